This design comes from an exercise in tuning for small area and a short achievable clock period on the open sky130 flow, not from production work.
Where RTL was checked, it was by simulation tests only, not by an equivalence proof against the original.
Order is by start time. A run may have started before the one above it ended, and the first run may already hold edits.
Not every run is shown, and edits may drop behaviour that the tests do not exercise.
For runs 2 to 5, 9 to 16, 19, 22 to 26, 29 to 35, 38, 42 and 44, only the layout was checked, not whether the RTL still works.
No driver is modelled on the clock port, so clock power and skew are understated where the tree is cut down; a real chip needs a root buffer or a tree.
Power figures rest on the tool's default switching activity, not on a simulated workload.

## flow/design.v

```verilog
module partial_full_adder (
    input  wire in_a,
    input  wire in_b,
    input  wire carry_in,
    output wire sum_out,
    output wire propagate,
    output wire generate_out
);
    assign sum_out = in_a ^ in_b ^ carry_in;
    assign propagate = in_a ^ in_b;
    assign generate_out = in_a & in_b;
endmodule
module carry_look_ahead_4bit (
    input  wire [3:0] operand_a,
    input  wire [3:0] operand_b,
    input  wire       carry_in,
    output wire [3:0] sum_out,
    output wire       carry_out,
    output wire       prop_group,
    output wire       gen_group
);
    wire [3:0] prop, gen;
    wire carry1, carry2, carry3;
    partial_full_adder PFA1 (.in_a(operand_a[0]), .in_b(operand_b[0]), .carry_in(carry_in), .sum_out(sum_out[0]), .propagate(prop[0]), .generate_out(gen[0]));
    partial_full_adder PFA2 (.in_a(operand_a[1]), .in_b(operand_b[1]), .carry_in(carry1),  .sum_out(sum_out[1]), .propagate(prop[1]), .generate_out(gen[1]));
    partial_full_adder PFA3 (.in_a(operand_a[2]), .in_b(operand_b[2]), .carry_in(carry2),  .sum_out(sum_out[2]), .propagate(prop[2]), .generate_out(gen[2]));
    partial_full_adder PFA4 (.in_a(operand_a[3]), .in_b(operand_b[3]), .carry_in(carry3),  .sum_out(sum_out[3]), .propagate(prop[3]), .generate_out(gen[3]));
    assign carry1   = gen[0] | (prop[0] & carry_in);
    assign carry2   = gen[1] | (prop[1] & gen[0]) | (prop[1] & prop[0] & carry_in);
    assign carry3   = gen[2] | (prop[2] & gen[1]) | (prop[2] & prop[1] & gen[0]) | (prop[2] & prop[1] & prop[0] & carry_in);
    assign carry_out = gen[3] | (prop[3] & gen[2]) | (prop[3] & prop[2] & gen[1]) |
                  (prop[3] & prop[2] & prop[1] & gen[0]) |
                  (prop[3] & prop[2] & prop[1] & prop[0] & carry_in);
    assign prop_group = &prop;
    assign gen_group = gen[3] | (prop[3] & gen[2]) | (prop[3] & prop[2] & gen[1]) |
                     (prop[3] & prop[2] & prop[1] & gen[0]);
endmodule
module carry_look_ahead_32bit (
    input  wire [31:0] input_a,
    input  wire [31:0] input_b,
    input  wire        carry_in,
    output wire [31:0] sum_out,
    output wire        carry_out
);
    wire [7:0] prop_group, gen_group;
    wire [8:0] carry_block;
    assign carry_block[0] = carry_in;
    genvar idx;
    generate
        for (idx = 0; idx < 8; idx = idx + 1) begin : CLA_4BIT_GEN
            carry_look_ahead_4bit CLA4 (
                .operand_a(input_a[(idx*4)+3 : (idx*4)]),
                .operand_b(input_b[(idx*4)+3 : (idx*4)]),
                .carry_in(carry_block[idx]),
                .sum_out(sum_out[(idx*4)+3 : (idx*4)]),
                .carry_out(),
                .prop_group(prop_group[idx]),
                .gen_group(gen_group[idx])
            );
            assign carry_block[idx+1] = gen_group[idx] | (prop_group[idx] & carry_block[idx]);
        end
    endgenerate
    assign carry_out = carry_block[8];
endmodule
module compressor_4to2(
    input  wire [31:0] in1,
    input  wire [31:0] in2,
    input  wire [31:0] in3,
    input  wire [31:0] in4,
    output wire [31:0] sum_out,
    output wire [31:0] carry_out
);
    wire [31:0] xor_12;
    wire [31:0] and_12, and_13, and_23;
    wire [31:0] temp_sum1, temp_carry1;
    wire [31:0] shifted_carry1;
    wire [31:0] temp_sum2, temp_carry2;
    assign xor_12 = in1 ^ in2;
    assign and_12 = in1 & in2;
    assign and_13 = in1 & in3;
    assign and_23 = in2 & in3;
    assign temp_sum1 = xor_12 ^ in3;
    assign temp_carry1 = and_12 | and_13 | and_23;
    assign shifted_carry1 = temp_carry1 << 1;
    assign temp_sum2 = temp_sum1 ^ in4 ^ shifted_carry1;
    assign temp_carry2 = (temp_sum1 & in4) | (temp_sum1 & shifted_carry1) | (in4 & shifted_carry1);
    assign sum_out = temp_sum2;
    assign carry_out = temp_carry2 << 1;
endmodule
module wallace_multiplier_16bit(
    input  wire        clk,
    input  wire        rst,
    input  wire [15:0] multiplicand,
    input  wire [15:0] multiplier,
    output reg  [31:0] result
);
    wire bit_products [15:0][15:0];
    wire [31:0] partial_prod [15:0];
    genvar row_idx, col_idx;
    generate
        for (row_idx = 0; row_idx < 16; row_idx = row_idx + 1) begin : BIT_PRODUCT_GEN
            for (col_idx = 0; col_idx < 16; col_idx = col_idx + 1) begin : BIT_AND
                assign bit_products[row_idx][col_idx] = multiplicand[col_idx] & multiplier[row_idx];
            end
        end
        for (row_idx = 0; row_idx < 16; row_idx = row_idx + 1) begin : PARTIAL_PROD_GEN
            wire [31:0] extended_row;
            wire [15:0] row_bits;
            genvar bit_idx;
            for (bit_idx = 0; bit_idx < 16; bit_idx = bit_idx + 1) begin : ROW_BITS
                assign row_bits[bit_idx] = bit_products[row_idx][bit_idx];
            end
            assign extended_row = {16'b0, row_bits};
            assign partial_prod[row_idx] = extended_row << row_idx;
        end
    endgenerate
    reg [31:0] partial_prod_reg [15:0];
    integer reg_idx;
    always @(posedge clk or posedge rst) begin
        if (rst) begin
            for (reg_idx = 0; reg_idx < 16; reg_idx = reg_idx + 1)
                partial_prod_reg[reg_idx] <= 32'd0;
        end else begin
            for (reg_idx = 0; reg_idx < 16; reg_idx = reg_idx + 1)
                partial_prod_reg[reg_idx] <= partial_prod[reg_idx];
        end
    end
    wire [31:0] stage1_sum [3:0];
    wire [31:0] stage1_carry [3:0];
    genvar comp_idx;
    generate
        for (comp_idx = 0; comp_idx < 4; comp_idx = comp_idx + 1) begin : LEVEL1_COMPRESS
            compressor_4to2 comp_l1 (
                .in1(partial_prod_reg[comp_idx*4]),
                .in2(partial_prod_reg[comp_idx*4+1]),
                .in3(partial_prod_reg[comp_idx*4+2]),
                .in4(partial_prod_reg[comp_idx*4+3]),
                .sum_out(stage1_sum[comp_idx]),
                .carry_out(stage1_carry[comp_idx])
            );
        end
    endgenerate
    reg [31:0] stage1_sum_reg [3:0];
    reg [31:0] stage1_carry_reg [3:0];
    always @(posedge clk or posedge rst) begin
        if (rst) begin
            for (reg_idx = 0; reg_idx < 4; reg_idx = reg_idx + 1) begin
                stage1_sum_reg[reg_idx] <= 32'd0;
                stage1_carry_reg[reg_idx] <= 32'd0;
            end
        end else begin
            for (reg_idx = 0; reg_idx < 4; reg_idx = reg_idx + 1) begin
                stage1_sum_reg[reg_idx] <= stage1_sum[reg_idx];
                stage1_carry_reg[reg_idx] <= stage1_carry[reg_idx];
            end
        end
    end
    wire [31:0] stage2_sum [1:0];
    wire [31:0] stage2_carry [1:0];
    compressor_4to2 comp_l2_0 (
        .in1(stage1_sum_reg[0]),
        .in2(stage1_carry_reg[0]),
        .in3(stage1_sum_reg[1]),
        .in4(stage1_carry_reg[1]),
        .sum_out(stage2_sum[0]),
        .carry_out(stage2_carry[0])
    );
    compressor_4to2 comp_l2_1 (
        .in1(stage1_sum_reg[2]),
        .in2(stage1_carry_reg[2]),
        .in3(stage1_sum_reg[3]),
        .in4(stage1_carry_reg[3]),
        .sum_out(stage2_sum[1]),
        .carry_out(stage2_carry[1])
    );
    reg [31:0] stage2_sum_reg [1:0];
    reg [31:0] stage2_carry_reg [1:0];
    always @(posedge clk or posedge rst) begin
        if (rst) begin
            stage2_sum_reg[0] <= 32'd0;
            stage2_sum_reg[1] <= 32'd0;
            stage2_carry_reg[0] <= 32'd0;
            stage2_carry_reg[1] <= 32'd0;
        end else begin
            stage2_sum_reg[0] <= stage2_sum[0];
            stage2_sum_reg[1] <= stage2_sum[1];
            stage2_carry_reg[0] <= stage2_carry[0];
            stage2_carry_reg[1] <= stage2_carry[1];
        end
    end
    wire [31:0] stage3_sum;
    wire [31:0] stage3_carry;
    compressor_4to2 comp_l3 (
        .in1(stage2_sum_reg[0]),
        .in2(stage2_carry_reg[0]),
        .in3(stage2_sum_reg[1]),
        .in4(stage2_carry_reg[1]),
        .sum_out(stage3_sum),
        .carry_out(stage3_carry)
    );
    reg [31:0] stage3_sum_reg;
    reg [31:0] stage3_carry_reg;
    always @(posedge clk or posedge rst) begin
        if (rst) begin
            stage3_sum_reg <= 32'd0;
            stage3_carry_reg <= 32'd0;
        end else begin
            stage3_sum_reg <= stage3_sum;
            stage3_carry_reg <= stage3_carry;
        end
    end
    wire [31:0] final_output;
    carry_look_ahead_32bit cla_final (
        .input_a(stage3_sum_reg),
        .input_b(stage3_carry_reg),
        .carry_in(1'b0),
        .sum_out(final_output),
        .carry_out()
    );
    always @(posedge clk or posedge rst) begin
        if (rst)
            result <= 32'd0;
        else
            result <= final_output;
    end
endmodule
```

## flow/constraint.sdc

```tcl
create_clock -name core_clock -period 3.0 [get_ports {clk}]
set_input_delay 0.6000 -clock core_clock [delete_from_list [all_inputs] [get_ports {clk}]]
set_output_delay 0.6000 -clock core_clock [all_outputs]
set_load 0.01 [all_outputs]
```

## flow/config.mk

```make
export PLATFORM = sky130hd
export DESIGN_NAME = wallace_multiplier_16bit
export DESIGN_NICKNAME = wallace_multiplier_16bit
export VERILOG_FILES = /design/flow/design.v
export SDC_FILE = /design/flow/constraint.sdc
export NUM_CORES = 4
export LEC_CHECK = 0
export CAP_MARGIN = 20
export CORE_MARGIN = 2
export CORE_UTILIZATION = 40
export SLEW_MARGIN = 20
```

## flow/run.sh

```bash
#!/bin/bash
# synth_recipe.tcl (not shown) runs the flow's synth.tcl, then flattens the netlist and writes it again
# the make line also repeats each setting of config.mk as NAME=value (left out here)
make -C /OpenROAD-flow-scripts/flow DESIGN_CONFIG=/design/flow/config.mk WORK_HOME=/design/flow/orfs CLKGATE_MAP_FILE= SYNTH_SCRIPT=/design/flow/synth_recipe.tcl finish
```

==> flow_summary_export.csv, run 1 <==
group,metric,value,unit
placement,place_area,23300,sq um
sta,min_period,2830,ps
pwr,p_leak,12.0,nW
yosys,syn_area_per_cell,17.0,sq um
grt,grt_pass1_wl,62.2,mm
drt,wire_per_inst,17.8,um
floorplan,initial_utilization,40.4,%
sta,fmax,353,MHz
placement,dp_cells,2021,
drt,drc,0,
yosys,syn_inst,1278,
critical_path,critPathTopFamily,"compound AO/OA/AOI/OAI gates",
cells_and_area,fin_cells,2119,
sta,tns,0,ps
yosys,yosys_warnings,11,
cells_and_area,final_layout_size_suffix_gt1_share,7.59,%
yosys,yosysSeqAreaShare,65.6,%
floorplan,core_area,53700,sq um
pwr,finalPower,21.1,mW
run,cap_violations,0,
yosys,async_flop_share,100,%
critical_path,crit_buf_inv,1,
sta,hold_violations,0,
worst_hold_path,hold_path_class,"input port to async pin",
critical_path,rrSetupSlack,170,ps
sta,worst_pin_slew,899,ps
sta,skew,17.9,ps
placement,port_buffers,65,
sta,slew_headroom,39.9,%
cells_and_area,fin_nets,1688,
drt,viasPerCell,4.50,
clocking,clock-sinks,569,
yosys,synthDistinctLibCells,34,
placement,dp_hpwl,26.2,mm
floorplan,die_area,56100,sq um
critical_path,crit_path_end_kind,"register",
grt,antenna_found_initial,4,
grt,met2_usage,21.1,%
floorplan,dieWidth,237,um
clocking,cts-root-buf,"clkbuf_16",
sta,fin_crit_sh,94.4,%
critical_path,path_class,"register to register",
clocking,cts_buffer_depth,3,
pwr,peakVddDrop,391,uV
yosys,synth_area_leaders,"dfrtp_1 (66%), fa_1 (19%), and2_1 (7.4%), ha_1 (3.9%), inv_1 (1.2%)",
grt,grt_pass1_vias,10900,
yosys,synth_top_area_cell,"dfrtp_1",
drt,drtPass1Iterations,5,
critical_path,crit_path_cell_trace,"ha_1 -> nand4_1 -> nor3_2 -> o311ai_1 -> buf_4 -> a21boi_4 -> a31oi_4 -> o21ai_1 -> a21oi_1 -> fa_1 -> xnor2_1",
cells_and_area,fin_area,25200,sq um
clocking,cts_tree,"done",
pwr,power_density,840,nW/um^2
critical_path,critPathMaxStageDelay,450,ps
critical_path,cp_slowest_cell,"fa_1",
yosys,synth.cell_area,21700,sq um
sta,finalSetupViolations,0,
yosys,ys_ff_latch,569,
yosys,synth_top_flop_cell,"dfrtp_1",
yosys,synth_edf_count,0,
critical_path,rr_endpoint,"result[29]$_DFF_PP0_",
critical_path,critPathArrivalTime,3300,ps
outcome,status,"no timing/DRC/antenna violations",
floorplan,die_h,237,um
clocking,cts-hold-fix-buffers,0,
critical_path,r2r-start,"stage3_carry_reg[17]$_DFF_PP0_",
yosys,netlist.area_leader.share,65.6,%
placement,place_congestion,0.747,
grt,grt_use_met1,22.4,%
cells_and_area,largest_reg_flops,76,
grt,grt-ovfl-total,0,
drt,initialDrtViolationCount,556,
drt,antenna_left,0,
grt,track_usage,14.5,%
drt,vias,9527,
grt,top_usage_layer,"met1",
clocking,path_clk_slew,60,ps
grt,use_met3,2.88,%
critical_path,start_kind,"register",
drt,postRouteWirelength,37.8,mm
cells_and_area,areaGrowthSynthToFinish,15.9,%
clocking,clk_latency,590,ps
critical_path,rr_worst_depth,11,
grt,grt_max_degree,100,
critical_path,cp_max_fo,4,
sta,slew_viol_final,0,
floorplan,num_io_pins,66,
critical_path,required,3470,ps
clocking,numCtsBuffers,55,
sta,rsz0062_at_grt,"false",
floorplan,rows,85,
clocking,htreeDepth,2,
[per-layer routing]
| metal | up-vias | share of wire (%) |
|---|---|---|
| li1 | 4141 | - |
| met3 | 55 | 4.8 |
| met2 | 149 | 44 |
| met1 | 5182 | 49 |
| met5 | - | 0 |
| met4 | 0 | 2.0 |
[kinds of logic after synthesis]
logic type | count (synthesis) | synth area share (%)
flops | 569 | 65.6
xor+xnor | 16 | 0.646
simple gates | 281 | 7.96
compound gates | 38 | 1.26
fa+ha+maj | 272 | 22.8
buf+inv | 102 | 1.76
[metrics by stage]
stage	util, %	setup slack (ps)	hold slack, ps
after floorplan	-	-5350	331
after global placement	43.4	59.0	332
after detailed placement	43.4	41.7	335
after CTS	46.8	78.2	256
after global routing	46.8	13.9	273
final	46.8	167	288
[worst reg2reg max path, delay by kind of cell (launching register included)]
kind,cells,cell delay [ps]
and+or+nand+nor,2,390
adders and majority gates,2,820
DFF,1,370
buffers and inverters,1,170
AOI/OAI and AO/OA,5,840
xor gates and xnor gates,1,130
[power by group]
| group | internal (mW) | switching, mW | total [mW] |
|---|---|---|---|
| Combinational | 2.15 | 2.43 | 4.57 |
| Sequential | 9.14 | 0.614 | 9.75 |
| Clock | 4.04 | 2.77 | 6.80 |
[final cells by class]
cell class / instances / area (sq um)
diodes: 1 / 2.50
clock buffers: 82 / 1650
clock inverters: 15 / 160
fillers: 4510 / 28600
inverters: 70 / 267
multi-input cells: 607 / 7100
flip-flops and latches: 569 / 14200
well taps: 696 / 871
repair buffers: 79 / 868
[synthesized netlist by cell type (all sizes together) (3+ instances only)]
master,instances
a211oi,3
a21oi,11
and2,256
clkbuf,32
dfrtp,569
fa,205
ha,67
inv,70
nand2,4
nor2,9
nor3,4
o21ai,8
o311ai,3
xnor2,12
xor2,4
[what timing repair did]
item | in CTS | in global routing
setup endpoints to repair | 1 | 3
gates resized for setup | 1 | 2
gates cloned | 0 | 0
setup buffers | 0 | 0
endpoints found under the hold margin | 0 | 0
[layout by cell type (no fill, tap or decap), drive strengths merged, types with 3 or more instances in the layout]
cell,synthesis,routed
bufinv,0,3
nand2,4,4
a21oi,11,11
fa,205,205
ha,67,67
o21ai,8,8
nor2,9,9
o311ai,3,3
xnor2,12,12
clkdlybuf4s50,0,65
clkinv,0,8
xor2,4,4
inv,70,69
a211oi,3,3
and2,256,256
clkinvlp,0,5
buf,0,14
clkbuf,32,82
nor3,4,4
dfrtp,569,569
[how the worst max path moves through the flow]
stage	endpoint	from	slack (ps)	depth (start not counted)
after detailed placement	result[29]$_DFF_PP0_	stage3_carry_reg[19]$_DFF_PP0_	40	11
after global placement	result[28]$_DFF_PP0_	stage3_carry_reg[19]$_DFF_PP0_	60	11
after global routing	result[28]$_DFF_PP0_	stage3_carry_reg[8]$_DFF_PP0_	10	11
final	result[29]$_DFF_PP0_	stage3_carry_reg[17]$_DFF_PP0_	170	11
after CTS	result[29]$_DFF_PP0_	stage3_carry_reg[19]$_DFF_PP0_	80	11
after floorplan	LEVEL1_COMPRESS[0].comp_l1.in2[10]$_DFF_PP0_	rst	-5350	1
==> run 2: changes to the inputs <==
==> flow/design.v (replaced) <==
module wallace_multiplier_16bit(
    input  wire        clk,
    input  wire        rst,
    input  wire [15:0] multiplicand,
    input  wire [15:0] multiplier,
    output reg  [31:0] result
);
    reg [15:0] a_r, b_r;
    reg [31:0] p2, p3, p4;
    reg [3:0] v;
    always @(posedge clk) begin
        a_r <= multiplicand;
        b_r <= multiplier;
        p2 <= a_r * b_r;
        p3 <= p2;
        p4 <= p3;
    end
    always @(posedge clk or posedge rst) begin
        if (rst) begin
            v <= 4'd0;
            result <= 32'd0;
        end else begin
            v <= {v[2:0], 1'b1};
            result <= v[3] ? p4 : 32'd0;
        end
    end
endmodule
==> flow_summary_export.csv, run 2 <==
group,metric,value,unit
drt,vias,8566,
grt,grt-ovfl-total,0,
floorplan,rows,64,
critical_path,critPathTopFamily,"adder cells",
clocking,numCtsBuffers,17,
cells_and_area,fin_nets,1787,
sta,fmax,188,MHz
sta,fin_crit_sh,177,%
clocking,clock-sinks,164,
sta,rsz0062_at_grt,"true",
yosys,synth_top_flop_cell,"dfxtp_1",
sta,min_period,5320,ps
yosys,syn_area_per_cell,10.3,sq um
clocking,path_clk_slew,80,ps
critical_path,critPathMaxStageDelay,550,ps
sta,skew,17.2,ps
placement,dp_hpwl,22.1,mm
run,cap_violations,0,
critical_path,crit_top_cell,"fa_1",
critical_path,cp_slowest_cell,"fa_1",
critical_path,crit_path_cell_trace,"buf_6 -> and2_4 -> fa_1 -> inv_2 -> fa_2 -> fa_1 -> fa_1 -> inv_1 -> fa_1 -> inv_2 -> fa_1 -> inv_2 -> ha_4 -> o21a_1 -> nor2_4 -> nor4_4 -> a21oi_2 -> a41oi_2 -> mux2i_1 -> a221oi_1",
placement,place_congestion,0.861,
sta,finalSetupViolations,28,
drt,wire_per_inst,14.9,um
drt,drc,0,
yosys,synthDistinctLibCells,52,
yosys,synth_edf_count,0,
outcome,status,"finished with violations",
cells_and_area,fin_cells,1864,
floorplan,die_h,180,um
sta,slew_headroom,47.2,%
cells_and_area,mostFrequentLayoutCells,"inv_1 (204), fa_1 (173), buf_4 (172)",
yosys,syn_inst,1204,
yosys,synthTopCellsByCount,"inv_1 (231), fa_1 (194), and2_1 (157)",
critical_path,crit_buf_inv,5,
clocking,cts_tree,"done",
clocking,clk_latency,440,ps
yosys,ys_ff_latch,164,
outcome,failed_checks,"setup timing",
clocking,cts_buffer_depth,2,
critical_path,crit_path_end_kind,"register",
placement,dp_cells,1775,
critical_path,rrSetupSlack,-2320,ps
clocking,cts-root-buf,"clkbuf_16",
grt,grt_pass1_vias,9280,
floorplan,dieWidth,180,um
drt,postRouteWirelength,27.8,mm
critical_path,path_class,"register to register",
grt,grt_pass1_wl,45.6,mm
floorplan,core_area,30500,sq um
placement,post-place-ws,-2600,ps
floorplan,num_io_pins,66,
critical_path,rr_worst_depth,20,
drt,viasPerCell,4.60,
yosys,yosysSeqAreaShare,28.0,%
sta,worst_pin_slew,791,ps
worst_hold_path,hold_path_class,"register to register",
cells_and_area,final_layout_size_suffix_gt1_share,29.0,%
worst_hold_path,hold_path_depth,0,
critical_path,critPathArrivalTime,5660,ps
grt,track_usage,17.7,%
yosys,async_flop_share,22.0,%
drt,drtPass1Iterations,5,
sta,fin_hold_ws,324,ps
cells_and_area,diodes,0,
yosys,yosys_warnings,1,
drt,antenna_left,0,
sta,timing.final.ws_setup,-2320,ps
floorplan,die_area,32300,sq um
yosys,netlist.area_leader.share,31.4,%
critical_path,cp_max_fo,7,
critical_path,required,3340,ps
cells_and_area,post-route-util,54.3,%
yosys,synth.cell_area,12300,sq um
drt,initialDrtViolationCount,434,
grt,antenna_found_initial,0,
sta,hold_violations,0,
floorplan,initial_utilization,40.5,%
yosys,synth_area_leaders,"fa_1 (31%), dfxtp_1 (21%), ha_1 (11%), and2_1 (8.0%), dfrtp_1 (7.3%)",
sta,slew_viol_final,0,
clocking,cts-hold-fix-buffers,0,
critical_path,start_kind,"register",
cells_and_area,areaGrowthSynthToFinish,34.2,%
critical_path,crit_cells,20,
grt,grt_max_degree,37,
cells_and_area,final_common_cell,"inv_1",
clocking,htreeDepth,4,
placement,port_buffers,65,
yosys,synth_top_area_cell,"fa_1",
cells_and_area,fill_cells,2661,
yosys,synth_most_common_cell,"inv_1",
==> run 2: cell families (layout without fill, tap and decap cells) <==
kind of cell	count (synthesis)	in the layout	share of synthesized area, %
muxes	1	1	0.0811
xor gates and xnor gates	26	26	1.84
and+or+nand+nor	350	350	14.5
other	1	1	0.0304
AOI/OAI and AO/OA	92	92	5.23
adders and majority gates	298	298	42.0
DFF	164	164	28.0
buffers and inverters	272	536	8.31
==> run 2: path summary, 6_finish.rpt <==
| path | start | endpoint |
|---|---|---|
| max reg2reg | a_r[5]$_DFF_P_ | p2[31]$_DFF_P_ |
| min in group asynchronous | rst | v[1]$_DFF_PP0_ |
| max | a_r[5]$_DFF_P_ | p2[31]$_DFF_P_ |
| min reg2reg | p3[30]$_DFF_P_ | p4[30]$_DFF_P_ |
| min | p3[30]$_DFF_P_ | p4[30]$_DFF_P_ |
| max in group asynchronous | rst | result[14]$_DFF_PP0_ |
==> run 2: what timing repair did <==
action / 4_1_cts / 5_1_grt
setup buffers: 45 / 16
pin swaps: 49 / 64
setup endpoints to repair: 28 / 28
gates resized for setup: 129 / 72
==> run 2: per-stage QoR <==
stage          TNS (ps)  area (sq um)
5_1_grt          -56960         16600
2_1_floorplan    -44610         12900
3_3_place_gp     -54610         14800
4_1_cts          -51830         16200
6_report         -52170         16600
3_5_place_dp     -55720         14800
==> run 2: routing by layer <==
metal  GRT usage [%]  routed length, um
met1            22.4              12200
met2            31.3              14300
met3            2.33                705
met4            5.98                559
met5               0                  0
==> run 2: area by class of cell <==
cell class / count / area [sq um] / share of cell area (%)
Sequential cell: 164 / 3550 / 21.4
Clock inverter: 14 / 168 / 1.01
Clock buffer: 18 / 429 / 2.59
Timing Repair Buffer: 273 / 2420 / 14.6
Inverter: 231 / 867 / 5.23
Multi-Input combinational cell: 768 / 8640 / 52.1
Tap cell: 396 / 495 / 2.99
Power of run 2 is left out: the tool's default activity adds up to more than one toggle a clock period on the data nets, which glitch-free logic cannot reach.
==> run 3: too many edits to list; what changed since run 2 <==
flow/design.v: 27 -> 1340 lines; modules unchanged: 0
  wallace_multiplier_16bit: edited, 27 -> 1340 lines, shown in part
==> module wallace_multiplier_16bit, changes in run 3, first 88 of 1355 lines <==
@@ -5,23 +5,1336 @@
     input  wire [15:0] multiplier,
     output reg  [31:0] result
 );
-    reg [15:0] a_r, b_r;
-    reg [31:0] p2, p3, p4;
-    reg [3:0] v;
-    always @(posedge clk) begin
-        a_r <= multiplicand;
-        b_r <= multiplier;
-        p2 <= a_r * b_r;
-        p3 <= p2;
-        p4 <= p3;
-    end
-    always @(posedge clk or posedge rst) begin
-        if (rst) begin
-            v <= 4'd0;
-            result <= 32'd0;
-        end else begin
-            v <= {v[2:0], 1'b1};
-            result <= v[3] ? p4 : 32'd0;
-        end
+reg q1_multiplicand_0;
+reg q1_multiplicand_1;
+reg q1_multiplicand_2;
+reg q1_multiplicand_3;
+reg q1_multiplicand_4;
+reg q1_multiplicand_5;
+reg q1_multiplicand_6;
+reg q1_multiplicand_7;
+reg q1_multiplicand_8;
+reg q1_multiplicand_9;
+reg q1_multiplicand_10;
+reg q1_multiplicand_11;
+reg q1_multiplicand_12;
+reg q1_multiplicand_13;
+reg q1_multiplicand_14;
+reg q1_multiplicand_15;
+reg q1_multiplier_0;
+reg q1_multiplier_1;
+reg q1_multiplier_2;
+reg q1_multiplier_3;
+reg q1_multiplier_4;
+reg q1_multiplier_5;
+reg q1_multiplier_6;
+reg q1_multiplier_7;
+reg q1_multiplier_8;
+reg q1_multiplier_9;
+reg q1_multiplier_10;
+reg q1_multiplier_11;
+reg q1_multiplier_12;
+reg q1_multiplier_13;
+reg q1_multiplier_14;
+reg q1_multiplier_15;
+reg q2_p33;
+reg q2_s397;
+reg q2_s399;
+reg q2_s413;
+reg q2_s401;
+reg q2_s421;
+reg q2_c402;
+reg q2_s403;
+reg q2_c422;
+reg q2_s335;
+reg q2_c386;
+reg q2_s387;
+reg q2_c404;
+reg q2_s339;
+reg q2_c388;
+reg q2_s389;
+reg q2_c338;
+reg q2_c340;
+reg q2_s341;
+reg q2_s343;
+reg q2_c390;
+reg q2_c342;
+reg q2_c344;
+reg q2_s345;
+reg q2_s347;
+reg q2_s265;
+reg q2_s267;
+reg q2_s269;
+reg q2_c346;
+reg q2_c348;
+reg q2_s349;
+reg q2_c270;
+reg q2_s273;
+reg q2_s275;
==> flow_summary_export.csv, run 3 <==
group,metric,value,unit
pwr,p_comb_share,30.5,%
yosys,yosysSeqAreaShare,45.1,%
run,cap_violations,0,
critical_path,path_class,"register to register",
sta,rsz0062_at_grt,"false",
yosys,synth.cell_area,15100,sq um
critical_path,required,3450,ps
yosys,ys_ff_latch,331,
cells_and_area,largest_reg_flops,32,
yosys,synth_top_area_cell,"dfxtp_1",
critical_path,critPathMaxStageDelay,460,ps
critical_path,critPathTopFamily,"compound AO/OA/AOI/OAI gates",
pwr,p_int,10.6,mW
critical_path,cp_max_fo,4,
clocking,cts-root-buf,"clkbuf_16",
pwr,pwr-share-clk,29.8,%
sta,fmax,402,MHz
critical_path,critPathArrivalTime,2930,ps
placement,place_congestion,0.786,
sta,slew_headroom,41.4,%
placement,port_buffers,65,
floorplan,dieWidth,198,um
drt,drtPass1Iterations,5,
pwr,peakVddDrop,401,uV
yosys,synth_area_leaders,"dfxtp_1 (39%), fa_1 (27%), inv_1 (7.8%), dfrtp_1 (6.0%), and2_1 (5.5%)",
floorplan,initial_utilization,40.4,%
yosys,syn_inst,1354,
yosys,synth_edf_count,0,
cells_and_area,fill_cells,3417,
cells_and_area,fin_area,17600,sq um
sta,worst_pin_slew,877,ps
yosys,synth_top_flop_cell,"dfxtp_1",
yosys,netlist.area_leader.share,39.1,%
placement,place_area,16300,sq um
clocking,cts_resized,0,
clocking,post_cts_buffers,0,
sta,timing.final.ws_setup,514,ps
grt,grt_max_degree,37,
cells_and_area,final_common_cell,"inv_1",
critical_path,cp_slowest_cell,"fa_1",
cells_and_area,final_layout_size_suffix_gt1_share,5.29,%
worst_hold_path,hold_path_class,"register to register",
critical_path,crit_path_cell_trace,"inv_1 -> fa_1 -> inv_1 -> fa_1 -> nand2b_1 -> a21oi_1 -> o2111ai_1 -> nand2_1 -> a211oi_1 -> mux2i_1",
sta,fin_hold_ws,323,ps
clocking,cts_buffer_depth,3,
placement,dp_hpwl,20.1,mm
sta,slew_viol_final,0,
drt,postRouteWirelength,28.4,mm
floorplan,die_area,39300,sq um
sta,min_period,2490,ps
sta,skew,13.2,ps
critical_path,start_kind,"register",
floorplan,rows,71,
yosys,synth_most_common_cell,"inv_1",
clocking,cts_tree,"done",
drt,wire_per_inst,14.4,um
grt,grt-ovfl-total,0,
critical_path,crit_path_end_kind,"register",
grt,grt_pass1_vias,8979,
cells_and_area,fin_cells,1966,
clocking,numCtsBuffers,36,
drt,initialDrtViolationCount,330,
floorplan,die_h,198,um
yosys,async_flop_share,10.9,%
drt,viasPerCell,4.33,
drt,drc,0,
clocking,cts-hold-fix-buffers,0,
outcome,status,"no timing/DRC/antenna violations",
drt,antenna_left,0,
yosys,synthTopCellsByCount,"inv_1 (315), dfxtp_1 (295), fa_1 (200)",
sta,tns,0,ps
clocking,clock-sinks,331,
clocking,path_clk_slew,60,ps
grt,track_usage,15.3,%
sta,hold_violations,0,
cells_and_area,diodes,0,
cells_and_area,seqCellArea,6810,sq um
cells_and_area,fin_nets,1721,
placement,dp_cells,1901,
pwr,swShare,31.3,%
sta,fin_crit_sh,82.9,%
drt,vias,8515,
clocking,clk_latency,530,ps
grt,antenna_found_initial,0,
cells_and_area,mostFrequentLayoutCells,"inv_1 (315), dfxtp_1 (295), fa_1 (200)",
yosys,syn_area_per_cell,11.2,sq um
yosys,synthDistinctLibCells,37,
cells_and_area,multiInputGateArea,6970,sq um
cells_and_area,reg.largest.list,"result: 32 flops, vld: 4 flops",
clocking,htreeDepth,2,
pwr,p_leak,8.31,nW
grt,grt_pass1_wl,46.7,mm
floorplan,num_io_pins,66,
critical_path,crit_buf_inv,2,
cells_and_area,areaGrowthSynthToFinish,16.4,%
floorplan,core_area,37400,sq um
pwr,seq_power_share,39.7,%
yosys,yosys_warnings,1,
sta,finalSetupViolations,0,
pwr,power_density,879,nW/um^2
placement,post-place-ws,503,ps
pwr,power.switching,4.84,mW
## run 3: cell count changes after synthesis, sizes merged, moves of 7 or more
cell / previous run / this run
a21o: 17 / 5
ha: 104 / 59
o21a: 8 / 1
dfxtp: 128 / 295
and2: 157 / 133
inv: 231 / 315
nand2: 146 / 167
xnor2: 17 / 10
## run 3: worst paths after layout
kind	slack [ps]	cells after the start	endpoint	start
max	510	10	result[27]$_DFF_PP0_	q4_q3_c638$_DFF_P_
min in group asynchronous	480	3	result[2]$_DFF_PP0_	rst
min	320	0	q4_q3_r471_0$_DFF_P_	q3_r471_0$_DFF_P_
max in group asynchronous	2190	3	result[25]$_DFF_PP0_	rst
min reg2reg	320	0	q4_q3_r471_0$_DFF_P_	q3_r471_0$_DFF_P_
max reg2reg	510	10	result[27]$_DFF_PP0_	q4_q3_c638$_DFF_P_
## run 3: kinds of logic (layout without fill, tap and decap cells)
group	count (synthesis)	after routing	synth area share (%)
buffers and inverters	351	452	8.73
multiplexers	2	2	0.133
adder cells (fa/ha/maj)	259	259	31.4
AO/OA/AOI/OAI	59	59	2.69
XOR/XNOR	19	19	1.10
AND/OR/NAND/NOR	332	332	10.8
flip-flops	331	331	45.1
other	1	1	0.0248
## run 3: area by class of cell
type                       count  share of cell area (%)
multi-input combinational    672                    39.7
inverter                     315                    6.73
clock buffer                  49                    6.22
sequential                   331                    38.7
tap                          511                    3.64
timing repair buffer          72                    4.00
clock inverter                16                    1.01
## run 3: through the flow
step / power, mW / util (%)
5_1_grt: 16.7 / 47.0
2_1_floorplan: 9.43 / -
4_1_cts: 15.7 / 47.0
6_report: 15.4 / 47.0
3_5_place_dp: 11.0 / 43.6
3_3_place_gp: 10.9 / 43.6
## run 3: power groups by stage
stage               Sequential, mW  Combinational, mW  Clock (mW)
floorplan                     6.10               3.33           0
global placement              6.22               4.66           0
detailed placement            6.24               4.77           0
CTS                           6.15               4.80        4.74
global route                  6.26               5.55        4.93
finish                        6.13               4.72        4.60
## run 3: metal layers
layer	part of all wire [%]	global-route usage, %	wire length (um)	vias up
met1	47	21.1	13400	4190
li1	-	-	-	4064
met3	5.8	3.29	1630	54
met2	45	24.2	12700	207
met4	2.3	4.87	655	0
met5	0	0	0	-
==> run 4: changes to the inputs <==
--- a/flow/config.mk
+++ b/flow/config.mk
@@ -8,4 +8,5 @@
 export CAP_MARGIN = 20
 export CORE_MARGIN = 2
 export CORE_UTILIZATION = 40
+export SETUP_SLACK_MARGIN = 1.0
 export SLEW_MARGIN = 20
==> flow_summary_export.csv, run 4 <==
group,metric,value,unit
cells_and_area,mostFrequentLayoutCells,"inv_1 (311), dfxtp_1 (263), fa_1 (196)",
yosys,syn_inst,1354,
cells_and_area,diodes,0,
run,cap_violations,0,
floorplan,dieWidth,198,um
pwr,peakVddDrop,387,uV
yosys,synthDistinctLibCells,37,
critical_path,start_kind,"register",
critical_path,cp_max_fo,5,
clocking,cts_buffer_depth,3,
yosys,netlist.area_leader.share,39.1,%
yosys,synthTopCellsByCount,"inv_1 (315), dfxtp_1 (295), fa_1 (200)",
yosys,synth_compound_area_share,2.69,%
cells_and_area,reg.largest.list,"result: 32 flops, vld: 4 flops",
grt,use_met3,3.41,%
sta,rsz0062_at_grt,"true",
placement,place_congestion,0.796,
yosys,syn_area_per_cell,11.2,sq um
grt,grt_max_degree,37,
yosys,yosys_warnings,1,
pwr,power_density,874,nW/um^2
yosys,synth.cell_area,15100,sq um
yosys,synth_most_common_cell,"inv_1",
cells_and_area,fill_cells,3399,
grt,grt_pass1_vias,9186,
yosys,synth_top_area_cell,"dfxtp_1",
drt,drtPass1Iterations,5,
clocking,clock-sinks,331,
critical_path,path_class,"register to register",
drt,wire_per_inst,14.4,um
sta,slew_viol_final,0,
cells_and_area,largest_reg_flops,32,
placement,dp_hpwl,20.2,mm
sta,fin_hold_ws,324,ps
cells_and_area,fin_area,17700,sq um
yosys,ys_ff_latch,331,
floorplan,num_io_pins,66,
yosys,synthSimpleGateAreaFrac,10.8,%
critical_path,critPathArrivalTime,2550,ps
sta,skew,22.4,ps
drt,vias,8466,
cells_and_area,areaGrowthSynthToFinish,17.4,%
floorplan,initial_utilization,40.4,%
sta,worst_pin_slew,857,ps
clocking,htreeDepth,2,
yosys,synth.area.mux_share,0.133,%
grt,antenna_found_initial,0,
sta,timing.final.ws_setup,842,ps
cells_and_area,post-route-util,47.4,%
pwr,finalPower,15.5,mW
yosys,synth_top_family_by_area,"adder cells",
drt,viasPerCell,4.30,
sta,tns,0,ps
drt,antenna_left,0,
yosys,async_flop_share,10.9,%
placement,port_buffers,65,
grt,met2_usage,24.3,%
outcome,status,"no timing/DRC/antenna violations",
yosys,synth_xor_area_share,1.10,%
cells_and_area,final_layout_size_suffix_gt1_share,9.12,%
sta,finalSetupViolations,0,
yosys,synth_top_flop_cell,"dfxtp_1",
placement,dp_cells,1901,
floorplan,die_area,39300,sq um
grt,grt-ovfl-total,0,
placement,post-place-ws,769,ps
yosys,synthAdderAreaFrac,31.4,%
yosys,synth_area_leaders,"dfxtp_1 (39%), fa_1 (27%), inv_1 (7.8%), dfrtp_1 (6.0%), and2_1 (5.5%)",
critical_path,crit_path_end_kind,"register",
cells_and_area,fin_nets,1728,
clocking,cts_tree,"done",
placement,place_area,16300,sq um
yosys,yosysSeqAreaShare,45.1,%
sta,min_period,2160,ps
floorplan,core_area,37400,sq um
sta,fmax,463,MHz
cells_and_area,fin_cells,1970,
clocking,numCtsBuffers,37,
grt,grt_pass1_wl,47.1,mm
sta,slew_headroom,42.9,%
clocking,path_clk_slew,60,ps
critical_path,required,3390,ps
worst_hold_path,hold_path_class,"register to register",
yosys,synth_edf_count,0,
clocking,cts-hold-fix-buffers,0,
sta,hold_violations,0,
drt,initialDrtViolationCount,339,
floorplan,die_h,198,um
clocking,cts-root-buf,"clkbuf_16",
grt,track_usage,15.4,%
sta,fin_crit_sh,71.9,%
pwr,p_leak,8.58,nW
grt,top_usage_layer,"met2",
drt,drc,0,
grt,grt_use_met1,21.3,%
drt,postRouteWirelength,28.5,mm
floorplan,rows,71,
cells_and_area,final_common_cell,"inv_1",
clocking,clk_latency,520,ps
run 4: cell count changes in the layout (fill, tap and decap cells not counted), sizes merged:
cell           delta
inv               -2
clkdlybuf4s50    -29
clkbuf            +3
bufinv            -1
dlygate4sd2      +14
buf               +6
dlymetal6s2s     +15
clkinv            -1
clkinvlp          -1
run 4: layout make-up:
class	count	area, sq um	share of cell area [%]
clock buffers	52	1090	6.16
clock inverters	11	115	0.649
inverters	315	1180	6.67
multi-input cells	672	7080	39.9
flip-flops and latches	331	6850	38.6
well taps	511	639	3.61
repair buffers	78	776	4.38
run 4: worst paths after layout:
| kind | start | to | slack (ps) | cells past startpoint |
|---|---|---|---|---|
| max | q4_k640$_DFF_P_ | result[28]$_DFF_PP0_ | 840 | 8 |
| min | q1_multiplier_13$_DFF_P_ | q2_q1_multiplier_13$_DFF_P_ | 320 | 0 |
| max reg2reg | q4_k640$_DFF_P_ | result[28]$_DFF_PP0_ | 840 | 8 |
| min reg2reg | q1_multiplier_13$_DFF_P_ | q2_q1_multiplier_13$_DFF_P_ | 320 | 0 |
| max in group asynchronous | rst | result[30]$_DFF_PP0_ | 2170 | 3 |
| min in group asynchronous | rst | result[4]$_DFF_PP0_ | 500 | 3 |
run 4: worst max-delay path: stages (launching register included):
cell      delay (ps)
dfxtp_2          330
fa_2             390
buf_4            150
a211oi_4         240
o211ai_2         150
a41oi_4          360
o31ai_2          120
xnor2_1          140
and2_1           160
run 4: metal layers:
metal / vias to the layer above / wire, um
li1: 4080 / -
met1: 4145 / 13600
met2: 187 / 12500
met3: 54 / 1630
met4: 0 / 721
met5: - / 0
run 4: cell families after synthesis:
kind of cell	Yosys count
simple gates	332
buf+inv	351
fa+ha+maj	259
flops	331
other cells	1
compound gates	59
xor+xnor	19
mux	2
run 4: what timing repair did:
item	CTS	global route
gates resized for setup	55	29
buffers inserted	5	1
pin swaps	14	10
endpoints found under the setup margin	81	33
run 4: report_power, final:
part	internal [mW]	total [mW]	switching [mW]
Clock	2.70	4.41	1.71
Combinational	2.25	4.96	2.72
Sequential	5.63	6.13	0.498
Total	10.6	15.5	4.93
==> run 5: too many edits to list; what changed since run 4 <==
flow/design.v: 1340 -> 1256 lines; modules unchanged: 0
  wallace_multiplier_16bit: edited, 1340 -> 1242 lines, not shown
  mul_fa: new, 4 lines
  mul_han: new, 4 lines
  mul_xnor: new, 3 lines
  mul_or: new, 3 lines
==> module mul_fa as of run 5 <==
module mul_fa(input wire a, input wire b, input wire c, output wire s, output wire co);
    assign s = a ^ b ^ c;
    assign co = (a & b) | (a & c) | (b & c);
endmodule
==> module mul_han as of run 5 <==
module mul_han(input wire a, input wire b, output wire s, output wire co);
    mul_xnor u_s (.a(a), .b(b), .y(s));
    mul_or u_c (.a(a), .b(b), .y(co));
endmodule
==> module mul_xnor as of run 5 <==
module mul_xnor(input wire a, input wire b, output wire y);
    assign y = ~(a ^ b);
endmodule
==> module mul_or as of run 5 <==
module mul_or(input wire a, input wire b, output wire y);
    assign y = a | b;
endmodule
--- a/flow/config.mk
+++ b/flow/config.mk
@@ -8,5 +8,7 @@
 export CAP_MARGIN = 20
 export CORE_MARGIN = 2
 export CORE_UTILIZATION = 40
-export SETUP_SLACK_MARGIN = 1.0
+export SETUP_SLACK_MARGIN = 0.6
 export SLEW_MARGIN = 20
+export SYNTH_HIERARCHICAL = 1
+export SYNTH_MINIMUM_KEEP_SIZE = 0
==> flow_summary_export.csv, run 5 <==
group,metric,value,unit
pwr,swShare,32.1,%
critical_path,start_kind,"register",
cells_and_area,fin_nets,1394,
drt,vias,7234,
drt,antenna_left,0,
floorplan,rows,65,
floorplan,core_area,31600,sq um
pwr,peakVddDrop,522,uV
clocking,htreeDepth,1,
pwr,power_density,948,nW/um^2
critical_path,rrSetupSlack,670,ps
sta,tns,0,ps
drt,wire_per_inst,14.8,um
critical_path,crit_cells,9,
clocking,cts_tree,"done",
yosys,syn_inst,1071,
clocking,clk_latency,550,ps
grt,grt_max_degree,37,
sta,slew_headroom,52.0,%
cells_and_area,areaGrowthSynthToFinish,17.1,%
placement,port_buffers,65,
critical_path,cp_max_fo,5,
critical_path,critPathArrivalTime,2780,ps
critical_path,critPathMaxStageDelay,380,ps
clocking,cts_buffer_depth,3,
placement,place_congestion,0.837,
cells_and_area,largest_reg_flops,32,
pwr,p_int,9.65,mW
cells_and_area,mostFrequentLayoutCells,"nand2_1 (274), dfxtp_1 (214), fa_1 (200)",
sta,fin_crit_sh,77.7,%
grt,track_usage,14.4,%
clocking,path_clk_slew,60,ps
critical_path,crit_path_end_kind,"register",
floorplan,die_h,183,um
critical_path,crit_start,"q4_s645$_DFF_P_",
cells_and_area,final_layout_size_suffix_gt1_share,8.72,%
sta,worst_pin_slew,720,ps
grt,grt_pass1_vias,7849,
sta,hold_violations,0,
drt,drc,0,
pwr,p_leak,5.82,nW
critical_path,critPathTopFamily,"compound AO/OA/AOI/OAI gates",
clocking,numCtsBuffers,30,
pwr,seq_power_share,37.0,%
cells_and_area,fill_cells,2866,
grt,antenna_found_initial,0,
yosys,yosys_warnings,7,
pwr,power.switching,4.56,mW
worst_hold_path,hold_path_class,"register to register",
sta,timing.final.ws_setup,668,ps
sta,fmax,429,MHz
yosys,synth.cell_area,12800,sq um
drt,drtPass1Iterations,5,
placement,post-place-ws,491,ps
sta,finalSetupViolations,0,
cells_and_area,final_common_cell,"nand2_1",
floorplan,die_area,33400,sq um
clocking,clock-sinks,275,
placement,dp_hpwl,17.7,mm
pwr,p_comb_share,36.0,%
critical_path,rr_endpoint,"result[29]$_DFF_PP0_",
outcome,status,"no timing/DRC/antenna violations",
critical_path,cp-endpoint,"result[29]$_DFF_PP0_",
critical_path,r2r-start,"q4_s645$_DFF_P_",
critical_path,cp_slowest_cell,"fa_1",
floorplan,num_io_pins,66,
clocking,cts-root-buf,"clkbuf_16",
yosys,syn_area_per_cell,11.9,sq um
pwr,pwr-share-clk,27.0,%
sta,skew,8.08,ps
run,cap_violations,0,
sta,min_period,2330,ps
critical_path,rr_worst_depth,9,
floorplan,dieWidth,183,um
grt,grt_pass1_wl,39.1,mm
cells_and_area,reg.largest.list,"result: 32 flops, vld: 4 flops",
critical_path,path_class,"register to register",
drt,initialDrtViolationCount,332,
sta,rsz0062_at_grt,"true",
critical_path,crit_buf_inv,1,
drt,viasPerCell,4.64,
cells_and_area,diodes,0,
critical_path,crit_path_cell_trace,"fa_2 -> inv_1 -> fa_1 -> nand2b_4 -> a21oi_4 -> o2111ai_1 -> o211ai_1 -> mux2_1 -> o311ai_1",
sta,slew_viol_final,0,
critical_path,required,3450,ps
floorplan,initial_utilization,40.5,%
grt,grt-ovfl-total,0,
drt,postRouteWirelength,23.1,mm
[run 5: routing by layer]
layer  track usage (%)  vias up  wire [um]
met5                 0        -          0
met4              4.51        0        585
met3              2.44       45       1280
met2              23.8      213      10400
met1              19.6     3551      10800
li1                  -     3425          -
[run 5: how the worst min path moves through the flow]
stage / from / endpoint / cells after the start
6_report: q3_r355_1$_DFF_P_ / q4_q3_r355_1$_DFF_P_ / 0
3_3_place_gp: q1_multiplier_15$_DFF_P_ / q2_q1_multiplier_15$_DFF_P_ / 0
3_5_place_dp: q1_multiplier_8$_DFF_P_ / q2_q1_multiplier_8$_DFF_P_ / 0
2_1_floorplan: q1_multiplier_10$_DFF_P_ / q2_q1_multiplier_10$_DFF_P_ / 0
5_1_grt: q3_q2_r81_0$_DFF_P_ / q4_q3_q2_r81_0$_DFF_P_ / 0
4_1_cts: q3_r355_1$_DFF_P_ / q4_q3_r355_1$_DFF_P_ / 0
[run 5: power groups by stage]
stage	combinational (mW)	clock, mW	sequential, mW
2_1_floorplan	3.67	0	5.25
3_3_place_gp	4.96	0	5.33
3_5_place_dp	5.08	0	5.35
4_1_cts	5.12	3.93	5.28
5_1_grt	5.84	4.06	5.37
6_report	5.11	3.83	5.26
[run 5: layout make-up]
class / count / area (sq um) / area share (%)
Tap cell: 402 / 503 / 3.36
Inverter: 34 / 128 / 0.852
Clock buffer: 37 / 828 / 5.53
Sequential cell: 275 / 5720 / 38.2
Timing Repair Buffer: 82 / 778 / 5.20
Clock inverter: 17 / 223 / 1.49
Multi-Input combinational cell: 713 / 6800 / 45.4
[run 5: through the flow]
stage,instance area [sq um],instances,power [mW],utilization (%),hold WS [ps]
6_report,15000,1560,14.2,47.5,321
3_3_place_gp,13900,1505,10.3,44.0,311
2_1_floorplan,12800,1071,8.92,-,310
4_1_cts,14900,1559,14.3,47.4,323
5_1_grt,15000,1560,15.3,47.5,330
3_5_place_dp,13900,1505,10.4,44.0,312
[run 5: repair_timing]
action,4_1_cts,5_1_grt
pin swaps,1,1
setup endpoints to repair,41,47
hold buffers,0,0
gates resized for setup,13,17
setup buffers,0,1
--- run 6: outline of the changes from run 5 ---
flow/design.v: 1256 -> 1354 lines; modules unchanged: 4
  wallace_multiplier_16bit: edited, 1242 -> 1340 lines, not shown
--- a/flow/config.mk
+++ b/flow/config.mk
@@ -8,7 +8,7 @@
 export CAP_MARGIN = 20
 export CORE_MARGIN = 2
 export CORE_UTILIZATION = 40
-export SETUP_SLACK_MARGIN = 0.6
+export SETUP_SLACK_MARGIN = 1.0
 export SLEW_MARGIN = 20
 export SYNTH_HIERARCHICAL = 1
 export SYNTH_MINIMUM_KEEP_SIZE = 0
==> flow_summary_export.csv, run 6 <==
group,metric,value,unit
outcome,status,"no timing/DRC/antenna violations",
sta,slew_headroom,60.1,%
yosys,synthTopCellsByCount,"dfxtp_1 (295), nand2_1 (279), fa_1 (200)",
grt,antenna_found_initial,0,
placement,dp_hpwl,18.9,mm
placement,port_buffers,65,
sta,min_period,2050,ps
clocking,clock-sinks,331,
yosys,syn_inst,1120,
cells_and_area,reg.largest.list,"result: 32 flops, vld: 4 flops",
cells_and_area,mostFrequentLayoutCells,"nand2_1 (279), dfxtp_1 (264), fa_1 (198)",
cells_and_area,areaGrowthSynthToFinish,18.6,%
grt,grt-ovfl-total,0,
pwr,power_density,966,nW/um^2
drt,viasPerCell,4.58,
cells_and_area,fin_nets,1443,
yosys,synth_area_leaders,"dfxtp_1 (43%), fa_1 (29%), nand2_1 (7.6%), dfrtp_1 (6.5%), ha_1 (2.3%)",
grt,grt_pass1_vias,8393,
clocking,cts-root-buf,"clkbuf_16",
clocking,cts_tree,"done",
yosys,yosysSeqAreaShare,49.1,%
drt,antenna_left,0,
sta,hold_violations,0,
critical_path,path_class,"register to register",
yosys,synth.cell_area,13900,sq um
critical_path,crit_path_end_kind,"register",
floorplan,die_area,36200,sq um
clocking,cts-hold-fix-buffers,0,
run,cap_violations,0,
floorplan,num_io_pins,66,
clocking,clk_latency,510,ps
drt,drc,0,
critical_path,rrSetupSlack,950,ps
critical_path,start_kind,"register",
sta,timing.final.ws_setup,953,ps
drt,initialDrtViolationCount,372,
drt,postRouteWirelength,26.9,mm
sta,fin_crit_sh,68.2,%
yosys,synthDistinctLibCells,42,
floorplan,rows,68,
yosys,synth_edf_count,0,
cells_and_area,diodes,0,
pwr,peakVddDrop,384,uV
yosys,ys_ff_latch,331,
worst_hold_path,min-delay-start,"q2_r209_0$_DFF_P_",
worst_hold_path,hold_path_class,"register to register",
clocking,htreeDepth,2,
placement,post-place-ws,746,ps
clocking,post_cts_buffers,0,
sta,finalSetupViolations,0,
sta,worst_pin_slew,597,ps
clocking,numCtsBuffers,35,
worst_hold_path,hold_end,"q3_q2_r209_0$_DFF_P_",
critical_path,rr_worst_depth,9,
yosys,async_flop_share,10.9,%
pwr,p_leak,6.73,nW
drt,wire_per_inst,16.1,um
critical_path,cp_max_fo,4,
cells_and_area,final_common_cell,"nand2_1",
yosys,netlist.area_leader.share,42.6,%
sta,slew_viol_final,0,
yosys,yosys_warnings,7,
critical_path,critPathArrivalTime,2430,ps
placement,place_congestion,0.836,
sta,rsz0062_at_grt,"true",
clocking,path_clk_slew,60,ps
critical_path,critPathMaxStageDelay,400,ps
cells_and_area,fill_cells,3080,
critical_path,cp_slowest_cell,"fa_2",
yosys,synth_most_common_cell,"dfxtp_1",
critical_path,rr_endpoint,"result[31]$_DFF_PP0_",
floorplan,initial_utilization,40.3,%
critical_path,crit_top_cell,"fa_2",
sta,skew,8.37,ps
cells_and_area,final_layout_size_suffix_gt1_share,10.2,%
critical_path,required,3390,ps
worst_hold_path,hold_path_depth,0,
drt,drtPass1Iterations,5,
floorplan,dieWidth,190,um
yosys,synth_top_area_cell,"dfxtp_1",
critical_path,crit_path_cell_trace,"fa_2 -> inv_2 -> fa_2 -> nand2b_4 -> a21oi_4 -> o211ai_2 -> nand4_1 -> a41o_1 -> mux2i_1",
sta,tns,0,ps
yosys,synth_top_flop_cell,"dfxtp_1",
critical_path,r2r-start,"q4_q3_c638$_DFF_P_",
cells_and_area,largest_reg_flops,32,
grt,grt_max_degree,37,
yosys,syn_area_per_cell,12.4,sq um
grt,grt_pass1_wl,44.8,mm
floorplan,core_area,34400,sq um
floorplan,die_h,190,um
sta,fmax,489,MHz
grt,track_usage,15.7,%
drt,vias,7632,
clocking,cts_buffer_depth,3,
[run 6: logic make-up after synthesis]
logic type / after synthesis / synth area share [%]
other: 1 / 0.0270
AND/OR/NAND/NOR: 368 / 11.1
multiplexers: 8 / 0.578
flip-flops: 331 / 49.1
adder cells (fa/ha/maj): 226 / 31.2
AO/OA/AOI/OAI: 66 / 3.18
buffers and inverters: 77 / 2.14
XOR/XNOR: 43 / 2.72
[run 6: worst max path at each step]
stage,from,to,slack (ps),depth (start not counted)
after floorplan,q1_multiplier_3$_DFF_P_,q2_s281$_DFF_P_,1020,5
after global placement,q1_multiplier_8$_DFF_P_,q2_c406$_DFF_P_,810,4
after detailed placement,q1_multiplier_8$_DFF_P_,q2_c406$_DFF_P_,750,4
after CTS,q4_q3_c638$_DFF_P_,result[29]$_DFF_PP0_,1000,9
after global routing,q4_q3_c638$_DFF_P_,result[31]$_DFF_PP0_,830,9
final,q4_q3_c638$_DFF_P_,result[31]$_DFF_PP0_,950,9
[run 6: timing repair]
action | in CTS | in global routing
resized for setup | 40 | 37
setup endpoints to repair | 80 | 41
pin swaps | 7 | 2
[run 6: report_power, final]
| part | switching (mW) | leakage (nW) | internal [mW] |
|---|---|---|---|
| clock | 1.73 | 0.642 | 3.04 |
| combinational | 2.54 | 3.15 | 2.34 |
| sequential | 0.602 | 2.94 | 5.64 |
| total | 4.88 | 6.73 | 11.0 |
[run 6: layout make-up]
class	count	area [sq um]	area share [%]
Inverter	26	97.6	0.593
Clock inverter	11	228	1.38
Sequential cell	331	6860	41.7
Tap cell	455	569	3.46
Multi-Input combinational cell	712	6820	41.5
Clock buffer	53	1090	6.61
Timing Repair Buffer	77	793	4.82
[run 6: through the flow]
stage          util [%]  std cells  total power, mW  hold slack, ps  cell area, sq um
2_1_floorplan         -       1120             9.64             310             13900
3_3_place_gp       43.6       1601             11.1             312             15000
3_5_place_dp       43.6       1601             11.2             312             15000
4_1_cts            47.6       1665             16.0             326             16400
5_1_grt            47.9       1665             17.1             328             16400
6_report           47.9       1665             15.9             326             16400
[run 6: critical path: cells and delay by family (launching register included)]
kind | cells | cell delay, ps
compound gates | 3 | 500
fa+ha+maj | 2 | 600
buf+inv | 1 | 70
flops | 1 | 320
mux | 1 | 120
simple gates | 2 | 320
[run 6: modules after synthesis (local to each module, per instance), a selection]
module                    copies in the design  cell area, sq um
mul_fa                                     193              20.0
mul_xnor                                    33              8.76
mul_or                                      33              6.26
wallace_multiplier_16bit                     1              9510
[run 6: layer usage]
metal  track usage, %  part of all wire [%]  vias to the layer above  wire [um]
li1                 -                     -                     3583          -
met1             22.1                    48                     3804      12800
met2             24.7                    44                      208      11800
met3             3.38                   6.5                       37       1760
met4             4.38                   1.9                        0        506
met5                0                     0                        -          0
==> run 7: changes to the inputs <==
--- a/flow/config.mk
+++ b/flow/config.mk
@@ -7,7 +7,7 @@
 export LEC_CHECK = 0
 export CAP_MARGIN = 20
 export CORE_MARGIN = 2
-export CORE_UTILIZATION = 40
+export CORE_UTILIZATION = 60
 export SETUP_SLACK_MARGIN = 1.0
 export SLEW_MARGIN = 20
 export SYNTH_HIERARCHICAL = 1
==> flow_summary_export.csv, run 7 <==
group,metric,value,unit
floorplan,die_h,156,um
sta,fin_crit_sh,66.5,%
cells_and_area,mostFrequentLayoutCells,"nand2_1 (279), dfxtp_1 (265), fa_1 (198)",
clocking,clk_latency,510,ps
grt,grt_pass1_wl,41.5,mm
sta,fmax,501,MHz
cells_and_area,fin_nets,1441,
grt,grt_max_degree,37,
yosys,synth.cell_area,13900,sq um
yosys,async_flop_share,10.9,%
grt,track_usage,22.2,%
yosys,syn_area_per_cell,12.4,sq um
yosys,synthDistinctLibCells,42,
sta,rsz0062_at_grt,"true",
cells_and_area,diodes,0,
yosys,syn_inst,1120,
pwr,finalPower,15.6,mW
critical_path,start_kind,"register",
grt,antenna_found_initial,0,
pwr,power_density,969,nW/um^2
drt,initialDrtViolationCount,374,
sta,worst_pin_slew,665,ps
critical_path,critPathArrivalTime,2390,ps
cells_and_area,fin_cells,1492,
clocking,cts_buffer_depth,3,
grt,grt-ovfl-total,0,
cells_and_area,reg.largest.list,"result: 32 flops, vld: 4 flops",
floorplan,dieWidth,156,um
outcome,status,"no timing/DRC/antenna violations",
pwr,p_leak,6.46,nW
drt,drc,0,
cells_and_area,final_common_cell,"nand2_1",
placement,place_congestion,0.850,
yosys,synth_top_area_cell,"dfxtp_1",
pwr,peakVddDrop,637,uV
drt,vias,7703,
floorplan,initial_utilization,61.2,%
floorplan,rows,55,
sta,slew_headroom,55.6,%
grt,grt_pass1_vias,8020,
sta,finalSetupViolations,0,
critical_path,rrSetupSlack,1000,ps
clocking,clock-sinks,331,
placement,place_area,14700,sq um
clocking,cts-hold-fix-buffers,0,
clocking,htreeDepth,2,
clocking,numCtsBuffers,35,
yosys,synth_most_common_cell,"dfxtp_1",
yosys,synth_top_flop_cell,"dfxtp_1",
sta,min_period,2000,ps
sta,slew_viol_final,0,
run,cap_violations,0,
clocking,cts-root-buf,"clkbuf_16",
cells_and_area,areaGrowthSynthToFinish,15.9,%
drt,viasPerCell,5.16,
yosys,netlist.area_leader.share,42.6,%
cells_and_area,fin_area,16100,sq um
drt,postRouteWirelength,25.1,mm
critical_path,cp_max_fo,4,
yosys,synthTopCellsByCount,"dfxtp_1 (295), nand2_1 (279), fa_1 (200)",
cells_and_area,fill_cells,1556,
floorplan,num_io_pins,66,
yosys,synth_edf_count,0,
yosys,synth_area_leaders,"dfxtp_1 (43%), fa_1 (29%), nand2_1 (7.6%), dfrtp_1 (6.5%), ha_1 (2.3%)",
drt,wire_per_inst,16.8,um
placement,post-place-ws,820,ps
sta,timing.final.ws_setup,1000,ps
sta,skew,12.1,ps
floorplan,core_area,22600,sq um
placement,dp_hpwl,18.1,mm
clocking,path_clk_slew,60,ps
placement,port_buffers,65,
placement,dp_cells,1427,
critical_path,path_class,"register to register",
clocking,cts_tree,"done",
drt,antenna_left,0,
critical_path,crit_path_end_kind,"register",
worst_hold_path,hold_path_class,"register to register",
cells_and_area,largest_reg_flops,32,
yosys,yosysSeqAreaShare,49.1,%
critical_path,required,3390,ps
sta,hold_violations,0,
floorplan,die_area,24300,sq um
cells_and_area,final_layout_size_suffix_gt1_share,9.53,%
yosys,ys_ff_latch,331,
yosys,yosys_warnings,7,
drt,drtPass1Iterations,8,
sta,tns,0,ps
[run 7: area by class of cell]
type	instances	area, sq um	area share, %
Clock buffer	50	1020	6.38
Inverter	26	97.6	0.607
Tap cell	285	357	2.22
Sequential cell	331	6850	42.6
Multi-Input combinational cell	712	6810	42.4
Timing Repair Buffer	75	748	4.66
Clock inverter	13	184	1.14
[run 7: timing repair]
action | CTS | global route
pin swaps | 6 | 3
gates resized for setup | 34 | 17
setup buffers | 2 | 0
setup endpoints to repair | 65 | 37
[run 7: critical path: stages (launching register included)]
cell      delay (ps)
dfxtp_2          320
fa_2             390
inv_2             60
fa_2             180
nand2b_4         130
a21oi_4           60
o211ai_2         190
nand4_1          170
a41o_1           260
mux2i_1          110
[run 7: logic make-up after synthesis]
family                   count (synthesis)  synth area share, %
other                                    1               0.0270
flip-flops                             331                 49.1
AND/OR/NAND/NOR                        368                 11.1
adder cells (fa/ha/maj)                226                 31.2
XOR/XNOR                                43                 2.72
multiplexers                             8                0.578
buffers and inverters                   77                 2.14
AO/OA/AOI/OAI                           66                 3.18
[run 7: per-layer routing]
metal | vias to the layer above | wire, um | GRT usage, %
li1 | 3586 | - | -
met1 | 3789 | 12400 | 34.0
met2 | 277 | 10600 | 32.0
met3 | 51 | 1660 | 4.39
met4 | 0 | 525 | 7.43
met5 | - | 0 | 0
[run 7: power breakdown]
group          switching, mW  internal, mW
registers              0.601          5.64
clock network           1.68          2.74
logic                   2.51          2.40
[run 7: path summary, 6_finish.rpt]
check | start | end | cells after the start
hold reg to reg | q3_r471_1$_DFF_P_ | q4_q3_r471_1$_DFF_P_ | 0
min in group asynchronous | rst | result[10]$_DFF_PP0_ | 3
setup / recovery | q4_k640$_DFF_P_ | result[31]$_DFF_PP0_ | 9
setup reg to reg | q4_k640$_DFF_P_ | result[31]$_DFF_PP0_ | 9
max in group asynchronous | rst | result[25]$_DFF_PP0_ | 3
hold / removal | q3_r471_1$_DFF_P_ | q4_q3_r471_1$_DFF_P_ | 0
[run 7: stage by stage]
step / utilization (%) / hold slack, ps
2_1_floorplan: - / 310
3_3_place_gp: 65.1 / 312
3_5_place_dp: 65.1 / 312
4_1_cts: 70.8 / 326
5_1_grt: 71.0 / 332
6_report: 71.0 / 325
[run 7: modules after synthesis, one instance, submodules excluded, excerpt]
module,flops+latches,cells,copies in the design,area (sq um)
mul_fa,0,1,193,20.0
mul_or,0,1,33,6.26
mul_xnor,0,1,33,8.76
wallace_multiplier_16bit,331,861,1,9510
==> run 8: changes to the inputs <==
--- a/flow/config.mk
+++ b/flow/config.mk
@@ -8,6 +8,8 @@
 export CAP_MARGIN = 20
 export CORE_MARGIN = 2
 export CORE_UTILIZATION = 60
+export CTS_BUF_LIST = sky130_fd_sc_hd__clkbuf_8
+export CTS_CLUSTER_SIZE = 20
 export SETUP_SLACK_MARGIN = 1.0
 export SLEW_MARGIN = 20
 export SYNTH_HIERARCHICAL = 1
==> flow_summary_export.csv, run 8 <==
group,metric,value,unit
floorplan,die_h,156,um
clocking,cts_tree,"done",
cells_and_area,diodes,0,
grt,antenna_found_initial,0,
critical_path,crit_path_end_kind,"register",
grt,grt-ovfl-total,0,
cells_and_area,largest_reg_flops,32,
sta,finalSetupViolations,0,
run,cap_violations,0,
pwr,power_density,927,nW/um^2
grt,grt_pass1_wl,41.3,mm
pwr,pwr-share-clk,24.9,%
cells_and_area,final_common_cell,"nand2_1",
yosys,synth_top_flop_cell,"dfxtp_1",
cells_and_area,final_layout_size_suffix_gt1_share,11.0,%
placement,port_buffers,65,
critical_path,rr_worst_depth,9,
sta,fin_crit_sh,66.9,%
pwr,swShare,32.2,%
sta,tns,0,ps
yosys,ys_ff_latch,331,
drt,wire_per_inst,16.3,um
pwr,power.switching,4.73,mW
yosys,synth_most_common_cell,"dfxtp_1",
critical_path,critPathArrivalTime,2460,ps
cells_and_area,fin_cells,1524,
yosys,netlist.area_leader.share,42.6,%
yosys,synth_area_leaders,"dfxtp_1 (43%), fa_1 (29%), nand2_1 (7.6%), dfrtp_1 (6.5%), ha_1 (2.3%)",
pwr,p_int,9.94,mW
grt,grt_max_degree,37,
yosys,yosys_warnings,7,
sta,skew,17.0,ps
clocking,path_clk_slew,60,ps
cells_and_area,fin_nets,1458,
clocking,numCtsBuffers,52,
yosys,synth_edf_count,0,
floorplan,rows,55,
floorplan,core_area,22600,sq um
floorplan,num_io_pins,66,
yosys,synth.cell_area,13900,sq um
critical_path,rrSetupSlack,990,ps
drt,initialDrtViolationCount,350,
critical_path,path_class,"register to register",
placement,dp_cells,1427,
yosys,async_flop_share,10.9,%
yosys,syn_inst,1120,
sta,slew_viol_final,0,
worst_hold_path,hold_path_depth,0,
grt,grt_pass1_vias,8087,
pwr,peakVddDrop,431,uV
clocking,clock-sinks,331,
drt,vias,7661,
cells_and_area,mostFrequentLayoutCells,"nand2_1 (279), dfxtp_1 (265), fa_1 (198)",
cells_and_area,areaGrowthSynthToFinish,14.2,%
yosys,yosysSeqAreaShare,49.1,%
pwr,p_leak,6.45,nW
sta,slew_headroom,55.9,%
critical_path,start_kind,"register",
placement,place_congestion,0.850,
floorplan,initial_utilization,61.2,%
clocking,cts_buffer_depth,3,
placement,dp_hpwl,18.1,mm
sta,rsz0062_at_grt,"true",
floorplan,die_area,24300,sq um
sta,worst_pin_slew,661,ps
clocking,cts-root-buf,"clkbuf_8",
drt,postRouteWirelength,24.9,mm
drt,antenna_left,0,
drt,drc,0,
outcome,status,"no timing/DRC/antenna violations",
worst_hold_path,hold_path_class,"register to register",
floorplan,dieWidth,156,um
yosys,synthDistinctLibCells,42,
pwr,p_comb_share,32.7,%
critical_path,cp_max_fo,4,
clocking,cts-hold-fix-buffers,0,
drt,drtPass1Iterations,5,
grt,track_usage,22.1,%
drt,viasPerCell,5.03,
sta,min_period,2010,ps
yosys,synthTopCellsByCount,"dfxtp_1 (295), nand2_1 (279), fa_1 (200)",
clocking,htreeDepth,2,
pwr,seq_power_share,42.5,%
clocking,clk_latency,580,ps
sta,fmax,498,MHz
sta,hold_violations,0,
critical_path,required,3450,ps
yosys,synth_top_area_cell,"dfxtp_1",
cells_and_area,reg.largest.list,"result: 32 flops, vld: 4 flops",
yosys,syn_area_per_cell,12.4,sq um
==> run 8: cell families (layout without fill, tap and decap cells) <==
logic type	count (synthesis)	after routing	share of synthesized area (%)
muxes	8	8	0.578
AOI/OAI and AO/OA	66	66	3.18
DFF	331	331	49.1
other	1	1	0.0270
xor gates and xnor gates	43	43	2.72
buffers and inverters	77	196	2.14
and+or+nand+nor	368	368	11.1
adders and majority gates	226	226	31.2
==> run 8: what timing repair did <==
action / 4_1_cts / 5_1_grt
resized for setup: 66 / 8
buffers inserted: 2 / 0
gates cloned: 0 / 0
setup endpoints to repair: 95 / 23
pin swaps: 6 / 3
==> run 8: worst max-delay path: stages, from the launching register on <==
cell      delay [ps]
dfxtp_2          320
fa_2             390
inv_2             60
fa_2             180
nand2b_4         130
a21oi_4           60
o211ai_2         200
nand4_1          170
a41o_1           260
mux2i_1          110
==> run 8: per-module statistics from Yosys (local to each module, per instance), excerpt <==
module                    cells inside  copies in the design  flip-flops and latches  area [sq um]
mul_or                               1                    33                       0          6.26
wallace_multiplier_16bit           861                     1                     331          9510
mul_fa                               1                   193                       0          20.0
mul_xnor                             1                    33                       0          8.76
==> run 8: power groups by stage <==
stage / combinational [mW] / sequential, mW / clock, mW
finish: 4.79 / 6.23 / 3.65
global placement: 4.70 / 6.31 / 0
global route: 5.50 / 6.36 / 3.97
floorplan: 3.43 / 6.20 / 0
detailed placement: 4.80 / 6.34 / 0
CTS: 4.83 / 6.25 / 3.76
==> run 8: routing by layer <==
| metal | vias to the layer above | wire length, um | global-route usage, % |
|---|---|---|---|
| li1 | 3628 | - | - |
| met1 | 3728 | 12300 | 33.8 |
| met2 | 259 | 10400 | 31.7 |
| met3 | 46 | 1620 | 4.83 |
| met4 | 0 | 459 | 6.99 |
| met5 | - | 0 | 0 |
==> run 8: layout make-up <==
class                           count  area, sq um
Clock inverter                     32          174
Fill cell                        1663         6810
Timing Repair Buffer               75          686
Tap cell                          285          357
Inverter                           26         97.6
Multi-Input combinational cell    712         6800
Clock buffer                       63          867
Sequential cell                   331         6850
==> run 8: worst paths after layout <==
kind	from	to
setup / recovery	q4_k640$_DFF_P_	result[31]$_DFF_PP0_
hold reg to reg	q2_r209_0$_DFF_P_	q3_q2_r209_0$_DFF_P_
max in group asynchronous	rst	result[21]$_DFF_PP0_
hold / removal	q2_r209_0$_DFF_P_	q3_q2_r209_0$_DFF_P_
min in group asynchronous	rst	result[10]$_DFF_PP0_
setup reg to reg	q4_k640$_DFF_P_	result[31]$_DFF_PP0_
==> run 8: stage by stage <==
stage	utilization [%]	power [mW]	hold slack [ps]	cell area (sq um)	setup slack, ps
finish	69.9	14.7	324	15800	992
global placement	65.1	11.0	312	14700	852
CTS	69.9	14.8	325	15800	991
floorplan	-	9.64	310	13900	1020
global route	69.9	15.8	327	15800	854
detailed placement	65.1	11.1	312	14700	820
--- run 9: outline of the changes from run 8 ---
flow/design.v: 1354 -> 1439 lines; modules unchanged: 4
  wallace_multiplier_16bit: edited, 1340 -> 1418 lines, not shown
  mul_ha: new, 4 lines
  mul_bpp: new, 3 lines
==> module mul_ha as of run 9 <==
module mul_ha(input wire a, input wire b, output wire s, output wire co);
    assign s = a ^ b;
    assign co = a & b;
endmodule
==> module mul_bpp as of run 9 <==
module mul_bpp(input wire ah, input wire al, input wire one, input wire two, input wire neg, output wire y);
    assign y = ~(((one & ah) | (two & al)) ^ neg);
endmodule
--- a/flow/config.mk
+++ b/flow/config.mk
@@ -8,9 +8,10 @@
 export CAP_MARGIN = 20
 export CORE_MARGIN = 2
 export CORE_UTILIZATION = 60
-export CTS_BUF_LIST = sky130_fd_sc_hd__clkbuf_8
-export CTS_CLUSTER_SIZE = 20
-export SETUP_SLACK_MARGIN = 1.0
+export CTS_BUF_LIST = sky130_fd_sc_hd__clkbuf_4 sky130_fd_sc_hd__clkbuf_8
+export CTS_CLUSTER_DIAMETER = 50
+export CTS_CLUSTER_SIZE = 12
+export SETUP_SLACK_MARGIN = 1.25
 export SLEW_MARGIN = 20
 export SYNTH_HIERARCHICAL = 1
 export SYNTH_MINIMUM_KEEP_SIZE = 0
==> flow_summary_export.csv, run 9 <==
group,metric,value,unit
cells_and_area,diodes,0,
floorplan,dieWidth,157,um
placement,port_buffers,65,
drt,drtPass1Iterations,4,
grt,grt_max_degree,37,
sta,finalSetupViolations,0,
cells_and_area,final_common_cell,"dfxtp_1",
yosys,syn_area_per_cell,13.3,sq um
placement,post-place-ws,116,ps
drt,viasPerCell,5.33,
cells_and_area,reg.largest.list,"result: 32 flops, vld: 4 flops",
drt,drc,0,
clocking,cts_buffer_depth,3,
clocking,cts_tree,"done",
grt,grt_pass1_wl,46.8,mm
clocking,clk_latency,540,ps
cells_and_area,fin_nets,1459,
grt,track_usage,24.9,%
sta,tns,0,ps
drt,antenna_left,0,
critical_path,cp_max_fo,2,
floorplan,initial_utilization,60.4,%
cells_and_area,largest_reg_flops,32,
drt,postRouteWirelength,30.7,mm
drt,dr.max_layer_used,"met4",
drt,wire_per_inst,19.0,um
outcome,status,"no timing/DRC/antenna violations",
drt,vias,8631,
sta,skew,13.9,ps
cells_and_area,fin_area,18000,sq um
floorplan,num_io_pins,66,
grt,grt_pass1_vias,8670,
placement,place_area,16200,sq um
clocking,clock-sinks,325,
drt,wl_met3,2.38,mm
sta,slew_viol_final,0,
floorplan,rows,56,
yosys,yosys_warnings,7,
critical_path,crit_path_cell_trace,"fa_2 -> a211oi_4 -> buf_4 -> nor3_4 -> or3_4 -> a221o_1 -> xor2_1",
cells_and_area,final_layout_size_suffix_gt1_share,38.7,%
cells_and_area,areaGrowthSynthToFinish,28.1,%
sta,hold_violations,0,
sta,min_period,2150,ps
pwr,peakVddDrop,661,uV
pwr,power_density,952,nW/um^2
drt,initialDrtViolationCount,435,
clocking,htreeDepth,2,
sta,fmax,465,MHz
critical_path,path_class,"register to register",
clocking,cts-root-buf,"clkbuf_8",
floorplan,die_h,157,um
clocking,numCtsBuffers,36,
yosys,syn_inst,1054,
sta,rsz0062_at_grt,"true",
critical_path,critPathTopFamily,"compound AO/OA/AOI/OAI gates",
sta,timing.final.ws_setup,848,ps
yosys,synth.cell_area,14100,sq um
placement,dp_hpwl,20.0,mm
critical_path,start_kind,"register",
pwr,finalPower,17.1,mW
floorplan,die_area,24700,sq um
grt,grt-ovfl-total,0,
placement,place_congestion,0.868,
critical_path,required,3420,ps
critical_path,crit_buf_inv,1,
floorplan,core_area,23300,sq um
worst_hold_path,hold_path_class,"register to register",
critical_path,critPathArrivalTime,2580,ps
pwr,p_leak,7.21,nW
drt,wl_met2,13.8,mm
sta,fin_crit_sh,71.7,%
clocking,cts-hold-fix-buffers,0,
sta,slew_headroom,42.0,%
grt,antenna_found_initial,0,
run,cap_violations,0,
cells_and_area,mostFrequentLayoutCells,"dfxtp_1 (278), a22oi_2 (121), xor2_1 (100)",
clocking,path_clk_slew,70,ps
critical_path,cp_slowest_cell,"fa_2",
sta,worst_pin_slew,869,ps
drt,m1WireLength,14.1,mm
critical_path,crit_path_end_kind,"register",
critical_path,critPathMaxStageDelay,420,ps
## run 9: metrics by stage
stage          hold slack (ps)  util [%]  instances
2_1_floorplan              310         -       1054
3_3_place_gp               310      69.5       1497
3_5_place_dp               312      69.5       1497
4_1_cts                    330      75.5       1593
5_1_grt                    338      77.5       1618
6_report                   329      77.5       1618
## run 9: repair_timing
item,in CTS,in global routing
pin swaps,36,47
buffers inserted,34,21
resized for setup,221,100
cloned,4,4
setup endpoints to repair,150,82
## run 9: layer usage
layer | track usage [%] | up-vias
met5 | 0 | -
met1 | 37.1 | 4304
met2 | 38.3 | 328
met3 | 4.43 | 44
met4 | 5.45 | 0
li1 | - | 3955
## run 9: power by group
| group | total (mW) | switching (mW) | internal [mW] |
|---|---|---|---|
| registers | 6.83 | 0.774 | 6.05 |
| clock network | 3.24 | 1.49 | 1.74 |
| logic | 7.08 | 3.32 | 3.76 |
## run 9: path summary, 6_finish.rpt
| path | startpoint | end | slack, ps | cells after the start |
|---|---|---|---|---|
| setup reg to reg | q3_k413$_DFF_P_ | q4_r491_10$_DFF_P_ | 850 | 7 |
| hold / removal | q1_s259$_DFF_P_ | q2_q1_s259$_DFF_P_ | 330 | 0 |
| max in group asynchronous | rst | result[29]$_DFF_PP0_ | 2190 | 3 |
| hold reg to reg | q1_s259$_DFF_P_ | q2_q1_s259$_DFF_P_ | 330 | 0 |
| setup / recovery | q3_k413$_DFF_P_ | q4_r491_10$_DFF_P_ | 850 | 7 |
| min in group asynchronous | rst | result[7]$_DFF_PP0_ | 480 | 3 |
## run 9: cell type report
class                   instances  area (sq um)
multi-input cells             680          8020
flip-flops and latches        325          6700
fillers                      1519          5250
repair buffers                194          1950
clock buffers                  48           598
well taps                     319           399
clock inverters                10           190
inverters                      42           160
## Run 10: large edit since run 9, in outline
flow/design.v: 1439 -> 1529 lines; modules unchanged: 5
  wallace_multiplier_16bit: edited, 1418 -> 1511 lines, shown in part
  removed: mul_bpp
==> module wallace_multiplier_16bit as of run 10, first 83 of 1511 lines <==
module wallace_multiplier_16bit(
    input  wire        clk,
    input  wire        rst,
    input  wire [15:0] multiplicand,
    input  wire [15:0] multiplier,
    output reg  [31:0] result
);
reg q1_multiplicand_0;
reg q1_multiplicand_1;
reg q1_multiplicand_2;
reg q1_multiplicand_3;
reg q1_multiplicand_4;
reg q1_multiplicand_5;
reg q1_multiplicand_6;
reg q1_multiplicand_7;
reg q1_multiplicand_8;
reg q1_multiplicand_9;
reg q1_multiplicand_10;
reg q1_multiplicand_11;
reg q1_multiplicand_12;
reg q1_multiplicand_13;
reg q1_multiplicand_14;
reg q1_multiplicand_15;
reg q1_multiplier_0;
reg q1_multiplier_1;
reg q1_multiplier_2;
reg q1_multiplier_3;
reg q1_multiplier_4;
reg q1_multiplier_5;
reg q1_multiplier_6;
reg q1_multiplier_7;
reg q1_multiplier_8;
reg q1_multiplier_9;
reg q1_multiplier_10;
reg q1_multiplier_11;
reg q1_multiplier_12;
reg q1_multiplier_13;
reg q1_multiplier_14;
reg q1_multiplier_15;
reg q2_p33;
reg q2_s398;
reg q2_s400;
reg q2_s416;
reg q2_c417;
reg q2_s418;
reg q2_c419;
reg q2_s420;
reg q2_s336;
reg q2_c387;
reg q2_s388;
reg q2_c405;
reg q2_c421;
reg q2_s390;
reg q2_s406;
reg q2_c339;
reg q2_c341;
reg q2_s342;
reg q2_s344;
reg q2_c391;
reg q2_c407;
reg q2_c343;
reg q2_c345;
reg q2_s346;
reg q2_s348;
reg q2_s266;
reg q2_s268;
reg q2_s270;
reg q2_c347;
reg q2_c349;
reg q2_s350;
reg q2_c271;
reg q2_s274;
reg q2_s276;
reg q2_c351;
reg q2_s352;
reg q2_c277;
reg q2_s280;
reg q2_s282;
reg q2_c353;
reg q2_s354;
reg q2_c281;
reg q2_c283;
reg q2_s286;
--- a/flow/config.mk
+++ b/flow/config.mk
@@ -11,7 +11,7 @@
 export CTS_BUF_LIST = sky130_fd_sc_hd__clkbuf_4 sky130_fd_sc_hd__clkbuf_8
 export CTS_CLUSTER_DIAMETER = 50
 export CTS_CLUSTER_SIZE = 12
-export SETUP_SLACK_MARGIN = 1.25
+export SETUP_SLACK_MARGIN = 1.05
 export SLEW_MARGIN = 20
 export SYNTH_HIERARCHICAL = 1
 export SYNTH_MINIMUM_KEEP_SIZE = 0
==> flow_summary_export.csv, run 10 <==
group,metric,value,unit
clocking,cts-hold-fix-buffers,0,
sta,finalSetupViolations,0,
yosys,synth_compound_area_share,2.00,%
clocking,clock-sinks,327,
clocking,htreeDepth,2,
drt,wire_per_inst,17.2,um
critical_path,start_kind,"register",
drt,drtPass1Iterations,4,
cells_and_area,reg.largest.list,"result: 32 flops, vld: 4 flops",
critical_path,rr_worst_depth,8,
pwr,p_leak,6.28,nW
sta,skew,24.8,ps
pwr,peakVddDrop,355,uV
cells_and_area,seqCellArea,6830,sq um
yosys,ys_ff_latch,327,
outcome,status,"no timing/DRC/antenna violations",
placement,dp_hpwl,18.4,mm
sta,rsz0062_at_grt,"true",
sta,worst_pin_slew,566,ps
critical_path,crit_path_end_kind,"register",
yosys,synth.area.mux_share,0.156,%
yosys,synth.cell_area,13600,sq um
yosys,synth_edf_count,0,
grt,grt_max_degree,37,
sta,fmax,446,MHz
grt,grt-ovfl-total,0,
floorplan,num_io_pins,66,
cells_and_area,final_common_cell,"nand2_1",
critical_path,required,3460,ps
floorplan,initial_utilization,60.6,%
drt,viasPerCell,5.10,
cells_and_area,areaGrowthSynthToFinish,16.3,%
critical_path,rrSetupSlack,760,ps
sta,min_period,2240,ps
critical_path,r2r-start,"q4_s702$_DFF_P_",
yosys,syn_inst,1076,
yosys,synth_top_area_cell,"dfxtp_1",
sta,slew_headroom,62.2,%
yosys,synth_area_leaders,"dfxtp_1 (43%), fa_1 (30%), nand2_1 (7.2%), dfrtp_1 (6.6%), xnor2_1 (2.2%)",
drt,vias,7565,
cells_and_area,post-route-util,70.5,%
sta,hold_violations,0,
yosys,synth_xor_area_share,2.71,%
yosys,synth_top_family_by_area,"adder cells",
critical_path,cp-endpoint,"result[27]$_DFF_PP0_",
cells_and_area,largest_reg_flops,32,
yosys,async_flop_share,11.0,%
sta,slew_viol_final,0,
yosys,synthDistinctLibCells,43,
critical_path,critPathArrivalTime,2710,ps
sta,tns,0,ps
drt,drc,0,
critical_path,crit_start,"q4_s702$_DFF_P_",
clocking,path_clk_slew,80,ps
grt,track_usage,22.5,%
drt,postRouteWirelength,25.5,mm
floorplan,dieWidth,155,um
clocking,cts-root-buf,"clkbuf_8",
cells_and_area,multiInputGateArea,6840,sq um
worst_hold_path,hold_path_class,"register to register",
yosys,synthAdderAreaFrac,32.4,%
pwr,power_density,893,nW/um^2
sta,fin_crit_sh,74.8,%
critical_path,cp_max_fo,5,
drt,initialDrtViolationCount,350,
cells_and_area,mostFrequentLayoutCells,"nand2_1 (259), dfxtp_1 (244), fa_1 (196)",
critical_path,path_class,"register to register",
yosys,synthTopCellsByCount,"dfxtp_1 (291), nand2_1 (260), fa_1 (206)",
drt,antenna_left,0,
run,cap_violations,0,
cells_and_area,fin_nets,1445,
floorplan,core_area,22400,sq um
grt,grt_pass1_vias,8196,
floorplan,rows,55,
grt,grt_pass1_wl,41.5,mm
clocking,clk_latency,540,ps
cells_and_area,final_layout_size_suffix_gt1_share,17.5,%
yosys,synthSimpleGateAreaFrac,11.0,%
cells_and_area,fill_cells,1606,
cells_and_area,diodes,0,
floorplan,die_h,155,um
floorplan,die_area,23900,sq um
clocking,cts_buffer_depth,3,
placement,place_congestion,0.813,
grt,antenna_found_initial,0,
clocking,numCtsBuffers,35,
yosys,yosys_warnings,7,
placement,port_buffers,65,
critical_path,rr_endpoint,"result[27]$_DFF_PP0_",
yosys,synth_most_common_cell,"dfxtp_1",
clocking,cts_tree,"done",
yosys,syn_area_per_cell,12.6,sq um
yosys,netlist.area_leader.share,42.8,%
yosys,yosysSeqAreaShare,49.5,%
yosys,synth_top_flop_cell,"dfxtp_1",
## run 10: Yosys stat by module, one instance, submodules excluded, excerpt
| module | flops+latches | times used | area [sq um] |
|---|---|---|---|
| mul_or | 0 | 33 | 6.26 |
| mul_fa | 0 | 193 | 20.0 |
| wallace_multiplier_16bit | 327 | 1 | 9240 |
| mul_xnor | 0 | 33 | 8.76 |
## run 10: layout make-up
type,count,share of cell area [%]
multi-input cells,670,43.3
inverters,30,0.712
clock buffers,45,3.68
flip-flops and latches,327,43.2
well taps,285,2.25
repair buffers,118,6.60
clock inverters,7,0.340
## run 10: per-layer routing
metal / routed length (um) / up-vias / share of wire, % / global-route usage [%]
met5: 0 / - / 0 / 0
met4: 682 / 0 / 2.7 / 8.11
met2: 11200 / 246 / 44 / 34.3
met3: 1480 / 59 / 5.8 / 5.13
met1: 12100 / 3776 / 48 / 32.2
li1: - / 3484 / - / -
## run 10: per-stage QoR
step                      hold WS (ps)  setup slack [ps]  area (sq um)  cells  power [mW]
final                              329               756         15800   1482        14.1
after global routing               331               663         15800   1482        15.2
after CTS                          330               858         15600   1468        13.9
after detailed placement           313               698         14600   1398        10.7
after global placement             312               751         14600   1398        10.6
after floorplan                    310               896         13700   1076        9.18
## run 10: cells by family (layout without fill, tap and decap cells)
logic type | count (synthesis) | in the layout
compound gates | 40 | 40
flops | 327 | 327
buf+inv | 79 | 200
other cells | 1 | 1
simple gates | 356 | 356
mux | 2 | 2
fa+ha+maj | 229 | 229
xor+xnor | 42 | 42
## run 10: worst min path at each step
stage                                   from                     endpoint  cells past startpoint
global route        q1_multiplier_14$_DFF_P_  q2_q1_multiplier_14$_DFF_P_                      0
floorplan           q1_multiplier_13$_DFF_P_  q2_q1_multiplier_13$_DFF_P_                      0
finish              q1_multiplier_14$_DFF_P_  q2_q1_multiplier_14$_DFF_P_                      0
CTS                 q1_multiplier_14$_DFF_P_  q2_q1_multiplier_14$_DFF_P_                      0
detailed placement         q3_r637_0$_DFF_P_         q4_q3_r637_0$_DFF_P_                      0
global placement    q1_multiplier_15$_DFF_P_  q2_q1_multiplier_15$_DFF_P_                      0
## run 10: repair_timing
action                                  4_1_cts  5_1_grt
endpoints found under the setup margin      129       36
pin swaps                                    26       20
buffers inserted                             18       14
resized for setup                           110       41
## run 10: critical path: stages, from the launching register on
cell and delay (ps):
dfxtp_2 340, ha_4 300, nand4_1 230, a211oi_4 330
o21ai_2 150, a21boi_2 180, or2_4 130, fa_2 420
nor2_1 90
## run 10: where the power goes
part / internal, mW / total [mW] / switching [mW]
Sequential: 5.58 / 6.23 / 0.650
Clock: 1.27 / 2.71 / 1.44
Combinational: 2.66 / 5.18 / 2.52
--- run 11: outline of the changes from run 10 ---
flow/design.v: 1529 -> 1386 lines; modules unchanged: 5
  wallace_multiplier_16bit: edited, 1511 -> 1365 lines, not shown
  mul_bpp: new, 3 lines
==> module mul_bpp as of run 11 <==
module mul_bpp(input wire ah, input wire al, input wire one, input wire two, input wire neg, output wire y);
    assign y = ~(((one & ah) | (two & al)) ^ neg);
endmodule
==> flow_summary_export.csv, run 11 <==
group,metric,value,unit
outcome,status,"no timing/DRC/antenna violations",
critical_path,r2r-start,"q4_c452$_DFF_P_",
cells_and_area,fin_nets,1420,
drt,vias,8346,
cells_and_area,largest_reg_flops,32,
grt,grt_pass1_vias,8628,
sta,fin_crit_sh,73.0,%
yosys,yosys_warnings,7,
floorplan,rows,54,
drt,drtPass1Iterations,5,
cells_and_area,post-route-util,78.2,%
cells_and_area,fin_cells,1539,
clocking,cts_tree,"done",
grt,grt_use_met1,37.2,%
sta,slew_viol_final,0,
clocking,htreeDepth,2,
clocking,clock-sinks,304,
grt,top_usage_layer,"met2",
run,cap_violations,0,
critical_path,required,3410,ps
drt,drc,0,
sta,slew_headroom,58.1,%
cells_and_area,reg.largest.list,"result: 32 flops, vld: 4 flops",
critical_path,crit_path_cell_trace,"ha_4 -> nor2b_4 -> o311a_4 -> o211a_1 -> o21ai_1 -> nand2b_1 -> fa_2 -> nor2_1",
worst_hold_path,hold_path_class,"register to register",
sta,tns,0,ps
clocking,clk_latency,540,ps
pwr,p_leak,6.95,nW
floorplan,initial_utilization,61.5,%
grt,grt_pass1_wl,46.9,mm
floorplan,num_io_pins,66,
clocking,cts_buffer_depth,3,
sta,hold_violations,0,
cells_and_area,fin_area,17200,sq um
grt,use_met3,5.78,%
grt,grt-ovfl-total,0,
grt,grt_max_degree,37,
clocking,numCtsBuffers,34,
cells_and_area,final_common_cell,"dfxtp_1",
sta,finalSetupViolations,0,
critical_path,cp_slowest_cell,"fa_2",
cells_and_area,final_layout_size_suffix_gt1_share,33.5,%
drt,viasPerCell,5.42,
yosys,syn_inst,1024,
critical_path,crit_buf_inv,0,
yosys,syn_area_per_cell,13.2,sq um
critical_path,path_class,"register to register",
placement,dp_hpwl,20.0,mm
sta,fmax,456,MHz
critical_path,critPathMaxStageDelay,530,ps
drt,initialDrtViolationCount,564,
pwr,power_density,893,nW/um^2
sta,skew,25.1,ps
sta,min_period,2190,ps
cells_and_area,mostFrequentLayoutCells,"dfxtp_1 (237), a22oi_2 (120), xor2_1 (104)",
critical_path,rr_worst_depth,8,
placement,place_area,15000,sq um
sta,worst_pin_slew,612,ps
sta,timing.final.ws_setup,809,ps
grt,track_usage,25.6,%
critical_path,cp_max_fo,2,
floorplan,core_area,22000,sq um
floorplan,dieWidth,154,um
clocking,path_clk_slew,80,ps
drt,wire_per_inst,19.5,um
cells_and_area,areaGrowthSynthToFinish,27.2,%
grt,met2_usage,39.1,%
placement,post-place-ws,623,ps
clocking,cts-root-buf,"clkbuf_8",
sta,rsz0062_at_grt,"true",
worst_hold_path,hold_path_depth,0,
critical_path,start_kind,"register",
worst_hold_path,min-delay-start,"q3_r296_1$_DFF_P_",
critical_path,crit_cells,8,
drt,antenna_left,0,
critical_path,critPathTopFamily,"adder cells",
pwr,finalPower,15.3,mW
drt,postRouteWirelength,29.9,mm
sta,fin_hold_ws,321,ps
placement,port_buffers,65,
grt,antenna_found_initial,0,
critical_path,critPathArrivalTime,2600,ps
yosys,synth.cell_area,13500,sq um
floorplan,die_h,154,um
cells_and_area,diodes,0,
critical_path,crit_path_end_kind,"register",
critical_path,crit_start,"q4_c452$_DFF_P_",
placement,dp_cells,1392,
pwr,peakVddDrop,588,uV
floorplan,die_area,23700,sq um
placement,place_congestion,0.901,
[run 11: timing repair]
action | in CTS | in global routing
setup buffers | 70 | 18
cloned | 1 | 3
setup endpoints to repair | 135 | 84
pin swaps | 27 | 85
resized for setup | 77 | 81
hold buffers | 0 | 0
[run 11: path summary, 6_finish.rpt]
path	end	slack (ps)
worst max-delay path	result[29]$_DFF_PP0_	810
worst min-delay path	q4_q3_r296_1$_DFF_P_	320
worst max register to register	result[29]$_DFF_PP0_	810
worst min register to register	q4_q3_r296_1$_DFF_P_	320
max in group asynchronous	result[22]$_DFF_PP0_	2200
min in group asynchronous	result[6]$_DFF_PP0_	480
[run 11: layer usage]
layer | wire length, um | vias up
met2 | 13300 | 282
met4 | 599 | 0
li1 | - | 3861
met5 | 0 | -
met1 | 14000 | 4160
met3 | 1940 | 43
[run 11: power by group]
part	switching, mW	leakage (nW)	internal [mW]
combinational	3.00	3.86	3.07
clock	1.41	0.375	1.60
sequential	0.737	2.72	5.53
total	5.14	6.95	10.2
[run 11: area by class of cell]
cell class | instances | area (sq um)
clock buffers | 45 | 569
clock inverters | 10 | 171
flip-flops and latches | 304 | 6330
repair buffers | 187 | 1900
multi-input cells | 673 | 7700
well taps | 280 | 350
inverters | 40 | 156
fillers | 1390 | 4780
--- run 12: outline of the changes from run 11 ---
flow/design.v: 1386 -> 1574 lines; modules unchanged: 5
  wallace_multiplier_16bit: edited, 1365 -> 1556 lines, shown in part
  removed: mul_bpp
==> module wallace_multiplier_16bit as of run 12, first 83 of 1556 lines <==
module wallace_multiplier_16bit(
    input  wire        clk,
    input  wire        rst,
    input  wire [15:0] multiplicand,
    input  wire [15:0] multiplier,
    output reg  [31:0] result
);
reg q1_multiplicand_0;
reg q1_multiplicand_1;
reg q1_multiplicand_2;
reg q1_multiplicand_3;
reg q1_multiplicand_4;
reg q1_multiplicand_5;
reg q1_multiplicand_6;
reg q1_multiplicand_7;
reg q1_multiplicand_8;
reg q1_multiplicand_9;
reg q1_multiplicand_10;
reg q1_multiplicand_11;
reg q1_multiplicand_12;
reg q1_multiplicand_13;
reg q1_multiplicand_14;
reg q1_multiplicand_15;
reg q1_multiplier_0;
reg q1_multiplier_1;
reg q1_multiplier_2;
reg q1_multiplier_3;
reg q1_multiplier_4;
reg q1_multiplier_5;
reg q1_multiplier_6;
reg q1_multiplier_7;
reg q1_multiplier_8;
reg q1_multiplier_9;
reg q1_multiplier_10;
reg q1_multiplier_11;
reg q1_multiplier_12;
reg q1_multiplier_13;
reg q1_multiplier_14;
reg q1_multiplier_15;
reg q2_p33;
reg q2_s494;
reg q2_s496;
reg q2_s510;
reg q2_s498;
reg q2_s518;
reg q2_c499;
reg q2_s500;
reg q2_c519;
reg q2_s438;
reg q2_c483;
reg q2_s484;
reg q2_c501;
reg q2_s442;
reg q2_c485;
reg q2_s486;
reg q2_c441;
reg q2_c443;
reg q2_s444;
reg q2_s446;
reg q2_c487;
reg q2_c445;
reg q2_c447;
reg q2_s448;
reg q2_s450;
reg q2_s356;
reg q2_s358;
reg q2_s360;
reg q2_c449;
reg q2_c451;
reg q2_s452;
reg q2_c361;
reg q2_s364;
reg q2_s366;
reg q2_c453;
reg q2_s454;
reg q2_c367;
reg q2_s370;
reg q2_s372;
reg q2_c455;
reg q2_s456;
reg q2_c369;
reg q2_c371;
reg q2_c373;
--- a/flow/config.mk
+++ b/flow/config.mk
@@ -11,7 +11,7 @@
 export CTS_BUF_LIST = sky130_fd_sc_hd__clkbuf_4 sky130_fd_sc_hd__clkbuf_8
 export CTS_CLUSTER_DIAMETER = 50
 export CTS_CLUSTER_SIZE = 12
-export SETUP_SLACK_MARGIN = 1.05
+export SETUP_SLACK_MARGIN = 1.15
 export SLEW_MARGIN = 20
 export SYNTH_HIERARCHICAL = 1
 export SYNTH_MINIMUM_KEEP_SIZE = 0
==> flow_summary_export.csv, run 12 <==
group,metric,value,unit
outcome,status,"no timing/DRC/antenna violations",
grt,antenna_found_initial,0,
placement,dp_hpwl,18.9,mm
cells_and_area,areaGrowthSynthToFinish,17.9,%
floorplan,die_h,157,um
cells_and_area,fin_cells,1561,
grt,grt-ovfl-total,0,
clocking,numCtsBuffers,38,
sta,finalSetupViolations,0,
sta,worst_pin_slew,724,ps
clocking,cts_tree,"done",
sta,slew_viol_final,0,
grt,track_usage,23.0,%
cells_and_area,final_common_cell,"dfxtp_1",
pwr,p_comb_share,35.0,%
floorplan,rows,55,
pwr,p_leak,6.59,nW
critical_path,rr_worst_depth,10,
floorplan,num_io_pins,66,
drt,vias,7879,
cells_and_area,multiInputGateArea,7070,sq um
sta,min_period,2220,ps
grt,grt_pass1_wl,43.0,mm
drt,drtPass1Iterations,6,
drt,postRouteWirelength,26.9,mm
pwr,power_density,894,nW/um^2
yosys,yosys_warnings,7,
sta,tns,0,ps
sta,fmax,451,MHz
drt,initialDrtViolationCount,488,
floorplan,core_area,22800,sq um
sta,hold_violations,0,
cells_and_area,diodes,0,
pwr,power.switching,4.65,mW
grt,grt_pass1_vias,8222,
critical_path,path_class,"register to register",
cells_and_area,fill_cells,1571,
placement,port_buffers,65,
cells_and_area,fin_nets,1490,
drt,drc,0,
sta,fin_crit_sh,73.8,%
clocking,cts_buffer_depth,3,
cells_and_area,largest_reg_flops,32,
drt,wire_per_inst,17.2,um
critical_path,crit_path_end_kind,"register",
critical_path,cp_max_fo,2,
cells_and_area,post-route-util,72.7,%
sta,skew,26.1,ps
worst_hold_path,hold_path_depth,0,
clocking,htreeDepth,2,
critical_path,critPathArrivalTime,2640,ps
drt,antenna_left,0,
yosys,syn_area_per_cell,12.5,sq um
critical_path,required,3420,ps
sta,rsz0062_at_grt,"true",
critical_path,start_kind,"register",
clocking,path_clk_slew,80,ps
pwr,peakVddDrop,401,uV
pwr,p_int,10.2,mW
placement,dp_cells,1458,
floorplan,initial_utilization,61.6,%
yosys,syn_inst,1122,
yosys,synth.cell_area,14000,sq um
cells_and_area,final_layout_size_suffix_gt1_share,16.0,%
cells_and_area,seqCellArea,6980,sq um
pwr,pwr-share-clk,21.7,%
placement,place_congestion,0.861,
sta,slew_headroom,51.8,%
drt,viasPerCell,5.05,
pwr,seq_power_share,43.2,%
worst_hold_path,hold_path_class,"register to register",
clocking,cts-root-buf,"clkbuf_8",
floorplan,die_area,24600,sq um
grt,grt_max_degree,37,
cells_and_area,reg.largest.list,"result: 32 flops, vld: 4 flops",
clocking,clock-sinks,334,
clocking,cts-hold-fix-buffers,0,
clocking,clk_latency,550,ps
cells_and_area,mostFrequentLayoutCells,"dfxtp_1 (261), nand2_1 (259), fa_1 (196)",
floorplan,dieWidth,157,um
pwr,swShare,31.4,%
run,cap_violations,0,
run 12: cell type report:
class | instances | share of cell area, %
multi-input combinational | 699 | 42.7
sequential | 334 | 42.2
tap | 313 | 2.37
timing repair buffer | 129 | 7.36
inverter | 26 | 0.590
clock inverter | 10 | 0.907
clock buffer | 50 | 3.89
run 12: worst max-delay path, cell delays in order (launching register included):
cell      delay [ps]
dfxtp_2          330
inv_2             40
fa_2             380
nand2b_4         160
a211oi_4         250
o21ai_2          130
a21oi_2          170
nor2_2            50
fa_2             330
xor2_1           140
and2_1           130
run 12: final timing paths:
path | start | slack (ps) | endpoint
setup / recovery | q4_s661$_DFF_P_ | 780 | result[27]$_DFF_PP0_
hold / removal | q2_c517$_DFF_P_ | 330 | q3_q2_c517$_DFF_P_
setup reg to reg | q4_s661$_DFF_P_ | 780 | result[27]$_DFF_PP0_
hold reg to reg | q2_c517$_DFF_P_ | 330 | q3_q2_c517$_DFF_P_
max in group asynchronous | rst | 2230 | result[30]$_DFF_PP0_
min in group asynchronous | rst | 460 | result[15]$_DFF_PP0_
run 12: per-layer routing:
metal	vias up	wire, um	global-route usage (%)
met1	3844	12300	33.5
met4	0	767	7.47
met2	329	11300	33.3
li1	3633	-	-
met5	-	0	0
met3	73	2630	7.10
run 12: per-stage QoR:
step / cell area [sq um] / power (mW) / hold WS [ps] / worst slack, ps
final: 16600 / 14.8 / 329 / 785
after global routing: 16600 / 16.0 / 332 / 663
after CTS: 16000 / 14.5 / 329 / 774
after global placement: 15000 / 11.0 / 309 / 690
after detailed placement: 15000 / 11.2 / 312 / 658
after floorplan: 14200 / 9.76 / 310 / 806
run 12: power by group through the flow:
stage | clock [mW] | sequential (mW) | combinational (mW)
after detailed placement | 0 | 6.50 | 4.70
after global routing | 3.51 | 6.54 | 5.91
after floorplan | 0 | 6.35 | 3.41
after CTS | 3.32 | 6.40 | 4.78
final | 3.22 | 6.40 | 5.19
after global placement | 0 | 6.45 | 4.59
run 12: repair_timing:
| action | 4_1_cts | 5_1_grt |
|---|---|---|
| pin swaps | 12 | 27 |
| gates cloned | 0 | 0 |
| setup buffers | 10 | 33 |
| gates resized for setup | 102 | 39 |
| setup endpoints to repair | 143 | 36 |
==> run 13: too many edits to list; what changed since run 12 <==
flow/design.v: 1574 -> 1389 lines; modules unchanged: 5
  wallace_multiplier_16bit: edited, 1556 -> 1365 lines, shown in part
  mul_xor: new, 3 lines
  mul_bpp: new, 3 lines
==> module wallace_multiplier_16bit as of run 13, first 60 of 1365 lines <==
module wallace_multiplier_16bit(
    input  wire        clk,
    input  wire        rst,
    input  wire [15:0] multiplicand,
    input  wire [15:0] multiplier,
    output reg  [31:0] result
);
reg q1_multiplicand_0;
reg q1_multiplicand_1;
reg q1_multiplicand_2;
reg q1_multiplicand_3;
reg q1_multiplicand_4;
reg q1_multiplicand_5;
reg q1_multiplicand_6;
reg q1_multiplicand_7;
reg q1_multiplicand_8;
reg q1_multiplicand_9;
reg q1_multiplicand_10;
reg q1_multiplicand_11;
reg q1_multiplicand_12;
reg q1_multiplicand_13;
reg q1_multiplicand_14;
reg q1_multiplicand_15;
reg q1_multiplier_0;
reg q1_multiplier_1;
reg q1_multiplier_2;
reg q1_multiplier_3;
reg q1_multiplier_4;
reg q1_multiplier_5;
reg q1_multiplier_6;
reg q1_multiplier_7;
reg q1_multiplier_8;
reg q1_multiplier_9;
reg q1_multiplier_10;
reg q1_multiplier_11;
reg q1_multiplier_12;
reg q1_multiplier_13;
reg q1_multiplier_14;
reg q1_multiplier_15;
reg q2_p21;
reg q2_s266;
reg q2_c267;
reg q2_s268;
reg q2_s270;
reg q2_s286;
reg q2_c287;
reg q2_s288;
reg q2_p42;
reg q2_p59;
reg q2_s252;
reg q2_c273;
reg q2_c289;
reg q2_s254;
reg q2_s274;
reg q2_s212;
reg q2_c255;
reg q2_s256;
reg q2_c275;
reg q2_p62;
reg q2_p79;
==> module mul_xor as of run 13 <==
module mul_xor(input wire a, input wire b, output wire y);
    assign y = a ^ b;
endmodule
==> module mul_bpp as of run 13 <==
module mul_bpp(input wire ah, input wire al, input wire one, input wire two, input wire neg, output wire y);
    assign y = ~(((one & ah) | (two & al)) ^ neg);
endmodule
--- a/flow/config.mk
+++ b/flow/config.mk
@@ -11,7 +11,7 @@
 export CTS_BUF_LIST = sky130_fd_sc_hd__clkbuf_4 sky130_fd_sc_hd__clkbuf_8
 export CTS_CLUSTER_DIAMETER = 50
 export CTS_CLUSTER_SIZE = 12
-export SETUP_SLACK_MARGIN = 1.15
+export SETUP_SLACK_MARGIN = 1.0
 export SLEW_MARGIN = 20
 export SYNTH_HIERARCHICAL = 1
 export SYNTH_MINIMUM_KEEP_SIZE = 0
==> flow_summary_export.csv, run 13 <==
group,metric,value,unit
cells_and_area,areaGrowthSynthToFinish,25.9,%
sta,min_period,2220,ps
critical_path,start_kind,"register",
grt,grt-ovfl-total,0,
critical_path,rr_worst_depth,9,
clocking,clock-sinks,304,
cells_and_area,largest_reg_flops,32,
yosys,synth.cell_area,13400,sq um
critical_path,r2r-start,"q4_s451$_DFF_P_",
critical_path,crit_start,"q4_s451$_DFF_P_",
clocking,cts-hold-fix-buffers,0,
sta,rsz0062_at_grt,"true",
drt,viasPerCell,5.41,
placement,place_congestion,0.844,
floorplan,num_io_pins,66,
grt,grt_max_degree,37,
clocking,clk_latency,550,ps
critical_path,required,3460,ps
worst_hold_path,hold_path_class,"register to register",
placement,dp_hpwl,19.6,mm
yosys,yosys_warnings,7,
sta,slew_viol_final,0,
critical_path,rr_endpoint,"result[27]$_DFF_PP0_",
clocking,numCtsBuffers,36,
drt,initialDrtViolationCount,611,
sta,finalSetupViolations,0,
floorplan,rows,54,
run,cap_violations,0,
pwr,power_density,927,nW/um^2
sta,fin_crit_sh,74.0,%
cells_and_area,mostFrequentLayoutCells,"dfxtp_1 (244), xor2_1 (134), a22oi_2 (120)",
clocking,path_clk_slew,80,ps
clocking,cts_buffer_depth,3,
grt,grt_pass1_vias,8584,
cells_and_area,diodes,0,
critical_path,cp_max_fo,3,
yosys,syn_inst,990,
critical_path,rrSetupSlack,780,ps
floorplan,dieWidth,153,um
grt,antenna_found_initial,0,
grt,grt_pass1_wl,46.8,mm
cells_and_area,fin_area,16800,sq um
floorplan,die_h,153,um
sta,skew,22.4,ps
clocking,cts-root-buf,"clkbuf_8",
sta,slew_headroom,34.1,%
cells_and_area,reg.largest.list,"result: 32 flops, vld: 4 flops",
cells_and_area,fin_nets,1386,
drt,drtPass1Iterations,5,
drt,antenna_left,0,
cells_and_area,final_common_cell,"dfxtp_1",
critical_path,crit_path_end_kind,"register",
sta,fmax,451,MHz
pwr,p_leak,6.84,nW
floorplan,die_area,23500,sq um
cells_and_area,final_layout_size_suffix_gt1_share,31.8,%
placement,place_area,14800,sq um
drt,wire_per_inst,19.5,um
sta,worst_pin_slew,989,ps
drt,postRouteWirelength,29.7,mm
drt,vias,8236,
critical_path,critPathArrivalTime,2680,ps
yosys,syn_area_per_cell,13.5,sq um
cells_and_area,fill_cells,1414,
floorplan,initial_utilization,61.2,%
drt,drc,0,
clocking,cts_tree,"done",
sta,hold_violations,0,
clocking,htreeDepth,2,
floorplan,core_area,21800,sq um
sta,fin_hold_ws,329,ps
grt,track_usage,25.6,%
sta,tns,0,ps
critical_path,cp-endpoint,"result[27]$_DFF_PP0_",
pwr,peakVddDrop,649,uV
critical_path,path_class,"register to register",
placement,port_buffers,65,
outcome,status,"no timing/DRC/antenna violations",
## run 13: how the worst min path moves through the flow
| stage | from | end | slack, ps | cells after the start |
|---|---|---|---|---|
| final | q2_r169_1$_DFF_P_ | q3_q2_r169_1$_DFF_P_ | 330 | 0 |
| after CTS | q2_r169_1$_DFF_P_ | q3_q2_r169_1$_DFF_P_ | 330 | 0 |
| after floorplan | q2_r169_0$_DFF_P_ | q3_q2_r169_0$_DFF_P_ | 310 | 0 |
| after detailed placement | q2_r169_1$_DFF_P_ | q3_q2_r169_1$_DFF_P_ | 310 | 0 |
| after global placement | q3_q2_r169_1$_DFF_P_ | q4_q3_q2_r169_1$_DFF_P_ | 310 | 0 |
| after global routing | q3_r296_1$_DFF_P_ | q4_q3_r296_1$_DFF_P_ | 340 | 0 |
## run 13: through the flow
step	setup slack, ps	power (mW)	utilization, %	instances
global route	708	16.8	77.0	1521
CTS	728	15.4	74.8	1493
floorplan	763	10.2	-	991
global placement	646	11.7	67.8	1353
finish	781	15.6	77.0	1521
detailed placement	595	11.9	67.8	1353
## run 13: power by group
group	internal [mW]	switching, mW
logic	3.30	2.99
clock network	1.56	1.48
registers	5.54	0.713
## run 13: worst max-delay path, stage by stage (launching register included)
cell,delay [ps]
dfxtp_2,340
ha_4,230
a21o_1,180
a31o_4,250
a31o_4,260
a31o_4,270
a21o_1,190
a21o_1,160
xor2_1,150
nor2b_1,110
## run 13: layer usage
layer,part of all wire (%),vias to the layer above,track usage (%)
met5,0,-,0
met3,5.8,65,4.00
met2,46,296,40.3
met1,46,4086,37.0
li1,-,3789,-
met4,2.5,0,7.50
## run 13: timing repair
| action | CTS | global route |
|---|---|---|
| pin swaps | 33 | 57 |
| endpoints found under the setup margin | 133 | 58 |
| gates cloned | 1 | 1 |
| resized for setup | 51 | 48 |
| setup buffers | 74 | 27 |
## run 13: layout make-up
cell class              count  area [sq um]  share of cell area, %
inverters                  13          58.8                  0.350
clock buffers              52           628                   3.74
clock inverters            13           146                  0.871
repair buffers            192          1800                   10.7
well taps                 280           350                   2.08
multi-input cells         667          7500                   44.7
flip-flops and latches    304          6320                   37.6
--- run 14: outline of the changes from run 13 ---
flow/design.v: 1389 -> 1532 lines; modules unchanged: 6
  wallace_multiplier_16bit: edited, 1365 -> 1511 lines, not shown
  removed: mul_bpp
--- a/flow/config.mk
+++ b/flow/config.mk
@@ -11,7 +11,7 @@
 export CTS_BUF_LIST = sky130_fd_sc_hd__clkbuf_4 sky130_fd_sc_hd__clkbuf_8
 export CTS_CLUSTER_DIAMETER = 50
 export CTS_CLUSTER_SIZE = 12
-export SETUP_SLACK_MARGIN = 1.0
+export SETUP_SLACK_MARGIN = 1.05
 export SLEW_MARGIN = 20
 export SYNTH_HIERARCHICAL = 1
 export SYNTH_MINIMUM_KEEP_SIZE = 0
==> flow_summary_export.csv, run 14 <==
group,metric,value,unit
cells_and_area,largest_reg_flops,32,
cells_and_area,seqCellArea,6830,sq um
sta,worst_pin_slew,714,ps
critical_path,critPathArrivalTime,2490,ps
floorplan,initial_utilization,61.5,%
sta,slew_headroom,52.4,%
clocking,clock-sinks,327,
critical_path,rr_worst_depth,9,
yosys,synth_top_area_cell,"dfxtp_1",
critical_path,r2r-start,"q4_c703$_DFF_P_",
drt,drtPass1Iterations,5,
grt,grt-ovfl-total,0,
drt,wire_per_inst,17.2,um
sta,tns,0,ps
critical_path,cp_slowest_cell,"or3_4",
clocking,htreeDepth,2,
floorplan,die_area,23700,sq um
cells_and_area,mostFrequentLayoutCells,"nand2_1 (258), dfxtp_1 (245), fa_1 (193)",
sta,rsz0062_at_grt,"true",
yosys,synth_top_flop_cell,"dfxtp_1",
worst_hold_path,min-delay-start,"q3_q2_r209_0$_DFF_P_",
sta,fin_hold_ws,328,ps
worst_hold_path,hold_path_class,"register to register",
cells_and_area,final_common_cell,"nand2_1",
sta,min_period,2090,ps
drt,postRouteWirelength,24.9,mm
floorplan,dieWidth,154,um
sta,skew,28.5,ps
clocking,cts-hold-fix-buffers,0,
drt,viasPerCell,5.06,
critical_path,cp_max_fo,5,
cells_and_area,diodes,0,
clocking,clk_latency,540,ps
critical_path,critPathMaxStageDelay,380,ps
sta,fmax,479,MHz
yosys,yosys_warnings,7,
drt,antenna_left,0,
sta,slew_viol_final,0,
worst_hold_path,hold_path_depth,0,
floorplan,core_area,22000,sq um
critical_path,crit_path_end_kind,"register",
cells_and_area,fin_nets,1406,
yosys,synth.cell_area,13500,sq um
yosys,netlist.area_leader.share,43.1,%
critical_path,rr_endpoint,"result[29]$_DFF_PP0_",
pwr,power_density,893,nW/um^2
yosys,synthDistinctLibCells,32,
critical_path,crit_path_cell_trace,"ha_4 -> and4_4 -> nand2_4 -> or3_4 -> a41o_4 -> buf_4 -> nand2b_4 -> xor2_1 -> nor2b_1",
placement,dp_hpwl,17.8,mm
clocking,numCtsBuffers,35,
floorplan,die_h,154,um
placement,port_buffers,65,
yosys,syn_area_per_cell,12.8,sq um
grt,track_usage,22.2,%
cells_and_area,multiInputGateArea,6830,sq um
outcome,status,"no timing/DRC/antenna violations",
drt,drc,0,
critical_path,crit_buf_inv,1,
sta,finalSetupViolations,0,
critical_path,start_kind,"register",
worst_hold_path,hold_end,"q4_q3_q2_r209_0$_DFF_P_",
floorplan,rows,54,
cells_and_area,reg.largest.list,"result: 32 flops, vld: 4 flops",
drt,initialDrtViolationCount,350,
cells_and_area,final_layout_size_suffix_gt1_share,14.6,%
grt,grt_max_degree,37,
yosys,synth_area_leaders,"dfxtp_1 (43%), fa_1 (29%), nand2_1 (7.2%), dfrtp_1 (6.7%), ha_1 (2.8%)",
grt,grt_pass1_vias,7720,
clocking,cts_buffer_depth,3,
yosys,syn_inst,1052,
yosys,synth_most_common_cell,"dfxtp_1",
critical_path,path_class,"register to register",
critical_path,critPathTopFamily,"simple AND/OR/NAND/NOR gates",
placement,place_congestion,0.831,
clocking,cts_tree,"done",
cells_and_area,fill_cells,1567,
sta,fin_crit_sh,69.5,%
drt,vias,7321,
yosys,synth_edf_count,0,
yosys,yosysSeqAreaShare,49.8,%
floorplan,num_io_pins,66,
pwr,p_leak,6.24,nW
clocking,cts-root-buf,"clkbuf_8",
cells_and_area,areaGrowthSynthToFinish,15.7,%
run,cap_violations,0,
yosys,ys_ff_latch,327,
pwr,peakVddDrop,403,uV
critical_path,required,3400,ps
sta,hold_violations,0,
yosys,synthTopCellsByCount,"dfxtp_1 (291), nand2_1 (259), fa_1 (193)",
clocking,path_clk_slew,70,ps
grt,antenna_found_initial,0,
grt,grt_pass1_wl,41.0,mm
critical_path,rrSetupSlack,910,ps
yosys,async_flop_share,11.0,%
==> run 14: power by group <==
group | internal [mW] | switching, mW | total (mW)
registers | 5.61 | 0.671 | 6.28
logic | 2.57 | 2.36 | 4.93
clock network | 1.30 | 1.45 | 2.75
total | 9.48 | 4.49 | 14.0
==> run 14: layout make-up <==
class,count,share of cell area [%]
inverters,4,0.0960
flip-flops and latches,327,43.6
clock inverters,9,0.352
multi-input cells,674,43.6
repair buffers,107,6.21
well taps,280,2.24
clock buffers,46,3.81
==> run 14: kinds of logic (layout without fill, tap and decap cells) <==
logic type / Yosys count / count (layout) / synth area share, %
other: 1 / 3 / 0.0277
adder cells (fa/ha/maj): 223 / 223 / 31.4
AO/OA/AOI/OAI: 42 / 42 / 2.15
AND/OR/NAND/NOR: 340 / 340 / 10.9
XOR/XNOR: 66 / 66 / 4.28
buffers and inverters: 53 / 166 / 1.47
flip-flops: 327 / 327 / 49.8
==> run 14: modules after synthesis, one instance, submodules excluded, a selection <==
module,flops+latches,times used,cells inside,area [sq um]
wallace_multiplier_16bit,327,1,761,8870
mul_xnor,0,33,1,8.76
mul_fa,0,193,1,20.0
mul_xor,0,32,1,8.76
mul_or,0,33,1,6.26
==> run 14: how the worst max path moves through the flow <==
stage / slack, ps / cells after the start / end / from
after floorplan: 970 / 6 / q2_c421$_DFF_P_ / q1_multiplier_5$_DFF_P_
after global placement: 790 / 4 / q2_c421$_DFF_P_ / q1_multiplier_0$_DFF_P_
after detailed placement: 760 / 4 / q2_c421$_DFF_P_ / q1_multiplier_0$_DFF_P_
after CTS: 980 / 8 / result[31]$_DFF_PP0_ / q4_c713$_DFF_P_
after global routing: 830 / 9 / result[29]$_DFF_PP0_ / q4_c703$_DFF_P_
final: 910 / 9 / result[29]$_DFF_PP0_ / q4_c703$_DFF_P_
==> run 14: repair_timing <==
item                                    4_1_cts  5_1_grt
endpoints found under the setup margin      122       17
resized for setup                            95       28
endpoints found under the hold margin         0        0
pin swaps                                    14       12
setup buffers                                 7       22
==> run 14: routing by layer <==
| layer | share of wire, % | routed length (um) | global-route usage, % | vias to the layer above |
|---|---|---|---|---|
| met1 | 50 | 12400 | 35.2 | 3587 |
| met4 | 1.7 | 421 | 5.83 | 0 |
| li1 | - | - | - | 3421 |
| met3 | 6.5 | 1620 | 3.86 | 37 |
| met5 | 0 | 0 | 0 | - |
| met2 | 42 | 10500 | 31.9 | 276 |
==> run 14: stage by stage <==
| stage | power, mW | setup slack [ps] | std cells | instance area (sq um) | utilization (%) |
|---|---|---|---|---|---|
| 5_1_grt | 15.0 | 831 | 1447 | 15600 | 71.2 |
| 3_5_place_dp | 10.7 | 757 | 1363 | 14400 | 65.8 |
| 3_3_place_gp | 10.6 | 786 | 1363 | 14400 | 65.8 |
| 6_report | 14.0 | 914 | 1447 | 15600 | 71.2 |
| 2_1_floorplan | 9.28 | 966 | 1054 | 13600 | - |
| 4_1_cts | 13.8 | 982 | 1425 | 15400 | 69.9 |
## Run 15: large edit since run 14, in outline
flow/design.v: 1532 -> 1411 lines; modules unchanged: 6
  wallace_multiplier_16bit: edited, 1511 -> 1387 lines, not shown
  mul_bpp: new, 3 lines
==> module mul_bpp as of run 15 <==
module mul_bpp(input wire ah, input wire al, input wire one, input wire two, input wire neg, output wire y);
    assign y = ~(((one & ah) | (two & al)) ^ neg);
endmodule
--- a/flow/config.mk
+++ b/flow/config.mk
@@ -11,7 +11,7 @@
 export CTS_BUF_LIST = sky130_fd_sc_hd__clkbuf_4 sky130_fd_sc_hd__clkbuf_8
 export CTS_CLUSTER_DIAMETER = 50
 export CTS_CLUSTER_SIZE = 12
-export SETUP_SLACK_MARGIN = 1.05
+export SETUP_SLACK_MARGIN = 1.1
 export SLEW_MARGIN = 20
 export SYNTH_HIERARCHICAL = 1
 export SYNTH_MINIMUM_KEEP_SIZE = 0
==> flow_summary_export.csv, run 15 <==
group,metric,value,unit
sta,hold_violations,0,
placement,place_congestion,0.802,
critical_path,rrSetupSlack,960,ps
clocking,cts_buffer_depth,3,
critical_path,path_class,"register to register",
grt,antenna_found_initial,1,
sta,tns,0,ps
drt,wire_per_inst,18.6,um
yosys,yosys_warnings,7,
outcome,status,"no timing/DRC/antenna violations",
clocking,numCtsBuffers,34,
sta,finalSetupViolations,0,
floorplan,rows,54,
clocking,clk_latency,540,ps
sta,min_period,2040,ps
sta,fin_crit_sh,67.9,%
floorplan,die_h,154,um
worst_hold_path,hold_path_class,"register to register",
grt,grt_pass1_vias,8185,
run,cap_violations,0,
floorplan,core_area,22000,sq um
cells_and_area,fill_cells,1426,
drt,initialDrtViolationCount,353,
sta,worst_pin_slew,802,ps
grt,grt_use_met1,35.5,%
clocking,cts-root-buf,"clkbuf_8",
critical_path,required,3400,ps
cells_and_area,final_layout_size_suffix_gt1_share,30.2,%
clocking,htreeDepth,2,
critical_path,start_kind,"register",
pwr,peakVddDrop,532,uV
grt,met2_usage,35.5,%
critical_path,critPathArrivalTime,2430,ps
cells_and_area,final_common_cell,"dfxtp_1",
cells_and_area,mostFrequentLayoutCells,"dfxtp_1 (265), xor2_1 (138), a22oi_2 (120)",
grt,track_usage,23.8,%
clocking,path_clk_slew,80,ps
sta,slew_viol_final,0,
placement,port_buffers,65,
sta,slew_headroom,46.5,%
drt,drtPass1Iterations,4,
drt,viasPerCell,5.29,
floorplan,die_area,23800,sq um
floorplan,num_io_pins,66,
critical_path,crit_path_end_kind,"register",
grt,grt_pass1_wl,44.3,mm
placement,dp_hpwl,18.5,mm
floorplan,dieWidth,154,um
drt,antenna_left,0,
cells_and_area,fin_nets,1333,
floorplan,initial_utilization,61.6,%
drt,postRouteWirelength,27.1,mm
clocking,clock-sinks,318,
sta,fin_hold_ws,328,ps
sta,rsz0062_at_grt,"true",
pwr,power_density,928,nW/um^2
cells_and_area,reg.largest.list,"result: 32 flops, vld: 4 flops",
pwr,p_leak,6.71,nW
grt,grt-ovfl-total,0,
clocking,cts_tree,"done",
cells_and_area,diodes,0,
sta,fmax,491,MHz
grt,top_usage_layer,"met1",
cells_and_area,areaGrowthSynthToFinish,22.1,%
grt,use_met3,4.54,%
yosys,syn_area_per_cell,13.6,sq um
clocking,cts-hold-fix-buffers,0,
drt,vias,7717,
cells_and_area,largest_reg_flops,32,
sta,skew,21.4,ps
critical_path,cp_max_fo,6,
yosys,syn_inst,995,
drt,drc,0,
grt,grt_max_degree,37,
yosys,synth.cell_area,13500,sq um
==> run 15: what timing repair did <==
item / CTS / global route
setup endpoints to repair: 153 / 68
cloned: 2 / 1
pin swaps: 37 / 25
setup buffers: 36 / 3
gates resized for setup: 66 / 58
hold endpoints to repair: 0 / 0
==> run 15: final cells by class <==
class / count / area, sq um / area share [%]
Clock buffer: 49 / 599 / 3.63
Clock inverter: 8 / 55.1 / 0.333
Inverter: 18 / 81.3 / 0.492
Multi-Input combinational cell: 655 / 7440 / 45.1
Sequential cell: 318 / 6580 / 39.8
Tap cell: 280 / 350 / 2.12
Timing Repair Buffer: 132 / 1410 / 8.51
==> run 15: worst paths after layout <==
| path | cells after the start | start | to |
|---|---|---|---|
| setup reg to reg | 7 | q1_multiplier_9$_DFF_P_ | q2_s264$_DFF_P_ |
| max in group asynchronous | 3 | rst | result[27]$_DFF_PP0_ |
| hold reg to reg | 0 | q3_q2_r215_0$_DFF_P_ | q4_q3_q2_r215_0$_DFF_P_ |
| hold / removal | 0 | q3_q2_r215_0$_DFF_P_ | q4_q3_q2_r215_0$_DFF_P_ |
| setup / recovery | 7 | q1_multiplier_9$_DFF_P_ | q2_s264$_DFF_P_ |
| min in group asynchronous | 3 | rst | vld[1]$_DFF_PP0_ |
==> run 15: stage by stage <==
step / instance area [sq um] / total power [mW] / utilization [%] / instances / worst slack [ps]
floorplan: 13900 / 10.5 / - / 997 / 852
global route: 16500 / 16.5 / 75.2 / 1460 / 926
finish: 16500 / 15.3 / 75.2 / 1460 / 964
CTS: 16300 / 15.2 / 74.0 / 1456 / 981
detailed placement: 15100 / 12.3 / 68.8 / 1361 / 205
global placement: 15100 / 12.1 / 68.8 / 1361 / 237
==> run 15: critical path: stages (launching register included) <==
cell and delay [ps]:
dfxtp_4 380, buf_6 130, buf_6 120, xor2_4 210
buf_16 180, a22oi_2 180, xor2_1 210, fa_2 490
==> run 15: routing by layer <==
metal  share of wire [%]  wire length, um  up-vias
met5                   0                0        -
met2                  44            12000      216
met3                 5.3             1450       45
met1                  48            13000     3785
met4                 2.4              642        0
li1                    -                -     3671
==> run 15: power by group <==
part | switching [mW] | internal (mW)
clock | 1.41 | 1.30
combinational | 2.99 | 3.12
sequential | 0.674 | 5.84
## Run 16: large edit since run 15, in outline
flow/design.v: 1411 -> 1551 lines; modules unchanged: 6
  wallace_multiplier_16bit: edited, 1387 -> 1530 lines, not shown
  removed: mul_bpp
==> flow_summary_export.csv, run 16 <==
group,metric,value,unit
outcome,status,"no timing/DRC/antenna violations",
drt,wire_per_inst,18.3,um
critical_path,required,3410,ps
cells_and_area,final_common_cell,"dfxtp_1",
cells_and_area,areaGrowthSynthToFinish,19.7,%
clocking,clock-sinks,340,
sta,rsz0062_at_grt,"true",
yosys,synth.cell_area,13700,sq um
critical_path,crit_top_cell,"fa_1",
sta,fin_crit_sh,64.7,%
cells_and_area,largest_reg_flops,32,
grt,grt_pass1_wl,43.5,mm
placement,place_congestion,0.821,
floorplan,initial_utilization,60.8,%
clocking,cts_buffer_depth,3,
yosys,syn_inst,1058,
sta,slew_viol_final,0,
floorplan,rows,55,
critical_path,critPathArrivalTime,2350,ps
pwr,pwr-share-clk,21.7,%
pwr,power_density,867,nW/um^2
yosys,synth_top_area_cell,"dfxtp_1",
pwr,p_int,9.88,mW
clocking,path_clk_slew,70,ps
pwr,seq_power_share,45.8,%
critical_path,critPathMaxStageDelay,630,ps
yosys,ys_ff_latch,340,
drt,vias,7637,
sta,fmax,515,MHz
floorplan,die_area,24100,sq um
critical_path,crit_path_end_kind,"register",
worst_hold_path,hold_path_class,"register to register",
floorplan,core_area,22600,sq um
yosys,async_flop_share,10.6,%
sta,min_period,1940,ps
yosys,synthTopCellsByCount,"dfxtp_1 (304), nand2_1 (259), fa_1 (193)",
floorplan,num_io_pins,66,
clocking,cts_tree,"done",
clocking,numCtsBuffers,37,
drt,postRouteWirelength,27.5,mm
grt,grt-ovfl-total,0,
sta,finalSetupViolations,0,
yosys,synth_edf_count,0,
cells_and_area,mostFrequentLayoutCells,"dfxtp_1 (301), nand2_1 (238), fa_1 (185)",
critical_path,start_kind,"input port",
sta,hold_violations,0,
sta,worst_pin_slew,664,ps
yosys,syn_area_per_cell,13.0,sq um
grt,antenna_found_initial,0,
clocking,cts-root-buf,"clkbuf_8",
cells_and_area,post-route-util,72.8,%
cells_and_area,seqCellArea,6990,sq um
critical_path,path_class,"input port to register",
yosys,synthDistinctLibCells,31,
cells_and_area,fill_cells,1594,
pwr,p_comb_share,32.5,%
yosys,synth_area_leaders,"dfxtp_1 (44%), fa_1 (28%), nand2_1 (7.1%), dfrtp_1 (6.6%), ha_1 (2.7%)",
drt,drtPass1Iterations,5,
pwr,peakVddDrop,395,uV
cells_and_area,multiInputGateArea,6690,sq um
clocking,cts-hold-fix-buffers,0,
yosys,synth_most_common_cell,"dfxtp_1",
cells_and_area,reg.largest.list,"result: 32 flops, vld: 4 flops",
sta,tns,0,ps
yosys,yosys_warnings,7,
sta,slew_headroom,55.7,%
placement,port_buffers,65,
drt,viasPerCell,5.08,
yosys,netlist.area_leader.share,44.3,%
drt,antenna_left,0,
floorplan,dieWidth,155,um
pwr,power.switching,4.37,mW
cells_and_area,diodes,0,
critical_path,crit_path_cell_trace,"clkdlybuf4s50_1 -> nand2_2 -> fa_1 -> fa_1",
grt,track_usage,23.8,%
critical_path,cp_slowest_cell,"clkdlybuf4s50_1",
floorplan,die_h,155,um
clocking,htreeDepth,2,
grt,grt_pass1_vias,7993,
grt,grt_max_degree,37,
yosys,yosysSeqAreaShare,50.9,%
drt,initialDrtViolationCount,392,
pwr,p_leak,6.81,nW
critical_path,cp_max_fo,4,
placement,dp_hpwl,17.7,mm
run,cap_violations,0,
pwr,swShare,30.7,%
drt,drc,0,
clocking,clk_latency,540,ps
cells_and_area,fin_nets,1461,
yosys,synth_top_flop_cell,"dfxtp_1",
cells_and_area,final_layout_size_suffix_gt1_share,15.3,%
sta,skew,33.6,ps
run 16: power by group through the flow:
| stage | Combinational (mW) | Clock, mW | Sequential, mW |
|---|---|---|---|
| 2_1_floorplan | 3.02 | 0 | 6.54 |
| 3_3_place_gp | 4.23 | 0 | 6.59 |
| 3_5_place_dp | 4.34 | 0 | 6.63 |
| 4_1_cts | 4.51 | 3.18 | 6.54 |
| 5_1_grt | 5.28 | 3.36 | 6.65 |
| 6_report | 4.63 | 3.09 | 6.52 |
run 16: path summary, 6_finish.rpt:
| path | to | from | slack [ps] | cells past startpoint |
|---|---|---|---|---|
| min in group asynchronous | result[30]$_DFF_PP0_ | rst | 460 | 3 |
| setup / recovery | q1_s368$_DFF_P_ | multiplier[12] | 1060 | 4 |
| setup reg to reg | q4_r714_12$_DFF_P_ | q3_q2_c634$_DFF_P_ | 1070 | 8 |
| hold / removal | q3_q2_q1_r209_1$_DFF_P_ | q2_q1_r209_1$_DFF_P_ | 320 | 0 |
| max in group asynchronous | result[17]$_DFF_PP0_ | rst | 2230 | 3 |
| hold reg to reg | q3_q2_q1_r209_1$_DFF_P_ | q2_q1_r209_1$_DFF_P_ | 320 | 0 |
run 16: timing repair:
action | 4_1_cts | 5_1_grt
cloned | 16 | 2
endpoints found under the hold margin | 0 | 0
gates resized for setup | 99 | 28
setup endpoints to repair | 136 | 43
buffers inserted | 33 | 3
pin swaps | 12 | 13
run 16: cell families after synthesis:
family	Yosys count	share of synthesized area, %
DFF	340	50.9
and+or+nand+nor	339	10.6
adders and majority gates	223	30.9
xor gates and xnor gates	64	4.08
buffers and inverters	54	1.48
AOI/OAI and AO/OA	37	2.02
other	1	0.0273
run 16: per-module statistics from Yosys, one instance, submodules excluded, excerpt:
module	times used	area, sq um	cells inside
mul_xnor	31	8.76	1
mul_xor	32	8.76	1
wallace_multiplier_16bit	1	9120	771
mul_or	31	6.26	1
mul_fa	193	20.0	1
run 16: metrics by stage:
stage | hold WS, ps | worst slack (ps) | instance area [sq um] | power (mW) | cells
6_report | 322 | 1060 | 16400 | 14.2 | 1504
5_1_grt | 334 | 1010 | 16400 | 15.3 | 1504
4_1_cts | 325 | 1070 | 16300 | 14.2 | 1499
3_5_place_dp | 312 | 165 | 14900 | 11.0 | 1396
3_3_place_gp | 310 | 205 | 14900 | 10.8 | 1396
2_1_floorplan | 310 | 1010 | 14100 | 9.56 | 1060
run 16: area by class of cell:
| cell class | count | share of cell area [%] |
|---|---|---|
| Timing Repair Buffer | 154 | 10.0 |
| Multi-Input combinational cell | 666 | 40.7 |
| Clock inverter | 11 | 1.04 |
| Inverter | 5 | 0.114 |
| Tap cell | 285 | 2.17 |
| Sequential cell | 340 | 42.6 |
| Clock buffer | 43 | 3.37 |
run 16: per-layer routing:
layer	track usage [%]	routed length [um]	part of all wire, %
met1	34.6	12600	46
met3	5.77	2000	7.3
met4	8.87	956	3.5
met5	0	0	0
met2	35.3	11900	43
run 16: critical path: cells and delay by family:
| family | cells | cell delay, ps |
|---|---|---|
| adder cells (fa/ha/maj) | 2 | 1010 |
| buffers and inverters | 1 | 630 |
| AND/OR/NAND/NOR | 1 | 110 |
==> run 17: changes to the inputs <==
==> flow/design.v: back to that of run 6 <==
--- a/flow/config.mk
+++ b/flow/config.mk
@@ -11,7 +11,7 @@
 export CTS_BUF_LIST = sky130_fd_sc_hd__clkbuf_4 sky130_fd_sc_hd__clkbuf_8
 export CTS_CLUSTER_DIAMETER = 50
 export CTS_CLUSTER_SIZE = 12
-export SETUP_SLACK_MARGIN = 1.1
+export SETUP_SLACK_MARGIN = 1.0
 export SLEW_MARGIN = 20
 export SYNTH_HIERARCHICAL = 1
 export SYNTH_MINIMUM_KEEP_SIZE = 0
==> flow_summary_export.csv, run 17 <==
group,metric,value,unit
floorplan,initial_utilization,61.2,%
sta,slew_headroom,55.6,%
sta,min_period,2000,ps
clocking,htreeDepth,2,
drt,postRouteWirelength,24.6,mm
critical_path,rrSetupSlack,1000,ps
critical_path,critPathArrivalTime,2430,ps
pwr,peakVddDrop,419,uV
sta,skew,17.1,ps
pwr,pwr-share-clk,21.9,%
cells_and_area,reg.largest.list,"result: 32 flops, vld: 4 flops",
placement,place_congestion,0.850,
cells_and_area,fin_cells,1484,
sta,slew_viol_final,0,
critical_path,crit_path_end_kind,"register",
grt,grt-ovfl-total,0,
clocking,numCtsBuffers,36,
grt,grt_pass1_wl,40.8,mm
pwr,p_leak,6.23,nW
grt,grt_pass1_vias,7897,
sta,tns,0,ps
yosys,netlist.area_leader.share,42.6,%
floorplan,die_h,156,um
drt,vias,7567,
clocking,path_clk_slew,80,ps
pwr,p_int,9.58,mW
clocking,cts_tree,"done",
worst_hold_path,min-delay-start,"q1_multiplier_13$_DFF_P_",
drt,initialDrtViolationCount,360,
yosys,yosysSeqAreaShare,49.1,%
floorplan,core_area,22600,sq um
yosys,yosys_warnings,7,
outcome,status,"no timing/DRC/antenna violations",
cells_and_area,fill_cells,1668,
cells_and_area,largest_reg_flops,32,
critical_path,start_kind,"register",
yosys,ys_ff_latch,331,
sta,rsz0062_at_grt,"true",
cells_and_area,fin_nets,1442,
yosys,synthTopCellsByCount,"dfxtp_1 (295), nand2_1 (279), fa_1 (200)",
grt,grt_max_degree,37,
run,cap_violations,0,
cells_and_area,final_common_cell,"nand2_1",
critical_path,path_class,"register to register",
sta,hold_violations,0,
cells_and_area,diodes,0,
drt,wire_per_inst,16.6,um
yosys,synth_top_area_cell,"dfxtp_1",
pwr,power_density,909,nW/um^2
yosys,synth_top_flop_cell,"dfxtp_1",
clocking,clk_latency,550,ps
placement,dp_cells,1427,
yosys,synth_edf_count,0,
sta,finalSetupViolations,0,
pwr,power.switching,4.55,mW
sta,fmax,499,MHz
sta,fin_crit_sh,66.8,%
pwr,swShare,32.2,%
yosys,synth_area_leaders,"dfxtp_1 (43%), fa_1 (29%), nand2_1 (7.6%), dfrtp_1 (6.5%), ha_1 (2.3%)",
drt,viasPerCell,5.10,
pwr,seq_power_share,44.0,%
worst_hold_path,hold_end,"q2_q1_multiplier_13$_DFF_P_",
floorplan,num_io_pins,66,
placement,dp_hpwl,18.1,mm
pwr,finalPower,14.1,mW
cells_and_area,areaGrowthSynthToFinish,12.2,%
critical_path,rr_endpoint,"result[31]$_DFF_PP0_",
critical_path,cp_max_fo,4,
pwr,p_comb_share,34.0,%
floorplan,die_area,24300,sq um
drt,antenna_left,0,
cells_and_area,final_layout_size_suffix_gt1_share,9.67,%
critical_path,rr_worst_depth,9,
floorplan,rows,55,
placement,post-place-ws,820,ps
sta,worst_pin_slew,666,ps
grt,track_usage,21.9,%
worst_hold_path,hold_path_class,"register to register",
drt,drtPass1Iterations,4,
yosys,synth.cell_area,13900,sq um
yosys,syn_area_per_cell,12.4,sq um
critical_path,r2r-start,"q4_k640$_DFF_P_",
placement,port_buffers,65,
yosys,async_flop_share,10.9,%
worst_hold_path,hold_path_depth,0,
clocking,cts_buffer_depth,3,
yosys,synthDistinctLibCells,42,
clocking,cts-root-buf,"clkbuf_8",
critical_path,required,3430,ps
floorplan,dieWidth,156,um
drt,drc,0,
sta,timing.final.ws_setup,997,ps
grt,antenna_found_initial,0,
yosys,synth_most_common_cell,"dfxtp_1",
yosys,syn_inst,1120,
clocking,clock-sinks,331,
cells_and_area,mostFrequentLayoutCells,"nand2_1 (279), dfxtp_1 (264), fa_1 (198)",
run 17: changes by cell type after synthesis, sizes merged, moves of 6 or more:
cell	change
nor2b	-33
xor2	-26
nor2	+24
inv	+21
nand2	+20
a21oi	+17
a21o	-12
dfxtp	-9
nand2b	+9
mux2i	+8
o21ai	+8
fa	+7
o21a	+6
run 17: per-module statistics from Yosys (local to each module, per instance), a selection:
| module | cells inside | area (sq um) |
|---|---|---|
| mul_xnor | 1 | 8.76 |
| mul_or | 1 | 6.26 |
| wallace_multiplier_16bit | 861 | 9510 |
| mul_fa | 1 | 20.0 |
run 17: cells by family (layout without fill, tap and decap cells):
group	count (synthesis)	in the layout	synth area share [%]
AND/OR/NAND/NOR	368	368	11.1
flip-flops	331	331	49.1
adder cells (fa/ha/maj)	226	226	31.2
buffers and inverters	77	156	2.14
AO/OA/AOI/OAI	66	66	3.18
XOR/XNOR	43	43	2.72
multiplexers	8	8	0.578
other	1	1	0.0270
run 17: power by group through the flow:
stage / Sequential [mW] / Combinational, mW / Clock (mW)
after global routing: 6.35 / 5.51 / 3.39
final: 6.22 / 4.81 / 3.10
after floorplan: 6.20 / 3.43 / 0
after CTS: 6.24 / 4.82 / 3.21
after detailed placement: 6.34 / 4.80 / 0
after global placement: 6.31 / 4.70 / 0
run 17: worst max path at each step:
stage                          startpoint                   end  cells after the start
6_report                  q4_k640$_DFF_P_  result[31]$_DFF_PP0_                      9
5_1_grt                   q4_k640$_DFF_P_  result[29]$_DFF_PP0_                      9
4_1_cts                   q4_k640$_DFF_P_  result[30]$_DFF_PP0_                      7
3_5_place_dp           q4_q3_c638$_DFF_P_  result[29]$_DFF_PP0_                      9
3_3_place_gp   q1_multiplicand_15$_DFF_P_       q2_c406$_DFF_P_                      4
2_1_floorplan     q1_multiplier_3$_DFF_P_       q2_s281$_DFF_P_                      5
run 17: final cells by class:
class                      count  area [sq um]  area share, %
inverter                      26          97.6          0.627
tap                          285           357           2.29
clock inverter                 7           121          0.780
timing repair buffer          75           686           4.41
sequential                   331          6850           44.0
clock buffer                  48           636           4.09
multi-input combinational    712          6810           43.8
run 17: through the flow:
stage	instance area (sq um)	util, %	hold slack [ps]
finish	15600	68.7	326
global placement	14700	65.1	312
global route	15600	68.7	337
floorplan	13900	-	310
detailed placement	14700	65.1	312
CTS	15500	68.6	330
run 17: timing repair:
action,in CTS,in global routing
endpoints found under the setup margin,95,25
setup buffers,2,0
pin swaps,6,3
hold endpoints to repair,0,0
gates resized for setup,66,10
hold buffers,0,0
run 17: worst max-delay path, cell delays in order (launching register included):
cell	delay [ps]
dfxtp_2	330
fa_2	390
inv_2	60
fa_2	180
nand2b_4	130
a21oi_4	60
o211ai_2	200
nand4_1	170
a41o_1	260
mux2i_1	110
run 17: metal layers:
metal / global-route usage, % / wire length (um) / up-vias
met5: 0 / 0 / -
met4: 6.25 / 514 / 0
met3: 5.75 / 1690 / 51
met2: 31.1 / 10200 / 242
met1: 33.5 / 12300 / 3702
li1: - / - / 3572
==> run 18: changes to the inputs <==
==> flow/flow/run.sh (new file) <==
#!/bin/bash
# Standard ORFS layout (standard.sh) with plain buf_1 cells as the
# port buffers instead of the delay cells buffer_ports picks by default.
set -euo pipefail
export BUFFER_PORTS_ARGS="-buffer_cell sky130_fd_sc_hd__buf_1"
bash standard.sh > standard_flow.log 2>&1
==> flow/standard.sh (new file) <==
#!/bin/bash
# synth_recipe.tcl (not shown) runs the flow's synth.tcl, then flattens the netlist and writes it again
# the make line also repeats each setting of config.mk as NAME=value (left out here)
make -C /OpenROAD-flow-scripts/flow DESIGN_CONFIG=/design/flow/config.mk WORK_HOME=/design/flow/orfs CLKGATE_MAP_FILE= SYNTH_SCRIPT=/design/flow/synth_recipe.tcl "${@:-finish}"
removed: flow/run.sh
==> flow_summary_export.csv, run 18 <==
group,metric,value,unit
placement,port_buffers,65,
cells_and_area,fin_nets,1440,
floorplan,die_h,156,um
grt,antenna_found_initial,0,
floorplan,num_io_pins,66,
grt,track_usage,22.4,%
clocking,cts_buffer_depth,3,
placement,place_congestion,0.832,
cells_and_area,post-route-util,66.8,%
yosys,yosys_warnings,7,
cells_and_area,largest_reg_flops,32,
yosys,synthDistinctLibCells,42,
clocking,cts-root-buf,"clkbuf_8",
critical_path,cp-endpoint,"result[31]$_DFF_PP0_",
cells_and_area,reg.largest.list,"result: 32 flops, vld: 4 flops",
critical_path,crit_path_end_kind,"register",
critical_path,critPathArrivalTime,2480,ps
critical_path,critPathMaxStageDelay,390,ps
pwr,finalPower,13.9,mW
yosys,netlist.area_leader.share,42.6,%
yosys,synth_edf_count,0,
floorplan,rows,55,
sta,slew_viol_final,0,
critical_path,r2r-start,"q4_k640$_DFF_P_",
outcome,status,"no timing/DRC/antenna violations",
pwr,peakVddDrop,397,uV
grt,grt_pass1_vias,8077,
floorplan,initial_utilization,61.2,%
grt,grt-ovfl-total,0,
clocking,clk_latency,540,ps
cells_and_area,diodes,0,
drt,postRouteWirelength,25.3,mm
drt,drtPass1Iterations,5,
floorplan,die_area,24300,sq um
drt,vias,7559,
cells_and_area,fin_cells,1483,
clocking,numCtsBuffers,36,
floorplan,core_area,22600,sq um
critical_path,cp_slowest_cell,"fa_2",
placement,place_area,14300,sq um
sta,min_period,2060,ps
placement,dp_hpwl,18.3,mm
critical_path,crit_top_cell,"fa_2",
cells_and_area,final_common_cell,"nand2_1",
run,cap_violations,0,
placement,post-place-ws,733,ps
drt,wire_per_inst,17.0,um
placement,dp_cells,1426,
sta,finalSetupViolations,0,
yosys,async_flop_share,10.9,%
yosys,yosysSeqAreaShare,49.1,%
sta,worst_pin_slew,659,ps
sta,tns,0,ps
critical_path,rr_worst_depth,9,
drt,viasPerCell,5.10,
sta,rsz0062_at_grt,"true",
yosys,synth.cell_area,13900,sq um
clocking,path_clk_slew,80,ps
critical_path,cp_max_fo,4,
sta,fmax,486,MHz
clocking,cts-hold-fix-buffers,0,
sta,slew_headroom,56.1,%
drt,initialDrtViolationCount,363,
critical_path,crit_path_cell_trace,"fa_2 -> inv_2 -> fa_2 -> nand2b_4 -> a21oi_4 -> o211ai_2 -> nand4_1 -> a41o_1 -> mux2i_1",
drt,antenna_left,0,
pwr,p_leak,5.92,nW
worst_hold_path,hold_path_class,"input port to async pin",
yosys,synthTopCellsByCount,"dfxtp_1 (295), nand2_1 (279), fa_1 (200)",
critical_path,crit_start,"q4_k640$_DFF_P_",
cells_and_area,fin_area,15100,sq um
grt,grt_pass1_wl,42.0,mm
critical_path,rrSetupSlack,940,ps
critical_path,start_kind,"register",
sta,fin_crit_sh,68.6,%
yosys,syn_inst,1120,
cells_and_area,areaGrowthSynthToFinish,9.11,%
yosys,synth_most_common_cell,"dfxtp_1",
floorplan,dieWidth,156,um
cells_and_area,mostFrequentLayoutCells,"nand2_1 (279), dfxtp_1 (265), fa_1 (198)",
yosys,synth_area_leaders,"dfxtp_1 (43%), fa_1 (29%), nand2_1 (7.6%), dfrtp_1 (6.5%), ha_1 (2.3%)",
yosys,synth_top_flop_cell,"dfxtp_1",
sta,fin_hold_ws,121,ps
yosys,synth_top_area_cell,"dfxtp_1",
sta,timing.final.ws_setup,943,ps
pwr,power_density,917,nW/um^2
yosys,syn_area_per_cell,12.4,sq um
critical_path,path_class,"register to register",
cells_and_area,final_layout_size_suffix_gt1_share,9.60,%
grt,grt_max_degree,37,
critical_path,required,3430,ps
yosys,ys_ff_latch,331,
drt,drc,0,
sta,hold_violations,0,
clocking,cts_tree,"done",
critical_path,rr_endpoint,"result[31]$_DFF_PP0_",
clocking,htreeDepth,2,
clocking,clock-sinks,331,
sta,skew,19.5,ps
[run 18: cell counts after synthesis]
No cell type changed its count.
[run 18: critical path: cells and delay by family (launching register included)]
kind	cells	cell delay (ps)
AND/OR/NAND/NOR	2	340
flip-flops	1	330
AO/OA/AOI/OAI	3	540
buffers and inverters	1	60
multiplexers	1	120
adder cells (fa/ha/maj)	2	580
[run 18: worst min path at each step]
stage | end | cells after the start | slack, ps | from
finish | result[6]$_DFF_PP0_ | 3 | 120 | rst
global route | q1_multiplicand_9$_DFF_P_ | 1 | 130 | multiplicand[9]
CTS | result[6]$_DFF_PP0_ | 3 | 100 | rst
detailed placement | q2_q1_multiplier_15$_DFF_P_ | 0 | 310 | q1_multiplier_15$_DFF_P_
global placement | q2_q1_multiplier_14$_DFF_P_ | 0 | 310 | q1_multiplier_14$_DFF_P_
floorplan | q2_q1_multiplier_13$_DFF_P_ | 0 | 310 | q1_multiplier_13$_DFF_P_
[run 18: routing by layer]
layer / global-route usage [%] / wire, um
met5: 0 / 0
met2: 32.4 / 10700
met1: 33.8 / 12300
met3: 4.61 / 1650
met4: 8.13 / 621
[run 18: repair_timing]
| action | CTS | global route |
|---|---|---|
| resized for setup | 35 | 8 |
| endpoints found under the setup margin | 72 | 24 |
| buffers inserted | 1 | 0 |
| pin swaps | 6 | 4 |
[run 18: cell type report]
cell class	count	area, sq um
inverters	26	97.6
fillers	1719	7510
repair buffers	73	304
well taps	285	357
flip-flops and latches	331	6850
clock buffers	49	637
clock inverters	7	76.3
multi-input cells	712	6810
[run 18: where the power goes]
part           leakage [nW]  switching (mW)  internal, mW  total, mW
combinational          2.62            2.49          2.20       4.70
clock                 0.364            1.47          1.47       2.94
sequential             2.94           0.600          5.63       6.23
[run 18: modules after synthesis (local to each module, per instance), a selection]
module,copies in the design,flip-flops and latches
wallace_multiplier_16bit,1,331
mul_or,33,0
mul_fa,193,0
mul_xnor,33,0
[run 18: logic make-up after synthesis]
logic type      after synthesis  synth area share (%)
simple gates                368                  11.1
flops                       331                  49.1
fa+ha+maj                   226                  31.2
buf+inv                      77                  2.14
compound gates               66                  3.18
xor+xnor                     43                  2.72
mux                           8                 0.578
other cells                   1                0.0270
==> run 19: too many edits to list; what changed since run 18 <==
flow/design.v: 1354 -> 1597 lines; modules unchanged: 4
  wallace_multiplier_16bit: edited, 1340 -> 1576 lines, not shown
  mul_xor: new, 3 lines
  mul_ha: new, 4 lines
==> module mul_xor as of run 19 <==
module mul_xor(input wire a, input wire b, output wire y);
    assign y = a ^ b;
endmodule
==> module mul_ha as of run 19 <==
module mul_ha(input wire a, input wire b, output wire s, output wire co);
    assign s = a ^ b;
    assign co = a & b;
endmodule
removed: flow/flow/run.sh
removed: flow/standard.sh
==> flow/run.sh (new file) <==
#!/bin/bash
# synth_recipe.tcl (not shown) runs the flow's synth.tcl, then flattens the netlist and writes it again
# the make line also repeats each setting of config.mk as NAME=value (left out here)
make -C /OpenROAD-flow-scripts/flow DESIGN_CONFIG=/design/flow/config.mk WORK_HOME=/design/flow/orfs CLKGATE_MAP_FILE= SYNTH_SCRIPT=/design/flow/synth_recipe.tcl finish
--- a/flow/config.mk
+++ b/flow/config.mk
@@ -11,7 +11,7 @@
 export CTS_BUF_LIST = sky130_fd_sc_hd__clkbuf_4 sky130_fd_sc_hd__clkbuf_8
 export CTS_CLUSTER_DIAMETER = 50
 export CTS_CLUSTER_SIZE = 12
-export SETUP_SLACK_MARGIN = 1.0
+export SETUP_SLACK_MARGIN = 1.2
 export SLEW_MARGIN = 20
 export SYNTH_HIERARCHICAL = 1
 export SYNTH_MINIMUM_KEEP_SIZE = 0
==> flow_summary_export.csv, run 19 <==
group,metric,value,unit
sta,skew,29.5,ps
cells_and_area,largest_reg_flops,32,
grt,top_usage_layer,"met2",
grt,grt_pass1_wl,49.5,mm
drt,wire_per_inst,20.2,um
grt,antenna_found_initial,0,
critical_path,cp_slowest_cell,"dfxtp_2",
sta,finalSetupViolations,0,
floorplan,die_h,157,um
grt,use_met3,7.90,%
clocking,cts-root-buf,"clkbuf_8",
floorplan,dieWidth,157,um
critical_path,crit_path_end_kind,"register",
critical_path,crit_buf_inv,0,
cells_and_area,final_common_cell,"dfxtp_1",
drt,viasPerCell,5.24,
cells_and_area,fin_cells,1611,
cells_and_area,areaGrowthSynthToFinish,26.1,%
floorplan,rows,56,
critical_path,path_class,"register to register",
placement,dp_cells,1483,
floorplan,num_io_pins,66,
clocking,clock-sinks,342,
drt,initialDrtViolationCount,607,
clocking,htreeDepth,2,
sta,fin_hold_ws,321,ps
drt,drc,0,
placement,port_buffers,65,
sta,hold_violations,0,
clocking,clk_latency,550,ps
run,cap_violations,0,
cells_and_area,final_layout_size_suffix_gt1_share,23.8,%
floorplan,die_area,24800,sq um
yosys,synth.cell_area,14100,sq um
worst_hold_path,hold_path_class,"register to register",
sta,rsz0062_at_grt,"true",
grt,grt_max_degree,37,
yosys,syn_inst,1121,
critical_path,required,3410,ps
grt,grt-ovfl-total,0,
grt,track_usage,27.4,%
outcome,status,"no timing/DRC/antenna violations",
cells_and_area,reg.largest.list,"result: 32 flops, vld: 4 flops",
sta,fmax,543,MHz
critical_path,critPathTopFamily,"compound AO/OA/AOI/OAI gates",
cells_and_area,diodes,0,
clocking,path_clk_slew,80,ps
critical_path,cp_max_fo,4,
cells_and_area,post-route-util,76.5,%
cells_and_area,fill_cells,1519,
grt,grt_pass1_vias,8770,
pwr,p_leak,7.22,nW
critical_path,critPathMaxStageDelay,340,ps
critical_path,crit_path_cell_trace,"ha_4 -> and3_4 -> a22o_4 -> a41o_4 -> a31oi_4 -> o21bai_1 -> xor2_1",
clocking,cts-hold-fix-buffers,0,
cells_and_area,mostFrequentLayoutCells,"dfxtp_1 (300), nand2_1 (199), fa_1 (146)",
pwr,peakVddDrop,494,uV
placement,dp_hpwl,18.3,mm
placement,place_congestion,0.846,
drt,postRouteWirelength,32.5,mm
grt,met2_usage,41.4,%
cells_and_area,multiInputGateArea,7270,sq um
sta,worst_pin_slew,674,ps
drt,antenna_left,0,
critical_path,start_kind,"register",
sta,min_period,1840,ps
critical_path,critPathArrivalTime,2250,ps
sta,fin_crit_sh,61.3,%
sta,slew_headroom,55.1,%
clocking,numCtsBuffers,37,
floorplan,core_area,23300,sq um
drt,vias,8441,
sta,tns,0,ps
yosys,yosys_warnings,7,
grt,grt_use_met1,36.9,%
yosys,syn_area_per_cell,12.6,sq um
clocking,cts_buffer_depth,3,
sta,slew_viol_final,0,
cells_and_area,seqCellArea,7030,sq um
floorplan,initial_utilization,60.7,%
pwr,power_density,844,nW/um^2
clocking,cts_tree,"done",
cells_and_area,fin_nets,1525,
drt,drtPass1Iterations,5,
run 19: worst paths after layout:
kind / startpoint / to / slack, ps / cells past startpoint
min reg2reg: q1_r257_0$_DFF_P_ / q2_q1_r257_0$_DFF_P_ / 320 / 0
max in group asynchronous: rst / vld[0]$_DFF_PP0_ / 2240 / 3
min in group asynchronous: rst / result[17]$_DFF_PP0_ / 470 / 3
max: q3_c719$_DFF_P_ / q4_r756_12$_DFF_P_ / 1160 / 7
max reg2reg: q3_c719$_DFF_P_ / q4_r756_12$_DFF_P_ / 1160 / 7
min: q1_r257_0$_DFF_P_ / q2_q1_r257_0$_DFF_P_ / 320 / 0
run 19: power breakdown:
group	switching, mW	internal (mW)
clock	1.55	1.57
sequential	0.598	6.05
combinational	2.50	2.75
total	4.65	10.4
run 19: stage by stage:
step	area, sq um	total power [mW]	worst slack, ps
floorplan	15300	10.1	993
global placement	15600	11.3	399
detailed placement	15600	11.5	379
CTS	17800	14.9	1150
global route	17800	16.1	1080
finish	17800	15.0	1160
run 19: final cells by class:
type	count	share of cell area, %
Multi-Input combinational cell	712	40.8
Clock inverter	8	0.591
Clock buffer	52	3.63
Inverter	6	0.127
Sequential cell	342	39.5
Tap cell	319	2.24
Timing Repair Buffer	172	13.1
run 19: timing repair:
| item | 4_1_cts | 5_1_grt |
|---|---|---|
| pin swaps | 12 | 10 |
| resized for setup | 160 | 60 |
| setup endpoints to repair | 130 | 66 |
| gates cloned | 28 | 0 |
| buffers inserted | 37 | 3 |
run 19: routing by layer:
metal / vias to the layer above / share of wire (%)
met2: 498 / 44
met4: 0 / 4.9
met3: 119 / 10
met1: 4094 / 41
li1: 3730 / -
met5: - / 0
==> run 20: changes to the inputs <==
==> flow/design.v: back to that of run 6 <==
--- a/flow/config.mk
+++ b/flow/config.mk
@@ -11,7 +11,7 @@
 export CTS_BUF_LIST = sky130_fd_sc_hd__clkbuf_4 sky130_fd_sc_hd__clkbuf_8
 export CTS_CLUSTER_DIAMETER = 50
 export CTS_CLUSTER_SIZE = 12
-export SETUP_SLACK_MARGIN = 1.2
+export SETUP_SLACK_MARGIN = 0.5
 export SLEW_MARGIN = 20
 export SYNTH_HIERARCHICAL = 1
 export SYNTH_MINIMUM_KEEP_SIZE = 0
==> flow_summary_export.csv, run 20 <==
group,metric,value,unit
outcome,status,"no timing/DRC/antenna violations",
yosys,synth.area.mux_share,0.578,%
yosys,async_flop_share,10.9,%
drt,viasPerCell,5.11,
sta,finalSetupViolations,0,
cells_and_area,areaGrowthSynthToFinish,11.7,%
yosys,synthSimpleGateAreaFrac,11.1,%
clocking,cts-hold-fix-buffers,0,
yosys,yosys_warnings,7,
pwr,p_comb_share,33.9,%
drt,drtPass1Iterations,5,
yosys,synth_top_family_by_area,"adder cells",
drt,initialDrtViolationCount,403,
critical_path,start_kind,"register",
critical_path,critPathMaxStageDelay,430,ps
yosys,synth.cell_area,13900,sq um
cells_and_area,reg.largest.list,"result: 32 flops, vld: 4 flops",
critical_path,crit_path_end_kind,"register",
pwr,swShare,31.9,%
grt,top_usage_layer,"met1",
grt,use_met3,5.64,%
clocking,cts-root-buf,"clkbuf_8",
cells_and_area,fin_nets,1440,
critical_path,rr_worst_depth,9,
cells_and_area,final_layout_size_suffix_gt1_share,6.27,%
grt,grt_pass1_vias,7879,
sta,fin_crit_sh,73.5,%
sta,skew,18.1,ps
clocking,clock-sinks,331,
cells_and_area,multiInputGateArea,6760,sq um
pwr,power.switching,4.50,mW
clocking,cts_buffer_depth,3,
placement,dp_hpwl,18.1,mm
placement,post-place-ws,820,ps
yosys,synth_top_area_cell,"dfxtp_1",
critical_path,critPathArrivalTime,2660,ps
critical_path,crit_top_cell,"fa_1",
grt,track_usage,21.9,%
yosys,netlist.area_leader.share,42.6,%
sta,slew_viol_final,0,
pwr,pwr-share-clk,22.0,%
cells_and_area,mostFrequentLayoutCells,"dfxtp_1 (295), nand2_1 (279), fa_1 (200)",
sta,rsz0062_at_grt,"false",
cells_and_area,seqCellArea,6810,sq um
critical_path,rrSetupSlack,800,ps
pwr,p_leak,6.11,nW
grt,grt_pass1_wl,40.8,mm
sta,fmax,454,MHz
critical_path,r2r-start,"q4_q3_c638$_DFF_P_",
sta,worst_pin_slew,788,ps
drt,vias,7578,
drt,drc,0,
sta,tns,0,ps
run,cap_violations,0,
yosys,synthDistinctLibCells,42,
critical_path,cp_max_fo,4,
placement,port_buffers,65,
drt,antenna_left,0,
critical_path,crit_start,"q4_q3_c638$_DFF_P_",
drt,wire_per_inst,16.6,um
cells_and_area,largest_reg_flops,32,
sta,hold_violations,0,
grt,antenna_found_initial,0,
pwr,peakVddDrop,418,uV
yosys,synth_xor_area_share,2.72,%
pwr,p_int,9.61,mW
floorplan,die_h,156,um
sta,min_period,2200,ps
placement,place_congestion,0.850,
critical_path,cp_slowest_cell,"fa_1",
grt,grt_use_met1,33.6,%
clocking,clk_latency,550,ps
critical_path,rr_endpoint,"result[29]$_DFF_PP0_",
yosys,synthTopCellsByCount,"dfxtp_1 (295), nand2_1 (279), fa_1 (200)",
yosys,synth_area_leaders,"dfxtp_1 (43%), fa_1 (29%), nand2_1 (7.6%), dfrtp_1 (6.5%), ha_1 (2.3%)",
clocking,post_cts_buffers,0,
floorplan,core_area,22600,sq um
critical_path,cp-endpoint,"result[29]$_DFF_PP0_",
clocking,path_clk_slew,70,ps
clocking,cts_resized,0,
floorplan,dieWidth,156,um
drt,postRouteWirelength,24.6,mm
worst_hold_path,hold_path_class,"register to register",
critical_path,required,3460,ps
cells_and_area,fill_cells,1667,
cells_and_area,diodes,0,
yosys,synth_top_flop_cell,"dfxtp_1",
sta,fin_hold_ws,329,ps
floorplan,initial_utilization,61.2,%
sta,slew_headroom,47.4,%
yosys,yosysSeqAreaShare,49.1,%
floorplan,rows,55,
cells_and_area,final_common_cell,"dfxtp_1",
clocking,htreeDepth,2,
yosys,synth_compound_area_share,3.18,%
grt,grt_max_degree,37,
critical_path,path_class,"register to register",
yosys,syn_area_per_cell,12.4,sq um
pwr,seq_power_share,44.1,%
sta,timing.final.ws_setup,796,ps
pwr,power_density,911,nW/um^2
floorplan,die_area,24300,sq um
cells_and_area,post-route-util,68.4,%
yosys,synth_edf_count,0,
yosys,syn_inst,1120,
grt,met2_usage,31.0,%
grt,grt-ovfl-total,0,
critical_path,crit_path_cell_trace,"fa_1 -> inv_1 -> fa_1 -> nand2b_1 -> a21oi_2 -> o211ai_2 -> nand4_1 -> a21boi_0 -> mux2i_1",
clocking,numCtsBuffers,36,
clocking,cts_tree,"done",
yosys,synth_most_common_cell,"dfxtp_1",
yosys,ys_ff_latch,331,
floorplan,num_io_pins,66,
yosys,synthAdderAreaFrac,31.2,%
run 20: worst min path at each step:
stage / start / to / cells after the start
finish: q3_r471_1$_DFF_P_ / q4_q3_r471_1$_DFF_P_ / 0
global route: q3_q2_r209_0$_DFF_P_ / q4_q3_q2_r209_0$_DFF_P_ / 0
CTS: q3_r471_1$_DFF_P_ / q4_q3_r471_1$_DFF_P_ / 0
detailed placement: q3_r471_1$_DFF_P_ / q4_q3_r471_1$_DFF_P_ / 0
global placement: q1_multiplier_14$_DFF_P_ / q2_q1_multiplier_14$_DFF_P_ / 0
floorplan: q1_multiplier_13$_DFF_P_ / q2_q1_multiplier_13$_DFF_P_ / 0
run 20: per-module statistics from Yosys (local to each module, per instance), excerpt:
module                    cell area (sq um)  flip-flops and latches  cells inside  times used
wallace_multiplier_16bit               9510                     331           861           1
mul_fa                                 20.0                       0             1         193
mul_xnor                               8.76                       0             1          33
mul_or                                 6.26                       0             1          33
run 20: cells by family (layout without fill, tap and decap cells):
logic type | after synthesis | in the layout
buf+inv | 77 | 154
mux | 8 | 8
simple gates | 368 | 368
fa+ha+maj | 226 | 226
flops | 331 | 331
xor+xnor | 43 | 43
other cells | 1 | 1
compound gates | 66 | 66
run 20: worst max-delay path, delay by kind of cell (launching register included):
family | cells | cell delay, ps
AO/OA/AOI/OAI | 3 | 580
adder cells (fa/ha/maj) | 2 | 600
buffers and inverters | 1 | 80
flip-flops | 1 | 320
multiplexers | 1 | 220
AND/OR/NAND/NOR | 2 | 320
run 20: power by group through the flow:
stage	sequential (mW)	clock [mW]	combinational, mW
floorplan	6.20	0	3.43
global route	6.35	3.39	5.47
global placement	6.31	0	4.70
detailed placement	6.34	0	4.80
CTS	6.24	3.21	4.81
finish	6.22	3.10	4.78
run 20: area by class of cell:
class                      instances  share of cell area, %
clock buffer                      48                   4.10
sequential                       331                   43.9
inverter                          26                  0.630
timing repair buffer              73                   4.59
multi-input combinational        712                   43.7
clock inverter                     7                  0.783
tap                              285                   2.30
run 20: layer usage:
metal  wire length (um)  share of wire (%)
met1              12100                 49
met2              10100                 41
met3               1860                7.6
met4                484                2.0
met5                  0                  0
run 20: metrics by stage:
step                instance area [sq um]  instances  power [mW]
floorplan                           13900       1120        9.64
global placement                    14700       1427        11.0
detailed placement                  14700       1427        11.1
CTS                                 15500       1482        14.3
global route                        15500       1482        15.2
finish                              15500       1482        14.1
==> run 21: changes to the inputs <==
--- a/flow/config.mk
+++ b/flow/config.mk
@@ -11,7 +11,7 @@
 export CTS_BUF_LIST = sky130_fd_sc_hd__clkbuf_4 sky130_fd_sc_hd__clkbuf_8
 export CTS_CLUSTER_DIAMETER = 50
 export CTS_CLUSTER_SIZE = 12
-export SETUP_SLACK_MARGIN = 0.5
+export SETUP_SLACK_MARGIN = 1.3
 export SLEW_MARGIN = 20
 export SYNTH_HIERARCHICAL = 1
 export SYNTH_MINIMUM_KEEP_SIZE = 0
==> flow_summary_export.csv, run 21 <==
group,metric,value,unit
yosys,synth_top_flop_cell,"dfxtp_1",
yosys,ys_ff_latch,331,
critical_path,cp_max_fo,3,
sta,timing.final.ws_setup,964,ps
sta,min_period,2040,ps
cells_and_area,post-route-util,75.9,%
yosys,synth_top_area_cell,"dfxtp_1",
yosys,async_flop_share,10.9,%
drt,wire_per_inst,18.5,um
clocking,cts_tree,"done",
yosys,synthTopCellsByCount,"dfxtp_1 (295), nand2_1 (279), fa_1 (200)",
grt,grt-ovfl-total,0,
pwr,peakVddDrop,463,uV
run,cap_violations,0,
floorplan,initial_utilization,61.2,%
floorplan,rows,55,
critical_path,crit_path_cell_trace,"fa_2 -> inv_2 -> fa_2 -> nand2b_4 -> a21oi_4 -> o211ai_2 -> nand4_1 -> a21boi_1 -> mux2i_1",
placement,dp_hpwl,17.9,mm
drt,vias,8216,
cells_and_area,areaGrowthSynthToFinish,24.0,%
pwr,p_leak,6.98,nW
sta,skew,29.5,ps
yosys,yosys_warnings,7,
critical_path,critPathMaxStageDelay,410,ps
worst_hold_path,hold_path_class,"register to register",
grt,antenna_found_initial,0,
placement,post-place-ws,822,ps
sta,finalSetupViolations,0,
sta,hold_violations,0,
yosys,synth_edf_count,0,
floorplan,num_io_pins,66,
floorplan,dieWidth,156,um
cells_and_area,diodes,0,
yosys,netlist.area_leader.share,42.6,%
critical_path,crit_path_end_kind,"register",
clocking,cts_buffer_depth,3,
critical_path,crit_buf_inv,1,
cells_and_area,reg.largest.list,"result: 32 flops, vld: 4 flops",
yosys,syn_inst,1120,
drt,antenna_left,0,
sta,fin_crit_sh,67.9,%
sta,fmax,491,MHz
cells_and_area,fin_cells,1594,
sta,worst_pin_slew,709,ps
sta,slew_headroom,52.7,%
placement,dp_cells,1430,
clocking,clk_latency,550,ps
grt,grt_max_degree,37,
sta,slew_viol_final,0,
pwr,power_density,848,nW/um^2
cells_and_area,mostFrequentLayoutCells,"dfxtp_1 (249), nand2_1 (236), fa_1 (155)",
cells_and_area,largest_reg_flops,32,
floorplan,core_area,22600,sq um
yosys,yosysSeqAreaShare,49.1,%
drt,initialDrtViolationCount,540,
yosys,syn_area_per_cell,12.4,sq um
yosys,synthDistinctLibCells,42,
grt,grt_pass1_vias,8418,
grt,track_usage,23.5,%
clocking,numCtsBuffers,36,
clocking,htreeDepth,2,
yosys,synth.cell_area,13900,sq um
sta,rsz0062_at_grt,"true",
sta,tns,0,ps
cells_and_area,final_common_cell,"dfxtp_1",
drt,drtPass1Iterations,4,
critical_path,start_kind,"register",
floorplan,die_area,24300,sq um
critical_path,crit_top_cell,"fa_2",
drt,drc,0,
floorplan,die_h,156,um
drt,postRouteWirelength,29.4,mm
clocking,path_clk_slew,80,ps
grt,grt_pass1_wl,43.8,mm
placement,port_buffers,65,
drt,viasPerCell,5.15,
outcome,status,"no timing/DRC/antenna violations",
yosys,synth_area_leaders,"dfxtp_1 (43%), fa_1 (29%), nand2_1 (7.6%), dfrtp_1 (6.5%), ha_1 (2.3%)",
critical_path,critPathTopFamily,"adder cells",
critical_path,critPathArrivalTime,2490,ps
cells_and_area,fin_nets,1551,
critical_path,cp_slowest_cell,"fa_2",
cells_and_area,final_layout_size_suffix_gt1_share,28.6,%
critical_path,required,3460,ps
placement,place_congestion,0.828,
critical_path,path_class,"register to register",
yosys,synth_most_common_cell,"dfxtp_1",
clocking,cts-root-buf,"clkbuf_8",
clocking,clock-sinks,331,
## run 21: worst paths after layout
check	cells past startpoint	slack [ps]	startpoint	to
max	9	960	q4_q3_c638$_DFF_P_	result[29]$_DFF_PP0_
min	0	330	q3_r471_2$_DFF_P_	q4_q3_r471_2$_DFF_P_
max reg2reg	9	960	q4_q3_c638$_DFF_P_	result[29]$_DFF_PP0_
min reg2reg	0	330	q3_r471_2$_DFF_P_	q4_q3_r471_2$_DFF_P_
max in group asynchronous	3	2230	rst	result[31]$_DFF_PP0_
min in group asynchronous	3	460	rst	result[4]$_DFF_PP0_
## run 21: per-module statistics from Yosys (local to each module, per instance), excerpt
module,flops+latches,cell area [sq um],times used,cells
mul_xnor,0,8.76,33,1
wallace_multiplier_16bit,331,9510,1,861
mul_or,0,6.26,33,1
mul_fa,0,20.0,193,1
## run 21: layer usage
layer  global-route usage [%]  vias to the layer above  wire [um]
met1                     33.9                     3961      12900
met4                     8.08                        0       1160
met2                     35.2                      360      13000
li1                         -                     3800          -
met3                     6.03                       95       2370
met5                        0                        -          0
## run 21: where the power goes
| group | total [mW] | leakage (nW) | internal, mW | switching, mW |
|---|---|---|---|---|
| clock | 2.96 | 0.368 | 1.47 | 1.49 |
| sequential | 6.20 | 2.94 | 5.63 | 0.571 |
| combinational | 5.41 | 3.67 | 2.64 | 2.78 |
## run 21: cell families (layout without fill, tap and decap cells)
kind of cell | Yosys count | after routing | share of synthesized area (%)
and+or+nand+nor | 368 | 368 | 11.1
other | 1 | 1 | 0.0270
xor gates and xnor gates | 43 | 43 | 2.72
muxes | 8 | 8 | 0.578
adders and majority gates | 226 | 226 | 31.2
buffers and inverters | 77 | 266 | 2.14
AOI/OAI and AO/OA | 66 | 66 | 3.18
DFF | 331 | 331 | 49.1
## run 21: worst reg2reg max path, delay by kind of cell (launching register included)
kind / cells / cell delay (ps)
AOI/OAI and AO/OA: 3 / 470
adders and majority gates: 2 / 600
buffers and inverters: 1 / 70
DFF: 1 / 330
muxes: 1 / 190
and+or+nand+nor: 2 / 300
## run 21: timing repair
item | CTS | global route
pin swaps | 36 | 52
setup endpoints to repair | 173 | 82
buffers inserted | 51 | 54
gates cloned | 2 | 1
gates resized for setup | 250 | 103
hold buffers | 0 | 0
## run 21: area by class of cell
type,instances,area (sq um)
clock inverters,10,113
repair buffers,184,1860
flip-flops and latches,331,6940
well taps,285,357
clock buffers,46,596
multi-input cells,712,7230
inverters,26,97.6
fillers,1398,5450
## run 21: metrics by stage
step           hold slack, ps  cell area (sq um)  power [mW]
3_5_place_dp              312              14900        11.2
4_1_cts                   327              16300        14.3
3_3_place_gp              311              14900        11.1
5_1_grt                   331              17200        15.7
2_1_floorplan             310              14400        9.80
6_report                  326              17200        14.6
==> run 22: too many edits to list; what changed since run 21 <==
flow/design.v: 1354 -> 1545 lines; modules unchanged: 4
  wallace_multiplier_16bit: edited, 1340 -> 1524 lines, not shown
  mul_xor: new, 3 lines
  mul_ha: new, 4 lines
==> module mul_xor as of run 22 <==
module mul_xor(input wire a, input wire b, output wire y);
    assign y = a ^ b;
endmodule
==> module mul_ha as of run 22 <==
module mul_ha(input wire a, input wire b, output wire s, output wire co);
    assign s = a ^ b;
    assign co = a & b;
endmodule
--- a/flow/config.mk
+++ b/flow/config.mk
@@ -11,7 +11,7 @@
 export CTS_BUF_LIST = sky130_fd_sc_hd__clkbuf_4 sky130_fd_sc_hd__clkbuf_8
 export CTS_CLUSTER_DIAMETER = 50
 export CTS_CLUSTER_SIZE = 12
-export SETUP_SLACK_MARGIN = 1.3
+export SETUP_SLACK_MARGIN = 1.1
 export SLEW_MARGIN = 20
 export SYNTH_HIERARCHICAL = 1
 export SYNTH_MINIMUM_KEEP_SIZE = 0
==> flow_summary_export.csv, run 22 <==
group,metric,value,unit
outcome,status,"no timing/DRC/antenna violations",
critical_path,crit_path_cell_trace,"fa_1 -> fa_1 -> fa_1",
yosys,synth.cell_area,13600,sq um
drt,wire_per_inst,17.1,um
grt,grt_pass1_wl,40.8,mm
floorplan,die_h,155,um
yosys,netlist.area_leader.share,43.2,%
cells_and_area,seqCellArea,6870,sq um
critical_path,required,3400,ps
floorplan,die_area,23900,sq um
pwr,finalPower,13.7,mW
worst_hold_path,hold_path_class,"register to register",
critical_path,cp_max_fo,1,
drt,initialDrtViolationCount,402,
critical_path,crit_path_end_kind,"register",
yosys,syn_inst,1060,
sta,slew_headroom,50.2,%
pwr,swShare,31.5,%
yosys,synth_top_flop_cell,"dfxtp_1",
clocking,numCtsBuffers,37,
critical_path,start_kind,"register",
drt,vias,7304,
cells_and_area,multiInputGateArea,6680,sq um
clocking,clock-sinks,330,
drt,drtPass1Iterations,5,
floorplan,num_io_pins,66,
critical_path,path_class,"register to register",
yosys,yosysSeqAreaShare,49.8,%
yosys,synth_area_leaders,"dfxtp_1 (43%), fa_1 (28%), nand2_1 (7.2%), dfrtp_1 (6.6%), ha_1 (2.8%)",
yosys,syn_area_per_cell,12.8,sq um
cells_and_area,areaGrowthSynthToFinish,12.7,%
cells_and_area,mostFrequentLayoutCells,"nand2_1 (260), dfxtp_1 (260), fa_1 (190)",
run,cap_violations,0,
sta,hold_violations,0,
floorplan,rows,55,
placement,place_congestion,0.860,
cells_and_area,fill_cells,1700,
cells_and_area,reg.largest.list,"result: 32 flops, vld: 4 flops",
clocking,path_clk_slew,70,ps
sta,worst_pin_slew,748,ps
critical_path,crit_top_cell,"fa_1",
sta,min_period,1880,ps
clocking,cts-root-buf,"clkbuf_8",
grt,antenna_found_initial,0,
pwr,p_leak,6.11,nW
grt,grt_pass1_vias,7708,
cells_and_area,fin_area,15400,sq um
sta,skew,18.1,ps
pwr,peakVddDrop,457,uV
critical_path,critPathMaxStageDelay,520,ps
sta,fin_crit_sh,62.8,%
floorplan,core_area,22400,sq um
sta,slew_viol_final,0,
sta,fmax,531,MHz
pwr,p_int,9.38,mW
cells_and_area,diodes,0,
worst_hold_path,hold_path_depth,0,
sta,fin_hold_ws,326,ps
pwr,seq_power_share,47.2,%
drt,viasPerCell,5.10,
cells_and_area,final_layout_size_suffix_gt1_share,9.95,%
floorplan,initial_utilization,60.7,%
placement,port_buffers,65,
yosys,synth_edf_count,0,
clocking,cts_buffer_depth,3,
grt,grt-ovfl-total,0,
yosys,ys_ff_latch,330,
clocking,clk_latency,540,ps
pwr,p_comb_share,30.5,%
grt,grt_max_degree,37,
yosys,yosys_warnings,7,
cells_and_area,largest_reg_flops,32,
drt,antenna_left,0,
yosys,synth_most_common_cell,"dfxtp_1",
sta,rsz0062_at_grt,"true",
clocking,cts_tree,"done",
yosys,synth_top_area_cell,"dfxtp_1",
yosys,async_flop_share,10.9,%
sta,finalSetupViolations,0,
grt,track_usage,22.1,%
drt,drc,0,
yosys,synthDistinctLibCells,34,
placement,dp_hpwl,17.4,mm
critical_path,critPathArrivalTime,2280,ps
pwr,power_density,891,nW/um^2
cells_and_area,post-route-util,68.4,%
pwr,power.switching,4.30,mW
pwr,pwr-share-clk,22.4,%
drt,postRouteWirelength,24.4,mm
critical_path,cp_slowest_cell,"fa_1",
cells_and_area,fin_nets,1383,
yosys,synthTopCellsByCount,"dfxtp_1 (294), nand2_1 (260), fa_1 (193)",
sta,tns,0,ps
floorplan,dieWidth,155,um
clocking,htreeDepth,2,
placement,place_area,14500,sq um
critical_path,rr_worst_depth,3,
-- run 22: critical path: cells and delay by family, from the launching register on --
family | cells | cell delay, ps
adder cells (fa/ha/maj) | 3 | 1420
flip-flops | 1 | 320
-- run 22: layout make-up --
class,instances,share of cell area (%)
clock inverter,10,0.733
inverter,8,0.196
multi-input combinational,675,43.5
timing repair buffer,73,4.37
clock buffer,50,4.12
sequential,330,44.7
tap,285,2.32
-- run 22: logic make-up after synthesis --
kind of cell               share of synthesized area (%)
and+or+nand+nor                                     10.8
DFF                                                 49.8
adders and majority gates                           31.2
xor gates and xnor gates                            4.24
buffers and inverters                               1.57
AOI/OAI and AO/OA                                   2.26
other                                             0.0275
-- run 22: final timing paths --
| check | to | slack, ps | start |
|---|---|---|---|
| worst max-delay path | q3_s579$_DFF_P_ | 1120 | q2_s300$_DFF_P_ |
| worst min-delay path | q2_q1_multiplier_13$_DFF_P_ | 330 | q1_multiplier_13$_DFF_P_ |
| worst max register to register | q3_s579$_DFF_P_ | 1120 | q2_s300$_DFF_P_ |
| worst min register to register | q2_q1_multiplier_13$_DFF_P_ | 330 | q1_multiplier_13$_DFF_P_ |
| max in group asynchronous | result[31]$_DFF_PP0_ | 2230 | rst |
| min in group asynchronous | result[7]$_DFF_PP0_ | 460 | rst |
-- run 22: stage by stage --
stage,std cells,worst slack (ps)
after floorplan,1062,1060
after global placement,1369,758
after detailed placement,1369,741
after CTS,1430,1040
after global routing,1431,1080
final,1431,1120
-- run 22: per-module statistics from Yosys, one instance, submodules excluded, excerpt --
module / flops+latches / cells / cell area [sq um] / copies in the design
wallace_multiplier_16bit: 330 / 746 / 8700 / 1
mul_fa: 0 / 1 / 20.0 / 193
mul_ha: 0 / 1 / 12.5 / 21
mul_xnor: 0 / 1 / 8.76 / 34
mul_xor: 0 / 1 / 8.76 / 32
mul_or: 0 / 1 / 6.26 / 34
-- run 22: routing by layer --
layer | vias up | part of all wire (%) | track usage, %
met2 | 294 | 41 | 31.5
li1 | 3374 | - | -
met1 | 3576 | 49 | 34.6
met4 | 0 | 2.4 | 7.10
met3 | 60 | 7.2 | 4.23
met5 | - | 0 | 0
-- run 22: power by group through the flow --
stage	Sequential [mW]	Combinational [mW]	Clock (mW)
after detailed placement	6.56	4.21	0
after floorplan	6.38	2.88	0
after global routing	6.59	4.93	3.33
after CTS	6.46	4.17	3.15
final	6.45	4.17	3.06
after global placement	6.52	4.13	0
-- run 22: timing repair --
| action | 4_1_cts | 5_1_grt |
|---|---|---|
| gates cloned | 0 | 0 |
| resized for setup | 66 | 27 |
| pin swaps | 1 | 7 |
| endpoints found under the setup margin | 132 | 25 |
| hold buffers | 0 | 0 |
| setup buffers | 1 | 1 |
==> run 23: changes to the inputs <==
==> flow/flow/run.sh (new file) <==
#!/bin/bash
# Standard ORFS layout (standard.sh) with two changes:
#  - plain buf_1 cells as the port buffers (buffer_ports picks delay cells by default);
#  - clock tree synthesis without dummy load cells.
set -euo pipefail
export BUFFER_PORTS_ARGS="-buffer_cell sky130_fd_sc_hd__buf_1"
export CTS_ARGS="-sink_clustering_enable -repair_clock_nets -dont_use_dummy_load -sink_clustering_size 12 -sink_clustering_max_diameter 50 -buf_list {sky130_fd_sc_hd__clkbuf_4 sky130_fd_sc_hd__clkbuf_8}"
bash standard.sh > standard_flow.log 2>&1
==> flow/standard.sh (new file) <==
#!/bin/bash
# synth_recipe.tcl (not shown) runs the flow's synth.tcl, then flattens the netlist and writes it again
# the make line also repeats each setting of config.mk as NAME=value (left out here)
make -C /OpenROAD-flow-scripts/flow DESIGN_CONFIG=/design/flow/config.mk WORK_HOME=/design/flow/orfs CLKGATE_MAP_FILE= SYNTH_SCRIPT=/design/flow/synth_recipe.tcl "${@:-finish}"
removed: flow/run.sh
==> flow_summary_export.csv, run 23 <==
group,metric,value,unit
placement,place_congestion,0.870,
pwr,p_leak,5.71,nW
drt,drtPass1Iterations,4,
critical_path,critPathArrivalTime,2290,ps
drt,initialDrtViolationCount,343,
floorplan,dieWidth,155,um
critical_path,crit_path_end_kind,"register",
worst_hold_path,hold_path_class,"input port to async pin",
yosys,ys_ff_latch,330,
cells_and_area,fin_nets,1384,
placement,port_buffers,65,
yosys,synthDistinctLibCells,34,
yosys,synthTopCellsByCount,"dfxtp_1 (294), nand2_1 (260), fa_1 (193)",
cells_and_area,diodes,0,
floorplan,die_h,155,um
clocking,htreeDepth,2,
floorplan,num_io_pins,66,
yosys,synth_edf_count,0,
drt,viasPerCell,5.05,
critical_path,required,3440,ps
floorplan,rows,55,
yosys,synth_top_flop_cell,"dfxtp_1",
clocking,cts-root-buf,"clkbuf_8",
yosys,synth.cell_area,13600,sq um
drt,drc,0,
yosys,synth_area_leaders,"dfxtp_1 (43%), fa_1 (28%), nand2_1 (7.2%), dfrtp_1 (6.6%), ha_1 (2.8%)",
sta,tns,0,ps
sta,hold_violations,0,
drt,antenna_left,0,
yosys,yosysSeqAreaShare,49.8,%
clocking,cts_tree,"done",
critical_path,path_class,"register to register",
cells_and_area,post-route-util,65.6,%
critical_path,start_kind,"register",
yosys,synth_top_area_cell,"dfxtp_1",
grt,antenna_found_initial,0,
grt,track_usage,21.7,%
grt,grt_max_degree,37,
floorplan,die_area,23900,sq um
clocking,cts_buffer_depth,3,
placement,dp_hpwl,17.4,mm
cells_and_area,reg.largest.list,"result: 32 flops, vld: 4 flops",
cells_and_area,fill_cells,1722,
clocking,clock-sinks,330,
sta,rsz0062_at_grt,"true",
sta,worst_pin_slew,699,ps
clocking,path_clk_slew,80,ps
pwr,peakVddDrop,423,uV
cells_and_area,final_common_cell,"dfxtp_1",
pwr,power_density,876,nW/um^2
yosys,syn_inst,1060,
cells_and_area,areaGrowthSynthToFinish,8.11,%
sta,slew_viol_final,0,
floorplan,core_area,22400,sq um
clocking,cts-hold-fix-buffers,0,
yosys,yosys_warnings,7,
grt,grt-ovfl-total,0,
grt,grt_pass1_vias,7543,
sta,slew_headroom,53.4,%
cells_and_area,final_layout_size_suffix_gt1_share,7.47,%
grt,grt_pass1_wl,40.1,mm
drt,vias,7117,
drt,postRouteWirelength,24.0,mm
sta,min_period,1860,ps
critical_path,cp_max_fo,3,
yosys,async_flop_share,10.9,%
sta,finalSetupViolations,0,
yosys,synth_most_common_cell,"dfxtp_1",
sta,fin_crit_sh,61.9,%
yosys,netlist.area_leader.share,43.2,%
floorplan,initial_utilization,60.7,%
cells_and_area,mostFrequentLayoutCells,"dfxtp_1 (263), nand2_1 (260), fa_1 (191)",
sta,skew,31.2,ps
yosys,syn_area_per_cell,12.8,sq um
run,cap_violations,0,
drt,wire_per_inst,17.0,um
cells_and_area,largest_reg_flops,32,
sta,fmax,539,MHz
outcome,status,"no timing/DRC/antenna violations",
clocking,numCtsBuffers,36,
clocking,clk_latency,520,ps
==> run 23: layout make-up <==
class / count / area, sq um / share of cell area, %
Sequential cell: 330 / 6870 / 46.7
Clock buffer: 36 / 495 / 3.37
Multi-Input combinational cell: 675 / 6650 / 45.1
Tap cell: 285 / 357 / 2.42
Timing Repair Buffer: 75 / 323 / 2.19
Inverter: 8 / 30.0 / 0.204
==> run 23: cell families after synthesis <==
logic type,Yosys count,synth area share [%]
simple gates,340,10.8
flops,330,49.8
fa+ha+maj,224,31.2
xor+xnor,66,4.24
buf+inv,57,1.57
compound gates,42,2.26
other cells,1,0.0275
==> run 23: layer usage <==
| layer | share of wire, % | track usage [%] | vias up |
|---|---|---|---|
| met4 | 1.8 | 6.97 | 0 |
| met3 | 7.5 | 4.48 | 37 |
| met1 | 50 | 33.8 | 3488 |
| met5 | 0 | 0 | - |
| li1 | - | - | 3364 |
| met2 | 41 | 30.8 | 228 |
==> run 23: final timing paths <==
path	start	end	slack [ps]	cells past startpoint
worst min register to register	q3_q2_r209_1$_DFF_P_	q4_q3_q2_r209_1$_DFF_P_	330	0
min in group core_clock	multiplier[3]	q1_multiplier_3$_DFF_P_	160	1
max in group asynchronous	rst	result[24]$_DFF_PP0_	2550	3
worst max-delay path	q4_pp729$_DFF_P_	result[28]$_DFF_PP0_	1140	7
worst min-delay path	rst	result[6]$_DFF_PP0_	130	3
worst max register to register	q4_pp729$_DFF_P_	result[28]$_DFF_PP0_	1140	7
==> run 23: worst max-delay path, cell delays in order (launching register included) <==
cell,delay [ps]
dfxtp_1,340
and3_1,200
a22o_4,280
a22o_1,220
or2_4,250
a31o_1,230
xor2_1,160
nor2b_1,100
==> run 23: per-module statistics from Yosys, one instance, submodules excluded, excerpt <==
module                    cells inside  cell area (sq um)
wallace_multiplier_16bit           746               8700
mul_fa                               1               20.0
mul_ha                               1               12.5
mul_xnor                             1               8.76
mul_xor                              1               8.76
mul_or                               1               6.26
==> run 23: through the flow <==
step                area (sq um)  total power, mW  setup WS, ps  std cells  hold slack [ps]
floorplan                  13600             9.26          1060       1062              310
global placement           14100             10.5           801       1372              310
detailed placement         14100             10.6           783       1372              313
CTS                        14700             13.1          1050       1408              122
global route               14700             14.1          1050       1409              132
finish                     14700             12.9          1140       1409              134
==> run 23: timing repair <==
| action | 4_1_cts | 5_1_grt |
|---|---|---|
| pin swaps | 0 | 2 |
| setup buffers | 0 | 1 |
| gates cloned | 0 | 0 |
| resized for setup | 32 | 24 |
| setup endpoints to repair | 101 | 35 |
| hold endpoints to repair | 0 | 0 |
==> run 23: power by group <==
part | switching (mW) | internal (mW) | total, mW
clock network | 1.34 | 1.07 | 2.41
registers | 0.738 | 5.70 | 6.44
logic | 2.03 | 2.02 | 4.05
total | 4.11 | 8.79 | 12.9
--- run 24: outline of the changes from run 23 ---
flow/design.v: 1545 -> 1543 lines; modules unchanged: 6
  wallace_multiplier_16bit: edited, 1524 -> 1522 lines, not shown
removed: flow/flow/run.sh
removed: flow/standard.sh
==> flow/run.sh (new file) <==
#!/bin/bash
# synth_recipe.tcl (not shown) runs the flow's synth.tcl, then flattens the netlist and writes it again
# the make line also repeats each setting of config.mk as NAME=value (left out here)
make -C /OpenROAD-flow-scripts/flow DESIGN_CONFIG=/design/flow/config.mk WORK_HOME=/design/flow/orfs CLKGATE_MAP_FILE= SYNTH_SCRIPT=/design/flow/synth_recipe.tcl finish
--- a/flow/config.mk
+++ b/flow/config.mk
@@ -11,7 +11,7 @@
 export CTS_BUF_LIST = sky130_fd_sc_hd__clkbuf_4 sky130_fd_sc_hd__clkbuf_8
 export CTS_CLUSTER_DIAMETER = 50
 export CTS_CLUSTER_SIZE = 12
-export SETUP_SLACK_MARGIN = 1.1
+export SETUP_SLACK_MARGIN = 1.15
 export SLEW_MARGIN = 20
 export SYNTH_HIERARCHICAL = 1
 export SYNTH_MINIMUM_KEEP_SIZE = 0
==> flow_summary_export.csv, run 24 <==
group,metric,value,unit
outcome,status,"no timing/DRC/antenna violations",
sta,fmax,541,MHz
placement,dp_cells,1368,
floorplan,die_area,23900,sq um
yosys,synthDistinctLibCells,34,
yosys,yosysSeqAreaShare,49.9,%
clocking,clock-sinks,330,
critical_path,critPathTopFamily,"adder cells",
clocking,cts_buffer_depth,3,
cells_and_area,multiInputGateArea,6710,sq um
yosys,synth_most_common_cell,"dfxtp_1",
drt,wire_per_inst,16.7,um
clocking,clk_latency,540,ps
pwr,seq_power_share,47.5,%
sta,timing.final.ws_setup,1150,ps
sta,skew,21.2,ps
sta,rsz0062_at_grt,"true",
sta,slew_headroom,51.9,%
drt,initialDrtViolationCount,350,
critical_path,cp_slowest_cell,"fa_1",
grt,antenna_found_initial,0,
critical_path,critPathMaxStageDelay,540,ps
critical_path,crit_path_cell_trace,"fa_2 -> fa_1 -> fa_1",
critical_path,crit_path_end_kind,"register",
cells_and_area,diodes,0,
worst_hold_path,hold_path_class,"register to register",
clocking,htreeDepth,2,
critical_path,path_class,"register to register",
cells_and_area,mostFrequentLayoutCells,"nand2_1 (260), dfxtp_1 (254), fa_1 (183)",
pwr,swShare,31.4,%
yosys,ys_ff_latch,330,
drt,postRouteWirelength,24.0,mm
pwr,p_leak,6.13,nW
drt,viasPerCell,5.02,
critical_path,rrSetupSlack,1150,ps
floorplan,num_io_pins,66,
yosys,synth_top_area_cell,"dfxtp_1",
cells_and_area,fin_nets,1388,
worst_hold_path,min-delay-start,"q1_multiplier_13$_DFF_P_",
placement,place_congestion,0.839,
critical_path,crit_top_cell,"fa_1",
yosys,async_flop_share,10.9,%
grt,grt_pass1_vias,7499,
pwr,pwr-share-clk,20.9,%
critical_path,required,3390,ps
floorplan,initial_utilization,60.6,%
placement,port_buffers,65,
clocking,cts-root-buf,"clkbuf_8",
yosys,synth_area_leaders,"dfxtp_1 (43%), fa_1 (28%), nand2_1 (7.2%), dfrtp_1 (6.6%), ha_1 (2.9%)",
pwr,finalPower,13.6,mW
critical_path,r2r-start,"q2_s266$_DFF_P_",
cells_and_area,final_layout_size_suffix_gt1_share,11.8,%
clocking,cts_tree,"done",
clocking,numCtsBuffers,36,
grt,grt_max_degree,37,
cells_and_area,fin_cells,1433,
sta,finalSetupViolations,0,
sta,tns,0,ps
critical_path,cp_max_fo,1,
clocking,path_clk_slew,70,ps
critical_path,rr_endpoint,"q3_s617$_DFF_P_",
placement,dp_hpwl,17.4,mm
critical_path,crit_start,"q2_s266$_DFF_P_",
yosys,synth_edf_count,0,
yosys,syn_inst,1058,
floorplan,rows,55,
grt,grt_pass1_wl,39.8,mm
sta,slew_viol_final,0,
sta,worst_pin_slew,722,ps
cells_and_area,areaGrowthSynthToFinish,13.6,%
yosys,synthTopCellsByCount,"dfxtp_1 (294), nand2_1 (260), fa_1 (193)",
worst_hold_path,hold_end,"q2_q1_multiplier_13$_DFF_P_",
grt,track_usage,21.7,%
worst_hold_path,hold_path_depth,0,
pwr,peakVddDrop,399,uV
grt,grt-ovfl-total,0,
floorplan,core_area,22400,sq um
pwr,p_int,9.31,mW
yosys,syn_area_per_cell,12.9,sq um
pwr,power.switching,4.25,mW
critical_path,crit_buf_inv,0,
pwr,p_comb_share,31.6,%
yosys,synth_top_flop_cell,"dfxtp_1",
yosys,synth.cell_area,13600,sq um
pwr,power_density,878,nW/um^2
drt,antenna_left,0,
critical_path,critPathArrivalTime,2240,ps
drt,vias,7198,
floorplan,die_h,155,um
drt,drc,0,
cells_and_area,seqCellArea,6900,sq um
drt,drtPass1Iterations,5,
yosys,yosys_warnings,7,
run,cap_violations,0,
sta,hold_violations,0,
cells_and_area,reg.largest.list,"result: 32 flops, vld: 4 flops",
sta,fin_hold_ws,327,ps
yosys,netlist.area_leader.share,43.3,%
placement,post-place-ws,799,ps
cells_and_area,largest_reg_flops,32,
floorplan,dieWidth,155,um
cells_and_area,final_common_cell,"nand2_1",
critical_path,start_kind,"register",
sta,fin_crit_sh,61.6,%
cells_and_area,fill_cells,1679,
sta,min_period,1850,ps
critical_path,rr_worst_depth,3,
[run 24: cell count changes in the layout (fill, tap and decap cells not counted), moves of 3 or more]
cell and delta:
buf_1 -65, buf_12 +3, clkbuf_4 +12, clkdlybuf4s50_1 +33, dfxtp_1 -9, dfxtp_4 +7, dlygate4sd2_1 +32, fa_1 -8
fa_2 +8, o31ai_1 -3, o31ai_2 +3
[run 24: worst reg2reg max path: stages (launching register included)]
cell	delay, ps
dfxtp_2	330
fa_2	390
fa_1	540
fa_1	460
[run 24: per-stage QoR]
stage                     instance area [sq um]  util (%)
after floorplan                           13700         -
after global placement                    14500      64.6
after detailed placement                  14500      64.6
after CTS                                 15200      67.8
after global routing                      15500      68.9
final                                     15500      68.9
[run 24: worst max-delay path by stage]
stage                      endpoint  slack [ps]  depth (start not counted)
2_1_floorplan       q3_s579$_DFF_P_        1160                          5
6_report            q3_s617$_DFF_P_        1150                          3
5_1_grt        result[28]$_DFF_PP0_        1100                          7
3_3_place_gp        q2_c407$_DFF_P_         820                          4
3_5_place_dp        q2_c407$_DFF_P_         800                          4
4_1_cts             q2_c407$_DFF_P_        1050                          4
[run 24: cells by family after synthesis]
logic type | share of synthesized area, %
buffers and inverters | 1.57
xor gates and xnor gates | 4.19
DFF | 49.9
adders and majority gates | 31.3
other | 0.0276
AOI/OAI and AO/OA | 2.26
and+or+nand+nor | 10.8
[run 24: area by class of cell]
cell class / count / area share (%)
Timing Repair Buffer: 81 / 5.02
Clock inverter: 6 / 0.437
Multi-Input combinational cell: 673 / 43.4
Inverter: 8 / 0.194
Clock buffer: 50 / 3.97
Sequential cell: 330 / 44.7
Tap cell: 285 / 2.31
[run 24: repair_timing]
action                     CTS  global route
pin swaps                    7            14
buffers inserted             2             7
gates resized for setup     73            53
setup endpoints to repair  142            53
hold buffers                 0             0
[run 24: power groups by stage]
stage          clock [mW]  sequential (mW)  combinational [mW]
2_1_floorplan           0             6.38                2.88
3_3_place_gp            0             6.52                4.13
3_5_place_dp            0             6.55                4.24
4_1_cts              2.95             6.44                4.20
5_1_grt              3.14             6.58                4.99
6_report             2.83             6.45                4.29
[run 24: per-module statistics from Yosys (local to each module, per instance), excerpt]
module                    cell area [sq um]  flip-flops and latches  copies in the design
wallace_multiplier_16bit               8700                     330                     1
mul_fa                                 20.0                       0                   193
mul_ha                                 12.5                       0                    21
mul_xor                                8.76                       0                    32
mul_xnor                               8.76                       0                    33
mul_or                                 6.26                       0                    33
[run 24: per-layer routing]
| layer | global-route usage, % | up-vias | part of all wire, % |
|---|---|---|---|
| li1 | - | 3379 | - |
| met1 | 33.2 | 3523 | 48 |
| met2 | 31.1 | 263 | 42 |
| met3 | 5.21 | 33 | 8.1 |
| met4 | 6.35 | 0 | 1.6 |
| met5 | 0 | - | 0 |
==> run 25: changes to the inputs <==
==> flow/design.v: back to that of run 22 <==
==> flow/flow/run.sh (new file) <==
#!/bin/bash
# Standard ORFS layout (standard.sh) with two changes:
#  - plain buf_1 cells as the port buffers (buffer_ports picks delay cells by default);
#  - clock tree synthesis without dummy load cells.
set -euo pipefail
export BUFFER_PORTS_ARGS="-buffer_cell sky130_fd_sc_hd__buf_1"
export CTS_ARGS="-sink_clustering_enable -repair_clock_nets -dont_use_dummy_load -sink_clustering_size 16 -sink_clustering_max_diameter 60 -buf_list {sky130_fd_sc_hd__clkbuf_4 sky130_fd_sc_hd__clkbuf_8}"
bash standard.sh > standard_flow.log 2>&1
==> flow/standard.sh (new file) <==
#!/bin/bash
# synth_recipe.tcl (not shown) runs the flow's synth.tcl, then flattens the netlist and writes it again
# the make line also repeats each setting of config.mk as NAME=value (left out here)
make -C /OpenROAD-flow-scripts/flow DESIGN_CONFIG=/design/flow/config.mk WORK_HOME=/design/flow/orfs CLKGATE_MAP_FILE= SYNTH_SCRIPT=/design/flow/synth_recipe.tcl "${@:-finish}"
--- a/flow/config.mk
+++ b/flow/config.mk
@@ -11,7 +11,7 @@
 export CTS_BUF_LIST = sky130_fd_sc_hd__clkbuf_4 sky130_fd_sc_hd__clkbuf_8
 export CTS_CLUSTER_DIAMETER = 50
 export CTS_CLUSTER_SIZE = 12
-export SETUP_SLACK_MARGIN = 1.15
+export SETUP_SLACK_MARGIN = 1.1
 export SLEW_MARGIN = 20
 export SYNTH_HIERARCHICAL = 1
 export SYNTH_MINIMUM_KEEP_SIZE = 0
removed: flow/run.sh
==> flow_summary_export.csv, run 25 <==
group,metric,value,unit
outcome,status,"no timing/DRC/antenna violations",
drt,viasPerCell,5.08,
clocking,clk_latency,570,ps
clocking,numCtsBuffers,27,
grt,track_usage,21.3,%
placement,place_congestion,0.870,
critical_path,crit_path_end_kind,"register",
drt,drc,0,
drt,antenna_left,0,
grt,antenna_found_initial,0,
floorplan,rows,55,
cells_and_area,multiInputGateArea,6690,sq um
yosys,synth_area_leaders,"dfxtp_1 (43%), fa_1 (28%), nand2_1 (7.2%), dfrtp_1 (6.6%), ha_1 (2.8%)",
yosys,ys_ff_latch,330,
grt,grt_max_degree,37,
pwr,power.switching,4.09,mW
grt,grt-ovfl-total,0,
floorplan,core_area,22400,sq um
sta,fin_crit_sh,62.5,%
drt,wl_met2,9.56,mm
pwr,swShare,32.4,%
critical_path,critPathArrivalTime,2270,ps
yosys,synth.cell_area,13600,sq um
cells_and_area,diodes,0,
cells_and_area,fill_cells,1720,
sta,rsz0062_at_grt,"false",
pwr,p_comb_share,32.6,%
placement,dp_hpwl,17.4,mm
sta,min_period,1870,ps
cells_and_area,seqCellArea,6890,sq um
floorplan,dieWidth,155,um
grt,grt_pass1_vias,7484,
cells_and_area,fin_nets,1380,
drt,postRouteWirelength,23.8,mm
drt,wire_per_inst,17.0,um
worst_hold_path,hold_path_class,"input port to async pin",
pwr,finalPower,12.6,mW
sta,fmax,534,MHz
critical_path,path_class,"register to register",
placement,port_buffers,65,
pwr,power_density,859,nW/um^2
drt,vias,7143,
yosys,synth_top_area_cell,"dfxtp_1",
grt,grt_pass1_wl,39.6,mm
drt,dr.max_layer_used,"met4",
floorplan,die_area,23900,sq um
clocking,htreeDepth,1,
yosys,synth_most_common_cell,"dfxtp_1",
yosys,yosysSeqAreaShare,49.8,%
yosys,synth_top_flop_cell,"dfxtp_1",
critical_path,cp_max_fo,1,
floorplan,die_h,155,um
sta,worst_pin_slew,694,ps
drt,wl_met3,1.70,mm
pwr,p_leak,5.69,nW
sta,finalSetupViolations,0,
yosys,yosys_warnings,7,
critical_path,required,3400,ps
sta,hold_violations,0,
cells_and_area,largest_reg_flops,32,
pwr,peakVddDrop,395,uV
clocking,path_clk_slew,100,ps
cells_and_area,areaGrowthSynthToFinish,8.00,%
drt,m1WireLength,12.1,mm
yosys,synthTopCellsByCount,"dfxtp_1 (294), nand2_1 (260), fa_1 (193)",
cells_and_area,final_layout_size_suffix_gt1_share,7.95,%
yosys,syn_area_per_cell,12.8,sq um
drt,initialDrtViolationCount,371,
floorplan,num_io_pins,66,
clocking,cts_buffer_depth,3,
clocking,cts_tree,"done",
yosys,netlist.area_leader.share,43.2,%
floorplan,initial_utilization,60.7,%
sta,tns,0,ps
yosys,async_flop_share,10.9,%
clocking,cts-root-buf,"clkbuf_8",
yosys,syn_inst,1060,
run,cap_violations,0,
sta,fin_hold_ws,87.1,ps
yosys,synth_edf_count,0,
cells_and_area,mostFrequentLayoutCells,"nand2_1 (260), dfxtp_1 (260), fa_1 (191)",
sta,slew_viol_final,0,
pwr,p_int,8.55,mW
cells_and_area,reg.largest.list,"result: 32 flops, vld: 4 flops",
clocking,clock-sinks,330,
drt,drtPass1Iterations,5,
yosys,synthDistinctLibCells,34,
pwr,seq_power_share,51.0,%
sta,skew,49.3,ps
clocking,cts-hold-fix-buffers,0,
critical_path,start_kind,"register",
sta,slew_headroom,53.7,%
pwr,pwr-share-clk,16.4,%
[run 25: cell types whose count changed in the layout (fill, tap and decap cells not counted), moves of 8 or more]
cell             delta
clkbuf_8           -11
fa_2                -8
clkbuf_4           -12
clkdlybuf4s50_1    -33
dlygate4sd2_1      -32
fa_1                +8
buf_1              +65
[run 25: worst max-delay path: stages (launching register included)]
cell     delay (ps)
dfxtp_1         330
fa_1            430
fa_1            510
fa_1            450
[run 25: final cells by class]
class / count / share of cell area (%)
clock buffer: 27 / 2.53
inverter: 8 / 0.204
multi-input combinational: 675 / 45.5
sequential: 330 / 46.8
tap: 285 / 2.42
timing repair buffer: 80 / 2.51
[run 25: per-stage QoR]
step / instance area, sq um / util, % / setup slack [ps] / instances
3_3_place_gp: 14100 / 62.9 / 801 / 1372
5_1_grt: 14700 / 65.6 / 1100 / 1405
4_1_cts: 14500 / 64.8 / 1060 / 1399
3_5_place_dp: 14100 / 62.9 / 783 / 1372
2_1_floorplan: 13600 / - / 1060 / 1062
6_report: 14700 / 65.6 / 1130 / 1405
[run 25: kinds of logic after synthesis]
| group | count (synthesis) | synth area share, % |
|---|---|---|
| buffers and inverters | 57 | 1.57 |
| adder cells (fa/ha/maj) | 224 | 31.2 |
| other | 1 | 0.0275 |
| XOR/XNOR | 66 | 4.24 |
| AND/OR/NAND/NOR | 340 | 10.8 |
| AO/OA/AOI/OAI | 42 | 2.26 |
| flip-flops | 330 | 49.8 |
[run 25: path summary, 6_finish.rpt]
check                                            to  slack, ps         startpoint  cells after the start
min                            result[17]$_DFF_PP0_         90                rst                      3
max reg2reg                         q3_s617$_DFF_P_       1130    q2_s266$_DFF_P_                      3
min reg2reg                    q4_q3_r472_1$_DFF_P_        320  q3_r472_1$_DFF_P_                      0
max in group asynchronous      result[15]$_DFF_PP0_       2600                rst                      3
max                                 q3_s617$_DFF_P_       1130    q2_s266$_DFF_P_                      3
min in group core_clock    q1_multiplier_13$_DFF_P_        110     multiplier[13]                      1
[run 25: per-layer routing]
metal	vias to the layer above	track usage, %
met2	247	30.3
met4	0	5.47
met1	3499	33.8
li1	3349	-
met5	-	0
met3	48	4.09
[run 25: per-module statistics from Yosys (local to each module, per instance), excerpt]
module                    flops+latches  area (sq um)  times used
mul_fa                                0          20.0         193
mul_ha                                0          12.5          21
mul_xor                               0          8.76          32
wallace_multiplier_16bit            330          8700           1
mul_xnor                              0          8.76          34
mul_or                                0          6.26          34
[run 25: repair_timing]
action | CTS | global route
endpoints found under the setup margin | 99 | 35
pin swaps | 0 | 5
buffers inserted | 0 | 6
gates resized for setup | 34 | 37
[run 25: power by group through the flow]
stage	logic (mW)	registers [mW]	clock network, mW
6_report	4.12	6.44	2.07
5_1_grt	4.83	6.59	2.33
4_1_cts	4.06	6.45	2.17
3_5_place_dp	4.04	6.55	0
3_3_place_gp	3.96	6.52	0
2_1_floorplan	2.88	6.38	0
==> run 26: changes to the inputs <==
==> flow/flow/run.sh (replaced) <==
#!/bin/bash
# Standard ORFS layout (standard.sh) with two changes:
#  - plain buf_1 cells as the port buffers (buffer_ports picks delay cells by default);
#  - clock tree synthesis without dummy load cells.
set -euo pipefail
export BUFFER_PORTS_ARGS="-buffer_cell sky130_fd_sc_hd__buf_1"
export CTS_ARGS="-sink_clustering_enable -repair_clock_nets -dont_use_dummy_load -sink_clustering_size 10 -sink_clustering_max_diameter 40 -buf_list {sky130_fd_sc_hd__clkbuf_4}"
bash standard.sh > standard_flow.log 2>&1
==> flow_summary_export.csv, run 26 <==
group,metric,value,unit
grt,track_usage,21.6,%
outcome,status,"no timing/DRC/antenna violations",
placement,dp_hpwl,17.4,mm
sta,hold_violations,0,
sta,rsz0062_at_grt,"true",
yosys,synth.cell_area,13600,sq um
clocking,clk_latency,640,ps
grt,grt_max_degree,37,
sta,tns,0,ps
clocking,cts-root-buf,"clkbuf_4",
critical_path,critPathArrivalTime,2360,ps
sta,slew_headroom,53.6,%
critical_path,crit_path_end_kind,"register",
placement,post-place-ws,783,ps
cells_and_area,fin_nets,1397,
cells_and_area,fin_area,14600,sq um
yosys,synth_top_area_cell,"dfxtp_1",
clocking,numCtsBuffers,44,
sta,worst_pin_slew,696,ps
clocking,path_clk_slew,100,ps
yosys,ys_ff_latch,330,
drt,postRouteWirelength,24.0,mm
drt,antenna_left,0,
drt,initialDrtViolationCount,335,
yosys,synth_edf_count,0,
placement,place_area,14100,sq um
critical_path,path_class,"register to register",
pwr,finalPower,12.5,mW
floorplan,initial_utilization,60.7,%
sta,slew_viol_final,0,
clocking,htreeDepth,2,
drt,wire_per_inst,16.8,um
cells_and_area,post-route-util,65.3,%
clocking,cts_buffer_depth,3,
drt,drc,0,
sta,min_period,1890,ps
floorplan,die_h,155,um
yosys,async_flop_share,10.9,%
drt,vias,7227,
yosys,synth_top_flop_cell,"dfxtp_1",
yosys,netlist.area_leader.share,43.2,%
cells_and_area,largest_reg_flops,32,
cells_and_area,mostFrequentLayoutCells,"nand2_1 (260), dfxtp_1 (260), fa_1 (190)",
placement,port_buffers,65,
floorplan,die_area,23900,sq um
pwr,power_density,854,nW/um^2
critical_path,start_kind,"register",
grt,grt_pass1_vias,7635,
pwr,peakVddDrop,388,uV
cells_and_area,reg.largest.list,"result: 32 flops, vld: 4 flops",
drt,viasPerCell,5.08,
critical_path,cp_max_fo,16,
yosys,syn_area_per_cell,12.8,sq um
placement,place_congestion,0.870,
yosys,syn_inst,1060,
cells_and_area,areaGrowthSynthToFinish,7.55,%
critical_path,required,3480,ps
yosys,yosys_warnings,7,
grt,antenna_found_initial,1,
yosys,synthDistinctLibCells,34,
worst_hold_path,hold_path_class,"input port to register",
pwr,p_leak,5.68,nW
sta,fmax,530,MHz
floorplan,num_io_pins,66,
clocking,clock-sinks,330,
sta,timing.final.ws_setup,1110,ps
sta,skew,45.5,ps
sta,finalSetupViolations,0,
cells_and_area,final_layout_size_suffix_gt1_share,9.15,%
yosys,synthTopCellsByCount,"dfxtp_1 (294), nand2_1 (260), fa_1 (193)",
sta,fin_crit_sh,62.9,%
clocking,cts_tree,"done",
yosys,synth_most_common_cell,"dfxtp_1",
floorplan,core_area,22400,sq um
drt,drtPass1Iterations,4,
grt,grt-ovfl-total,0,
yosys,yosysSeqAreaShare,49.8,%
floorplan,rows,55,
floorplan,dieWidth,155,um
yosys,synth_area_leaders,"dfxtp_1 (43%), fa_1 (28%), nand2_1 (7.2%), dfrtp_1 (6.6%), ha_1 (2.8%)",
grt,grt_pass1_wl,40.0,mm
run,cap_violations,0,
==> run 26: cell families after synthesis <==
| kind of cell | Yosys count | synth area share (%) |
|---|---|---|
| compound gates | 42 | 2.26 |
| simple gates | 340 | 10.8 |
| xor+xnor | 66 | 4.24 |
| other cells | 1 | 0.0275 |
| flops | 330 | 49.8 |
| fa+ha+maj | 224 | 31.2 |
| buf+inv | 57 | 1.57 |
==> run 26: worst max-delay path, cell delays in order, from the launching register on <==
cell and delay (ps):
dfxtp_2 600, nand2_1 140, fa_1 530, fa_1 470
==> run 26: cell type report <==
type,instances,area (sq um)
clock buffer,44,330
tap,285,357
antenna,1,2.50
sequential,330,6870
multi-input combinational,675,6690
inverter,8,30.0
fill,1736,7790
timing repair buffer,80,364
==> run 26: worst paths after layout <==
kind	startpoint	to	slack, ps	cells after the start
max in group asynchronous	rst	result[21]$_DFF_PP0_	2110	4
min reg2reg	q3_r472_2$_DFF_P_	q4_q3_r472_2$_DFF_P_	310	0
min	multiplicand[5]	q1_multiplicand_5$_DFF_P_	40	1
max reg2reg	q1_multiplier_4$_DFF_P_	q2_s368$_DFF_P_	1110	3
max	q1_multiplier_4$_DFF_P_	q2_s368$_DFF_P_	1110	3
min in group asynchronous	rst	result[9]$_DFF_PP0_	570	4
==> run 26: metrics by stage <==
| stage | std cells | hold slack [ps] |
|---|---|---|
| 3_5_place_dp | 1372 | 313 |
| 5_1_grt | 1423 | 1.22 |
| 2_1_floorplan | 1062 | 310 |
| 6_report | 1423 | 42.6 |
| 3_3_place_gp | 1372 | 310 |
| 4_1_cts | 1419 | 7.69 |
==> run 26: per-layer routing <==
| layer | vias to the layer above | track usage [%] | wire length [um] | share of wire, % |
|---|---|---|---|---|
| li1 | 3407 | - | - | - |
| met1 | 3528 | 33.2 | 11900 | 50 |
| met2 | 245 | 31.0 | 9760 | 41 |
| met3 | 47 | 4.90 | 1770 | 7.4 |
| met4 | 0 | 6.88 | 523 | 2.2 |
| met5 | - | 0 | 0 | 0 |
==> run 26: power breakdown <==
part	total (mW)	switching [mW]	internal, mW
Sequential	6.45	0.748	5.70
Combinational	4.10	2.05	2.05
Clock	1.95	1.28	0.676
Total	12.5	4.08	8.43
==> run 26: modules after synthesis (local to each module, per instance), excerpt <==
module                    flops+latches  copies in the design  area [sq um]
mul_fa                                0                   193          20.0
mul_ha                                0                    21          12.5
mul_or                                0                    34          6.26
mul_xnor                              0                    34          8.76
mul_xor                               0                    32          8.76
wallace_multiplier_16bit            330                     1          8700
==> run 26: timing repair <==
action | in CTS | in global routing
setup buffers | 0 | 3
endpoints found under the hold margin | 38 | 0
setup endpoints to repair | 95 | 33
gates resized for setup | 33 | 31
hold buffers | 3 | 0
pin swaps | 2 | 6
--- run 27: outline of the changes from run 26 ---
flow/design.v: 1545 -> 1543 lines; modules unchanged: 6
  wallace_multiplier_16bit: edited, 1524 -> 1522 lines, not shown
==> flow/flow/run.sh (replaced) <==
#!/bin/bash
# Standard ORFS layout (standard.sh) with two changes:
#  - plain buf_1 cells as the port buffers (buffer_ports picks delay cells by default);
#  - clock tree synthesis without dummy load cells.
set -euo pipefail
export BUFFER_PORTS_ARGS="-buffer_cell sky130_fd_sc_hd__buf_1"
export CTS_ARGS="-sink_clustering_enable -repair_clock_nets -dont_use_dummy_load -sink_clustering_size 12 -sink_clustering_max_diameter 50 -buf_list {sky130_fd_sc_hd__clkbuf_4 sky130_fd_sc_hd__clkbuf_8}"
bash standard.sh > standard_flow.log 2>&1
--- a/flow/config.mk
+++ b/flow/config.mk
@@ -7,11 +7,11 @@
 export LEC_CHECK = 0
 export CAP_MARGIN = 20
 export CORE_MARGIN = 2
-export CORE_UTILIZATION = 60
+export CORE_UTILIZATION = 75
 export CTS_BUF_LIST = sky130_fd_sc_hd__clkbuf_4 sky130_fd_sc_hd__clkbuf_8
 export CTS_CLUSTER_DIAMETER = 50
 export CTS_CLUSTER_SIZE = 12
-export SETUP_SLACK_MARGIN = 1.1
+export SETUP_SLACK_MARGIN = 1.15
 export SLEW_MARGIN = 20
 export SYNTH_HIERARCHICAL = 1
 export SYNTH_MINIMUM_KEEP_SIZE = 0
==> flow_summary_export.csv, run 27 <==
group,metric,value,unit
yosys,synthTopCellsByCount,"dfxtp_1 (294), nand2_1 (261), fa_1 (193)",
cells_and_area,post-route-util,81.9,%
yosys,netlist.area_leader.share,43.5,%
cells_and_area,areaGrowthSynthToFinish,8.12,%
clocking,path_clk_slew,70,ps
floorplan,initial_utilization,75.8,%
clocking,cts-root-buf,"clkbuf_8",
clocking,numCtsBuffers,34,
drt,vias,7323,
yosys,yosysSeqAreaShare,50.2,%
sta,finalSetupViolations,0,
critical_path,crit_path_end_kind,"register",
critical_path,crit_path_cell_trace,"a21o_1 -> a22o_1 -> a22o_1 -> nor3_2 -> o31ai_2 -> xor2_1 -> nor2_1",
critical_path,required,3370,ps
placement,place_congestion,0.873,
run,cap_violations,0,
critical_path,rrSetupSlack,1160,ps
pwr,peakVddDrop,579,uV
clocking,clk_latency,520,ps
critical_path,critPathArrivalTime,2210,ps
floorplan,core_area,17800,sq um
yosys,async_flop_share,10.9,%
yosys,synth.cell_area,13500,sq um
clocking,htreeDepth,2,
cells_and_area,reg.largest.list,"result: 32 flops, vld_n: 4 flops",
grt,grt_pass1_vias,7848,
yosys,synth_top_flop_cell,"dfxtp_1",
floorplan,dieWidth,138,um
yosys,synthDistinctLibCells,34,
drt,drtPass1Iterations,5,
sta,min_period,1840,ps
placement,port_buffers,65,
yosys,syn_area_per_cell,12.8,sq um
grt,antenna_found_initial,0,
drt,wire_per_inst,17.9,um
critical_path,crit_buf_inv,0,
sta,slew_viol_final,0,
critical_path,path_class,"register to register",
floorplan,die_area,19100,sq um
cells_and_area,fin_nets,1383,
grt,grt_max_degree,33,
sta,hold_violations,0,
placement,dp_hpwl,17.3,mm
critical_path,crit_top_cell,"a22o_1",
sta,skew,56.7,ps
drt,viasPerCell,5.42,
drt,antenna_left,0,
floorplan,die_h,138,um
critical_path,critPathMaxStageDelay,320,ps
critical_path,start_kind,"register",
cells_and_area,fin_area,14600,sq um
drt,drc,0,
cells_and_area,diodes,0,
worst_hold_path,hold_path_class,"input port to async pin",
outcome,status,"no timing/DRC/antenna violations",
sta,fin_crit_sh,61.2,%
cells_and_area,final_common_cell,"nand2_1",
cells_and_area,mostFrequentLayoutCells,"nand2_1 (261), dfxtp_1 (255), fa_1 (185)",
pwr,power_density,885,nW/um^2
drt,postRouteWirelength,24.2,mm
clocking,cts_tree,"done",
clocking,cts_buffer_depth,3,
floorplan,num_io_pins,66,
critical_path,critPathTopFamily,"compound AO/OA/AOI/OAI gates",
sta,worst_pin_slew,717,ps
grt,track_usage,26.2,%
yosys,synth_most_common_cell,"dfxtp_1",
grt,grt_pass1_wl,38.8,mm
yosys,synth_top_area_cell,"dfxtp_1",
sta,fin_hold_ws,164,ps
cells_and_area,largest_reg_flops,32,
clocking,clock-sinks,330,
critical_path,cp_max_fo,3,
drt,initialDrtViolationCount,461,
sta,slew_headroom,52.2,%
yosys,yosys_warnings,7,
pwr,p_leak,5.70,nW
yosys,ys_ff_latch,330,
sta,fmax,545,MHz
clocking,cts-hold-fix-buffers,0,
cells_and_area,final_layout_size_suffix_gt1_share,9.71,%
pwr,finalPower,12.9,mW
yosys,synth_area_leaders,"dfxtp_1 (44%), fa_1 (29%), nand2_1 (7.2%), dfrtp_1 (5.9%), ha_1 (2.9%)",
placement,place_area,13900,sq um
yosys,synth_edf_count,0,
floorplan,rows,49,
yosys,syn_inst,1058,
sta,tns,0,ps
grt,grt-ovfl-total,0,
sta,rsz0062_at_grt,"true",
critical_path,cp_slowest_cell,"dfxtp_2",
-- run 27: path summary, 6_finish.rpt --
path | from | endpoint | cells past startpoint
worst min register to register | q1_multiplier_14$_DFF_P_ | q2_q1_multiplier_14$_DFF_P_ | 0
worst min-delay path | rst | result[14]$_DFF_PP0_ | 2
worst max-delay path | q4_pp721$_DFF_P_ | result[30]$_DFF_PP0_ | 7
min in group core_clock | multiplier[9] | q1_multiplier_9$_DFF_P_ | 1
max in group asynchronous | rst | result[21]$_DFF_PP0_ | 3
worst max register to register | q4_pp721$_DFF_P_ | result[30]$_DFF_PP0_ | 7
-- run 27: cells by family (layout without fill, tap and decap cells) --
group / Yosys count / count (layout) / synth area share [%]
and+or+nand+nor: 339 / 339 / 10.3
xor gates and xnor gates: 64 / 64 / 4.15
DFF: 330 / 330 / 50.2
AOI/OAI and AO/OA: 42 / 42 / 2.28
other: 2 / 2 / 0.0555
buffers and inverters: 57 / 122 / 1.58
adders and majority gates: 224 / 224 / 31.4
-- run 27: final cells by class --
class / count / area, sq um
repair buffers: 80 / 369
clock buffers: 34 / 468
fillers: 1014 / 3220
well taps: 229 / 287
multi-input cells: 671 / 6570
inverters: 8 / 30.0
flip-flops and latches: 330 / 6900
-- run 27: where the power goes --
part / leakage (nW) / total [mW] / internal, mW / switching, mW
clock: 0.244 / 2.32 / 1.01 / 1.31
combinational: 2.53 / 4.15 / 2.07 / 2.08
sequential: 2.93 / 6.46 / 5.71 / 0.753
-- run 27: repair_timing --
item / in CTS / in global routing
endpoints found under the setup margin: 110 / 42
buffers inserted: 3 / 8
pin swaps: 6 / 10
endpoints found under the hold margin: 0 / 0
resized for setup: 44 / 36
-- run 27: worst reg2reg max path, stage by stage (launching register included) --
cell and delay (ps):
dfxtp_2 320, a21o_1 210, a22o_1 260, a22o_1 260, nor3_2 320, o31ai_2 110, xor2_1 170, nor2_1 50
-- run 27: layer usage --
metal / global-route usage, % / part of all wire, % / up-vias
met5: 1.75 / 0.19 / -
met4: 10.0 / 2.6 / 2
met3: 6.27 / 7.9 / 59
met2: 40.8 / 45 / 331
met1: 36.6 / 44 / 3578
li1: - / - / 3353
-- run 27: modules after synthesis, one instance, submodules excluded, a selection --
module,cells,times used,cell area (sq um)
mul_xor,1,31,8.76
mul_fa,1,193,20.0
mul_or,1,33,6.26
mul_ha,1,21,12.5
wallace_multiplier_16bit,747,1,8630
mul_xnor,1,33,8.76
-- run 27: through the flow --
stage | worst slack, ps | std cells
3_5_place_dp | 807 | 1307
3_3_place_gp | 824 | 1307
6_report | 1160 | 1352
5_1_grt | 1090 | 1352
4_1_cts | 1060 | 1344
2_1_floorplan | 1160 | 1058
==> run 28: changes to the inputs <==
--- a/flow/config.mk
+++ b/flow/config.mk
@@ -7,7 +7,7 @@
 export LEC_CHECK = 0
 export CAP_MARGIN = 20
 export CORE_MARGIN = 2
-export CORE_UTILIZATION = 75
+export CORE_UTILIZATION = 60
 export CTS_BUF_LIST = sky130_fd_sc_hd__clkbuf_4 sky130_fd_sc_hd__clkbuf_8
 export CTS_CLUSTER_DIAMETER = 50
 export CTS_CLUSTER_SIZE = 12
==> flow_summary_export.csv, run 28 <==
group,metric,value,unit
sta,fin_crit_sh,61.6,%
clocking,clock-sinks,330,
drt,initialDrtViolationCount,451,
yosys,synth_area_leaders,"dfxtp_1 (44%), fa_1 (29%), nand2_1 (7.2%), dfrtp_1 (5.9%), ha_1 (2.9%)",
pwr,p_leak,5.71,nW
clocking,cts-root-buf,"clkbuf_8",
clocking,clk_latency,520,ps
cells_and_area,fill_cells,1663,
critical_path,required,3390,ps
floorplan,core_area,22000,sq um
drt,antenna_left,0,
cells_and_area,multiInputGateArea,6580,sq um
yosys,synth_most_common_cell,"dfxtp_1",
critical_path,cp_max_fo,1,
drt,viasPerCell,5.12,
yosys,synth.cell_area,13500,sq um
cells_and_area,final_layout_size_suffix_gt1_share,9.55,%
floorplan,num_io_pins,66,
yosys,syn_area_per_cell,12.8,sq um
floorplan,die_h,154,um
sta,fin_hold_ws,132,ps
clocking,htreeDepth,2,
cells_and_area,mostFrequentLayoutCells,"nand2_1 (261), dfxtp_1 (255), fa_1 (185)",
worst_hold_path,hold_path_class,"input port to async pin",
yosys,ys_ff_latch,330,
yosys,yosys_warnings,7,
critical_path,critPathArrivalTime,2240,ps
floorplan,rows,54,
cells_and_area,diodes,0,
placement,place_congestion,0.857,
sta,worst_pin_slew,538,ps
pwr,power_density,880,nW/um^2
yosys,netlist.area_leader.share,43.5,%
floorplan,dieWidth,154,um
drt,wire_per_inst,17.2,um
drt,m1WireLength,12.3,mm
grt,grt_pass1_wl,40.2,mm
critical_path,path_class,"register to register",
grt,antenna_found_initial,0,
grt,track_usage,21.8,%
yosys,synthTopCellsByCount,"dfxtp_1 (294), nand2_1 (261), fa_1 (193)",
run,cap_violations,0,
clocking,cts-hold-fix-buffers,0,
grt,grt_pass1_vias,7592,
clocking,cts_tree,"done",
drt,vias,7170,
placement,dp_hpwl,17.5,mm
yosys,synth_edf_count,0,
critical_path,crit_path_end_kind,"register",
cells_and_area,reg.largest.list,"result: 32 flops, vld_n: 4 flops",
floorplan,initial_utilization,61.6,%
clocking,numCtsBuffers,35,
sta,hold_violations,0,
sta,finalSetupViolations,0,
yosys,syn_inst,1058,
yosys,yosysSeqAreaShare,50.2,%
drt,wl_met2,9.81,mm
grt,grt_max_degree,37,
yosys,synth_top_flop_cell,"dfxtp_1",
sta,slew_headroom,64.1,%
outcome,status,"no timing/DRC/antenna violations",
sta,fmax,541,MHz
drt,postRouteWirelength,24.1,mm
critical_path,start_kind,"register",
cells_and_area,largest_reg_flops,32,
cells_and_area,fin_nets,1381,
cells_and_area,areaGrowthSynthToFinish,8.62,%
grt,grt-ovfl-total,0,
clocking,path_clk_slew,80,ps
sta,min_period,1850,ps
drt,drc,0,
yosys,async_flop_share,10.9,%
sta,slew_viol_final,0,
clocking,cts_buffer_depth,3,
sta,tns,0,ps
yosys,synth_top_area_cell,"dfxtp_1",
pwr,peakVddDrop,463,uV
placement,port_buffers,65,
cells_and_area,final_common_cell,"nand2_1",
drt,dr.max_layer_used,"met4",
drt,wl_met3,1.35,mm
cells_and_area,seqCellArea,6900,sq um
floorplan,die_area,23800,sq um
sta,skew,20.5,ps
drt,drtPass1Iterations,5,
sta,rsz0062_at_grt,"true",
yosys,synthDistinctLibCells,34,
## run 28: cell types whose count changed in the layout (fill, tap and decap cells not counted)
cell	previous run	this run
buf_4	14	10
a22o_1	2	0
a22o_4	0	2
a21oi_1	6	7
a21oi_2	1	0
buf_6	0	1
clkbuf_8	34	35
o31ai_1	0	1
o31ai_2	3	2
## run 28: cells by family (layout without fill, tap and decap cells)
family	count (synthesis)	count (layout)	share of synthesized area, %
AOI/OAI and AO/OA	42	42	2.28
xor gates and xnor gates	64	64	4.15
adders and majority gates	224	224	31.4
buffers and inverters	57	120	1.58
DFF	330	330	50.2
other	2	2	0.0555
and+or+nand+nor	339	339	10.3
## run 28: per-module statistics from Yosys, one instance, submodules excluded, a selection
| module | cells | cell area, sq um | copies in the design |
|---|---|---|---|
| mul_fa | 1 | 20.0 | 193 |
| mul_ha | 1 | 12.5 | 21 |
| mul_or | 1 | 6.26 | 33 |
| mul_xnor | 1 | 8.76 | 33 |
| mul_xor | 1 | 8.76 | 31 |
| wallace_multiplier_16bit | 747 | 8630 | 1 |
## run 28: repair_timing
action | CTS | global route
gates cloned | 0 | 0
pin swaps | 7 | 10
buffers inserted | 2 | 3
setup endpoints to repair | 108 | 49
resized for setup | 42 | 39
## run 28: power breakdown
part           internal (mW)  switching, mW  leakage (nW)  total [mW]
sequential              5.71          0.747          2.93        6.46
clock                   1.04           1.33         0.252        2.38
combinational           2.04           2.06          2.52        4.09
## run 28: per-stage QoR
stage	total power [mW]	setup slack [ps]	area (sq um)	instances	utilization, %
after floorplan	9.24	1160	13600	1058	-
after global placement	10.4	835	14000	1361	63.7
after detailed placement	10.6	782	14000	1361	63.7
after CTS	13.0	1100	14600	1398	66.3
after global routing	14.1	1090	14700	1401	66.9
final	12.9	1150	14700	1401	66.9
## run 28: worst max-delay path: stages, from the launching register on
cell	delay, ps
dfxtp_1	330
fa_2	430
fa_1	540
fa_1	410
## run 28: cell type report
cell class | instances | area share, %
Clock buffer | 35 | 3.28
Multi-Input combinational cell | 671 | 44.8
Tap cell | 280 | 2.39
Timing Repair Buffer | 77 | 2.39
Sequential cell | 330 | 47.0
Inverter | 8 | 0.204
## run 28: metal layers
layer	track usage (%)	vias to the layer above
li1	-	3352
met1	34.9	3536
met2	30.8	225
met3	3.38	57
met4	6.63	0
met5	0	-
## run 28: final timing paths
kind                                   start                 endpoint  slack (ps)  cells after the start
max reg2reg                  q2_c293$_DFF_P_          q3_s579$_DFF_P_        1150                      3
max                          q2_c293$_DFF_P_          q3_s579$_DFF_P_        1150                      3
min in group core_clock        multiplier[7]  q1_multiplier_7$_DFF_P_         170                      1
max in group asynchronous                rst       vld_n[3]$_DFF_PP1_        2540                      3
min                                      rst      result[8]$_DFF_PP0_         130                      3
min reg2reg                q2_r209_0$_DFF_P_     q3_q2_r209_0$_DFF_P_         330                      0
--- run 29: outline of the changes from run 28 ---
flow/design.v: 1543 -> 1458 lines; modules unchanged: 6
  wallace_multiplier_16bit: edited, 1522 -> 1437 lines, not shown
new, not shown: flow/flow/skew.tcl
==> flow/flow/run.sh (replaced) <==
#!/bin/bash
set -euo pipefail
export BUFFER_PORTS_ARGS="-buffer_cell sky130_fd_sc_hd__buf_1"
export CTS_ARGS="-sink_clustering_enable -repair_clock_nets -dont_use_dummy_load -sink_clustering_size 12 -sink_clustering_max_diameter 50 -buf_list {sky130_fd_sc_hd__clkbuf_4 sky130_fd_sc_hd__clkbuf_8}"
bash standard.sh cts > standard_to_cts.log 2>&1
RES=orfs/results/${FLOW_PLATFORM:-sky130hd}/wallace_multiplier_16bit/base R5_MODE=none \
  openroad -no_init -exit flow/skew.tcl > skew.log 2>&1
bash standard.sh > standard_finish.log 2>&1
==> flow_summary_export.csv, run 29 <==
group,metric,value,unit
outcome,status,"no timing/DRC/antenna violations",
sta,min_period,1950,ps
critical_path,start_kind,"register",
placement,dp_hpwl,17.5,mm
clocking,path_clk_slew,110,ps
sta,worst_pin_slew,583,ps
grt,track_usage,25.2,%
floorplan,die_h,149,um
pwr,p_comb_share,37.0,%
cells_and_area,post-route-util,75.8,%
grt,grt_pass1_wl,42.2,mm
pwr,p_int,8.38,mW
critical_path,required,3380,ps
pwr,seq_power_share,45.5,%
sta,slew_viol_final,0,
pwr,p_leak,6.28,nW
grt,grt_pass1_vias,8080,
cells_and_area,fin_nets,1490,
cells_and_area,mostFrequentLayoutCells,"dfxtp_1 (210), nand2_1 (209), fa_1 (99)",
cells_and_area,diodes,0,
sta,skew,355,ps
drt,drc,0,
cells_and_area,reg.largest.list,"result: 32 flops, vld_n: 4 flops",
critical_path,critPathArrivalTime,2330,ps
critical_path,cp_max_fo,13,
critical_path,cp_slowest_cell,"fa_1",
grt,use_met3,6.88,%
floorplan,core_area,20900,sq um
run,cap_violations,0,
sta,fin_crit_sh,65.0,%
grt,met2_usage,37.3,%
floorplan,initial_utilization,60.7,%
critical_path,path_class,"register to register",
pwr,power.switching,4.04,mW
critical_path,critPathTopFamily,"adder cells",
floorplan,rows,53,
grt,grt_max_degree,33,
sta,finalSetupViolations,0,
grt,top_usage_layer,"met2",
floorplan,die_area,22300,sq um
critical_path,crit_top_cell,"fa_1",
worst_hold_path,hold_path_class,"input port to async pin",
clocking,clk_latency,520,ps
drt,initialDrtViolationCount,539,
grt,grt_use_met1,35.8,%
critical_path,crit_buf_inv,0,
cells_and_area,final_common_cell,"dfxtp_1",
yosys,syn_area_per_cell,12.1,sq um
pwr,peakVddDrop,683,uV
cells_and_area,largest_reg_flops,32,
floorplan,num_io_pins,66,
floorplan,dieWidth,149,um
sta,slew_headroom,61.1,%
yosys,yosys_warnings,7,
yosys,synth.cell_area,12700,sq um
drt,vias,7836,
critical_path,critPathMaxStageDelay,590,ps
sta,rsz0062_at_grt,"true",
drt,wire_per_inst,18.0,um
grt,antenna_found_initial,1,
drt,drtPass1Iterations,5,
sta,hold_violations,0,
critical_path,crit_path_end_kind,"register",
grt,grt-ovfl-total,0,
pwr,swShare,32.6,%
drt,postRouteWirelength,27.1,mm
critical_path,crit_path_cell_trace,"nand2_1 -> fa_1 -> fa_1 -> fa_2",
sta,tns,0,ps
cells_and_area,final_layout_size_suffix_gt1_share,30.2,%
drt,antenna_left,0,
clocking,clock-sinks,277,
cells_and_area,areaGrowthSynthToFinish,24.9,%
sta,fmax,513,MHz
cells_and_area,fill_cells,1342,
yosys,syn_inst,1046,
pwr,pwr-share-clk,17.4,%
drt,viasPerCell,5.20,
pwr,power_density,784,nW/um^2
placement,port_buffers,65,
placement,place_congestion,0.884,
-- run 29: final cells by class --
class	count	area (sq um)	share of cell area, %
sequential	277	5820	36.7
timing repair buffer	216	1990	12.6
inverter	7	26.3	0.166
tap	275	344	2.17
multi-input combinational	699	7190	45.4
buffer	1	25.0	0.158
clock buffer	32	440	2.78
-- run 29: per-stage QoR --
stage | area (sq um) | power (mW) | hold slack, ps | instances | worst slack (ps)
3_5_place_dp | 13600 | 9.94 | 312 | 1359 | 497
3_3_place_gp | 13600 | 9.80 | 310 | 1359 | 509
2_1_floorplan | 13700 | 8.85 | 310 | 1046 | 788
4_1_cts | 15400 | 12.4 | 91.1 | 1473 | 767
5_1_grt | 15800 | 13.5 | 120 | 1507 | 1020
6_report | 15800 | 12.4 | 104 | 1507 | 1050
-- run 29: repair_timing --
action / 4_1_cts / 5_1_grt
hold buffers: 0 / 0
resized for setup: 128 / 43
pin swaps: 26 / 35
cloned: 4 / 2
endpoints found under the setup margin: 89 / 36
buffers inserted: 76 / 33
-- run 29: routing by layer --
metal  vias up  wire length [um]  part of all wire [%]
met5         -                 0                     0
met4         0               962                   3.6
met3        80              2270                   8.4
met2       352             11800                    44
met1      3861             12000                    44
li1       3543                 -                     -
-- run 29: power groups by stage --
stage                     Combinational, mW  Sequential, mW  Clock [mW]
final                                  4.60            5.66        2.16
after global routing                   5.27            5.79        2.41
after CTS                              4.46            5.65        2.26
after detailed placement               4.20            5.74           0
after global placement                 4.09            5.71           0
after floorplan                        3.23            5.62           0
-- run 29: final timing paths --
kind                                              start                   end  slack, ps  cells after the start
max in group asynchronous                           rst   result[5]$_DFF_PP0_       2220                      3
worst min register to register        q3_r585_2$_DFF_P_  q4_q3_r585_2$_DFF_P_        330                      0
worst min-delay path                                rst  result[21]$_DFF_PP0_        100                      2
worst max-delay path            q1_multiplier_1$_DFF_P_       q2_s468$_DFF_P_       1050                      4
worst max register to register  q1_multiplier_1$_DFF_P_       q2_s468$_DFF_P_       1050                      4
min in group core_clock               q3_r585_2$_DFF_P_  q4_q3_r585_2$_DFF_P_        330                      0
--- run 30: outline of the changes from run 29 ---
flow/design.v: 1458 -> 1476 lines; modules unchanged: 6
  wallace_multiplier_16bit: edited, 1437 -> 1455 lines, not shown
==> flow/flow/run.sh (replaced) <==
#!/bin/bash
set -euo pipefail
export BUFFER_PORTS_ARGS="-buffer_cell sky130_fd_sc_hd__buf_1"
export CTS_ARGS="-sink_clustering_enable -repair_clock_nets -dont_use_dummy_load -sink_clustering_size 12 -sink_clustering_max_diameter 50 -buf_list {sky130_fd_sc_hd__clkbuf_4 sky130_fd_sc_hd__clkbuf_8}"
bash standard.sh cts > standard_to_cts.log 2>&1
RES=orfs/results/${FLOW_PLATFORM:-sky130hd}/wallace_multiplier_16bit/base R5_MODE=leaf \
  openroad -no_init -exit flow/skew.tcl > skew.log 2>&1
bash standard.sh > standard_finish.log 2>&1
--- a/flow/config.mk
+++ b/flow/config.mk
@@ -11,7 +11,7 @@
 export CTS_BUF_LIST = sky130_fd_sc_hd__clkbuf_4 sky130_fd_sc_hd__clkbuf_8
 export CTS_CLUSTER_DIAMETER = 50
 export CTS_CLUSTER_SIZE = 12
-export SETUP_SLACK_MARGIN = 1.15
+export SETUP_SLACK_MARGIN = 1.2
 export SLEW_MARGIN = 20
 export SYNTH_HIERARCHICAL = 1
 export SYNTH_MINIMUM_KEEP_SIZE = 0
==> flow_summary_export.csv, run 30 <==
group,metric,value,unit
outcome,status,"no timing/DRC/antenna violations",
floorplan,num_io_pins,66,
cells_and_area,fin_nets,1427,
yosys,yosys_warnings,7,
pwr,peakVddDrop,528,uV
cells_and_area,final_layout_size_suffix_gt1_share,24.4,%
grt,antenna_found_initial,0,
sta,rsz0062_at_grt,"true",
critical_path,required,3390,ps
drt,initialDrtViolationCount,362,
drt,wire_per_inst,17.1,um
worst_hold_path,hold_end,"q2_q1_multiplier_12$_DFF_P_",
worst_hold_path,hold_path_class,"register to register",
sta,fin_crit_sh,64.5,%
clocking,cts_tree,"done",
sta,tns,0,ps
sta,skew,349,ps
worst_hold_path,min-delay-start,"q1_multiplier_12$_DFF_P_",
critical_path,crit_start,"q1_multiplier_2$_DFF_P_",
yosys,netlist.area_leader.share,40.8,%
placement,place_area,13600,sq um
floorplan,initial_utilization,61.2,%
drt,drc,0,
sta,min_period,1930,ps
critical_path,start_kind,"register",
sta,finalSetupViolations,0,
critical_path,critPathArrivalTime,2320,ps
yosys,synthTopCellsByCount,"dfxtp_1 (262), nand2_1 (262), fa_1 (193)",
sta,slew_headroom,64.4,%
drt,postRouteWirelength,24.6,mm
placement,port_buffers,65,
floorplan,die_area,22600,sq um
pwr,power_density,835,nW/um^2
critical_path,rr_worst_depth,5,
floorplan,rows,53,
cells_and_area,mostFrequentLayoutCells,"nand2_1 (230), dfxtp_1 (230), fa_1 (130)",
sta,fin_hold_ws,7.91,ps
critical_path,path_class,"register to register",
yosys,syn_inst,1030,
grt,grt_max_degree,37,
sta,slew_viol_final,0,
floorplan,dieWidth,150,um
yosys,syn_area_per_cell,12.5,sq um
yosys,synth_top_area_cell,"dfxtp_1",
yosys,async_flop_share,12.1,%
cells_and_area,reg.largest.list,"result: 32 flops, vld_n: 4 flops",
grt,track_usage,23.3,%
grt,grt_pass1_wl,39.7,mm
clocking,htreeDepth,2,
drt,antenna_left,0,
critical_path,cp_max_fo,9,
clocking,path_clk_slew,120,ps
clocking,numCtsBuffers,34,
yosys,synth_edf_count,0,
cells_and_area,post-route-util,72.3,%
yosys,yosysSeqAreaShare,47.8,%
clocking,cts-root-buf,"clkbuf_8",
placement,dp_hpwl,16.9,mm
sta,fmax,517,MHz
floorplan,core_area,21000,sq um
drt,drtPass1Iterations,5,
cells_and_area,fin_area,15200,sq um
yosys,ys_ff_latch,298,
pwr,finalPower,12.7,mW
drt,vias,7340,
sta,worst_pin_slew,533,ps
floorplan,die_h,150,um
yosys,synth_area_leaders,"dfxtp_1 (41%), fa_1 (30%), nand2_1 (7.6%), dfrtp_1 (6.2%), ha_1 (3.0%)",
yosys,synthDistinctLibCells,33,
clocking,cts_buffer_depth,3,
cells_and_area,largest_reg_flops,32,
pwr,p_leak,6.05,nW
grt,grt_pass1_vias,7508,
critical_path,rrSetupSlack,1070,ps
critical_path,r2r-start,"q1_multiplier_2$_DFF_P_",
run,cap_violations,0,
yosys,synth.cell_area,12900,sq um
placement,place_congestion,0.865,
sta,hold_violations,0,
drt,viasPerCell,5.09,
clocking,clock-sinks,298,
clocking,clk_latency,520,ps
yosys,synth_top_flop_cell,"dfxtp_1",
cells_and_area,diodes,0,
cells_and_area,areaGrowthSynthToFinish,18.1,%
worst_hold_path,hold_path_depth,0,
critical_path,crit_path_end_kind,"register",
critical_path,rr_endpoint,"q2_s320$_DFF_P_",
grt,grt-ovfl-total,0,
run 30: cell count changes in the layout (fill, tap and decap cells not counted), moves of 10 or more:
cell      before  now
nand2_1      209  230
clkbuf_2       0   27
fa_1          99  130
buf_4         92   49
buf_1         65   35
buf_12        30   14
dfxtp_4       19   29
dfxtp_1      210  230
xnor2_1       46   32
or2_1         46   33
nand2_2       31   19
fa_2          92   63
run 30: logic make-up after synthesis:
family	count (synthesis)	share of synthesized area, %
AO/OA/AOI/OAI	42	2.24
XOR/XNOR	63	4.29
adder cells (fa/ha/maj)	224	33.0
buffers and inverters	55	1.60
flip-flops	298	47.8
other	2	0.0584
AND/OR/NAND/NOR	346	11.0
run 30: power by group:
group	switching, mW	internal (mW)	leakage, nW	total, mW
Clock	1.26	1.13	0.269	2.39
Sequential	0.705	5.27	2.67	5.97
Combinational	2.14	2.18	3.12	4.32
Total	4.11	8.57	6.05	12.7
run 30: worst max path at each step:
stage	endpoint
detailed placement	q2_s384$_DFF_P_
CTS	q2_s380$_DFF_P_
global placement	q2_s384$_DFF_P_
floorplan	q2_s320$_DFF_P_
finish	q2_s320$_DFF_P_
global route	q2_s386$_DFF_P_
run 30: modules after synthesis, one instance, submodules excluded, excerpt:
module                    cells inside  cell area (sq um)  copies in the design  flops+latches
mul_or                               1               6.26                    32              0
mul_fa                               1               20.0                   193              0
mul_xnor                             1               8.76                    32              0
mul_xor                              1               8.76                    31              0
wallace_multiplier_16bit           723               8010                     1            298
mul_ha                               1               12.5                    19              0
run 30: critical path: stages (launching register included):
cell	delay, ps
dfxtp_4	440
buf_4	130
nand2_1	60
fa_1	500
fa_2	580
fa_2	430
run 30: per-layer routing:
layer / routed length, um / global-route usage, %
met5: 0 / 0
met4: 736 / 7.69
met3: 1660 / 4.94
met2: 10700 / 34.5
met1: 11500 / 34.6
run 30: timing repair:
| action | in CTS | in global routing |
|---|---|---|
| setup endpoints to repair | 99 | 68 |
| pin swaps | 31 | 20 |
| cloned | 1 | 1 |
| hold buffers | 0 | 2 |
| hold endpoints to repair | 0 | 33 |
| buffers inserted | 44 | 17 |
| resized for setup | 99 | 70 |
run 30: stage by stage:
step                      setup slack, ps  std cells
after detailed placement              428       1341
final                                1070       1442
after global routing                 1040       1442
after floorplan                       843       1030
after global placement                538       1341
after CTS                             826       1420
run 30: cell type report:
| class | count | area, sq um |
|---|---|---|
| sequential | 298 | 6260 |
| inverter | 6 | 22.5 |
| tap | 275 | 344 |
| clock buffer | 34 | 468 |
| timing repair buffer | 150 | 1230 |
| multi-input combinational | 677 | 6810 |
| buffer | 2 | 50.0 |
| fill | 1465 | 5830 |
==> run 31: changes to the inputs <==
==> flow/design.v: back to that of run 29 <==
==> flow/flow/run.sh (replaced) <==
#!/bin/bash
# Standard ORFS layout (standard.sh) with these changes:
#  - plain buf_1 cells as the port buffers (buffer_ports picks delay cells by default);
#  - clock tree synthesis without dummy load cells;
set -euo pipefail
export BUFFER_PORTS_ARGS="-buffer_cell sky130_fd_sc_hd__buf_1"
export CTS_ARGS="-sink_clustering_enable -repair_clock_nets -dont_use_dummy_load -sink_clustering_size 12 -sink_clustering_max_diameter 50 -buf_list {sky130_fd_sc_hd__clkbuf_4 sky130_fd_sc_hd__clkbuf_8}"
SKIP_CTS_REPAIR_TIMING=1 SETUP_SLACK_MARGIN=0 bash standard.sh cts > standard_to_cts.log 2>&1
RES=orfs/results/${FLOW_PLATFORM:-sky130hd}/wallace_multiplier_16bit/base R5_MODE=none \
  openroad -no_init -exit flow/skew.tcl > skew.log 2>&1
SETUP_SLACK_MARGIN=1.15 bash standard.sh > standard_finish.log 2>&1
--- a/flow/config.mk
+++ b/flow/config.mk
@@ -11,7 +11,6 @@
 export CTS_BUF_LIST = sky130_fd_sc_hd__clkbuf_4 sky130_fd_sc_hd__clkbuf_8
 export CTS_CLUSTER_DIAMETER = 50
 export CTS_CLUSTER_SIZE = 12
-export SETUP_SLACK_MARGIN = 1.2
 export SLEW_MARGIN = 20
 export SYNTH_HIERARCHICAL = 1
 export SYNTH_MINIMUM_KEEP_SIZE = 0
==> flow_summary_export.csv, run 31 <==
group,metric,value,unit
clocking,clk_latency,560,ps
floorplan,initial_utilization,60.7,%
critical_path,start_kind,"register",
cells_and_area,largest_reg_flops,32,
sta,hold_violations,0,
sta,fmax,523,MHz
sta,skew,394,ps
floorplan,die_h,149,um
drt,drc,0,
cells_and_area,fin_nets,1449,
floorplan,die_area,22300,sq um
sta,slew_headroom,54.1,%
critical_path,crit_path_end_kind,"register",
cells_and_area,final_common_cell,"nand2_1",
placement,dp_hpwl,17.9,mm
pwr,power_density,809,nW/um^2
cells_and_area,fill_cells,1485,
critical_path,r2r-start,"q1_multiplier_10$_DFF_P_",
cells_and_area,reg.largest.list,"result: 32 flops, vld_n: 4 flops",
floorplan,rows,53,
drt,viasPerCell,5.18,
clocking,path_clk_slew,120,ps
cells_and_area,diodes,0,
pwr,pwr-share-clk,16.4,%
placement,port_buffers,65,
drt,drtPass1Iterations,5,
pwr,p_int,8.11,mW
grt,antenna_found_initial,0,
critical_path,rrSetupSlack,1090,ps
sta,rsz0062_at_grt,"true",
sta,fin_crit_sh,63.7,%
pwr,p_leak,5.88,nW
floorplan,core_area,20900,sq um
placement,place_congestion,0.889,
sta,timing.final.ws_setup,1090,ps
yosys,syn_area_per_cell,12.1,sq um
pwr,seq_power_share,47.0,%
sta,worst_pin_slew,687,ps
sta,tns,0,ps
grt,grt_max_degree,33,
cells_and_area,areaGrowthSynthToFinish,17.5,%
cells_and_area,final_layout_size_suffix_gt1_share,18.6,%
drt,vias,7589,
critical_path,rr_worst_depth,5,
critical_path,cp_max_fo,12,
drt,initialDrtViolationCount,602,
grt,grt_pass1_wl,38.4,mm
grt,grt-ovfl-total,0,
yosys,synth.cell_area,12700,sq um
sta,slew_viol_final,0,
critical_path,required,3380,ps
pwr,swShare,32.7,%
clocking,clock-sinks,277,
drt,antenna_left,0,
floorplan,dieWidth,149,um
grt,track_usage,22.3,%
placement,post-place-ws,407,ps
drt,postRouteWirelength,25.9,mm
placement,place_area,13300,sq um
pwr,power.switching,3.95,mW
worst_hold_path,hold_path_class,"input port to async pin",
sta,min_period,1910,ps
yosys,syn_inst,1046,
cells_and_area,fin_area,14900,sq um
critical_path,rr_endpoint,"q2_s476$_DFF_P_",
critical_path,path_class,"register to register",
grt,grt_pass1_vias,7573,
sta,finalSetupViolations,0,
critical_path,critPathArrivalTime,2300,ps
yosys,yosys_warnings,7,
pwr,p_comb_share,36.5,%
cells_and_area,mostFrequentLayoutCells,"nand2_1 (253), dfxtp_1 (207), fa_1 (165)",
run,cap_violations,0,
outcome,status,"no timing/DRC/antenna violations",
floorplan,num_io_pins,66,
drt,wire_per_inst,17.7,um
pwr,peakVddDrop,650,uV
[run 31: how the worst max path moves through the flow]
stage / slack, ps / end / cells after the start / startpoint
5_1_grt: 1080 / q2_s476$_DFF_P_ / 5 / q1_multiplier_10$_DFF_P_
4_1_cts: 410 / q2_s486$_DFF_P_ / 4 / q1_multiplier_2$_DFF_P_
3_5_place_dp: 410 / q2_s486$_DFF_P_ / 4 / q1_multiplier_2$_DFF_P_
3_3_place_gp: 450 / q2_s486$_DFF_P_ / 4 / q1_multiplier_2$_DFF_P_
6_report: 1090 / q2_s476$_DFF_P_ / 5 / q1_multiplier_10$_DFF_P_
2_1_floorplan: 530 / q2_s476$_DFF_P_ / 6 / q1_multiplier_6$_DFF_P_
[run 31: cell type report]
cell class / instances / area [sq um] / area share [%]
flip-flops and latches: 277 / 5840 / 39.2
inverters: 7 / 26.3 / 0.176
clock buffers: 28 / 385 / 2.59
well taps: 275 / 344 / 2.31
multi-input cells: 699 / 6820 / 45.8
plain buffers: 1 / 25.0 / 0.168
repair buffers: 179 / 1460 / 9.77
[run 31: through the flow]
| stage | instances | power [mW] | utilization [%] | hold slack (ps) |
|---|---|---|---|---|
| after global routing | 1466 | 13.1 | 71.3 | 144 |
| after CTS | 1393 | 11.9 | 65.8 | 85.8 |
| after detailed placement | 1363 | 9.90 | 63.8 | 312 |
| final | 1466 | 12.1 | 71.3 | 112 |
| after floorplan | 1046 | 8.69 | - | 310 |
| after global placement | 1363 | 9.75 | 63.8 | 311 |
[run 31: power groups by stage]
stage	sequential [mW]	clock, mW	combinational [mW]
3_5_place_dp	5.78	0	4.12
2_1_floorplan	5.62	0	3.07
5_1_grt	5.81	2.21	5.08
3_3_place_gp	5.74	0	4.01
6_report	5.67	1.98	4.41
4_1_cts	5.69	2.07	4.14
[run 31: layer usage]
| layer | track usage (%) | part of all wire, % | up-vias |
|---|---|---|---|
| met3 | 5.05 | 9.2 | 65 |
| met2 | 32.5 | 43 | 365 |
| met5 | 0 | 0 | - |
| met4 | 5.86 | 3.0 | 0 |
| li1 | - | - | 3466 |
| met1 | 34.2 | 45 | 3693 |
[run 31: critical path, stage by stage (launching register included)]
cell     delay [ps]
dfxtp_2         350
buf_8           150
nand2_1         110
fa_1            490
fa_1            580
fa_1            430
## Run 32: large edit since run 31, in outline
flow/design.v: 1458 -> 1550 lines; modules unchanged: 6
  wallace_multiplier_16bit: edited, 1437 -> 1529 lines, not shown
==> flow_summary_export.csv, run 32 <==
group,metric,value,unit
floorplan,die_area,23800,sq um
clocking,clk_latency,530,ps
cells_and_area,fin_nets,1420,
cells_and_area,post-route-util,67.7,%
sta,finalSetupViolations,0,
sta,worst_pin_slew,560,ps
critical_path,cp_slowest_cell,"or3b_4",
placement,place_area,14100,sq um
drt,drtPass1Iterations,5,
critical_path,crit_path_cell_trace,"and4_4 -> and2_4 -> or3b_4 -> a31o_4 -> a21boi_2 -> xor2_1 -> nor2_1",
cells_and_area,fin_area,14900,sq um
cells_and_area,diodes,0,
grt,track_usage,23.1,%
grt,grt-ovfl-total,0,
placement,port_buffers,65,
critical_path,critPathArrivalTime,2230,ps
sta,slew_headroom,62.7,%
drt,drc,0,
clocking,clock-sinks,321,
sta,min_period,1860,ps
cells_and_area,multiInputGateArea,6730,sq um
cells_and_area,final_common_cell,"nand2_1",
cells_and_area,areaGrowthSynthToFinish,9.77,%
outcome,status,"no timing/DRC/antenna violations",
drt,antenna_left,0,
pwr,p_leak,5.83,nW
floorplan,dieWidth,154,um
grt,grt_pass1_wl,41.4,mm
yosys,yosys_warnings,7,
critical_path,critPathMaxStageDelay,380,ps
drt,viasPerCell,5.14,
grt,antenna_found_initial,0,
cells_and_area,largest_reg_flops,32,
drt,vias,7409,
sta,tns,0,ps
critical_path,required,3370,ps
critical_path,rr_worst_depth,7,
cells_and_area,final_layout_size_suffix_gt1_share,12.0,%
floorplan,num_io_pins,66,
grt,grt_pass1_vias,7726,
sta,slew_viol_final,0,
floorplan,core_area,22000,sq um
sta,fmax,538,MHz
sta,fin_crit_sh,62.0,%
sta,skew,366,ps
clocking,path_clk_slew,70,ps
yosys,synth.cell_area,13500,sq um
pwr,power_density,877,nW/um^2
cells_and_area,reg.largest.list,"result: 32 flops, vld_n: 4 flops",
critical_path,path_class,"register to register",
pwr,finalPower,13.0,mW
placement,place_congestion,0.909,
sta,fin_hold_ws,125,ps
critical_path,cp_max_fo,3,
floorplan,initial_utilization,61.6,%
run,cap_violations,0,
floorplan,die_h,154,um
drt,initialDrtViolationCount,510,
sta,hold_violations,0,
placement,dp_hpwl,19.5,mm
grt,grt_max_degree,37,
pwr,peakVddDrop,573,uV
worst_hold_path,hold_path_class,"input port to async pin",
critical_path,start_kind,"register",
critical_path,crit_buf_inv,0,
drt,wire_per_inst,17.8,um
critical_path,rr_endpoint,"result[30]$_DFF_PP0_",
drt,postRouteWirelength,25.7,mm
critical_path,rrSetupSlack,1140,ps
yosys,syn_inst,1080,
sta,rsz0062_at_grt,"true",
floorplan,rows,54,
cells_and_area,fill_cells,1658,
cells_and_area,seqCellArea,6700,sq um
critical_path,r2r-start,"q4_pp778$_DFF_P_",
cells_and_area,mostFrequentLayoutCells,"nand2_1 (258), dfxtp_1 (245), fa_1 (191)",
critical_path,crit_path_end_kind,"register",
critical_path,critPathTopFamily,"simple AND/OR/NAND/NOR gates",
yosys,syn_area_per_cell,12.5,sq um
## run 32: worst max path at each step
stage                           endpoint  cells past startpoint                 startpoint  slack [ps]
floorplan                q2_s460$_DFF_P_                      6    q1_multiplier_6$_DFF_P_         680
CTS                      q2_s460$_DFF_P_                      4  q1_multiplicand_3$_DFF_P_         560
global placement         q2_s460$_DFF_P_                      4  q1_multiplicand_3$_DFF_P_         680
global route        result[28]$_DFF_PP0_                      8           q4_pp778$_DFF_P_        1060
finish              result[30]$_DFF_PP0_                      7           q4_pp778$_DFF_P_        1140
detailed placement       q2_s460$_DFF_P_                      4  q1_multiplicand_3$_DFF_P_         590
## run 32: final cells by class
type,instances,area share [%]
plain buffers,1,0.168
clock buffers,32,2.96
inverters,2,0.0505
multi-input cells,694,45.3
flip-flops and latches,321,45.1
well taps,280,2.36
repair buffers,112,4.02
## run 32: layer usage
metal	global-route usage (%)	part of all wire [%]	vias to the layer above	wire, um
li1	-	-	3446	-
met1	35.5	49	3657	12600
met2	33.1	41	259	10600
met3	5.63	7.8	47	2010
met4	6.23	2.2	0	561
met5	0	0	-	0
## run 32: per-stage QoR
| step | worst slack (ps) | instances |
|---|---|---|
| after floorplan | 682 | 1080 |
| after global placement | 677 | 1391 |
| after detailed placement | 594 | 1391 |
| after CTS | 560 | 1425 |
| after global routing | 1060 | 1442 |
| final | 1140 | 1442 |
## run 32: power breakdown
group	total (mW)	switching [mW]	internal (mW)
clock	2.28	1.27	1.01
sequential	6.41	0.727	5.68
combinational	4.34	2.15	2.19
total	13.0	4.14	8.89
## run 32: worst reg2reg max path: stages (launching register included)
cell      delay, ps
dfxtp_4         350
and4_4          230
and2_4          140
or3b_4          380
a31o_4          260
a21boi_2        150
xor2_1          150
nor2_1           50
==> run 33: changes to the inputs <==
==> flow/design.v: back to that of run 29 <==
--- a/flow/flow/run.sh
+++ b/flow/flow/run.sh
@@ -8,4 +8,4 @@
 SKIP_CTS_REPAIR_TIMING=1 SETUP_SLACK_MARGIN=0 bash standard.sh cts > standard_to_cts.log 2>&1
 RES=orfs/results/${FLOW_PLATFORM:-sky130hd}/wallace_multiplier_16bit/base R5_MODE=none \
   openroad -no_init -exit flow/skew.tcl > skew.log 2>&1
-SETUP_SLACK_MARGIN=1.15 bash standard.sh > standard_finish.log 2>&1
+SETUP_SLACK_MARGIN=1.05 bash standard.sh > standard_finish.log 2>&1
==> flow_summary_export.csv, run 33 <==
group,metric,value,unit
outcome,status,"no timing/DRC/antenna violations",
grt,grt_pass1_wl,38.4,mm
drt,initialDrtViolationCount,471,
floorplan,rows,53,
critical_path,crit_buf_inv,1,
drt,antenna_left,0,
cells_and_area,multiInputGateArea,6710,sq um
pwr,peakVddDrop,678,uV
placement,dp_hpwl,17.9,mm
yosys,syn_inst,1046,
grt,antenna_found_initial,0,
critical_path,cp_slowest_cell,"fa_1",
grt,grt_pass1_vias,7573,
sta,slew_headroom,54.1,%
drt,wire_per_inst,16.8,um
critical_path,path_class,"register to register",
sta,rsz0062_at_grt,"true",
placement,port_buffers,65,
critical_path,crit_path_end_kind,"register",
critical_path,required,3380,ps
floorplan,die_area,22300,sq um
critical_path,critPathMaxStageDelay,590,ps
yosys,synth.cell_area,12700,sq um
sta,worst_pin_slew,687,ps
cells_and_area,fin_nets,1383,
sta,finalSetupViolations,0,
placement,place_congestion,0.889,
grt,grt_max_degree,33,
critical_path,start_kind,"register",
floorplan,num_io_pins,66,
cells_and_area,fin_cells,1400,
sta,fmax,508,MHz
sta,slew_viol_final,0,
cells_and_area,fill_cells,1623,
sta,fin_crit_sh,65.6,%
grt,grt-ovfl-total,0,
sta,min_period,1970,ps
cells_and_area,areaGrowthSynthToFinish,10.4,%
floorplan,die_h,149,um
worst_hold_path,hold_path_class,"input port to async pin",
cells_and_area,reg.largest.list,"result: 32 flops, vld_n: 4 flops",
cells_and_area,diodes,0,
sta,tns,0,ps
floorplan,dieWidth,149,um
pwr,power_density,843,nW/um^2
sta,skew,395,ps
critical_path,cp_max_fo,11,
critical_path,critPathTopFamily,"adder cells",
critical_path,critPathArrivalTime,2350,ps
cells_and_area,final_layout_size_suffix_gt1_share,10.3,%
yosys,syn_area_per_cell,12.1,sq um
critical_path,crit_top_cell,"fa_1",
clocking,path_clk_slew,120,ps
drt,postRouteWirelength,23.5,mm
pwr,p_leak,5.44,nW
cells_and_area,final_common_cell,"nand2_1",
sta,hold_violations,0,
floorplan,core_area,20900,sq um
critical_path,crit_path_cell_trace,"buf_6 -> nand2_1 -> fa_1 -> fa_1 -> fa_1",
yosys,yosys_warnings,7,
cells_and_area,largest_reg_flops,32,
clocking,clk_latency,560,ps
placement,dp_cells,1363,
drt,drtPass1Iterations,5,
clocking,clock-sinks,277,
cells_and_area,seqCellArea,5810,sq um
drt,viasPerCell,5.11,
floorplan,initial_utilization,60.7,%
drt,vias,7160,
cells_and_area,mostFrequentLayoutCells,"nand2_1 (261), dfxtp_1 (216), fa_1 (186)",
grt,track_usage,22.3,%
run,cap_violations,0,
drt,drc,0,
## run 33: area by class of cell
| type | instances | area share, % |
|---|---|---|
| clock buffers | 28 | 2.75 |
| plain buffers | 1 | 0.179 |
| repair buffers | 113 | 4.97 |
| well taps | 275 | 2.46 |
| flip-flops and latches | 277 | 41.5 |
| multi-input cells | 699 | 47.9 |
| inverters | 7 | 0.188 |
## run 33: per-layer routing
layer / track usage (%) / wire length (um)
met1: 34.2 / 11300
met5: 0 / 0
met2: 32.5 / 9940
met4: 5.86 / 374
met3: 5.05 / 1900
## run 33: worst paths after layout
path,startpoint,endpoint,slack (ps),cells past startpoint
min in group core_clock,q1_multiplier_0$_DFF_P_,q2_r257_0$_DFF_P_,250,2
min reg2reg,q1_multiplier_0$_DFF_P_,q2_r257_0$_DFF_P_,250,2
max in group asynchronous,rst,result[16]$_DFF_PP0_,2210,3
max,q1_multiplier_8$_DFF_P_,q2_s476$_DFF_P_,1030,5
min,rst,result[23]$_DFF_PP0_,110,2
max reg2reg,q1_multiplier_8$_DFF_P_,q2_s476$_DFF_P_,1030,5
## run 33: where the power goes
group / switching (mW) / internal [mW] / total, mW
sequential: 0.681 / 4.99 / 5.67
combinational: 2.08 / 2.07 / 4.15
clock: 1.09 / 0.885 / 1.98
total: 3.85 / 7.95 / 11.8
## run 33: stage by stage
stage / total power, mW / hold WS [ps] / instance area [sq um] / setup WS [ps] / util, %
global placement: 9.75 / 311 / 13300 / 449 / 63.8
detailed placement: 9.90 / 312 / 13300 / 407 / 63.8
CTS: 11.9 / 85.8 / 13700 / 415 / 65.8
global route: 12.9 / 144 / 14000 / 1010 / 67.0
floorplan: 8.69 / 310 / 12700 / 529 / -
finish: 11.8 / 111 / 14000 / 1030 / 67.0
==> run 34: changes to the inputs <==
==> flow/design.v: back to that of run 32 <==
==> flow/flow/run.sh (replaced) <==
#!/bin/bash
# Standard ORFS layout (standard.sh) with these changes:
#  - plain buf_1 cells as the port buffers (buffer_ports picks delay cells by default);
#  - clock tree synthesis without dummy load cells;
set -euo pipefail
export BUFFER_PORTS_ARGS="-buffer_cell sky130_fd_sc_hd__buf_1"
export CTS_ARGS="-sink_clustering_enable -repair_clock_nets -dont_use_dummy_load -sink_clustering_size 12 -sink_clustering_max_diameter 50 -buf_list {sky130_fd_sc_hd__clkbuf_4 sky130_fd_sc_hd__clkbuf_8}"
SKIP_CTS_REPAIR_TIMING=1 SETUP_SLACK_MARGIN=0 bash standard.sh cts > standard_to_cts.log 2>&1
RES=orfs/results/${FLOW_PLATFORM:-sky130hd}/wallace_multiplier_16bit/base R5_MODE=leaf \
  openroad -no_init -exit flow/skew.tcl > skew.log 2>&1
SETUP_SLACK_MARGIN=1.2 bash standard.sh > standard_finish.log 2>&1
==> flow_summary_export.csv, run 34 <==
group,metric,value,unit
cells_and_area,fill_cells,1679,
pwr,p_int,8.78,mW
floorplan,rows,54,
sta,fin_crit_sh,61.6,%
critical_path,critPathArrivalTime,1250,ps
cells_and_area,fin_nets,1411,
sta,slew_headroom,62.5,%
sta,hold_violations,0,
critical_path,crit_path_cell_trace,"clkbuf_2",
pwr,swShare,31.7,%
pwr,p_leak,5.87,nW
run,cap_violations,0,
clocking,clock-sinks,321,
grt,track_usage,23.2,%
yosys,yosys_warnings,7,
floorplan,num_io_pins,66,
drt,postRouteWirelength,25.5,mm
sta,slew_viol_final,0,
drt,drc,0,
grt,grt-ovfl-total,0,
drt,antenna_left,0,
placement,port_buffers,65,
cells_and_area,largest_reg_flops,32,
worst_hold_path,hold_path_class,"register to register",
sta,rsz0062_at_grt,"true",
critical_path,start_kind,"register",
yosys,synth.cell_area,13500,sq um
sta,finalSetupViolations,0,
critical_path,path_class,"register to output pin",
grt,antenna_found_initial,0,
drt,drtPass1Iterations,5,
cells_and_area,areaGrowthSynthToFinish,9.39,%
pwr,seq_power_share,49.8,%
floorplan,initial_utilization,61.6,%
floorplan,dieWidth,154,um
sta,fmax,541,MHz
critical_path,cp_max_fo,1,
floorplan,core_area,22000,sq um
drt,vias,7344,
critical_path,critPathMaxStageDelay,390,ps
critical_path,crit_path_end_kind,"output pin",
pwr,peakVddDrop,569,uV
grt,grt_max_degree,37,
outcome,status,"no timing/DRC/antenna violations",
placement,dp_hpwl,19.5,mm
pwr,pwr-share-clk,18.3,%
floorplan,die_h,154,um
floorplan,die_area,23800,sq um
critical_path,critPathTopFamily,"flip-flops",
drt,viasPerCell,5.12,
cells_and_area,final_common_cell,"nand2_1",
yosys,syn_area_per_cell,12.5,sq um
critical_path,cp_slowest_cell,"dfrtp_1",
yosys,syn_inst,1080,
critical_path,crit_buf_inv,1,
drt,initialDrtViolationCount,497,
cells_and_area,diodes,0,
clocking,path_clk_slew,120,ps
clocking,clk_latency,530,ps
pwr,p_comb_share,31.9,%
cells_and_area,final_layout_size_suffix_gt1_share,13.2,%
sta,worst_pin_slew,563,ps
grt,grt_pass1_wl,41.6,mm
critical_path,required,2400,ps
pwr,power_density,868,nW/um^2
placement,place_congestion,0.909,
sta,skew,369,ps
grt,grt_pass1_vias,7767,
pwr,finalPower,12.9,mW
pwr,power.switching,4.07,mW
sta,tns,0,ps
cells_and_area,mostFrequentLayoutCells,"nand2_1 (258), dfxtp_1 (246), fa_1 (191)",
sta,min_period,1850,ps
drt,wire_per_inst,17.8,um
cells_and_area,reg.largest.list,"result: 32 flops, vld_n: 4 flops",
==> run 34: cell types whose count changed in the layout (fill, tap and decap cells not counted), sizes merged, moves of 3 or more <==
cell and delta:
dfxtp +44, buf -41, clkbuf +34, a21o +7, nor2 -6, inv -5
a31o +3, nand2 -3
==> run 34: path summary, 6_finish.rpt <==
kind / slack (ps) / depth (start not counted) / to / start
worst max-delay path: 1150 / 1 / result[5] / result[5]$_DFF_PP0_
worst min-delay path: 140 / 1 / result[0]$_DFF_PP0_ / q4_q3_q2_r257_0$_DFF_P_
worst max register to register: 1180 / 4 / q2_s460$_DFF_P_ / q1_multiplier_11$_DFF_P_
worst min register to register: 140 / 1 / result[0]$_DFF_PP0_ / q4_q3_q2_r257_0$_DFF_P_
max in group asynchronous: 2170 / 4 / vld_n[0]$_DFF_PP1_ / rst
min in group asynchronous: 500 / 4 / result[4]$_DFF_PP0_ / rst
==> run 34: cell type report <==
class                      count  area (sq um)  area share, %
sequential                   321          6700           45.2
timing repair buffer         102           564           3.81
tap                          280           350           2.37
buffer                         2          50.0          0.338
multi-input combinational    694          6700           45.2
clock buffer                  32           440           2.97
inverter                       2          7.51         0.0507
==> run 34: power groups by stage <==
stage | logic (mW) | clock network [mW] | registers, mW
floorplan | 2.91 | 0 | 6.32
global placement | 3.91 | 0 | 6.45
detailed placement | 4.06 | 0 | 6.49
CTS | 4.08 | 2.40 | 6.39
global route | 4.84 | 2.61 | 6.55
finish | 4.10 | 2.36 | 6.40
==> run 34: routing by layer <==
metal	vias up	part of all wire, %	global-route usage (%)	routed length, um
li1	3429	-	-	-
met1	3634	49	35.4	12400
met2	242	41	33.6	10500
met4	0	1.8	6.23	463
met3	39	8.1	5.63	2070
met5	-	0	0	0
==> run 34: metrics by stage <==
| step | utilization (%) | worst slack [ps] | area (sq um) | hold WS, ps | std cells |
|---|---|---|---|---|---|
| floorplan | - | 682 | 13500 | 310 | 1080 |
| global placement | 64.3 | 677 | 14100 | 311 | 1391 |
| detailed placement | 64.3 | 594 | 14100 | 313 | 1391 |
| CTS | 66.4 | 560 | 14600 | 108 | 1425 |
| global route | 67.4 | 1090 | 14800 | 150 | 1433 |
| finish | 67.4 | 1150 | 14800 | 141 | 1433 |
## Run 35: large edit since run 34, in outline
flow/design.v: 1550 -> 1361 lines; modules unchanged: 6
  wallace_multiplier_16bit: edited, 1529 -> 1337 lines, not shown
  mul_bpp: new, 3 lines
==> module mul_bpp as of run 35 <==
module mul_bpp(input wire ah, input wire al, input wire one, input wire two, input wire neg, output wire y);
    assign y = ~(((one & ah) | (two & al)) ^ neg);
endmodule
changed, not shown: flow/flow/skew.tcl
--- a/flow/flow/run.sh
+++ b/flow/flow/run.sh
@@ -6,6 +6,6 @@
 export BUFFER_PORTS_ARGS="-buffer_cell sky130_fd_sc_hd__buf_1"
 export CTS_ARGS="-sink_clustering_enable -repair_clock_nets -dont_use_dummy_load -sink_clustering_size 12 -sink_clustering_max_diameter 50 -buf_list {sky130_fd_sc_hd__clkbuf_4 sky130_fd_sc_hd__clkbuf_8}"
 SKIP_CTS_REPAIR_TIMING=1 SETUP_SLACK_MARGIN=0 bash standard.sh cts > standard_to_cts.log 2>&1
-RES=orfs/results/${FLOW_PLATFORM:-sky130hd}/wallace_multiplier_16bit/base R5_MODE=leaf \
+RES=orfs/results/${FLOW_PLATFORM:-sky130hd}/wallace_multiplier_16bit/base R5_MODE=none \
   openroad -no_init -exit flow/skew.tcl > skew.log 2>&1
-SETUP_SLACK_MARGIN=1.2 bash standard.sh > standard_finish.log 2>&1
+SETUP_SLACK_MARGIN=1.15 bash standard.sh > standard_finish.log 2>&1
==> flow_summary_export.csv, run 35 <==
group,metric,value,unit
outcome,status,"no timing/DRC/antenna violations",
sta,rsz0062_at_grt,"true",
cells_and_area,largest_reg_flops,32,
pwr,peakVddDrop,565,uV
cells_and_area,mostFrequentLayoutCells,"dfxtp_1 (222), xor2_1 (141), a22oi_2 (120)",
cells_and_area,fin_cells,1477,
floorplan,die_area,22800,sq um
grt,grt_max_degree,37,
critical_path,required,3370,ps
cells_and_area,diodes,0,
yosys,syn_inst,998,
floorplan,num_io_pins,66,
floorplan,initial_utilization,61.4,%
placement,place_area,14100,sq um
placement,dp_hpwl,19.2,mm
clocking,clk_latency,550,ps
drt,initialDrtViolationCount,456,
yosys,syn_area_per_cell,13.0,sq um
drt,drtPass1Iterations,5,
sta,skew,421,ps
drt,viasPerCell,5.40,
yosys,yosys_warnings,7,
critical_path,cp_max_fo,6,
sta,finalSetupViolations,0,
clocking,clock-sinks,277,
floorplan,rows,53,
floorplan,core_area,21100,sq um
run,cap_violations,0,
sta,min_period,2090,ps
sta,fmax,478,MHz
cells_and_area,final_layout_size_suffix_gt1_share,28.2,%
placement,port_buffers,65,
critical_path,path_class,"register to register",
sta,tns,0,ps
sta,slew_viol_final,0,
cells_and_area,fin_nets,1376,
grt,grt_pass1_wl,42.2,mm
sta,hold_violations,0,
sta,worst_pin_slew,637,ps
drt,postRouteWirelength,26.9,mm
yosys,synth.cell_area,12900,sq um
grt,track_usage,24.3,%
cells_and_area,areaGrowthSynthToFinish,19.4,%
placement,dp_cells,1386,
sta,slew_headroom,57.5,%
cells_and_area,fin_area,15400,sq um
cells_and_area,final_common_cell,"dfxtp_1",
grt,antenna_found_initial,0,
grt,grt-ovfl-total,0,
placement,place_congestion,0.850,
drt,drc,0,
grt,grt_pass1_vias,7841,
sta,fin_crit_sh,69.8,%
drt,wire_per_inst,18.2,um
drt,antenna_left,0,
drt,vias,7969,
worst_hold_path,hold_path_class,"input port to async pin",
pwr,p_leak,6.10,nW
critical_path,start_kind,"register",
pwr,finalPower,13.6,mW
floorplan,dieWidth,151,um
pwr,power_density,882,nW/um^2
cells_and_area,reg.largest.list,"result: 32 flops, vld_n: 4 flops",
critical_path,crit_path_end_kind,"register",
floorplan,die_h,151,um
clocking,path_clk_slew,80,ps
critical_path,critPathArrivalTime,2470,ps
==> run 35: where the power goes <==
group | internal, mW | switching [mW] | leakage, nW
clock | 0.942 | 1.11 | 0.226
sequential | 5.25 | 0.836 | 2.49
combinational | 2.83 | 2.64 | 3.38
==> run 35: metal layers <==
metal | global-route usage (%) | up-vias | wire length, um
met5 | 0 | - | 0
met4 | 7.38 | 0 | 591
met3 | 5.48 | 47 | 1840
met2 | 36.3 | 291 | 11900
met1 | 35.4 | 3879 | 12500
li1 | - | 3752 | -
==> run 35: worst paths after layout <==
path	start	to	slack, ps	depth (start not counted)
min reg2reg	q3_r342_3$_DFF_P_	q4_q3_r342_3$_DFF_P_	330	0
min in group core_clock	q3_r342_3$_DFF_P_	q4_q3_r342_3$_DFF_P_	330	0
max	q1_multiplier_7$_DFF_P_	q2_s238$_DFF_P_	910	9
min	rst	result[28]$_DFF_PP0_	110	3
max in group asynchronous	rst	vld_n[3]$_DFF_PP1_	2550	3
max reg2reg	q1_multiplier_7$_DFF_P_	q2_s238$_DFF_P_	910	9
==> run 35: critical path: stages (launching register included) <==
cell and delay, ps:
dfxtp_4 410, buf_4 140, nand2b_4 50, o21ai_4 180, buf_6 150, buf_6 140
a22oi_2 60, xor2_1 190, fa_1 580, fa_1 440
==> run 35: stage by stage <==
step | utilization (%) | worst slack [ps] | hold slack [ps]
3_5_place_dp | 66.8 | 287 | 312
5_1_grt | 73.2 | 884 | 121
6_report | 73.2 | 907 | 112
2_1_floorplan | - | 104 | 310
4_1_cts | 68.7 | 311 | 68.6
3_3_place_gp | 66.8 | 362 | 313
==> run 35: layout make-up <==
cell class	count	area (sq um)
sequential	277	5770
inverter	14	63.8
tap	275	344
multi-input combinational	699	7470
clock buffer	28	385
buffer	2	50.0
timing repair buffer	182	1360
fill	1541	5640
## Run 36: large edit since run 35, in outline
flow/design.v: 1361 -> 1534 lines; modules unchanged: 6
  wallace_multiplier_16bit: edited, 1337 -> 1513 lines, not shown
  removed: mul_bpp
==> flow_summary_export.csv, run 36 <==
group,metric,value,unit
outcome,status,"no timing/DRC/antenna violations",
sta,fin_hold_ws,143,ps
drt,drtPass1Iterations,5,
floorplan,core_area,21900,sq um
cells_and_area,final_common_cell,"dfxtp_1",
placement,place_congestion,0.864,
floorplan,num_io_pins,66,
critical_path,rrSetupSlack,1200,ps
critical_path,cp_max_fo,12,
drt,viasPerCell,5.04,
cells_and_area,largest_reg_flops,32,
cells_and_area,post-route-util,66.1,%
floorplan,dieWidth,153,um
placement,dp_hpwl,19.7,mm
pwr,p_leak,5.66,nW
clocking,cts_tree,"done",
floorplan,die_h,153,um
yosys,syn_area_per_cell,12.6,sq um
pwr,pwr-share-clk,18.3,%
critical_path,path_class,"register to register",
grt,track_usage,22.8,%
sta,slew_headroom,46.4,%
sta,timing.final.ws_setup,1200,ps
worst_hold_path,hold_path_class,"input port to async pin",
sta,skew,448,ps
sta,worst_pin_slew,804,ps
sta,tns,0,ps
critical_path,crit_path_cell_trace,"buf_4 -> nand2_1 -> fa_1 -> fa_1 -> fa_1",
yosys,syn_inst,1063,
critical_path,required,3420,ps
cells_and_area,fin_nets,1386,
clocking,cts_buffer_depth,3,
run,cap_violations,0,
critical_path,cp_slowest_cell,"dfxtp_1",
critical_path,start_kind,"register",
drt,antenna_left,0,
pwr,power.switching,4.05,mW
drt,drc,0,
pwr,peakVddDrop,719,uV
pwr,seq_power_share,50.6,%
critical_path,crit_path_end_kind,"register",
cells_and_area,final_layout_size_suffix_gt1_share,8.34,%
pwr,p_comb_share,31.1,%
grt,grt_pass1_vias,7587,
grt,antenna_found_initial,0,
cells_and_area,diodes,0,
sta,min_period,1800,ps
floorplan,initial_utilization,61.2,%
floorplan,rows,54,
drt,initialDrtViolationCount,442,
cells_and_area,fill_cells,1678,
clocking,clk_latency,580,ps
clocking,htreeDepth,1,
sta,fin_crit_sh,60.1,%
grt,grt-ovfl-total,0,
placement,post-place-ws,601,ps
critical_path,crit_top_cell,"fa_1",
sta,hold_violations,0,
placement,port_buffers,65,
clocking,cts-root-buf,"clkbuf_8",
sta,rsz0062_at_grt,"true",
clocking,path_clk_slew,90,ps
pwr,swShare,31.9,%
sta,finalSetupViolations,0,
grt,grt_max_degree,33,
drt,wire_per_inst,18.0,um
clocking,numCtsBuffers,31,
clocking,clock-sinks,320,
drt,vias,7094,
critical_path,crit_buf_inv,1,
cells_and_area,areaGrowthSynthToFinish,8.10,%
critical_path,critPathMaxStageDelay,480,ps
critical_path,critPathArrivalTime,2220,ps
critical_path,critPathTopFamily,"adder cells",
yosys,synth.cell_area,13400,sq um
yosys,yosys_warnings,7,
cells_and_area,mostFrequentLayoutCells,"dfxtp_1 (265), nand2_1 (260), fa_1 (197)",
pwr,power_density,875,nW/um^2
grt,grt_pass1_wl,41.6,mm
sta,slew_viol_final,0,
floorplan,die_area,23500,sq um
pwr,p_int,8.62,mW
cells_and_area,reg.largest.list,"result: 32 flops, vld_n: 4 flops",
drt,postRouteWirelength,25.3,mm
sta,fmax,554,MHz
run 36: cell count changes in the layout (fill, tap and decap cells not counted), sizes merged, moves of 16 or more:
| cell | before | now |
|---|---|---|
| nand2 | 33 | 260 |
| xor2 | 159 | 31 |
| o21ai | 21 | 5 |
| xnor2 | 66 | 32 |
| buf | 180 | 94 |
| a22oi | 120 | 0 |
| or2 | 54 | 35 |
| fa | 99 | 197 |
| dfxtp | 241 | 284 |
run 36: final timing paths:
check | start | to | cells after the start
setup / recovery | q1_multiplicand_13$_DFF_P_ | q2_s496$_DFF_P_ | 5
hold / removal | rst | result[17]$_DFF_PP0_ | 2
setup reg to reg | q1_multiplicand_13$_DFF_P_ | q2_s496$_DFF_P_ | 5
hold reg to reg | q1_multiplier_0$_DFF_P_ | q2_r257_0$_DFF_P_ | 1
max in group asynchronous | rst | result[25]$_DFF_PP0_ | 3
min in group core_clock | q1_multiplier_0$_DFF_P_ | q2_r257_0$_DFF_P_ | 1
run 36: final cells by class:
type	instances	area [sq um]	share of cell area [%]
inverter	8	30.0	0.207
tap	280	350	2.42
timing repair buffer	94	462	3.19
buffer	2	50.0	0.346
clock buffer	31	427	2.95
sequential	320	6620	45.7
multi-input combinational	672	6540	45.2
run 36: worst register-to-register path, delay by kind of cell (launching register included):
family,cells,cell delay (ps)
adders and majority gates,3,1220
DFF,1,480
buffers and inverters,1,270
and+or+nand+nor,1,100
run 36: power groups by stage:
stage,logic [mW],registers (mW),clock network (mW)
after floorplan,2.82,6.35,0
after global placement,3.90,6.47,0
after detailed placement,4.00,6.51,0
after CTS,4.02,6.41,2.26
after global routing,4.66,6.56,2.56
final,3.94,6.41,2.32
run 36: metrics by stage:
step | std cells | power, mW | area [sq um]
detailed placement | 1374 | 10.5 | 14000
global placement | 1374 | 10.4 | 14000
floorplan | 1063 | 9.17 | 13400
finish | 1407 | 12.7 | 14500
global route | 1407 | 13.8 | 14500
CTS | 1405 | 12.7 | 14400
run 36: layer usage:
layer	vias to the layer above	wire length, um	global-route usage [%]
met5	-	0	0
met4	0	355	4.98
met3	34	1550	4.00
met2	225	10600	33.3
met1	3500	12800	36.3
li1	3335	-	-
==> run 37: changes to the inputs <==
--- a/flow/flow/run.sh
+++ b/flow/flow/run.sh
@@ -8,4 +8,4 @@
 SKIP_CTS_REPAIR_TIMING=1 SETUP_SLACK_MARGIN=0 bash standard.sh cts > standard_to_cts.log 2>&1
 RES=orfs/results/${FLOW_PLATFORM:-sky130hd}/wallace_multiplier_16bit/base R5_MODE=none \
   openroad -no_init -exit flow/skew.tcl > skew.log 2>&1
-SETUP_SLACK_MARGIN=1.15 bash standard.sh > standard_finish.log 2>&1
+SETUP_SLACK_MARGIN=1.22 bash standard.sh > standard_finish.log 2>&1
==> flow_summary_export.csv, run 37 <==
group,metric,value,unit
grt,grt_max_degree,33,
sta,worst_pin_slew,804,ps
placement,dp_hpwl,19.7,mm
yosys,yosys_warnings,7,
floorplan,core_area,21900,sq um
drt,postRouteWirelength,25.3,mm
sta,fin_hold_ws,140,ps
cells_and_area,final_common_cell,"nand2_1",
drt,dr.max_layer_used,"met4",
placement,place_congestion,0.864,
critical_path,required,3390,ps
drt,wl_met2,10.6,mm
cells_and_area,largest_reg_flops,32,
pwr,peakVddDrop,721,uV
yosys,synth.cell_area,13400,sq um
placement,dp_cells,1374,
critical_path,critPathArrivalTime,2170,ps
clocking,path_clk_slew,90,ps
grt,antenna_found_initial,0,
worst_hold_path,hold_path_class,"input port to async pin",
cells_and_area,post-route-util,66.3,%
floorplan,rows,54,
clocking,cts_tree,"done",
outcome,status,"no timing/DRC/antenna violations",
cells_and_area,fin_nets,1386,
cells_and_area,fin_cells,1407,
pwr,p_leak,5.66,nW
floorplan,dieWidth,153,um
sta,skew,450,ps
cells_and_area,mostFrequentLayoutCells,"nand2_1 (260), dfxtp_1 (259), fa_1 (196)",
critical_path,path_class,"register to register",
drt,vias,7154,
sta,tns,0,ps
grt,grt-ovfl-total,0,
drt,antenna_left,0,
grt,grt_pass1_vias,7587,
clocking,clock-sinks,320,
placement,port_buffers,65,
cells_and_area,reg.largest.list,"result: 32 flops, vld_n: 4 flops",
drt,wire_per_inst,18.0,um
grt,track_usage,22.8,%
clocking,cts_buffer_depth,3,
floorplan,die_h,153,um
floorplan,initial_utilization,61.2,%
clocking,htreeDepth,1,
sta,finalSetupViolations,0,
critical_path,rr_worst_depth,5,
pwr,power_density,876,nW/um^2
clocking,clk_latency,580,ps
clocking,cts-root-buf,"clkbuf_8",
grt,grt_pass1_wl,41.6,mm
sta,slew_headroom,46.3,%
cells_and_area,diodes,0,
cells_and_area,areaGrowthSynthToFinish,8.32,%
drt,initialDrtViolationCount,454,
floorplan,die_area,23500,sq um
sta,fin_crit_sh,59.4,%
drt,m1WireLength,12.7,mm
yosys,syn_area_per_cell,12.6,sq um
clocking,numCtsBuffers,31,
drt,drc,0,
sta,hold_violations,0,
sta,min_period,1780,ps
drt,wl_met3,1.57,mm
run,cap_violations,0,
sta,rsz0062_at_grt,"true",
critical_path,crit_path_end_kind,"register",
critical_path,cp_max_fo,9,
sta,slew_viol_final,0,
yosys,syn_inst,1063,
cells_and_area,final_layout_size_suffix_gt1_share,9.14,%
drt,viasPerCell,5.08,
sta,fmax,561,MHz
floorplan,num_io_pins,66,
drt,drtPass1Iterations,5,
critical_path,start_kind,"register",
-- run 37: power breakdown --
part	internal [mW]	switching, mW	total [mW]	leakage (nW)
sequential	5.64	0.770	6.41	2.84
combinational	1.98	2.00	3.98	2.57
clock	1.03	1.29	2.32	0.248
total	8.65	4.07	12.7	5.66
-- run 37: critical path, cell delays in order, from the launching register on --
cell and delay [ps]:
dfxtp_2 440, buf_4 200, nand2_1 90, fa_1 450
fa_1 390, fa_1 440
-- run 37: path summary, 6_finish.rpt --
| path | end | start | slack, ps |
|---|---|---|---|
| hold / removal | result[17]$_DFF_PP0_ | rst | 140 |
| setup / recovery | q2_s458$_DFF_P_ | q1_multiplier_6$_DFF_P_ | 1220 |
| max in group asynchronous | result[25]$_DFF_PP0_ | rst | 2190 |
| min in group core_clock | q2_r257_0$_DFF_P_ | q1_multiplier_0$_DFF_P_ | 200 |
| hold reg to reg | q2_r257_0$_DFF_P_ | q1_multiplier_0$_DFF_P_ | 200 |
| setup reg to reg | q2_s458$_DFF_P_ | q1_multiplier_6$_DFF_P_ | 1220 |
-- run 37: area by class of cell --
cell class / instances / area [sq um]
fillers: 1679 / 7390
flip-flops and latches: 320 / 6630
multi-input cells: 672 / 6550
repair buffers: 94 / 465
clock buffers: 31 / 427
well taps: 280 / 350
plain buffers: 2 / 50.0
inverters: 8 / 30.0
-- run 37: stage by stage --
| stage | setup WS, ps | area, sq um | power, mW |
|---|---|---|---|
| after global placement | 693 | 14000 | 10.4 |
| after CTS | 593 | 14400 | 12.7 |
| final | 1220 | 14500 | 12.7 |
| after floorplan | 682 | 13400 | 9.17 |
| after detailed placement | 601 | 14000 | 10.5 |
| after global routing | 1130 | 14500 | 13.8 |
-- run 37: per-layer routing --
layer	global-route usage, %	vias to the layer above
met4	4.98	0
met5	0	-
met2	33.3	251
met1	36.3	3537
met3	4.00	33
li1	-	3333
--- run 38: outline of the changes from run 37 ---
flow/design.v: 1534 -> 1545 lines; modules unchanged: 6
  wallace_multiplier_16bit: edited, 1513 -> 1524 lines, not shown
==> flow_summary_export.csv, run 38 <==
group,metric,value,unit
outcome,status,"no timing/DRC/antenna violations",
critical_path,path_class,"register to register",
clocking,cts_tree,"done",
grt,track_usage,23.1,%
floorplan,num_io_pins,66,
sta,timing.final.ws_setup,1190,ps
sta,rsz0062_at_grt,"true",
clocking,cts-root-buf,"clkbuf_8",
floorplan,die_h,154,um
floorplan,core_area,22000,sq um
cells_and_area,areaGrowthSynthToFinish,9.31,%
critical_path,critPathMaxStageDelay,380,ps
sta,worst_pin_slew,648,ps
critical_path,rrSetupSlack,1190,ps
floorplan,die_area,23700,sq um
cells_and_area,largest_reg_flops,32,
floorplan,rows,54,
drt,viasPerCell,5.13,
placement,dp_hpwl,19.7,mm
clocking,path_clk_slew,70,ps
critical_path,cp_slowest_cell,"a211o_1",
clocking,numCtsBuffers,34,
placement,post-place-ws,661,ps
grt,grt_max_degree,33,
yosys,syn_inst,1079,
sta,min_period,1810,ps
drt,drc,0,
cells_and_area,mostFrequentLayoutCells,"nand2_1 (264), dfxtp_1 (255), fa_1 (197)",
placement,place_congestion,0.886,
sta,hold_violations,0,
drt,drtPass1Iterations,5,
drt,antenna_left,0,
cells_and_area,diodes,0,
pwr,finalPower,13.1,mW
pwr,power_density,888,nW/um^2
critical_path,critPathTopFamily,"compound AO/OA/AOI/OAI gates",
cells_and_area,final_layout_size_suffix_gt1_share,10.7,%
critical_path,crit_path_end_kind,"register",
cells_and_area,fin_nets,1409,
critical_path,cp_max_fo,4,
drt,wire_per_inst,18.2,um
cells_and_area,reg.largest.list,"result: 32 flops, vld_n: 4 flops",
sta,finalSetupViolations,0,
sta,fin_crit_sh,60.4,%
grt,grt-ovfl-total,0,
drt,initialDrtViolationCount,372,
critical_path,start_kind,"register",
drt,vias,7336,
critical_path,critPathArrivalTime,2200,ps
yosys,yosys_warnings,7,
yosys,synth.cell_area,13500,sq um
clocking,cts_buffer_depth,3,
clocking,clk_latency,520,ps
cells_and_area,final_common_cell,"nand2_1",
critical_path,required,3380,ps
drt,postRouteWirelength,26.0,mm
sta,slew_headroom,56.7,%
worst_hold_path,hold_path_class,"input port to async pin",
floorplan,initial_utilization,61.5,%
grt,grt_pass1_vias,7619,
floorplan,dieWidth,154,um
sta,fmax,552,MHz
pwr,p_leak,5.77,nW
pwr,peakVddDrop,501,uV
yosys,syn_area_per_cell,12.5,sq um
placement,port_buffers,65,
clocking,htreeDepth,2,
cells_and_area,fin_cells,1430,
grt,antenna_found_initial,2,
grt,grt_pass1_wl,41.5,mm
sta,tns,0,ps
run,cap_violations,0,
critical_path,crit_buf_inv,0,
sta,skew,389,ps
critical_path,crit_path_cell_trace,"o211ai_1 -> a211o_1 -> o21ai_4 -> a41oi_2 -> o21ai_1 -> xor2_1 -> nor2_1",
placement,dp_cells,1391,
sta,slew_viol_final,0,
sta,fin_hold_ws,104,ps
clocking,clock-sinks,323,
-- run 38: layout make-up --
type | count | area (sq um)
buffer | 2 | 50.0
clock buffer | 34 | 468
fill | 1637 | 7190
inverter | 10 | 37.5
multi-input combinational | 683 | 6650
sequential | 323 | 6710
tap | 280 | 350
timing repair buffer | 98 | 495
-- run 38: layer usage --
metal	up-vias	GRT usage, %	wire length [um]
met5	-	0	13
li1	3410	-	-
met1	3602	35.5	12600
met3	51	4.74	1910
met4	2	7.61	601
met2	271	33.0	10900
-- run 38: power breakdown --
group	switching [mW]	internal, mW	leakage (nW)
registers	0.822	5.70	2.87
clock network	1.33	1.13	0.269
logic	2.08	2.04	2.63
total	4.24	8.87	5.77
-- run 38: through the flow --
stage	utilization (%)	cell area (sq um)
3_5_place_dp	64.2	14100
6_report	67.3	14800
3_3_place_gp	64.2	14100
2_1_floorplan	-	13500
5_1_grt	67.3	14800
4_1_cts	66.3	14600
-- run 38: final timing paths --
check / from / endpoint / depth (start not counted)
min in group core_clock: q1_multiplier_0$_DFF_P_ / q2_r257_0$_DFF_P_ / 1
hold / removal: rst / result[20]$_DFF_PP0_ / 2
setup / recovery: q4_pp741$_DFF_P_ / result[27]$_DFF_PP0_ / 7
max in group asynchronous: rst / result[17]$_DFF_PP0_ / 3
setup reg to reg: q4_pp741$_DFF_P_ / result[27]$_DFF_PP0_ / 7
hold reg to reg: q1_multiplier_0$_DFF_P_ / q2_r257_0$_DFF_P_ / 1
==> run 39: changes to the inputs <==
==> flow/design.v: back to that of run 36 <==
--- a/flow/flow/run.sh
+++ b/flow/flow/run.sh
@@ -8,4 +8,4 @@
 SKIP_CTS_REPAIR_TIMING=1 SETUP_SLACK_MARGIN=0 bash standard.sh cts > standard_to_cts.log 2>&1
 RES=orfs/results/${FLOW_PLATFORM:-sky130hd}/wallace_multiplier_16bit/base R5_MODE=none \
   openroad -no_init -exit flow/skew.tcl > skew.log 2>&1
-SETUP_SLACK_MARGIN=1.22 bash standard.sh > standard_finish.log 2>&1
+SETUP_SLACK_MARGIN=1.4 bash standard.sh > standard_finish.log 2>&1
==> flow_summary_export.csv, run 39 <==
group,metric,value,unit
grt,grt_pass1_wl,41.6,mm
outcome,status,"no timing/DRC/antenna violations",
pwr,peakVddDrop,743,uV
cells_and_area,final_common_cell,"nand2_1",
clocking,clock-sinks,320,
floorplan,num_io_pins,66,
floorplan,rows,54,
critical_path,rrSetupSlack,1260,ps
floorplan,die_area,23500,sq um
drt,antenna_left,0,
critical_path,cp_slowest_cell,"dfxtp_2",
sta,slew_viol_final,0,
critical_path,crit_path_end_kind,"register",
sta,min_period,1740,ps
yosys,yosys_warnings,7,
run,cap_violations,0,
critical_path,path_class,"register to register",
critical_path,cp_max_fo,3,
clocking,cts_tree,"done",
floorplan,dieWidth,153,um
sta,fin_crit_sh,58.1,%
drt,dr.max_layer_used,"met4",
drt,drc,0,
drt,initialDrtViolationCount,528,
sta,fin_hold_ws,140,ps
cells_and_area,final_layout_size_suffix_gt1_share,17.2,%
drt,wire_per_inst,17.9,um
sta,skew,446,ps
pwr,p_leak,5.97,nW
grt,antenna_found_initial,0,
grt,grt_max_degree,33,
clocking,cts-root-buf,"clkbuf_8",
sta,timing.final.ws_setup,1260,ps
cells_and_area,largest_reg_flops,32,
clocking,numCtsBuffers,31,
drt,drtPass1Iterations,5,
critical_path,start_kind,"register",
pwr,power_density,870,nW/um^2
yosys,syn_area_per_cell,12.6,sq um
grt,grt-ovfl-total,0,
sta,fmax,573,MHz
clocking,htreeDepth,1,
critical_path,crit_path_cell_trace,"a21o_1 -> a31oi_4 -> o21ai_4 -> a21o_1 -> buf_4 -> a21o_1 -> xor2_1 -> nor2_1",
floorplan,die_h,153,um
clocking,clk_latency,580,ps
yosys,synth.cell_area,13400,sq um
cells_and_area,reg.largest.list,"result: 32 flops, vld_n: 4 flops",
critical_path,required,3440,ps
sta,worst_pin_slew,799,ps
drt,m1WireLength,12.7,mm
drt,viasPerCell,5.07,
worst_hold_path,hold_path_class,"input port to async pin",
placement,place_congestion,0.864,
floorplan,initial_utilization,61.2,%
drt,postRouteWirelength,26.0,mm
cells_and_area,mostFrequentLayoutCells,"nand2_1 (260), dfxtp_1 (246), fa_1 (185)",
drt,wl_met2,11.0,mm
drt,wl_met3,1.81,mm
drt,vias,7364,
placement,dp_hpwl,19.7,mm
clocking,path_clk_slew,70,ps
sta,tns,0,ps
sta,finalSetupViolations,0,
placement,port_buffers,65,
sta,slew_headroom,46.7,%
critical_path,critPathMaxStageDelay,320,ps
cells_and_area,areaGrowthSynthToFinish,12.7,%
critical_path,crit_start,"q4_k688$_DFF_P_",
grt,track_usage,22.8,%
yosys,syn_inst,1063,
critical_path,crit_top_cell,"a21o_1",
floorplan,core_area,21900,sq um
cells_and_area,fin_nets,1430,
clocking,cts_buffer_depth,3,
sta,hold_violations,0,
critical_path,rr_endpoint,"result[22]$_DFF_PP0_",
critical_path,r2r-start,"q4_k688$_DFF_P_",
sta,rsz0062_at_grt,"true",
placement,post-place-ws,601,ps
critical_path,rr_worst_depth,8,
critical_path,critPathArrivalTime,2180,ps
grt,grt_pass1_vias,7587,
run 39: cell types whose count changed in the layout (fill, tap and decap cells not counted), moves of 4 or more:
cell and delta:
dfxtp_2 -11, dfxtp_1 -9, dfxtp_4 +17, clkbuf_2 +21
fa_1 -12, buf_6 +5, buf_4 +30, fa_2 +12
nand2_1 -4, ha_1 -4, a21o_1 +5, buf_1 -21
run 39: worst max-delay path by stage:
stage,end,slack [ps]
2_1_floorplan,q2_s460$_DFF_P_,680
3_3_place_gp,q2_s458$_DFF_P_,690
3_5_place_dp,q2_s458$_DFF_P_,600
4_1_cts,q2_s458$_DFF_P_,590
5_1_grt,result[22]$_DFF_PP0_,1170
6_report,result[22]$_DFF_PP0_,1260
run 39: cell type report:
type / instances / area [sq um]
antenna: 1 / 2.50
buffer: 2 / 50.0
clock buffer: 31 / 427
fill: 1613 / 6800
inverter: 8 / 30.0
multi-input combinational: 672 / 6650
sequential: 320 / 6700
tap: 280 / 350
timing repair buffer: 138 / 878
run 39: layer usage:
metal	vias up	global-route usage, %
li1	3426	-
met1	3623	36.3
met2	276	33.3
met3	39	4.00
met4	0	4.98
met5	-	0
run 39: power breakdown:
part	internal, mW	switching, mW
Clock	1.03	1.29
Combinational	2.26	2.14
Sequential	5.64	0.773
Total	8.92	4.21
run 39: worst max-delay path: cells and delay by family (launching register included):
kind / cells / cell delay, ps
compound gates: 5 / 950
xor+xnor: 1 / 170
buf+inv: 1 / 140
flops: 1 / 320
simple gates: 1 / 50
run 39: per-stage QoR:
| stage | cell area [sq um] | utilization (%) | power [mW] | instances |
|---|---|---|---|---|
| 6_report | 15100 | 68.9 | 13.1 | 1452 |
| 5_1_grt | 15100 | 68.9 | 14.2 | 1451 |
| 4_1_cts | 14400 | 65.7 | 12.7 | 1405 |
| 3_5_place_dp | 14000 | 63.8 | 10.5 | 1374 |
| 3_3_place_gp | 14000 | 63.8 | 10.4 | 1374 |
| 2_1_floorplan | 13400 | - | 9.17 | 1063 |
==> run 40: changes to the inputs <==
--- a/flow/flow/run.sh
+++ b/flow/flow/run.sh
@@ -8,4 +8,4 @@
 SKIP_CTS_REPAIR_TIMING=1 SETUP_SLACK_MARGIN=0 bash standard.sh cts > standard_to_cts.log 2>&1
 RES=orfs/results/${FLOW_PLATFORM:-sky130hd}/wallace_multiplier_16bit/base R5_MODE=none \
   openroad -no_init -exit flow/skew.tcl > skew.log 2>&1
-SETUP_SLACK_MARGIN=1.4 bash standard.sh > standard_finish.log 2>&1
+SETUP_SLACK_MARGIN=1.3 bash standard.sh > standard_finish.log 2>&1
==> flow_summary_export.csv, run 40 <==
group,metric,value,unit
critical_path,crit_path_end_kind,"register",
drt,postRouteWirelength,25.6,mm
sta,finalSetupViolations,0,
clocking,cts-root-buf,"clkbuf_8",
clocking,clock-sinks,320,
critical_path,cp_max_fo,3,
drt,drtPass1Iterations,5,
floorplan,initial_utilization,61.2,%
floorplan,core_area,21900,sq um
grt,track_usage,22.8,%
drt,antenna_left,0,
critical_path,r2r-start,"q4_k688$_DFF_P_",
drt,drc,0,
sta,rsz0062_at_grt,"true",
yosys,synth.cell_area,13400,sq um
sta,skew,450,ps
cells_and_area,seqCellArea,6660,sq um
critical_path,cp_slowest_cell,"dfxtp_2",
cells_and_area,fin_nets,1396,
sta,hold_violations,0,
cells_and_area,largest_reg_flops,32,
sta,slew_viol_final,0,
cells_and_area,diodes,0,
run,cap_violations,0,
pwr,p_leak,5.76,nW
grt,grt_pass1_wl,41.6,mm
sta,slew_headroom,46.6,%
grt,grt_pass1_vias,7587,
cells_and_area,multiInputGateArea,6590,sq um
floorplan,dieWidth,153,um
critical_path,required,3440,ps
sta,worst_pin_slew,801,ps
clocking,htreeDepth,1,
cells_and_area,areaGrowthSynthToFinish,9.59,%
placement,dp_hpwl,19.7,mm
clocking,numCtsBuffers,31,
drt,wire_per_inst,18.0,um
critical_path,start_kind,"register",
clocking,cts_buffer_depth,3,
sta,min_period,1740,ps
worst_hold_path,hold_path_class,"input port to async pin",
outcome,status,"no timing/DRC/antenna violations",
floorplan,rows,54,
critical_path,critPathMaxStageDelay,320,ps
pwr,peakVddDrop,717,uV
yosys,syn_inst,1063,
sta,fmax,574,MHz
critical_path,crit_buf_inv,1,
critical_path,crit_top_cell,"a21o_1",
placement,post-place-ws,601,ps
floorplan,die_area,23500,sq um
cells_and_area,final_common_cell,"nand2_1",
placement,port_buffers,65,
critical_path,crit_path_cell_trace,"a21o_1 -> a31oi_4 -> o21ai_4 -> a21o_1 -> buf_4 -> a21o_1 -> xor2_1 -> nor2_1",
critical_path,critPathTopFamily,"compound AO/OA/AOI/OAI gates",
sta,tns,0,ps
yosys,yosys_warnings,7,
cells_and_area,final_layout_size_suffix_gt1_share,12.2,%
drt,vias,7202,
yosys,syn_area_per_cell,12.6,sq um
placement,place_congestion,0.864,
sta,timing.final.ws_setup,1260,ps
critical_path,path_class,"register to register",
drt,initialDrtViolationCount,486,
sta,fin_crit_sh,58.0,%
floorplan,num_io_pins,66,
grt,antenna_found_initial,0,
clocking,path_clk_slew,70,ps
cells_and_area,mostFrequentLayoutCells,"nand2_1 (260), dfxtp_1 (253), fa_1 (192)",
critical_path,crit_start,"q4_k688$_DFF_P_",
pwr,power_density,880,nW/um^2
grt,grt-ovfl-total,0,
critical_path,critPathArrivalTime,2180,ps
grt,grt_max_degree,33,
cells_and_area,reg.largest.list,"result: 32 flops, vld_n: 4 flops",
clocking,cts_tree,"done",
cells_and_area,fill_cells,1656,
floorplan,die_h,153,um
clocking,clk_latency,580,ps
drt,viasPerCell,5.08,
-- run 40: area by class of cell --
type                       instances  area share (%)
inverter                           8           0.205
sequential                       320            45.4
multi-input combinational        672            44.9
timing repair buffer             104            3.86
buffer                             2           0.341
tap                              280            2.39
clock buffer                      31            2.91
-- run 40: final timing paths --
kind,to,cells past startpoint,slack [ps]
hold reg to reg,q2_r257_0$_DFF_P_,2,260
max in group asynchronous,result[25]$_DFF_PP0_,3,2200
setup reg to reg,result[22]$_DFF_PP0_,8,1260
min in group core_clock,q2_r257_0$_DFF_P_,2,260
setup / recovery,result[22]$_DFF_PP0_,8,1260
hold / removal,result[17]$_DFF_PP0_,2,140
-- run 40: power breakdown --
group	internal, mW	switching [mW]
Clock	1.03	1.29
Sequential	5.64	0.780
Combinational	2.11	2.06
-- run 40: worst register-to-register path: stages (launching register included) --
cell     delay (ps)
dfxtp_2         320
a21o_1          230
a31oi_4         240
o21ai_4          90
a21o_1          210
buf_4           140
a21o_1          180
xor2_1          170
nor2_1           50
-- run 40: per-layer routing --
layer,GRT usage (%),vias up,wire [um]
li1,-,3356,-
met1,36.3,3545,12700
met2,33.3,267,10800
met3,4.00,34,1720
met4,4.98,0,356
met5,0,-,0
-- run 40: metrics by stage --
stage	area [sq um]	util (%)	total power, mW	hold slack, ps	std cells
after floorplan	13400	-	9.17	310	1063
after global routing	14700	67.0	14.0	212	1417
after CTS	14400	65.7	12.7	66.7	1405
after detailed placement	14000	63.8	10.5	314	1374
after global placement	14000	63.8	10.4	312	1374
final	14700	67.0	12.9	138	1417
==> run 41: changes to the inputs <==
--- a/flow/config.mk
+++ b/flow/config.mk
@@ -7,7 +7,7 @@
 export LEC_CHECK = 0
 export CAP_MARGIN = 20
 export CORE_MARGIN = 2
-export CORE_UTILIZATION = 60
+export CORE_UTILIZATION = 70
 export CTS_BUF_LIST = sky130_fd_sc_hd__clkbuf_4 sky130_fd_sc_hd__clkbuf_8
 export CTS_CLUSTER_DIAMETER = 50
 export CTS_CLUSTER_SIZE = 12
==> flow_summary_export.csv, run 41 <==
group,metric,value,unit
placement,port_buffers,65,
sta,rsz0062_at_grt,"true",
sta,fmax,580,MHz
drt,drtPass1Iterations,5,
pwr,pwr-share-clk,18.8,%
outcome,status,"no timing/DRC/antenna violations",
clocking,numCtsBuffers,34,
sta,finalSetupViolations,0,
cells_and_area,final_common_cell,"nand2_1",
sta,worst_pin_slew,696,ps
grt,grt_pass1_wl,41.1,mm
sta,hold_violations,0,
placement,place_congestion,0.891,
sta,skew,390,ps
clocking,cts_tree,"done",
drt,viasPerCell,5.37,
pwr,p_leak,5.75,nW
yosys,yosys_warnings,7,
grt,grt-ovfl-total,0,
floorplan,rows,50,
critical_path,path_class,"register to register",
pwr,p_comb_share,31.8,%
sta,slew_headroom,53.6,%
drt,drc,0,
grt,track_usage,27.2,%
pwr,power.switching,4.15,mW
floorplan,initial_utilization,71.3,%
pwr,seq_power_share,49.3,%
pwr,p_int,8.86,mW
critical_path,required,3370,ps
floorplan,die_h,142,um
yosys,syn_area_per_cell,12.6,sq um
critical_path,crit_path_end_kind,"register",
cells_and_area,final_layout_size_suffix_gt1_share,11.4,%
clocking,path_clk_slew,90,ps
drt,postRouteWirelength,25.6,mm
sta,min_period,1720,ps
clocking,htreeDepth,2,
run,cap_violations,0,
floorplan,num_io_pins,66,
critical_path,rrSetupSlack,1280,ps
yosys,syn_inst,1063,
sta,tns,0,ps
cells_and_area,mostFrequentLayoutCells,"nand2_1 (260), dfxtp_1 (254), fa_1 (189)",
cells_and_area,areaGrowthSynthToFinish,9.59,%
cells_and_area,fin_nets,1399,
clocking,clock-sinks,320,
grt,grt_pass1_vias,7943,
critical_path,cp_max_fo,16,
placement,dp_hpwl,19.0,mm
critical_path,critPathArrivalTime,2090,ps
clocking,cts-root-buf,"clkbuf_8",
drt,initialDrtViolationCount,564,
sta,slew_viol_final,0,
drt,antenna_left,0,
floorplan,die_area,20300,sq um
grt,grt_max_degree,37,
pwr,swShare,31.9,%
cells_and_area,post-route-util,78.2,%
cells_and_area,fin_cells,1375,
floorplan,core_area,18800,sq um
pwr,power_density,887,nW/um^2
clocking,cts_buffer_depth,3,
sta,fin_crit_sh,57.4,%
worst_hold_path,hold_path_class,"input port to async pin",
drt,vias,7382,
clocking,clk_latency,520,ps
yosys,synth.cell_area,13400,sq um
cells_and_area,largest_reg_flops,32,
placement,dp_cells,1321,
floorplan,dieWidth,142,um
cells_and_area,reg.largest.list,"result: 32 flops, vld_n: 4 flops",
critical_path,start_kind,"register",
grt,antenna_found_initial,1,
drt,wire_per_inst,18.6,um
pwr,peakVddDrop,553,uV
==> run 41: power groups by stage <==
stage / Combinational, mW / Clock, mW / Sequential [mW]
after global routing: 4.81 / 2.68 / 6.57
after floorplan: 2.82 / 0 / 6.35
after CTS: 4.03 / 2.38 / 6.42
after global placement: 3.81 / 0 / 6.47
final: 4.14 / 2.45 / 6.42
after detailed placement: 3.98 / 0 / 6.51
==> run 41: per-layer routing <==
metal | wire length, um | share of wire (%) | global-route usage (%)
met4 | 595 | 2.3 | 9.12
met1 | 11200 | 44 | 38.3
met2 | 11300 | 44 | 40.7
met5 | 51 | 0.20 | 2.01
met3 | 2490 | 9.7 | 8.61
==> run 41: through the flow <==
stage	setup WS [ps]	instance area, sq um	power (mW)	hold WS [ps]
2_1_floorplan	682	13400	9.17	310
3_3_place_gp	676	13900	10.3	311
3_5_place_dp	540	13900	10.5	312
4_1_cts	530	14300	12.8	128
5_1_grt	1180	14700	14.1	193
6_report	1280	14700	13.0	137
==> run 41: critical path, stage by stage (launching register included) <==
cell	delay (ps)
dfxtp_4	460
nand2_1	110
fa_1	460
fa_1	440
fa_1	460
==> run 41: path summary, 6_finish.rpt <==
kind,cells after the start,end,startpoint
worst max-delay path,4,q2_s458$_DFF_P_,q1_multiplicand_13$_DFF_P_
worst min-delay path,3,result[31]$_DFF_PP0_,rst
worst max register to register,4,q2_s458$_DFF_P_,q1_multiplicand_13$_DFF_P_
worst min register to register,1,q2_p256$_DFF_P_,q1_multiplicand_15$_DFF_P_
max in group asynchronous,3,vld_n[0]$_DFF_PP1_,rst
min in group core_clock,1,q2_p256$_DFF_P_,q1_multiplicand_15$_DFF_P_
==> run 41: final cells by class <==
cell class,count,area [sq um]
Sequential cell,320,6680
Fill cell,1165,4090
Buffer,2,50.0
Timing Repair Buffer,104,576
Multi-Input combinational cell,672,6580
Antenna cell,1,2.50
Tap cell,234,293
Clock buffer,34,468
Inverter,8,30.0
==> run 42: changes to the inputs <==
--- a/flow/design.v
+++ b/flow/design.v
@@ -1110,79 +1110,151 @@
 wire a774_g2 = q4_s690 & 1'b1;
 wire a774_p2 = q4_s690 ^ 1'b1;
 wire a774_G0_1 = q4_gg731 | (q4_pp730 & q4_k688);
+wire a774_G0_2 = q4_gg733 | (q4_pp732 & q4_gg731);
+wire a774_P0_2 = q4_pp732 & q4_pp730;
 wire a774_G0_3 = a774_g2 | (a774_p2 & q4_gg733);
 wire a774_P0_3 = a774_p2 & q4_pp732;
+wire a774_G0_4 = q4_gg735 | (q4_pp734 & a774_g2);
+wire a774_P0_4 = q4_pp734 & a774_p2;
 wire a774_G0_5 = q4_gg737 | (q4_pp736 & q4_gg735);
 wire a774_P0_5 = q4_pp736 & q4_pp734;
+wire a774_G0_6 = q4_gg739 | (q4_pp738 & q4_gg737);
+wire a774_P0_6 = q4_pp738 & q4_pp736;
 wire a774_G0_7 = q4_gg741 | (q4_pp740 & q4_gg739);
 wire a774_P0_7 = q4_pp740 & q4_pp738;
+wire a774_G0_8 = q4_gg743 | (q4_pp742 & q4_gg741);
+wire a774_P0_8 = q4_pp742 & q4_pp740;
 wire a774_G0_9 = q4_gg745 | (q4_pp744 & q4_gg743);
 wire a774_P0_9 = q4_pp744 & q4_pp742;
+wire a774_G0_10 = q4_gg747 | (q4_pp746 & q4_gg745);
+wire a774_P0_10 = q4_pp746 & q4_pp744;
 wire a774_G0_11 = q4_gg749 | (q4_pp748 & q4_gg747);
 wire a774_P0_11 = q4_pp748 & q4_pp746;
+wire a774_G0_12 = q4_gg751 | (q4_pp750 & q4_gg749);
+wire a774_P0_12 = q4_pp750 & q4_pp748;
 wire a774_G0_13 = q4_gg753 | (q4_pp752 & q4_gg751);
 wire a774_P0_13 = q4_pp752 & q4_pp750;
+wire a774_G0_14 = q4_gg755 | (q4_pp754 & q4_gg753);
+wire a774_P0_14 = q4_pp754 & q4_pp752;
 wire a774_G0_15 = q4_gg757 | (q4_pp756 & q4_gg755);
 wire a774_P0_15 = q4_pp756 & q4_pp754;
+wire a774_G0_16 = q4_gg759 | (q4_pp758 & q4_gg757);
+wire a774_P0_16 = q4_pp758 & q4_pp756;
 wire a774_G0_17 = q4_gg761 | (q4_pp760 & q4_gg759);
 wire a774_P0_17 = q4_pp760 & q4_pp758;
+wire a774_G0_18 = q4_gg763 | (q4_pp762 & q4_gg761);
+wire a774_P0_18 = q4_pp762 & q4_pp760;
 wire a774_G0_19 = q4_gg765 | (q4_pp764 & q4_gg763);
 wire a774_P0_19 = q4_pp764 & q4_pp762;
+wire a774_G0_20 = q4_gg767 | (q4_pp766 & q4_gg765);
+wire a774_P0_20 = q4_pp766 & q4_pp764;
 wire a774_G0_21 = q4_gg769 | (q4_pp768 & q4_gg767);
 wire a774_P0_21 = q4_pp768 & q4_pp766;
-wire a774_G1_2 = q4_gg733 | (q4_pp732 & a774_G0_1);
+wire a774_G0_22 = q4_gg771 | (q4_pp770 & q4_gg769);
+wire a774_P0_22 = q4_pp770 & q4_pp768;
+wire a774_G1_2 = a774_G0_2 | (a774_P0_2 & q4_k688);
 wire a774_G1_3 = a774_G0_3 | (a774_P0_3 & a774_G0_1);
-wire a774_G1_6 = q4_gg739 | (q4_pp738 & a774_G0_5);
-wire a774_P1_6 = q4_pp738 & a774_P0_5;
+wire a774_G1_4 = a774_G0_4 | (a774_P0_4 & a774_G0_2);
+wire a774_P1_4 = a774_P0_4 & a774_P0_2;
+wire a774_G1_5 = a774_G0_5 | (a774_P0_5 & a774_G0_3);
+wire a774_P1_5 = a774_P0_5 & a774_P0_3;
+wire a774_G1_6 = a774_G0_6 | (a774_P0_6 & a774_G0_4);
+wire a774_P1_6 = a774_P0_6 & a774_P0_4;
 wire a774_G1_7 = a774_G0_7 | (a774_P0_7 & a774_G0_5);
 wire a774_P1_7 = a774_P0_7 & a774_P0_5;
-wire a774_G1_10 = q4_gg747 | (q4_pp746 & a774_G0_9);
-wire a774_P1_10 = q4_pp746 & a774_P0_9;
+wire a774_G1_8 = a774_G0_8 | (a774_P0_8 & a774_G0_6);
+wire a774_P1_8 = a774_P0_8 & a774_P0_6;
+wire a774_G1_9 = a774_G0_9 | (a774_P0_9 & a774_G0_7);
+wire a774_P1_9 = a774_P0_9 & a774_P0_7;
+wire a774_G1_10 = a774_G0_10 | (a774_P0_10 & a774_G0_8);
+wire a774_P1_10 = a774_P0_10 & a774_P0_8;
 wire a774_G1_11 = a774_G0_11 | (a774_P0_11 & a774_G0_9);
 wire a774_P1_11 = a774_P0_11 & a774_P0_9;
-wire a774_G1_14 = q4_gg755 | (q4_pp754 & a774_G0_13);
-wire a774_P1_14 = q4_pp754 & a774_P0_13;
+wire a774_G1_12 = a774_G0_12 | (a774_P0_12 & a774_G0_10);
+wire a774_P1_12 = a774_P0_12 & a774_P0_10;
+wire a774_G1_13 = a774_G0_13 | (a774_P0_13 & a774_G0_11);
+wire a774_P1_13 = a774_P0_13 & a774_P0_11;
+wire a774_G1_14 = a774_G0_14 | (a774_P0_14 & a774_G0_12);
+wire a774_P1_14 = a774_P0_14 & a774_P0_12;
 wire a774_G1_15 = a774_G0_15 | (a774_P0_15 & a774_G0_13);
 wire a774_P1_15 = a774_P0_15 & a774_P0_13;
-wire a774_G1_18 = q4_gg763 | (q4_pp762 & a774_G0_17);
-wire a774_P1_18 = q4_pp762 & a774_P0_17;
+wire a774_G1_16 = a774_G0_16 | (a774_P0_16 & a774_G0_14);
+wire a774_P1_16 = a774_P0_16 & a774_P0_14;
+wire a774_G1_17 = a774_G0_17 | (a774_P0_17 & a774_G0_15);
+wire a774_P1_17 = a774_P0_17 & a774_P0_15;
+wire a774_G1_18 = a774_G0_18 | (a774_P0_18 & a774_G0_16);
+wire a774_P1_18 = a774_P0_18 & a774_P0_16;
 wire a774_G1_19 = a774_G0_19 | (a774_P0_19 & a774_G0_17);
 wire a774_P1_19 = a774_P0_19 & a774_P0_17;
-wire a774_G1_22 = q4_gg771 | (q4_pp770 & a774_G0_21);
-wire a774_P1_22 = q4_pp770 & a774_P0_21;
-wire a774_G2_4 = q4_gg735 | (q4_pp734 & a774_G1_3);
-wire a774_G2_5 = a774_G0_5 | (a774_P0_5 & a774_G1_3);
-wire a774_G2_6 = a774_G1_6 | (a774_P1_6 & a774_G1_3);
+wire a774_G1_20 = a774_G0_20 | (a774_P0_20 & a774_G0_18);
+wire a774_P1_20 = a774_P0_20 & a774_P0_18;
+wire a774_G1_21 = a774_G0_21 | (a774_P0_21 & a774_G0_19);
+wire a774_P1_21 = a774_P0_21 & a774_P0_19;
+wire a774_G1_22 = a774_G0_22 | (a774_P0_22 & a774_G0_20);
+wire a774_P1_22 = a774_P0_22 & a774_P0_20;
+wire a774_G2_4 = a774_G1_4 | (a774_P1_4 & q4_k688);
+wire a774_G2_5 = a774_G1_5 | (a774_P1_5 & a774_G0_1);
+wire a774_G2_6 = a774_G1_6 | (a774_P1_6 & a774_G1_2);
 wire a774_G2_7 = a774_G1_7 | (a774_P1_7 & a774_G1_3);
-wire a774_G2_12 = q4_gg751 | (q4_pp750 & a774_G1_11);
-wire a774_P2_12 = q4_pp750 & a774_P1_11;
-wire a774_G2_13 = a774_G0_13 | (a774_P0_13 & a774_G1_11);
-wire a774_P2_13 = a774_P0_13 & a774_P1_11;
-wire a774_G2_14 = a774_G1_14 | (a774_P1_14 & a774_G1_11);
-wire a774_P2_14 = a774_P1_14 & a774_P1_11;
+wire a774_G2_8 = a774_G1_8 | (a774_P1_8 & a774_G1_4);
+wire a774_P2_8 = a774_P1_8 & a774_P1_4;
+wire a774_G2_9 = a774_G1_9 | (a774_P1_9 & a774_G1_5);
+wire a774_P2_9 = a774_P1_9 & a774_P1_5;
+wire a774_G2_10 = a774_G1_10 | (a774_P1_10 & a774_G1_6);
+wire a774_P2_10 = a774_P1_10 & a774_P1_6;
+wire a774_G2_11 = a774_G1_11 | (a774_P1_11 & a774_G1_7);
+wire a774_P2_11 = a774_P1_11 & a774_P1_7;
+wire a774_G2_12 = a774_G1_12 | (a774_P1_12 & a774_G1_8);
+wire a774_P2_12 = a774_P1_12 & a774_P1_8;
+wire a774_G2_13 = a774_G1_13 | (a774_P1_13 & a774_G1_9);
+wire a774_P2_13 = a774_P1_13 & a774_P1_9;
+wire a774_G2_14 = a774_G1_14 | (a774_P1_14 & a774_G1_10);
+wire a774_P2_14 = a774_P1_14 & a774_P1_10;
 wire a774_G2_15 = a774_G1_15 | (a774_P1_15 & a774_G1_11);
 wire a774_P2_15 = a774_P1_15 & a774_P1_11;
-wire a774_G2_20 = q4_gg767 | (q4_pp766 & a774_G1_19);
-wire a774_P2_20 = q4_pp766 & a774_P1_19;
-wire a774_G2_21 = a774_G0_21 | (a774_P0_21 & a774_G1_19);
-wire a774_P2_21 = a774_P0_21 & a774_P1_19;
-wire a774_G2_22 = a774_G1_22 | (a774_P1_22 & a774_G1_19);
-wire a774_P2_22 = a774_P1_22 & a774_P1_19;
-wire a774_G3_8 = q4_gg743 | (q4_pp742 & a774_G2_7);
-wire a774_G3_9 = a774_G0_9 | (a774_P0_9 & a774_G2_7);
-wire a774_G3_10 = a774_G1_10 | (a774_P1_10 & a774_G2_7);
-wire a774_G3_11 = a774_G1_11 | (a774_P1_11 & a774_G2_7);
-wire a774_G3_12 = a774_G2_12 | (a774_P2_12 & a774_G2_7);
-wire a774_G3_13 = a774_G2_13 | (a774_P2_13 & a774_G2_7);
-wire a774_G3_14 = a774_G2_14 | (a774_P2_14 & a774_G2_7);
+wire a774_G2_16 = a774_G1_16 | (a774_P1_16 & a774_G1_12);
+wire a774_P2_16 = a774_P1_16 & a774_P1_12;
+wire a774_G2_17 = a774_G1_17 | (a774_P1_17 & a774_G1_13);
+wire a774_P2_17 = a774_P1_17 & a774_P1_13;
+wire a774_G2_18 = a774_G1_18 | (a774_P1_18 & a774_G1_14);
+wire a774_P2_18 = a774_P1_18 & a774_P1_14;
+wire a774_G2_19 = a774_G1_19 | (a774_P1_19 & a774_G1_15);
+wire a774_P2_19 = a774_P1_19 & a774_P1_15;
+wire a774_G2_20 = a774_G1_20 | (a774_P1_20 & a774_G1_16);
+wire a774_P2_20 = a774_P1_20 & a774_P1_16;
+wire a774_G2_21 = a774_G1_21 | (a774_P1_21 & a774_G1_17);
+wire a774_P2_21 = a774_P1_21 & a774_P1_17;
+wire a774_G2_22 = a774_G1_22 | (a774_P1_22 & a774_G1_18);
+wire a774_P2_22 = a774_P1_22 & a774_P1_18;
+wire a774_G3_8 = a774_G2_8 | (a774_P2_8 & q4_k688);
+wire a774_G3_9 = a774_G2_9 | (a774_P2_9 & a774_G0_1);
+wire a774_G3_10 = a774_G2_10 | (a774_P2_10 & a774_G1_2);
+wire a774_G3_11 = a774_G2_11 | (a774_P2_11 & a774_G1_3);
+wire a774_G3_12 = a774_G2_12 | (a774_P2_12 & a774_G2_4);
+wire a774_G3_13 = a774_G2_13 | (a774_P2_13 & a774_G2_5);
+wire a774_G3_14 = a774_G2_14 | (a774_P2_14 & a774_G2_6);
 wire a774_G3_15 = a774_G2_15 | (a774_P2_15 & a774_G2_7);
-wire a774_G4_16 = q4_gg759 | (q4_pp758 & a774_G3_15);
-wire a774_G4_17 = a774_G0_17 | (a774_P0_17 & a774_G3_15);
-wire a774_G4_18 = a774_G1_18 | (a774_P1_18 & a774_G3_15);
-wire a774_G4_19 = a774_G1_19 | (a774_P1_19 & a774_G3_15);
-wire a774_G4_20 = a774_G2_20 | (a774_P2_20 & a774_G3_15);
-wire a774_G4_21 = a774_G2_21 | (a774_P2_21 & a774_G3_15);
-wire a774_G4_22 = a774_G2_22 | (a774_P2_22 & a774_G3_15);
+wire a774_G3_16 = a774_G2_16 | (a774_P2_16 & a774_G2_8);
+wire a774_P3_16 = a774_P2_16 & a774_P2_8;
+wire a774_G3_17 = a774_G2_17 | (a774_P2_17 & a774_G2_9);
+wire a774_P3_17 = a774_P2_17 & a774_P2_9;
+wire a774_G3_18 = a774_G2_18 | (a774_P2_18 & a774_G2_10);
+wire a774_P3_18 = a774_P2_18 & a774_P2_10;
+wire a774_G3_19 = a774_G2_19 | (a774_P2_19 & a774_G2_11);
+wire a774_P3_19 = a774_P2_19 & a774_P2_11;
+wire a774_G3_20 = a774_G2_20 | (a774_P2_20 & a774_G2_12);
+wire a774_P3_20 = a774_P2_20 & a774_P2_12;
+wire a774_G3_21 = a774_G2_21 | (a774_P2_21 & a774_G2_13);
+wire a774_P3_21 = a774_P2_21 & a774_P2_13;
+wire a774_G3_22 = a774_G2_22 | (a774_P2_22 & a774_G2_14);
+wire a774_P3_22 = a774_P2_22 & a774_P2_14;
+wire a774_G4_16 = a774_G3_16 | (a774_P3_16 & q4_k688);
+wire a774_G4_17 = a774_G3_17 | (a774_P3_17 & a774_G0_1);
+wire a774_G4_18 = a774_G3_18 | (a774_P3_18 & a774_G1_2);
+wire a774_G4_19 = a774_G3_19 | (a774_P3_19 & a774_G1_3);
+wire a774_G4_20 = a774_G3_20 | (a774_P3_20 & a774_G2_4);
+wire a774_G4_21 = a774_G3_21 | (a774_P3_21 & a774_G2_5);
+wire a774_G4_22 = a774_G3_22 | (a774_P3_22 & a774_G2_6);
 mul_xor u_a774_x0 (.a(q4_pp730), .b(q4_k688), .y(r772[0]));
 mul_xor u_a774_x1 (.a(q4_pp732), .b(a774_G0_1), .y(r772[1]));
 mul_xor u_a774_x2 (.a(a774_p2), .b(a774_G1_2), .y(r772[2]));
--- a/flow/config.mk
+++ b/flow/config.mk
@@ -7,7 +7,7 @@
 export LEC_CHECK = 0
 export CAP_MARGIN = 20
 export CORE_MARGIN = 2
-export CORE_UTILIZATION = 70
+export CORE_UTILIZATION = 60
 export CTS_BUF_LIST = sky130_fd_sc_hd__clkbuf_4 sky130_fd_sc_hd__clkbuf_8
 export CTS_CLUSTER_DIAMETER = 50
 export CTS_CLUSTER_SIZE = 12
==> flow_summary_export.csv, run 42 <==
group,metric,value,unit
outcome,status,"no timing/DRC/antenna violations",
cells_and_area,areaGrowthSynthToFinish,11.0,%
critical_path,crit_path_end_kind,"register",
cells_and_area,fin_area,15100,sq um
pwr,finalPower,13.5,mW
pwr,pwr-share-clk,18.3,%
grt,met2_usage,33.1,%
cells_and_area,reg.largest.list,"result: 32 flops, vld_n: 4 flops",
floorplan,core_area,22400,sq um
yosys,synth.cell_area,13600,sq um
pwr,seq_power_share,48.2,%
sta,fin_crit_sh,68.9,%
drt,wire_per_inst,17.8,um
placement,post-place-ws,649,ps
sta,slew_headroom,64.7,%
yosys,yosys_warnings,7,
drt,initialDrtViolationCount,530,
sta,fmax,483,MHz
placement,port_buffers,65,
drt,vias,7601,
grt,track_usage,23.1,%
clocking,clk_latency,560,ps
grt,antenna_found_initial,2,
critical_path,critPathArrivalTime,2450,ps
placement,dp_hpwl,19.9,mm
pwr,p_comb_share,33.5,%
grt,grt_pass1_wl,42.0,mm
cells_and_area,final_common_cell,"nand2_1",
critical_path,cp_slowest_cell,"or4_1",
sta,tns,0,ps
grt,grt_pass1_vias,7771,
cells_and_area,fin_cells,1475,
placement,place_congestion,0.904,
yosys,syn_area_per_cell,12.3,sq um
drt,drc,0,
cells_and_area,largest_reg_flops,32,
critical_path,rr_worst_depth,7,
floorplan,num_io_pins,66,
run,cap_violations,0,
pwr,power_density,893,nW/um^2
cells_and_area,fill_cells,1697,
critical_path,crit_path_cell_trace,"a21o_1 -> a311oi_4 -> o21ai_2 -> nor4b_4 -> or4_1 -> xor2_1 -> nor2_1",
cells_and_area,mostFrequentLayoutCells,"nand2_1 (267), dfxtp_1 (247), fa_1 (187)",
floorplan,initial_utilization,60.6,%
drt,drtPass1Iterations,6,
drt,postRouteWirelength,26.2,mm
sta,hold_violations,0,
floorplan,die_area,23900,sq um
floorplan,rows,55,
sta,timing.final.ws_setup,932,ps
clocking,clock-sinks,320,
pwr,peakVddDrop,729,uV
placement,dp_cells,1417,
pwr,power.switching,4.45,mW
sta,min_period,2070,ps
critical_path,required,3380,ps
grt,grt-ovfl-total,0,
worst_hold_path,hold_path_class,"input port to async pin",
grt,use_met3,5.91,%
cells_and_area,final_layout_size_suffix_gt1_share,13.4,%
sta,worst_pin_slew,529,ps
pwr,swShare,33.0,%
sta,fin_hold_ws,91.5,ps
cells_and_area,fin_nets,1448,
floorplan,dieWidth,154,um
floorplan,die_h,154,um
pwr,p_leak,5.87,nW
clocking,path_clk_slew,70,ps
sta,rsz0062_at_grt,"true",
critical_path,path_class,"register to register",
yosys,syn_inst,1100,
critical_path,start_kind,"register",
sta,slew_viol_final,0,
drt,antenna_left,0,
grt,top_usage_layer,"met1",
cells_and_area,post-route-util,67.2,%
drt,viasPerCell,5.15,
grt,grt_max_degree,37,
critical_path,cp_max_fo,4,
placement,place_area,14200,sq um
pwr,p_int,9.02,mW
sta,skew,424,ps
sta,finalSetupViolations,0,
grt,grt_use_met1,35.4,%
critical_path,critPathMaxStageDelay,480,ps
[run 42: cell types whose count changed in the layout (fill, tap and decap cells not counted), moves of 3 or more]
cell	change
inv_1	+6
a21o_1	-5
a21oi_1	+12
buf_4	+12
nand2_1	+7
dfxtp_2	+9
o21ai_0	+4
dfxtp_1	-7
nand3_1	+3
nand4_1	+4
[run 42: path summary, 6_finish.rpt]
kind,end,slack [ps],startpoint
setup / recovery,result[26]$_DFF_PP0_,930,q4_k688$_DFF_P_
hold / removal,result[9]$_DFF_PP0_,90,rst
setup reg to reg,result[26]$_DFF_PP0_,930,q4_k688$_DFF_P_
hold reg to reg,q2_s516$_DFF_P_,230,q1_multiplier_14$_DFF_P_
max in group asynchronous,result[31]$_DFF_PP0_,2570,rst
min in group core_clock,q2_s516$_DFF_P_,230,q1_multiplier_14$_DFF_P_
[run 42: metal layers]
layer  vias up  part of all wire [%]
li1       3529                     -
met1      3742                    48
met2       282                    42
met3        46                   7.8
met4         2                   2.0
met5         -                 0.050
[run 42: final cells by class]
type / instances / area, sq um / share of cell area [%]
multi-input combinational: 701 / 6790 / 45.0
sequential: 320 / 6680 / 44.3
timing repair buffer: 117 / 678 / 4.50
clock buffer: 34 / 468 / 3.10
tap: 285 / 357 / 2.36
inverter: 15 / 56.3 / 0.373
buffer: 2 / 50.0 / 0.332
antenna: 1 / 2.50 / 0.0166
[run 42: critical path, delay by kind of cell (launching register included)]
kind,cells,cell delay (ps)
XOR/XNOR,1,160
AND/OR/NAND/NOR,3,690
AO/OA/AOI/OAI,3,720
flip-flops,1,320
[run 42: power groups by stage]
stage	Clock, mW	Combinational (mW)	Sequential (mW)
finish	2.46	4.51	6.50
global route	2.71	5.21	6.66
CTS	2.45	4.25	6.48
detailed placement	0	4.23	6.58
global placement	0	4.10	6.55
floorplan	0	3.00	6.40
==> run 43: changes to the inputs <==
==> flow/design.v: back to that of run 27 <==
==> flow/flow/run.sh (replaced) <==
#!/bin/bash
# Standard ORFS layout (standard.sh) with these changes:
#  - plain buf_1 cells as the port buffers (buffer_ports picks delay cells by default);
#  - clock tree synthesis without dummy load cells;
#  - timing repair only after global routing, with a setup margin.
set -euo pipefail
export BUFFER_PORTS_ARGS="-buffer_cell sky130_fd_sc_hd__buf_1"
export CTS_ARGS="-sink_clustering_enable -repair_clock_nets -dont_use_dummy_load -sink_clustering_size 12 -sink_clustering_max_diameter 50 -buf_list {sky130_fd_sc_hd__clkbuf_4 sky130_fd_sc_hd__clkbuf_8}"
SKIP_CTS_REPAIR_TIMING=1 SETUP_SLACK_MARGIN=0 bash standard.sh cts > standard_to_cts.log 2>&1
SETUP_SLACK_MARGIN=1.3 bash standard.sh > standard_finish.log 2>&1
removed: flow/flow/skew.tcl
==> flow_summary_export.csv, run 43 <==
group,metric,value,unit
yosys,synth_edf_count,0,
pwr,peakVddDrop,470,uV
run,cap_violations,0,
clocking,cts_tree,"done",
critical_path,critPathArrivalTime,2280,ps
cells_and_area,fill_cells,1400,
drt,vias,8046,
sta,rsz0062_at_grt,"true",
clocking,clk_latency,530,ps
yosys,syn_inst,1058,
cells_and_area,diodes,0,
pwr,power_density,822,nW/um^2
grt,antenna_found_initial,0,
drt,postRouteWirelength,30.0,mm
cells_and_area,final_common_cell,"dfxtp_1",
drt,wire_per_inst,19.9,um
yosys,synth_most_common_cell,"dfxtp_1",
cells_and_area,final_layout_size_suffix_gt1_share,24.9,%
sta,tns,0,ps
pwr,p_int,9.06,mW
floorplan,die_area,23800,sq um
pwr,finalPower,13.5,mW
yosys,async_flop_share,10.9,%
clocking,numCtsBuffers,36,
clocking,path_clk_slew,70,ps
clocking,htreeDepth,2,
pwr,pwr-share-clk,18.2,%
sta,hold_violations,0,
clocking,cts_buffer_depth,3,
floorplan,dieWidth,154,um
sta,worst_pin_slew,530,ps
critical_path,cp_max_fo,1,
pwr,swShare,32.7,%
pwr,power.switching,4.39,mW
yosys,ys_ff_latch,330,
floorplan,core_area,22000,sq um
outcome,status,"no timing/DRC/antenna violations",
floorplan,rows,54,
cells_and_area,fin_area,16400,sq um
sta,fin_crit_sh,63.3,%
yosys,synthTopCellsByCount,"dfxtp_1 (294), nand2_1 (261), fa_1 (193)",
cells_and_area,seqCellArea,6930,sq um
drt,antenna_left,0,
yosys,yosysSeqAreaShare,50.2,%
grt,grt-ovfl-total,0,
cells_and_area,reg.largest.list,"result: 32 flops, vld_n: 4 flops",
cells_and_area,largest_reg_flops,32,
pwr,p_leak,6.52,nW
yosys,yosys_warnings,7,
yosys,synth.cell_area,13500,sq um
yosys,netlist.area_leader.share,43.5,%
yosys,synth_area_leaders,"dfxtp_1 (44%), fa_1 (29%), nand2_1 (7.2%), dfrtp_1 (5.9%), ha_1 (2.9%)",
yosys,syn_area_per_cell,12.8,sq um
pwr,seq_power_share,47.7,%
sta,fin_hold_ws,136,ps
sta,fmax,526,MHz
critical_path,path_class,"register to register",
drt,drc,0,
floorplan,initial_utilization,61.6,%
yosys,synthDistinctLibCells,34,
placement,place_congestion,0.857,
floorplan,die_h,154,um
grt,grt_max_degree,37,
clocking,clock-sinks,330,
cells_and_area,mostFrequentLayoutCells,"dfxtp_1 (244), nand2_1 (224), fa_1 (148)",
critical_path,start_kind,"register",
cells_and_area,multiInputGateArea,6940,sq um
cells_and_area,post-route-util,74.5,%
clocking,cts-root-buf,"clkbuf_8",
critical_path,crit_path_end_kind,"register",
critical_path,required,3380,ps
cells_and_area,fin_nets,1486,
grt,grt_pass1_vias,7703,
placement,port_buffers,65,
drt,initialDrtViolationCount,589,
drt,drtPass1Iterations,5,
yosys,synth_top_flop_cell,"dfxtp_1",
pwr,p_comb_share,34.1,%
yosys,synth_top_area_cell,"dfxtp_1",
placement,dp_hpwl,17.6,mm
sta,min_period,1900,ps
grt,grt_pass1_wl,40.8,mm
worst_hold_path,hold_path_class,"input port to async pin",
drt,viasPerCell,5.34,
sta,finalSetupViolations,0,
grt,track_usage,22.2,%
cells_and_area,areaGrowthSynthToFinish,21.0,%
sta,slew_headroom,64.7,%
critical_path,rrSetupSlack,1100,ps
floorplan,num_io_pins,66,
sta,skew,36.7,ps
placement,place_area,14000,sq um
sta,slew_viol_final,0,
## run 43: cell type report
cell class | count | area share (%)
repair buffers | 181 | 9.88
multi-input cells | 671 | 42.4
flip-flops and latches | 330 | 42.4
clock buffers | 36 | 3.03
well taps | 280 | 2.14
inverters | 8 | 0.183
## run 43: logic make-up after synthesis
logic type	after synthesis	share of synthesized area, %
AO/OA/AOI/OAI	42	2.28
AND/OR/NAND/NOR	339	10.3
flip-flops	330	50.2
other	2	0.0555
XOR/XNOR	64	4.15
buffers and inverters	57	1.58
adder cells (fa/ha/maj)	224	31.4
## run 43: power groups by stage
stage	logic, mW	clock network, mW	registers [mW]
floorplan	2.85	0	6.38
global placement	3.91	0	6.53
detailed placement	4.03	0	6.55
CTS	4.04	2.50	6.45
global route	5.29	2.68	6.55
finish	4.59	2.44	6.42
## run 43: per-stage QoR
stage,worst slack [ps],instances
after global routing,1050,1506
after detailed placement,757,1361
after global placement,782,1361
after floorplan,1020,1058
final,1100,1506
after CTS,750,1397
## run 43: per-module statistics from Yosys, one instance, submodules excluded, a selection
| module | copies in the design | flops+latches |
|---|---|---|
| mul_xnor | 33 | 0 |
| wallace_multiplier_16bit | 1 | 330 |
| mul_ha | 21 | 0 |
| mul_or | 33 | 0 |
| mul_fa | 193 | 0 |
| mul_xor | 31 | 0 |
## run 43: worst max-delay path: stages, from the launching register on
cell,delay [ps]
dfxtp_2,330
fa_2,440
fa_2,570
fa_2,420
## run 43: path summary, 6_finish.rpt
check,from,endpoint,cells after the start
max in group asynchronous,rst,vld_n[0]$_DFF_PP1_,3
min in group core_clock,multiplicand[12],q1_multiplicand_12$_DFF_P_,1
worst min register to register,q3_r629_0$_DFF_P_,q4_q3_r629_0$_DFF_P_,0
worst max register to register,q2_c301$_DFF_P_,q3_s581$_DFF_P_,3
worst min-delay path,rst,result[9]$_DFF_PP0_,3
worst max-delay path,q2_c301$_DFF_P_,q3_s581$_DFF_P_,3
## run 43: per-layer routing
metal,GRT usage (%),routed length (um),up-vias
li1,-,-,3571
met1,35.0,13400,3983
met2,30.8,12900,399
met3,4.90,2650,93
met4,6.90,1040,0
met5,0,0,-
--- run 44: outline of the changes from run 43 ---
flow/design.v: 1543 -> 1464 lines; modules unchanged: 6
  wallace_multiplier_16bit: edited, 1522 -> 1443 lines, not shown
==> flow/flow/run.sh (replaced) <==
#!/bin/bash
# Standard ORFS layout (standard.sh) with these changes:
#  - plain buf_1 cells as the port buffers (buffer_ports picks delay cells by default);
#  - clock tree synthesis without dummy load cells;
set -euo pipefail
export BUFFER_PORTS_ARGS="-buffer_cell sky130_fd_sc_hd__buf_1"
export CTS_ARGS="-sink_clustering_enable -repair_clock_nets -dont_use_dummy_load -sink_clustering_size 12 -sink_clustering_max_diameter 50 -buf_list {sky130_fd_sc_hd__clkbuf_4 sky130_fd_sc_hd__clkbuf_8}"
SKIP_CTS_REPAIR_TIMING=1 SETUP_SLACK_MARGIN=0 bash standard.sh cts > standard_to_cts.log 2>&1
RES=orfs/results/${FLOW_PLATFORM:-sky130hd}/wallace_multiplier_16bit/base R5_MODE=none \
  openroad -no_init -exit flow/skew.tcl > skew.log 2>&1
SETUP_SLACK_MARGIN=1.25 bash standard.sh > standard_finish.log 2>&1
==> flow/flow/skew.tcl: back to that of run 35 <==
==> flow_summary_export.csv, run 44 <==
group,metric,value,unit
outcome,status,"no timing/DRC/antenna violations",
floorplan,die_area,22300,sq um
placement,place_congestion,0.882,
critical_path,rr_endpoint,"q2_s476$_DFF_P_",
pwr,pwr-share-clk,17.6,%
sta,skew,450,ps
critical_path,start_kind,"register",
pwr,p_leak,5.61,nW
cells_and_area,reg.largest.list,"result: 32 flops, vld_n: 4 flops",
critical_path,crit_path_end_kind,"register",
sta,fin_crit_sh,60.3,%
grt,grt_pass1_wl,39.1,mm
sta,worst_pin_slew,531,ps
grt,antenna_found_initial,0,
cells_and_area,mostFrequentLayoutCells,"nand2_1 (260), dfxtp_1 (218), fa_1 (160)",
cells_and_area,fin_area,14400,sq um
cells_and_area,areaGrowthSynthToFinish,13.6,%
critical_path,cp_slowest_cell,"fa_2",
placement,place_area,13300,sq um
cells_and_area,final_common_cell,"nand2_1",
worst_hold_path,hold_path_class,"input port to async pin",
floorplan,rows,53,
clocking,clk_latency,580,ps
clocking,clock-sinks,285,
critical_path,r2r-start,"q1_multiplicand_9$_DFF_P_",
sta,tns,0,ps
critical_path,cp_max_fo,16,
critical_path,crit_top_cell,"fa_1",
cells_and_area,fill_cells,1569,
critical_path,crit_path_cell_trace,"buf_12 -> nand2_1 -> fa_1 -> fa_2 -> fa_1",
drt,viasPerCell,5.11,
placement,port_buffers,65,
sta,rsz0062_at_grt,"true",
critical_path,crit_cells,5,
pwr,p_int,8.06,mW
critical_path,rr_worst_depth,5,
cells_and_area,fin_cells,1404,
placement,dp_hpwl,17.3,mm
cells_and_area,largest_reg_flops,32,
drt,initialDrtViolationCount,502,
pwr,swShare,32.3,%
cells_and_area,diodes,0,
sta,min_period,1810,ps
critical_path,crit_buf_inv,1,
cells_and_area,fin_nets,1388,
drt,drc,0,
pwr,seq_power_share,48.7,%
grt,grt-ovfl-total,0,
critical_path,required,3360,ps
yosys,yosys_warnings,7,
critical_path,crit_start,"q1_multiplicand_9$_DFF_P_",
critical_path,rrSetupSlack,1190,ps
run,cap_violations,0,
pwr,peakVddDrop,727,uV
floorplan,core_area,20900,sq um
grt,track_usage,23.1,%
sta,fmax,553,MHz
drt,drtPass1Iterations,5,
critical_path,cp-endpoint,"q2_s476$_DFF_P_",
placement,dp_cells,1336,
sta,fin_hold_ws,86.7,ps
sta,finalSetupViolations,0,
pwr,p_comb_share,33.7,%
yosys,syn_inst,1025,
grt,grt_pass1_vias,7393,
critical_path,critPathTopFamily,"adder cells",
floorplan,num_io_pins,66,
yosys,synth.cell_area,12700,sq um
pwr,power_density,828,nW/um^2
cells_and_area,final_layout_size_suffix_gt1_share,16.3,%
grt,grt_max_degree,37,
drt,vias,7178,
critical_path,critPathArrivalTime,2170,ps
pwr,power.switching,3.85,mW
yosys,syn_area_per_cell,12.4,sq um
critical_path,path_class,"register to register",
drt,wire_per_inst,17.7,um
floorplan,die_h,149,um
floorplan,dieWidth,149,um
sta,slew_viol_final,0,
floorplan,initial_utilization,60.6,%
sta,hold_violations,0,
drt,postRouteWirelength,24.9,mm
drt,antenna_left,0,
critical_path,critPathMaxStageDelay,550,ps
clocking,path_clk_slew,70,ps
sta,slew_headroom,64.6,%
run 44: how the worst min path moves through the flow:
stage | start | endpoint | slack [ps]
floorplan | q2_c566$_DFF_P_ | q3_q2_c566$_DFF_P_ | 310
global placement | q3_r567_0$_DFF_P_ | q4_q3_r567_0$_DFF_P_ | 310
detailed placement | q3_r567_2$_DFF_P_ | q4_q3_r567_2$_DFF_P_ | 310
CTS | rst | result[27]$_DFF_PP0_ | 70
global route | rst | result[28]$_DFF_PP0_ | 100
finish | rst | result[27]$_DFF_PP0_ | 90
run 44: routing by layer:
layer	vias to the layer above	track usage, %	wire length [um]
met2	342	34.5	10600
met5	-	0	0
met1	3481	34.7	11300
met3	56	5.78	2310
met4	0	5.38	612
li1	3299	-	-
run 44: area by class of cell:
class	count	area (sq um)	area share, %
Multi-Input combinational cell	666	6610	46.0
Sequential cell	285	5990	41.6
Timing Repair Buffer	137	966	6.71
Clock buffer	28	385	2.68
Tap cell	275	344	2.39
Buffer	2	50.0	0.348
Inverter	11	41.3	0.287
run 44: power groups by stage:
stage	Clock (mW)	Sequential, mW	Combinational (mW)
finish	2.10	5.80	4.01
global route	2.35	5.95	4.70
CTS	2.13	5.79	3.88
detailed placement	0	5.88	3.87
global placement	0	5.85	3.79
floorplan	0	5.74	2.78
run 44: metrics by stage:
| step | setup WS [ps] | utilization [%] | total power [mW] |
|---|---|---|---|
| after floorplan | 587 | - | 8.51 |
| after global placement | 495 | 63.5 | 9.64 |
| after detailed placement | 439 | 63.5 | 9.75 |
| after CTS | 412 | 65.5 | 11.8 |
| after global routing | 1150 | 68.9 | 13.0 |
| final | 1190 | 68.9 | 11.9 |
run 44: tightest hold or removal path, delay by kind of cell:
| kind | cells | cell delay, ps |
|---|---|---|
| buf+inv | 3 | 490 |
==> run 45: changes to the inputs <==
==> flow/design.v: back to that of run 36 <==
==> flow/flow/run.sh (replaced) <==
#!/bin/bash
# Standard ORFS layout (standard.sh) with these changes:
#  - plain buf_1 cells as the port buffers (buffer_ports picks delay cells by default);
#  - clock tree synthesis without dummy load cells;
set -euo pipefail
export BUFFER_PORTS_ARGS="-buffer_cell sky130_fd_sc_hd__buf_1"
export CTS_ARGS="-sink_clustering_enable -repair_clock_nets -dont_use_dummy_load -sink_clustering_size 12 -sink_clustering_max_diameter 50 -buf_list {sky130_fd_sc_hd__clkbuf_4 sky130_fd_sc_hd__clkbuf_8}"
SKIP_CTS_REPAIR_TIMING=1 SETUP_SLACK_MARGIN=0 bash standard.sh cts > standard_to_cts.log 2>&1
RES=orfs/results/${FLOW_PLATFORM:-sky130hd}/wallace_multiplier_16bit/base R5_MODE=mid \
  openroad -no_init -exit flow/skew.tcl > skew.log 2>&1
SETUP_SLACK_MARGIN=1.3 bash standard.sh > standard_finish.log 2>&1
--- a/flow/flow/skew.tcl
+++ b/flow/flow/skew.tcl
@@ -85,7 +85,7 @@
   if {$r5_mode eq "leaf"} {
     regroup ckskew_r5 $r5 $leaf sky130_fd_sc_hd__clkbuf_16
   } elseif {$r5_mode eq "mid"} {
-    regroup ckskew_r5 $r5 [driver_input_net $leaf] {sky130_fd_sc_hd__clkbuf_2 sky130_fd_sc_hd__clkbuf_16}
+    regroup ckskew_r5 $r5 [driver_input_net $leaf] sky130_fd_sc_hd__clkbuf_16
   }
 }
 
==> flow_summary_export.csv, run 45 <==
group,metric,value,unit
placement,dp_cells,1374,
critical_path,crit_buf_inv,1,
floorplan,num_io_pins,66,
drt,wl_met3,1.73,mm
floorplan,dieWidth,153,um
yosys,syn_area_per_cell,12.6,sq um
pwr,finalPower,13.0,mW
floorplan,die_h,153,um
critical_path,cp_slowest_cell,"dfrtp_1",
sta,finalSetupViolations,0,
sta,rsz0062_at_grt,"true",
drt,wl_met2,11.0,mm
sta,slew_headroom,46.5,%
critical_path,crit_path_cell_trace,"clkbuf_2",
placement,port_buffers,65,
drt,wire_per_inst,18.1,um
critical_path,required,2400,ps
drt,antenna_left,0,
yosys,syn_inst,1063,
run,cap_violations,0,
grt,grt_pass1_vias,7609,
sta,skew,447,ps
sta,slew_viol_final,0,
grt,grt-ovfl-total,0,
cells_and_area,final_common_cell,"nand2_1",
pwr,p_leak,5.80,nW
placement,dp_hpwl,19.7,mm
sta,fmax,581,MHz
placement,post-place-ws,601,ps
drt,postRouteWirelength,25.6,mm
drt,initialDrtViolationCount,495,
critical_path,critPathMaxStageDelay,390,ps
cells_and_area,fin_nets,1395,
clocking,htreeDepth,1,
cells_and_area,fin_area,14700,sq um
cells_and_area,final_layout_size_suffix_gt1_share,13.5,%
clocking,cts-root-buf,"clkbuf_8",
cells_and_area,fin_cells,1416,
floorplan,initial_utilization,61.2,%
critical_path,critPathTopFamily,"flip-flops",
sta,fin_hold_ws,94.4,ps
clocking,numCtsBuffers,31,
clocking,clk_latency,580,ps
cells_and_area,areaGrowthSynthToFinish,9.89,%
critical_path,start_kind,"register",
cells_and_area,reg.largest.list,"result: 32 flops, vld_n: 4 flops",
cells_and_area,mostFrequentLayoutCells,"nand2_1 (260), dfxtp_1 (251), fa_1 (191)",
pwr,power_density,885,nW/um^2
cells_and_area,post-route-util,67.2,%
placement,place_congestion,0.864,
drt,drc,0,
drt,dr.max_layer_used,"met4",
worst_hold_path,hold_path_class,"input port to async pin",
clocking,cts_tree,"done",
floorplan,rows,54,
outcome,status,"no timing/DRC/antenna violations",
sta,fin_crit_sh,57.4,%
yosys,yosys_warnings,7,
sta,min_period,1720,ps
critical_path,path_class,"register to output pin",
floorplan,core_area,21900,sq um
clocking,clock-sinks,320,
pwr,peakVddDrop,717,uV
cells_and_area,diodes,0,
floorplan,die_area,23500,sq um
sta,timing.final.ws_setup,1280,ps
sta,tns,0,ps
cells_and_area,fill_cells,1650,
critical_path,cp_max_fo,1,
drt,vias,7204,
critical_path,critPathArrivalTime,1120,ps
drt,m1WireLength,12.6,mm
yosys,synth.cell_area,13400,sq um
sta,worst_pin_slew,802,ps
grt,grt_max_degree,37,
drt,drtPass1Iterations,5,
sta,hold_violations,0,
grt,track_usage,22.9,%
drt,viasPerCell,5.09,
grt,antenna_found_initial,0,
placement,place_area,14000,sq um
clocking,cts_buffer_depth,3,
critical_path,crit_path_end_kind,"output pin",
cells_and_area,largest_reg_flops,32,
clocking,path_clk_slew,110,ps
grt,grt_pass1_wl,41.7,mm
[run 45: layer usage]
layer,vias to the layer above,global-route usage [%]
met4,0,5.02
met3,30,4.03
met5,-,0
met2,271,33.6
met1,3552,36.1
li1,3351,-
[run 45: layout make-up]
cell class / count / area, sq um / share of cell area [%]
buffer: 3 / 75.1 / 0.510
tap: 280 / 350 / 2.38
inverter: 8 / 30.0 / 0.204
sequential: 320 / 6660 / 45.3
clock buffer: 31 / 427 / 2.90
timing repair buffer: 102 / 568 / 3.86
multi-input combinational: 672 / 6600 / 44.9
[run 45: path summary, 6_finish.rpt]
path / depth (start not counted) / from / end / slack [ps]
setup / recovery: 1 / result[26]$_DFF_PP0_ / result[26] / 1280
hold / removal: 2 / rst / result[17]$_DFF_PP0_ / 90
setup reg to reg: 5 / q1_multiplier_6$_DFF_P_ / q2_s458$_DFF_P_ / 1290
hold reg to reg: 1 / q1_multiplier_0$_DFF_P_ / q2_r257_0$_DFF_P_ / 180
max in group asynchronous: 3 / rst / result[20]$_DFF_PP0_ / 2250
min in group core_clock: 1 / q1_multiplier_0$_DFF_P_ / q2_r257_0$_DFF_P_ / 180
[run 45: report_power, final]
part / internal (mW) / switching, mW
clock: 1.08 / 1.31
combinational: 2.14 / 2.07
sequential: 5.64 / 0.788
total: 8.87 / 4.16

-- port drivers added, routing unchanged --
In the flow no input, the clock included, has a driving cell. The finished layouts below were timed again as built, in two steps.
Step 1, drivers: a clkbuf_16 drives clk and a buf_2 each remaining input, both assumed.
Step 2, shift: input delay + t, output delay - t, t = (earliest + latest rising clock arrival at the registers) / 2. This alone moves slack from input paths to output paths.
Three values: no drivers, after step 1, after step 2; two values: the first two.
run | t (ns) | setup slack, ns | hold WS [ns] | clock arrival spread, ns | worst data-port slew with drivers (ns) | cell pins on the clock port's net
run 1 | 0.639 | 0.167 / 0.167 / 0.167 | 0.288 / 0.253 / 0.347 | 0.020 / 0.020 | 0.04 | 1
run 2 | 0.477 | -2.324 / -2.324 / -2.324 | 0.324 / 0.324 / 0.324 | 0.018 / 0.018 | 0.04 | 1
run 3 | 0.571 | 0.514 / 0.514 / 0.514 | 0.323 / 0.323 / 0.323 | 0.015 / 0.016 | 0.04 | 1
run 4 | 0.562 | 0.842 / 0.842 / 0.842 | 0.324 / 0.324 / 0.324 | 0.026 / 0.025 | 0.04 | 1
run 5 | 0.596 | 0.668 / 0.668 / 0.668 | 0.321 / 0.321 / 0.321 | 0.011 / 0.010 | 0.04 | 1
run 6 | 0.555 | 0.953 / 0.953 / 0.953 | 0.326 / 0.326 / 0.326 | 0.012 / 0.012 | 0.04 | 1
run 7 | 0.551 | 1.004 / 0.998 / 1.004 | 0.325 / 0.325 / 0.325 | 0.012 / 0.012 | 0.04 | 1
run 8 | 0.605 | 0.992 / 0.992 / 0.992 | 0.324 / 0.324 / 0.324 | 0.029 / 0.029 | 0.04 | 1
run 9 | 0.577 | 0.848 / 0.848 / 0.618 | 0.329 / 0.329 / 0.329 | 0.017 / 0.016 | 0.10 | 1
run 10 | 0.575 | 0.756 / 0.756 / 0.756 | 0.329 / 0.329 / 0.329 | 0.024 / 0.025 | 0.03 | 1
run 11 | 0.578 | 0.809 / 0.809 / 0.809 | 0.321 / 0.321 / 0.321 | 0.030 / 0.031 | 0.04 | 1
run 12 | 0.579 | 0.785 / 0.785 / 0.785 | 0.329 / 0.329 / 0.329 | 0.029 / 0.029 | 0.05 | 1
run 13 | 0.577 | 0.781 / 0.781 / 0.781 | 0.329 / 0.329 / 0.329 | 0.023 / 0.023 | 0.04 | 1
run 14 | 0.570 | 0.914 / 0.914 / 0.914 | 0.328 / 0.328 / 0.328 | 0.032 / 0.032 | 0.04 | 1
run 15 | 0.570 | 0.964 / 0.964 / 0.607 | 0.328 / 0.328 / 0.328 | 0.025 / 0.025 | 0.03 | 1
run 16 | 0.568 | 1.060 / 1.072 / 0.504 | 0.322 / 0.322 / 0.322 | 0.034 / 0.034 | 0.04 | 1
run 17 | 0.579 | 0.997 / 0.997 / 0.997 | 0.326 / 0.326 / 0.326 | 0.020 / 0.019 | 0.03 | 1
run 18 | 0.575 | 0.943 / 0.943 / 0.943 | 0.121 / 0.096 / 0.323 | 0.023 / 0.023 | 0.04 | 1
run 19 | 0.579 | 1.160 / 1.160 / 0.636 | 0.321 / 0.321 / 0.321 | 0.033 / 0.033 | 0.04 | 1
run 20 | 0.580 | 0.796 / 0.796 / 0.796 | 0.329 / 0.329 / 0.329 | 0.019 / 0.020 | 0.04 | 1
run 21 | 0.583 | 0.964 / 0.964 / 0.964 | 0.326 / 0.326 / 0.326 | 0.033 / 0.033 | 0.04 | 1
run 22 | 0.569 | 1.116 / 1.116 / 1.116 | 0.326 / 0.326 / 0.326 | 0.019 / 0.019 | 0.04 | 1
run 23 | 0.549 | 1.144 / 1.144 / 1.144 | 0.134 / 0.113 / 0.326 | 0.031 / 0.031 | 0.03 | 1
run 24 | 0.564 | 1.153 / 1.153 / 1.153 | 0.327 / 0.327 / 0.327 | 0.025 / 0.024 | 0.03 | 1
run 25 | 0.589 | 1.126 / 1.126 / 1.126 | 0.087 / 0.065 / 0.323 | 0.052 / 0.053 | 0.03 | 1
run 26 | 0.660 | 1.113 / 1.113 / 1.113 | 0.043 / 0.023 / 0.309 | 0.051 / 0.052 | 0.04 | 1
run 27 | 0.536 | 1.165 / 1.165 / 1.165 | 0.164 / 0.144 / 0.328 | 0.057 / 0.056 | 0.04 | 1
run 28 | 0.550 | 1.153 / 1.153 / 1.153 | 0.132 / 0.112 / 0.329 | 0.021 / 0.022 | 0.03 | 1
run 29 | 0.396 | 1.049 / 1.049 / 1.049 | 0.104 / 0.072 / 0.328 | 0.356 / 0.356 | 0.03 | 2
run 30 | 0.483 | 1.066 / 1.066 / 1.066 | 0.008 / 0.008 / 0.008 | 0.509 / 0.509 | 0.03 | 2
run 31 | 0.422 | 1.089 / 1.089 / 1.089 | 0.112 / 0.078 / 0.329 | 0.394 / 0.395 | 0.04 | 2
run 32 | 0.400 | 1.140 / 1.140 / 1.140 | 0.125 / 0.095 / 0.259 | 0.366 / 0.367 | 0.03 | 2
run 33 | 0.422 | 1.033 / 1.034 / 1.034 | 0.111 / 0.077 / 0.252 | 0.396 / 0.396 | 0.04 | 2
run 34 | 0.495 | 1.153 / 1.100 / 1.180 | 0.141 / 0.141 / 0.141 | 0.558 / 0.557 | 0.03 | 2
run 35 | 0.411 | 0.907 / 0.907 / 0.907 | 0.112 / 0.063 / 0.327 | 0.424 / 0.424 | 0.04 | 3
run 36 | 0.418 | 1.196 / 1.196 / 1.196 | 0.143 / 0.102 / 0.196 | 0.448 / 0.448 | 0.03 | 3
run 37 | 0.421 | 1.218 / 1.218 / 1.218 | 0.140 / 0.098 / 0.201 | 0.450 / 0.450 | 0.04 | 3
run 38 | 0.390 | 1.187 / 1.187 / 1.187 | 0.104 / 0.060 / 0.242 | 0.389 / 0.389 | 0.05 | 3
run 39 | 0.418 | 1.256 / 1.256 / 1.256 | 0.140 / 0.098 / 0.141 | 0.446 / 0.447 | 0.04 | 3
run 40 | 0.419 | 1.259 / 1.259 / 1.259 | 0.138 / 0.097 / 0.256 | 0.450 / 0.450 | 0.03 | 3
run 41 | 0.394 | 1.277 / 1.277 / 1.277 | 0.137 / 0.093 / 0.184 | 0.390 / 0.390 | 0.05 | 3
run 42 | 0.406 | 0.932 / 0.932 / 0.932 | 0.092 / 0.052 / 0.227 | 0.424 / 0.424 | 0.03 | 3
run 43 | 0.556 | 1.100 / 1.100 / 1.100 | 0.136 / 0.111 / 0.321 | 0.048 / 0.048 | 0.04 | 1
run 44 | 0.416 | 1.192 / 1.192 / 1.192 | 0.087 / 0.047 / 0.221 | 0.449 / 0.450 | 0.03 | 3
run 45 | 0.433 | 1.279 / 1.217 / 1.292 | 0.094 / 0.053 / 0.181 | 0.478 / 0.478 | 0.04 | 3
Clock arrivals are far apart in 16 of these runs, so t is only a midpoint there and step 2 fits no single register. For run 16, which loses most, drivers alone change the setup slack by +0.012 ns; drivers and shift together by -0.556 ns.
